This design comes from an exercise in tuning for small area and a short achievable clock period on the open sky130 flow, not from production work. RTL that was checked went through simulation tests only; none was proved equivalent to the original. Order is by start time. A run may have started before the one above it ended, and the first run may already hold edits. Not every run is shown, and edits may drop behaviour that the tests do not exercise. For runs 7, 16, 21, 22, 25, 26, 29 to 31, 33, 37 and 44, only the layout was checked, not whether the RTL still works. No activity file was given, so power comes from the tool's default toggle rates.

### config.mk
export PLATFORM = sky130hd
export DESIGN_NAME = div_non_restore_pip
export DESIGN_NICKNAME = div_non_restore_pip
export VERILOG_FILES = /design/flow/design.v
export SDC_FILE = /design/flow/constraint.sdc
export NUM_CORES = 4
export LEC_CHECK = 0
export CAP_MARGIN = 20
export CORE_MARGIN = 2
export CORE_UTILIZATION = 40
export SLEW_MARGIN = 20
### constraint.sdc
create_clock -name core_clock -period 4.5 [get_ports {clk}]
set_input_delay 0.9000 -clock core_clock [delete_from_list [all_inputs] [get_ports {clk}]]
set_output_delay 0.9000 -clock core_clock [all_outputs]
set_load 0.01 [all_outputs]
### design.v
module div_non_restore_pip #(parameter N = 16) (
	input          clk,
	input  [N-1:0] dividend,
	input  [N-1:0] divisor,
	output [N-1:0] quotient
);
	reg [2*N-1:0] A[N:0];
	reg [  N-1:0] B[N:0], Q[N+1:1];
	always @(posedge clk) begin
		B[0] <= divisor;
		A[0] <= dividend + {16'hFFFF,~divisor} + 1'b1;
	end
	always @(posedge clk) begin
		if(A[0][2*N-1] == 1'b1) begin
			Q[1][0] <= 1'b0;
			A[1] 	<= {A[0][2*N-2:0],1'b0} + B[0];
		end 
		else begin
			Q[1][0] <= 1'b1;
			A[1] 	<= {A[0][2*N-2:0],1'b0} + {16'hFFFF,~B[0]} + 1'b1;
		end
		B[1] <= B[0];
	end
	genvar i;
	generate
		for (i=2; i<=N; i=i+1) begin: pipeline_block
			always @(posedge clk) begin
				if(A[i-1][2*N-1] == 1'b1) begin
					Q[i][0] <= 1'b0;
					A[i] 	<= {A[i-1][2*N-2:0],1'b0} + B[i-1];
				end 
				else begin
					Q[i][0] <= 1'b1;
					A[i] 	<= {A[i-1][2*N-2:0],1'b0} + {16'hFFFF,~B[i-1]} + 1'b1;
				end
				Q[i][N-1:1] <= Q[i-1][N-2:0];
				B[i] 		<= B[i-1];
			end
		end
	endgenerate
	always @(posedge clk) begin
		if(A[N][2*N-1] == 1'b1) begin
			Q[N+1][0] <= 1'b0;
		end 
		else begin
			Q[N+1][0] <= 1'b1;
		end
		Q[N+1][N-1:1] <= Q[N][N-2:0];
	end
	assign quotient = Q[N+1];
endmodule
### run.sh
#!/bin/bash
# synth_recipe.tcl (not shown) runs the flow's synth.tcl, then flattens the netlist and writes it again
# the make line also repeats each setting of config.mk as NAME=value (left out here)
make -C /OpenROAD-flow-scripts/flow DESIGN_CONFIG=/design/flow/config.mk WORK_HOME=/design/flow/orfs CLKGATE_MAP_FILE= SYNTH_SCRIPT=/design/flow/synth_recipe.tcl finish
==> flow_summary.yaml, run 1 <==
setup_path:
  critPathMaxStageDelay_ns: 0.58
  path_buf_inv: 1
  worstSetupPathType: "flop to flop"
  worstPathRequired_ns: 5.08
  path_cells: "inv_1, ha_1, nand2b_1, a221oi_1, nor4_1, o41a_1, o21ai_0, a21oi_1, o21bai_1, a32oi_1, xnor2_1"
  critPathTopFamily: "compound AO/OA/AOI/OAI gates"
  slowest_stage: "o21bai_1"
  crit_fanout: 8
  worstSetupEndpointType: "flop"
  start_kind: "flop"
  cp.arrival_ns: 4.09
detailed_routing:
  via_per_inst: 5.34
  first_pass_iters: 6
  wl_per_cell_um: 15.5
  antenna_left: 0
  drc: 0
  drt_iter0_drc: 2807
  num_vias: 38700
  wl_um: 113000
clock_network:
  htreeDepth: 3
  postCtsSetupBuffers: 0
  cts_tree: "yes"
  cts_root_buffer: "clkbuf_16"
  cts_made_buffers: 101
  cts_resized: 0
  hold_buffers: 0
  clkTransAtPathRegs_ns: 0.06
  clock_sinks: 889
  clk_latency_ns: 0.70
  clockBufferDepth: 3
global_routing:
  met2_usage: 0.324
  grt_first_pass_wirelength_um: 187000
  antenna_found_initial: 1
  grt.busiest_layer: "met2"
  grt_start_max_net_pins: 41
  grt_pass1_vias: 37600
  use_met3: 0.0221
  grt-ovfl-total: 0
  grt_use_total: 0.177
  use_met1: 0.210
timing:
  maxSlewHeadroom: 0.293
  min_period_over_period: 0.780
  slew_violations: 0
  clock-skew-final_ns: 0.0325
  hold_viol_final: 0
  fmax_mhz: 285
  setup_slack_ns: 0.992
  setup_viol: 0
  worstMarginPinSlew_ns: 1.06
  period_needed_ns: 3.51
  holdWs_ns: 0.322
  tns_ns: 0
  rsz0062_at_grt: "no"
logic_synthesis:
  synth_seq_cells: 889
  syn_nets: 6121
  synth_cell_types: 108
  yosysTopAreaCell: "dfxtp_1"
  synthCells: 5560
  synth_area_leaders: "dfxtp_1 (37%), ha_1 (13%), xnor2_1 (5.9%), a21oi_1 (4.2%), inv_1 (3.9%)"
  synth_edf_count: 0
  synth_ff_type: "dfxtp_1"
  async_flop_share: 0
  yosysTopAreaCellShare: 0.366
  yosysWarningCount: 18
  yosysSeqAreaShare: 0.366
  synthesis.area_um2: 48700
  syn_avg_cell_area_um2: 8.75
die:
  initial_core_util: 0.404
  fp.dieH_um: 353
  die_area_um2: 124000
  core_um2: 120000
  rows: 127
  die_w_um: 353
  io_pins: 49
power_and_ir_drop:
  p_leak_nw: 23.1
  peakVddDrop_mv: 0.367
  p_per_area_nw_per_um2: 702
run_status:
  status: "no timing/DRC/antenna violations"
layout:
  nets: 6112
  layout-drive-gt1-share: 0.0497
  antenna_cells_inserted: 0
  instances_no_fill: 7251
  fin_area_um2: 54200
  syn2layout_area_growth_pct: 11.4
place:
  placed_area_um2: 50600
  dpl.hpwl_um: 86600
  gp_congestion: 0.885
  portBuffers: 48
  dp_cells: 7060
  dp_slack_ns: 0.255
hold_path:
  hold_path.class: "flop to flop"
job:
  drv_cap: 0
registers in the layout, indices dropped and copies added (netlist names):
signal and flops:
Q 136, A 512, B 241
layer usage:
layer | vias up | share of wire
li1 | 19600 | -
met1 | 18000 | 0.43
met2 | 855 | 0.50
met3 | 234 | 0.035
met4 | 0 | 0.030
met5 | - | 0
per-stage QoR:
stage	util	total power [mW]
2_1_floorplan	-	25.1
3_3_place_gp	0.420	29.1
3_5_place_dp	0.420	29.2
4_1_cts	0.451	38.2
5_1_grt	0.451	41.0
6_report	0.451	38.0
cells by family after synthesis:
group                      Yosys count  share of synthesized area
DFF                                889                      0.366
AOI/OAI and AO/OA                 1455                      0.196
xor gates and xnor gates           461                     0.0830
buffers and inverters              696                     0.0545
adders and majority gates          528                      0.139
muxes                               27                    0.00558
and+or+nand+nor                   1504                      0.156
Yosys cell counts, types with 20 or more instances:
library cell  number
dfxtp_1          889
xnor2_1          328
mux2i_1           26
a21oi_1          412
a221oi_1          21
or2_2             36
o31ai_1           63
o21a_1            60
nor3_1           171
nor4_1            65
nand4_1           37
o211ai_1          40
and3_1            68
clkbuf_1         140
o41ai_1           21
nor2b_1           59
o21bai_1          56
a22oi_1           21
a211oi_1          48
and2_1            31
nand2_1          271
a21o_1            63
inv_1            510
nor3b_1           20
or4_1             32
xor2_1           133
nand3_1           99
a32oi_1           25
nor2_1           403
a31oi_1           94
o22ai_1           25
or3_1             74
ha_1             510
nand2b_1          76
o21ai_0          278
layout make-up:
type                       instances  area (µm²)
tap                             1612        2020
timing repair buffer              65         608
inverter                         519        1950
clock inverter                    61         850
clock buffer                     130        2800
sequential                       889       17800
fill                           11800       66100
multi-input combinational       3975       28200
report_power, final:
part | switching, mW | internal, mW | total [mW]
registers | 2.30 | 10.4 | 12.7
clock network | 3.43 | 5.36 | 8.79
logic | 9.53 | 7.01 | 16.5
worst reg2reg max path, delay by kind of cell (launching register included):
kind / cells / cell delay (ns)
AND/OR/NAND/NOR: 2 / 0.33
flip-flops: 1 / 0.37
buffers and inverters: 1 / 0.06
AO/OA/AOI/OAI: 6 / 2.01
adder cells (fa/ha/maj): 1 / 0.35
XOR/XNOR: 1 / 0.29
path summary, 6_finish.rpt:
kind                            cells after the start  slack, ns     start        to
worst max-delay path                               11       0.99   B[6][3]  A[7][19]
worst min-delay path                                0       0.32  Q[10][5]  Q[11][6]
worst max register to register                     11       0.99   B[6][3]  A[7][19]
worst min register to register                      0       0.32  Q[10][5]  Q[11][6]
layout by cell type, fill, tap and decap left out, types with 59 or more instances in the layout:
master     netlist  final
a21oi_1        412    412
nor3_1         171    171
a31oi_1         94     94
o21a_1          60     60
clkbuf_16        0    103
nand3_1         99     99
nor2_1         403    403
nand2_1        271    271
inv_1          510    510
nor4_1          65     65
dfxtp_1        889    889
o21ai_0        278    278
and3_1          68     68
xor2_1         133    133
xnor2_1        328    328
ha_1           510    510
o31ai_1         63     63
or3_1           74     74
nand2b_1        76     76
nor2b_1         59     59
a21o_1          63     63
==> run 2: changes to the inputs <==
==> design.v (replaced) <==
module div_non_restore_pip #(parameter N = 16) (
	input          clk,
	input  [N-1:0] dividend,
	input  [N-1:0] divisor,
	output [N-1:0] quotient
);
	reg [N-1:0] R [0:N-1];
	reg [N-1:0] D [0:N-1];
	reg [N-1:0] Q [1:N-1];
	reg [N-1:0] QO, QF;
	always @(posedge clk) begin
		R[0] <= dividend;
		D[0] <= divisor;
	end
	genvar s;
	generate
		for (s = 1; s < N; s = s + 1) begin : stage
			wire [N+1:0] diff = {1'b0, R[s-1], 1'b0} - {2'b00, D[s-1]};
			wire         q    = ~diff[N+1];
			always @(posedge clk) begin
				R[s] <= q ? diff[N-1:0] : {R[s-1][N-2:0], 1'b0};
				D[s] <= D[s-1];
				Q[s] <= (s == 1) ? {{(N-1){1'b0}}, q} : {Q[s-1][N-2:0], q};
			end
		end
	endgenerate
	wire [N+1:0] dlast = {1'b0, R[N-1], 1'b0} - {2'b00, D[N-1]};
	always @(posedge clk) begin
		QO <= {Q[N-1][N-2:0], ~dlast[N+1]};
		QF <= QO;
	end
	assign quotient = QF;
endmodule
==> flow_summary.yaml, run 2 <==
timing:
  worstMarginPinSlew_ns: 1.11
  setup_slack_ns: 1.12
  hold_viol_final: 0
  fmax_mhz: 296
  maxSlewHeadroom: 0.253
  period_needed_ns: 3.38
  holdWs_ns: 0.313
  rsz0062_at_grt: "no"
  slew_violations: 0
  min_period_over_period: 0.751
  clock-skew-final_ns: 0.0327
  setup_viol: 0
  tns_ns: 0
logic_synthesis:
  syn_avg_cell_area_um2: 10.2
  yosysTopAreaCell: "dfxtp_1"
  synthesis.area_um2: 27600
  syn_nets: 2997
  synth_most_common_cell: "dfxtp_1"
  synth_seq_cells: 664
  synth_cell_types: 70
  yosysWarningCount: 4
  async_flop_share: 0
  yosysSeqAreaShare: 0.481
  synth_ff_type: "dfxtp_1"
  synth_edf_count: 0
  yosysTopAreaCellShare: 0.481
  synth_area_leaders: "dfxtp_1 (48%), ha_1 (11%), inv_1 (4.5%), o21ai_0 (3.6%), mux2_2 (3.2%)"
  synthCells: 2709
  synth_commonest_cells: "dfxtp_1 (664), inv_1 (328), ha_1 (240)"
layout:
  syn2layout_area_growth_pct: 13.7
  reg_top3: "D (256), R (256), Q (120)"
  nets: 3088
  layout_commonest_cell: "dfxtp_1"
  fillCellCount: 6322
  multiInputGateArea_um2: 12800
  layout-drive-gt1-share: 0.102
  ff_latch_area_um2: 13300
  antenna_cells_inserted: 0
  final_cell_mix: "dfxtp_1 (664), inv_1 (328), ha_1 (240), o21ai_0 (197), nand2_1 (152)"
clock_network:
  clk_latency_ns: 0.62
  cts_tree: "yes"
  hold_buffers: 0
  cts_made_buffers: 70
  clockBufferDepth: 3
  postCtsSetupBuffers: 0
  cts_resized: 0
  clkTransAtPathRegs_ns: 0.06
  cts_root_buffer: "clkbuf_16"
  clock_sinks: 664
  htreeDepth: 3
die:
  die_w_um: 267
  die_area_um2: 71100
  fp.dieH_um: 267
  initial_core_util: 0.403
  rows: 96
  io_pins: 49
  core_um2: 68500
power_and_ir_drop:
  p_total_mw: 25.2
  peakVddDrop_mv: 0.322
  p_leak_nw: 14.3
  p_per_area_nw_per_um2: 802
setup_path:
  cp.arrival_ns: 3.86
  worstSetupPathType: "flop to flop"
  crit_fanout: 16
  worstSetupEndpointType: "flop"
  worstPathRequired_ns: 4.98
  start_kind: "flop"
detailed_routing:
  first_pass_iters: 8
  num_vias: 18700
  antenna_left: 0
  wl_um: 51900
  drt_iter0_drc: 956
  wl_per_cell_um: 13.9
  via_per_inst: 5.01
  drc: 0
job:
  drv_cap: 0
global_routing:
  grt_pass1_vias: 19200
  antenna_found_initial: 0
  grt_first_pass_wirelength_um: 87800
  grt_use_total: 0.148
  grt-ovfl-total: 0
  grt_start_max_net_pins: 26
run_status:
  status: "no timing/DRC/antenna violations"
place:
  dpl.hpwl_um: 39300
  gp_congestion: 0.853
  dp_slack_ns: 1.12
  portBuffers: 48
hold_path:
  hold_path.class: "flop to flop"
[run 2: critical path, stage by stage (launching register included)]
cell and delay (ns):
dfxtp_1 0.35, inv_1 0.05, ha_1 0.33, a21oi_1 0.22, nor2_1 0.07, a211oi_1 0.44, o2bb2ai_1 0.14, a311oi_1 0.29
o21bai_1 0.15, a21boi_2 0.77, mux2_2 0.42
[run 2: final cells by class]
cell class | instances | area share
Clock inverter | 27 | 0.0137
Clock buffer | 98 | 0.0637
Timing Repair Buffer | 57 | 0.0175
Tap cell | 882 | 0.0352
Sequential cell | 664 | 0.424
Inverter | 328 | 0.0392
Multi-Input combinational cell | 1679 | 0.407
[run 2: power by group]
group          leakage [nW]  switching (mW)  internal, mW  total (mW)
clock network          1.18            2.36          3.55        5.91
logic                  7.54            5.45          5.16        10.6
registers              5.59           0.878          7.77        8.65
total                  14.3            8.69          16.5        25.2
[run 2: final timing paths]
check	slack, ns	depth (start not counted)	start	end
setup / recovery	1.12	10	D[6][6]	R[7][13]
hold / removal	0.31	0	Q[12][3]	Q[13][4]
setup reg to reg	1.12	10	D[6][6]	R[7][13]
hold reg to reg	0.31	0	Q[12][3]	Q[13][4]
[run 2: cells by family after synthesis]
family	share of synthesized area
DFF	0.481
buffers and inverters	0.0561
AOI/OAI and AO/OA	0.157
xor gates and xnor gates	0.0454
and+or+nand+nor	0.0854
muxes	0.0556
adders and majority gates	0.120
[run 2: through the flow]
stage                     instance area, µm²  utilization  cells
after detailed placement               28900        0.423   3610
final                                  31400        0.458   3735
after global routing                   31400        0.458   3735
after floorplan                        27600            -   2709
after global placement                 28900        0.423   3610
after CTS                              31400        0.458   3735
[run 2: metal layers]
metal / up-vias / routed length (µm) / track usage
li1: 9504 / - / -
met1: 8746 / 21100 / 0.152
met2: 322 / 27300 / 0.289
met3: 133 / 1800 / 0.0277
met4: 0 / 1720 / 0.0635
met5: - / 0 / 0
==> run 3: changes to the inputs <==
--- a/config.mk
+++ b/config.mk
@@ -8,4 +8,5 @@
 export CAP_MARGIN = 20
 export CORE_MARGIN = 2
 export CORE_UTILIZATION = 40
+export SETUP_SLACK_MARGIN = 2.0
 export SLEW_MARGIN = 20
==> flow_summary.yaml, run 3 <==
run_status:
  status: "no timing/DRC/antenna violations"
hold_path:
  whs_path_depth: 0
  hold_path.class: "flop to flop"
  min_from: "Q[13][6]"
  whs_endpoint: "Q[14][7]"
clock_network:
  htreeDepth: 3
  clk_latency_ns: 0.60
  clkTransAtPathRegs_ns: 0.06
  clockBufferDepth: 3
  cts_made_buffers: 71
  cts_root_buffer: "clkbuf_16"
  clock_sinks: 664
  cts_tree: "yes"
  hold_buffers: 0
logic_synthesis:
  synthesis.area_um2: 27600
  synth_cell_types: 70
  synth_commonest_cells: "dfxtp_1 (664), inv_1 (328), ha_1 (240)"
  synth_edf_count: 0
  synth_ff_type: "dfxtp_1"
  syn_avg_cell_area_um2: 10.2
  syn_nets: 2997
  synthCells: 2709
  synth_most_common_cell: "dfxtp_1"
  yosysTopAreaCell: "dfxtp_1"
  async_flop_share: 0
  yosysTopAreaCellShare: 0.481
  synth_seq_cells: 664
  yosysSeqAreaShare: 0.481
  synth_area_leaders: "dfxtp_1 (48%), ha_1 (11%), inv_1 (4.5%), o21ai_0 (3.6%), mux2_2 (3.2%)"
  yosysWarningCount: 4
global_routing:
  antenna_found_initial: 0
  grt_pass1_vias: 20800
  grt-ovfl-total: 0
  grt_start_max_net_pins: 15
  grt_use_total: 0.168
  grt_first_pass_wirelength_um: 98500
power_and_ir_drop:
  p_per_area_nw_per_um2: 823
  peakVddDrop_mv: 0.402
  p_leak_nw: 15.9
setup_path:
  cp.arrival_ns: 3.18
  start_kind: "flop"
  path_cells: "inv_2, ha_4, nor2b_4, o31a_1, o2111ai_2, nand2_1, a311oi_2, o21bai_2, a21boi_4, buf_6, mux2_4"
  slowest_stage: "dfxtp_2"
  rrSetupSlack_ns: 1.81
  critPathMaxStageDelay_ns: 0.35
  r2r_start: "D[1][1]"
  worstSetupEndpointType: "flop"
  reg2regPathDepth: 11
  critPathTopFamily: "compound AO/OA/AOI/OAI gates"
  r2r_end: "R[2][7]"
  crit_fanout: 7
  worstSetupPathType: "flop to flop"
  worstPathRequired_ns: 4.99
  path_buf_inv: 2
layout:
  layout_commonest_cell: "dfxtp_1"
  layout-drive-gt1-share: 0.271
  instances_no_fill: 3940
  nets: 3290
  reg_top3: "D (256), R (256), Q (120)"
  fillCellCount: 5879
  antenna_cells_inserted: 0
  final_cell_mix: "dfxtp_1 (596), inv_1 (307), ha_1 (175), o21ai_0 (157), nand2_1 (145)"
  syn2layout_area_growth_pct: 28.9
timing:
  setup_viol: 0
  fmax_mhz: 371
  holdWs_ns: 0.317
  maxSlewHeadroom: 0.551
  setup_slack_ns: 1.81
  hold_viol_final: 0
  rsz0062_at_grt: "yes"
  clock-skew-final_ns: 0.0187
  period_needed_ns: 2.69
  min_period_over_period: 0.599
  tns_ns: 0
  slew_violations: 0
  worstMarginPinSlew_ns: 0.667
detailed_routing:
  num_vias: 20100
  wl_um: 61500
  first_pass_iters: 5
  drt_iter0_drc: 902
  drc: 0
  antenna_left: 0
  wl_per_cell_um: 15.6
  via_per_inst: 5.11
place:
  dp_cells: 3612
  gp_congestion: 0.841
  dp_slack_ns: 1.23
  portBuffers: 48
  dpl.hpwl_um: 39800
die:
  die_w_um: 267
  fp.dieH_um: 267
  rows: 96
  die_area_um2: 71100
  core_um2: 68500
  initial_core_util: 0.403
  io_pins: 49
job:
  drv_cap: 0
==> run 3: power by group <==
part	leakage, nW	switching (mW)	total [mW]	internal (mW)
clock network	1.16	2.34	5.79	3.45
registers	5.60	1.06	8.86	7.80
logic	9.11	6.91	14.6	7.70
==> run 3: repair_timing <==
item | CTS | global route
setup buffers | 107 | 78
gates resized for setup | 308 | 254
pin swaps | 123 | 152
setup endpoints to repair | 245 | 226
cloned | 14 | 0
==> run 3: logic make-up (layout without fill, tap and decap cells) <==
group	after synthesis	after routing	share of synthesized area
XOR/XNOR	143	143	0.0454
AO/OA/AOI/OAI	653	656	0.157
adder cells (fa/ha/maj)	255	255	0.120
buffers and inverters	366	707	0.0561
multiplexers	126	126	0.0556
flip-flops	664	664	0.481
AND/OR/NAND/NOR	502	507	0.0854
==> run 3: cell type report <==
class / count / area, µm² / share of cell area
multi-input cells: 1687 / 15100 / 0.423
repair buffers: 250 / 2410 / 0.0677
clock buffers: 106 / 2110 / 0.0593
clock inverters: 23 / 264 / 0.00742
well taps: 882 / 1100 / 0.0310
inverters: 328 / 1230 / 0.0346
flip-flops and latches: 664 / 13400 / 0.377
==> run 3: worst max-delay path by stage <==
stage	depth (start not counted)	endpoint	slack [ns]	start
after CTS	11	R[2][5]	1.71	D[1][1]
final	11	R[2][7]	1.81	D[1][1]
after global routing	11	R[2][13]	1.70	D[1][1]
after floorplan	12	R[3][10]	1.91	D[2][10]
after global placement	10	R[7][2]	1.35	D[6][1]
after detailed placement	9	R[1][1]	1.23	D[0][1]
==> run 3: stage by stage <==
step / instance area, µm² / power [mW] / utilization
floorplan: 27800 / 17.4 / -
global placement: 29100 / 19.1 / 0.425
detailed placement: 29100 / 19.4 / 0.425
CTS: 33900 / 27.6 / 0.495
global route: 35600 / 31.2 / 0.520
finish: 35600 / 29.3 / 0.520
==> run 3: per-layer routing <==
| layer | global-route usage | wire (µm) | vias to the layer above |
|---|---|---|---|
| li1 | - | - | 9946 |
| met5 | 0 | 0 | - |
| met1 | 0.175 | 23800 | 9585 |
| met3 | 0.0280 | 2080 | 184 |
| met2 | 0.328 | 33000 | 399 |
| met4 | 0.0758 | 2650 | 0 |
==> run 4: changes to the inputs <==
--- a/config.mk
+++ b/config.mk
@@ -8,5 +8,5 @@
 export CAP_MARGIN = 20
 export CORE_MARGIN = 2
 export CORE_UTILIZATION = 40
-export SETUP_SLACK_MARGIN = 2.0
+export SETUP_SLACK_MARGIN = 3.0
 export SLEW_MARGIN = 20
==> flow_summary.yaml, run 4 <==
run_status:
  status: "no timing/DRC/antenna violations"
global_routing:
  grt_first_pass_wirelength_um: 99300
  use_met1: 0.164
  antenna_found_initial: 0
  grt.busiest_layer: "met2"
  grt-ovfl-total: 0
  met2_usage: 0.344
  grt_start_max_net_pins: 15
  grt_use_total: 0.171
  use_met3: 0.0289
  grt_pass1_vias: 21200
die:
  rows: 96
  io_pins: 49
  die_area_um2: 71100
  fp.dieH_um: 267
  core_um2: 68500
  die_w_um: 267
  initial_core_util: 0.403
layout:
  nets: 3353
  layout_commonest_cell: "dfxtp_1"
  antenna_cells_inserted: 0
  syn2layout_area_growth_pct: 34.3
  layout-drive-gt1-share: 0.355
  final_cell_mix: "dfxtp_1 (573), inv_1 (294), ha_1 (168), buf_4 (152), nor2_1 (120)"
  instances_no_fill: 3999
  reg_top3: "D (256), R (256), Q (120)"
logic_synthesis:
  synth_ff_type: "dfxtp_1"
  synth_area_leaders: "dfxtp_1 (48%), ha_1 (11%), inv_1 (4.5%), o21ai_0 (3.6%), mux2_2 (3.2%)"
  synth_cell_types: 70
  async_flop_share: 0
  syn_avg_cell_area_um2: 10.2
  yosysTopAreaCellShare: 0.481
  syn_nets: 2997
  synthCells: 2709
  yosysSeqAreaShare: 0.481
  synthesis.area_um2: 27600
  yosysWarningCount: 4
  yosysTopAreaCell: "dfxtp_1"
  synth_edf_count: 0
  synth_most_common_cell: "dfxtp_1"
  synth_seq_cells: 664
  synth_commonest_cells: "dfxtp_1 (664), inv_1 (328), ha_1 (240)"
setup_path:
  worstSetupPathType: "flop to flop"
  cp.arrival_ns: 3.23
  worstSetupEndpointType: "flop"
  worstPathRequired_ns: 5.05
  rrSetupSlack_ns: 1.82
  reg2regPathDepth: 11
  start_kind: "flop"
  crit_fanout: 5
clock_network:
  cts_root_buffer: "clkbuf_16"
  cts_made_buffers: 71
  clockBufferDepth: 3
  clkTransAtPathRegs_ns: 0.06
  hold_buffers: 0
  htreeDepth: 3
  clk_latency_ns: 0.60
  cts_tree: "yes"
  clock_sinks: 664
detailed_routing:
  drt_iter0_drc: 824
  first_pass_iters: 5
  wl_per_cell_um: 15.7
  num_vias: 20500
  antenna_left: 0
  drc: 0
  wl_um: 62900
  via_per_inst: 5.12
place:
  dpl.hpwl_um: 38900
  portBuffers: 48
  gp_congestion: 0.823
  dp_cells: 3610
  dp_slack_ns: 1.06
timing:
  setup_slack_ns: 1.82
  period_needed_ns: 2.68
  slew_violations: 0
  setup_viol: 0
  min_period_over_period: 0.596
  worstMarginPinSlew_ns: 0.665
  tns_ns: 0
  clock-skew-final_ns: 0.0230
  fmax_mhz: 373
  hold_viol_final: 0
  maxSlewHeadroom: 0.552
  rsz0062_at_grt: "yes"
job:
  drv_cap: 0
hold_path:
  whs_path_depth: 0
  hold_path.class: "flop to flop"
[run 4: cell counts after synthesis]
No cell type changed its count.
[run 4: layout make-up]
cell class,instances,area [µm²]
Tap cell,882,1100
Timing Repair Buffer,310,3120
Clock buffer,93,2020
Clock inverter,32,302
Fill cell,5724,31400
Multi-Input combinational cell,1690,15800
Inverter,328,1250
Sequential cell,664,13400
[run 4: kinds of logic after synthesis]
group,Yosys count,share of synthesized area
buffers and inverters,366,0.0561
adders and majority gates,255,0.120
DFF,664,0.481
muxes,126,0.0556
and+or+nand+nor,502,0.0854
xor gates and xnor gates,143,0.0454
AOI/OAI and AO/OA,653,0.157
[run 4: routing by layer]
| metal | vias to the layer above | wire length (µm) | share of wire |
|---|---|---|---|
| li1 | 10100 | - | - |
| met1 | 9820 | 22800 | 0.36 |
| met2 | 409 | 34800 | 0.55 |
| met3 | 184 | 2090 | 0.033 |
| met4 | 0 | 3150 | 0.050 |
| met5 | - | 0 | 0 |
[run 4: path summary, 6_finish.rpt]
path,startpoint,to
max,D[7][0],R[8][14]
min,Q[10][8],Q[11][9]
max reg2reg,D[7][0],R[8][14]
min reg2reg,Q[10][8],Q[11][9]
[run 4: metrics by stage]
step | hold WS [ns] | utilization | area (µm²)
after floorplan | 0.310 | - | 28200
after global placement | 0.310 | 0.430 | 29400
after detailed placement | 0.312 | 0.430 | 29400
after CTS | 0.314 | 0.514 | 35200
after global routing | 0.327 | 0.542 | 37100
final | 0.310 | 0.542 | 37100
[run 4: worst max-delay path: stages, from the launching register on]
cell and delay, ns:
dfxtp_1 0.42, inv_1 0.09, fa_2 0.39, a21o_1 0.18
a21oi_2 0.17, o21bai_1 0.13, o221a_2 0.34, o41ai_4 0.22
buf_4 0.20, nor3_2 0.05, a311oi_1 0.26, mux2_4 0.19
[run 4: what timing repair did]
| item | 4_1_cts | 5_1_grt |
|---|---|---|
| pin swaps | 189 | 164 |
| hold endpoints to repair | 0 | 0 |
| resized for setup | 527 | 325 |
| cloned | 16 | 1 |
| endpoints found under the setup margin | 272 | 272 |
| buffers inserted | 172 | 75 |
Power of run 4 is not shown: the default activity estimate is doubtful for this run.
==> run 5: changes to the inputs <==
==> flow/run.sh (new file) <==
#!/bin/bash
bash standard.sh > standard.log 2>&1
==> standard.sh (new file) <==
#!/bin/bash
# synth_recipe.tcl (not shown) runs the flow's synth.tcl, then flattens the netlist and writes it again
# the make line also repeats each setting of config.mk as NAME=value (left out here)
make -C /OpenROAD-flow-scripts/flow DESIGN_CONFIG=/design/flow/config.mk WORK_HOME=/design/flow/orfs CLKGATE_MAP_FILE= SYNTH_SCRIPT=/design/flow/synth_recipe.tcl "${@:-finish}"
--- a/config.mk
+++ b/config.mk
@@ -8,5 +8,4 @@
 export CAP_MARGIN = 20
 export CORE_MARGIN = 2
 export CORE_UTILIZATION = 40
-export SETUP_SLACK_MARGIN = 3.0
 export SLEW_MARGIN = 20
removed: run.sh
==> flow_summary.yaml, run 5 <==
clock_network:
  clockBufferDepth: 3
  cts_tree: "yes"
  clock_sinks: 664
  postCtsSetupBuffers: 0
  hold_buffers: 0
  cts_root_buffer: "clkbuf_16"
  clk_latency_ns: 0.62
  clkTransAtPathRegs_ns: 0.06
  htreeDepth: 3
  cts_resized: 0
  cts_made_buffers: 70
logic_synthesis:
  synth_commonest_cells: "dfxtp_1 (664), inv_1 (328), ha_1 (240)"
  synthCells: 2709
  synth_area_leaders: "dfxtp_1 (48%), ha_1 (11%), inv_1 (4.5%), o21ai_0 (3.6%), mux2_2 (3.2%)"
  synthesis.area_um2: 27600
  yosysSeqAreaShare: 0.481
  async_flop_share: 0
  yosysTopAreaCell: "dfxtp_1"
  synth_ff_type: "dfxtp_1"
  synth_most_common_cell: "dfxtp_1"
  synth_seq_cells: 664
  synth_edf_count: 0
  syn_avg_cell_area_um2: 10.2
  yosysTopAreaCellShare: 0.481
  syn_nets: 2997
  yosysWarningCount: 4
  synth_cell_types: 70
place:
  portBuffers: 48
  placed_area_um2: 28900
  dpl.hpwl_um: 39300
  gp_congestion: 0.853
die:
  die_w_um: 267
  fp.dieH_um: 267
  die_area_um2: 71100
  rows: 96
  io_pins: 49
  core_um2: 68500
  initial_core_util: 0.403
setup_path:
  cp-startpoint: "D[6][6]"
  worstPathRequired_ns: 4.98
  start_kind: "flop"
  reg2regPathDepth: 10
  cp.arrival_ns: 3.86
  cp-endpoint: "R[7][13]"
  worstSetupPathType: "flop to flop"
  r2r_start: "D[6][6]"
  worstSetupEndpointType: "flop"
  r2r_end: "R[7][13]"
  rrSetupSlack_ns: 1.12
  crit_fanout: 16
timing:
  slew_violations: 0
  period_needed_ns: 3.38
  rsz0062_at_grt: "no"
  maxSlewHeadroom: 0.253
  hold_viol_final: 0
  worstMarginPinSlew_ns: 1.11
  tns_ns: 0
  clock-skew-final_ns: 0.0327
  setup_viol: 0
  fmax_mhz: 296
  min_period_over_period: 0.751
global_routing:
  grt_first_pass_wirelength_um: 87800
  grt_use_total: 0.148
  antenna_found_initial: 0
  grt_pass1_vias: 19200
  grt_start_max_net_pins: 26
  grt-ovfl-total: 0
layout:
  fin_area_um2: 31400
  layout_commonest_cell: "dfxtp_1"
  reg_top3: "D (256), R (256), Q (120)"
  final_cell_mix: "dfxtp_1 (664), inv_1 (328), ha_1 (240), o21ai_0 (197), nand2_1 (152)"
  nets: 3088
  antenna_cells_inserted: 0
  syn2layout_area_growth_pct: 13.7
  layout-drive-gt1-share: 0.102
detailed_routing:
  via_per_inst: 5.01
  antenna_left: 0
  num_vias: 18700
  wl_per_cell_um: 13.9
  drt_iter0_drc: 956
  first_pass_iters: 8
  drc: 0
  wl_um: 51900
hold_path:
  min_from: "Q[12][3]"
  hold_path.class: "flop to flop"
power_and_ir_drop:
  peakVddDrop_mv: 0.322
  p_per_area_nw_per_um2: 802
  p_leak_nw: 14.3
run_status:
  status: "no timing/DRC/antenna violations"
job:
  drv_cap: 0
## run 5: per-stage QoR
step	instances	hold slack [ns]	worst slack (ns)	total power, mW	utilization
floorplan	2709	0.310	1.84	17.2	-
global placement	3610	0.310	1.19	18.9	0.423
detailed placement	3610	0.312	1.12	19.3	0.423
CTS	3735	0.310	1.11	25.4	0.458
global route	3735	0.324	0.850	27.1	0.458
finish	3735	0.313	1.12	25.2	0.458
## run 5: cells by family (layout without fill, tap and decap cells)
logic type	after synthesis	count (layout)	synth area share
compound gates	653	653	0.157
xor+xnor	143	143	0.0454
fa+ha+maj	255	255	0.120
buf+inv	366	510	0.0561
flops	664	664	0.481
mux	126	126	0.0556
simple gates	502	502	0.0854
## run 5: report_power, final
group | switching, mW | internal [mW]
registers | 0.878 | 7.77
clock network | 2.36 | 3.55
logic | 5.45 | 5.16
## run 5: worst min path at each step
stage / endpoint / depth (start not counted)
after floorplan: QF[0] / 0
after global placement: Q[14][5] / 0
after detailed placement: Q[10][4] / 0
after CTS: Q[13][4] / 0
after global routing: Q[13][4] / 0
final: Q[13][4] / 0
## run 5: routing by layer
metal / vias to the layer above / track usage / wire length [µm] / share of wire
li1: 9504 / - / - / -
met5: - / 0 / 0 / 0
met4: 0 / 0.0635 / 1720 / 0.033
met3: 133 / 0.0277 / 1800 / 0.035
met2: 322 / 0.289 / 27300 / 0.53
met1: 8746 / 0.152 / 21100 / 0.41
## run 5: area by class of cell
type / count / area (µm²)
Clock buffer: 98 / 2000
Multi-Input combinational cell: 1679 / 12800
Tap cell: 882 / 1100
Inverter: 328 / 1230
Sequential cell: 664 / 13300
Timing Repair Buffer: 57 / 548
Fill cell: 6322 / 37100
Clock inverter: 27 / 430
## run 5: critical path, cell delays in order, from the launching register on
cell and delay, ns:
dfxtp_1 0.35, inv_1 0.05, ha_1 0.33, a21oi_1 0.22
nor2_1 0.07, a211oi_1 0.44, o2bb2ai_1 0.14, a311oi_1 0.29
o21bai_1 0.15, a21boi_2 0.77, mux2_2 0.42
==> run 6: changes to the inputs <==
==> flow/run.sh (replaced) <==
#!/bin/bash
# Own flow: the standard layout, with the synthesis's final ABC mapping
# run from flow/abc.script (delay-oriented) instead of ORFS's abc_speed.script.
set -euo pipefail
W=$(pwd)
export MY_ABC_SCRIPT=$W/flow/abc.script
export MY_ABC_D=${MY_ABC_D:-1000}
cat flow/abc_override.tcl synth_recipe.tcl > my_synth.tcl
sed "s#SYNTH_SCRIPT=[^ ]*#SYNTH_SCRIPT=$W/my_synth.tcl#" standard.sh > my_standard.sh
bash my_standard.sh > flow.log 2>&1
==> flow/abc.script (new file) <==
&get -n
&st
&dch
&nf -p
&put
buffer -p
upsize {D}
dnsize {D}
==> flow/abc_override.tcl (new file) <==
# Use our own ABC script and delay target for the final technology mapping
# (the generic abc inside yosys synth is unchanged).
proc abc {args} {
  set here [file dirname [file normalize [info script]]]
  set i [lsearch $args -script]
  if {$i >= 0} { lset args [expr {$i+1}] $::env(MY_ABC_SCRIPT) }
  set i [lsearch $args -D]
  if {$i >= 0} { lset args [expr {$i+1}] $::env(MY_ABC_D) } else { lappend args -D $::env(MY_ABC_D) }
  puts "abc (own script): $args"
  yosys abc {*}$args
}
--- a/config.mk
+++ b/config.mk
@@ -8,4 +8,5 @@
 export CAP_MARGIN = 20
 export CORE_MARGIN = 2
 export CORE_UTILIZATION = 40
+export SETUP_SLACK_MARGIN = 2.5
 export SLEW_MARGIN = 20
==> flow_summary.yaml, run 6 <==
timing:
  clock-skew-final_ns: 0.0245
  maxSlewHeadroom: 0.652
  setup_viol: 0
  holdWs_ns: 0.319
  rsz0062_at_grt: "yes"
  fmax_mhz: 461
  hold_viol_final: 0
  slew_violations: 0
  tns_ns: 0
  worstMarginPinSlew_ns: 0.523
  setup_slack_ns: 2.33
  min_period_over_period: 0.482
  period_needed_ns: 2.17
logic_synthesis:
  async_flop_share: 0
  synthesis.area_um2: 27800
  synth_area_leaders: "dfxtp_1 (48%), ha_1 (11%), a21oi_1 (8.6%), xnor2_1 (4.3%), nor2_1 (3.9%)"
  syn_nets: 3238
  yosys.area_share.simple: 0.101
  yosysWarningCount: 4
  synth_top_family_by_area: "compound AO/OA/AOI/OAI gates"
  synth_fa_ha_area_frac: 0.119
  yosysTopAreaCell: "dfxtp_1"
  yosysTopAreaCellShare: 0.478
  synth_edf_count: 0
  synth_seq_cells: 664
  synth_compound_area_frac: 0.178
  synth_most_common_cell: "dfxtp_1"
  synth_cell_types: 37
  synth_xor_area_frac: 0.0661
  synth_ff_type: "dfxtp_1"
  synth_commonest_cells: "dfxtp_1 (664), a21oi_1 (479), nor2_1 (286)"
  syn_avg_cell_area_um2: 9.43
  synthMuxAreaShare: 0.00607
  synthCells: 2950
  yosysSeqAreaShare: 0.478
detailed_routing:
  num_vias: 22800
  via_per_inst: 5.24
  wl_um: 80600
  first_pass_iters: 6
  drt_iter0_drc: 1588
  wl_per_cell_um: 18.5
  antenna_left: 0
  drc: 0
setup_path:
  rrSetupSlack_ns: 2.33
  r2r_start: "D[2][8]"
  reg2regPathDepth: 11
  start_kind: "flop"
  worstSetupEndpointType: "flop"
  r2r_end: "R[3][12]"
  crit_fanout: 8
  cp.arrival_ns: 2.68
  worstSetupPathType: "flop to flop"
  worstPathRequired_ns: 5.01
clock_network:
  clkTransAtPathRegs_ns: 0.06
  clockBufferDepth: 3
  htreeDepth: 3
  clock_sinks: 664
  cts_root_buffer: "clkbuf_16"
  clk_latency_ns: 0.63
  cts_tree: "yes"
  cts_made_buffers: 71
global_routing:
  grt_pass1_vias: 22200
  grt_first_pass_wirelength_um: 115000
  antenna_found_initial: 1
  grt-ovfl-total: 0
  grt_use_total: 0.199
  grt_start_max_net_pins: 25
place:
  dp_slack_ns: 1.66
  dpl.hpwl_um: 48200
  gp_congestion: 0.876
  portBuffers: 48
layout:
  reg_top3: "D (256), R (256), Q (120)"
  layout-drive-gt1-share: 0.461
  syn2layout_area_growth_pct: 47.6
  antenna_cells_inserted: 0
  final_cell_mix: "dfxtp_1 (438), a21oi_1 (273), inv_1 (228), buf_4 (225), dfxtp_2 (200)"
  layout_commonest_cell: "dfxtp_1"
  nets: 3650
run_status:
  status: "no timing/DRC/antenna violations"
hold_path:
  hold_path.class: "flop to flop"
  whs_path_depth: 0
  min_from: "Q[9][5]"
  whs_endpoint: "Q[10][6]"
die:
  fp.dieH_um: 268
  initial_core_util: 0.405
  rows: 96
  die_w_um: 268
  io_pins: 49
  core_um2: 68700
  die_area_um2: 71600
job:
  drv_cap: 0
## run 6: logic make-up after synthesis
logic type,Yosys count
AOI/OAI and AO/OA,824
adders and majority gates,255
DFF,664
muxes,15
and+or+nand+nor,652
xor gates and xnor gates,210
buffers and inverters,330
## run 6: timing repair
action,CTS,global route
hold buffers,0,0
cloned,19,13
resized for setup,798,737
hold endpoints to repair,0,0
buffers inserted,157,133
pin swaps,136,170
endpoints found under the setup margin,270,242
## run 6: final cells by class
class | instances | area [µm²]
timing repair buffer | 377 | 3770
fill | 5122 | 27700
multi-input combinational | 1963 | 18900
sequential | 664 | 13600
inverter | 285 | 1070
clock buffer | 87 | 1930
clock inverter | 39 | 548
tap | 931 | 1160
## run 6: worst max path at each step
stage               cells after the start       end      start
floorplan                               8  R[10][0]   D[9][14]
global placement                        9  R[3][13]    D[2][7]
detailed placement                      9  R[3][12]    D[2][7]
CTS                                     8  R[13][0]  D[12][14]
global route                           11   R[7][5]    D[6][8]
finish                                 11  R[3][12]    D[2][8]
## run 6: critical path, cell delays in order, from the launching register on
cell      delay (ns)
dfxtp_2         0.36
inv_2           0.05
ha_4            0.29
nand4_1         0.16
nor4_4          0.20
a211oi_2        0.08
buf_4           0.17
o21ai_4         0.17
buf_12          0.16
buf_12          0.15
nor2_4          0.04
a21oi_1         0.21
## run 6: metrics by stage
step	cell area, µm²	instances	util
floorplan	27800	2950	-
global placement	29200	3898	0.425
detailed placement	29200	3898	0.425
CTS	37000	4200	0.539
global route	41000	4346	0.597
finish	41000	4346	0.597
## run 6: routing by layer
metal	vias up	GRT usage	part of all wire
li1	11000	-	-
met1	10900	0.230	0.40
met2	633	0.361	0.51
met3	245	0.0309	0.041
met4	2	0.0903	0.048
met5	-	0	0.00022
Power of run 6 is not shown: the default activity estimate is doubtful for this run.
==> run 7: changes to the inputs <==
==> design.v (replaced) <==
module div_non_restore_pip #(parameter N = 16) (
	input          clk,
	input  [N-1:0] dividend,
	input  [N-1:0] divisor,
	output [N-1:0] quotient
);
	reg [N-1:0] R0, D0;
	reg [N:0]   R [1:N-1];
	reg [N-1:0] D [1:N-1];
	reg [N-1:0] Q [1:N-1];
	reg [N-1:0] QO, QF;
	always @(posedge clk) begin
		R0 <= dividend;
		D0 <= divisor;
	end
	always @(posedge clk) begin
		R[1] <= {R0, 1'b0} - {1'b0, D0};
		D[1] <= D0;
		Q[1] <= {N{1'b0}};
	end
	genvar s;
	generate
		for (s = 2; s < N; s = s + 1) begin : stage
			wire neg = R[s-1][N];
			always @(posedge clk) begin
				R[s] <= {R[s-1][N-1:0], 1'b0} + (neg ? {1'b0, D[s-1]} : ~{1'b0, D[s-1]} + 1'b1);
				D[s] <= D[s-1];
				Q[s] <= {Q[s-1][N-2:0], ~neg};
			end
		end
	endgenerate
	wire        negl = R[N-1][N];
	wire [N:0]  rl   = {R[N-1][N-1:0], 1'b0} + (negl ? {1'b0, D[N-1]} : ~{1'b0, D[N-1]} + 1'b1);
	always @(posedge clk) begin
		QO <= {Q[N-1][N-3:0], ~negl, ~rl[N]};
		QF <= QO;
	end
	assign quotient = QF;
endmodule
==> flow_summary.yaml, run 7 <==
run_status:
  status: "no timing/DRC/antenna violations"
clock_network:
  clk_latency_ns: 0.61
  cts_made_buffers: 72
  clkTransAtPathRegs_ns: 0.06
  htreeDepth: 3
  hold_buffers: 0
  cts_root_buffer: "clkbuf_16"
  clock_sinks: 649
  cts_tree: "yes"
  clockBufferDepth: 3
timing:
  min_period_over_period: 0.637
  period_needed_ns: 2.87
  hold_viol_final: 0
  clock-skew-final_ns: 0.0203
  fmax_mhz: 349
  rsz0062_at_grt: "yes"
  tns_ns: 0
  maxSlewHeadroom: 0.413
  worstMarginPinSlew_ns: 0.872
  slew_violations: 0
  setup_viol: 0
logic_synthesis:
  yosysSeqAreaShare: 0.459
  async_flop_share: 0
  synth_cell_types: 53
  yosysTopAreaCellShare: 0.459
  synth_top_family_by_area: "compound AO/OA/AOI/OAI gates"
  synth_seq_cells: 649
  synthCells: 2944
  synth_commonest_cells: "dfxtp_1 (649), a21oi_1 (363), xor2_1 (314)"
  synth_edf_count: 0
  syn_nets: 3249
  yosysWarningCount: 4
  yosysTopAreaCell: "dfxtp_1"
  synth_compound_area_frac: 0.144
  synth_most_common_cell: "dfxtp_1"
  synth_xor_area_frac: 0.134
  synth_fa_ha_area_frac: 0.124
  syn_avg_cell_area_um2: 9.62
  yosys.area_share.simple: 0.121
  synthMuxAreaShare: 0.00155
  synthesis.area_um2: 28300
  synth_ff_type: "dfxtp_1"
  synth_area_leaders: "dfxtp_1 (46%), ha_1 (11%), xor2_1 (9.7%), a21oi_1 (6.4%), xnor2_1 (3.7%)"
detailed_routing:
  wl_um: 78200
  drt_iter0_drc: 1134
  num_vias: 23000
  drc: 0
  antenna_left: 0
  wl_per_cell_um: 17.8
  via_per_inst: 5.25
  first_pass_iters: 5
die:
  io_pins: 49
  die_w_um: 270
  fp.dieH_um: 270
  initial_core_util: 0.405
  core_um2: 70000
  die_area_um2: 73000
  rows: 97
layout:
  nets: 3699
  reg_top3: "D (240), R (240), Q (105)"
  syn2layout_area_growth_pct: 48.7
  layout-drive-gt1-share: 0.449
  final_cell_mix: "dfxtp_1 (561), xor2_1 (276), buf_4 (254), nor2_1 (212), a21oi_2 (139)"
  layout_commonest_cell: "dfxtp_1"
global_routing:
  antenna_found_initial: 0
  grt-ovfl-total: 0
  grt_pass1_vias: 23100
  grt_first_pass_wirelength_um: 117000
  grt_use_total: 0.192
  grt_start_max_net_pins: 19
setup_path:
  crit_fanout: 4
  r2r_start: "D[12][1]"
  worstSetupEndpointType: "flop"
  worstSetupPathType: "flop to flop"
  reg2regPathDepth: 12
  start_kind: "flop"
  r2r_end: "R[13][16]"
  worstPathRequired_ns: 4.99
  cp.arrival_ns: 3.36
  rrSetupSlack_ns: 1.63
place:
  dpl.hpwl_um: 49500
  portBuffers: 48
  gp_congestion: 0.905
hold_path:
  whs_path_depth: 0
  whs_endpoint: "Q[14][12]"
  min_from: "Q[13][11]"
  hold_path.class: "flop to flop"
job:
  drv_cap: 0
==> run 7: cell types whose count changed in the layout (fill, tap and decap cells not counted), sizes merged, moves of 17 or more <==
cell   delta
inv     -195
ha       +17
o41ai    -17
nor4     +26
buf      +36
nor3     +37
o21ai    -29
xor2    +239
o21a     +17
a21oi   -136
a31oi    +32
==> run 7: cells by family after synthesis <==
family / after synthesis
multiplexers: 4
AO/OA/AOI/OAI: 719
AND/OR/NAND/NOR: 742
adder cells (fa/ha/maj): 272
buffers and inverters: 124
flip-flops: 649
XOR/XNOR: 434
==> run 7: metal layers <==
metal	global-route usage	wire length [µm]	share of wire
met1	0.249	34600	0.44
met2	0.331	39100	0.50
met3	0.0284	2820	0.036
met4	0.0539	1670	0.021
met5	0	0	0
==> run 7: layout make-up <==
type	count	area (µm²)
fillers	5331	27900
multi-input cells	2171	21400
flip-flops and latches	649	13200
repair buffers	403	3490
clock buffers	93	2030
well taps	940	1180
clock inverters	35	402
inverters	97	397
diodes	1	2.50
==> run 7: critical path, cell delays in order, from the launching register on <==
cell	delay (ns)
dfxtp_2	0.32
or4_4	0.55
buf_6	0.15
nor4_4	0.12
nor2_1	0.08
xor2_1	0.19
ha_4	0.32
nand2_4	0.07
o21ai_2	0.21
a21oi_2	0.07
buf_6	0.14
o41ai_4	0.42
xnor2_1	0.11
==> run 7: worst max path at each step <==
stage	from	end	slack [ns]	depth (start not counted)
floorplan	D[2][3]	R[3][14]	1.84	9
global placement	D[2][0]	R[3][14]	1.51	10
detailed placement	D[2][0]	R[3][14]	1.40	10
CTS	D[8][1]	R[9][15]	1.65	12
global route	D[2][2]	R[3][14]	1.52	10
finish	D[12][1]	R[13][16]	1.63	12
==> run 7: what timing repair did <==
action,CTS,global route
endpoints found under the setup margin,195,186
pin swaps,400,386
gates cloned,0,0
resized for setup,729,629
setup buffers,224,130
==> run 7: per-stage QoR <==
stage	area, µm²	std cells	worst slack, ns	utilization	hold slack, ns
global route	42100	4388	1.52	0.601	0.327
finish	42100	4389	1.63	0.602	0.314
CTS	38000	4258	1.65	0.542	0.319
global placement	31100	3906	1.51	0.445	0.310
detailed placement	31100	3906	1.40	0.445	0.312
floorplan	29600	2944	1.84	-	0.310
Power of run 7 is not shown: default switching activity piles up to over one toggle a cycle in this logic, so the estimate is an artifact.
==> run 8: changes to the inputs <==
==> design.v (replaced) <==
module div_non_restore_pip #(parameter N = 16) (
	input          clk,
	input  [N-1:0] dividend,
	input  [N-1:0] divisor,
	output [N-1:0] quotient
);
	reg [N-1:0] R [0:N-1];
	reg [N-1:0] D [0:N-1];
	reg [N-1:0] Q [1:N-1];
	reg [N-1:0] QO, QF;
	always @(posedge clk) begin
		R[0] <= dividend;
		D[0] <= divisor;
	end
	genvar s;
	generate
		for (s = 1; s < N; s = s + 1) begin : stage
			wire [N+1:0] diff = {1'b0, R[s-1], 1'b0} - {2'b00, D[s-1]};
			wire         q    = ~diff[N+1];
			always @(posedge clk) begin
				R[s] <= q ? diff[N-1:0] : {R[s-1][N-2:0], 1'b0};
				D[s] <= D[s-1];
				Q[s] <= (s == 1) ? {{(N-1){1'b0}}, q} : {Q[s-1][N-2:0], q};
			end
		end
	endgenerate
	wire [N+1:0] dlast = {1'b0, R[N-1], 1'b0} - {2'b00, D[N-1]};
	always @(posedge clk) begin
		QO <= {Q[N-1][N-2:0], ~dlast[N+1]};
		QF <= QO;
	end
	assign quotient = QF;
endmodule
--- a/config.mk
+++ b/config.mk
@@ -7,6 +7,8 @@
 export LEC_CHECK = 0
 export CAP_MARGIN = 20
 export CORE_MARGIN = 2
-export CORE_UTILIZATION = 40
-export SETUP_SLACK_MARGIN = 2.5
+export CORE_UTILIZATION = 70
+export PLACE_DENSITY = 0.85
+export SETUP_SLACK_MARGIN = 2.3
 export SLEW_MARGIN = 20
+export TNS_END_PERCENT = 100
==> flow_summary.yaml, run 8 <==
timing:
  period_needed_ns: 3.08
  clock-skew-final_ns: 0.0578
  rsz0062_at_grt: "yes"
  maxSlewHeadroom: 0.386
  hold_viol_final: 0
  min_period_over_period: 0.683
  slew_violations: 0
  worstMarginPinSlew_ns: 0.921
  setup_viol: 0
  fmax_mhz: 325
  tns_ns: 0
layout:
  syn2layout_area_growth_pct: 25.1
  nets: 3441
  final_cell_mix: "dfxtp_1 (596), a21oi_1 (393), inv_1 (279), nor2_1 (273), nand2_1 (188)"
  layout_commonest_cell: "dfxtp_1"
  ff_latch_area_um2: 13400
  multiInputGateArea_um2: 15700
  layout-drive-gt1-share: 0.238
  reg_top3: "D (256), R (256), Q (120)"
  fillCellCount: 1702
place:
  dpl.hpwl_um: 50400
  gp_congestion: 0.973
  portBuffers: 48
global_routing:
  grt_use_total: 0.366
  antenna_found_initial: 11
  grt-ovfl-total: 0
  grt_start_max_net_pins: 18
  grt_pass1_vias: 22800
  grt_first_pass_wirelength_um: 119000
die:
  initial_core_util: 0.705
  die_area_um2: 41300
  io_pins: 49
  core_um2: 39500
  die_w_um: 203
  rows: 73
  fp.dieH_um: 203
logic_synthesis:
  synth_edf_count: 0
  yosysTopAreaCellShare: 0.478
  synthCells: 2950
  synth_commonest_cells: "dfxtp_1 (664), a21oi_1 (479), nor2_1 (286)"
  yosysTopAreaCell: "dfxtp_1"
  synth_cell_types: 37
  synth_ff_type: "dfxtp_1"
  synth_seq_cells: 664
  synth_area_leaders: "dfxtp_1 (48%), ha_1 (11%), a21oi_1 (8.6%), xnor2_1 (4.3%), nor2_1 (3.9%)"
  synthesis.area_um2: 27800
  syn_nets: 3238
  yosysWarningCount: 4
  syn_avg_cell_area_um2: 9.43
  synth_most_common_cell: "dfxtp_1"
  async_flop_share: 0
  yosysSeqAreaShare: 0.478
detailed_routing:
  first_pass_iters: 12
  antenna_left: 0
  drt_iter0_drc: 3205
  wl_um: 94500
  drc: 0
  wl_per_cell_um: 25.3
  via_per_inst: 6.57
  num_vias: 24600
job:
  drv_cap: 0
clock_network:
  clockBufferDepth: 3
  cts_made_buffers: 61
  cts_tree: "yes"
  cts_root_buffer: "clkbuf_16"
  clk_latency_ns: 0.69
  htreeDepth: 2
  clkTransAtPathRegs_ns: 0.08
  clock_sinks: 664
setup_path:
  critPathMaxStageDelay_ns: 0.60
  path_buf_inv: 1
  critPathTopFamily: "simple AND/OR/NAND/NOR gates"
  crit_fanout: 5
  worstSetupPathType: "flop to flop"
  start_kind: "flop"
  slowest_stage: "nor2b_2"
  cp.arrival_ns: 3.64
  path_cells: "inv_1, fa_1, nand3_1, a21oi_1, nor2b_2, o21bai_1, xnor2_1, a21oi_1"
  worstPathRequired_ns: 5.06
  crit_top_cell: "a21oi_1"
  worstSetupEndpointType: "flop"
run_status:
  status: "no timing/DRC/antenna violations"
hold_path:
  hold_path.class: "flop to flop"
[run 8: cell types whose count changed after synthesis, moves of 20 or more]
cell	change
a31oi_1	-32
nor3_1	-36
xor2_1	-239
clkbuf_1	-27
a21oi_2	+20
inv_1	+188
a21oi_1	+116
nor4_1	-23
o21ai_2	+30
o21ai_0	-22
buf_4	+22
[run 8: per-layer routing]
metal / share of wire / up-vias / global-route usage
li1: - / 10500 / -
met1: 0.34 / 11400 / 0.407
met2: 0.47 / 1890 / 0.645
met3: 0.095 / 748 / 0.0622
met4: 0.094 / 10 / 0.241
met5: 0.0021 / - / 0
[run 8: worst paths after layout]
| check | endpoint | slack [ns] | startpoint | cells past startpoint |
|---|---|---|---|---|
| worst max register to register | R[11][10] | 1.42 | D[10][0] | 8 |
| worst min-delay path | D[14][3] | 0.30 | D[13][3] | 0 |
| worst max-delay path | R[11][10] | 1.42 | D[10][0] | 8 |
| worst min register to register | D[14][3] | 0.30 | D[13][3] | 0 |
[run 8: per-stage QoR]
step / hold slack, ns / setup WS, ns / util / area, µm² / std cells
4_1_cts: 0.322 / 2.26 / 0.825 / 32500 / 3684
6_report: 0.296 / 1.42 / 0.881 / 34800 / 3738
2_1_floorplan: 0.310 / 2.61 / - / 27800 / 2950
3_3_place_gp: 0.310 / 1.63 / 0.726 / 28700 / 3488
3_5_place_dp: 0.313 / 1.62 / 0.726 / 28700 / 3488
5_1_grt: 0.316 / 1.36 / 0.881 / 34800 / 3733
[run 8: final cells by class]
type / count / share of cell area
multi-input combinational: 1965 / 0.451
sequential: 664 / 0.385
clock buffer: 80 / 0.0491
timing repair buffer: 176 / 0.0481
inverter: 285 / 0.0308
tap: 525 / 0.0189
clock inverter: 36 / 0.0161
antenna: 7 / 0.000504
[run 8: cell families after synthesis]
| kind of cell | share of synthesized area |
|---|---|
| mux | 0.00607 |
| simple gates | 0.101 |
| compound gates | 0.178 |
| xor+xnor | 0.0661 |
| fa+ha+maj | 0.119 |
| buf+inv | 0.0513 |
| flops | 0.478 |
[run 8: repair_timing]
| action | 4_1_cts | 5_1_grt |
|---|---|---|
| pin swaps | 52 | 95 |
| gates cloned | 11 | 1 |
| setup endpoints to repair | 269 | 239 |
| hold buffers | 0 | 0 |
| setup buffers | 69 | 46 |
| resized for setup | 202 | 420 |
Power of run 8 is not shown: the default activity estimate is doubtful for this run.
==> run 9: changes to the inputs <==
--- a/config.mk
+++ b/config.mk
@@ -9,6 +9,4 @@
 export CORE_MARGIN = 2
 export CORE_UTILIZATION = 70
 export PLACE_DENSITY = 0.85
-export SETUP_SLACK_MARGIN = 2.3
 export SLEW_MARGIN = 20
-export TNS_END_PERCENT = 100
==> flow_summary.yaml, run 9 <==
setup_path:
  worstPathRequired_ns: 5.07
  path_cells: "inv_1, ha_1, nand2_1, o21ai_0, a211oi_1, o21ai_2, buf_4, nor2_1, a21oi_1"
  critPathMaxStageDelay_ns: 0.60
  worstSetupEndpointType: "flop"
  start_kind: "flop"
  crit_fanout: 18
  cp.arrival_ns: 3.49
  worstSetupPathType: "flop to flop"
  slowest_stage: "o21ai_2"
  path_buf_inv: 2
  critPathTopFamily: "compound AO/OA/AOI/OAI gates"
layout:
  fillCellCount: 2602
  syn2layout_area_growth_pct: 11.4
  antenna_cells_inserted: 0
  multiInputGateArea_um2: 13100
  final_cell_mix: "dfxtp_1 (664), a21oi_1 (479), nor2_1 (286), inv_1 (285), ha_1 (240)"
  ff_latch_area_um2: 13300
  layout_commonest_cell: "dfxtp_1"
  nets: 3314
  layout-drive-gt1-share: 0.0695
  reg_top3: "D (256), R (256), Q (120)"
clock_network:
  clk_latency_ns: 0.65
  cts_made_buffers: 61
  clock_sinks: 664
  clockBufferDepth: 3
  htreeDepth: 2
  postCtsSetupBuffers: 0
  hold_buffers: 0
  cts_resized: 0
  clkTransAtPathRegs_ns: 0.07
  cts_tree: "yes"
  cts_root_buffer: "clkbuf_16"
detailed_routing:
  wl_per_cell_um: 18.9
  drc: 0
  num_vias: 21100
  first_pass_iters: 7
  antenna_left: 0
  drt_iter0_drc: 1634
  via_per_inst: 5.85
  wl_um: 68000
logic_synthesis:
  yosysSeqAreaShare: 0.478
  synthCells: 2950
  synth_cell_types: 37
  yosysTopAreaCell: "dfxtp_1"
  yosysWarningCount: 4
  synth_seq_cells: 664
  synth_commonest_cells: "dfxtp_1 (664), a21oi_1 (479), nor2_1 (286)"
  synth_edf_count: 0
  synth_ff_type: "dfxtp_1"
  syn_nets: 3238
  syn_avg_cell_area_um2: 9.43
  synth_area_leaders: "dfxtp_1 (48%), ha_1 (11%), a21oi_1 (8.6%), xnor2_1 (4.3%), nor2_1 (3.9%)"
  yosysTopAreaCellShare: 0.478
  async_flop_share: 0
  synth_most_common_cell: "dfxtp_1"
  synthesis.area_um2: 27800
timing:
  maxSlewHeadroom: 0.470
  period_needed_ns: 2.92
  setup_viol: 0
  clock-skew-final_ns: 0.0399
  hold_viol_final: 0
  fmax_mhz: 343
  slew_violations: 0
  rsz0062_at_grt: "no"
  min_period_over_period: 0.648
  tns_ns: 0
  worstMarginPinSlew_ns: 0.795
place:
  portBuffers: 48
  gp_congestion: 0.973
  dpl.hpwl_um: 50400
global_routing:
  grt_start_max_net_pins: 32
  grt-ovfl-total: 0
  grt_first_pass_wirelength_um: 108000
  grt_pass1_vias: 21200
  grt_use_total: 0.329
  antenna_found_initial: 0
die:
  die_area_um2: 41300
  initial_core_util: 0.705
  io_pins: 49
  die_w_um: 203
  fp.dieH_um: 203
  core_um2: 39500
  rows: 73
hold_path:
  hold_path.class: "flop to flop"
job:
  drv_cap: 0
run_status:
  status: "no timing/DRC/antenna violations"
[run 9: layout make-up]
class	instances	area share
Clock inverter	36	0.0181
Tap cell	525	0.0212
Inverter	285	0.0345
Clock buffer	80	0.0552
Timing Repair Buffer	58	0.0179
Sequential cell	664	0.429
Multi-Input combinational cell	1956	0.424
[run 9: routing by layer]
layer  wire [µm]  track usage
met1       26900        0.379
met2       33800        0.588
met5           0            0
met4        3890        0.187
met3        3380       0.0446
[run 9: final timing paths]
path | startpoint | to | slack [ns] | cells past startpoint
min | Q[10][2] | Q[11][3] | 0.32 | 0
max reg2reg | D[10][4] | R[11][12] | 1.58 | 9
min reg2reg | Q[10][2] | Q[11][3] | 0.32 | 0
max | D[10][4] | R[11][12] | 1.58 | 9
[run 9: kinds of logic after synthesis]
family | count (synthesis) | synth area share
AO/OA/AOI/OAI | 824 | 0.178
flip-flops | 664 | 0.478
AND/OR/NAND/NOR | 652 | 0.101
buffers and inverters | 330 | 0.0513
adder cells (fa/ha/maj) | 255 | 0.119
XOR/XNOR | 210 | 0.0661
multiplexers | 15 | 0.00607
[run 9: through the flow]
stage / setup WS [ns] / hold WS (ns) / util / area (µm²) / std cells
after CTS: 1.61 / 0.322 / 0.784 / 30900 / 3604
final: 1.58 / 0.320 / 0.785 / 31000 / 3604
after global routing: 1.44 / 0.323 / 0.785 / 31000 / 3604
after floorplan: 2.61 / 0.310 / - / 27800 / 2950
after global placement: 1.63 / 0.310 / 0.726 / 28700 / 3488
after detailed placement: 1.62 / 0.313 / 0.726 / 28700 / 3488
[run 9: worst reg2reg max path, stage by stage, from the launching register on]
cell      delay, ns
dfxtp_1        0.39
inv_1          0.08
ha_1           0.41
nand2_1        0.16
o21ai_0        0.40
a211oi_1       0.23
o21ai_2        0.60
buf_4          0.33
nor2_1         0.07
a21oi_1        0.16
Power of run 9 is not shown: the default activity estimate is doubtful for this run.
==> run 10: changes to the inputs <==
--- a/config.mk
+++ b/config.mk
@@ -7,6 +7,7 @@
 export LEC_CHECK = 0
 export CAP_MARGIN = 20
 export CORE_MARGIN = 2
-export CORE_UTILIZATION = 70
-export PLACE_DENSITY = 0.85
+export CORE_UTILIZATION = 80
+export PLACE_DENSITY = 0.9
+export SETUP_SLACK_MARGIN = 2.6
 export SLEW_MARGIN = 20
==> flow_summary.yaml, run 10 <==
logic_synthesis:
  yosysWarningCount: 4
  yosysTopAreaCellShare: 0.478
  synth_edf_count: 0
  async_flop_share: 0
  synthesis.area_um2: 27800
  synth_seq_cells: 664
  synth_commonest_cells: "dfxtp_1 (664), a21oi_1 (479), nor2_1 (286)"
  synth_most_common_cell: "dfxtp_1"
  synth_cell_types: 37
  synth_ff_type: "dfxtp_1"
  syn_avg_cell_area_um2: 9.43
  synthCells: 2950
  yosysSeqAreaShare: 0.478
  synth_area_leaders: "dfxtp_1 (48%), ha_1 (11%), a21oi_1 (8.6%), xnor2_1 (4.3%), nor2_1 (3.9%)"
  yosysTopAreaCell: "dfxtp_1"
  syn_nets: 3238
clock_network:
  hold_buffers: 0
  htreeDepth: 2
  postCtsSetupBuffers: 319
  cts_resized: 1521
  cts_root_buffer: "clkbuf_16"
  clockBufferDepth: 3
  cts_made_buffers: 61
  clock_sinks: 664
place:
  portBuffers: 48
  dp_cells: 3418
  dpl.hpwl_um: 51000
  gp_congestion: 1.01
  dp_slack_ns: 1.52
run_status:
  stop_stage: "clock tree synthesis (4_1_cts)"
  status: "stopped before the end"
  first-error: "[ERROR DPL-0038] Utilization greater than 100%, impossible to legalize"
die:
  io_pins: 49
  fp.dieH_um: 190
  rows: 68
  initial_core_util: 0.809
  die_w_um: 190
-- run 10: cell counts after synthesis --
No cell type changed its count.
-- run 10: cell families after synthesis --
family	Yosys count	share of synthesized area
flip-flops	664	0.478
adder cells (fa/ha/maj)	255	0.119
multiplexers	15	0.00607
XOR/XNOR	210	0.0661
AND/OR/NAND/NOR	652	0.101
buffers and inverters	330	0.0513
AO/OA/AOI/OAI	824	0.178
-- run 10: worst max path at each step --
| stage | from | endpoint | cells after the start |
|---|---|---|---|
| floorplan | D[9][14] | R[10][0] | 8 |
| global placement | D[11][6] | R[12][1] | 7 |
| detailed placement | D[3][7] | R[4][1] | 7 |
-- run 10: stage by stage --
step | cell area [µm²] | utilization | hold slack, ns
2_1_floorplan | 27800 | - | 0.310
3_3_place_gp | 28600 | 0.831 | 0.310
3_5_place_dp | 28600 | 0.831 | 0.312
==> run 11: changes to the inputs <==
--- a/design.v
+++ b/design.v
@@ -20,7 +20,11 @@
 			always @(posedge clk) begin
 				R[s] <= q ? diff[N-1:0] : {R[s-1][N-2:0], 1'b0};
 				D[s] <= D[s-1];
-				Q[s] <= (s == 1) ? {{(N-1){1'b0}}, q} : {Q[s-1][N-2:0], q};
+			end
+			if (s == 1) begin : qfirst
+				always @(posedge clk) Q[s] <= {{(N-1){1'b0}}, q};
+			end else begin : qnext
+				always @(posedge clk) Q[s] <= {Q[s-1][N-2:0], q};
 			end
 		end
 	endgenerate
--- a/config.mk
+++ b/config.mk
@@ -7,7 +7,6 @@
 export LEC_CHECK = 0
 export CAP_MARGIN = 20
 export CORE_MARGIN = 2
-export CORE_UTILIZATION = 80
-export PLACE_DENSITY = 0.9
-export SETUP_SLACK_MARGIN = 2.6
+export CORE_UTILIZATION = 40
+export SETUP_SLACK_MARGIN = 2.5
 export SLEW_MARGIN = 20
==> flow_summary.yaml, run 11 <==
setup_path:
  start_kind: "flop"
  reg2regPathDepth: 11
  worstPathRequired_ns: 5.01
  crit_fanout: 8
  cp.arrival_ns: 2.68
  worstSetupPathType: "flop to flop"
  worstSetupEndpointType: "flop"
timing:
  rsz0062_at_grt: "yes"
  clock-skew-final_ns: 0.0245
  maxSlewHeadroom: 0.652
  slew_violations: 0
  setup_slack_ns: 2.33
  setup_viol: 0
  fmax_mhz: 461
  tns_ns: 0
  hold_viol_final: 0
  period_needed_ns: 2.17
  min_period_over_period: 0.482
  worstMarginPinSlew_ns: 0.523
  holdWs_ns: 0.319
layout:
  fillCellCount: 5122
  final_cell_mix: "dfxtp_1 (438), a21oi_1 (273), inv_1 (228), buf_4 (225), dfxtp_2 (200)"
  multiInputGateArea_um2: 18900
  syn2layout_area_growth_pct: 47.6
  nets: 3650
  antenna_cells_inserted: 0
  layout-drive-gt1-share: 0.461
  layout_commonest_cell: "dfxtp_1"
  fin_area_um2: 41000
  ff_latch_area_um2: 13600
  reg_top3: "D (256), R (256), Q (120)"
detailed_routing:
  antenna_left: 0
  via_per_inst: 5.24
  wl_per_cell_um: 18.5
  drt_iter0_drc: 1588
  num_vias: 22800
  first_pass_iters: 6
  wl_um: 80600
  drc: 0
logic_synthesis:
  synth_seq_cells: 664
  synth_commonest_cells: "dfxtp_1 (664), a21oi_1 (479), nor2_1 (286)"
  async_flop_share: 0
  synth_ff_type: "dfxtp_1"
  syn_avg_cell_area_um2: 9.43
  yosysTopAreaCellShare: 0.478
  synth_edf_count: 0
  synth_area_leaders: "dfxtp_1 (48%), ha_1 (11%), a21oi_1 (8.6%), xnor2_1 (4.3%), nor2_1 (3.9%)"
  yosysTopAreaCell: "dfxtp_1"
  synth_cell_types: 37
  yosysWarningCount: 4
  synthCells: 2950
  syn_nets: 3238
  synth_most_common_cell: "dfxtp_1"
  yosysSeqAreaShare: 0.478
  synthesis.area_um2: 27800
clock_network:
  clk_latency_ns: 0.63
  clkTransAtPathRegs_ns: 0.06
  clock_sinks: 664
  cts_root_buffer: "clkbuf_16"
  clockBufferDepth: 3
  cts_tree: "yes"
  cts_made_buffers: 71
  htreeDepth: 3
  hold_buffers: 0
die:
  fp.dieH_um: 268
  core_um2: 68700
  io_pins: 49
  die_area_um2: 71600
  rows: 96
  initial_core_util: 0.405
  die_w_um: 268
place:
  gp_congestion: 0.876
  dpl.hpwl_um: 48200
  dp_slack_ns: 1.66
  placed_area_um2: 29200
  portBuffers: 48
global_routing:
  antenna_found_initial: 1
  grt_use_total: 0.199
  grt_start_max_net_pins: 25
  grt-ovfl-total: 0
  grt_pass1_vias: 22200
  grt_first_pass_wirelength_um: 115000
hold_path:
  whs_path_depth: 0
  hold_path.class: "flop to flop"
run_status:
  status: "no timing/DRC/antenna violations"
job:
  drv_cap: 0
[run 11: cell counts after synthesis]
Identical to the previous run, type by type.
[run 11: layer usage]
metal  wire, µm  share of wire  global-route usage  vias up
li1           -              -                   -    11000
met1      32300           0.40               0.230    10900
met2      41200           0.51               0.361      633
met3       3280          0.041              0.0309      245
met4       3830          0.048              0.0903        2
met5         18        0.00022                   0        -
[run 11: through the flow]
step           cells  utilization
2_1_floorplan   2950            -
3_3_place_gp    3898        0.425
3_5_place_dp    3898        0.425
4_1_cts         4200        0.539
5_1_grt         4346        0.597
6_report        4346        0.597
[run 11: cell type report]
class / count / area share
clock buffers: 87 / 0.0470
clock inverters: 39 / 0.0134
inverters: 285 / 0.0262
multi-input cells: 1963 / 0.461
flip-flops and latches: 664 / 0.332
well taps: 931 / 0.0284
repair buffers: 377 / 0.0918
[run 11: cell families after synthesis]
logic type | synth area share
AOI/OAI and AO/OA | 0.178
xor gates and xnor gates | 0.0661
adders and majority gates | 0.119
buffers and inverters | 0.0513
DFF | 0.478
muxes | 0.00607
and+or+nand+nor | 0.101
[run 11: critical path, cell delays in order, from the launching register on]
cell	delay, ns
dfxtp_2	0.36
inv_2	0.05
ha_4	0.29
nand4_1	0.16
nor4_4	0.20
a211oi_2	0.08
buf_4	0.17
o21ai_4	0.17
buf_12	0.16
buf_12	0.15
nor2_4	0.04
a21oi_1	0.21
[run 11: repair_timing]
| item | CTS | global route |
|---|---|---|
| endpoints found under the setup margin | 270 | 242 |
| pin swaps | 136 | 170 |
| setup buffers | 157 | 133 |
| gates resized for setup | 798 | 737 |
| gates cloned | 19 | 13 |
[run 11: worst paths after layout]
check / from / slack [ns] / endpoint
max reg2reg: D[2][8] / 2.33 / R[3][12]
min reg2reg: Q[9][5] / 0.32 / Q[10][6]
max: D[2][8] / 2.33 / R[3][12]
min: Q[9][5] / 0.32 / Q[10][6]
Power of run 11 is not shown: the default activity estimate is doubtful for this run.
==> run 12: changes to the inputs <==
--- a/config.mk
+++ b/config.mk
@@ -7,6 +7,7 @@
 export LEC_CHECK = 0
 export CAP_MARGIN = 20
 export CORE_MARGIN = 2
-export CORE_UTILIZATION = 40
-export SETUP_SLACK_MARGIN = 2.5
+export CORE_UTILIZATION = 55
+export PLACE_DENSITY = 0.75
+export SETUP_SLACK_MARGIN = 2.4
 export SLEW_MARGIN = 20
==> flow_summary.yaml, run 12 <==
layout:
  nets: 3568
  final_cell_mix: "dfxtp_1 (536), a21oi_1 (345), inv_1 (257), nor2_1 (221), buf_4 (186)"
  layout_commonest_cell: "dfxtp_1"
  reg_top3: "D (256), R (256), Q (120)"
  fin_area_um2: 37900
  antenna_cells_inserted: 0
  layout-drive-gt1-share: 0.344
  fillCellCount: 3207
  syn2layout_area_growth_pct: 36.1
die:
  fp.dieH_um: 229
  die_w_um: 229
  core_um2: 50100
  die_area_um2: 52400
  initial_core_util: 0.555
  rows: 82
  io_pins: 49
clock_network:
  hold_buffers: 0
  htreeDepth: 3
  clk_latency_ns: 0.61
  clockBufferDepth: 3
  cts_root_buffer: "clkbuf_16"
  cts_made_buffers: 68
  clock_sinks: 664
  cts_tree: "yes"
  clkTransAtPathRegs_ns: 0.06
run_status:
  status: "no timing/DRC/antenna violations"
global_routing:
  antenna_found_initial: 2
  grt_start_max_net_pins: 19
  grt-ovfl-total: 0
  grt_first_pass_wirelength_um: 112000
  grt_pass1_vias: 22100
  grt_use_total: 0.265
logic_synthesis:
  synth_edf_count: 0
  synth_ff_type: "dfxtp_1"
  syn_nets: 3238
  synth_seq_cells: 664
  yosysTopAreaCell: "dfxtp_1"
  synthCells: 2950
  synth_area_leaders: "dfxtp_1 (48%), ha_1 (11%), a21oi_1 (8.6%), xnor2_1 (4.3%), nor2_1 (3.9%)"
  synth_most_common_cell: "dfxtp_1"
  synthesis.area_um2: 27800
  syn_avg_cell_area_um2: 9.43
  yosysWarningCount: 4
  yosysTopAreaCellShare: 0.478
  yosysSeqAreaShare: 0.478
  synth_cell_types: 37
  async_flop_share: 0
  synth_commonest_cells: "dfxtp_1 (664), a21oi_1 (479), nor2_1 (286)"
timing:
  worstMarginPinSlew_ns: 0.566
  tns_ns: 0
  period_needed_ns: 2.20
  maxSlewHeadroom: 0.623
  clock-skew-final_ns: 0.0188
  fmax_mhz: 455
  slew_violations: 0
  min_period_over_period: 0.489
  setup_viol: 0
  hold_viol_final: 0
  rsz0062_at_grt: "yes"
detailed_routing:
  via_per_inst: 5.63
  drc: 0
  antenna_left: 0
  num_vias: 22500
  wl_um: 77800
  drt_iter0_drc: 1572
  first_pass_iters: 7
  wl_per_cell_um: 19.4
setup_path:
  critPathTopFamily: "compound AO/OA/AOI/OAI gates"
  start_kind: "flop"
  worstSetupPathType: "flop to flop"
  path_buf_inv: 0
  worstPathRequired_ns: 4.97
  worstSetupEndpointType: "flop"
  slowest_stage: "dfxtp_1"
  path_cells: "ha_4, a21oi_1, o21ai_2, a21oi_1, o41ai_1, xnor2_1, a21oi_2"
  cp.arrival_ns: 2.67
  critPathMaxStageDelay_ns: 0.44
  crit_fanout: 4
  crit_top_cell: "a21oi_1"
job:
  drv_cap: 0
place:
  placed_area_um2: 28900
  gp_congestion: 0.942
  portBuffers: 48
  dpl.hpwl_um: 49200
hold_path:
  hold_path.class: "flop to flop"
## run 12: layout make-up
| class | instances | area (µm²) | share of cell area |
|---|---|---|---|
| timing repair buffer | 294 | 2850 | 0.0752 |
| inverter | 285 | 1070 | 0.0284 |
| tap | 672 | 841 | 0.0222 |
| multi-input combinational | 1967 | 17200 | 0.455 |
| sequential | 664 | 13500 | 0.356 |
| clock inverter | 37 | 520 | 0.0138 |
| clock buffer | 83 | 1870 | 0.0494 |
## run 12: worst reg2reg max path, stage by stage, from the launching register on
cell and delay (ns):
dfxtp_1 0.44, ha_4 0.25, a21oi_1 0.25, o21ai_2 0.14, a21oi_1 0.43, o41ai_1 0.17
xnor2_1 0.26, a21oi_2 0.12
## run 12: final timing paths
path,start,to,slack (ns),depth (start not counted)
worst max-delay path,R[11][1],R[12][15],2.30,7
worst min-delay path,Q[14][0],Q[15][1],0.32,0
worst max register to register,R[11][1],R[12][15],2.30,7
worst min register to register,Q[14][0],Q[15][1],0.32,0
## run 12: repair_timing
item                                    CTS  global route
endpoints found under the setup margin  269           252
gates resized for setup                 392           583
buffers inserted                         85           137
endpoints found under the hold margin     0             0
pin swaps                                77           145
cloned                                   15             8
## run 12: per-layer routing
layer,GRT usage,routed length (µm)
met5,0,0
met4,0.109,3340
met3,0.0398,3380
met2,0.481,40200
met1,0.311,30900
## run 12: cell families (layout without fill, tap and decap cells)
group,after synthesis,count (layout),synth area share
adders and majority gates,255,255,0.119
buffers and inverters,330,699,0.0513
muxes,15,15,0.00607
DFF,664,664,0.478
xor gates and xnor gates,210,210,0.0661
and+or+nand+nor,652,652,0.101
AOI/OAI and AO/OA,824,835,0.178
## run 12: through the flow
step	setup slack (ns)	util	std cells	hold WS, ns
after global placement	1.61	0.576	3637	0.310
after detailed placement	1.62	0.576	3637	0.312
after global routing	2.23	0.756	4002	0.327
after floorplan	2.61	-	2950	0.310
after CTS	2.36	0.681	3857	0.324
final	2.30	0.756	4002	0.321
Power of run 12 is not shown: the default activity estimate is doubtful for this run.
==> run 13: changes to the inputs <==
==> design.v (replaced) <==
module div_non_restore_pip #(parameter N = 16) (
	input          clk,
	input  [N-1:0] dividend,
	input  [N-1:0] divisor,
	output [N-1:0] quotient
);
	localparam H = N / 2;
	reg [N-1:0] R0, D0;
	reg [N:0]   R  [1:N-1];
	reg         QB [1:N-1];
	reg [N-1:0] D  [1:N-1];
	reg [N-1:0] Q  [1:N-1];
	reg [N-1:0] QO, QF;
	always @(posedge clk) begin
		R0 <= dividend;
		D0 <= divisor;
	end
	wire [N:0] r1 = {R0, 1'b0} - {1'b0, D0};
	always @(posedge clk) begin
		R[1]  <= r1;
		QB[1] <= ~r1[N];
		D[1]  <= D0;
		Q[1]  <= {N{1'b0}};
	end
	genvar s, j;
	generate
		for (s = 2; s <= N; s = s + 1) begin : stage
			wire        neg = R[s-1][N];
			wire        pos = QB[s-1];
			wire [N:0]  b;
			for (j = 0; j <= N; j = j + 1) begin : op
				wire dj = (j < N) ? D[s-1][j] : 1'b0;
				if (j < H) begin : lo
					assign b[j] = dj ^ pos;
				end else begin : hi
					assign b[j] = ~(dj ^ neg);
				end
			end
			wire [N:0] rn = {R[s-1][N-1:0], 1'b0} + b + {{N{1'b0}}, pos};
			if (s < N) begin : mid
				always @(posedge clk) begin
					R[s]  <= rn;
					QB[s] <= ~rn[N];
					D[s]  <= D[s-1];
					Q[s]  <= {Q[s-1][N-2:0], pos};
				end
			end else begin : last
				always @(posedge clk) begin
					QO <= {Q[N-1][N-3:0], pos, ~rn[N]};
					QF <= QO;
				end
			end
		end
	endgenerate
	assign quotient = QF;
endmodule
==> flow/run.sh (replaced) <==
#!/bin/bash
# Own flow: the standard layout, with the synthesis's final ABC mapping
# run from flow/abc.script (delay-oriented) instead of ORFS's abc_speed.script.
# flow/make_args, if present, holds extra make variable settings.
set -euo pipefail
W=$(pwd)
export MY_ABC_SCRIPT=$W/flow/abc.script
export MY_ABC_D=${MY_ABC_D:-1000}
EXTRA=()
if [[ -f flow/make_args ]]; then read -r -a EXTRA < flow/make_args; fi
cat flow/abc_override.tcl synth_recipe.tcl > my_synth.tcl
sed "s#SYNTH_SCRIPT=[^ ]*#SYNTH_SCRIPT=$W/my_synth.tcl#" standard.sh > my_standard.sh
bash my_standard.sh "${EXTRA[@]}" finish > flow.log 2>&1
==> flow_summary.yaml, run 13 <==
clock_network:
  cts_tree: "yes"
  clockBufferDepth: 3
  htreeDepth: 3
  clock_sinks: 678
  clk_latency_ns: 0.63
  cts_root_buffer: "clkbuf_16"
  cts_made_buffers: 69
  clkTransAtPathRegs_ns: 0.07
setup_path:
  rrSetupSlack_ns: 2.22
  worstPathRequired_ns: 5.01
  critPathMaxStageDelay_ns: 0.40
  start_kind: "flop"
  crit_top_cell: "xor2_1"
  slowest_stage: "dfxtp_4"
  path_cells: "xor2_1, ha_1, nand2_1, o21ai_4, a31oi_4, o21a_4, o31ai_4, xor2_1"
  worstSetupEndpointType: "flop"
  crit_fanout: 7
  worstSetupPathType: "flop to flop"
  reg2regPathDepth: 8
  cp.arrival_ns: 2.79
layout:
  ff_latch_area_um2: 13700
  largest_register: "R"
  layout_commonest_cell: "dfxtp_1"
  syn2layout_area_growth_pct: 39.9
  layout-drive-gt1-share: 0.375
  final_cell_mix: "dfxtp_1 (625), buf_4 (288), xnor2_1 (206), xor2_1 (160), nand2_1 (159)"
  fin_util: 0.780
  antenna_cells_inserted: 0
  reg_top3: "R (254), D (240), Q (105)"
  fin_area_um2: 38300
  fillCellCount: 2609
  nets: 3190
  largest_reg_flops: 254
  multiInputGateArea_um2: 18100
die:
  core_um2: 49100
  die_area_um2: 51500
  io_pins: 49
  die_w_um: 227
  rows: 81
  fp.dieH_um: 227
  initial_core_util: 0.558
place:
  placed_area_um2: 28500
  portBuffers: 48
  gp_congestion: 0.888
  dpl.hpwl_um: 39300
logic_synthesis:
  synth_cell_types: 30
  synth_most_common_cell: "dfxtp_1"
  synth_edf_count: 0
  synthesis.area_um2: 27300
  synthCells: 2522
  synth_commonest_cells: "dfxtp_1 (678), xnor2_1 (285), ha_1 (254)"
  synth_seq_cells: 678
  synth_area_leaders: "dfxtp_1 (50%), ha_1 (12%), xnor2_1 (9.1%), xor2_1 (6.7%), nand2_1 (2.5%)"
  yosysTopAreaCellShare: 0.496
  yosysWarningCount: 5
  yosysSeqAreaShare: 0.496
  yosysTopAreaCell: "dfxtp_1"
  syn_nets: 2824
  syn_avg_cell_area_um2: 10.8
  async_flop_share: 0
  synth_ff_type: "dfxtp_1"
detailed_routing:
  drt_iter0_drc: 1289
  first_pass_iters: 5
  drc: 0
  antenna_left: 0
  wl_um: 76900
  wl_per_cell_um: 21.3
  num_vias: 20400
  via_per_inst: 5.67
global_routing:
  antenna_found_initial: 1
  grt_use_total: 0.237
  grt-ovfl-total: 0
  grt_pass1_vias: 19400
  grt_first_pass_wirelength_um: 98000
  grt_start_max_net_pins: 16
timing:
  maxSlewHeadroom: 0.623
  clock-skew-final_ns: 0.0274
  period_needed_ns: 2.28
  worstMarginPinSlew_ns: 0.564
  hold_viol_final: 0
  slew_violations: 0
  fmax_mhz: 439
  tns_ns: 0
  rsz0062_at_grt: "yes"
  min_period_over_period: 0.506
  setup_viol: 0
hold_path:
  whs_path_depth: 0
  hold_path.class: "flop to flop"
job:
  drv_cap: 0
run_status:
  status: "no timing/DRC/antenna violations"
==> run 13: changes by cell type in the layout (fill, tap and decap cells not counted), moves of 86 or more <==
cell and change:
a21oi_1 -298, buf_4 +102, inv_1 -176, dfxtp_2 -97
a21o_1 +86, nor2_1 -117, dfxtp_1 +89
==> run 13: worst max-delay path: cells and delay by family (launching register included) <==
family,cells,cell delay (ns)
AOI/OAI and AO/OA,4,0.78
DFF,1,0.40
adders and majority gates,1,0.39
and+or+nand+nor,1,0.13
xor gates and xnor gates,2,0.47
==> run 13: cell type report <==
cell class / count / share of cell area
tap: 664 / 0.0217
multi-input combinational: 1684 / 0.472
inverter: 85 / 0.00834
sequential: 678 / 0.359
clock buffer: 95 / 0.0522
clock inverter: 28 / 0.00726
timing repair buffer: 370 / 0.0798
==> run 13: repair_timing <==
action,4_1_cts,5_1_grt
setup buffers,147,175
resized for setup,457,535
hold buffers,0,0
pin swaps,145,315
endpoints found under the setup margin,177,140
==> run 13: stage by stage <==
stage	setup slack [ns]	cells	hold WS [ns]
after global placement	1.75	3159	0.310
after global routing	2.15	3604	0.321
after floorplan	2.38	2522	0.310
final	2.22	3604	0.305
after CTS	2.32	3429	0.319
after detailed placement	1.79	3159	0.312
==> run 13: logic make-up (layout without fill, tap and decap cells) <==
logic type	Yosys count	after routing	share of synthesized area
AO/OA/AOI/OAI	506	506	0.130
adder cells (fa/ha/maj)	269	269	0.127
XOR/XNOR	495	495	0.159
AND/OR/NAND/NOR	414	414	0.0649
flip-flops	678	678	0.496
buffers and inverters	160	578	0.0234
==> run 13: path summary, 6_finish.rpt <==
check | start | endpoint
hold reg to reg | Q[7][0] | Q[8][1]
setup / recovery | QB[1] | QB[2]
setup reg to reg | QB[1] | QB[2]
hold / removal | Q[7][0] | Q[8][1]
==> run 13: routing by layer <==
layer  global-route usage  vias up  share of wire
li1                     -     9397              -
met3               0.0454      251          0.049
met1                0.307    10100           0.40
met5                    0        -              0
met4               0.0761        0          0.038
met2                0.400      693           0.51
Power of run 13 is not shown: default switching activity piles up to over one toggle a cycle in this logic, so the estimate is an artifact.
==> run 14: changes to the inputs <==
==> flow/make_args (new file) <==
ADDER_MAP_FILE=
==> flow_summary.yaml, run 14 <==
run_status:
  status: "no timing/DRC/antenna violations"
timing:
  maxSlewHeadroom: 0.635
  period_needed_ns: 2.15
  slew_violations: 0
  fmax_mhz: 464
  setup_viol: 0
  clock-skew-final_ns: 0.0176
  worstMarginPinSlew_ns: 0.544
  min_period_over_period: 0.479
  hold_viol_final: 0
  rsz0062_at_grt: "yes"
  tns_ns: 0
place:
  dpl.hpwl_um: 42500
  gp_congestion: 0.910
  portBuffers: 48
detailed_routing:
  drc: 0
  num_vias: 18400
  wl_met2_um: 28400
  wl_um: 60100
  wl_met1_um: 28200
  antenna_left: 0
  top_layer_used: "met4"
  drt_iter0_drc: 1035
  via_per_inst: 5.23
  wl_met3_um: 1980
  first_pass_iters: 5
  wl_per_cell_um: 17.1
clock_network:
  htreeDepth: 3
  hold_buffers: 0
  clkTransAtPathRegs_ns: 0.06
  cts_made_buffers: 69
  clock_sinks: 678
  cts_root_buffer: "clkbuf_16"
  clk_latency_ns: 0.60
  cts_tree: "yes"
  clockBufferDepth: 3
logic_synthesis:
  synth_edf_count: 0
  yosysSeqAreaShare: 0.502
  syn_nets: 2726
  syn_avg_cell_area_um2: 10.0
  synthCells: 2693
  synth_ff_type: "dfxtp_1"
  yosysTopAreaCell: "dfxtp_1"
  synth_commonest_cells: "dfxtp_1 (678), xnor2_1 (495), nand2_1 (341)"
  yosysWarningCount: 5
  synth_cell_types: 69
  async_flop_share: 0
  yosysTopAreaCellShare: 0.502
  synthesis.area_um2: 27100
  synth_area_leaders: "dfxtp_1 (50%), xnor2_1 (16%), xor2_1 (7.0%), nand2_1 (4.7%), o21ai_0 (4.1%)"
  synth_seq_cells: 678
  synth_most_common_cell: "dfxtp_1"
die:
  rows: 81
  die_area_um2: 51000
  die_w_um: 226
  io_pins: 49
  fp.dieH_um: 226
  initial_core_util: 0.555
  core_um2: 48700
global_routing:
  grt_pass1_vias: 18400
  grt_start_max_net_pins: 16
  grt_first_pass_wirelength_um: 92300
  grt_use_total: 0.228
  grt-ovfl-total: 0
  antenna_found_initial: 0
layout:
  largest_reg_flops: 254
  fillCellCount: 3582
  nets: 2843
  final_cell_mix: "dfxtp_1 (640), xnor2_1 (357), nand2_1 (340), o21ai_0 (187), nor2_1 (181)"
  largest_register: "R"
  multiInputGateArea_um2: 15400
  layout-drive-gt1-share: 0.190
  ff_latch_area_um2: 13700
  reg_top3: "R (254), D (240), Q (105)"
  syn2layout_area_growth_pct: 22.5
  layout_commonest_cell: "dfxtp_1"
  antenna_cells_inserted: 0
setup_path:
  worstPathRequired_ns: 4.98
  path_cells: "buf_8, o21bai_2, o21ai_4, maj3_4, a41oi_4, o311ai_4, buf_4, xnor2_1"
  slowest_stage: "dfxtp_4"
  worstSetupPathType: "flop to flop"
  start_kind: "flop"
  worstSetupEndpointType: "flop"
  crit_fanout: 6
  cp.arrival_ns: 2.64
  critPathMaxStageDelay_ns: 0.41
job:
  drv_cap: 0
hold_path:
  hold_path.class: "flop to flop"
-- run 14: path summary, 6_finish.rpt --
check	from	endpoint	slack, ns	cells after the start
max reg2reg	QB[1]	R[2][16]	2.35	8
max	QB[1]	R[2][16]	2.35	8
min reg2reg	QO[1]	QF[1]	0.32	0
min	QO[1]	QF[1]	0.32	0
-- run 14: final cells by class --
cell class / instances / area share
multi-input combinational: 1962 / 0.464
sequential: 678 / 0.413
clock buffer: 92 / 0.0594
tap: 664 / 0.0251
timing repair buffer: 90 / 0.0242
clock inverter: 28 / 0.0131
inverter: 9 / 0.00102
-- run 14: critical path, delay by kind of cell (launching register included) --
family                   cells  cell delay (ns)
buffers and inverters        2             0.34
XOR/XNOR                     1             0.11
flip-flops                   1             0.41
adder cells (fa/ha/maj)      1             0.38
AO/OA/AOI/OAI                4             0.79
-- run 14: cells by family (layout without fill, tap and decap cells) --
family,Yosys count,after routing,share of synthesized area
adders and majority gates,8,8,0.00310
and+or+nand+nor,642,642,0.0994
xor gates and xnor gates,725,725,0.241
AOI/OAI and AO/OA,585,585,0.143
muxes,2,2,0.000832
buffers and inverters,53,219,0.0108
DFF,678,678,0.502
-- run 14: per-layer routing --
metal,global-route usage,vias up
met5,0,-
met4,0.0793,0
met1,0.305,8763
met2,0.377,344
met3,0.0324,110
li1,-,9198
-- run 14: what timing repair did --
item                       in CTS  in global routing
setup endpoints to repair     189                134
pin swaps                      21                 44
resized for setup             184                282
hold endpoints to repair        0                  0
cloned                          0                  0
buffers inserted                8                 34
-- run 14: stage by stage --
step	instances	setup WS [ns]	area, µm²	hold slack [ns]	utilization
3_3_place_gp	3361	1.84	28100	0.310	0.577
4_1_cts	3489	2.31	31300	0.325	0.641
5_1_grt	3523	2.28	33100	0.330	0.680
3_5_place_dp	3361	1.78	28100	0.312	0.577
2_1_floorplan	2693	2.45	27100	0.310	-
6_report	3523	2.35	33100	0.324	0.680
Power of run 14 is left out for the same reason.
==> run 15: changes to the inputs <==
--- a/config.mk
+++ b/config.mk
@@ -9,5 +9,5 @@
 export CORE_MARGIN = 2
 export CORE_UTILIZATION = 55
 export PLACE_DENSITY = 0.75
-export SETUP_SLACK_MARGIN = 2.4
+export SETUP_SLACK_MARGIN = 2.7
 export SLEW_MARGIN = 20
==> flow_summary.yaml, run 15 <==
run_status:
  status: "no timing/DRC/antenna violations"
layout:
  largest_register: "R"
  antenna_cells_inserted: 0
  syn2layout_area_growth_pct: 50.3
  layout_commonest_cell: "dfxtp_1"
  fillCellCount: 2231
  final_cell_mix: "dfxtp_1 (625), nand2_1 (318), buf_4 (271), xnor2_1 (250), xnor2_2 (202)"
  nets: 3187
  largest_reg_flops: 254
  layout-drive-gt1-share: 0.434
  reg_top3: "R (254), D (240), Q (105)"
detailed_routing:
  wl_um: 89900
  wl_per_cell_um: 23.2
  first_pass_iters: 6
  via_per_inst: 5.80
  antenna_left: 0
  num_vias: 22500
  drc: 0
  drt_iter0_drc: 1801
global_routing:
  grt_use_total: 0.276
  grt_start_max_net_pins: 15
  antenna_found_initial: 2
  grt-ovfl-total: 0
  grt_pass1_vias: 21200
  grt_first_pass_wirelength_um: 111000
logic_synthesis:
  synth_ff_type: "dfxtp_1"
  synthCells: 2693
  syn_nets: 2726
  synth_edf_count: 0
  synth_commonest_cells: "dfxtp_1 (678), xnor2_1 (495), nand2_1 (341)"
  synth_xor_area_frac: 0.241
  synth_fa_ha_area_frac: 0.00310
  yosysWarningCount: 5
  yosysTopAreaCell: "dfxtp_1"
  synthesis.area_um2: 27100
  yosysTopAreaCellShare: 0.502
  synth_cell_types: 69
  yosysSeqAreaShare: 0.502
  synth_area_leaders: "dfxtp_1 (50%), xnor2_1 (16%), xor2_1 (7.0%), nand2_1 (4.7%), o21ai_0 (4.1%)"
  synth_top_family_by_area: "XOR/XNOR gates"
  yosys.area_share.simple: 0.0994
  synthMuxAreaShare: 0.000833
  async_flop_share: 0
  syn_avg_cell_area_um2: 10.0
  synth_seq_cells: 678
  synth_compound_area_frac: 0.143
  synth_most_common_cell: "dfxtp_1"
timing:
  period_needed_ns: 2.21
  min_period_over_period: 0.491
  rsz0062_at_grt: "yes"
  tns_ns: 0
  hold_viol_final: 0
  worstMarginPinSlew_ns: 0.543
  slew_violations: 0
  setup_viol: 0
  maxSlewHeadroom: 0.635
  clock-skew-final_ns: 0.0277
  fmax_mhz: 452
clock_network:
  htreeDepth: 3
  clk_latency_ns: 0.64
  cts_made_buffers: 71
  cts_root_buffer: "clkbuf_16"
  clockBufferDepth: 3
  clkTransAtPathRegs_ns: 0.07
  hold_buffers: 0
  clock_sinks: 678
  cts_tree: "yes"
setup_path:
  critPathMaxStageDelay_ns: 0.41
  cp.arrival_ns: 2.72
  crit_fanout: 6
  worstSetupEndpointType: "flop"
  worstSetupPathType: "flop to flop"
  worstPathRequired_ns: 5.01
  start_kind: "flop"
  slowest_stage: "dfxtp_4"
  path_cells: "buf_8, xnor2_4, xnor2_2, nor2_1, nand2_1, o311ai_4, xor2_1"
place:
  portBuffers: 48
  gp_congestion: 0.883
  dpl.hpwl_um: 42800
hold_path:
  hold_path.class: "flop to flop"
job:
  drv_cap: 0
die:
  io_pins: 49
  initial_core_util: 0.555
  die_w_um: 226
  core_um2: 48700
  rows: 81
  die_area_um2: 51000
  fp.dieH_um: 226
[run 15: cell counts after synthesis]
Identical to the previous run, type by type.
[run 15: repair_timing]
| action | in CTS | in global routing |
|---|---|---|
| gates resized for setup | 707 | 539 |
| pin swaps | 208 | 292 |
| hold endpoints to repair | 0 | 0 |
| setup endpoints to repair | 221 | 203 |
| setup buffers | 210 | 174 |
[run 15: worst max-delay path: cells and delay by family, from the launching register on]
| family | cells | cell delay, ns |
|---|---|---|
| buffers and inverters | 1 | 0.17 |
| flip-flops | 1 | 0.41 |
| AND/OR/NAND/NOR | 2 | 0.50 |
| XOR/XNOR | 3 | 0.68 |
| AO/OA/AOI/OAI | 1 | 0.36 |
[run 15: final cells by class]
class / instances / area, µm² / share of cell area
multi-input combinational: 1962 / 19700 / 0.484
timing repair buffer: 432 / 3960 / 0.0973
sequential: 678 / 13700 / 0.337
clock buffer: 101 / 2120 / 0.0523
inverter: 9 / 33.8 / 0.000831
tap: 664 / 831 / 0.0204
clock inverter: 29 / 312 / 0.00766
[run 15: worst paths after layout]
kind | cells past startpoint | slack (ns) | to | from
setup reg to reg | 7 | 2.29 | QB[8] | R[7][16]
hold / removal | 0 | 0.33 | Q[15][12] | Q[14][11]
setup / recovery | 7 | 2.29 | QB[8] | R[7][16]
hold reg to reg | 0 | 0.33 | Q[15][12] | Q[14][11]
[run 15: through the flow]
step	instances	setup slack [ns]	utilization	area, µm²	hold WS (ns)
6_report	3875	2.29	0.834	40700	0.325
5_1_grt	3875	2.24	0.834	40700	0.332
4_1_cts	3701	2.49	0.747	36400	0.323
3_5_place_dp	3361	1.99	0.598	29200	0.312
3_3_place_gp	3361	1.96	0.598	29200	0.310
2_1_floorplan	2693	2.60	-	28200	0.310
[run 15: routing by layer]
layer  vias to the layer above  routed length [µm]  track usage
met5                         -                  30            0
met1                     11000               34200        0.345
met3                       445                5100       0.0435
li1                       9919                   -            -
met4                         4                5610        0.106
met2                      1095               44900        0.479
[run 15: cell families (layout without fill, tap and decap cells)]
kind of cell               count (synthesis)  count (layout)
AOI/OAI and AO/OA                        585             585
DFF                                      678             678
adders and majority gates                  8               8
muxes                                      2               2
xor gates and xnor gates                 725             725
buffers and inverters                     53             571
and+or+nand+nor                          642             642
Power of run 15 is left out for the same reason.
==> run 16: changes to the inputs <==
==> design.v (replaced) <==
module nr_step (
	input  [15:0] R,
	input         neg,
	input         pos,
	input  [15:0] D,
	output [16:0] Rn
);
	wire [16:0] a = {R, 1'b0};
	wire [16:0] b;
	genvar j, l;
	generate
		for (j = 0; j <= 16; j = j + 1) begin : op
			if (j < 8) begin : lo
				assign b[j] = D[j] ^ pos;
			end else if (j < 16) begin : hi
				assign b[j] = ~(D[j] ^ neg);
			end else begin : top
				assign b[j] = ~neg;
			end
		end
	endgenerate
	wire [15:0] p, g;
	assign p[0] = 1'b0;
	assign g[0] = pos & ~D[0];
	generate
		for (j = 1; j < 16; j = j + 1) begin : pg
			assign p[j] = a[j] ^ b[j];
			assign g[j] = a[j] & b[j];
		end
	endgenerate
	wire [15:0] G [0:4];
	wire [15:0] P [0:4];
	assign G[0] = g;
	assign P[0] = p;
	generate
		for (l = 0; l < 4; l = l + 1) begin : lvl
			for (j = 0; j < 16; j = j + 1) begin : node
				if ((j >> l) % 2 == 1) begin : comb
					assign G[l+1][j] = G[l][j] | (P[l][j] & G[l][((j >> l) << l) - 1]);
					assign P[l+1][j] = P[l][j] & P[l][((j >> l) << l) - 1];
				end else begin : pass
					assign G[l+1][j] = G[l][j];
					assign P[l+1][j] = P[l][j];
				end
			end
		end
	endgenerate
	assign Rn[0] = D[0];
	generate
		for (j = 1; j <= 16; j = j + 1) begin : sum
			assign Rn[j] = a[j] ^ b[j] ^ G[4][j-1];
		end
	endgenerate
endmodule
module div_non_restore_pip #(parameter N = 16) (
	input          clk,
	input  [N-1:0] dividend,
	input  [N-1:0] divisor,
	output [N-1:0] quotient
);
	reg [N-1:0] R0, D0;
	reg [N:0]   R  [1:N-1];
	reg         QB [1:N-1];
	reg [N-1:0] D  [1:N-1];
	reg [N-1:0] Q  [1:N-1];
	reg [N-1:0] QO, QF;
	always @(posedge clk) begin
		R0 <= dividend;
		D0 <= divisor;
	end
	wire [N:0] r1;
	nr_step u_first (.R(R0), .neg(1'b0), .pos(1'b1), .D(D0), .Rn(r1));
	always @(posedge clk) begin
		R[1]  <= r1;
		QB[1] <= ~r1[N];
		D[1]  <= D0;
		Q[1]  <= {N{1'b0}};
	end
	genvar s;
	generate
		for (s = 2; s <= N; s = s + 1) begin : stage
			wire [N:0] rn;
			nr_step u_step (.R(R[s-1][N-1:0]), .neg(R[s-1][N]), .pos(QB[s-1]),
			                .D(D[s-1]), .Rn(rn));
			if (s < N) begin : mid
				always @(posedge clk) begin
					R[s]  <= rn;
					QB[s] <= ~rn[N];
					D[s]  <= D[s-1];
					Q[s]  <= {Q[s-1][N-2:0], QB[s-1]};
				end
			end else begin : last
				always @(posedge clk) begin
					QO <= {Q[N-1][N-3:0], QB[N-1], ~rn[N]};
					QF <= QO;
				end
			end
		end
	endgenerate
	assign quotient = QF;
endmodule
--- a/config.mk
+++ b/config.mk
@@ -9,5 +9,5 @@
 export CORE_MARGIN = 2
 export CORE_UTILIZATION = 55
 export PLACE_DENSITY = 0.75
-export SETUP_SLACK_MARGIN = 2.7
+export SETUP_SLACK_MARGIN = 2.4
 export SLEW_MARGIN = 20
==> flow_summary.yaml, run 16 <==
run_status:
  status: "no timing/DRC/antenna violations"
die:
  rows: 78
  fp.dieH_um: 218
  io_pins: 49
  die_w_um: 218
  die_area_um2: 47400
  core_um2: 45200
  initial_core_util: 0.556
setup_path:
  r2r_start: "D[6][10]"
  path_buf_inv: 0
  rrSetupSlack_ns: 2.09
  slowest_stage: "dfxtp_1"
  worstSetupPathType: "flop to flop"
  worstPathRequired_ns: 5.03
  critPathMaxStageDelay_ns: 0.49
  path_cells: "xnor2_2, xor2_1, nor2b_2, nand4_1, nor3_1, a221o_1, xor2_1"
  start_kind: "flop"
  worstSetupEndpointType: "flop"
  critPathTopFamily: "simple AND/OR/NAND/NOR gates"
  r2r_end: "QB[7]"
  cp.arrival_ns: 2.95
  reg2regPathDepth: 7
  crit_top_cell: "xor2_1"
  crit_fanout: 3
detailed_routing:
  num_vias: 18500
  wl_per_cell_um: 21.5
  wl_um: 70700
  antenna_left: 0
  first_pass_iters: 6
  drt_iter0_drc: 1006
  via_per_inst: 5.64
  drc: 0
hold_path:
  whs_endpoint: "Q[11][3]"
  min_from: "Q[10][2]"
  whs_path_depth: 0
  hold_path.class: "flop to flop"
clock_network:
  clk_latency_ns: 0.62
  cts_made_buffers: 66
  cts_root_buffer: "clkbuf_16"
  clock_sinks: 664
  htreeDepth: 3
  clkTransAtPathRegs_ns: 0.07
  hold_buffers: 0
  cts_tree: "yes"
  clockBufferDepth: 3
timing:
  hold_viol_final: 0
  min_period_over_period: 0.536
  period_needed_ns: 2.41
  tns_ns: 0
  maxSlewHeadroom: 0.573
  clock-skew-final_ns: 0.0300
  fmax_mhz: 414
  slew_violations: 0
  worstMarginPinSlew_ns: 0.636
  rsz0062_at_grt: "yes"
  setup_viol: 0
layout:
  ff_latch_area_um2: 13400
  antenna_cells_inserted: 0
  fin_area_um2: 34500
  syn2layout_area_growth_pct: 37.3
  nets: 2669
  final_cell_mix: "dfxtp_1 (624), nand2_1 (217), xnor2_1 (215), buf_4 (193), xor2_1 (187)"
  fillCellCount: 2310
  layout-drive-gt1-share: 0.323
  multiInputGateArea_um2: 15300
  reg_top3: "D (240), R (240), Q (105)"
  layout_commonest_cell: "dfxtp_1"
logic_synthesis:
  yosysTopAreaCell: "dfxtp_1"
  synth_area_leaders: "dfxtp_1 (53%), xnor2_1 (12%), xor2_1 (10%), nand2_1 (3.3%), o21ai_0 (2.4%)"
  synth_commonest_cells: "dfxtp_1 (664), xnor2_1 (333), xor2_1 (297)"
  synthesis.area_um2: 25100
  synth_most_common_cell: "dfxtp_1"
  syn_avg_cell_area_um2: 10.9
  synth_seq_cells: 664
  yosysWarningCount: 10
  synthCells: 2298
  yosysTopAreaCellShare: 0.529
  yosysSeqAreaShare: 0.529
  async_flop_share: 0
  synth_edf_count: 0
  syn_nets: 2331
  synth_ff_type: "dfxtp_1"
  synth_cell_types: 63
global_routing:
  grt_pass1_vias: 17600
  grt_use_total: 0.212
  met2_usage: 0.438
  grt-ovfl-total: 0
  grt_start_max_net_pins: 16
  use_met3: 0.0378
  antenna_found_initial: 0
  grt.busiest_layer: "met2"
  use_met1: 0.186
  grt_first_pass_wirelength_um: 81300
job:
  drv_cap: 0
place:
  gp_congestion: 0.835
  placed_area_um2: 26100
  dpl.hpwl_um: 30600
  portBuffers: 48
## run 16: cell count changes after synthesis, sizes merged, moves of 51 or more
| cell | change |
|---|---|
| o21ai | -87 |
| xnor2 | -136 |
| nor2 | -68 |
| xor2 | +91 |
| nand2 | -120 |
| a21oi | -51 |
## run 16: how the worst max path moves through the flow
stage | start | end | slack [ns] | cells after the start
detailed placement | QB[9] | QB[10] | 1.74 | 7
finish | D[6][10] | QB[7] | 2.09 | 7
floorplan | QB[6] | QB[7] | 2.40 | 8
CTS | QB[6] | QB[7] | 2.30 | 7
global route | R[6][16] | QB[7] | 2.04 | 7
global placement | QB[9] | QB[10] | 1.82 | 7
## run 16: through the flow
step                      worst slack, ns   util  instances  hold WS (ns)
after floorplan                      2.40      -       2298         0.310
after global placement               1.82  0.578       2916         0.310
after detailed placement             1.74  0.578       2916         0.312
after CTS                            2.30  0.683       3141         0.323
after global routing                 2.04  0.763       3286         0.331
final                                2.09  0.763       3286         0.326
## run 16: what timing repair did
item / 4_1_cts / 5_1_grt
cloned: 1 / 3
resized for setup: 316 / 418
setup endpoints to repair: 189 / 154
setup buffers: 106 / 142
pin swaps: 71 / 154
hold endpoints to repair: 0 / 0
## run 16: area by class of cell
cell class / instances / area share
flip-flops and latches: 664 / 0.389
clock buffers: 87 / 0.0534
well taps: 600 / 0.0218
multi-input cells: 1591 / 0.443
clock inverters: 31 / 0.0127
inverters: 17 / 0.00185
repair buffers: 296 / 0.0786
## run 16: layer usage
metal	share of wire	up-vias
li1	-	8287
met3	0.048	414
met2	0.55	824
met5	0	-
met1	0.31	9001
met4	0.087	0
## run 16: kinds of logic after synthesis
kind of cell,after synthesis,synth area share
buffers and inverters,47,0.0121
and+or+nand+nor,517,0.0928
xor gates and xnor gates,673,0.248
DFF,664,0.529
adders and majority gates,21,0.00837
AOI/OAI and AO/OA,376,0.109
## run 16: worst reg2reg max path: cells and delay by family, from the launching register on
family,cells,cell delay (ns)
AND/OR/NAND/NOR,3,0.89
AO/OA/AOI/OAI,1,0.25
flip-flops,1,0.49
XOR/XNOR,3,0.71
Power of run 16 is left out for the same reason.
==> run 17: changes to the inputs <==
==> design.v (replaced) <==
module div_non_restore_pip #(parameter N = 16) (
	input          clk,
	input  [N-1:0] dividend,
	input  [N-1:0] divisor,
	output [N-1:0] quotient
);
	localparam H = N / 2;
	reg [N-1:0] R0, D0;
	reg [N:0]   R  [1:N-1];
	reg         QB [1:N-1];
	reg [N-1:0] D  [1:N-1];
	reg [N-1:0] Q  [1:N-1];
	reg [N-1:0] QO, QF;
	always @(posedge clk) begin
		R0 <= dividend;
		D0 <= divisor;
	end
	wire [N:0] r1 = {R0, 1'b0} - {1'b0, D0};
	always @(posedge clk) begin
		R[1]  <= r1;
		QB[1] <= ~r1[N];
		D[1]  <= D0;
		Q[1]  <= {N{1'b0}};
	end
	genvar s, j;
	generate
		for (s = 2; s <= N; s = s + 1) begin : stage
			wire        neg = R[s-1][N];
			wire        pos = QB[s-1];
			wire [N:0]  b;
			for (j = 0; j <= N; j = j + 1) begin : op
				wire dj = (j < N) ? D[s-1][j] : 1'b0;
				if (j < H) begin : lo
					assign b[j] = dj ^ pos;
				end else begin : hi
					assign b[j] = ~(dj ^ neg);
				end
			end
			wire [N:0] rn = {R[s-1][N-1:0], 1'b0} + b + {{N{1'b0}}, pos};
			if (s < N) begin : mid
				always @(posedge clk) begin
					R[s]  <= rn;
					QB[s] <= ~rn[N];
					D[s]  <= D[s-1];
					Q[s]  <= {Q[s-1][N-2:0], pos};
				end
			end else begin : last
				always @(posedge clk) begin
					QO <= {Q[N-1][N-3:0], pos, ~rn[N]};
					QF <= QO;
				end
			end
		end
	endgenerate
	assign quotient = QF;
endmodule
--- a/config.mk
+++ b/config.mk
@@ -9,5 +9,5 @@
 export CORE_MARGIN = 2
 export CORE_UTILIZATION = 55
 export PLACE_DENSITY = 0.75
-export SETUP_SLACK_MARGIN = 2.4
+export SETUP_SLACK_MARGIN = 2.5
 export SLEW_MARGIN = 20
==> flow_summary.yaml, run 17 <==
detailed_routing:
  num_vias: 20100
  drc: 0
  drt_iter0_drc: 1413
  antenna_left: 0
  first_pass_iters: 6
  wl_um: 72700
  via_per_inst: 5.46
  wl_per_cell_um: 19.7
clock_network:
  cts_made_buffers: 69
  clock_sinks: 678
  cts_tree: "yes"
  cts_root_buffer: "clkbuf_16"
  clockBufferDepth: 3
  hold_buffers: 0
  clkTransAtPathRegs_ns: 0.06
  clk_latency_ns: 0.62
  htreeDepth: 3
timing:
  rsz0062_at_grt: "yes"
  worstMarginPinSlew_ns: 0.563
  holdWs_ns: 0.312
  tns_ns: 0
  maxSlewHeadroom: 0.621
  hold_viol_final: 0
  min_period_over_period: 0.482
  fmax_mhz: 461
  setup_slack_ns: 2.33
  setup_viol: 0
  slew_violations: 0
  period_needed_ns: 2.17
  clock-skew-final_ns: 0.0207
die:
  io_pins: 49
  initial_core_util: 0.555
  rows: 81
  fp.dieH_um: 226
  core_um2: 48700
  die_w_um: 226
  die_area_um2: 51000
logic_synthesis:
  yosysTopAreaCell: "dfxtp_1"
  synth_xor_area_frac: 0.241
  synthesis.area_um2: 27100
  synth_cell_types: 69
  yosysSeqAreaShare: 0.502
  yosysTopAreaCellShare: 0.502
  synth_fa_ha_area_frac: 0.00310
  synth_ff_type: "dfxtp_1"
  syn_avg_cell_area_um2: 10.0
  synth_edf_count: 0
  async_flop_share: 0
  synth_most_common_cell: "dfxtp_1"
  synthCells: 2693
  synth_compound_area_frac: 0.143
  yosysWarningCount: 5
  synth_area_leaders: "dfxtp_1 (50%), xnor2_1 (16%), xor2_1 (7.0%), nand2_1 (4.7%), o21ai_0 (4.1%)"
  yosys.area_share.simple: 0.0994
  synth_commonest_cells: "dfxtp_1 (678), xnor2_1 (495), nand2_1 (341)"
  synth_seq_cells: 678
  syn_nets: 2726
  synth_top_family_by_area: "XOR/XNOR gates"
  synthMuxAreaShare: 0.000833
layout:
  layout_commonest_cell: "dfxtp_1"
  final_cell_mix: "dfxtp_1 (632), nand2_1 (335), xnor2_1 (287), xnor2_2 (180), buf_4 (167)"
  instances_no_fill: 3685
  fillCellCount: 2906
  nets: 3001
  syn2layout_area_growth_pct: 36.5
  reg_top3: "R (254), D (240), Q (105)"
  largest_reg_flops: 254
  layout-drive-gt1-share: 0.318
  antenna_cells_inserted: 0
  largest_register: "R"
setup_path:
  slowest_stage: "o21ai_0"
  worstSetupPathType: "flop to flop"
  worstSetupEndpointType: "flop"
  path_cells: "xor2_2, xnor2_2, o21ai_0, o21bai_1, a21oi_2, o41ai_2, xor2_1"
  cp.arrival_ns: 2.72
  worstPathRequired_ns: 5.05
  start_kind: "flop"
  crit_fanout: 6
  critPathMaxStageDelay_ns: 0.49
place:
  dp_cells: 3361
  portBuffers: 48
  gp_congestion: 0.908
  dp_slack_ns: 1.77
  dpl.hpwl_um: 42500
global_routing:
  grt-ovfl-total: 0
  antenna_found_initial: 2
  grt_pass1_vias: 19000
  grt_start_max_net_pins: 17
  grt_use_total: 0.239
  grt_first_pass_wirelength_um: 96900
run_status:
  status: "no timing/DRC/antenna violations"
job:
  drv_cap: 0
hold_path:
  hold_path.class: "flop to flop"
==> run 17: changes by cell type after synthesis, sizes merged, moves of 18 or more <==
cell    previous run  this run
xnor2            359       495
nand2            222       342
xor2             311       220
o21ai            138       225
nor2             124       192
a21oi             57       108
o221ai            42         6
a21o              13        47
nand3             33        10
and2              31         9
o21a              26        45
or3               18         0
==> run 17: kinds of logic (layout without fill, tap and decap cells) <==
group | count (synthesis) | after routing
AND/OR/NAND/NOR | 642 | 642
adder cells (fa/ha/maj) | 8 | 8
XOR/XNOR | 725 | 725
AO/OA/AOI/OAI | 585 | 585
multiplexers | 2 | 2
buffers and inverters | 53 | 381
flip-flops | 678 | 678
==> run 17: area by class of cell <==
type	count	area, µm²	area share
clock inverters	38	609	0.0165
inverters	9	33.8	0.000915
repair buffers	248	2140	0.0581
well taps	664	831	0.0225
multi-input cells	1962	17700	0.480
flip-flops and latches	678	13700	0.371
clock buffers	86	1870	0.0506
==> run 17: routing by layer <==
metal  track usage  routed length (µm)  up-vias
met5             0                   0        -
met4        0.0769                2750        0
met3        0.0418                3110      204
met2         0.400               36100      617
met1         0.316               30800     9770
li1              -                   -     9521
==> run 17: worst max-delay path, delay by kind of cell (launching register included) <==
family | cells | cell delay (ns)
flip-flops | 1 | 0.44
XOR/XNOR | 3 | 0.54
AO/OA/AOI/OAI | 4 | 1.13
==> run 17: final timing paths <==
path	from	end	slack, ns	cells after the start
worst max-delay path	QB[9]	R[10][15]	2.33	7
worst min-delay path	QO[4]	QF[4]	0.31	0
worst max register to register	QB[9]	R[10][15]	2.33	7
worst min register to register	QO[4]	QF[4]	0.31	0
==> run 17: stage by stage <==
step,cell area [µm²],util
after floorplan,27100,-
after global placement,28100,0.577
after detailed placement,28100,0.577
after CTS,32600,0.668
after global routing,36900,0.758
final,36900,0.758
==> run 17: what timing repair did <==
| action | 4_1_cts | 5_1_grt |
|---|---|---|
| buffers inserted | 40 | 160 |
| cloned | 0 | 0 |
| pin swaps | 61 | 175 |
| endpoints found under the setup margin | 206 | 141 |
| resized for setup | 395 | 568 |
Power of run 17 is left out for the same reason.
==> run 18: changes to the inputs <==
--- a/config.mk
+++ b/config.mk
@@ -8,6 +8,9 @@
 export CAP_MARGIN = 20
 export CORE_MARGIN = 2
 export CORE_UTILIZATION = 55
+export CTS_BUF_LIST = sky130_fd_sc_hd__clkbuf_16
+export CTS_CLUSTER_DIAMETER = 80
+export CTS_CLUSTER_SIZE = 30
 export PLACE_DENSITY = 0.75
-export SETUP_SLACK_MARGIN = 2.5
+export SETUP_SLACK_MARGIN = 2.4
 export SLEW_MARGIN = 20
==> flow_summary.yaml, run 18 <==
clock_network:
  clk_latency_ns: 0.63
  htreeDepth: 1
  cts_made_buffers: 31
  clock_sinks: 678
  cts_tree: "yes"
  clkTransAtPathRegs_ns: 0.11
  clockBufferDepth: 3
  cts_root_buffer: "clkbuf_16"
  hold_buffers: 0
global_routing:
  grt_pass1_vias: 17800
  grt_start_max_net_pins: 31
  grt_use_total: 0.219
  grt_first_pass_wirelength_um: 89700
  grt-ovfl-total: 0
  antenna_found_initial: 1
setup_path:
  cp-startpoint: "QB[4]"
  worstPathRequired_ns: 5.04
  path_cells: "clkbuf_4, xor2_2, xnor2_2, o21ai_0, a21o_2, a31oi_4, o31ai_4, xor2_1"
  start_kind: "flop"
  rrSetupSlack_ns: 2.38
  worstSetupEndpointType: "flop"
  r2r_start: "QB[4]"
  cp_num_cells: 8
  path_buf_inv: 1
  reg2regPathDepth: 8
  slowest_stage: "dfxtp_4"
  r2r_end: "QB[5]"
  critPathMaxStageDelay_ns: 0.43
  worstSetupPathType: "flop to flop"
  cp-endpoint: "QB[5]"
  cp.arrival_ns: 2.66
  critPathTopFamily: "compound AO/OA/AOI/OAI gates"
  crit_fanout: 6
layout:
  largest_reg_flops: 254
  nets: 2839
  largest_register: "R"
  reg_top3: "R (254), D (240), Q (105)"
  final_cell_mix: "dfxtp_1 (637), xnor2_1 (351), nand2_1 (339), o21ai_0 (174), nor2_1 (172)"
  layout-drive-gt1-share: 0.203
  syn2layout_area_growth_pct: 19.5
  layout_commonest_cell: "dfxtp_1"
die:
  rows: 81
  io_pins: 49
  fp.dieH_um: 226
  die_w_um: 226
  core_um2: 48700
  initial_core_util: 0.555
  die_area_um2: 51000
logic_synthesis:
  yosysTopAreaCell: "dfxtp_1"
  synthCells: 2693
  yosysWarningCount: 5
  synth_cell_types: 69
  synth_edf_count: 0
  async_flop_share: 0
  synth_seq_cells: 678
  yosysTopAreaCellShare: 0.502
  synthesis.area_um2: 27100
  synth_area_leaders: "dfxtp_1 (50%), xnor2_1 (16%), xor2_1 (7.0%), nand2_1 (4.7%), o21ai_0 (4.1%)"
  synth_most_common_cell: "dfxtp_1"
  yosysSeqAreaShare: 0.502
  syn_avg_cell_area_um2: 10.0
  syn_nets: 2726
  synth_commonest_cells: "dfxtp_1 (678), xnor2_1 (495), nand2_1 (341)"
  synth_ff_type: "dfxtp_1"
place:
  dpl.hpwl_um: 42500
  gp_congestion: 0.910
  portBuffers: 48
timing:
  setup_viol: 0
  clock-skew-final_ns: 0.0162
  hold_viol_final: 0
  slew_violations: 0
  rsz0062_at_grt: "yes"
  fmax_mhz: 473
  period_needed_ns: 2.12
  tns_ns: 0
  worstMarginPinSlew_ns: 0.531
  holdWs_ns: 0.330
  maxSlewHeadroom: 0.645
  min_period_over_period: 0.470
job:
  drv_cap: 0
detailed_routing:
  via_per_inst: 5.23
  first_pass_iters: 5
  wl_um: 59900
  wl_per_cell_um: 17.2
  num_vias: 18200
  antenna_left: 0
  drt_iter0_drc: 992
  drc: 0
run_status:
  status: "no timing/DRC/antenna violations"
hold_path:
  hold_path.class: "flop to flop"
run 18: how the worst min path moves through the flow:
| stage | endpoint | start | cells after the start |
|---|---|---|---|
| after global routing | Q[12][6] | Q[11][5] | 0 |
| after global placement | Q[5][1] | Q[4][0] | 0 |
| after detailed placement | Q[10][4] | Q[9][3] | 0 |
| after CTS | Q[12][4] | Q[11][3] | 0 |
| after floorplan | QF[0] | QO[0] | 0 |
| final | Q[7][3] | Q[6][2] | 0 |
run 18: stage by stage:
step / cell area, µm² / utilization / std cells / setup slack (ns)
after floorplan: 27100 / - / 2693 / 2.45
after global placement: 28100 / 0.577 / 3361 / 1.84
after detailed placement: 28100 / 0.577 / 3361 / 1.78
after CTS: 29900 / 0.613 / 3421 / 2.34
after global routing: 32300 / 0.663 / 3488 / 2.22
final: 32300 / 0.663 / 3489 / 2.38
run 18: cells by family after synthesis:
group	Yosys count	synth area share
DFF	678	0.502
adders and majority gates	8	0.00310
buffers and inverters	53	0.0108
xor gates and xnor gates	725	0.241
AOI/OAI and AO/OA	585	0.143
and+or+nand+nor	642	0.0994
muxes	2	0.000832
run 18: worst reg2reg max path, cell delays in order (launching register included):
cell and delay [ns]:
dfxtp_4 0.43, clkbuf_4 0.21, xor2_2 0.24, xnor2_2 0.14
o21ai_0 0.22, a21o_2 0.20, a31oi_4 0.13, o31ai_4 0.30
xor2_1 0.17
run 18: what timing repair did:
item,in CTS,in global routing
setup buffers,9,67
gates resized for setup,204,375
endpoints found under the setup margin,193,145
pin swaps,23,65
run 18: area by class of cell:
| cell class | instances | area [µm²] |
|---|---|---|
| flip-flops and latches | 678 | 13700 |
| multi-input cells | 1962 | 15700 |
| clock buffers | 31 | 776 |
| repair buffers | 124 | 1040 |
| inverters | 9 | 33.8 |
| well taps | 664 | 831 |
| diodes | 1 | 2.50 |
| fillers | 3713 | 16400 |
| clock inverters | 20 | 259 |
run 18: layer usage:
layer  global-route usage  vias to the layer above  wire, µm
li1                     -                     9169         -
met1                0.299                     8665     27900
met2                0.373                      306     28600
met3               0.0212                      104      1750
met4               0.0549                        0      1670
met5                    0                        -         0
Power of run 18 is left out for the same reason.
==> run 19: changes to the inputs <==
--- a/config.mk
+++ b/config.mk
@@ -12,5 +12,5 @@
 export CTS_CLUSTER_DIAMETER = 80
 export CTS_CLUSTER_SIZE = 30
 export PLACE_DENSITY = 0.75
-export SETUP_SLACK_MARGIN = 2.4
+export SETUP_SLACK_MARGIN = 2.2
 export SLEW_MARGIN = 20
==> flow_summary.yaml, run 19 <==
run_status:
  status: "no timing/DRC/antenna violations"
layout:
  fillCellCount: 4051
  layout-drive-gt1-share: 0.0800
  antenna_cells_inserted: 0
  syn2layout_area_growth_pct: 9.96
  reg_top3: "R (254), D (240), Q (105)"
  ff_latch_area_um2: 13600
  final_cell_mix: "dfxtp_1 (649), xnor2_1 (457), nand2_1 (341), o21ai_0 (212), xor2_1 (208)"
  nets: 2766
  multiInputGateArea_um2: 13700
  largest_reg_flops: 254
  fin_util: 0.610
  instances_no_fill: 3415
  largest_register: "R"
  layout_commonest_cell: "dfxtp_1"
setup_path:
  start_kind: "flop"
  path_cells: "xnor2_4, and2_1, a221oi_4, o211ai_1, a31oi_2, o31a_1, xnor2_1"
  crit_fanout: 4
  cp.arrival_ns: 2.76
  slowest_stage: "o211ai_1"
  worstSetupPathType: "flop to flop"
  critPathTopFamily: "compound AO/OA/AOI/OAI gates"
  worstPathRequired_ns: 5.00
  path_buf_inv: 0
  worstSetupEndpointType: "flop"
  reg2regPathDepth: 7
  cp_num_cells: 7
  critPathMaxStageDelay_ns: 0.50
logic_synthesis:
  async_flop_share: 0
  synthCells: 2693
  synth_area_leaders: "dfxtp_1 (50%), xnor2_1 (16%), xor2_1 (7.0%), nand2_1 (4.7%), o21ai_0 (4.1%)"
  yosysTopAreaCellShare: 0.502
  synthesis.area_um2: 27100
  synth_seq_cells: 678
  yosysTopAreaCell: "dfxtp_1"
  yosysWarningCount: 5
  synth_commonest_cells: "dfxtp_1 (678), xnor2_1 (495), nand2_1 (341)"
  synth_edf_count: 0
  yosysSeqAreaShare: 0.502
  syn_avg_cell_area_um2: 10.0
  syn_nets: 2726
  synth_most_common_cell: "dfxtp_1"
  synth_cell_types: 69
  synth_ff_type: "dfxtp_1"
job:
  drv_cap: 0
place:
  portBuffers: 48
  gp_congestion: 0.910
  dp_cells: 3361
  dpl.hpwl_um: 42500
timing:
  clock-skew-final_ns: 0.0137
  hold_viol_final: 0
  worstMarginPinSlew_ns: 0.634
  tns_ns: 0
  maxSlewHeadroom: 0.573
  min_period_over_period: 0.502
  slew_violations: 0
  setup_viol: 0
  period_needed_ns: 2.26
  rsz0062_at_grt: "yes"
  fmax_mhz: 443
global_routing:
  grt_start_max_net_pins: 31
  antenna_found_initial: 0
  grt-ovfl-total: 0
  grt_pass1_vias: 17600
  grt_use_total: 0.215
  grt_first_pass_wirelength_um: 88000
detailed_routing:
  drc: 0
  via_per_inst: 5.17
  first_pass_iters: 5
  drt_iter0_drc: 957
  wl_um: 55500
  wl_per_cell_um: 16.3
  antenna_left: 0
  num_vias: 17600
die:
  die_w_um: 226
  core_um2: 48700
  rows: 81
  io_pins: 49
  initial_core_util: 0.555
  fp.dieH_um: 226
  die_area_um2: 51000
clock_network:
  clock_sinks: 678
  cts_made_buffers: 31
  cts_root_buffer: "clkbuf_16"
  clockBufferDepth: 3
  clk_latency_ns: 0.62
  clkTransAtPathRegs_ns: 0.11
  htreeDepth: 1
  cts_tree: "yes"
hold_path:
  hold_path.class: "flop to flop"
  whs_path_depth: 0
run 19: per-layer routing:
layer	wire (µm)	up-vias	GRT usage
li1	-	9033	-
met2	25400	292	0.360
met4	1450	0	0.0564
met1	27100	8244	0.296
met5	0	-	0
met3	1640	77	0.0209
run 19: worst paths after layout:
check | startpoint | to | slack [ns]
hold reg to reg | Q[11][3] | Q[12][4] | 0.33
hold / removal | Q[11][3] | Q[12][4] | 0.33
setup reg to reg | D0[2] | R[1][13] | 2.24
setup / recovery | D0[2] | R[1][13] | 2.24
run 19: final cells by class:
cell class,instances,share of cell area
clock inverters,20,0.00871
repair buffers,51,0.0162
flip-flops and latches,678,0.458
clock buffers,31,0.0261
well taps,664,0.0279
inverters,9,0.00114
multi-input cells,1962,0.461
run 19: cells by family after synthesis:
| logic type | Yosys count | share of synthesized area |
|---|---|---|
| and+or+nand+nor | 642 | 0.0994 |
| AOI/OAI and AO/OA | 585 | 0.143 |
| adders and majority gates | 8 | 0.00310 |
| buffers and inverters | 53 | 0.0108 |
| DFF | 678 | 0.502 |
| muxes | 2 | 0.000832 |
| xor gates and xnor gates | 725 | 0.241 |
run 19: worst register-to-register path, cell delays in order (launching register included):
cell and delay (ns):
dfxtp_1 0.49, xnor2_4 0.19, and2_1 0.21, a221oi_4 0.08, o211ai_1 0.50, a31oi_2 0.23
o31a_1 0.30, xnor2_1 0.13
run 19: repair_timing:
action                                  in CTS  in global routing
resized for setup                           54                 94
setup buffers                                0                  3
pin swaps                                    1                  3
endpoints found under the hold margin        0                  0
endpoints found under the setup margin     122                 91
hold buffers                                 0                  0
run 19: stage by stage:
stage / area, µm² / hold slack, ns / worst slack (ns)
after CTS: 29200 / 0.334 / 2.19
after detailed placement: 28100 / 0.312 / 1.78
after global placement: 28100 / 0.310 / 1.84
final: 29700 / 0.328 / 2.24
after global routing: 29700 / 0.336 / 2.17
after floorplan: 27100 / 0.310 / 2.45
Power of run 19 is left out for the same reason.
==> run 20: changes to the inputs <==
--- a/config.mk
+++ b/config.mk
@@ -12,5 +12,5 @@
 export CTS_CLUSTER_DIAMETER = 80
 export CTS_CLUSTER_SIZE = 30
 export PLACE_DENSITY = 0.75
-export SETUP_SLACK_MARGIN = 2.2
+export SETUP_SLACK_MARGIN = 2.3
 export SLEW_MARGIN = 20
==> flow_summary.yaml, run 20 <==
timing:
  clock-skew-final_ns: 0.0130
  rsz0062_at_grt: "yes"
  period_needed_ns: 2.18
  slew_violations: 0
  setup_slack_ns: 2.32
  maxSlewHeadroom: 0.656
  min_period_over_period: 0.484
  fmax_mhz: 459
  worstMarginPinSlew_ns: 0.514
  tns_ns: 0
  setup_viol: 0
  hold_viol_final: 0
layout:
  largest_register: "R"
  fillCellCount: 3971
  antenna_cells_inserted: 0
  largest_reg_flops: 254
  nets: 2778
  reg_top3: "R (254), D (240), Q (105)"
  layout-drive-gt1-share: 0.113
  layout_commonest_cell: "dfxtp_1"
  final_cell_mix: "dfxtp_1 (645), xnor2_1 (421), nand2_1 (341), o21ai_0 (206), xor2_1 (196)"
  syn2layout_area_growth_pct: 12.6
  fin_area_um2: 30500
hold_path:
  min_from: "Q[6][2]"
  hold_path.class: "flop to flop"
  whs_endpoint: "Q[7][3]"
  whs_path_depth: 0
die:
  fp.dieH_um: 226
  die_w_um: 226
  initial_core_util: 0.555
  core_um2: 48700
  io_pins: 49
  rows: 81
  die_area_um2: 51000
place:
  portBuffers: 48
  gp_congestion: 0.910
  dpl.hpwl_um: 42500
  placed_area_um2: 28100
  dp_slack_ns: 1.78
global_routing:
  grt-ovfl-total: 0
  grt_first_pass_wirelength_um: 88600
  antenna_found_initial: 0
  grt_use_total: 0.216
  grt_pass1_vias: 17700
  grt_start_max_net_pins: 31
setup_path:
  cp_num_cells: 6
  path_buf_inv: 0
  r2r_start: "QB[5]"
  slowest_stage: "xnor3_2"
  path_cells: "xnor3_2, nand2b_4, o21ai_1, a21oi_1, o31ai_2, xnor2_1"
  critPathTopFamily: "compound AO/OA/AOI/OAI gates"
  start_kind: "flop"
  r2r_end: "R[6][13]"
  critPathMaxStageDelay_ns: 0.47
  reg2regPathDepth: 6
  worstSetupEndpointType: "flop"
  worstSetupPathType: "flop to flop"
  crit_fanout: 10
  worstPathRequired_ns: 5.03
  cp.arrival_ns: 2.71
  rrSetupSlack_ns: 2.32
detailed_routing:
  first_pass_iters: 5
  drc: 0
  antenna_left: 0
  wl_um: 56700
  via_per_inst: 5.19
  wl_per_cell_um: 16.5
  num_vias: 17800
  drt_iter0_drc: 990
run_status:
  status: "no timing/DRC/antenna violations"
logic_synthesis:
  async_flop_share: 0
  synth_cell_types: 69
  synthesis.area_um2: 27100
  yosysSeqAreaShare: 0.502
  synth_edf_count: 0
  synthCells: 2693
  yosysWarningCount: 5
  synth_most_common_cell: "dfxtp_1"
  synth_seq_cells: 678
  synth_ff_type: "dfxtp_1"
  syn_avg_cell_area_um2: 10.0
  yosysTopAreaCell: "dfxtp_1"
  synth_area_leaders: "dfxtp_1 (50%), xnor2_1 (16%), xor2_1 (7.0%), nand2_1 (4.7%), o21ai_0 (4.1%)"
  yosysTopAreaCellShare: 0.502
  synth_commonest_cells: "dfxtp_1 (678), xnor2_1 (495), nand2_1 (341)"
  syn_nets: 2726
clock_network:
  clock_sinks: 678
  htreeDepth: 1
  clk_latency_ns: 0.62
  clkTransAtPathRegs_ns: 0.10
  clockBufferDepth: 3
  cts_tree: "yes"
  cts_made_buffers: 31
  cts_root_buffer: "clkbuf_16"
job:
  drv_cap: 0
==> run 20: cell counts after synthesis <==
Identical to the previous run, type by type.
==> run 20: worst max path at each step <==
stage                         from        to  slack, ns
final                        QB[5]  R[6][13]       2.32
after global routing         QB[6]     QB[7]       2.21
after CTS                   QB[10]    QB[11]       2.30
after detailed placement     QB[6]  R[7][13]       1.78
after global placement    R[7][16]     QB[8]       1.84
after floorplan              QB[6]  R[7][13]       2.45
==> run 20: what timing repair did <==
item,4_1_cts,5_1_grt
hold buffers,0,0
pin swaps,2,21
endpoints found under the hold margin,0,0
gates resized for setup,94,163
endpoints found under the setup margin,162,114
setup buffers,4,11
==> run 20: layer usage <==
metal,routed length (µm),track usage,up-vias
met3,1600,0.0208,79
met1,27400,0.296,8379
met2,26200,0.365,279
met4,1520,0.0573,0
li1,-,-,9058
met5,0,0,-
==> run 20: cells by family after synthesis <==
logic type	Yosys count	synth area share
compound gates	585	0.143
xor+xnor	725	0.241
fa+ha+maj	8	0.00310
buf+inv	53	0.0108
simple gates	642	0.0994
flops	678	0.502
mux	2	0.000832
==> run 20: stage by stage <==
| stage | std cells | util | hold slack [ns] |
|---|---|---|---|
| finish | 3427 | 0.625 | 0.334 |
| detailed placement | 3361 | 0.577 | 0.312 |
| floorplan | 2693 | - | 0.310 |
| global placement | 3361 | 0.577 | 0.310 |
| CTS | 3416 | 0.603 | 0.334 |
| global route | 3427 | 0.625 | 0.336 |
==> run 20: cell type report <==
class | instances | area (µm²) | area share
well taps | 664 | 831 | 0.0273
clock inverters | 20 | 259 | 0.00850
repair buffers | 63 | 586 | 0.0192
multi-input cells | 1962 | 14300 | 0.470
inverters | 9 | 33.8 | 0.00111
clock buffers | 31 | 776 | 0.0255
flip-flops and latches | 678 | 13700 | 0.449
==> run 20: worst reg2reg max path, stage by stage (launching register included) <==
cell	delay, ns
dfxtp_4	0.46
xnor3_2	0.48
nand2b_4	0.16
o21ai_1	0.29
a21oi_1	0.20
o31ai_2	0.31
xnor2_1	0.20
Power of run 20 is left out for the same reason.
==> run 21: changes to the inputs <==
--- a/design.v
+++ b/design.v
@@ -17,7 +17,7 @@
 	end
 	wire [N:0] r1 = {R0, 1'b0} - {1'b0, D0};
 	always @(posedge clk) begin
-		R[1]  <= r1;
+		R[1]  <= {r1[N:1], D0[0]};
 		QB[1] <= ~r1[N];
 		D[1]  <= D0;
 		Q[1]  <= {N{1'b0}};
@@ -39,7 +39,7 @@
 			wire [N:0] rn = {R[s-1][N-1:0], 1'b0} + b + {{N{1'b0}}, pos};
 			if (s < N) begin : mid
 				always @(posedge clk) begin
-					R[s]  <= rn;
+					R[s]  <= {rn[N:1], D[s-1][0]};
 					QB[s] <= ~rn[N];
 					D[s]  <= D[s-1];
 					Q[s]  <= {Q[s-1][N-2:0], pos};
==> flow/abc.script (replaced) <==
&get -n
&st
&nf -p
&put
buffer -p
upsize {D}
dnsize {D}
==> flow_summary.yaml, run 21 <==
die:
  die_w_um: 233
  core_um2: 51500
  die_area_um2: 54100
  io_pins: 49
  fp.dieH_um: 233
  initial_core_util: 0.558
  rows: 83
global_routing:
  grt_pass1_vias: 20200
  grt_start_max_net_pins: 31
  grt-ovfl-total: 0
  antenna_found_initial: 0
  grt_use_total: 0.232
  grt_first_pass_wirelength_um: 103000
layout:
  fin_util: 0.626
  instances_no_fill: 3648
  syn2layout_area_growth_pct: 12.2
  final_cell_mix: "dfxtp_1 (632), xnor2_1 (429), nand2_1 (314), nor2_1 (209), xor2_1 (197)"
  fin_area_um2: 32200
  layout-drive-gt1-share: 0.127
  reg_top3: "D (240), R (240), Q (105)"
  nets: 2985
  antenna_cells_inserted: 0
  layout_commonest_cell: "dfxtp_1"
logic_synthesis:
  syn_avg_cell_area_um2: 10.1
  synth_seq_cells: 664
  yosysWarningCount: 5
  synthesis.area_um2: 28700
  yosysSeqAreaShare: 0.463
  yosysTopAreaCellShare: 0.463
  syn_nets: 2890
  synth_most_common_cell: "dfxtp_1"
  synth_commonest_cells: "dfxtp_1 (664), xnor2_1 (460), nand2_1 (314)"
  async_flop_share: 0
  yosysTopAreaCell: "dfxtp_1"
  synth_edf_count: 0
  synth_ff_type: "dfxtp_1"
  synthCells: 2857
  synth_area_leaders: "dfxtp_1 (46%), xnor2_1 (14%), xor2_1 (6.3%), nand2_1 (4.1%), a21oi_1 (3.1%)"
  synth_cell_types: 51
clock_network:
  hold_buffers: 0
  htreeDepth: 1
  cts_tree: "yes"
  clock_sinks: 664
  cts_root_buffer: "clkbuf_16"
  clk_latency_ns: 0.64
  clkTransAtPathRegs_ns: 0.10
  clockBufferDepth: 3
  cts_made_buffers: 31
setup_path:
  start_kind: "flop"
  rrSetupSlack_ns: 2.28
  slowest_stage: "dfxtp_4"
  crit_top_cell: "buf_4"
  worstPathRequired_ns: 5.01
  path_cells: "xor2_1, xnor2_2, buf_4, buf_4, nor2_1, a221oi_2, o221ai_1, xnor2_1"
  crit_fanout: 12
  r2r_start: "QB[10]"
  cp-startpoint: "QB[10]"
  worstSetupPathType: "flop to flop"
  cp-endpoint: "R[11][14]"
  cp.arrival_ns: 2.73
  worstSetupEndpointType: "flop"
  reg2regPathDepth: 8
  r2r_end: "R[11][14]"
  critPathMaxStageDelay_ns: 0.42
timing:
  period_needed_ns: 2.22
  setup_slack_ns: 2.28
  clock-skew-final_ns: 0.0266
  min_period_over_period: 0.492
  rsz0062_at_grt: "yes"
  worstMarginPinSlew_ns: 0.741
  hold_viol_final: 0
  maxSlewHeadroom: 0.501
  tns_ns: 0
  holdWs_ns: 0.334
  slew_violations: 0
  fmax_mhz: 451
  setup_viol: 0
place:
  placed_area_um2: 29800
  portBuffers: 48
  dpl.hpwl_um: 49700
  dp_cells: 3555
  gp_congestion: 0.926
  dp_slack_ns: 1.91
detailed_routing:
  antenna_left: 0
  wl_per_cell_um: 17.8
  drc: 0
  first_pass_iters: 6
  via_per_inst: 5.67
  drt_iter0_drc: 1377
  num_vias: 20700
  wl_um: 64900
hold_path:
  hold_path.class: "flop to flop"
job:
  drv_cap: 0
run_status:
  status: "no timing/DRC/antenna violations"
## run 21: cell count changes after synthesis, sizes merged, moves of 23 or more
| cell | previous run | this run |
|---|---|---|
| o221ai | 6 | 100 |
| nand4 | 6 | 86 |
| a21oi | 108 | 178 |
| a221oi | 9 | 59 |
| a21o | 47 | 1 |
| o21ai | 225 | 181 |
| o21a | 45 | 2 |
| nor4 | 4 | 45 |
| a31oi | 34 | 2 |
| nand2 | 342 | 314 |
| o31ai | 29 | 2 |
| inv | 9 | 33 |
| nand3 | 10 | 33 |
## run 21: cell type report
| cell class | instances | area (µm²) |
|---|---|---|
| Fill cell | 4294 | 19300 |
| Multi-Input combinational cell | 2130 | 16000 |
| Sequential cell | 664 | 13400 |
| Tap cell | 680 | 851 |
| Timing Repair Buffer | 92 | 792 |
| Clock buffer | 31 | 776 |
| Clock inverter | 18 | 264 |
| Inverter | 33 | 124 |
## run 21: logic make-up after synthesis
kind of cell,count (synthesis),share of synthesized area
buffers and inverters,63,0.0126
xor gates and xnor gates,733,0.248
AOI/OAI and AO/OA,596,0.146
and+or+nand+nor,785,0.125
adders and majority gates,16,0.00558
DFF,664,0.463
## run 21: timing repair
item / in CTS / in global routing
gates cloned: 0 / 0
buffers inserted: 9 / 35
resized for setup: 88 / 157
pin swaps: 7 / 40
hold endpoints to repair: 0 / 0
endpoints found under the setup margin: 193 / 129
## run 21: worst min path at each step
stage,startpoint,to,depth (start not counted)
detailed placement,Q[9][7],Q[10][8],0
global route,Q[15][1],QO[3],0
finish,Q[15][9],QO[11],0
global placement,Q[12][3],Q[13][4],0
floorplan,QO[0],QF[0],0
CTS,Q[15][1],QO[3],0
## run 21: worst max-delay path, delay by kind of cell, from the launching register on
family	cells	cell delay, ns
xor+xnor	3	0.75
compound gates	2	0.59
flops	1	0.42
buf+inv	2	0.30
simple gates	1	0.06
## run 21: per-layer routing
| layer | vias up | global-route usage | routed length (µm) | share of wire |
|---|---|---|---|---|
| met4 | 0 | 0.0721 | 2130 | 0.033 |
| met3 | 126 | 0.0202 | 2230 | 0.034 |
| met2 | 491 | 0.425 | 32900 | 0.51 |
| met5 | - | 0 | 0 | 0 |
| li1 | 10200 | - | - | - |
| met1 | 9846 | 0.288 | 27600 | 0.43 |
Power of run 21 is left out for the same reason.
==> run 22: changes to the inputs <==
==> design.v (replaced) <==
module nr_step (
	input  [15:0] R,
	input         neg,
	input         pos,
	input  [15:0] D,
	output [16:0] Rn
);
	wire [16:0] a = {R, 1'b0};
	wire [16:0] b;
	genvar j, l;
	generate
		for (j = 0; j <= 16; j = j + 1) begin : op
			if (j < 8) begin : lo
				assign b[j] = D[j] ^ pos;
			end else if (j < 16) begin : hi
				assign b[j] = ~(D[j] ^ neg);
			end else begin : top
				assign b[j] = ~neg;
			end
		end
	endgenerate
	wire [15:0] p, g;
	assign p[0] = 1'b0;
	assign g[0] = pos & ~D[0];
	generate
		for (j = 1; j < 16; j = j + 1) begin : pg
			assign p[j] = a[j] ^ b[j];
			assign g[j] = a[j] & b[j];
		end
	endgenerate
	wire [15:0] G [0:4];
	wire [15:0] P [0:4];
	assign G[0] = g;
	assign P[0] = p;
	generate
		for (l = 0; l < 4; l = l + 1) begin : lvl
			for (j = 0; j < 16; j = j + 1) begin : node
				if ((j >> l) % 2 == 1) begin : comb
					assign G[l+1][j] = G[l][j] | (P[l][j] & G[l][((j >> l) << l) - 1]);
					assign P[l+1][j] = P[l][j] & P[l][((j >> l) << l) - 1];
				end else begin : pass
					assign G[l+1][j] = G[l][j];
					assign P[l+1][j] = P[l][j];
				end
			end
		end
	endgenerate
	assign Rn[0] = D[0];
	generate
		for (j = 1; j <= 16; j = j + 1) begin : sum
			assign Rn[j] = a[j] ^ b[j] ^ G[4][j-1];
		end
	endgenerate
endmodule
module div_non_restore_pip #(parameter N = 16) (
	input          clk,
	input  [N-1:0] dividend,
	input  [N-1:0] divisor,
	output [N-1:0] quotient
);
	reg [N-1:0] R0, D0;
	reg [N:0]   R  [1:N-1];
	reg         QB [1:N-1];
	reg [N-1:0] D  [1:N-1];
	reg [N-1:0] Q  [1:N-1];
	reg [N-1:0] QO, QF;
	always @(posedge clk) begin
		R0 <= dividend;
		D0 <= divisor;
	end
	wire [N:0] r1;
	nr_step u_first (.R(R0), .neg(1'b0), .pos(1'b1), .D(D0), .Rn(r1));
	always @(posedge clk) begin
		R[1]  <= r1;
		QB[1] <= ~r1[N];
		D[1]  <= D0;
		Q[1]  <= {N{1'b0}};
	end
	genvar s;
	generate
		for (s = 2; s <= N; s = s + 1) begin : stage
			wire [N:0] rn;
			nr_step u_step (.R(R[s-1][N-1:0]), .neg(R[s-1][N]), .pos(QB[s-1]),
			                .D(D[s-1]), .Rn(rn));
			if (s < N) begin : mid
				always @(posedge clk) begin
					R[s]  <= rn;
					QB[s] <= ~rn[N];
					D[s]  <= D[s-1];
					Q[s]  <= {Q[s-1][N-2:0], QB[s-1]};
				end
			end else begin : last
				always @(posedge clk) begin
					QO <= {Q[N-1][N-3:0], QB[N-1], ~rn[N]};
					QF <= QO;
				end
			end
		end
	endgenerate
	assign quotient = QF;
endmodule
==> flow_summary.yaml, run 22 <==
setup_path:
  worstSetupPathType: "flop to flop"
  critPathMaxStageDelay_ns: 0.47
  rrSetupSlack_ns: 2.30
  crit_fanout: 6
  cp_num_cells: 7
  critPathTopFamily: "XOR/XNOR gates"
  path_cells: "xnor3_2, or2_1, o221ai_4, a221oi_4, buf_6, o221ai_4, xor2_1"
  crit_top_cell: "o221ai_4"
  r2r_start: "QB[6]"
  slowest_stage: "xnor3_2"
  reg2regPathDepth: 7
  worstPathRequired_ns: 5.03
  worstSetupEndpointType: "flop"
  cp-endpoint: "QB[7]"
  path_buf_inv: 1
  cp.arrival_ns: 2.73
  start_kind: "flop"
  cp-startpoint: "QB[6]"
  r2r_end: "QB[7]"
logic_synthesis:
  yosysSeqAreaShare: 0.510
  yosysWarningCount: 10
  syn_avg_cell_area_um2: 11.2
  synthMuxAreaShare: 0
  synthesis.area_um2: 26000
  synth_cell_types: 42
  synth_ff_type: "dfxtp_1"
  synth_commonest_cells: "dfxtp_1 (664), xnor2_1 (463), xor2_1 (237)"
  syn_nets: 2353
  synth_area_leaders: "dfxtp_1 (51%), xnor2_1 (16%), xor2_1 (8.0%), nand2_1 (3.3%), xnor3_1 (2.4%)"
  yosysTopAreaCellShare: 0.510
  yosysTopAreaCell: "dfxtp_1"
  yosys.area_share.simple: 0.0806
  synth_edf_count: 0
  synth_seq_cells: 664
  synthCells: 2320
  synth_most_common_cell: "dfxtp_1"
  synth_compound_area_frac: 0.110
  synth_top_family_by_area: "XOR/XNOR gates"
  synth_xor_area_frac: 0.264
  synth_fa_ha_area_frac: 0.0135
  async_flop_share: 0
clock_network:
  cts_root_buffer: "clkbuf_16"
  cts_tree: "yes"
  clockBufferDepth: 3
  clkTransAtPathRegs_ns: 0.10
  clock_sinks: 664
  cts_made_buffers: 31
  htreeDepth: 1
  clk_latency_ns: 0.63
layout:
  instances_no_fill: 3104
  layout_commonest_cell: "dfxtp_1"
  reg_top3: "D (240), R (240), Q (105)"
  layout-drive-gt1-share: 0.186
  multiInputGateArea_um2: 14100
  nets: 2513
  antenna_cells_inserted: 0
  ff_latch_area_um2: 13400
  fillCellCount: 3266
  syn2layout_area_growth_pct: 18.5
  final_cell_mix: "dfxtp_1 (629), xnor2_1 (383), nand2_1 (226), xor2_1 (215), buf_4 (82)"
hold_path:
  hold_path.class: "flop to flop"
detailed_routing:
  wl_per_cell_um: 15.6
  num_vias: 16300
  wl_um: 48400
  first_pass_iters: 5
  drt_iter0_drc: 614
  via_per_inst: 5.25
  antenna_left: 0
  drc: 0
place:
  dp_cells: 2945
  portBuffers: 48
  dp_slack_ns: 1.64
  gp_congestion: 0.820
  dpl.hpwl_um: 30600
die:
  die_w_um: 222
  fp.dieH_um: 222
  io_pins: 49
  rows: 79
  initial_core_util: 0.558
  core_um2: 46700
  die_area_um2: 49100
global_routing:
  grt_first_pass_wirelength_um: 76600
  grt_use_total: 0.185
  grt_start_max_net_pins: 31
  grt-ovfl-total: 0
  grt_pass1_vias: 16900
  antenna_found_initial: 0
timing:
  holdWs_ns: 0.328
  slew_violations: 0
  rsz0062_at_grt: "yes"
  worstMarginPinSlew_ns: 0.705
  clock-skew-final_ns: 0.0241
  tns_ns: 0
  fmax_mhz: 454
  setup_slack_ns: 2.30
  period_needed_ns: 2.20
  min_period_over_period: 0.489
  setup_viol: 0
  hold_viol_final: 0
  maxSlewHeadroom: 0.526
job:
  drv_cap: 0
run_status:
  status: "no timing/DRC/antenna violations"
[run 22: kinds of logic after synthesis]
logic type,after synthesis
xor gates and xnor gates,734
DFF,664
and+or+nand+nor,453
AOI/OAI and AO/OA,337
buffers and inverters,97
adders and majority gates,35
[run 22: routing by layer]
metal | vias to the layer above | global-route usage | share of wire
met3 | 138 | 0.0211 | 0.022
met5 | - | 0 | 0
met2 | 266 | 0.395 | 0.58
met1 | 7777 | 0.170 | 0.35
met4 | 0 | 0.0826 | 0.047
li1 | 8120 | - | -
[run 22: through the flow]
step	instance area, µm²	utilization
2_1_floorplan	26100	-
3_3_place_gp	27000	0.578
3_5_place_dp	27000	0.578
4_1_cts	29400	0.630
5_1_grt	30900	0.662
6_report	30900	0.662
[run 22: worst reg2reg max path: stages, from the launching register on]
cell	delay [ns]
dfxtp_4	0.42
xnor3_2	0.48
or2_1	0.26
o221ai_4	0.32
a221oi_4	0.11
buf_6	0.17
o221ai_4	0.15
xor2_1	0.21
[run 22: area by class of cell]
cell class                 count  share of cell area
clock inverter                19             0.00888
inverter                      67             0.00815
multi-input combinational   1570               0.456
timing repair buffer         146              0.0428
tap                          607              0.0246
sequential                   664               0.434
clock buffer                  31              0.0251
[run 22: what timing repair did]
action | in CTS | in global routing
pin swaps | 45 | 65
hold buffers | 0 | 0
endpoints found under the setup margin | 203 | 130
resized for setup | 204 | 177
gates cloned | 11 | 0
setup buffers | 43 | 55
[run 22: how the worst min path moves through the flow]
stage              end  cells past startpoint       from  slack (ns)
4_1_cts        Q[5][2]                      0    Q[4][1]        0.33
3_3_place_gp    QO[14]                      0  Q[15][12]        0.31
5_1_grt        Q[5][2]                      0    Q[4][1]        0.33
6_report       Q[5][2]                      0    Q[4][1]        0.33
3_5_place_dp     QF[2]                      0      QO[2]        0.31
2_1_floorplan    QF[0]                      0      QO[0]        0.31
Power of run 22 is left out for the same reason.
==> run 23: changes to the inputs <==
==> design.v (replaced) <==
module div_non_restore_pip #(parameter N = 16) (
	input          clk,
	input  [N-1:0] dividend,
	input  [N-1:0] divisor,
	output [N-1:0] quotient
);
	localparam H = N / 2;
	reg [N-1:0] R0, D0;
	reg [N:0]   R  [1:N-1];
	reg         QB [1:N-1];
	reg [N-1:0] D  [1:N-1];
	reg [N-1:0] Q  [1:N-1];
	reg [N-1:0] QO, QF;
	always @(posedge clk) begin
		R0 <= dividend;
		D0 <= divisor;
	end
	wire [N:0] r1 = {R0, 1'b0} - {1'b0, D0};
	always @(posedge clk) begin
		R[1]  <= r1;
		QB[1] <= ~r1[N];
		D[1]  <= D0;
		Q[1]  <= {N{1'b0}};
	end
	genvar s, j;
	generate
		for (s = 2; s <= N; s = s + 1) begin : stage
			wire        neg = R[s-1][N];
			wire        pos = QB[s-1];
			wire [N:0]  b;
			for (j = 0; j <= N; j = j + 1) begin : op
				wire dj = (j < N) ? D[s-1][j] : 1'b0;
				if (j < H) begin : lo
					assign b[j] = dj ^ pos;
				end else begin : hi
					assign b[j] = ~(dj ^ neg);
				end
			end
			wire [N:0] rn = {R[s-1][N-1:0], 1'b0} + b + {{N{1'b0}}, pos};
			if (s < N) begin : mid
				always @(posedge clk) begin
					R[s]  <= rn;
					QB[s] <= ~rn[N];
					D[s]  <= D[s-1];
					Q[s]  <= {Q[s-1][N-2:0], pos};
				end
			end else begin : last
				always @(posedge clk) begin
					QO <= {Q[N-1][N-3:0], pos, ~rn[N]};
					QF <= QO;
				end
			end
		end
	endgenerate
	assign quotient = QF;
endmodule
==> flow/abc.script (replaced) <==
&get -n
&st
&dch
&nf -p
&put
buffer -p
upsize {D}
dnsize {D}
--- a/config.mk
+++ b/config.mk
@@ -7,10 +7,10 @@
 export LEC_CHECK = 0
 export CAP_MARGIN = 20
 export CORE_MARGIN = 2
-export CORE_UTILIZATION = 55
+export CORE_UTILIZATION = 62
 export CTS_BUF_LIST = sky130_fd_sc_hd__clkbuf_16
 export CTS_CLUSTER_DIAMETER = 80
 export CTS_CLUSTER_SIZE = 30
-export PLACE_DENSITY = 0.75
+export PLACE_DENSITY = 0.8
 export SETUP_SLACK_MARGIN = 2.3
 export SLEW_MARGIN = 20
==> flow_summary.yaml, run 23 <==
die:
  initial_core_util: 0.628
  io_pins: 49
  fp.dieH_um: 213
  die_w_um: 213
  die_area_um2: 45300
  rows: 76
  core_um2: 43100
global_routing:
  grt_pass1_vias: 17800
  grt_first_pass_wirelength_um: 88600
  antenna_found_initial: 0
  grt-ovfl-total: 0
  grt_start_max_net_pins: 31
  grt_use_total: 0.243
logic_synthesis:
  synth_cell_types: 69
  synthCells: 2693
  yosysSeqAreaShare: 0.502
  synth_most_common_cell: "dfxtp_1"
  synth_edf_count: 0
  synth_ff_type: "dfxtp_1"
  synth_seq_cells: 678
  syn_avg_cell_area_um2: 10.0
  synth_commonest_cells: "dfxtp_1 (678), xnor2_1 (495), nand2_1 (341)"
  async_flop_share: 0
  syn_nets: 2726
  yosysTopAreaCellShare: 0.502
  synth_area_leaders: "dfxtp_1 (50%), xnor2_1 (16%), xor2_1 (7.0%), nand2_1 (4.7%), o21ai_0 (4.1%)"
  yosysTopAreaCell: "dfxtp_1"
  yosysWarningCount: 5
  synthesis.area_um2: 27100
timing:
  period_needed_ns: 2.20
  tns_ns: 0
  min_period_over_period: 0.490
  maxSlewHeadroom: 0.574
  hold_viol_final: 0
  setup_viol: 0
  rsz0062_at_grt: "yes"
  slew_violations: 0
  fmax_mhz: 454
  worstMarginPinSlew_ns: 0.634
  clock-skew-final_ns: 0.0215
clock_network:
  clockBufferDepth: 3
  cts_made_buffers: 28
  hold_buffers: 0
  htreeDepth: 1
  cts_tree: "yes"
  clkTransAtPathRegs_ns: 0.10
  clock_sinks: 678
  cts_root_buffer: "clkbuf_16"
  clk_latency_ns: 0.61
setup_path:
  cp-startpoint: "QB[5]"
  r2r_end: "QB[6]"
  crit_fanout: 9
  worstSetupPathType: "flop to flop"
  path_cells: "xnor3_2, nand2b_4, nand2_1, a21o_2, a31oi_4, o311ai_4, xor2_1"
  rrSetupSlack_ns: 2.30
  cp-endpoint: "QB[6]"
  worstSetupEndpointType: "flop"
  slowest_stage: "dfxtp_4"
  worstPathRequired_ns: 5.00
  start_kind: "flop"
  reg2regPathDepth: 7
  critPathMaxStageDelay_ns: 0.47
  cp.arrival_ns: 2.71
  r2r_start: "QB[5]"
place:
  dpl.hpwl_um: 42600
  dp_cells: 3282
  portBuffers: 48
  gp_congestion: 0.910
layout:
  largest_reg_flops: 254
  layout_commonest_cell: "dfxtp_1"
  nets: 2782
  instances_no_fill: 3343
  syn2layout_area_growth_pct: 11.7
  reg_top3: "R (254), D (240), Q (105)"
  layout-drive-gt1-share: 0.115
  largest_register: "R"
  final_cell_mix: "dfxtp_1 (643), xnor2_1 (407), nand2_1 (341), o21ai_0 (208), xor2_1 (200)"
detailed_routing:
  drt_iter0_drc: 1076
  drc: 0
  wl_per_cell_um: 17.0
  num_vias: 18100
  wl_um: 57000
  via_per_inst: 5.41
  antenna_left: 0
  first_pass_iters: 5
hold_path:
  hold_path.class: "flop to flop"
  min_from: "Q[5][0]"
run_status:
  status: "no timing/DRC/antenna violations"
job:
  drv_cap: 0
-- run 23: cell families after synthesis --
group           share of synthesized area
xor+xnor                            0.241
flops                               0.502
simple gates                       0.0994
compound gates                      0.143
buf+inv                            0.0108
fa+ha+maj                         0.00310
mux                              0.000832
-- run 23: critical path: cells and delay by family (launching register included) --
kind,cells,cell delay (ns)
and+or+nand+nor,2,0.26
xor gates and xnor gates,2,0.70
AOI/OAI and AO/OA,3,0.69
DFF,1,0.47
-- run 23: cell type report --
cell class	count	area, µm²
tap	585	732
fill	3260	12900
multi-input combinational	1962	14300
clock inverter	9	92.6
timing repair buffer	70	637
inverter	9	33.8
antenna	1	2.50
clock buffer	29	726
sequential	678	13700
-- run 23: stage by stage --
step                area [µm²]  utilization  worst slack, ns  hold WS [ns]
CTS                      29000        0.674             2.27         0.329
global placement         28000        0.650             1.94         0.310
finish                   30200        0.701             2.30         0.329
global route             30200        0.701             2.20         0.334
floorplan                27100            -             2.45         0.310
detailed placement       28000        0.650             1.89         0.312
-- run 23: how the worst min path moves through the flow --
stage,to,cells after the start
floorplan,QF[0],0
global placement,Q[3][1],0
global route,Q[6][1],0
CTS,Q[13][2],0
detailed placement,QO[12],0
finish,Q[6][1],0
-- run 23: what timing repair did --
item,4_1_cts,5_1_grt
pin swaps,3,22
setup endpoints to repair,160,113
resized for setup,85,176
buffers inserted,3,19
-- run 23: routing by layer --
layer	global-route usage	part of all wire	routed length (µm)	vias up
li1	-	-	-	9059
met1	0.330	0.47	26900	8616
met2	0.421	0.48	27100	318
met3	0.0232	0.029	1630	86
met4	0.0567	0.024	1360	0
met5	0	0	0	-
Power of run 23 is left out for the same reason.
==> run 24: changes to the inputs <==
==> design.v (replaced) <==
module div_non_restore_pip #(parameter N = 16) (
	input          clk,
	input  [N-1:0] dividend,
	input  [N-1:0] divisor,
	output [N-1:0] quotient
);
	reg [N-1:0] R [0:N-1];
	reg [N-1:0] D [0:N-1];
	reg [N-1:0] Q [1:N-1];
	reg [N-1:0] QO, QF;
	always @(posedge clk) begin
		R[0] <= dividend;
		D[0] <= divisor;
	end
	genvar s;
	generate
		for (s = 1; s < N; s = s + 1) begin : stage
			wire [N+1:0] diff = {1'b0, R[s-1], 1'b0} - {2'b00, D[s-1]};
			wire         q    = ~diff[N+1];
			always @(posedge clk) begin
				R[s] <= q ? diff[N-1:0] : {R[s-1][N-2:0], 1'b0};
				D[s] <= D[s-1];
			end
			if (s == 1) begin : qfirst
				always @(posedge clk) Q[s] <= {{(N-1){1'b0}}, q};
			end else begin : qnext
				always @(posedge clk) Q[s] <= {Q[s-1][N-2:0], q};
			end
		end
	endgenerate
	wire [N+1:0] dlast = {1'b0, R[N-1], 1'b0} - {2'b00, D[N-1]};
	always @(posedge clk) begin
		QO <= {Q[N-1][N-2:0], ~dlast[N+1]};
		QF <= QO;
	end
	assign quotient = QF;
endmodule
--- a/config.mk
+++ b/config.mk
@@ -7,10 +7,10 @@
 export LEC_CHECK = 0
 export CAP_MARGIN = 20
 export CORE_MARGIN = 2
-export CORE_UTILIZATION = 62
+export CORE_UTILIZATION = 55
 export CTS_BUF_LIST = sky130_fd_sc_hd__clkbuf_16
 export CTS_CLUSTER_DIAMETER = 80
 export CTS_CLUSTER_SIZE = 30
-export PLACE_DENSITY = 0.8
+export PLACE_DENSITY = 0.75
 export SETUP_SLACK_MARGIN = 2.3
 export SLEW_MARGIN = 20
==> flow_summary.yaml, run 24 <==
detailed_routing:
  num_vias: 22800
  via_per_inst: 5.86
  wl_per_cell_um: 19.5
  antenna_left: 0
  drt_iter0_drc: 1585
  wl_um: 76100
  drc: 0
  first_pass_iters: 9
setup_path:
  cp-startpoint: "D[10][4]"
  start_kind: "flop"
  cp.arrival_ns: 2.67
  worstSetupPathType: "flop to flop"
  r2r_start: "D[10][4]"
  worstSetupEndpointType: "flop"
  crit_fanout: 13
  worstPathRequired_ns: 4.97
clock_network:
  clk_latency_ns: 0.59
  clock_sinks: 664
  clockBufferDepth: 3
  cts_root_buffer: "clkbuf_16"
  clkTransAtPathRegs_ns: 0.11
  htreeDepth: 2
  cts_tree: "yes"
  hold_buffers: 0
  cts_made_buffers: 36
timing:
  holdWs_ns: 0.322
  hold_viol_final: 0
  slew_violations: 0
  rsz0062_at_grt: "yes"
  fmax_mhz: 455
  setup_slack_ns: 2.30
  tns_ns: 0
  min_period_over_period: 0.488
  setup_viol: 0
  maxSlewHeadroom: 0.610
  period_needed_ns: 2.20
  clock-skew-final_ns: 0.0342
  worstMarginPinSlew_ns: 0.571
place:
  dp_slack_ns: 1.92
  portBuffers: 48
  dpl.hpwl_um: 55300
  placed_area_um2: 31200
  gp_congestion: 1.02
logic_synthesis:
  synth_ff_type: "dfxtp_1"
  yosysTopAreaCell: "dfxtp_1"
  async_flop_share: 0
  synth_seq_cells: 664
  synth_commonest_cells: "dfxtp_1 (664), xnor2_1 (264), nand2_1 (223)"
  synthCells: 2944
  yosysWarningCount: 4
  synth_area_leaders: "dfxtp_1 (44%), xnor2_1 (7.7%), mux2_4 (5.2%), xor2_1 (3.7%), nor2b_1 (3.5%)"
  syn_avg_cell_area_um2: 10.2
  synthesis.area_um2: 30100
  syn_nets: 2977
  yosysSeqAreaShare: 0.442
  synth_edf_count: 0
  synth_cell_types: 59
  yosysTopAreaCellShare: 0.442
  synth_most_common_cell: "dfxtp_1"
die:
  die_w_um: 238
  core_um2: 53900
  fp.dieH_um: 238
  rows: 85
  io_pins: 49
  initial_core_util: 0.558
  die_area_um2: 56600
global_routing:
  grt-ovfl-total: 0
  grt_pass1_vias: 22000
  grt_start_max_net_pins: 31
  grt_use_total: 0.255
  grt_first_pass_wirelength_um: 116000
  antenna_found_initial: 1
run_status:
  status: "no timing/DRC/antenna violations"
job:
  drv_cap: 0
power_and_ir_drop:
  p_leak_nw: 14.5
  p_total_mw: 29.5
  p_per_area_nw_per_um2: 805
  peakVddDrop_mv: 0.459
layout:
  layout-drive-gt1-share: 0.283
  layout_commonest_cell: "dfxtp_1"
  final_cell_mix: "dfxtp_1 (563), nand2_1 (195), a21oi_1 (195), nor2b_1 (170), buf_4 (166)"
  nets: 3216
  syn2layout_area_growth_pct: 21.8
  fin_area_um2: 36700
  antenna_cells_inserted: 0
  reg_top3: "D (256), R (256), Q (120)"
hold_path:
  hold_path.class: "flop to flop"
  min_from: "Q[5][0]"
==> run 24: cell types whose count changed after synthesis, moves of 67 or more <==
cell | before | now
a21oi_1 | 108 | 209
nand2_1 | 341 | 223
nor2b_1 | 34 | 170
o21ai_0 | 220 | 108
o211ai_1 | 10 | 77
inv_1 | 9 | 98
xnor2_1 | 495 | 264
nor2_1 | 192 | 115
mux2_4 | 0 | 105
xor2_1 | 216 | 128
==> run 24: per-stage QoR <==
stage,util,instances
final,0.680,3899
after global routing,0.680,3899
after CTS,0.646,3785
after detailed placement,0.579,3673
after global placement,0.579,3673
after floorplan,-,2944
==> run 24: kinds of logic after synthesis <==
group	Yosys count	synth area share
mux	165	0.0742
simple gates	770	0.134
xor+xnor	415	0.127
fa+ha+maj	33	0.0110
compound gates	769	0.190
flops	664	0.442
buf+inv	128	0.0231
==> run 24: per-layer routing <==
| layer | global-route usage | wire length [µm] |
|---|---|---|
| met1 | 0.334 | 33900 |
| met2 | 0.432 | 36100 |
| met3 | 0.0282 | 3180 |
| met4 | 0.0991 | 2830 |
| met5 | 0 | 0 |
==> run 24: layout make-up <==
type	instances	area, µm²
Clock buffer	37	926
Multi-Input combinational cell	2152	18800
Clock inverter	21	329
Sequential cell	664	13400
Inverter	113	552
Timing Repair Buffer	215	1730
Timing Repair inverter	1	8.76
Fill cell	4065	17300
Tap cell	696	871
==> run 24: final timing paths <==
kind	to	slack, ns	depth (start not counted)
max	R[11][6]	2.30	8
min	Q[6][1]	0.32	0
min reg2reg	Q[6][1]	0.32	0
max reg2reg	R[11][6]	2.30	8
==> run 24: timing repair <==
| item | in CTS | in global routing |
|---|---|---|
| gates cloned | 0 | 1 |
| gates resized for setup | 329 | 245 |
| endpoints found under the setup margin | 232 | 191 |
| buffers inserted | 54 | 113 |
| pin swaps | 62 | 109 |
==> run 24: power breakdown <==
part           internal (mW)  switching (mW)
clock network           1.70            2.14
registers               7.85            1.99
logic                   7.92            7.92
total                   17.5            12.0
==> run 24: critical path, cell delays in order (launching register included) <==
cell and delay, ns:
dfxtp_1 0.46, xnor2_4 0.11, buf_4 0.16, a21oi_2 0.23, o21ai_2 0.15, a211oi_4 0.33, o21a_4 0.24, clkinv_8 0.11
mux2_4 0.30
==> run 25: changes to the inputs <==
==> design.v (replaced) <==
module nr_step (
	input  [15:0] R,
	input         neg,
	input         pos,
	input  [15:0] D,
	output [16:0] Rn
);
	wire [16:0] a = {R, 1'b0};
	wire [16:0] b;
	genvar j, l;
	generate
		for (j = 0; j <= 16; j = j + 1) begin : op
			if (j < 8) begin : lo
				assign b[j] = D[j] ^ pos;
			end else if (j < 16) begin : hi
				assign b[j] = ~(D[j] ^ neg);
			end else begin : top
				assign b[j] = ~neg;
			end
		end
	endgenerate
	wire [15:0] p, g;
	assign p[0] = 1'b0;
	assign g[0] = pos & ~D[0];
	generate
		for (j = 1; j < 16; j = j + 1) begin : pg
			assign p[j] = a[j] ^ b[j];
			assign g[j] = a[j] & b[j];
		end
	endgenerate
	wire [15:0] G [0:4];
	wire [15:0] P [0:4];
	assign G[0] = g;
	assign P[0] = p;
	generate
		for (l = 0; l < 4; l = l + 1) begin : lvl
			for (j = 0; j < 16; j = j + 1) begin : node
				if ((j >> l) % 2 == 1) begin : comb
					assign G[l+1][j] = G[l][j] | (P[l][j] & G[l][((j >> l) << l) - 1]);
					assign P[l+1][j] = P[l][j] & P[l][((j >> l) << l) - 1];
				end else begin : pass
					assign G[l+1][j] = G[l][j];
					assign P[l+1][j] = P[l][j];
				end
			end
		end
	endgenerate
	assign Rn[0] = D[0];
	generate
		for (j = 1; j <= 16; j = j + 1) begin : sum
			assign Rn[j] = a[j] ^ b[j] ^ G[4][j-1];
		end
	endgenerate
endmodule
module div_non_restore_pip #(parameter N = 16) (
	input          clk,
	input  [N-1:0] dividend,
	input  [N-1:0] divisor,
	output [N-1:0] quotient
);
	reg [N-1:0] R0, D0;
	reg [N:0]   R  [1:N-1];
	reg         QB [1:N-1];
	reg [N-1:0] D  [1:N-1];
	reg [N-1:0] Q  [1:N-1];
	reg [N-1:0] QO, QF;
	always @(posedge clk) begin
		R0 <= dividend;
		D0 <= divisor;
	end
	wire [N:0] r1;
	nr_step u_first (.R(R0), .neg(1'b0), .pos(1'b1), .D(D0), .Rn(r1));
	always @(posedge clk) begin
		R[1]  <= r1;
		QB[1] <= ~r1[N];
		D[1]  <= D0;
		Q[1]  <= {N{1'b0}};
	end
	genvar s;
	generate
		for (s = 2; s <= N; s = s + 1) begin : stage
			wire [N:0] rn;
			nr_step u_step (.R(R[s-1][N-1:0]), .neg(R[s-1][N]), .pos(QB[s-1]),
			                .D(D[s-1]), .Rn(rn));
			if (s < N) begin : mid
				always @(posedge clk) begin
					R[s]  <= rn;
					QB[s] <= ~rn[N];
					D[s]  <= D[s-1];
					Q[s]  <= {Q[s-1][N-2:0], QB[s-1]};
				end
			end else begin : last
				always @(posedge clk) begin
					QO <= {Q[N-1][N-3:0], QB[N-1], ~rn[N]};
					QF <= QO;
				end
			end
		end
	endgenerate
	assign quotient = QF;
endmodule
==> flow_summary.yaml, run 25 <==
layout:
  nets: 2496
  layout_commonest_cell: "dfxtp_1"
  antenna_cells_inserted: 0
  instances_no_fill: 3075
  final_cell_mix: "dfxtp_1 (634), xnor2_1 (274), xor2_1 (230), nand2_1 (218), nor2_1 (110)"
  reg_top3: "D (240), R (240), Q (105)"
  syn2layout_area_growth_pct: 19.7
  layout-drive-gt1-share: 0.194
run_status:
  status: "no timing/DRC/antenna violations"
global_routing:
  use_met3: 0.0208
  grt-ovfl-total: 0
  antenna_found_initial: 0
  grt_first_pass_wirelength_um: 69400
  grt_start_max_net_pins: 31
  met2_usage: 0.370
  grt_use_total: 0.175
  grt_pass1_vias: 15700
  use_met1: 0.163
  grt.busiest_layer: "met2"
die:
  rows: 78
  core_um2: 45200
  initial_core_util: 0.556
  die_area_um2: 47400
  die_w_um: 218
  fp.dieH_um: 218
  io_pins: 49
clock_network:
  clock_sinks: 664
  htreeDepth: 1
  hold_buffers: 0
  cts_made_buffers: 29
  clk_latency_ns: 0.61
  cts_root_buffer: "clkbuf_16"
  clkTransAtPathRegs_ns: 0.11
  clockBufferDepth: 3
  cts_tree: "yes"
logic_synthesis:
  synth_commonest_cells: "dfxtp_1 (664), xnor2_1 (333), xor2_1 (297)"
  syn_avg_cell_area_um2: 10.9
  synth_cell_types: 63
  yosysWarningCount: 10
  yosysTopAreaCell: "dfxtp_1"
  synthesis.area_um2: 25100
  yosysTopAreaCellShare: 0.529
  synth_most_common_cell: "dfxtp_1"
  synth_seq_cells: 664
  syn_nets: 2331
  synthCells: 2298
  synth_area_leaders: "dfxtp_1 (53%), xnor2_1 (12%), xor2_1 (10%), nand2_1 (3.3%), o21ai_0 (2.4%)"
  synth_ff_type: "dfxtp_1"
  yosysSeqAreaShare: 0.529
  synth_edf_count: 0
  async_flop_share: 0
timing:
  maxSlewHeadroom: 0.635
  setup_slack_ns: 2.23
  min_period_over_period: 0.504
  slew_violations: 0
  setup_viol: 0
  rsz0062_at_grt: "yes"
  clock-skew-final_ns: 0.0316
  hold_viol_final: 0
  period_needed_ns: 2.27
  worstMarginPinSlew_ns: 0.544
  tns_ns: 0
  fmax_mhz: 441
place:
  dp_cells: 2916
  dp_slack_ns: 1.67
  gp_congestion: 0.831
  portBuffers: 48
  dpl.hpwl_um: 30400
setup_path:
  crit_fanout: 9
  cp.arrival_ns: 2.78
  worstPathRequired_ns: 5.01
  worstSetupPathType: "flop to flop"
  worstSetupEndpointType: "flop"
  start_kind: "flop"
detailed_routing:
  wl_met2_um: 27300
  via_per_inst: 5.17
  top_layer_used: "met4"
  drc: 0
  wl_per_cell_um: 15.2
  wl_met3_um: 1310
  antenna_left: 0
  wl_um: 46600
  num_vias: 15900
  wl_met1_um: 16000
  first_pass_iters: 5
  drt_iter0_drc: 651
hold_path:
  hold_path.class: "flop to flop"
job:
  drv_cap: 0
-- run 25: cell types whose count changed after synthesis, moves of 28 or more --
| cell | before | now |
|---|---|---|
| o211ai_1 | 77 | 4 |
| nor3_1 | 47 | 6 |
| xnor2_1 | 264 | 333 |
| a21oi_1 | 209 | 57 |
| o31ai_1 | 60 | 10 |
| nand4_1 | 49 | 14 |
| nor2b_1 | 170 | 42 |
| inv_1 | 98 | 17 |
| o21a_1 | 54 | 26 |
| mux2_2 | 45 | 0 |
| mux2_4 | 105 | 0 |
| xor2_1 | 128 | 297 |
-- run 25: worst paths after layout --
kind	startpoint	end	slack (ns)	cells past startpoint
hold / removal	Q[7][2]	Q[8][3]	0.33	0
hold reg to reg	Q[7][2]	Q[8][3]	0.33	0
setup / recovery	QB[8]	QB[9]	2.23	9
setup reg to reg	QB[8]	QB[9]	2.23	9
-- run 25: through the flow --
stage                     instance area, µm²  hold slack [ns]   util
after floorplan                        25100            0.310      -
after global placement                 26100            0.309  0.578
after detailed placement               26100            0.312  0.578
after CTS                              27900            0.331  0.617
after global routing                   30100            0.337  0.665
final                                  30100            0.328  0.665
-- run 25: layout make-up --
| class | instances | area, µm² |
|---|---|---|
| Clock buffer | 29 | 726 |
| Sequential cell | 664 | 13400 |
| Timing Repair Buffer | 161 | 1490 |
| Multi-Input combinational cell | 1590 | 13500 |
| Fill cell | 3140 | 15100 |
| Clock inverter | 14 | 184 |
| Tap cell | 600 | 751 |
| Inverter | 17 | 63.8 |
-- run 25: cells by family (layout without fill, tap and decap cells) --
kind of cell,after synthesis,after routing,share of synthesized area
AO/OA/AOI/OAI,376,379,0.109
XOR/XNOR,673,673,0.248
adder cells (fa/ha/maj),21,21,0.00837
buffers and inverters,47,221,0.0121
flip-flops,664,664,0.529
AND/OR/NAND/NOR,517,517,0.0928
-- run 25: critical path, cell delays in order (launching register included) --
cell,delay [ns]
dfxtp_4,0.47
buf_6,0.18
xor2_2,0.18
xnor2_1,0.14
o21ai_2,0.23
buf_4,0.16
a31oi_4,0.09
buf_12,0.16
o31ai_4,0.28
xor2_2,0.25
-- run 25: timing repair --
item / in CTS / in global routing
buffers inserted: 40 / 73
hold endpoints to repair: 0 / 0
gates cloned: 1 / 2
resized for setup: 129 / 251
endpoints found under the setup margin: 166 / 131
pin swaps: 28 / 66
Power of run 25 is left out: the tool's default activity adds up to more than one toggle a clock period on the data nets, which glitch-free logic cannot reach.
==> run 26: changes to the inputs <==
==> flow/abc.script (replaced) <==
&get -n
&st
&dch
&nf
&put
buffer -p
upsize {D}
dnsize {D}
==> flow_summary.yaml, run 26 <==
run_status:
  status: "no timing/DRC/antenna violations"
die:
  rows: 78
  initial_core_util: 0.554
  core_um2: 45100
  io_pins: 49
  die_area_um2: 47200
  fp.dieH_um: 217
  die_w_um: 217
detailed_routing:
  antenna_left: 0
  via_per_inst: 5.20
  num_vias: 16100
  drc: 0
  wl_um: 47500
  wl_per_cell_um: 15.3
  first_pass_iters: 5
  drt_iter0_drc: 636
clock_network:
  cts_made_buffers: 30
  cts_root_buffer: "clkbuf_16"
  clock_sinks: 664
  clkTransAtPathRegs_ns: 0.11
  htreeDepth: 1
  cts_tree: "yes"
  clk_latency_ns: 0.62
  hold_buffers: 0
  clockBufferDepth: 3
layout:
  layout_commonest_cell: "dfxtp_1"
  final_cell_mix: "dfxtp_1 (630), xnor2_1 (277), xor2_1 (225), nand2_1 (224), nor2_1 (116)"
  layout-drive-gt1-share: 0.206
  nets: 2517
  reg_top3: "D (240), R (240), Q (105)"
  fin_area_um2: 30400
  fillCellCount: 3136
  syn2layout_area_growth_pct: 21.6
timing:
  period_needed_ns: 2.28
  worstMarginPinSlew_ns: 0.554
  tns_ns: 0
  clock-skew-final_ns: 0.0185
  hold_viol_final: 0
  maxSlewHeadroom: 0.627
  min_period_over_period: 0.506
  fmax_mhz: 439
  setup_viol: 0
  rsz0062_at_grt: "yes"
  slew_violations: 0
setup_path:
  path_cells: "buf_4, xor2_2, o21ai_4, a2bb2oi_2, o21ai_4, a311oi_4, o31ai_1, xor2_1"
  worstPathRequired_ns: 5.02
  start_kind: "flop"
  worstSetupPathType: "flop to flop"
  crit_top_cell: "o21ai_4"
  slowest_stage: "dfxtp_4"
  worstSetupEndpointType: "flop"
  reg2regPathDepth: 8
  critPathMaxStageDelay_ns: 0.47
  crit_fanout: 6
  cp.arrival_ns: 2.79
place:
  placed_area_um2: 26000
  gp_congestion: 0.842
  dpl.hpwl_um: 30200
  portBuffers: 48
logic_synthesis:
  synth_area_leaders: "dfxtp_1 (53%), xnor2_1 (12%), xor2_1 (11%), nand2_1 (3.4%), o21ai_0 (2.5%)"
  synth_ff_type: "dfxtp_1"
  synthCells: 2305
  synth_cell_types: 65
  yosysWarningCount: 10
  syn_nets: 2338
  synth_edf_count: 0
  syn_avg_cell_area_um2: 10.8
  synth_commonest_cells: "dfxtp_1 (664), xnor2_1 (342), xor2_1 (302)"
  synth_seq_cells: 664
  synth_most_common_cell: "dfxtp_1"
  yosysSeqAreaShare: 0.532
  synthesis.area_um2: 25000
  yosysTopAreaCell: "dfxtp_1"
  async_flop_share: 0
  yosysTopAreaCellShare: 0.532
global_routing:
  grt_pass1_vias: 16000
  antenna_found_initial: 0
  grt-ovfl-total: 0
  grt_use_total: 0.182
  grt_start_max_net_pins: 31
  grt_first_pass_wirelength_um: 71700
hold_path:
  whs_path_depth: 0
  hold_path.class: "flop to flop"
job:
  drv_cap: 0
run 26: changes by cell type in the layout (fill, tap and decap cells not counted), sizes merged, moves of 5 or more:
cell / before / now
nor3: 6 / 13
buf: 110 / 127
nor2b: 42 / 21
or3: 18 / 7
inv: 24 / 33
nor2: 124 / 132
and2: 31 / 39
a31oi: 28 / 23
run 26: path summary, 6_finish.rpt:
check | slack [ns] | end | start
setup / recovery | 2.22 | R[7][12] | QB[6]
hold / removal | 0.32 | Q[6][4] | Q[5][3]
setup reg to reg | 2.22 | R[7][12] | QB[6]
hold reg to reg | 0.32 | Q[6][4] | Q[5][3]
run 26: cells by family after synthesis:
group / synth area share
AO/OA/AOI/OAI: 0.109
XOR/XNOR: 0.249
AND/OR/NAND/NOR: 0.0890
buffers and inverters: 0.0129
flip-flops: 0.532
adder cells (fa/ha/maj): 0.00886
run 26: timing repair:
action,4_1_cts,5_1_grt
setup buffers,58,71
pin swaps,31,83
gates resized for setup,185,240
setup endpoints to repair,167,120
run 26: area by class of cell:
type | count | area [µm²] | share of cell area
timing repair buffer | 177 | 1590 | 0.0523
sequential | 664 | 13400 | 0.441
tap | 600 | 751 | 0.0247
antenna | 1 | 2.50 | 0.0000823
clock buffer | 31 | 776 | 0.0255
clock inverter | 18 | 234 | 0.00770
inverter | 25 | 93.8 | 0.00309
multi-input combinational | 1586 | 13500 | 0.446
run 26: critical path, delay by kind of cell (launching register included):
kind                   cells  cell delay (ns)
XOR/XNOR                   2             0.51
AO/OA/AOI/OAI              5             1.02
flip-flops                 1             0.47
buffers and inverters      1             0.16
run 26: metrics by stage:
stage	setup WS (ns)	hold WS [ns]	std cells	util
finish	2.22	0.322	3102	0.674
global route	2.17	0.335	3101	0.674
CTS	2.07	0.330	3030	0.629
detailed placement	1.64	0.312	2923	0.577
global placement	1.68	0.310	2923	0.577
floorplan	2.37	0.310	2305	-
run 26: per-layer routing:
| layer | vias up | track usage | part of all wire |
|---|---|---|---|
| met4 | 0 | 0.0728 | 0.045 |
| met2 | 297 | 0.384 | 0.57 |
| met1 | 7715 | 0.172 | 0.36 |
| met3 | 123 | 0.0232 | 0.026 |
| li1 | 7988 | - | - |
| met5 | - | 0 | 0 |
Power of run 26 is left out for the same reason.
==> run 27: changes to the inputs <==
==> design.v (replaced) <==
module div_non_restore_pip #(parameter N = 16) (
	input          clk,
	input  [N-1:0] dividend,
	input  [N-1:0] divisor,
	output [N-1:0] quotient
);
	localparam H = N / 2;
	reg [N-1:0] R0, D0;
	reg [N:0]   R  [1:N-1];
	reg         QB [1:N-1];
	reg [N-1:0] D  [1:N-1];
	reg [N-1:0] Q  [1:N-1];
	reg [N-1:0] QO, QF;
	always @(posedge clk) begin
		R0 <= dividend;
		D0 <= divisor;
	end
	wire [N:0] r1 = {R0, 1'b0} - {1'b0, D0};
	always @(posedge clk) begin
		R[1]  <= r1;
		QB[1] <= ~r1[N];
		D[1]  <= D0;
		Q[1]  <= {N{1'b0}};
	end
	genvar s, j;
	generate
		for (s = 2; s <= N; s = s + 1) begin : stage
			wire        neg = R[s-1][N];
			wire        pos = QB[s-1];
			wire [N:0]  b;
			for (j = 0; j <= N; j = j + 1) begin : op
				wire dj = (j < N) ? D[s-1][j] : 1'b0;
				if (j < H) begin : lo
					assign b[j] = dj ^ pos;
				end else begin : hi
					assign b[j] = ~(dj ^ neg);
				end
			end
			wire [N:0] rn = {R[s-1][N-1:0], 1'b0} + b + {{N{1'b0}}, pos};
			if (s < N) begin : mid
				always @(posedge clk) begin
					R[s]  <= rn;
					QB[s] <= ~rn[N];
					D[s]  <= D[s-1];
					Q[s]  <= {Q[s-1][N-2:0], pos};
				end
			end else begin : last
				always @(posedge clk) begin
					QO <= {Q[N-1][N-3:0], pos, ~rn[N]};
					QF <= QO;
				end
			end
		end
	endgenerate
	assign quotient = QF;
endmodule
==> flow/abc.script (replaced) <==
&get -n
&st
&dch
&nf -p
&put
buffer -p
upsize {D}
dnsize {D}
--- a/config.mk
+++ b/config.mk
@@ -12,5 +12,5 @@
 export CTS_CLUSTER_DIAMETER = 80
 export CTS_CLUSTER_SIZE = 30
 export PLACE_DENSITY = 0.75
-export SETUP_SLACK_MARGIN = 2.3
+export SETUP_SLACK_MARGIN = 2.35
 export SLEW_MARGIN = 20
==> flow_summary.yaml, run 27 <==
clock_network:
  cts_root_buffer: "clkbuf_16"
  cts_made_buffers: 31
  clock_sinks: 678
  cts_tree: "yes"
  clk_latency_ns: 0.62
  clockBufferDepth: 3
  htreeDepth: 1
  hold_buffers: 0
  clkTransAtPathRegs_ns: 0.10
timing:
  setup_viol: 0
  tns_ns: 0
  rsz0062_at_grt: "yes"
  maxSlewHeadroom: 0.628
  slew_violations: 0
  hold_viol_final: 0
  clock-skew-final_ns: 0.0135
  min_period_over_period: 0.479
  holdWs_ns: 0.332
  period_needed_ns: 2.15
  fmax_mhz: 464
  worstMarginPinSlew_ns: 0.555
logic_synthesis:
  synth_most_common_cell: "dfxtp_1"
  syn_avg_cell_area_um2: 10.0
  synth_cell_types: 69
  yosysWarningCount: 5
  synth_commonest_cells: "dfxtp_1 (678), xnor2_1 (495), nand2_1 (341)"
  yosysTopAreaCellShare: 0.502
  synth_ff_type: "dfxtp_1"
  synthCells: 2693
  yosysTopAreaCell: "dfxtp_1"
  synth_edf_count: 0
  synth_area_leaders: "dfxtp_1 (50%), xnor2_1 (16%), xor2_1 (7.0%), nand2_1 (4.7%), o21ai_0 (4.1%)"
  async_flop_share: 0
  synth_seq_cells: 678
  yosysSeqAreaShare: 0.502
  synthesis.area_um2: 27100
  syn_nets: 2726
setup_path:
  crit_fanout: 8
  worstPathRequired_ns: 5.03
  cp.arrival_ns: 2.69
  worstSetupPathType: "flop to flop"
  start_kind: "flop"
  worstSetupEndpointType: "flop"
layout:
  fin_util: 0.640
  antenna_cells_inserted: 0
  final_cell_mix: "dfxtp_1 (644), xnor2_1 (393), nand2_1 (340), o21ai_0 (190), nor2_1 (188)"
  nets: 2802
  reg_top3: "R (254), D (240), Q (105)"
  layout_commonest_cell: "dfxtp_1"
  largest_reg_flops: 254
  instances_no_fill: 3451
  layout-drive-gt1-share: 0.149
  largest_register: "R"
  fillCellCount: 3859
  syn2layout_area_growth_pct: 15.4
die:
  io_pins: 49
  initial_core_util: 0.555
  core_um2: 48700
  rows: 81
  die_w_um: 226
  die_area_um2: 51000
  fp.dieH_um: 226
global_routing:
  grt_use_total: 0.218
  grt_start_max_net_pins: 31
  grt_pass1_vias: 17800
  grt_first_pass_wirelength_um: 89500
  grt-ovfl-total: 0
  antenna_found_initial: 1
place:
  dpl.hpwl_um: 42500
  gp_congestion: 0.910
  dp_cells: 3361
  portBuffers: 48
detailed_routing:
  drt_iter0_drc: 982
  num_vias: 18000
  wl_um: 58200
  antenna_left: 0
  first_pass_iters: 7
  drc: 0
  wl_per_cell_um: 16.9
  via_per_inst: 5.21
job:
  drv_cap: 0
hold_path:
  hold_path.class: "flop to flop"
run_status:
  status: "no timing/DRC/antenna violations"
## run 27: layout make-up
cell class | instances | area, µm² | area share
clock buffer | 31 | 776 | 0.0249
multi-input combinational | 1962 | 14900 | 0.477
timing repair buffer | 87 | 767 | 0.0246
sequential | 678 | 13700 | 0.438
inverter | 9 | 33.8 | 0.00108
tap | 664 | 831 | 0.0266
clock inverter | 20 | 259 | 0.00830
## run 27: metrics by stage
stage | setup WS, ns | cell area, µm²
6_report | 2.35 | 31200
3_5_place_dp | 1.78 | 28100
2_1_floorplan | 2.45 | 27100
3_3_place_gp | 1.84 | 28100
4_1_cts | 2.32 | 29600
5_1_grt | 2.18 | 31200
## run 27: worst max-delay path: stages, from the launching register on
cell and delay, ns:
dfxtp_4 0.45, xnor3_2 0.47, nand2b_4 0.16, nand2_1 0.10
a21o_2 0.19, a31oi_4 0.13, o311ai_4 0.35, xor2_1 0.22
## run 27: repair_timing
item,4_1_cts,5_1_grt
buffers inserted,9,30
setup endpoints to repair,181,136
pin swaps,10,32
gates resized for setup,130,251
## run 27: kinds of logic (layout without fill, tap and decap cells)
group	count (synthesis)	in the layout	share of synthesized area
xor+xnor	725	725	0.241
flops	678	678	0.502
simple gates	642	642	0.0994
compound gates	585	585	0.143
buf+inv	53	147	0.0108
fa+ha+maj	8	8	0.00310
mux	2	2	0.000832
## run 27: worst paths after layout
kind,start,end,slack (ns),cells after the start
worst max register to register,QB[5],QB[6],2.35,7
worst min register to register,Q[11][3],Q[12][4],0.33,0
worst max-delay path,QB[5],QB[6],2.35,7
worst min-delay path,Q[11][3],Q[12][4],0.33,0
## run 27: metal layers
| metal | track usage | part of all wire | vias to the layer above |
|---|---|---|---|
| li1 | - | - | 9091 |
| met1 | 0.299 | 0.48 | 8531 |
| met2 | 0.371 | 0.47 | 281 |
| met3 | 0.0209 | 0.026 | 88 |
| met4 | 0.0555 | 0.026 | 0 |
| met5 | 0 | 0 | - |
Power of run 27 is left out for the same reason.
==> run 28: changes to the inputs <==
==> flow/abc.script (replaced) <==
&get -n
&st
&dch -f
&nf -p
&put
&get -n
&st
&dch -f
&nf -p
&put
buffer -p
upsize {D}
dnsize {D}
--- a/config.mk
+++ b/config.mk
@@ -12,5 +12,5 @@
 export CTS_CLUSTER_DIAMETER = 80
 export CTS_CLUSTER_SIZE = 30
 export PLACE_DENSITY = 0.75
-export SETUP_SLACK_MARGIN = 2.35
+export SETUP_SLACK_MARGIN = 2.3
 export SLEW_MARGIN = 20
==> flow_summary.yaml, run 28 <==
logic_synthesis:
  synth_fa_ha_area_frac: 0.0133
  async_flop_share: 0
  synth_xor_area_frac: 0.224
  synth_commonest_cells: "dfxtp_1 (678), xnor2_1 (367), nand2_1 (279)"
  yosysSeqAreaShare: 0.506
  synth_seq_cells: 678
  synth_top_family_by_area: "XOR/XNOR gates"
  synthesis.area_um2: 26800
  synthCells: 2666
  synthMuxAreaShare: 0
  yosysWarningCount: 5
  yosys.area_share.simple: 0.139
  synth_compound_area_frac: 0.105
  synth_ff_type: "dfxtp_1"
  syn_nets: 2699
  synth_area_leaders: "dfxtp_1 (51%), xnor2_1 (12%), xor2_1 (8.8%), nand2_1 (3.9%), nor2_1 (2.8%)"
  yosysTopAreaCellShare: 0.506
  synth_cell_types: 78
  yosysTopAreaCell: "dfxtp_1"
  syn_avg_cell_area_um2: 10.1
  synth_most_common_cell: "dfxtp_1"
  synth_edf_count: 0
layout:
  final_cell_mix: "dfxtp_1 (625), xnor2_1 (308), nand2_1 (276), xor2_1 (207), nor2_1 (192)"
  fin_area_um2: 33100
  layout-drive-gt1-share: 0.228
  syn2layout_area_growth_pct: 23.4
  instances_no_fill: 3525
  layout_commonest_cell: "dfxtp_1"
  fillCellCount: 3363
  multiInputGateArea_um2: 15500
  largest_register: "R"
  largest_reg_flops: 254
  reg_top3: "R (254), D (240), Q (105)"
  nets: 2926
  ff_latch_area_um2: 13700
  antenna_cells_inserted: 0
run_status:
  status: "no timing/DRC/antenna violations"
die:
  die_w_um: 225
  fp.dieH_um: 225
  initial_core_util: 0.559
  rows: 80
  die_area_um2: 50500
  core_um2: 47900
  io_pins: 49
detailed_routing:
  wl_per_cell_um: 16.7
  wl_um: 58900
  drc: 0
  num_vias: 18600
  first_pass_iters: 5
  via_per_inst: 5.29
  antenna_left: 0
  drt_iter0_drc: 1210
timing:
  slew_violations: 0
  setup_slack_ns: 2.02
  rsz0062_at_grt: "yes"
  setup_viol: 0
  min_period_over_period: 0.552
  worstMarginPinSlew_ns: 0.563
  fmax_mhz: 403
  clock-skew-final_ns: 0.0275
  period_needed_ns: 2.48
  tns_ns: 0
  hold_viol_final: 0
  maxSlewHeadroom: 0.622
hold_path:
  hold_path.class: "flop to flop"
  min_from: "Q[12][5]"
setup_path:
  worstPathRequired_ns: 4.98
  r2r_start: "QB[4]"
  start_kind: "flop"
  cp-startpoint: "QB[4]"
  cp.arrival_ns: 2.96
  worstSetupPathType: "flop to flop"
  worstSetupEndpointType: "flop"
  crit_fanout: 7
clock_network:
  clock_sinks: 678
  htreeDepth: 1
  cts_made_buffers: 30
  clockBufferDepth: 3
  hold_buffers: 0
  clk_latency_ns: 0.63
  clkTransAtPathRegs_ns: 0.11
  cts_root_buffer: "clkbuf_16"
  cts_tree: "yes"
global_routing:
  grt-ovfl-total: 0
  use_met1: 0.292
  grt_use_total: 0.216
  grt_first_pass_wirelength_um: 89100
  use_met3: 0.0257
  antenna_found_initial: 0
  met2_usage: 0.368
  grt_start_max_net_pins: 31
  grt_pass1_vias: 18300
  grt.busiest_layer: "met2"
place:
  placed_area_um2: 28100
  dpl.hpwl_um: 39400
  dp_slack_ns: 1.60
  dp_cells: 3285
  gp_congestion: 0.876
  portBuffers: 48
job:
  drv_cap: 0
[run 28: cell types whose count changed in the layout (fill, tap and decap cells not counted), moves of 30 or more]
cell,previous run,this run
xnor2_1,393,308
xor2_1,177,207
nand2_1,340,276
a21oi_1,95,44
xnor2_2,102,50
nor2b_1,27,63
buf_4,35,163
o21ai_0,190,113
and2_1,9,42
o21a_1,45,8
[run 28: logic make-up after synthesis]
| family | after synthesis |
|---|---|
| DFF | 678 |
| adders and majority gates | 35 |
| AOI/OAI and AO/OA | 429 |
| xor gates and xnor gates | 656 |
| buffers and inverters | 69 |
| and+or+nand+nor | 799 |
[run 28: what timing repair did]
| item | CTS | global route |
|---|---|---|
| pin swaps | 125 | 134 |
| gates cloned | 0 | 0 |
| gates resized for setup | 253 | 270 |
| setup endpoints to repair | 174 | 116 |
| buffers inserted | 117 | 74 |
[run 28: layout make-up]
class                   count  share of cell area
repair buffers            239              0.0618
clock inverters            19             0.00722
flip-flops and latches    678               0.414
multi-input cells        1919               0.468
inverters                  25             0.00284
clock buffers              30              0.0227
well taps                 615              0.0233
[run 28: critical path, stage by stage, from the launching register on]
cell and delay (ns):
dfxtp_4 0.37, buf_6 0.13, xor3_2 0.44, nand3_1 0.09, and3_4 0.18, o221a_4 0.23, buf_4 0.14, or3_4 0.39
nor3_4 0.14, nor4_2 0.09, xnor2_1 0.14
[run 28: worst paths after layout]
check,end,slack [ns],depth (start not counted)
worst min register to register,Q[13][6],0.33,0
worst max-delay path,R[5][13],2.02,10
worst max register to register,R[5][13],2.02,10
worst min-delay path,Q[13][6],0.33,0
[run 28: routing by layer]
| metal | vias up | part of all wire | wire, µm |
|---|---|---|---|
| met1 | 8852 | 0.46 | 27000 |
| met2 | 391 | 0.48 | 28200 |
| met4 | 0 | 0.026 | 1500 |
| li1 | 9293 | - | - |
| met5 | - | 0 | 0 |
| met3 | 95 | 0.037 | 2190 |
[run 28: per-stage QoR]
step,util,hold WS (ns)
after floorplan,-,0.310
after global placement,0.585,0.310
after detailed placement,0.585,0.312
after CTS,0.647,0.335
after global routing,0.690,0.332
final,0.690,0.330
Power of run 28 is left out for the same reason.
==> run 29: changes to the inputs <==
==> design.v (replaced) <==
module div_non_restore_pip #(parameter N = 16) (
	input          clk,
	input  [N-1:0] dividend,
	input  [N-1:0] divisor,
	output [N-1:0] quotient
);
	reg [N-1:0] R0, D0;
	reg [N:0]   R  [1:N-1];
	reg         NB [1:N-1];
	reg         QB [1:N-1];
	reg         PB [1:N-1];
	reg [N-1:0] D  [1:N-1];
	reg [N-1:0] Q  [1:N-1];
	reg [N-1:0] QO, QF;
	always @(posedge clk) begin
		R0 <= dividend;
		D0 <= divisor;
	end
	wire [N:0] r1 = {R0, 1'b0} - {1'b0, D0};
	always @(posedge clk) begin
		R[1]  <= r1;
		NB[1] <= r1[N];
		QB[1] <= ~r1[N];
		PB[1] <= ~r1[N];
		D[1]  <= D0;
		Q[1]  <= {N{1'b0}};
	end
	genvar s, j;
	generate
		for (s = 2; s <= N; s = s + 1) begin : stage
			wire        neg  = R[s-1][N];
			wire        neg2 = NB[s-1];
			wire        pos  = QB[s-1];
			wire        pos2 = PB[s-1];
			wire [N:0]  b;
			for (j = 0; j < N; j = j + 1) begin : op
				if (j < N / 4)          begin : q0 assign b[j] = D[s-1][j] ^ pos;     end
				else if (j < N / 2)     begin : q1 assign b[j] = D[s-1][j] ^ pos2;    end
				else if (j < 3 * N / 4) begin : q2 assign b[j] = ~(D[s-1][j] ^ neg);  end
				else                    begin : q3 assign b[j] = ~(D[s-1][j] ^ neg2); end
			end
			assign b[N] = ~neg2;
			wire [N:0] rn = {R[s-1][N-1:0], 1'b0} + b + {{N{1'b0}}, pos};
			wire [N:0] t  = {R[s-1][N-1:0], 1'b0} + {pos2, b[N-1:0]} + {{N{1'b0}}, pos};
			if (s < N) begin : mid
				always @(posedge clk) begin
					R[s]  <= rn;
					NB[s] <= t[N];
					QB[s] <= ~rn[N];
					PB[s] <= ~t[N];
					D[s]  <= D[s-1];
					Q[s]  <= {Q[s-1][N-2:0], pos};
				end
			end else begin : last
				always @(posedge clk) begin
					QO <= {Q[N-1][N-3:0], pos, ~rn[N]};
					QF <= QO;
				end
			end
		end
	endgenerate
	assign quotient = QF;
endmodule
==> flow/abc.script (replaced) <==
&get -n
&st
&dch
&nf -p
&put
buffer -p
upsize {D}
dnsize {D}
==> flow_summary.yaml, run 29 <==
run_status:
  status: "no timing/DRC/antenna violations"
clock_network:
  cts_root_buffer: "clkbuf_16"
  htreeDepth: 1
  clk_latency_ns: 0.63
  clkTransAtPathRegs_ns: 0.10
  clockBufferDepth: 3
  clock_sinks: 706
  cts_made_buffers: 30
  cts_tree: "yes"
  hold_buffers: 0
setup_path:
  cp-startpoint: "D0[2]"
  reg2regPathDepth: 7
  worstSetupEndpointType: "flop"
  rrSetupSlack_ns: 2.28
  cp.arrival_ns: 2.76
  worstPathRequired_ns: 5.04
  cp-endpoint: "PB[1]"
  worstSetupPathType: "flop to flop"
  r2r_end: "PB[1]"
  crit_fanout: 3
  r2r_start: "D0[2]"
  start_kind: "flop"
logic_synthesis:
  async_flop_share: 0
  synthCells: 2760
  syn_nets: 2793
  synth_area_leaders: "dfxtp_1 (50%), xnor2_1 (16%), xor2_1 (8.0%), nand2_1 (4.3%), o21ai_0 (3.6%)"
  yosysSeqAreaShare: 0.504
  yosysWarningCount: 7
  synth_ff_type: "dfxtp_1"
  synth_most_common_cell: "dfxtp_1"
  syn_avg_cell_area_um2: 10.2
  synth_edf_count: 0
  synth_commonest_cells: "dfxtp_1 (706), xnor2_1 (502), nand2_1 (322)"
  synth_cell_types: 63
  yosysTopAreaCellShare: 0.504
  yosysTopAreaCell: "dfxtp_1"
  synth_seq_cells: 706
  synthesis.area_um2: 28000
place:
  portBuffers: 48
  gp_congestion: 0.901
  dp_cells: 3437
  dpl.hpwl_um: 45400
  placed_area_um2: 29200
timing:
  rsz0062_at_grt: "yes"
  period_needed_ns: 2.22
  clock-skew-final_ns: 0.0214
  slew_violations: 0
  min_period_over_period: 0.494
  tns_ns: 0
  setup_viol: 0
  fmax_mhz: 450
  hold_viol_final: 0
  worstMarginPinSlew_ns: 0.523
  maxSlewHeadroom: 0.649
detailed_routing:
  drt_iter0_drc: 1316
  antenna_left: 0
  wl_per_cell_um: 17.0
  drc: 0
  num_vias: 18400
  wl_um: 59200
  first_pass_iters: 6
  via_per_inst: 5.26
global_routing:
  grt_start_max_net_pins: 31
  grt_first_pass_wirelength_um: 94300
  grt_use_total: 0.219
  grt-ovfl-total: 0
  use_met1: 0.306
  grt.busiest_layer: "met2"
  use_met3: 0.0248
  antenna_found_initial: 1
  met2_usage: 0.363
  grt_pass1_vias: 18300
die:
  core_um2: 50300
  die_area_um2: 52800
  initial_core_util: 0.558
  rows: 82
  die_w_um: 230
  io_pins: 49
  fp.dieH_um: 230
layout:
  largest_register: "R"
  nets: 2840
  instances_no_fill: 3489
  syn2layout_area_growth_pct: 12.0
  layout-drive-gt1-share: 0.120
  antenna_cells_inserted: 0
  final_cell_mix: "dfxtp_1 (661), xnor2_1 (434), nand2_1 (322), xor2_1 (225), o21ai_0 (191)"
  multiInputGateArea_um2: 14900
  reg_top3: "R (254), D (240), Q (105)"
  ff_latch_area_um2: 14200
  largest_reg_flops: 254
  fin_area_um2: 31400
  layout_commonest_cell: "dfxtp_1"
  fillCellCount: 4100
  fin_util: 0.625
hold_path:
  hold_path.class: "flop to flop"
job:
  drv_cap: 0
## run 29: cell type report
class                           count  share of cell area
Inverter                           12             0.00143
Timing Repair Buffer               58              0.0171
Sequential cell                   706               0.452
Clock inverter                     12             0.00538
Tap cell                          672              0.0268
Clock buffer                       30              0.0239
Multi-Input combinational cell   1999               0.473
## run 29: how the worst min path moves through the flow
stage / slack, ns / endpoint / startpoint / depth (start not counted)
floorplan: 0.31 / QF[0] / QO[0] / 0
global placement: 0.31 / Q[11][7] / Q[10][6] / 0
CTS: 0.31 / Q[8][2] / Q[7][1] / 0
detailed placement: 0.31 / QF[2] / QO[2] / 0
finish: 0.32 / Q[8][2] / Q[7][1] / 0
global route: 0.31 / Q[8][2] / Q[7][1] / 0
## run 29: cells by family after synthesis
group                      after synthesis  synth area share
and+or+nand+nor                        652             0.101
muxes                                    2          0.000803
AOI/OAI and AO/OA                      569             0.139
DFF                                    706             0.504
adders and majority gates               11           0.00406
buffers and inverters                   55           0.00879
xor gates and xnor gates               765             0.242
## run 29: critical path, cell delays in order, from the launching register on
cell	delay, ns
dfxtp_2	0.36
xnor2_2	0.24
nand2_1	0.12
o21a_1	0.25
o31a_1	0.38
o21ba_4	0.23
o211ai_1	0.34
xor2_2	0.22
## run 29: layer usage
metal,vias up,share of wire
met5,-,0
met2,334,0.46
met3,76,0.034
met1,8696,0.49
met4,0,0.023
li1,9252,-
## run 29: timing repair
action,CTS,global route
gates resized for setup,87,174
pin swaps,11,18
endpoints found under the setup margin,130,134
setup buffers,4,6
hold endpoints to repair,0,0
## run 29: stage by stage
stage | setup slack (ns) | hold WS [ns]
detailed placement | 1.97 | 0.312
finish | 2.28 | 0.319
global placement | 2.01 | 0.310
CTS | 2.29 | 0.313
global route | 2.16 | 0.315
floorplan | 2.48 | 0.310
Power of run 29 is left out for the same reason.
==> run 30: changes to the inputs <==
--- a/config.mk
+++ b/config.mk
@@ -12,5 +12,5 @@
 export CTS_CLUSTER_DIAMETER = 80
 export CTS_CLUSTER_SIZE = 30
 export PLACE_DENSITY = 0.75
-export SETUP_SLACK_MARGIN = 2.3
+export SETUP_SLACK_MARGIN = 2.4
 export SLEW_MARGIN = 20
==> flow_summary.yaml, run 30 <==
run_status:
  status: "no timing/DRC/antenna violations"
detailed_routing:
  wl_met1_um: 29300
  drc: 0
  wl_um: 62200
  num_vias: 18700
  drt_iter0_drc: 1333
  top_layer_used: "met4"
  wl_per_cell_um: 17.6
  first_pass_iters: 8
  antenna_left: 0
  wl_met2_um: 29200
  via_per_inst: 5.31
  wl_met3_um: 2340
logic_synthesis:
  synth_edf_count: 0
  synth_xor_area_frac: 0.242
  yosysWarningCount: 7
  yosys.area_share.simple: 0.101
  synth_most_common_cell: "dfxtp_1"
  synth_fa_ha_area_frac: 0.00406
  yosysTopAreaCell: "dfxtp_1"
  synth_seq_cells: 706
  yosysSeqAreaShare: 0.504
  synth_ff_type: "dfxtp_1"
  synthMuxAreaShare: 0.000803
  synth_cell_types: 63
  async_flop_share: 0
  syn_nets: 2793
  synth_area_leaders: "dfxtp_1 (50%), xnor2_1 (16%), xor2_1 (8.0%), nand2_1 (4.3%), o21ai_0 (3.6%)"
  synth_top_family_by_area: "XOR/XNOR gates"
  synth_compound_area_frac: 0.139
  syn_avg_cell_area_um2: 10.2
  synthesis.area_um2: 28000
  synth_commonest_cells: "dfxtp_1 (706), xnor2_1 (502), nand2_1 (322)"
  synthCells: 2760
  yosysTopAreaCellShare: 0.504
timing:
  maxSlewHeadroom: 0.639
  clock-skew-final_ns: 0.0228
  period_needed_ns: 2.17
  rsz0062_at_grt: "yes"
  slew_violations: 0
  tns_ns: 0
  fmax_mhz: 461
  setup_slack_ns: 2.33
  worstMarginPinSlew_ns: 0.539
  setup_viol: 0
  hold_viol_final: 0
  min_period_over_period: 0.482
layout:
  antenna_cells_inserted: 0
  reg_top3: "R (254), D (240), Q (105)"
  layout_commonest_cell: "dfxtp_1"
  largest_reg_flops: 254
  final_cell_mix: "dfxtp_1 (638), xnor2_1 (348), nand2_1 (321), xor2_1 (184), o21ai_0 (177)"
  fin_area_um2: 33100
  syn2layout_area_growth_pct: 18.1
  largest_register: "R"
  nets: 2880
  layout-drive-gt1-share: 0.206
global_routing:
  grt_first_pass_wirelength_um: 95400
  grt_pass1_vias: 18500
  grt_start_max_net_pins: 31
  antenna_found_initial: 1
  grt-ovfl-total: 0
  grt_use_total: 0.221
hold_path:
  hold_path.class: "flop to flop"
  min_from: "Q[7][1]"
die:
  initial_core_util: 0.558
  io_pins: 49
  rows: 82
  core_um2: 50300
  die_w_um: 230
  die_area_um2: 52800
  fp.dieH_um: 230
setup_path:
  crit_fanout: 3
  start_kind: "flop"
  r2r_start: "R0[1]"
  worstSetupPathType: "flop to flop"
  cp.arrival_ns: 2.70
  worstSetupEndpointType: "flop"
  cp-startpoint: "R0[1]"
  worstPathRequired_ns: 5.03
place:
  dp_slack_ns: 1.97
  dpl.hpwl_um: 45400
  portBuffers: 48
  placed_area_um2: 29200
  gp_congestion: 0.901
clock_network:
  clk_latency_ns: 0.63
  htreeDepth: 1
  clkTransAtPathRegs_ns: 0.11
  cts_made_buffers: 30
  cts_tree: "yes"
  cts_root_buffer: "clkbuf_16"
  clock_sinks: 706
  clockBufferDepth: 3
job:
  drv_cap: 0
-- run 30: cell counts after synthesis --
Identical to the previous run, type by type.
-- run 30: area by class of cell --
class | count | area, µm²
multi-input combinational | 1999 | 16200
inverter | 12 | 45.0
timing repair buffer | 98 | 796
tap | 672 | 841
sequential | 706 | 14300
fill | 3862 | 17200
clock buffer | 30 | 751
clock inverter | 12 | 169
-- run 30: path summary, 6_finish.rpt --
check / cells after the start / endpoint / slack [ns]
worst min register to register: 0 / Q[8][2] / 0.32
worst max-delay path: 8 / R[1][13] / 2.33
worst max register to register: 8 / R[1][13] / 2.33
worst min-delay path: 0 / Q[8][2] / 0.32
-- run 30: layer usage --
layer,vias to the layer above,GRT usage
met4,0,0.0468
met3,88,0.0241
met2,383,0.370
met5,-,0
met1,8966,0.310
li1,9310,-
-- run 30: per-stage QoR --
step | std cells | hold WS, ns | utilization
2_1_floorplan | 2760 | 0.310 | -
3_3_place_gp | 3437 | 0.310 | 0.580
3_5_place_dp | 3437 | 0.312 | 0.580
4_1_cts | 3488 | 0.313 | 0.612
5_1_grt | 3529 | 0.312 | 0.659
6_report | 3529 | 0.320 | 0.659
-- run 30: kinds of logic after synthesis --
group | Yosys count
muxes | 2
AOI/OAI and AO/OA | 569
DFF | 706
xor gates and xnor gates | 765
buffers and inverters | 55
adders and majority gates | 11
and+or+nand+nor | 652
-- run 30: critical path, stage by stage (launching register included) --
cell and delay, ns:
dfxtp_2 0.37, xnor2_4 0.15, buf_4 0.15, and2_1 0.17, a221oi_4 0.38, o21bai_2 0.17, a31oi_4 0.26, o21ai_0 0.15
xnor2_1 0.27
-- run 30: timing repair --
action	CTS	global route
resized for setup	204	361
hold endpoints to repair	0	0
hold buffers	0	0
setup endpoints to repair	162	157
pin swaps	24	71
setup buffers	9	41
Power of run 30 is left out for the same reason.
==> run 31: changes to the inputs <==
==> flow/run.sh (replaced) <==
#!/bin/bash
# Own flow: the standard layout, with the synthesis's final ABC mapping
# run from flow/abc.script (delay-oriented) instead of ORFS's abc_speed.script.
# flow/make_args, if present, holds extra make variable settings; @W@ in it
# stands for this work folder.
set -euo pipefail
W=$(pwd)
export MY_ABC_SCRIPT=$W/flow/abc.script
export MY_ABC_D=${MY_ABC_D:-1000}
EXTRA=()
if [[ -f flow/make_args ]]; then read -r -a EXTRA < <(sed "s#@W@#$W#g" flow/make_args); fi
cat flow/abc_override.tcl synth_recipe.tcl > my_synth.tcl
sed "s#SYNTH_SCRIPT=[^ ]*#SYNTH_SCRIPT=$W/my_synth.tcl#" standard.sh > my_standard.sh
bash my_standard.sh "${EXTRA[@]}" finish > flow.log 2>&1
==> flow/io.tcl (new file) <==
# Keep the operand pins together, bit by bit, so the first stage's
# registers and logic sit close; keep the result pins together too.
set_io_pin_constraint -pin_names {dividend[15] divisor[15] dividend[14] divisor[14] dividend[13] divisor[13] dividend[12] divisor[12] dividend[11] divisor[11] dividend[10] divisor[10] dividend[9] divisor[9] dividend[8] divisor[8] dividend[7] divisor[7] dividend[6] divisor[6] dividend[5] divisor[5] dividend[4] divisor[4] dividend[3] divisor[3] dividend[2] divisor[2] dividend[1] divisor[1] dividend[0] divisor[0]} -region bottom:* -group -order
set_io_pin_constraint -pin_names {quotient[15] quotient[14] quotient[13] quotient[12] quotient[11] quotient[10] quotient[9] quotient[8] quotient[7] quotient[6] quotient[5] quotient[4] quotient[3] quotient[2] quotient[1] quotient[0]} -region top:* -group -order
==> flow/make_args (replaced) <==
ADDER_MAP_FILE= IO_CONSTRAINTS=@W@/flow/io.tcl
--- a/config.mk
+++ b/config.mk
@@ -12,5 +12,5 @@
 export CTS_CLUSTER_DIAMETER = 80
 export CTS_CLUSTER_SIZE = 30
 export PLACE_DENSITY = 0.75
-export SETUP_SLACK_MARGIN = 2.4
+export SETUP_SLACK_MARGIN = 2.3
 export SLEW_MARGIN = 20
==> flow_summary.yaml, run 31 <==
run_status:
  status: "no timing/DRC/antenna violations"
timing:
  min_period_over_period: 0.477
  tns_ns: 0
  maxSlewHeadroom: 0.648
  worstMarginPinSlew_ns: 0.521
  slew_violations: 0
  setup_viol: 0
  clock-skew-final_ns: 0.0321
  fmax_mhz: 466
  hold_viol_final: 0
  rsz0062_at_grt: "yes"
  period_needed_ns: 2.14
logic_synthesis:
  yosysSeqAreaShare: 0.504
  synthesis.area_um2: 28000
  synthMuxAreaShare: 0.000803
  yosysTopAreaCellShare: 0.504
  synth_most_common_cell: "dfxtp_1"
  synth_ff_type: "dfxtp_1"
  syn_avg_cell_area_um2: 10.2
  yosysTopAreaCell: "dfxtp_1"
  synthCells: 2760
  synth_commonest_cells: "dfxtp_1 (706), xnor2_1 (502), nand2_1 (322)"
  async_flop_share: 0
  synth_cell_types: 63
  synth_seq_cells: 706
  synth_area_leaders: "dfxtp_1 (50%), xnor2_1 (16%), xor2_1 (8.0%), nand2_1 (4.3%), o21ai_0 (3.6%)"
  yosys.area_share.simple: 0.101
  synth_fa_ha_area_frac: 0.00406
  synth_compound_area_frac: 0.139
  synth_top_family_by_area: "XOR/XNOR gates"
  syn_nets: 2793
  yosysWarningCount: 7
  synth_xor_area_frac: 0.242
  synth_edf_count: 0
clock_network:
  clockBufferDepth: 3
  cts_root_buffer: "clkbuf_16"
  cts_made_buffers: 34
  clock_sinks: 706
  cts_tree: "yes"
  htreeDepth: 2
  clkTransAtPathRegs_ns: 0.10
  clk_latency_ns: 0.59
global_routing:
  grt_use_total: 0.224
  antenna_found_initial: 0
  grt_first_pass_wirelength_um: 94800
  grt_pass1_vias: 18700
  grt-ovfl-total: 0
  grt_start_max_net_pins: 31
layout:
  largest_register: "R"
  layout-drive-gt1-share: 0.114
  instances_no_fill: 3496
  nets: 2839
  largest_reg_flops: 254
  antenna_cells_inserted: 0
  reg_top3: "R (254), D (240), Q (105)"
  syn2layout_area_growth_pct: 12.1
  fin_area_um2: 31400
  layout_commonest_cell: "dfxtp_1"
  fillCellCount: 4145
  fin_util: 0.625
  final_cell_mix: "dfxtp_1 (667), xnor2_1 (424), nand2_1 (322), xor2_1 (236), o21ai_0 (192)"
detailed_routing:
  wl_um: 59300
  drc: 0
  via_per_inst: 5.24
  num_vias: 18300
  wl_per_cell_um: 17.0
  drt_iter0_drc: 932
  first_pass_iters: 5
  antenna_left: 0
hold_path:
  whs_path_depth: 0
  hold_path.class: "flop to flop"
setup_path:
  slowest_stage: "dfxtp_4"
  start_kind: "flop"
  path_cells: "xor2_2, xnor2_1, o21ai_0, a21o_1, a31oi_2, o211ai_1, xor2_1"
  reg2regPathDepth: 7
  cp.arrival_ns: 2.64
  worstSetupEndpointType: "flop"
  worstSetupPathType: "flop to flop"
  critPathMaxStageDelay_ns: 0.41
  crit_fanout: 5
  worstPathRequired_ns: 5.00
die:
  initial_core_util: 0.558
  rows: 82
  die_area_um2: 52800
  io_pins: 49
  fp.dieH_um: 230
  core_um2: 50300
  die_w_um: 230
job:
  drv_cap: 0
place:
  gp_congestion: 0.927
  placed_area_um2: 29200
  portBuffers: 48
  dp_cells: 3437
  dpl.hpwl_um: 47300
==> run 31: cell count changes in the layout (fill, tap and decap cells not counted), sizes merged <==
| cell | change |
|---|---|
| dlygate4sd2 | +16 |
| clkinv | +7 |
| clkinvlp | +2 |
| clkbuf | +4 |
| bufinv | -1 |
| buf | -61 |
==> run 31: final timing paths <==
kind / from / endpoint / slack, ns
setup / recovery: PB[8] / R[9][15] / 2.36
setup reg to reg: PB[8] / R[9][15] / 2.36
hold reg to reg: Q[12][8] / Q[13][9] / 0.33
hold / removal: Q[12][8] / Q[13][9] / 0.33
==> run 31: kinds of logic after synthesis <==
family | Yosys count
multiplexers | 2
AO/OA/AOI/OAI | 569
flip-flops | 706
buffers and inverters | 55
AND/OR/NAND/NOR | 652
XOR/XNOR | 765
adder cells (fa/ha/maj) | 11
==> run 31: through the flow <==
stage	setup slack, ns	hold WS [ns]
after floorplan	2.48	0.310
after global placement	1.98	0.310
after detailed placement	1.99	0.312
after CTS	2.30	0.332
after global routing	2.24	0.338
final	2.36	0.330
==> run 31: routing by layer <==
layer | up-vias | global-route usage | routed length [µm]
met5 | - | 0 | 0
met3 | 115 | 0.0258 | 1570
met4 | 0 | 0.0716 | 1920
met1 | 8661 | 0.267 | 25300
met2 | 303 | 0.417 | 30600
li1 | 9243 | - | -
==> run 31: what timing repair did <==
item,in CTS,in global routing
setup endpoints to repair,114,123
setup buffers,1,4
hold buffers,0,0
cloned,0,0
gates resized for setup,74,160
pin swaps,4,16
==> run 31: cell type report <==
class	instances	area [µm²]	area share
Sequential cell	706	14200	0.452
Clock buffer	34	851	0.0271
Tap cell	672	841	0.0268
Clock inverter	20	248	0.00789
Multi-Input combinational cell	1999	14700	0.469
Timing Repair Buffer	53	498	0.0159
Inverter	12	45.0	0.00143
==> run 31: worst max-delay path, delay by kind of cell, from the launching register on <==
kind            cells  cell delay, ns
compound gates      4            0.84
xor+xnor            3            0.81
flops               1            0.41
Power of run 31 is left out for the same reason.
==> run 32: changes to the inputs <==
==> design.v (replaced) <==
module div_non_restore_pip #(parameter N = 16) (
	input          clk,
	input  [N-1:0] dividend,
	input  [N-1:0] divisor,
	output [N-1:0] quotient
);
	localparam H = N / 2;
	reg [N-1:0] R0, D0;
	reg [N:0]   R  [1:N-1];
	reg         QB [1:N-1];
	reg [N-1:0] D  [1:N-1];
	reg [N-1:0] Q  [1:N-1];
	reg [N-1:0] QO, QF;
	always @(posedge clk) begin
		R0 <= dividend;
		D0 <= divisor;
	end
	wire [N:0] r1 = {R0, 1'b0} - {1'b0, D0};
	always @(posedge clk) begin
		R[1]  <= r1;
		QB[1] <= ~r1[N];
		D[1]  <= D0;
		Q[1]  <= {N{1'b0}};
	end
	genvar s, j;
	generate
		for (s = 2; s <= N; s = s + 1) begin : stage
			wire        neg = R[s-1][N];
			wire        pos = QB[s-1];
			wire [N:0]  b;
			for (j = 0; j <= N; j = j + 1) begin : op
				wire dj = (j < N) ? D[s-1][j] : 1'b0;
				if (j < H) begin : lo
					assign b[j] = dj ^ pos;
				end else begin : hi
					assign b[j] = ~(dj ^ neg);
				end
			end
			wire [N:0] rn = {R[s-1][N-1:0], 1'b0} + b + {{N{1'b0}}, pos};
			if (s < N) begin : mid
				always @(posedge clk) begin
					R[s]  <= rn;
					QB[s] <= ~rn[N];
					D[s]  <= D[s-1];
					Q[s]  <= {Q[s-1][N-2:0], pos};
				end
			end else begin : last
				always @(posedge clk) begin
					QO <= {Q[N-1][N-3:0], pos, ~rn[N]};
					QF <= QO;
				end
			end
		end
	endgenerate
	assign quotient = QF;
endmodule
==> flow_summary.yaml, run 32 <==
timing:
  maxSlewHeadroom: 0.594
  min_period_over_period: 0.503
  rsz0062_at_grt: "yes"
  worstMarginPinSlew_ns: 0.603
  fmax_mhz: 441
  hold_viol_final: 0
  tns_ns: 0
  setup_viol: 0
  clock-skew-final_ns: 0.0260
  period_needed_ns: 2.27
  slew_violations: 0
global_routing:
  antenna_found_initial: 3
  grt_pass1_vias: 18400
  grt-ovfl-total: 0
  grt_first_pass_wirelength_um: 93500
  grt_use_total: 0.231
  grt_start_max_net_pins: 31
logic_synthesis:
  syn_nets: 2726
  synth_ff_type: "dfxtp_1"
  yosysWarningCount: 5
  synth_cell_types: 69
  yosysTopAreaCellShare: 0.502
  synthCells: 2693
  yosysTopAreaCell: "dfxtp_1"
  synth_most_common_cell: "dfxtp_1"
  synth_commonest_cells: "dfxtp_1 (678), xnor2_1 (495), nand2_1 (341)"
  yosysSeqAreaShare: 0.502
  synth_seq_cells: 678
  syn_avg_cell_area_um2: 10.0
  synthesis.area_um2: 27100
  synth_edf_count: 0
  synth_area_leaders: "dfxtp_1 (50%), xnor2_1 (16%), xor2_1 (7.0%), nand2_1 (4.7%), o21ai_0 (4.1%)"
  async_flop_share: 0
die:
  die_w_um: 226
  io_pins: 49
  die_area_um2: 51000
  rows: 81
  core_um2: 48700
  fp.dieH_um: 226
  initial_core_util: 0.555
setup_path:
  start_kind: "flop"
  cp.arrival_ns: 2.76
  worstSetupPathType: "flop to flop"
  worstSetupEndpointType: "flop"
  crit_fanout: 6
  reg2regPathDepth: 8
  worstPathRequired_ns: 5.00
detailed_routing:
  antenna_left: 0
  wl_um: 59900
  first_pass_iters: 7
  num_vias: 18300
  via_per_inst: 5.31
  drc: 0
  wl_per_cell_um: 17.3
  drt_iter0_drc: 981
layout:
  largest_register: "R"
  reg_top3: "R (254), D (240), Q (105)"
  ff_latch_area_um2: 13700
  multiInputGateArea_um2: 14500
  fillCellCount: 3881
  largest_reg_flops: 254
  nets: 2803
  final_cell_mix: "dfxtp_1 (646), xnor2_1 (413), nand2_1 (341), o21ai_0 (204), nor2_1 (188)"
  layout-drive-gt1-share: 0.132
  syn2layout_area_growth_pct: 14.6
  layout_commonest_cell: "dfxtp_1"
job:
  drv_cap: 0
clock_network:
  clkTransAtPathRegs_ns: 0.10
  cts_made_buffers: 35
  clockBufferDepth: 3
  cts_root_buffer: "clkbuf_16"
  clk_latency_ns: 0.60
  htreeDepth: 2
  clock_sinks: 678
  cts_tree: "yes"
run_status:
  status: "no timing/DRC/antenna violations"
place:
  portBuffers: 48
  gp_congestion: 0.917
  dpl.hpwl_um: 45400
hold_path:
  hold_path.class: "flop to flop"
  whs_path_depth: 0
[run 32: cell count changes after synthesis, sizes merged, moves of 6 or more]
cell	change
dfxtp	-28
nand2	+14
nor2b	-8
o21a	+15
o311ai	-6
o31ai	+9
or2	-7
xnor2	-7
xor2	-36
[run 32: layout make-up]
type                    count  area share
diodes                      1   0.0000807
repair buffers             84      0.0238
inverters                   9     0.00109
flip-flops and latches    678       0.440
well taps                 664      0.0268
multi-input cells        1962       0.469
clock buffers              35      0.0282
clock inverters            22      0.0105
[run 32: stage by stage]
stage          instance area [µm²]   util  worst slack (ns)  hold WS, ns  std cells
2_1_floorplan                27100      -              2.45        0.310       2693
3_3_place_gp                 28100  0.577              1.86        0.310       3361
3_5_place_dp                 28100  0.577              1.83        0.312       3361
4_1_cts                      29600  0.608              2.16        0.325       3426
5_1_grt                      31000  0.636              2.18        0.322       3454
6_report                     31000  0.636              2.23        0.328       3455
[run 32: metal layers]
| metal | share of wire | GRT usage | vias up |
|---|---|---|---|
| li1 | - | - | 9125 |
| met1 | 0.44 | 0.288 | 8716 |
| met2 | 0.48 | 0.400 | 363 |
| met3 | 0.037 | 0.0324 | 132 |
| met4 | 0.042 | 0.0961 | 6 |
| met5 | 0.00068 | 0 | - |
[run 32: cells by family (layout without fill, tap and decap cells)]
family	Yosys count	after routing	synth area share
buffers and inverters	53	150	0.0108
and+or+nand+nor	642	642	0.0994
xor gates and xnor gates	725	725	0.241
muxes	2	2	0.000832
DFF	678	678	0.502
other	0	1	0
AOI/OAI and AO/OA	585	585	0.143
adders and majority gates	8	8	0.00310
[run 32: critical path: stages (launching register included)]
cell and delay [ns]:
dfxtp_4 0.47, buf_4 0.17, xor2_4 0.19, xor2_2 0.27, nand2_1 0.13, o21bai_2 0.20, a41oi_4 0.08, o311ai_4 0.41
xor2_2 0.25
[run 32: path summary, 6_finish.rpt]
kind / slack (ns) / start / to
worst min-delay path: 0.33 / Q[9][1] / Q[10][2]
worst max-delay path: 2.23 / QB[1] / QB[2]
worst max register to register: 2.23 / QB[1] / QB[2]
worst min register to register: 0.33 / Q[9][1] / Q[10][2]
[run 32: what timing repair did]
action                                  4_1_cts  5_1_grt
endpoints found under the setup margin      159      111
pin swaps                                    10       35
hold buffers                                  0        0
buffers inserted                              8       28
gates resized for setup                     100      191
Power of run 32 is left out for the same reason.
==> run 33: changes to the inputs <==
--- a/design.v
+++ b/design.v
@@ -17,7 +17,7 @@
 	end
 	wire [N:0] r1 = {R0, 1'b0} - {1'b0, D0};
 	always @(posedge clk) begin
-		R[1]  <= r1;
+		R[1]  <= {r1[N:1], D0[0]};
 		QB[1] <= ~r1[N];
 		D[1]  <= D0;
 		Q[1]  <= {N{1'b0}};
@@ -39,7 +39,7 @@
 			wire [N:0] rn = {R[s-1][N-1:0], 1'b0} + b + {{N{1'b0}}, pos};
 			if (s < N) begin : mid
 				always @(posedge clk) begin
-					R[s]  <= rn;
+					R[s]  <= {rn[N:1], D[s-1][0]};
 					QB[s] <= ~rn[N];
 					D[s]  <= D[s-1];
 					Q[s]  <= {Q[s-1][N-2:0], pos};
==> flow_summary.yaml, run 33 <==
run_status:
  status: "no timing/DRC/antenna violations"
clock_network:
  htreeDepth: 2
  clockBufferDepth: 3
  cts_made_buffers: 34
  hold_buffers: 0
  cts_root_buffer: "clkbuf_16"
  clkTransAtPathRegs_ns: 0.10
  clk_latency_ns: 0.59
  clock_sinks: 664
  cts_tree: "yes"
setup_path:
  reg2regPathDepth: 8
  path_cells: "buf_2, buf_4, xor3_1, nand2b_1, a21oi_2, o31ai_2, o211ai_1, xnor2_1"
  r2r_start: "QB[14]"
  cp.arrival_ns: 2.69
  slowest_stage: "xor3_1"
  critPathMaxStageDelay_ns: 0.43
  rrSetupSlack_ns: 2.29
  start_kind: "flop"
  worstPathRequired_ns: 4.98
  crit_fanout: 6
  r2r_end: "R[15][15]"
  worstSetupEndpointType: "flop"
  worstSetupPathType: "flop to flop"
layout:
  layout-drive-gt1-share: 0.133
  fin_util: 0.638
  reg_top3: "D (240), R (240), Q (105)"
  fillCellCount: 4147
  nets: 3024
  syn2layout_area_growth_pct: 14.2
  antenna_cells_inserted: 0
  final_cell_mix: "dfxtp_1 (633), xnor2_1 (379), nand2_1 (345), nor2_1 (226), o21ai_0 (168)"
  layout_commonest_cell: "dfxtp_1"
die:
  die_w_um: 236
  core_um2: 52900
  initial_core_util: 0.559
  rows: 84
  fp.dieH_um: 236
  die_area_um2: 55600
  io_pins: 49
global_routing:
  antenna_found_initial: 0
  grt-ovfl-total: 0
  grt_pass1_vias: 20000
  grt_use_total: 0.233
  grt_start_max_net_pins: 31
  grt_first_pass_wirelength_um: 105000
detailed_routing:
  via_per_inst: 5.58
  wl_um: 67300
  drc: 0
  wl_per_cell_um: 18.2
  drt_iter0_drc: 1547
  antenna_left: 0
  first_pass_iters: 5
  num_vias: 20700
timing:
  maxSlewHeadroom: 0.527
  period_needed_ns: 2.21
  min_period_over_period: 0.492
  tns_ns: 0
  clock-skew-final_ns: 0.0289
  rsz0062_at_grt: "yes"
  hold_viol_final: 0
  fmax_mhz: 452
  setup_slack_ns: 2.29
  worstMarginPinSlew_ns: 0.704
  slew_violations: 0
  setup_viol: 0
hold_path:
  whs_path_depth: 0
  hold_path.class: "flop to flop"
  min_from: "QO[10]"
  whs_endpoint: "QF[10]"
logic_synthesis:
  synth_area_leaders: "dfxtp_1 (45%), xnor2_1 (12%), xor3_1 (8.4%), xor2_1 (5.3%), nand2_1 (4.4%)"
  synth_commonest_cells: "dfxtp_1 (664), xnor2_1 (407), nand2_1 (346)"
  synth_cell_types: 65
  synthCells: 2855
  synth_edf_count: 0
  yosysTopAreaCell: "dfxtp_1"
  yosysSeqAreaShare: 0.450
  yosysWarningCount: 5
  synthesis.area_um2: 29500
  synth_seq_cells: 664
  syn_avg_cell_area_um2: 10.3
  synth_most_common_cell: "dfxtp_1"
  yosysTopAreaCellShare: 0.450
  syn_nets: 2888
  async_flop_share: 0
  synth_ff_type: "dfxtp_1"
place:
  gp_congestion: 0.934
  portBuffers: 48
  dpl.hpwl_um: 50000
  dp_slack_ns: 1.72
job:
  drv_cap: 0
## run 33: critical path: cells and delay by family, from the launching register on
family	cells	cell delay [ns]
xor+xnor	2	0.65
compound gates	3	0.58
buf+inv	2	0.35
simple gates	1	0.11
flops	1	0.40
## run 33: cell type report
type | count | area (µm²) | share of cell area
Clock buffer | 37 | 926 | 0.0275
Clock inverter | 20 | 265 | 0.00787
Inverter | 28 | 105 | 0.00312
Multi-Input combinational cell | 2121 | 17000 | 0.503
Sequential cell | 664 | 13400 | 0.397
Tap cell | 688 | 861 | 0.0255
Timing Repair Buffer | 142 | 1200 | 0.0355
## run 33: cell families after synthesis
logic type / after synthesis / share of synthesized area
simple gates: 825 / 0.120
xor+xnor: 732 / 0.289
flops: 664 / 0.450
compound gates: 547 / 0.123
buf+inv: 70 / 0.0119
mux: 14 / 0.00474
fa+ha+maj: 3 / 0.00102
## run 33: how the worst max path moves through the flow
stage	from	to	slack, ns	cells past startpoint
after global routing	QB[14]	R[15][15]	2.20	8
after floorplan	QB[9]	QB[10]	2.36	7
after detailed placement	QB[9]	QB[10]	1.72	6
final	QB[14]	R[15][15]	2.29	8
after CTS	QB[9]	QB[10]	2.23	6
after global placement	QB[9]	QB[10]	1.80	6
## run 33: metal layers
metal  up-vias  routed length [µm]  GRT usage
li1      10100                   -          -
met4         0                2600     0.0928
met5         -                   0          0
met2       509               32800      0.404
met3       151                2370     0.0222
met1      9858               29600      0.300
## run 33: timing repair
action	4_1_cts	5_1_grt
endpoints found under the setup margin	188	98
pin swaps	9	44
resized for setup	127	166
buffers inserted	20	74
## run 33: per-stage QoR
step / cell area, µm² / hold WS (ns) / cells
2_1_floorplan: 29500 / 0.310 / 2855
3_3_place_gp: 30600 / 0.310 / 3549
3_5_place_dp: 30600 / 0.312 / 3549
4_1_cts: 32400 / 0.329 / 3626
5_1_grt: 33700 / 0.330 / 3700
6_report: 33700 / 0.328 / 3700
Power of run 33 is left out for the same reason.
==> run 34: changes to the inputs <==
--- a/design.v
+++ b/design.v
@@ -17,7 +17,7 @@
 	end
 	wire [N:0] r1 = {R0, 1'b0} - {1'b0, D0};
 	always @(posedge clk) begin
-		R[1]  <= {r1[N:1], D0[0]};
+		R[1]  <= r1;
 		QB[1] <= ~r1[N];
 		D[1]  <= D0;
 		Q[1]  <= {N{1'b0}};
@@ -39,7 +39,7 @@
 			wire [N:0] rn = {R[s-1][N-1:0], 1'b0} + b + {{N{1'b0}}, pos};
 			if (s < N) begin : mid
 				always @(posedge clk) begin
-					R[s]  <= {rn[N:1], D[s-1][0]};
+					R[s]  <= rn;
 					QB[s] <= ~rn[N];
 					D[s]  <= D[s-1];
 					Q[s]  <= {Q[s-1][N-2:0], pos};
==> flow/make_args (replaced) <==
ADDER_MAP_FILE=
--- a/config.mk
+++ b/config.mk
@@ -11,6 +11,6 @@
 export CTS_BUF_LIST = sky130_fd_sc_hd__clkbuf_16
 export CTS_CLUSTER_DIAMETER = 80
 export CTS_CLUSTER_SIZE = 30
-export PLACE_DENSITY = 0.75
+export PLACE_DENSITY = 0.65
 export SETUP_SLACK_MARGIN = 2.3
 export SLEW_MARGIN = 20
==> flow_summary.yaml, run 34 <==
run_status:
  status: "no timing/DRC/antenna violations"
clock_network:
  clock_sinks: 678
  cts_tree: "yes"
  hold_buffers: 0
  clkTransAtPathRegs_ns: 0.10
  clk_latency_ns: 0.60
  htreeDepth: 2
  cts_root_buffer: "clkbuf_16"
  cts_made_buffers: 36
  clockBufferDepth: 3
layout:
  layout-drive-gt1-share: 0.145
  largest_reg_flops: 254
  final_cell_mix: "dfxtp_1 (646), xnor2_1 (407), nand2_1 (341), o21ai_0 (192), nor2_1 (179)"
  multiInputGateArea_um2: 14800
  ff_latch_area_um2: 13700
  fillCellCount: 3977
  syn2layout_area_growth_pct: 15.6
  fin_area_um2: 31300
  nets: 2807
  antenna_cells_inserted: 0
  layout_commonest_cell: "dfxtp_1"
  largest_register: "R"
  reg_top3: "R (254), D (240), Q (105)"
detailed_routing:
  num_vias: 17900
  drt_iter0_drc: 806
  first_pass_iters: 5
  drc: 0
  via_per_inst: 5.18
  wl_per_cell_um: 16.9
  antenna_left: 0
  wl_um: 58400
logic_synthesis:
  synthCells: 2693
  synth_seq_cells: 678
  yosysTopAreaCellShare: 0.502
  synth_most_common_cell: "dfxtp_1"
  syn_nets: 2726
  yosysTopAreaCell: "dfxtp_1"
  async_flop_share: 0
  yosysWarningCount: 5
  synth_area_leaders: "dfxtp_1 (50%), xnor2_1 (16%), xor2_1 (7.0%), nand2_1 (4.7%), o21ai_0 (4.1%)"
  synth_edf_count: 0
  synth_commonest_cells: "dfxtp_1 (678), xnor2_1 (495), nand2_1 (341)"
  yosysSeqAreaShare: 0.502
  syn_avg_cell_area_um2: 10.0
  synth_cell_types: 69
  synth_ff_type: "dfxtp_1"
  synthesis.area_um2: 27100
die:
  rows: 81
  die_area_um2: 51000
  initial_core_util: 0.555
  fp.dieH_um: 226
  io_pins: 49
  die_w_um: 226
  core_um2: 48700
timing:
  slew_violations: 0
  fmax_mhz: 454
  setup_slack_ns: 2.30
  maxSlewHeadroom: 0.655
  tns_ns: 0
  clock-skew-final_ns: 0.0364
  holdWs_ns: 0.328
  period_needed_ns: 2.20
  worstMarginPinSlew_ns: 0.513
  hold_viol_final: 0
  setup_viol: 0
  min_period_over_period: 0.490
  rsz0062_at_grt: "yes"
global_routing:
  antenna_found_initial: 0
  grt_use_total: 0.224
  grt_start_max_net_pins: 31
  grt-ovfl-total: 0
  grt_first_pass_wirelength_um: 90700
  grt_pass1_vias: 17600
job:
  drv_cap: 0
place:
  portBuffers: 48
  gp_congestion: 0.868
  dpl.hpwl_um: 44100
  dp_slack_ns: 1.80
  placed_area_um2: 28100
hold_path:
  hold_path.class: "flop to flop"
setup_path:
  worstSetupEndpointType: "flop"
  cp.arrival_ns: 2.68
  worstPathRequired_ns: 4.98
  worstSetupPathType: "flop to flop"
  crit_fanout: 6
  start_kind: "flop"
[run 34: changes by cell type after synthesis, sizes merged, moves of 25 or more]
| cell | change |
|---|---|
| a21o | +44 |
| a31oi | +26 |
| nand3 | -103 |
| nor2 | -39 |
| nor2b | +27 |
| o2111ai | -31 |
| o211ai | -52 |
| o21a | +43 |
| xnor2 | +87 |
| xnor3 | -25 |
| xor2 | +38 |
| xor3 | -107 |
[run 34: kinds of logic (layout without fill, tap and decap cells)]
family,Yosys count,after routing,synth area share
fa+ha+maj,8,8,0.00310
buf+inv,53,152,0.0108
xor+xnor,725,725,0.241
mux,2,2,0.000832
compound gates,585,585,0.143
flops,678,678,0.502
simple gates,642,642,0.0994
[run 34: worst paths after layout]
kind,endpoint,slack (ns),from,cells past startpoint
setup reg to reg,R[5][11],2.30,QB[4],9
hold / removal,QF[8],0.33,QO[8],0
setup / recovery,R[5][11],2.30,QB[4],9
hold reg to reg,QF[8],0.33,QO[8],0
[run 34: per-layer routing]
layer,track usage,wire length (µm),vias to the layer above,part of all wire
met4,0.0754,1780,0,0.030
met5,0,0,-,0
met1,0.308,28300,8447,0.48
li1,-,-,9091,-
met2,0.363,26400,262,0.45
met3,0.0307,1970,92,0.034
[run 34: critical path, stage by stage (launching register included)]
cell     delay (ns)
dfxtp_4        0.39
buf_2          0.17
buf_4          0.15
xor2_2         0.19
xnor2_2        0.22
nor2_1         0.13
a21o_1         0.20
a31oi_4        0.20
o21ai_0        0.14
xnor2_1        0.31
[run 34: final cells by class]
type                       instances  share of cell area
clock inverter                    19             0.00928
tap                              664              0.0266
clock buffer                      37              0.0296
inverter                           9             0.00108
timing repair buffer              87              0.0247
sequential                       678               0.437
multi-input combinational       1962               0.472
[run 34: what timing repair did]
item | 4_1_cts | 5_1_grt
endpoints found under the hold margin | 0 | 0
setup buffers | 3 | 36
endpoints found under the setup margin | 165 | 118
pin swaps | 8 | 37
gates resized for setup | 104 | 243
[run 34: stage by stage]
| step | util | std cells |
|---|---|---|
| final | 0.642 | 3456 |
| after floorplan | - | 2693 |
| after global routing | 0.642 | 3456 |
| after CTS | 0.608 | 3420 |
| after global placement | 0.577 | 3361 |
| after detailed placement | 0.577 | 3361 |
Power of run 34 is left out for the same reason.
==> run 35: changes to the inputs <==
==> flow/run.sh (replaced) <==
#!/bin/bash
# Own flow: the standard layout, with the synthesis's final ABC mapping
# run from flow/abc.script (delay-oriented) instead of ORFS's abc_speed.script.
# flow/make_args, if present, holds extra make variable settings.
set -euo pipefail
W=$(pwd)
export MY_ABC_SCRIPT=$W/flow/abc.script
export MY_ABC_D=${MY_ABC_D:-1000}
EXTRA=()
if [[ -f flow/make_args ]]; then read -r -a EXTRA < flow/make_args; fi
cat flow/abc_override.tcl synth_recipe.tcl > my_synth.tcl
sed "s#SYNTH_SCRIPT=[^ ]*#SYNTH_SCRIPT=$W/my_synth.tcl#" standard.sh > my_standard.sh
bash my_standard.sh "${EXTRA[@]}" finish > flow.log 2>&1
--- a/config.mk
+++ b/config.mk
@@ -11,6 +11,6 @@
 export CTS_BUF_LIST = sky130_fd_sc_hd__clkbuf_16
 export CTS_CLUSTER_DIAMETER = 80
 export CTS_CLUSTER_SIZE = 30
-export PLACE_DENSITY = 0.65
+export PLACE_DENSITY = 0.8
 export SETUP_SLACK_MARGIN = 2.3
 export SLEW_MARGIN = 20
removed: flow/io.tcl
==> flow_summary.yaml, run 35 <==
timing:
  slew_violations: 0
  min_period_over_period: 0.495
  fmax_mhz: 449
  maxSlewHeadroom: 0.622
  tns_ns: 0
  setup_viol: 0
  clock-skew-final_ns: 0.0302
  setup_slack_ns: 2.27
  holdWs_ns: 0.325
  worstMarginPinSlew_ns: 0.563
  period_needed_ns: 2.23
  rsz0062_at_grt: "yes"
  hold_viol_final: 0
clock_network:
  clkTransAtPathRegs_ns: 0.11
  clock_sinks: 678
  clockBufferDepth: 3
  cts_tree: "yes"
  cts_made_buffers: 30
  htreeDepth: 1
  clk_latency_ns: 0.64
  cts_root_buffer: "clkbuf_16"
job:
  drv_cap: 0
layout:
  largest_register: "R"
  multiInputGateArea_um2: 14500
  layout_commonest_cell: "dfxtp_1"
  syn2layout_area_growth_pct: 13.1
  nets: 2789
  largest_reg_flops: 254
  ff_latch_area_um2: 13700
  reg_top3: "R (254), D (240), Q (105)"
  fillCellCount: 3952
  antenna_cells_inserted: 0
  final_cell_mix: "dfxtp_1 (642), xnor2_1 (422), nand2_1 (341), o21ai_0 (199), xor2_1 (187)"
  layout-drive-gt1-share: 0.123
place:
  dp_slack_ns: 1.78
  gp_congestion: 0.926
  portBuffers: 48
  dpl.hpwl_um: 45500
global_routing:
  grt_use_total: 0.226
  grt_first_pass_wirelength_um: 92200
  antenna_found_initial: 0
  grt_start_max_net_pins: 31
  grt_pass1_vias: 18100
  grt-ovfl-total: 0
die:
  die_area_um2: 51000
  die_w_um: 226
  rows: 81
  initial_core_util: 0.555
  core_um2: 48700
  fp.dieH_um: 226
  io_pins: 49
logic_synthesis:
  async_flop_share: 0
  synth_area_leaders: "dfxtp_1 (50%), xnor2_1 (16%), xor2_1 (7.0%), nand2_1 (4.7%), o21ai_0 (4.1%)"
  synth_seq_cells: 678
  yosysWarningCount: 5
  yosysTopAreaCellShare: 0.502
  synth_edf_count: 0
  synthesis.area_um2: 27100
  yosysTopAreaCell: "dfxtp_1"
  synth_most_common_cell: "dfxtp_1"
  synthCells: 2693
  syn_avg_cell_area_um2: 10.0
  synth_ff_type: "dfxtp_1"
  syn_nets: 2726
  yosysSeqAreaShare: 0.502
  synth_cell_types: 69
  synth_commonest_cells: "dfxtp_1 (678), xnor2_1 (495), nand2_1 (341)"
hold_path:
  hold_path.class: "flop to flop"
  whs_path_depth: 0
setup_path:
  crit_fanout: 6
  worstPathRequired_ns: 5.01
  worstSetupEndpointType: "flop"
  reg2regPathDepth: 7
  worstSetupPathType: "flop to flop"
  start_kind: "flop"
  cp.arrival_ns: 2.74
detailed_routing:
  antenna_left: 0
  drt_iter0_drc: 1041
  wl_per_cell_um: 17.3
  via_per_inst: 5.30
  first_pass_iters: 5
  drc: 0
  num_vias: 18200
  wl_um: 59400
run_status:
  status: "no timing/DRC/antenna violations"
[run 35: cell count changes in the layout (fill, tap and decap cells not counted), moves of 6 or more]
cell and change:
nor2_1 +7, xnor2_2 -15, xor2_2 -12, o31ai_2 -8, buf_4 -8, nor2_2 -6, clkbuf_16 -7, xnor2_1 +15
xor2_1 +12, o21ai_1 -9, o31ai_1 +7, o21ai_0 +7
[run 35: routing by layer]
metal,track usage,vias to the layer above,share of wire
li1,-,9076,-
met1,0.303,8680,0.46
met2,0.388,357,0.47
met3,0.0262,86,0.041
met4,0.0566,0,0.025
met5,0,-,0
[run 35: worst paths after layout]
kind / start / endpoint / slack (ns)
worst max-delay path: QB[1] / QB[2] / 2.27
worst min-delay path: Q[13][4] / Q[14][5] / 0.33
worst max register to register: QB[1] / QB[2] / 2.27
worst min register to register: Q[13][4] / Q[14][5] / 0.33
[run 35: worst max-delay path, cell delays in order (launching register included)]
cell and delay [ns]:
dfxtp_4 0.41, buf_4 0.19, o21bai_1 0.35, o21ai_4 0.14
maj3_4 0.38, a41oi_4 0.29, o311ai_4 0.15, xor2_1 0.19
[run 35: logic make-up (layout without fill, tap and decap cells)]
family / Yosys count / count (layout) / synth area share
buf+inv: 53 / 130 / 0.0108
fa+ha+maj: 8 / 8 / 0.00310
flops: 678 / 678 / 0.502
simple gates: 642 / 642 / 0.0994
xor+xnor: 725 / 725 / 0.241
compound gates: 585 / 585 / 0.143
mux: 2 / 2 / 0.000832
[run 35: cell type report]
cell class | count | area share
inverter | 9 | 0.00110
multi-input combinational | 1962 | 0.473
timing repair buffer | 75 | 0.0218
tap | 664 | 0.0272
clock inverter | 16 | 0.00597
clock buffer | 30 | 0.0245
sequential | 678 | 0.446
[run 35: metrics by stage]
step | cell area [µm²] | util | std cells
6_report | 30600 | 0.628 | 3434
3_5_place_dp | 28100 | 0.577 | 3361
2_1_floorplan | 27100 | - | 2693
5_1_grt | 30600 | 0.628 | 3434
4_1_cts | 29300 | 0.601 | 3411
3_3_place_gp | 28100 | 0.577 | 3361
[run 35: what timing repair did]
item / 4_1_cts / 5_1_grt
resized for setup: 95 / 202
endpoints found under the setup margin: 168 / 123
hold buffers: 0 / 0
setup buffers: 4 / 23
pin swaps: 5 / 24
cloned: 0 / 0
Power of run 35 is left out for the same reason.
==> run 36: changes to the inputs <==
--- a/config.mk
+++ b/config.mk
@@ -7,10 +7,10 @@
 export LEC_CHECK = 0
 export CAP_MARGIN = 20
 export CORE_MARGIN = 2
-export CORE_UTILIZATION = 55
+export CORE_UTILIZATION = 50
 export CTS_BUF_LIST = sky130_fd_sc_hd__clkbuf_16
 export CTS_CLUSTER_DIAMETER = 80
 export CTS_CLUSTER_SIZE = 30
-export PLACE_DENSITY = 0.8
+export PLACE_DENSITY = 0.7
 export SETUP_SLACK_MARGIN = 2.3
 export SLEW_MARGIN = 20
==> flow_summary.yaml, run 36 <==
run_status:
  status: "no timing/DRC/antenna violations"
detailed_routing:
  first_pass_iters: 5
  wl_per_cell_um: 16.3
  num_vias: 17900
  wl_um: 56600
  drc: 0
  drt_iter0_drc: 1048
  via_per_inst: 5.16
  antenna_left: 0
logic_synthesis:
  synth_seq_cells: 678
  synthesis.area_um2: 27100
  synth_commonest_cells: "dfxtp_1 (678), xnor2_1 (495), nand2_1 (341)"
  synth_cell_types: 69
  synth_most_common_cell: "dfxtp_1"
  synth_area_leaders: "dfxtp_1 (50%), xnor2_1 (16%), xor2_1 (7.0%), nand2_1 (4.7%), o21ai_0 (4.1%)"
  synthCells: 2693
  yosysSeqAreaShare: 0.502
  syn_avg_cell_area_um2: 10.0
  synth_ff_type: "dfxtp_1"
  syn_nets: 2726
  yosysTopAreaCellShare: 0.502
  synth_edf_count: 0
  yosysTopAreaCell: "dfxtp_1"
  yosysWarningCount: 5
  async_flop_share: 0
timing:
  worstMarginPinSlew_ns: 0.611
  hold_viol_final: 0
  fmax_mhz: 462
  clock-skew-final_ns: 0.0487
  maxSlewHeadroom: 0.588
  slew_violations: 0
  min_period_over_period: 0.481
  period_needed_ns: 2.16
  tns_ns: 0
  setup_viol: 0
  rsz0062_at_grt: "yes"
setup_path:
  r2r_end: "R[7][10]"
  worstSetupEndpointType: "flop"
  start_kind: "flop"
  worstSetupPathType: "flop to flop"
  r2r_start: "QB[6]"
  cp.arrival_ns: 2.65
  worstPathRequired_ns: 4.99
  crit_fanout: 6
  reg2regPathDepth: 8
  rrSetupSlack_ns: 2.34
die:
  initial_core_util: 0.504
  core_um2: 53700
  io_pins: 49
  die_area_um2: 56000
  fp.dieH_um: 237
  die_w_um: 237
  rows: 85
hold_path:
  hold_path.class: "flop to flop"
  whs_path_depth: 0
  whs_endpoint: "Q[7][1]"
  min_from: "Q[6][0]"
clock_network:
  cts_tree: "yes"
  htreeDepth: 1
  clkTransAtPathRegs_ns: 0.11
  clock_sinks: 678
  clk_latency_ns: 0.64
  cts_made_buffers: 31
  clockBufferDepth: 3
  cts_root_buffer: "clkbuf_16"
global_routing:
  grt_first_pass_wirelength_um: 90500
  antenna_found_initial: 1
  grt-ovfl-total: 0
  grt_pass1_vias: 17900
  grt_use_total: 0.196
  grt_start_max_net_pins: 31
layout:
  largest_register: "R"
  reg_top3: "R (254), D (240), Q (105)"
  syn2layout_area_growth_pct: 13.4
  largest_reg_flops: 254
  layout_commonest_cell: "dfxtp_1"
  nets: 2787
  fin_area_um2: 30700
  antenna_cells_inserted: 0
  layout-drive-gt1-share: 0.122
  final_cell_mix: "dfxtp_1 (646), xnor2_1 (406), nand2_1 (341), o21ai_0 (203), xor2_1 (192)"
job:
  drv_cap: 0
place:
  portBuffers: 48
  dpl.hpwl_um: 42500
  gp_congestion: 0.903
  placed_area_um2: 28100
==> run 36: cell count changes in the layout (fill, tap and decap cells not counted), moves of 4 or more <==
cell / change
dfxtp_1: +4
buf_4: -8
xor2_2: -4
a21oi_2: -5
xor2_1: +5
xnor2_2: +17
a21oi_1: +5
o21ai_0: +4
o21ai_2: -4
xnor2_1: -16
==> run 36: area by class of cell <==
class                   instances  area, µm²
flip-flops and latches        678      13700
clock buffers                  31        776
fillers                      4552      23000
multi-input cells            1962      14500
well taps                     696        871
clock inverters                18        208
repair buffers                 72        661
inverters                       9       33.8
==> run 36: per-stage QoR <==
stage,setup slack (ns),instances,hold WS (ns),utilization
after floorplan,2.45,2693,0.310,-
after global placement,1.90,3393,0.310,0.524
after detailed placement,1.88,3393,0.312,0.524
after CTS,2.23,3445,0.320,0.547
after global routing,2.14,3466,0.331,0.571
final,2.34,3466,0.328,0.571
==> run 36: timing repair <==
item,CTS,global route
pin swaps,2,22
endpoints found under the setup margin,158,109
gates resized for setup,93,185
buffers inserted,3,21
hold buffers,0,0
==> run 36: how the worst max path moves through the flow <==
stage,endpoint,depth (start not counted),start
floorplan,R[7][13],7,QB[6]
global placement,R[6][13],6,QB[5]
detailed placement,R[6][13],6,QB[5]
CTS,R[6][13],6,QB[5]
global route,R[8][15],8,QB[7]
finish,R[7][10],8,QB[6]
==> run 36: cells by family after synthesis <==
family	after synthesis	synth area share
xor+xnor	725	0.241
flops	678	0.502
simple gates	642	0.0994
compound gates	585	0.143
buf+inv	53	0.0108
fa+ha+maj	8	0.00310
mux	2	0.000832
==> run 36: routing by layer <==
metal,track usage,vias to the layer above,part of all wire
met4,0.0470,2,0.023
met2,0.320,323,0.45
li1,-,9080,-
met1,0.279,8384,0.50
met5,0,-,0.00023
met3,0.0224,92,0.032
==> run 36: critical path, stage by stage, from the launching register on <==
cell     delay (ns)
dfxtp_4        0.39
buf_4          0.14
xor2_1         0.26
xnor2_2        0.21
nor2_1         0.09
a21o_4         0.25
a21oi_1        0.32
o21ai_0        0.20
xnor2_1        0.17
Power of run 36 is left out for the same reason.
==> run 37: changes to the inputs <==
==> design.v (replaced) <==
module div_non_restore_pip #(parameter N = 16) (
	input          clk,
	input  [N-1:0] dividend,
	input  [N-1:0] divisor,
	output [N-1:0] quotient
);
	reg [N-1:0] R0, D0;
	reg [N:0]   R  [1:N-1];
	reg         NB [1:N-1];
	reg         QB [1:N-1];
	reg         PB [1:N-1];
	reg [N-1:0] D  [1:N-1];
	reg [N-1:0] Q  [1:N-1];
	reg [N-1:0] QO, QF;
	always @(posedge clk) begin
		R0 <= dividend;
		D0 <= divisor;
	end
	wire [N:0] r1 = {R0, 1'b0} - {1'b0, D0};
	always @(posedge clk) begin
		R[1]  <= r1;
		NB[1] <= r1[N];
		QB[1] <= ~r1[N];
		PB[1] <= ~r1[N];
		D[1]  <= D0;
		Q[1]  <= {N{1'b0}};
	end
	genvar s, j;
	generate
		for (s = 2; s <= N; s = s + 1) begin : stage
			wire        neg  = R[s-1][N];
			wire        neg2 = NB[s-1];
			wire        pos  = QB[s-1];
			wire        pos2 = PB[s-1];
			wire [N:0]  b;
			for (j = 0; j < N; j = j + 1) begin : op
				if (j < N / 4)          begin : q0 assign b[j] = D[s-1][j] ^ pos;     end
				else if (j < N / 2)     begin : q1 assign b[j] = D[s-1][j] ^ pos2;    end
				else if (j < 3 * N / 4) begin : q2 assign b[j] = ~(D[s-1][j] ^ neg);  end
				else                    begin : q3 assign b[j] = ~(D[s-1][j] ^ neg2); end
			end
			assign b[N] = ~neg2;
			wire [N:0] rn = {R[s-1][N-1:0], 1'b0} + b + {{N{1'b0}}, pos};
			wire [N:0] t  = {R[s-1][N-1:0], 1'b0} + {pos2, b[N-1:0]} + {{N{1'b0}}, pos};
			if (s < N) begin : mid
				always @(posedge clk) begin
					R[s]  <= rn;
					NB[s] <= t[N];
					QB[s] <= ~rn[N];
					PB[s] <= ~t[N];
					D[s]  <= D[s-1];
					Q[s]  <= {Q[s-1][N-2:0], pos};
				end
			end else begin : last
				always @(posedge clk) begin
					QO <= {Q[N-1][N-3:0], pos, ~rn[N]};
					QF <= QO;
				end
			end
		end
	endgenerate
	assign quotient = QF;
endmodule
==> flow/run.sh (replaced) <==
#!/bin/bash
# Own flow: the standard layout, with the synthesis's final ABC mapping
# run from flow/abc.script (delay-oriented) instead of ORFS's abc_speed.script,
# and the port buffers made with buf_2 cells.
# flow/make_args, if present, holds extra make variable settings.
set -euo pipefail
W=$(pwd)
export MY_ABC_SCRIPT=$W/flow/abc.script
export MY_ABC_D=${MY_ABC_D:-1000}
export BUFFER_PORTS_ARGS="-buffer_cell sky130_fd_sc_hd__buf_2"
EXTRA=()
if [[ -f flow/make_args ]]; then read -r -a EXTRA < flow/make_args; fi
cat flow/abc_override.tcl synth_recipe.tcl > my_synth.tcl
sed "s#SYNTH_SCRIPT=[^ ]*#SYNTH_SCRIPT=$W/my_synth.tcl#" standard.sh > my_standard.sh
bash my_standard.sh "${EXTRA[@]}" finish > flow.log 2>&1
--- a/config.mk
+++ b/config.mk
@@ -7,10 +7,10 @@
 export LEC_CHECK = 0
 export CAP_MARGIN = 20
 export CORE_MARGIN = 2
-export CORE_UTILIZATION = 50
+export CORE_UTILIZATION = 55
 export CTS_BUF_LIST = sky130_fd_sc_hd__clkbuf_16
 export CTS_CLUSTER_DIAMETER = 80
 export CTS_CLUSTER_SIZE = 30
-export PLACE_DENSITY = 0.7
+export PLACE_DENSITY = 0.75
 export SETUP_SLACK_MARGIN = 2.3
 export SLEW_MARGIN = 20
==> flow_summary.yaml, run 37 <==
logic_synthesis:
  synth_top_family_by_area: "XOR/XNOR gates"
  synthCells: 2760
  yosysTopAreaCellShare: 0.504
  syn_avg_cell_area_um2: 10.2
  syn_nets: 2793
  yosysSeqAreaShare: 0.504
  yosysWarningCount: 7
  synth_xor_area_frac: 0.242
  synthMuxAreaShare: 0.000803
  synth_compound_area_frac: 0.139
  synth_fa_ha_area_frac: 0.00406
  synth_ff_type: "dfxtp_1"
  yosysTopAreaCell: "dfxtp_1"
  synth_area_leaders: "dfxtp_1 (50%), xnor2_1 (16%), xor2_1 (8.0%), nand2_1 (4.3%), o21ai_0 (3.6%)"
  synth_seq_cells: 706
  synth_commonest_cells: "dfxtp_1 (706), xnor2_1 (502), nand2_1 (322)"
  synthesis.area_um2: 28000
  async_flop_share: 0
  synth_cell_types: 63
  yosys.area_share.simple: 0.101
  synth_edf_count: 0
  synth_most_common_cell: "dfxtp_1"
clock_network:
  clkTransAtPathRegs_ns: 0.11
  htreeDepth: 1
  cts_made_buffers: 31
  clk_latency_ns: 0.65
  clock_sinks: 706
  clockBufferDepth: 3
  cts_tree: "yes"
  cts_root_buffer: "clkbuf_16"
detailed_routing:
  num_vias: 18400
  wl_um: 59200
  antenna_left: 0
  first_pass_iters: 7
  wl_per_cell_um: 16.9
  via_per_inst: 5.26
  drt_iter0_drc: 1087
  drc: 0
setup_path:
  r2r_end: "PB[1]"
  path_buf_inv: 0
  worstPathRequired_ns: 5.01
  critPathTopFamily: "compound AO/OA/AOI/OAI gates"
  slowest_stage: "dfxtp_4"
  crit_fanout: 4
  rrSetupSlack_ns: 2.27
  path_cells: "xnor2_4, nand2_1, o21a_1, o31a_1, o21ba_4, o211ai_1, xor2_1"
  start_kind: "flop"
  worstSetupPathType: "flop to flop"
  r2r_start: "D0[3]"
  critPathMaxStageDelay_ns: 0.39
  reg2regPathDepth: 7
  worstSetupEndpointType: "flop"
  cp.arrival_ns: 2.74
layout:
  layout-drive-gt1-share: 0.136
  nets: 2848
  instances_no_fill: 3502
  largest_register: "R"
  syn2layout_area_growth_pct: 11.4
  multiInputGateArea_um2: 14800
  largest_reg_flops: 254
  fin_util: 0.621
  antenna_cells_inserted: 0
  reg_top3: "R (254), D (240), Q (105)"
  final_cell_mix: "dfxtp_1 (661), xnor2_1 (430), nand2_1 (322), xor2_1 (233), o21ai_0 (192)"
  ff_latch_area_um2: 14200
  fillCellCount: 4142
  layout_commonest_cell: "dfxtp_1"
  fin_area_um2: 31200
die:
  die_w_um: 230
  die_area_um2: 52800
  core_um2: 50300
  io_pins: 49
  initial_core_util: 0.558
  rows: 82
  fp.dieH_um: 230
timing:
  worstMarginPinSlew_ns: 0.545
  slew_violations: 0
  rsz0062_at_grt: "yes"
  hold_viol_final: 0
  clock-skew-final_ns: 0.0251
  setup_slack_ns: 2.27
  maxSlewHeadroom: 0.634
  holdWs_ns: 0.323
  period_needed_ns: 2.23
  fmax_mhz: 449
  tns_ns: 0
  setup_viol: 0
  min_period_over_period: 0.495
place:
  portBuffers: 48
  dpl.hpwl_um: 45600
  dp_cells: 3437
  placed_area_um2: 28900
  gp_congestion: 0.932
  dp_slack_ns: 1.96
global_routing:
  grt_start_max_net_pins: 31
  grt-ovfl-total: 0
  grt_pass1_vias: 18200
  grt_use_total: 0.218
  grt_first_pass_wirelength_um: 93700
  antenna_found_initial: 1
hold_path:
  whs_path_depth: 0
  min_from: "Q[5][0]"
  whs_endpoint: "Q[6][1]"
  hold_path.class: "flop to flop"
job:
  drv_cap: 0
run_status:
  status: "no timing/DRC/antenna violations"
## run 37: changes by cell type in the layout (fill, tap and decap cells not counted), moves of 16 or more
cell	change
xnor2_1	+24
dfxtp_2	+22
buf_2	+46
xnor2_2	-20
clkdlybuf4s50_1	-32
nand2_1	-19
xor2_1	+41
dlygate4sd2_1	-16
## run 37: worst reg2reg max path: stages (launching register included)
cell and delay (ns):
dfxtp_4 0.39, xnor2_4 0.20, nand2_1 0.08, o21a_1 0.23, o31a_1 0.35, o21ba_4 0.24, o211ai_1 0.26, xor2_1 0.35
## run 37: metal layers
layer	share of wire	GRT usage
met1	0.49	0.310
met2	0.46	0.361
met3	0.029	0.0205
met4	0.021	0.0482
met5	0	0
## run 37: cell type report
class	instances	share of cell area
Clock inverter	17	0.00685
Timing Repair Buffer	65	0.0118
Multi-Input combinational cell	1999	0.473
Tap cell	672	0.0269
Clock buffer	31	0.0249
Sequential cell	706	0.455
Inverter	12	0.00144
## run 37: worst max-delay path by stage
stage | startpoint | to | slack (ns) | cells after the start
after floorplan | PB[13] | NB[14] | 2.48 | 8
after global placement | PB[1] | R[2][15] | 1.99 | 7
after detailed placement | PB[1] | R[2][15] | 1.96 | 7
after CTS | D0[2] | PB[1] | 2.29 | 7
after global routing | D0[2] | R[1][13] | 2.17 | 7
final | D0[3] | PB[1] | 2.27 | 7
## run 37: cells by family (layout without fill, tap and decap cells)
kind of cell,count (synthesis),in the layout
and+or+nand+nor,652,652
xor gates and xnor gates,765,765
DFF,706,706
AOI/OAI and AO/OA,569,569
muxes,2,2
adders and majority gates,11,11
buffers and inverters,55,125
## run 37: timing repair
| action | CTS | global route |
|---|---|---|
| setup buffers | 3 | 14 |
| resized for setup | 67 | 166 |
| endpoints found under the setup margin | 105 | 140 |
| hold buffers | 0 | 0 |
| pin swaps | 9 | 26 |
Power of run 37 is left out for the same reason.
==> run 38: changes to the inputs <==
==> design.v (replaced) <==
module div_non_restore_pip #(parameter N = 16) (
	input          clk,
	input  [N-1:0] dividend,
	input  [N-1:0] divisor,
	output [N-1:0] quotient
);
	localparam H = N / 2;
	reg [N-1:0] R0, D0;
	reg [N:0]   R  [1:N-1];
	reg         QB [1:N-1];
	reg [N-1:0] D  [1:N-1];
	reg [N-1:0] Q  [1:N-1];
	reg [N-1:0] QO, QF;
	always @(posedge clk) begin
		R0 <= dividend;
		D0 <= divisor;
	end
	wire [N:0] r1 = {R0, 1'b0} - {1'b0, D0};
	always @(posedge clk) begin
		R[1]  <= r1;
		QB[1] <= ~r1[N];
		D[1]  <= D0;
		Q[1]  <= {N{1'b0}};
	end
	genvar s, j;
	generate
		for (s = 2; s <= N; s = s + 1) begin : stage
			wire        neg = R[s-1][N];
			wire        pos = QB[s-1];
			wire [N:0]  b;
			for (j = 0; j <= N; j = j + 1) begin : op
				wire dj = (j < N) ? D[s-1][j] : 1'b0;
				if (j < H) begin : lo
					assign b[j] = dj ^ pos;
				end else begin : hi
					assign b[j] = ~(dj ^ neg);
				end
			end
			wire [N:0] rn = {R[s-1][N-1:0], 1'b0} + b + {{N{1'b0}}, pos};
			if (s < N) begin : mid
				always @(posedge clk) begin
					R[s]  <= rn;
					QB[s] <= ~rn[N];
					D[s]  <= D[s-1];
					Q[s]  <= {Q[s-1][N-2:0], pos};
				end
			end else begin : last
				always @(posedge clk) begin
					QO <= {Q[N-1][N-3:0], pos, ~rn[N]};
					QF <= QO;
				end
			end
		end
	endgenerate
	assign quotient = QF;
endmodule
==> flow_summary.yaml, run 38 <==
clock_network:
  hold_buffers: 0
  cts_tree: "yes"
  htreeDepth: 1
  cts_root_buffer: "clkbuf_16"
  clock_sinks: 678
  cts_made_buffers: 31
  clk_latency_ns: 0.64
  clkTransAtPathRegs_ns: 0.10
  clockBufferDepth: 3
detailed_routing:
  antenna_left: 0
  drt_iter0_drc: 1114
  drc: 0
  wl_um: 54800
  wl_per_cell_um: 16.0
  via_per_inst: 5.25
  first_pass_iters: 5
  num_vias: 18000
global_routing:
  grt_pass1_vias: 17700
  antenna_found_initial: 0
  met2_usage: 0.337
  grt_start_max_net_pins: 31
  grt_use_total: 0.210
  grt.busiest_layer: "met2"
  use_met1: 0.301
  use_met3: 0.0226
  grt_first_pass_wirelength_um: 87400
  grt-ovfl-total: 0
logic_synthesis:
  yosysWarningCount: 5
  syn_nets: 2726
  synth_seq_cells: 678
  synth_area_leaders: "dfxtp_1 (50%), xnor2_1 (16%), xor2_1 (7.0%), nand2_1 (4.7%), o21ai_0 (4.1%)"
  synthCells: 2693
  synth_edf_count: 0
  synthMuxAreaShare: 0.000833
  synth_compound_area_frac: 0.143
  synth_commonest_cells: "dfxtp_1 (678), xnor2_1 (495), nand2_1 (341)"
  synth_fa_ha_area_frac: 0.00310
  synthesis.area_um2: 27100
  yosysTopAreaCellShare: 0.502
  synth_cell_types: 69
  synth_most_common_cell: "dfxtp_1"
  async_flop_share: 0
  yosysTopAreaCell: "dfxtp_1"
  syn_avg_cell_area_um2: 10.0
  synth_top_family_by_area: "XOR/XNOR gates"
  yosys.area_share.simple: 0.0994
  synth_ff_type: "dfxtp_1"
  yosysSeqAreaShare: 0.502
  synth_xor_area_frac: 0.241
layout:
  fillCellCount: 3914
  layout_commonest_cell: "dfxtp_1"
  nets: 2784
  final_cell_mix: "dfxtp_1 (647), xnor2_1 (421), nand2_1 (341), o21ai_0 (200), xor2_1 (192)"
  largest_reg_flops: 254
  syn2layout_area_growth_pct: 11.9
  largest_register: "R"
  reg_top3: "R (254), D (240), Q (105)"
  layout-drive-gt1-share: 0.132
  antenna_cells_inserted: 0
setup_path:
  rrSetupSlack_ns: 2.26
  worstSetupEndpointType: "flop"
  r2r_start: "QB[14]"
  worstSetupPathType: "flop to flop"
  worstPathRequired_ns: 5.02
  crit_top_cell: "xor2_1"
  cp-startpoint: "QB[14]"
  path_cells: "xor2_1, xnor2_1, o21ai_0, a21o_1, a31oi_1, o221ai_1, xor2_1"
  cp.arrival_ns: 2.76
  critPathMaxStageDelay_ns: 0.41
  slowest_stage: "dfxtp_4"
  start_kind: "flop"
  crit_fanout: 9
die:
  fp.dieH_um: 226
  die_w_um: 226
  initial_core_util: 0.555
  core_um2: 48700
  die_area_um2: 51000
  rows: 81
  io_pins: 49
timing:
  min_period_over_period: 0.497
  tns_ns: 0
  slew_violations: 0
  rsz0062_at_grt: "yes"
  fmax_mhz: 447
  setup_viol: 0
  maxSlewHeadroom: 0.621
  worstMarginPinSlew_ns: 0.563
  period_needed_ns: 2.24
  hold_viol_final: 0
  clock-skew-final_ns: 0.0391
place:
  gp_congestion: 0.942
  portBuffers: 48
  dpl.hpwl_um: 41200
job:
  drv_cap: 0
run_status:
  status: "no timing/DRC/antenna violations"
hold_path:
  min_from: "Q[8][1]"
  hold_path.class: "flop to flop"
[run 38: final timing paths]
path               end  cells past startpoint
min            Q[9][2]                      0
max          R[15][15]                      7
min reg2reg    Q[9][2]                      0
max reg2reg  R[15][15]                      7
[run 38: kinds of logic (layout without fill, tap and decap cells)]
| group | Yosys count | after routing |
|---|---|---|
| fa+ha+maj | 8 | 8 |
| buf+inv | 53 | 126 |
| simple gates | 642 | 642 |
| mux | 2 | 2 |
| xor+xnor | 725 | 725 |
| compound gates | 585 | 585 |
| flops | 678 | 678 |
[run 38: stage by stage]
| step | std cells | cell area (µm²) | utilization | setup WS (ns) | hold WS, ns |
|---|---|---|---|---|---|
| 3_5_place_dp | 3361 | 27900 | 0.572 | 1.88 | 0.312 |
| 6_report | 3430 | 30300 | 0.621 | 2.26 | 0.313 |
| 5_1_grt | 3430 | 30300 | 0.621 | 2.12 | 0.322 |
| 3_3_place_gp | 3361 | 27900 | 0.572 | 1.92 | 0.310 |
| 2_1_floorplan | 2693 | 27100 | - | 2.45 | 0.310 |
| 4_1_cts | 3410 | 29100 | 0.597 | 2.18 | 0.316 |
[run 38: timing repair]
| item | in CTS | in global routing |
|---|---|---|
| cloned | 0 | 0 |
| gates resized for setup | 66 | 179 |
| buffers inserted | 1 | 20 |
| pin swaps | 3 | 18 |
| setup endpoints to repair | 137 | 113 |
[run 38: worst max-delay path, delay by kind of cell (launching register included)]
family | cells | cell delay [ns]
xor gates and xnor gates | 3 | 0.74
AOI/OAI and AO/OA | 4 | 0.97
DFF | 1 | 0.41
[run 38: layout make-up]
class                           instances  area, µm²  area share
Tap cell                              664        831      0.0274
Clock buffer                           31        776      0.0256
Clock inverter                         17        254     0.00839
Inverter                                9       33.8     0.00112
Sequential cell                       678      13700       0.451
Multi-Input combinational cell       1962      14300       0.473
Timing Repair Buffer                   69        394      0.0130
[run 38: routing by layer]
layer / vias to the layer above / routed length (µm) / share of wire
met5: - / 0 / 0
met4: 0 / 1530 / 0.028
met3: 93 / 2240 / 0.041
met2: 394 / 24300 / 0.44
met1: 8458 / 26700 / 0.49
li1: 9065 / - / -
Power of run 38 is left out for the same reason.
==> run 39: changes to the inputs <==
--- a/config.mk
+++ b/config.mk
@@ -14,3 +14,4 @@
 export PLACE_DENSITY = 0.75
 export SETUP_SLACK_MARGIN = 2.3
 export SLEW_MARGIN = 20
+export TNS_END_PERCENT = 50
==> flow_summary.yaml, run 39 <==
run_status:
  status: "no timing/DRC/antenna violations"
die:
  io_pins: 49
  initial_core_util: 0.555
  die_w_um: 226
  core_um2: 48700
  rows: 81
  die_area_um2: 51000
  fp.dieH_um: 226
detailed_routing:
  drt_iter0_drc: 1122
  first_pass_iters: 5
  wl_um: 54500
  via_per_inst: 5.24
  antenna_left: 0
  wl_per_cell_um: 15.9
  num_vias: 18000
  drc: 0
logic_synthesis:
  synth_most_common_cell: "dfxtp_1"
  synthesis.area_um2: 27100
  synth_area_leaders: "dfxtp_1 (50%), xnor2_1 (16%), xor2_1 (7.0%), nand2_1 (4.7%), o21ai_0 (4.1%)"
  synthCells: 2693
  syn_avg_cell_area_um2: 10.0
  synth_cell_types: 69
  syn_nets: 2726
  synth_seq_cells: 678
  synth_commonest_cells: "dfxtp_1 (678), xnor2_1 (495), nand2_1 (341)"
  yosysTopAreaCell: "dfxtp_1"
  async_flop_share: 0
  yosysWarningCount: 5
  yosysSeqAreaShare: 0.502
  yosysTopAreaCellShare: 0.502
  synth_ff_type: "dfxtp_1"
  synth_edf_count: 0
timing:
  worstMarginPinSlew_ns: 0.579
  rsz0062_at_grt: "yes"
  period_needed_ns: 2.21
  slew_violations: 0
  min_period_over_period: 0.492
  hold_viol_final: 0
  tns_ns: 0
  clock-skew-final_ns: 0.0384
  fmax_mhz: 452
  maxSlewHeadroom: 0.611
  setup_viol: 0
clock_network:
  cts_tree: "yes"
  hold_buffers: 0
  clkTransAtPathRegs_ns: 0.10
  cts_root_buffer: "clkbuf_16"
  clock_sinks: 678
  clockBufferDepth: 3
  cts_made_buffers: 31
  htreeDepth: 1
  clk_latency_ns: 0.64
setup_path:
  crit_fanout: 9
  worstPathRequired_ns: 5.02
  start_kind: "flop"
  worstSetupEndpointType: "flop"
  cp.arrival_ns: 2.74
  worstSetupPathType: "flop to flop"
global_routing:
  antenna_found_initial: 0
  grt_first_pass_wirelength_um: 87300
  grt_start_max_net_pins: 31
  grt_pass1_vias: 17700
  grt-ovfl-total: 0
  grt_use_total: 0.210
layout:
  final_cell_mix: "dfxtp_1 (646), xnor2_1 (433), nand2_1 (341), o21ai_0 (202), xor2_1 (195)"
  syn2layout_area_growth_pct: 11.2
  fin_util: 0.617
  layout_commonest_cell: "dfxtp_1"
  largest_register: "R"
  antenna_cells_inserted: 0
  instances_no_fill: 3426
  reg_top3: "R (254), D (240), Q (105)"
  layout-drive-gt1-share: 0.122
  largest_reg_flops: 254
  fillCellCount: 3935
  nets: 2780
place:
  gp_congestion: 0.942
  dpl.hpwl_um: 41200
  dp_cells: 3361
  portBuffers: 48
hold_path:
  hold_path.class: "flop to flop"
job:
  drv_cap: 0
[run 39: worst paths after layout]
check,from,to,slack [ns],depth (start not counted)
max reg2reg,QB[14],R[15][15],2.29,7
max,QB[14],R[15][15],2.29,7
min reg2reg,Q[8][1],Q[9][2],0.32,0
min,Q[8][1],Q[9][2],0.32,0
[run 39: what timing repair did]
action,4_1_cts,5_1_grt
setup buffers,1,16
pin swaps,2,17
resized for setup,62,154
setup endpoints to repair,137,113
[run 39: through the flow]
step,instance area (µm²),setup slack [ns],hold WS (ns)
detailed placement,27900,1.88,0.312
finish,30100,2.29,0.316
global placement,27900,1.92,0.310
CTS,29100,2.18,0.316
global route,30100,2.14,0.322
floorplan,27100,2.45,0.310
[run 39: cell families (layout without fill, tap and decap cells)]
family | after synthesis | count (layout) | share of synthesized area
AOI/OAI and AO/OA | 585 | 585 | 0.143
muxes | 2 | 2 | 0.000832
and+or+nand+nor | 642 | 642 | 0.0994
adders and majority gates | 8 | 8 | 0.00310
DFF | 678 | 678 | 0.502
buffers and inverters | 53 | 122 | 0.0108
xor gates and xnor gates | 725 | 725 | 0.241
[run 39: per-layer routing]
layer | up-vias | part of all wire | global-route usage
li1 | 9061 | - | -
met1 | 8431 | 0.49 | 0.301
met2 | 368 | 0.44 | 0.337
met3 | 98 | 0.038 | 0.0226
met4 | 0 | 0.029 | 0.0579
met5 | - | 0 | 0
[run 39: worst max-delay path, stage by stage, from the launching register on]
cell,delay [ns]
dfxtp_4,0.41
xor2_1,0.20
xnor2_1,0.36
o21ai_0,0.18
a21o_1,0.21
a31oi_1,0.36
o221ai_1,0.20
xor2_1,0.17
[run 39: final cells by class]
class                      instances  area, µm²  area share
sequential                       678      13700       0.454
clock inverter                    17        254     0.00845
clock buffer                      31        776      0.0258
inverter                           9       33.8     0.00112
multi-input combinational       1962      14200       0.471
timing repair buffer              65        367      0.0122
tap                              664        831      0.0276
Power of run 39 is left out for the same reason.
==> run 40: changes to the inputs <==
--- a/config.mk
+++ b/config.mk
@@ -11,7 +11,7 @@
 export CTS_BUF_LIST = sky130_fd_sc_hd__clkbuf_16
 export CTS_CLUSTER_DIAMETER = 80
 export CTS_CLUSTER_SIZE = 30
+export GPL_ROUTABILITY_DRIVEN = 0
 export PLACE_DENSITY = 0.75
 export SETUP_SLACK_MARGIN = 2.3
 export SLEW_MARGIN = 20
-export TNS_END_PERCENT = 50
==> flow_summary.yaml, run 40 <==
global_routing:
  grt_use_total: 0.207
  grt_start_max_net_pins: 31
  antenna_found_initial: 1
  grt-ovfl-total: 0
  grt_first_pass_wirelength_um: 86300
  grt_pass1_vias: 17500
logic_synthesis:
  yosysTopAreaCellShare: 0.502
  yosysTopAreaCell: "dfxtp_1"
  synth_edf_count: 0
  synth_cell_types: 69
  syn_avg_cell_area_um2: 10.0
  synth_area_leaders: "dfxtp_1 (50%), xnor2_1 (16%), xor2_1 (7.0%), nand2_1 (4.7%), o21ai_0 (4.1%)"
  synth_seq_cells: 678
  yosysWarningCount: 5
  syn_nets: 2726
  synthesis.area_um2: 27100
  yosysSeqAreaShare: 0.502
  synth_commonest_cells: "dfxtp_1 (678), xnor2_1 (495), nand2_1 (341)"
  async_flop_share: 0
  synth_ff_type: "dfxtp_1"
  synthCells: 2693
  synth_most_common_cell: "dfxtp_1"
detailed_routing:
  drc: 0
  first_pass_iters: 7
  antenna_left: 0
  drt_iter0_drc: 1185
  via_per_inst: 5.30
  wl_um: 53900
  wl_per_cell_um: 15.8
  num_vias: 18100
run_status:
  status: "no timing/DRC/antenna violations"
clock_network:
  clk_latency_ns: 0.62
  hold_buffers: 0
  clkTransAtPathRegs_ns: 0.10
  cts_made_buffers: 28
  htreeDepth: 1
  cts_tree: "yes"
  clock_sinks: 678
  clockBufferDepth: 3
  cts_root_buffer: "clkbuf_16"
layout:
  largest_register: "R"
  layout_commonest_cell: "dfxtp_1"
  largest_reg_flops: 254
  layout-drive-gt1-share: 0.119
  syn2layout_area_growth_pct: 10.2
  final_cell_mix: "dfxtp_1 (646), xnor2_1 (424), nand2_1 (341), o21ai_0 (207), xor2_1 (202)"
  antenna_cells_inserted: 0
  fillCellCount: 3898
  reg_top3: "R (254), D (240), Q (105)"
  nets: 2773
setup_path:
  crit_top_cell: "o21ai_0"
  path_buf_inv: 0
  path_cells: "xor2_1, xnor2_2, o21ai_0, a21o_1, a31oi_2, o21ai_0, xnor2_1"
  critPathTopFamily: "compound AO/OA/AOI/OAI gates"
  slowest_stage: "dfxtp_4"
  worstPathRequired_ns: 5.01
  cp.arrival_ns: 2.69
  start_kind: "flop"
  crit_fanout: 10
  worstSetupEndpointType: "flop"
  critPathMaxStageDelay_ns: 0.44
  worstSetupPathType: "flop to flop"
timing:
  hold_viol_final: 0
  setup_viol: 0
  worstMarginPinSlew_ns: 0.548
  rsz0062_at_grt: "yes"
  fmax_mhz: 461
  clock-skew-final_ns: 0.0269
  tns_ns: 0
  slew_violations: 0
  min_period_over_period: 0.482
  maxSlewHeadroom: 0.625
  period_needed_ns: 2.17
die:
  rows: 81
  initial_core_util: 0.555
  die_area_um2: 51000
  io_pins: 49
  fp.dieH_um: 226
  core_um2: 48700
  die_w_um: 226
place:
  dpl.hpwl_um: 40600
  portBuffers: 48
job:
  drv_cap: 0
hold_path:
  hold_path.class: "flop to flop"
-- run 40: cell types whose count changed in the layout (fill, tap and decap cells not counted), moves of 3 or more --
cell,change
o21ai_0,+5
xor2_1,+7
clkbuf_16,-3
o21ai_1,-6
buf_4,-3
xnor2_1,-9
xor2_2,-7
xnor2_2,+9
a221oi_2,+3
a31oi_4,-4
a31oi_2,+5
inv_12,-4
-- run 40: per-layer routing --
metal  up-vias  global-route usage  share of wire
met2       469               0.334           0.44
met3       112              0.0196          0.036
met4         0              0.0566          0.028
met1      8451               0.296           0.49
met5         -                   0              0
li1       9047                   -              -
-- run 40: timing repair --
| item | 4_1_cts | 5_1_grt |
|---|---|---|
| resized for setup | 63 | 147 |
| setup buffers | 1 | 12 |
| endpoints found under the setup margin | 138 | 112 |
| pin swaps | 3 | 13 |
-- run 40: kinds of logic after synthesis --
family                   after synthesis  share of synthesized area
XOR/XNOR                             725                      0.241
flip-flops                           678                      0.502
AND/OR/NAND/NOR                      642                     0.0994
AO/OA/AOI/OAI                        585                      0.143
buffers and inverters                 53                     0.0108
adder cells (fa/ha/maj)                8                    0.00310
multiplexers                           2                   0.000832
-- run 40: worst register-to-register path, delay by kind of cell, from the launching register on --
kind	cells	cell delay (ns)
xor gates and xnor gates	3	0.77
AOI/OAI and AO/OA	4	0.87
DFF	1	0.44
-- run 40: metrics by stage --
step                instances  area [µm²]  hold slack, ns   util  setup WS, ns
floorplan                2693       27100           0.310      -          2.45
global placement         3361       27900           0.311  0.572          1.99
detailed placement       3361       27900           0.312  0.572          1.98
CTS                      3402       28900           0.335  0.593          2.30
global route             3414       29800           0.339  0.612          2.19
finish                   3414       29800           0.335  0.612          2.33
-- run 40: layout make-up --
class,instances,area [µm²],share of cell area
clock buffers,28,701,0.0235
clock inverters,12,119,0.00399
inverters,9,33.8,0.00113
multi-input cells,1962,14100,0.474
flip-flops and latches,678,13700,0.458
well taps,664,831,0.0279
repair buffers,61,339,0.0114
-- run 40: final timing paths --
path	start	end	slack [ns]	depth (start not counted)
worst max register to register	QB[6]	R[7][12]	2.33	7
worst min register to register	Q[14][8]	Q[15][9]	0.33	0
worst max-delay path	QB[6]	R[7][12]	2.33	7
worst min-delay path	Q[14][8]	Q[15][9]	0.33	0
Power of run 40 is left out for the same reason.
==> run 41: changes to the inputs <==
--- a/config.mk
+++ b/config.mk
@@ -15,3 +15,4 @@
 export PLACE_DENSITY = 0.75
 export SETUP_SLACK_MARGIN = 2.3
 export SLEW_MARGIN = 20
+export TNS_END_PERCENT = 25
==> flow_summary.yaml, run 41 <==
layout:
  largest_register: "R"
  syn2layout_area_growth_pct: 8.41
  nets: 2765
  antenna_cells_inserted: 0
  final_cell_mix: "dfxtp_1 (647), xnor2_1 (454), nand2_1 (341), o21ai_0 (211), xor2_1 (210)"
  fin_util: 0.602
  layout_commonest_cell: "dfxtp_1"
  layout-drive-gt1-share: 0.0959
  largest_reg_flops: 254
  fillCellCount: 3977
  reg_top3: "R (254), D (240), Q (105)"
timing:
  maxSlewHeadroom: 0.625
  slew_violations: 0
  min_period_over_period: 0.501
  setup_viol: 0
  tns_ns: 0
  rsz0062_at_grt: "yes"
  hold_viol_final: 0
  period_needed_ns: 2.25
  clock-skew-final_ns: 0.0290
  fmax_mhz: 444
  worstMarginPinSlew_ns: 0.548
logic_synthesis:
  synth_ff_type: "dfxtp_1"
  yosysWarningCount: 5
  synth_top_family_by_area: "XOR/XNOR gates"
  synth_most_common_cell: "dfxtp_1"
  synth_edf_count: 0
  synth_cell_types: 69
  synth_commonest_cells: "dfxtp_1 (678), xnor2_1 (495), nand2_1 (341)"
  yosysSeqAreaShare: 0.502
  yosysTopAreaCell: "dfxtp_1"
  yosys.area_share.simple: 0.0994
  async_flop_share: 0
  synthesis.area_um2: 27100
  synth_seq_cells: 678
  synth_compound_area_frac: 0.143
  synth_xor_area_frac: 0.241
  syn_avg_cell_area_um2: 10.0
  synthMuxAreaShare: 0.000833
  synth_fa_ha_area_frac: 0.00310
  yosysTopAreaCellShare: 0.502
  syn_nets: 2726
  synth_area_leaders: "dfxtp_1 (50%), xnor2_1 (16%), xor2_1 (7.0%), nand2_1 (4.7%), o21ai_0 (4.1%)"
  synthCells: 2693
setup_path:
  cp.arrival_ns: 2.74
  crit_fanout: 4
  path_buf_inv: 0
  slowest_stage: "dfxtp_1"
  reg2regPathDepth: 7
  worstSetupPathType: "flop to flop"
  worstSetupEndpointType: "flop"
  crit_top_cell: "o21ai_0"
  critPathMaxStageDelay_ns: 0.45
  path_cells: "xor2_1, xnor2_2, o21ai_0, a21o_1, a31oi_1, o21ai_0, xnor2_1"
  worstPathRequired_ns: 4.99
  critPathTopFamily: "XOR/XNOR gates"
  r2r_end: "R[7][11]"
  rrSetupSlack_ns: 2.25
  r2r_start: "D[6][6]"
  start_kind: "flop"
global_routing:
  antenna_found_initial: 0
  grt.busiest_layer: "met2"
  met2_usage: 0.333
  grt-ovfl-total: 0
  grt_start_max_net_pins: 31
  grt_use_total: 0.206
  grt_pass1_vias: 17400
  grt_first_pass_wirelength_um: 86200
  use_met1: 0.296
  use_met3: 0.0196
detailed_routing:
  wl_um: 53000
  wl_per_cell_um: 15.6
  drt_iter0_drc: 1298
  first_pass_iters: 5
  drc: 0
  antenna_left: 0
  via_per_inst: 5.25
  num_vias: 17900
clock_network:
  clkTransAtPathRegs_ns: 0.11
  clockBufferDepth: 3
  cts_root_buffer: "clkbuf_16"
  clk_latency_ns: 0.62
  clock_sinks: 678
  cts_made_buffers: 28
  cts_tree: "yes"
  htreeDepth: 1
die:
  io_pins: 49
  core_um2: 48700
  die_area_um2: 51000
  die_w_um: 226
  initial_core_util: 0.555
  fp.dieH_um: 226
  rows: 81
place:
  portBuffers: 48
  dpl.hpwl_um: 40600
hold_path:
  whs_endpoint: "Q[10][4]"
  min_from: "Q[9][3]"
  hold_path.class: "flop to flop"
  whs_path_depth: 0
job:
  drv_cap: 0
run_status:
  status: "no timing/DRC/antenna violations"
run 41: changes by cell type in the layout (fill, tap and decap cells not counted), moves of 3 or more:
cell / before / now
xor2_1: 202 / 210
xor2_2: 17 / 10
o21ai_0: 207 / 211
o21ai_2: 4 / 1
xnor2_1: 424 / 454
xnor2_2: 71 / 41
buf_4: 11 / 5
a31oi_1: 15 / 19
run 41: cell type report:
type | instances | area (µm²) | share of cell area
clock buffer | 28 | 701 | 0.0239
multi-input combinational | 1962 | 13700 | 0.468
tap | 664 | 831 | 0.0283
timing repair buffer | 53 | 278 | 0.00947
clock inverter | 12 | 119 | 0.00405
inverter | 9 | 33.8 | 0.00115
sequential | 678 | 13600 | 0.465
run 41: repair_timing:
action,4_1_cts,5_1_grt
setup endpoints to repair,138,121
resized for setup,48,88
pin swaps,3,8
hold buffers,0,0
setup buffers,1,4
cloned,0,0
hold endpoints to repair,0,0
run 41: cells by family (layout without fill, tap and decap cells):
| family | after synthesis | after routing |
|---|---|---|
| xor+xnor | 725 | 725 |
| flops | 678 | 678 |
| simple gates | 642 | 642 |
| compound gates | 585 | 585 |
| buf+inv | 53 | 102 |
| fa+ha+maj | 8 | 8 |
| mux | 2 | 2 |
run 41: stage by stage:
step | instance area (µm²) | cells | worst slack (ns) | hold WS (ns)
global route | 29300 | 3406 | 2.19 | 0.339
global placement | 27900 | 3361 | 1.99 | 0.311
CTS | 28800 | 3402 | 2.13 | 0.335
floorplan | 27100 | 2693 | 2.45 | 0.310
finish | 29300 | 3406 | 2.25 | 0.335
detailed placement | 27900 | 3361 | 1.98 | 0.312
run 41: worst max-delay path by stage:
stage	depth (start not counted)	slack [ns]	endpoint	start
3_3_place_gp	6	1.99	R[6][13]	QB[5]
4_1_cts	6	2.13	QB[15]	R[14][16]
3_5_place_dp	6	1.98	R[6][13]	QB[5]
5_1_grt	7	2.19	R[7][12]	QB[6]
2_1_floorplan	7	2.45	R[7][13]	QB[6]
6_report	7	2.25	R[7][11]	D[6][6]
run 41: routing by layer:
metal | routed length (µm) | vias up
li1 | - | 9025
met3 | 1890 | 100
met1 | 26200 | 8343
met5 | 0 | -
met4 | 1430 | 0
met2 | 23500 | 428
Power of run 41 is left out for the same reason.
==> run 42: changes to the inputs <==
--- a/config.mk
+++ b/config.mk
@@ -13,6 +13,6 @@
 export CTS_CLUSTER_SIZE = 30
 export GPL_ROUTABILITY_DRIVEN = 0
 export PLACE_DENSITY = 0.75
-export SETUP_SLACK_MARGIN = 2.3
+export SETUP_SLACK_MARGIN = 2.35
 export SLEW_MARGIN = 20
-export TNS_END_PERCENT = 25
+export TNS_END_PERCENT = 50
==> flow_summary.yaml, run 42 <==
logic_synthesis:
  synthesis.area_um2: 27100
  synth_most_common_cell: "dfxtp_1"
  synth_seq_cells: 678
  yosysSeqAreaShare: 0.502
  yosysTopAreaCellShare: 0.502
  yosysTopAreaCell: "dfxtp_1"
  syn_avg_cell_area_um2: 10.0
  synth_ff_type: "dfxtp_1"
  synth_edf_count: 0
  synth_commonest_cells: "dfxtp_1 (678), xnor2_1 (495), nand2_1 (341)"
  async_flop_share: 0
  syn_nets: 2726
  yosysWarningCount: 5
  synth_cell_types: 69
  synth_area_leaders: "dfxtp_1 (50%), xnor2_1 (16%), xor2_1 (7.0%), nand2_1 (4.7%), o21ai_0 (4.1%)"
  synthCells: 2693
layout:
  final_cell_mix: "dfxtp_1 (645), xnor2_1 (401), nand2_1 (341), o21ai_0 (195), xor2_1 (188)"
  syn2layout_area_growth_pct: 12.4
  nets: 2792
  layout_commonest_cell: "dfxtp_1"
  layout-drive-gt1-share: 0.144
  fillCellCount: 3809
  fin_area_um2: 30400
  instances_no_fill: 3433
  antenna_cells_inserted: 0
  reg_top3: "R (254), D (240), Q (105)"
  largest_reg_flops: 254
  largest_register: "R"
detailed_routing:
  wl_um: 55100
  antenna_left: 0
  drc: 0
  via_per_inst: 5.29
  first_pass_iters: 5
  drt_iter0_drc: 1113
  num_vias: 18100
  wl_per_cell_um: 16.1
global_routing:
  grt_start_max_net_pins: 31
  antenna_found_initial: 1
  grt-ovfl-total: 0
  grt_first_pass_wirelength_um: 87000
  grt_pass1_vias: 17600
  grt_use_total: 0.208
setup_path:
  worstSetupPathType: "flop to flop"
  worstSetupEndpointType: "flop"
  reg2regPathDepth: 8
  cp.arrival_ns: 2.73
  crit_fanout: 6
  path_cells: "clkbuf_4, xor2_2, xnor2_2, or2_1, nor3_1, a21oi_1, o41ai_2, xor2_1"
  start_kind: "flop"
  slowest_stage: "dfxtp_4"
  worstPathRequired_ns: 5.04
  rrSetupSlack_ns: 2.31
  critPathMaxStageDelay_ns: 0.38
place:
  portBuffers: 48
  dpl.hpwl_um: 40600
  dp_cells: 3361
  placed_area_um2: 27900
timing:
  hold_viol_final: 0
  period_needed_ns: 2.19
  fmax_mhz: 457
  setup_viol: 0
  min_period_over_period: 0.486
  rsz0062_at_grt: "yes"
  clock-skew-final_ns: 0.0251
  maxSlewHeadroom: 0.625
  tns_ns: 0
  worstMarginPinSlew_ns: 0.548
  slew_violations: 0
clock_network:
  clock_sinks: 678
  clk_latency_ns: 0.62
  clockBufferDepth: 3
  htreeDepth: 1
  cts_tree: "yes"
  clkTransAtPathRegs_ns: 0.11
  cts_made_buffers: 28
  cts_root_buffer: "clkbuf_16"
  hold_buffers: 0
job:
  drv_cap: 0
hold_path:
  whs_path_depth: 0
  hold_path.class: "flop to flop"
die:
  core_um2: 48700
  die_area_um2: 51000
  die_w_um: 226
  io_pins: 49
  initial_core_util: 0.555
  rows: 81
  fp.dieH_um: 226
run_status:
  status: "no timing/DRC/antenna violations"
==> run 42: cell counts after synthesis <==
No cell type changed its count.
==> run 42: layout make-up <==
cell class              count  area (µm²)  share of cell area
repair buffers             80         478              0.0157
flip-flops and latches    678       13700               0.450
well taps                 664         831              0.0273
clock inverters            12         119             0.00391
clock buffers              28         701              0.0230
inverters                   9        33.8             0.00111
multi-input cells        1962       14600               0.479
==> run 42: cells by family after synthesis <==
group                    synth area share
AND/OR/NAND/NOR                    0.0994
AO/OA/AOI/OAI                       0.143
XOR/XNOR                            0.241
adder cells (fa/ha/maj)           0.00310
buffers and inverters              0.0108
flip-flops                          0.502
multiplexers                     0.000832
==> run 42: path summary, 6_finish.rpt <==
path,startpoint,endpoint
min reg2reg,Q[13][6],Q[14][7]
min,Q[13][6],Q[14][7]
max reg2reg,QB[9],R[10][15]
max,QB[9],R[10][15]
==> run 42: timing repair <==
item	4_1_cts	5_1_grt
setup buffers	4	28
pin swaps	7	29
gates resized for setup	93	199
endpoints found under the setup margin	149	126
==> run 42: layer usage <==
metal  up-vias  part of all wire  global-route usage  wire length, µm
met2       448              0.45               0.339            25100
met3       103             0.039              0.0199             2130
met1      8506              0.48               0.296            26500
li1       9090                 -                   -                -
met4         0             0.026              0.0577             1440
met5         -                 0                   0                0
==> run 42: stage by stage <==
stage	hold slack, ns	setup slack [ns]	util
2_1_floorplan	0.310	2.45	-
3_3_place_gp	0.311	1.99	0.572
3_5_place_dp	0.312	1.98	0.572
4_1_cts	0.335	2.24	0.597
5_1_grt	0.340	2.18	0.624
6_report	0.336	2.31	0.624
==> run 42: worst max-delay path: cells and delay by family (launching register included) <==
family                    cells  cell delay [ns]
AOI/OAI and AO/OA             2             0.55
xor gates and xnor gates      3             0.55
buffers and inverters         1             0.20
DFF                           1             0.38
and+or+nand+nor               2             0.45
Power of run 42 is left out for the same reason.
==> run 43: changes to the inputs <==
--- a/config.mk
+++ b/config.mk
@@ -13,6 +13,6 @@
 export CTS_CLUSTER_SIZE = 30
 export GPL_ROUTABILITY_DRIVEN = 0
 export PLACE_DENSITY = 0.75
-export SETUP_SLACK_MARGIN = 2.35
+export SETUP_SLACK_MARGIN = 2.3
 export SLEW_MARGIN = 20
 export TNS_END_PERCENT = 50
==> flow_summary.yaml, run 43 <==
layout:
  layout-drive-gt1-share: 0.105
  instances_no_fill: 3410
  layout_commonest_cell: "dfxtp_1"
  syn2layout_area_growth_pct: 9.18
  reg_top3: "R (254), D (240), Q (105)"
  final_cell_mix: "dfxtp_1 (647), xnor2_1 (442), nand2_1 (341), o21ai_0 (210), xor2_1 (205)"
  largest_register: "R"
  nets: 2769
  antenna_cells_inserted: 0
  largest_reg_flops: 254
timing:
  maxSlewHeadroom: 0.625
  slew_violations: 0
  worstMarginPinSlew_ns: 0.548
  rsz0062_at_grt: "yes"
  fmax_mhz: 457
  tns_ns: 0
  min_period_over_period: 0.486
  hold_viol_final: 0
  period_needed_ns: 2.19
  holdWs_ns: 0.336
  setup_viol: 0
  clock-skew-final_ns: 0.0277
detailed_routing:
  antenna_left: 0
  first_pass_iters: 6
  num_vias: 18000
  drt_iter0_drc: 1158
  wl_per_cell_um: 15.7
  via_per_inst: 5.28
  drc: 0
  wl_um: 53400
logic_synthesis:
  async_flop_share: 0
  synth_ff_type: "dfxtp_1"
  synth_most_common_cell: "dfxtp_1"
  yosysSeqAreaShare: 0.502
  yosysTopAreaCell: "dfxtp_1"
  syn_avg_cell_area_um2: 10.0
  synth_area_leaders: "dfxtp_1 (50%), xnor2_1 (16%), xor2_1 (7.0%), nand2_1 (4.7%), o21ai_0 (4.1%)"
  yosysWarningCount: 5
  synth_seq_cells: 678
  synth_edf_count: 0
  yosysTopAreaCellShare: 0.502
  synthesis.area_um2: 27100
  synthCells: 2693
  syn_nets: 2726
  synth_cell_types: 69
  synth_commonest_cells: "dfxtp_1 (678), xnor2_1 (495), nand2_1 (341)"
setup_path:
  worstSetupPathType: "flop to flop"
  reg2regPathDepth: 7
  r2r_start: "QB[6]"
  cp-startpoint: "QB[6]"
  cp.arrival_ns: 2.70
  worstPathRequired_ns: 5.01
  worstSetupEndpointType: "flop"
  rrSetupSlack_ns: 2.31
  start_kind: "flop"
  crit_fanout: 10
clock_network:
  htreeDepth: 1
  clkTransAtPathRegs_ns: 0.11
  cts_tree: "yes"
  clock_sinks: 678
  hold_buffers: 0
  cts_root_buffer: "clkbuf_16"
  cts_made_buffers: 28
  clk_latency_ns: 0.62
  clockBufferDepth: 3
die:
  die_w_um: 226
  initial_core_util: 0.555
  io_pins: 49
  fp.dieH_um: 226
  core_um2: 48700
  rows: 81
  die_area_um2: 51000
place:
  dp_cells: 3361
  portBuffers: 48
  dpl.hpwl_um: 40600
hold_path:
  min_from: "Q[9][3]"
  whs_path_depth: 0
  hold_path.class: "flop to flop"
global_routing:
  grt_pass1_vias: 17500
  antenna_found_initial: 0
  grt_first_pass_wirelength_um: 86300
  grt_start_max_net_pins: 31
  grt_use_total: 0.207
  grt-ovfl-total: 0
job:
  drv_cap: 0
run_status:
  status: "no timing/DRC/antenna violations"
[run 43: cell count changes in the layout (fill, tap and decap cells not counted), sizes merged]
cell and change:
clkbuf -1, buf -22
[run 43: layout make-up]
class	count	area, µm²
Clock buffer	28	701
Sequential cell	678	13600
Clock inverter	12	119
Inverter	9	33.8
Timing Repair Buffer	57	312
Multi-Input combinational cell	1962	13900
Fill cell	3930	19200
Tap cell	664	831
[run 43: worst max-delay path, stage by stage (launching register included)]
cell,delay [ns]
dfxtp_4,0.45
xor2_1,0.34
xnor2_2,0.19
o21ai_0,0.18
a21o_1,0.21
a31oi_2,0.29
o21ai_0,0.17
xnor2_1,0.26
[run 43: stage by stage]
stage / utilization / worst slack [ns] / instance area (µm²)
4_1_cts: 0.593 / 2.18 / 28900
2_1_floorplan: - / 2.45 / 27100
3_5_place_dp: 0.572 / 1.98 / 27900
5_1_grt: 0.606 / 2.19 / 29500
6_report: 0.606 / 2.31 / 29500
3_3_place_gp: 0.572 / 1.99 / 27900
[run 43: cell families (layout without fill, tap and decap cells)]
kind of cell | after synthesis | after routing | share of synthesized area
flip-flops | 678 | 678 | 0.502
multiplexers | 2 | 2 | 0.000832
XOR/XNOR | 725 | 725 | 0.241
adder cells (fa/ha/maj) | 8 | 8 | 0.00310
AND/OR/NAND/NOR | 642 | 642 | 0.0994
buffers and inverters | 53 | 106 | 0.0108
AO/OA/AOI/OAI | 585 | 585 | 0.143
[run 43: routing by layer]
layer	GRT usage	routed length (µm)	part of all wire
met1	0.296	26400	0.49
met2	0.334	23600	0.44
met3	0.0196	2010	0.038
met4	0.0566	1460	0.027
met5	0	0	0
[run 43: final timing paths]
path / to
setup / recovery: R[7][12]
hold / removal: Q[10][4]
setup reg to reg: R[7][12]
hold reg to reg: Q[10][4]
[run 43: repair_timing]
action | in CTS | in global routing
gates resized for setup | 59 | 107
endpoints found under the setup margin | 138 | 114
buffers inserted | 1 | 8
pin swaps | 3 | 8
Power of run 43 is left out for the same reason.
==> run 44: changes to the inputs <==
==> design.v (replaced) <==
module nr_step (
	input  [15:0] R,
	input         neg,
	input         pos,
	input  [15:0] D,
	output [16:0] Rn
);
	wire [16:0] a = {R, 1'b0};
	wire [16:0] b;
	genvar j, l;
	generate
		for (j = 0; j <= 16; j = j + 1) begin : op
			if (j < 8) begin : lo
				assign b[j] = D[j] ^ pos;
			end else if (j < 16) begin : hi
				assign b[j] = ~(D[j] ^ neg);
			end else begin : top
				assign b[j] = ~neg;
			end
		end
	endgenerate
	wire [15:0] p, g;
	assign p[0] = 1'b0;
	assign g[0] = pos & ~D[0];
	generate
		for (j = 1; j < 16; j = j + 1) begin : pg
			assign p[j] = a[j] ^ b[j];
			assign g[j] = a[j] & b[j];
		end
	endgenerate
	wire [15:0] G [0:4];
	wire [15:0] P [0:4];
	assign G[0] = g;
	assign P[0] = p;
	generate
		for (l = 0; l < 4; l = l + 1) begin : lvl
			for (j = 0; j < 16; j = j + 1) begin : node
				if ((j >> l) % 2 == 1) begin : comb
					assign G[l+1][j] = G[l][j] | (P[l][j] & G[l][((j >> l) << l) - 1]);
					assign P[l+1][j] = P[l][j] & P[l][((j >> l) << l) - 1];
				end else begin : pass
					assign G[l+1][j] = G[l][j];
					assign P[l+1][j] = P[l][j];
				end
			end
		end
	endgenerate
	assign Rn[0] = D[0];
	generate
		for (j = 1; j <= 16; j = j + 1) begin : sum
			assign Rn[j] = a[j] ^ b[j] ^ G[4][j-1];
		end
	endgenerate
endmodule
module div_non_restore_pip #(parameter N = 16) (
	input          clk,
	input  [N-1:0] dividend,
	input  [N-1:0] divisor,
	output [N-1:0] quotient
);
	reg [N-1:0] R0, D0;
	reg [N:0]   R  [1:N-1];
	reg         QB [1:N-1];
	reg [N-1:0] D  [1:N-1];
	reg [N-1:0] Q  [1:N-1];
	reg [N-1:0] QO, QF;
	always @(posedge clk) begin
		R0 <= dividend;
		D0 <= divisor;
	end
	wire [N:0] r1;
	nr_step u_first (.R(R0), .neg(1'b0), .pos(1'b1), .D(D0), .Rn(r1));
	always @(posedge clk) begin
		R[1]  <= r1;
		QB[1] <= ~r1[N];
		D[1]  <= D0;
		Q[1]  <= {N{1'b0}};
	end
	genvar s;
	generate
		for (s = 2; s <= N; s = s + 1) begin : stage
			wire [N:0] rn;
			nr_step u_step (.R(R[s-1][N-1:0]), .neg(R[s-1][N]), .pos(QB[s-1]),
			                .D(D[s-1]), .Rn(rn));
			if (s < N) begin : mid
				always @(posedge clk) begin
					R[s]  <= rn;
					QB[s] <= ~rn[N];
					D[s]  <= D[s-1];
					Q[s]  <= {Q[s-1][N-2:0], QB[s-1]};
				end
			end else begin : last
				always @(posedge clk) begin
					QO <= {Q[N-1][N-3:0], QB[N-1], ~rn[N]};
					QF <= QO;
				end
			end
		end
	endgenerate
	assign quotient = QF;
endmodule
==> flow_summary.yaml, run 44 <==
die:
  die_w_um: 218
  die_area_um2: 47400
  io_pins: 49
  rows: 78
  initial_core_util: 0.556
  fp.dieH_um: 218
  core_um2: 45200
detailed_routing:
  wl_per_cell_um: 14.9
  via_per_inst: 5.20
  drt_iter0_drc: 594
  wl_um: 45500
  num_vias: 15900
  antenna_left: 0
  first_pass_iters: 5
  drc: 0
clock_network:
  clock_sinks: 664
  clockBufferDepth: 3
  clkTransAtPathRegs_ns: 0.11
  cts_made_buffers: 29
  clk_latency_ns: 0.63
  cts_tree: "yes"
  hold_buffers: 0
  cts_root_buffer: "clkbuf_16"
  htreeDepth: 1
timing:
  clock-skew-final_ns: 0.0514
  setup_viol: 0
  hold_viol_final: 0
  period_needed_ns: 2.33
  setup_slack_ns: 2.17
  slew_violations: 0
  fmax_mhz: 429
  maxSlewHeadroom: 0.642
  holdWs_ns: 0.328
  rsz0062_at_grt: "yes"
  min_period_over_period: 0.518
  worstMarginPinSlew_ns: 0.533
  tns_ns: 0
logic_synthesis:
  async_flop_share: 0
  yosysWarningCount: 10
  yosysSeqAreaShare: 0.529
  synth_area_leaders: "dfxtp_1 (53%), xnor2_1 (12%), xor2_1 (10%), nand2_1 (3.3%), o21ai_0 (2.4%)"
  synth_seq_cells: 664
  synthCells: 2298
  synthesis.area_um2: 25100
  synth_ff_type: "dfxtp_1"
  yosysTopAreaCellShare: 0.529
  syn_nets: 2331
  synth_edf_count: 0
  syn_avg_cell_area_um2: 10.9
  yosysTopAreaCell: "dfxtp_1"
  synth_most_common_cell: "dfxtp_1"
  synth_cell_types: 63
  synth_commonest_cells: "dfxtp_1 (664), xnor2_1 (333), xor2_1 (297)"
global_routing:
  grt-ovfl-total: 0
  grt_first_pass_wirelength_um: 69100
  grt_use_total: 0.174
  grt_start_max_net_pins: 31
  grt_pass1_vias: 15800
  antenna_found_initial: 0
setup_path:
  critPathMaxStageDelay_ns: 0.52
  crit_fanout: 6
  start_kind: "flop"
  path_buf_inv: 1
  worstSetupEndpointType: "flop"
  worstSetupPathType: "flop to flop"
  slowest_stage: "dfxtp_4"
  critPathTopFamily: "compound AO/OA/AOI/OAI gates"
  cp.arrival_ns: 2.87
  worstPathRequired_ns: 5.04
  path_cells: "xor2_4, xnor2_2, a2bb2oi_2, o21ai_4, a311o_1, buf_4, a211o_1, xnor2_1"
hold_path:
  hold_path.class: "flop to flop"
layout:
  final_cell_mix: "dfxtp_1 (634), xnor2_1 (276), xor2_1 (237), nand2_1 (221), nor2_1 (109)"
  layout_commonest_cell: "dfxtp_1"
  layout-drive-gt1-share: 0.200
  reg_top3: "D (240), R (240), Q (105)"
  nets: 2476
  antenna_cells_inserted: 0
  syn2layout_area_growth_pct: 17.7
  instances_no_fill: 3055
place:
  dp_slack_ns: 1.65
  portBuffers: 48
  dp_cells: 2916
  dpl.hpwl_um: 30700
job:
  drv_cap: 0
run_status:
  status: "no timing/DRC/antenna violations"
-- run 44: cell count changes after synthesis, moves of 19 or more --
cell | before | now
nand2_1 | 341 | 222
xnor2_2 | 0 | 26
xor2_1 | 216 | 297
o21a_1 | 45 | 26
xnor2_1 | 495 | 333
and2_1 | 9 | 31
a21oi_1 | 108 | 57
nand3_1 | 10 | 33
nor2_1 | 192 | 124
o21ai_0 | 220 | 122
o221ai_1 | 6 | 39
a21o_1 | 37 | 13
-- run 44: per-stage QoR --
stage,util,instance area (µm²)
final,0.654,29600
after global routing,0.654,29600
after CTS,0.609,27500
after detailed placement,0.572,25900
after global placement,0.572,25900
after floorplan,-,25100
-- run 44: final cells by class --
class                   count  area (µm²)
multi-input cells        1593       13400
clock buffers              29         726
flip-flops and latches    664       13400
inverters                  17        63.8
fillers                  3185       15600
clock inverters            14         166
well taps                 600         751
repair buffers            138        1070
-- run 44: metal layers --
metal	GRT usage	part of all wire	wire length, µm
met5	0	0	0
met4	0.0603	0.037	1700
met3	0.0204	0.026	1160
met2	0.383	0.60	27100
met1	0.157	0.34	15500
-- run 44: final timing paths --
| check | start | to | slack [ns] | cells past startpoint |
|---|---|---|---|---|
| setup reg to reg | QB[6] | R[7][15] | 2.17 | 8 |
| setup / recovery | QB[6] | R[7][15] | 2.17 | 8 |
| hold reg to reg | Q[14][3] | Q[15][4] | 0.33 | 0 |
| hold / removal | Q[14][3] | Q[15][4] | 0.33 | 0 |
-- run 44: repair_timing --
item                                    in CTS  in global routing
gates resized for setup                     99                244
gates cloned                                 1                  5
pin swaps                                   21                 59
setup buffers                               33                 57
endpoints found under the hold margin        0                  0
endpoints found under the setup margin     152                138
-- run 44: cell families (layout without fill, tap and decap cells) --
logic type                 Yosys count  count (layout)  share of synthesized area
xor gates and xnor gates           673             673                      0.248
and+or+nand+nor                    517             517                     0.0928
DFF                                664             664                      0.529
adders and majority gates           21              21                    0.00837
buffers and inverters               47             198                     0.0121
AOI/OAI and AO/OA                  376             382                      0.109
Power of run 44 is left out for the same reason.
==> run 45: changes to the inputs <==
==> design.v (replaced) <==
module div_non_restore_pip #(parameter N = 16) (
	input          clk,
	input  [N-1:0] dividend,
	input  [N-1:0] divisor,
	output [N-1:0] quotient
);
	localparam H = N / 2;
	reg [N-1:0] R0, D0;
	reg [N:0]   R  [1:N-1];
	reg         QB [1:N-1];
	reg [N-1:0] D  [1:N-1];
	reg [N-1:0] Q  [1:N-1];
	reg [N-1:0] QO, QF;
	always @(posedge clk) begin
		R0 <= dividend;
		D0 <= divisor;
	end
	wire [N:0] r1 = {R0, 1'b0} - {1'b0, D0};
	always @(posedge clk) begin
		R[1]  <= r1;
		QB[1] <= ~r1[N];
		D[1]  <= D0;
		Q[1]  <= {N{1'b0}};
	end
	genvar s, j;
	generate
		for (s = 2; s <= N; s = s + 1) begin : stage
			wire        neg = R[s-1][N];
			wire        pos = QB[s-1];
			wire [N:0]  b;
			for (j = 0; j <= N; j = j + 1) begin : op
				wire dj = (j < N) ? D[s-1][j] : 1'b0;
				if (j < H) begin : lo
					assign b[j] = dj ^ pos;
				end else begin : hi
					assign b[j] = ~(dj ^ neg);
				end
			end
			wire [N:0] rn = {R[s-1][N-1:0], 1'b0} + b + {{N{1'b0}}, pos};
			if (s < N) begin : mid
				always @(posedge clk) begin
					R[s]  <= rn;
					QB[s] <= ~rn[N];
					D[s]  <= D[s-1];
					Q[s]  <= {Q[s-1][N-2:0], pos};
				end
			end else begin : last
				always @(posedge clk) begin
					QO <= {Q[N-1][N-3:0], pos, ~rn[N]};
					QF <= QO;
				end
			end
		end
	endgenerate
	assign quotient = QF;
endmodule
--- a/config.mk
+++ b/config.mk
@@ -7,12 +7,12 @@
 export LEC_CHECK = 0
 export CAP_MARGIN = 20
 export CORE_MARGIN = 2
-export CORE_UTILIZATION = 55
+export CORE_UTILIZATION = 50
 export CTS_BUF_LIST = sky130_fd_sc_hd__clkbuf_16
 export CTS_CLUSTER_DIAMETER = 80
 export CTS_CLUSTER_SIZE = 30
 export GPL_ROUTABILITY_DRIVEN = 0
-export PLACE_DENSITY = 0.75
+export PLACE_DENSITY = 0.7
 export SETUP_SLACK_MARGIN = 2.3
 export SLEW_MARGIN = 20
 export TNS_END_PERCENT = 50
==> flow_summary.yaml, run 45 <==
run_status:
  status: "no timing/DRC/antenna violations"
setup_path:
  crit_fanout: 6
  worstSetupPathType: "flop to flop"
  worstSetupEndpointType: "flop"
  cp.arrival_ns: 2.77
  worstPathRequired_ns: 5.01
  start_kind: "flop"
global_routing:
  antenna_found_initial: 2
  grt_pass1_vias: 17900
  grt_start_max_net_pins: 31
  grt_use_total: 0.189
  grt-ovfl-total: 0
  grt_first_pass_wirelength_um: 87700
clock_network:
  cts_tree: "yes"
  clock_sinks: 678
  htreeDepth: 1
  clk_latency_ns: 0.63
  cts_made_buffers: 29
  clkTransAtPathRegs_ns: 0.10
  cts_root_buffer: "clkbuf_16"
  clockBufferDepth: 3
  hold_buffers: 0
die:
  fp.dieH_um: 237
  rows: 85
  core_um2: 53700
  initial_core_util: 0.504
  die_w_um: 237
  io_pins: 49
  die_area_um2: 56000
logic_synthesis:
  synth_most_common_cell: "dfxtp_1"
  synth_seq_cells: 678
  synth_ff_type: "dfxtp_1"
  async_flop_share: 0
  synth_commonest_cells: "dfxtp_1 (678), xnor2_1 (495), nand2_1 (341)"
  synth_cell_types: 69
  yosysTopAreaCellShare: 0.502
  synthesis.area_um2: 27100
  syn_nets: 2726
  yosysTopAreaCell: "dfxtp_1"
  syn_avg_cell_area_um2: 10.0
  yosysWarningCount: 5
  synth_edf_count: 0
  yosysSeqAreaShare: 0.502
  synthCells: 2693
  synth_area_leaders: "dfxtp_1 (50%), xnor2_1 (16%), xor2_1 (7.0%), nand2_1 (4.7%), o21ai_0 (4.1%)"
timing:
  hold_viol_final: 0
  setup_viol: 0
  slew_violations: 0
  fmax_mhz: 441
  period_needed_ns: 2.27
  min_period_over_period: 0.504
  holdWs_ns: 0.334
  clock-skew-final_ns: 0.0300
  maxSlewHeadroom: 0.555
  worstMarginPinSlew_ns: 0.661
  tns_ns: 0
  rsz0062_at_grt: "yes"
detailed_routing:
  top_layer_used: "met4"
  drt_iter0_drc: 1054
  wl_met2_um: 24200
  wl_met1_um: 27400
  wl_um: 54600
  wl_per_cell_um: 15.8
  via_per_inst: 5.20
  first_pass_iters: 5
  antenna_left: 0
  drc: 0
  wl_met3_um: 2010
  num_vias: 17900
layout:
  antenna_cells_inserted: 0
  nets: 2774
  layout-drive-gt1-share: 0.112
  reg_top3: "R (254), D (240), Q (105)"
  fillCellCount: 4577
  largest_register: "R"
  fin_util: 0.554
  fin_area_um2: 29800
  syn2layout_area_growth_pct: 10.1
  largest_reg_flops: 254
  final_cell_mix: "dfxtp_1 (646), xnor2_1 (448), nand2_1 (341), o21ai_0 (205), xor2_1 (198)"
  layout_commonest_cell: "dfxtp_1"
place:
  placed_area_um2: 27900
  dpl.hpwl_um: 41500
  portBuffers: 48
hold_path:
  hold_path.class: "flop to flop"
job:
  drv_cap: 0
run 45: area by class of cell:
class                           count  area [µm²]  area share
Multi-Input combinational cell   1962       14000       0.470
Sequential cell                   678       13600       0.458
Clock buffer                       29         726      0.0244
Clock inverter                     17         169     0.00567
Inverter                            9        33.8     0.00113
Tap cell                          696         871      0.0293
Timing Repair Buffer               61         342      0.0115
run 45: worst paths after layout:
| kind | startpoint | to | slack [ns] | depth (start not counted) |
|---|---|---|---|---|
| setup / recovery | QB[6] | R[7][11] | 2.23 | 8 |
| hold / removal | Q[13][10] | Q[14][11] | 0.33 | 0 |
| setup reg to reg | QB[6] | R[7][11] | 2.23 | 8 |
| hold reg to reg | Q[13][10] | Q[14][11] | 0.33 | 0 |
run 45: timing repair:
action | in CTS | in global routing
resized for setup | 57 | 128
setup buffers | 0 | 13
endpoints found under the setup margin | 137 | 133
pin swaps | 5 | 15
hold endpoints to repair | 0 | 0
run 45: logic make-up (layout without fill, tap and decap cells):
| logic type | count (synthesis) | after routing | synth area share |
|---|---|---|---|
| compound gates | 585 | 585 | 0.143 |
| xor+xnor | 725 | 725 | 0.241 |
| fa+ha+maj | 8 | 8 | 0.00310 |
| mux | 2 | 2 | 0.000832 |
| simple gates | 642 | 642 | 0.0994 |
| buf+inv | 53 | 116 | 0.0108 |
| flops | 678 | 678 | 0.502 |
run 45: routing by layer:
layer / vias to the layer above / global-route usage
met5: - / 0
met4: 0 / 0.0370
met3: 73 / 0.0212
met2: 383 / 0.307
met1: 8435 / 0.273
li1: 9057 / -
run 45: worst max-delay path: stages, from the launching register on:
cell	delay (ns)
dfxtp_4	0.39
clkbuf_4	0.19
xor2_2	0.20
xnor2_2	0.26
o21ai_0	0.20
a21o_1	0.19
a31oi_2	0.25
o21ai_0	0.16
xnor2_1	0.32
run 45: stage by stage:
stage / std cells / setup WS (ns)
after floorplan: 2693 / 2.45
after global placement: 3393 / 1.99
after detailed placement: 3393 / 1.95
after CTS: 3439 / 2.18
after global routing: 3452 / 2.13
final: 3452 / 2.23
Power of run 45 is left out for the same reason.
==> run 46: changes to the inputs <==
--- a/config.mk
+++ b/config.mk
@@ -7,12 +7,12 @@
 export LEC_CHECK = 0
 export CAP_MARGIN = 20
 export CORE_MARGIN = 2
-export CORE_UTILIZATION = 50
+export CORE_UTILIZATION = 55
 export CTS_BUF_LIST = sky130_fd_sc_hd__clkbuf_16
 export CTS_CLUSTER_DIAMETER = 80
 export CTS_CLUSTER_SIZE = 30
 export GPL_ROUTABILITY_DRIVEN = 0
-export PLACE_DENSITY = 0.7
-export SETUP_SLACK_MARGIN = 2.3
+export PLACE_DENSITY = 0.75
+export SETUP_SLACK_MARGIN = 2.25
 export SLEW_MARGIN = 20
 export TNS_END_PERCENT = 50
==> flow_summary.yaml, run 46 <==
setup_path:
  start_kind: "flop"
  worstSetupPathType: "flop to flop"
  worstSetupEndpointType: "flop"
  cp-startpoint: "R[15][16]"
  path_buf_inv: 0
  cp.arrival_ns: 2.78
  worstPathRequired_ns: 5.00
  path_cells: "xnor2_1, and2_1, a2111oi_0, o211ai_1, a211oi_1, nor4_1, xnor2_1"
  critPathMaxStageDelay_ns: 0.62
  r2r_start: "R[15][16]"
  crit_fanout: 9
  critPathTopFamily: "compound AO/OA/AOI/OAI gates"
  crit_top_cell: "xnor2_1"
  slowest_stage: "dfxtp_1"
logic_synthesis:
  synth_compound_area_frac: 0.143
  synth_fa_ha_area_frac: 0.00310
  synth_most_common_cell: "dfxtp_1"
  yosysSeqAreaShare: 0.502
  synth_ff_type: "dfxtp_1"
  synthesis.area_um2: 27100
  synthMuxAreaShare: 0.000833
  syn_nets: 2726
  syn_avg_cell_area_um2: 10.0
  yosys.area_share.simple: 0.0994
  synth_cell_types: 69
  yosysWarningCount: 5
  synth_area_leaders: "dfxtp_1 (50%), xnor2_1 (16%), xor2_1 (7.0%), nand2_1 (4.7%), o21ai_0 (4.1%)"
  synth_seq_cells: 678
  synth_commonest_cells: "dfxtp_1 (678), xnor2_1 (495), nand2_1 (341)"
  synth_top_family_by_area: "XOR/XNOR gates"
  yosysTopAreaCellShare: 0.502
  yosysTopAreaCell: "dfxtp_1"
  synth_edf_count: 0
  synth_xor_area_frac: 0.241
  async_flop_share: 0
  synthCells: 2693
clock_network:
  cts_made_buffers: 28
  clkTransAtPathRegs_ns: 0.10
  clockBufferDepth: 3
  cts_tree: "yes"
  htreeDepth: 1
  cts_root_buffer: "clkbuf_16"
  clk_latency_ns: 0.62
  hold_buffers: 0
  clock_sinks: 678
detailed_routing:
  drc: 0
  via_per_inst: 5.26
  wl_per_cell_um: 15.6
  num_vias: 17900
  wl_um: 53200
  antenna_left: 0
  drt_iter0_drc: 1246
  first_pass_iters: 7
layout:
  final_cell_mix: "dfxtp_1 (649), xnor2_1 (457), nand2_1 (341), o21ai_0 (214), xor2_1 (209)"
  fin_util: 0.601
  largest_reg_flops: 254
  nets: 2765
  layout_commonest_cell: "dfxtp_1"
  instances_no_fill: 3406
  layout-drive-gt1-share: 0.0930
  reg_top3: "R (254), D (240), Q (105)"
  fillCellCount: 3986
  largest_register: "R"
  antenna_cells_inserted: 0
  syn2layout_area_growth_pct: 8.38
global_routing:
  grt_start_max_net_pins: 31
  grt_first_pass_wirelength_um: 86100
  grt_pass1_vias: 17400
  grt_use_total: 0.206
  antenna_found_initial: 0
  grt-ovfl-total: 0
place:
  dpl.hpwl_um: 40600
  dp_slack_ns: 1.98
  dp_cells: 3361
  portBuffers: 48
die:
  initial_core_util: 0.555
  core_um2: 48700
  fp.dieH_um: 226
  die_area_um2: 51000
  rows: 81
  io_pins: 49
  die_w_um: 226
hold_path:
  hold_path.class: "flop to flop"
  min_from: "Q[11][6]"
timing:
  setup_viol: 0
  fmax_mhz: 439
  maxSlewHeadroom: 0.538
  worstMarginPinSlew_ns: 0.685
  clock-skew-final_ns: 0.0274
  setup_slack_ns: 2.22
  rsz0062_at_grt: "yes"
  hold_viol_final: 0
  tns_ns: 0
  min_period_over_period: 0.506
  period_needed_ns: 2.28
  slew_violations: 0
run_status:
  status: "no timing/DRC/antenna violations"
job:
  drv_cap: 0
run 46: changes by cell type in the layout (fill, tap and decap cells not counted), moves of 5 or more:
| cell | delta |
|---|---|
| xor2_1 | +11 |
| xor2_2 | -10 |
| o21ai_0 | +9 |
| xnor2_1 | +9 |
| xnor2_2 | -9 |
| buf_4 | -6 |
| a21oi_1 | +5 |
| a21oi_2 | -5 |
| o21ai_1 | -5 |
run 46: path summary, 6_finish.rpt:
check	end	slack, ns	depth (start not counted)
setup / recovery	QO[0]	2.22	7
hold / removal	Q[12][7]	0.34	0
setup reg to reg	QO[0]	2.22	7
hold reg to reg	Q[12][7]	0.34	0
run 46: logic make-up after synthesis:
group | after synthesis
XOR/XNOR | 725
flip-flops | 678
AND/OR/NAND/NOR | 642
AO/OA/AOI/OAI | 585
buffers and inverters | 53
adder cells (fa/ha/maj) | 8
multiplexers | 2
run 46: area by class of cell:
type	instances	area, µm²	area share
inverters	9	33.8	0.00115
clock buffers	28	701	0.0239
well taps	664	831	0.0283
clock inverters	12	119	0.00405
repair buffers	53	278	0.00947
multi-input cells	1962	13700	0.468
flip-flops and latches	678	13600	0.465
run 46: per-stage QoR:
stage               hold WS [ns]  cell area (µm²)
floorplan                  0.310            27100
global route               0.337            29300
CTS                        0.335            28800
global placement           0.311            27900
finish                     0.336            29300
detailed placement         0.312            27900
run 46: what timing repair did:
| item | 4_1_cts | 5_1_grt |
|---|---|---|
| setup buffers | 0 | 5 |
| pin swaps | 1 | 8 |
| gates cloned | 0 | 0 |
| endpoints found under the setup margin | 116 | 108 |
| resized for setup | 38 | 87 |
run 46: per-layer routing:
metal,vias up,track usage,wire [µm]
li1,9038,-,-
met1,8342,0.296,26300
met2,447,0.332,23500
met3,99,0.0196,2070
met4,0,0.0566,1450
met5,-,0,0
run 46: worst reg2reg max path: stages (launching register included):
cell       delay (ns)
dfxtp_1          0.62
xnor2_1          0.15
and2_1           0.19
a2111oi_0        0.53
o211ai_1         0.20
a211oi_1         0.25
nor4_1           0.10
xnor2_1          0.13
Power of run 46 is left out for the same reason.
==> run 47: changes to the inputs <==
--- a/config.mk
+++ b/config.mk
@@ -9,10 +9,10 @@
 export CORE_MARGIN = 2
 export CORE_UTILIZATION = 55
 export CTS_BUF_LIST = sky130_fd_sc_hd__clkbuf_16
-export CTS_CLUSTER_DIAMETER = 80
+export CTS_CLUSTER_DIAMETER = 60
 export CTS_CLUSTER_SIZE = 30
 export GPL_ROUTABILITY_DRIVEN = 0
 export PLACE_DENSITY = 0.75
-export SETUP_SLACK_MARGIN = 2.25
+export SETUP_SLACK_MARGIN = 2.3
 export SLEW_MARGIN = 20
 export TNS_END_PERCENT = 50
==> flow_summary.yaml, run 47 <==
timing:
  rsz0062_at_grt: "yes"
  tns_ns: 0
  holdWs_ns: 0.328
  period_needed_ns: 2.22
  slew_violations: 0
  setup_viol: 0
  maxSlewHeadroom: 0.625
  fmax_mhz: 451
  setup_slack_ns: 2.28
  worstMarginPinSlew_ns: 0.548
  hold_viol_final: 0
  clock-skew-final_ns: 0.0552
  min_period_over_period: 0.492
clock_network:
  cts_root_buffer: "clkbuf_16"
  cts_tree: "yes"
  clk_latency_ns: 0.61
  htreeDepth: 2
  cts_made_buffers: 38
  clock_sinks: 678
  clkTransAtPathRegs_ns: 0.10
  clockBufferDepth: 3
layout:
  layout-drive-gt1-share: 0.120
  layout_commonest_cell: "dfxtp_1"
  final_cell_mix: "dfxtp_1 (647), xnor2_1 (437), nand2_1 (341), o21ai_0 (205), xor2_1 (198)"
  fin_area_um2: 30200
  fin_util: 0.620
  largest_register: "R"
  largest_reg_flops: 254
  fillCellCount: 3843
  nets: 2778
  instances_no_fill: 3439
  antenna_cells_inserted: 0
  syn2layout_area_growth_pct: 11.8
  reg_top3: "R (254), D (240), Q (105)"
detailed_routing:
  num_vias: 18300
  drt_iter0_drc: 1207
  antenna_left: 0
  first_pass_iters: 5
  drc: 0
  wl_um: 54500
  via_per_inst: 5.32
  wl_per_cell_um: 15.8
logic_synthesis:
  synthCells: 2693
  synth_ff_type: "dfxtp_1"
  synth_most_common_cell: "dfxtp_1"
  yosysWarningCount: 5
  synth_commonest_cells: "dfxtp_1 (678), xnor2_1 (495), nand2_1 (341)"
  synth_cell_types: 69
  synth_edf_count: 0
  yosysSeqAreaShare: 0.502
  yosysTopAreaCell: "dfxtp_1"
  syn_nets: 2726
  synth_seq_cells: 678
  synth_area_leaders: "dfxtp_1 (50%), xnor2_1 (16%), xor2_1 (7.0%), nand2_1 (4.7%), o21ai_0 (4.1%)"
  synthesis.area_um2: 27100
  async_flop_share: 0
  yosysTopAreaCellShare: 0.502
  syn_avg_cell_area_um2: 10.0
place:
  dp_cells: 3361
  placed_area_um2: 27900
  portBuffers: 48
  dp_slack_ns: 1.98
  dpl.hpwl_um: 40600
global_routing:
  grt_start_max_net_pins: 31
  grt_use_total: 0.211
  grt-ovfl-total: 0
  grt_first_pass_wirelength_um: 87100
  antenna_found_initial: 1
  grt_pass1_vias: 17700
die:
  core_um2: 48700
  fp.dieH_um: 226
  initial_core_util: 0.555
  rows: 81
  die_w_um: 226
  die_area_um2: 51000
  io_pins: 49
setup_path:
  slowest_stage: "dfxtp_1"
  worstSetupEndpointType: "flop"
  critPathMaxStageDelay_ns: 0.38
  worstPathRequired_ns: 5.01
  start_kind: "flop"
  crit_fanout: 3
  cp.arrival_ns: 2.73
  path_cells: "nor2b_1, a21oi_1, o21a_1, o31a_1, o21ba_2, o2111ai_2, xor2_2"
  worstSetupPathType: "flop to flop"
job:
  drv_cap: 0
hold_path:
  hold_path.class: "flop to flop"
run_status:
  status: "no timing/DRC/antenna violations"
==> run 47: cell counts after synthesis <==
No cell type changed its count.
==> run 47: worst paths after layout <==
check,start,endpoint,slack [ns],depth (start not counted)
worst min register to register,Q[13][9],Q[14][10],0.33,0
worst max register to register,R0[0],QB[1],2.28,7
worst max-delay path,R0[0],QB[1],2.28,7
worst min-delay path,Q[13][9],Q[14][10],0.33,0
==> run 47: timing repair <==
action,CTS,global route
gates resized for setup,66,136
pin swaps,3,17
hold buffers,0,0
setup endpoints to repair,139,113
setup buffers,0,8
==> run 47: cells by family (layout without fill, tap and decap cells) <==
family | Yosys count | count (layout) | synth area share
AND/OR/NAND/NOR | 642 | 642 | 0.0994
XOR/XNOR | 725 | 725 | 0.241
buffers and inverters | 53 | 135 | 0.0108
AO/OA/AOI/OAI | 585 | 585 | 0.143
adder cells (fa/ha/maj) | 8 | 8 | 0.00310
flip-flops | 678 | 678 | 0.502
multiplexers | 2 | 2 | 0.000832
==> run 47: worst max-delay path, delay by kind of cell, from the launching register on <==
family                    cells  cell delay [ns]
AOI/OAI and AO/OA             5             1.27
xor gates and xnor gates      1             0.23
DFF                           1             0.38
and+or+nand+nor               1             0.24
==> run 47: layer usage <==
| metal | vias to the layer above | routed length [µm] | global-route usage |
|---|---|---|---|
| met2 | 541 | 24400 | 0.340 |
| met4 | 0 | 1270 | 0.0543 |
| met1 | 8564 | 26200 | 0.295 |
| met3 | 105 | 2640 | 0.0334 |
| met5 | - | 0 | 0 |
| li1 | 9082 | - | - |
==> run 47: area by class of cell <==
type | instances | area, µm² | share of cell area
Tap cell | 664 | 831 | 0.0275
Timing Repair Buffer | 56 | 308 | 0.0102
Sequential cell | 678 | 13600 | 0.451
Clock inverter | 31 | 357 | 0.0118
Clock buffer | 39 | 976 | 0.0323
Multi-Input combinational cell | 1962 | 14100 | 0.466
Inverter | 9 | 33.8 | 0.00112
Power of run 47 is left out for the same reason.
==> run 48: changes to the inputs <==
--- a/config.mk
+++ b/config.mk
@@ -7,9 +7,9 @@
 export LEC_CHECK = 0
 export CAP_MARGIN = 20
 export CORE_MARGIN = 2
-export CORE_UTILIZATION = 55
+export CORE_UTILIZATION = 58
 export CTS_BUF_LIST = sky130_fd_sc_hd__clkbuf_16
-export CTS_CLUSTER_DIAMETER = 60
+export CTS_CLUSTER_DIAMETER = 80
 export CTS_CLUSTER_SIZE = 30
 export GPL_ROUTABILITY_DRIVEN = 0
 export PLACE_DENSITY = 0.75
==> flow_summary.yaml, run 48 <==
run_status:
  status: "no timing/DRC/antenna violations"
die:
  core_um2: 46300
  fp.dieH_um: 220
  die_area_um2: 48400
  die_w_um: 220
  initial_core_util: 0.585
  io_pins: 49
  rows: 79
layout:
  layout-drive-gt1-share: 0.123
  final_cell_mix: "dfxtp_1 (647), xnor2_1 (438), nand2_1 (341), o21ai_0 (204), xor2_1 (188)"
  syn2layout_area_growth_pct: 10.7
  largest_reg_flops: 254
  fillCellCount: 3602
  reg_top3: "R (254), D (240), Q (105)"
  antenna_cells_inserted: 0
  layout_commonest_cell: "dfxtp_1"
  nets: 2782
  largest_register: "R"
timing:
  period_needed_ns: 2.22
  slew_violations: 0
  clock-skew-final_ns: 0.0180
  min_period_over_period: 0.494
  setup_slack_ns: 2.28
  setup_viol: 0
  rsz0062_at_grt: "yes"
  fmax_mhz: 450
  hold_viol_final: 0
  holdWs_ns: 0.327
  worstMarginPinSlew_ns: 0.501
  tns_ns: 0
  maxSlewHeadroom: 0.663
clock_network:
  cts_tree: "yes"
  clk_latency_ns: 0.61
  clock_sinks: 678
  clockBufferDepth: 3
  hold_buffers: 0
  cts_made_buffers: 30
  clkTransAtPathRegs_ns: 0.11
  htreeDepth: 1
  cts_root_buffer: "clkbuf_16"
logic_synthesis:
  syn_nets: 2726
  yosysSeqAreaShare: 0.502
  synth_most_common_cell: "dfxtp_1"
  synth_edf_count: 0
  yosysWarningCount: 5
  synth_compound_area_frac: 0.143
  synthMuxAreaShare: 0.000833
  synthesis.area_um2: 27100
  synthCells: 2693
  synth_fa_ha_area_frac: 0.00310
  synth_cell_types: 69
  synth_top_family_by_area: "XOR/XNOR gates"
  yosys.area_share.simple: 0.0994
  yosysTopAreaCell: "dfxtp_1"
  syn_avg_cell_area_um2: 10.0
  async_flop_share: 0
  synth_xor_area_frac: 0.241
  synth_seq_cells: 678
  synth_ff_type: "dfxtp_1"
  yosysTopAreaCellShare: 0.502
  synth_commonest_cells: "dfxtp_1 (678), xnor2_1 (495), nand2_1 (341)"
  synth_area_leaders: "dfxtp_1 (50%), xnor2_1 (16%), xor2_1 (7.0%), nand2_1 (4.7%), o21ai_0 (4.1%)"
detailed_routing:
  wl_per_cell_um: 16.4
  drc: 0
  num_vias: 18100
  via_per_inst: 5.38
  antenna_left: 0
  drt_iter0_drc: 1179
  wl_um: 55400
  first_pass_iters: 6
setup_path:
  worstSetupEndpointType: "flop"
  start_kind: "flop"
  rrSetupSlack_ns: 2.28
  crit_fanout: 9
  cp.arrival_ns: 2.70
  worstPathRequired_ns: 4.98
  worstSetupPathType: "flop to flop"
place:
  dp_slack_ns: 1.93
  dpl.hpwl_um: 41400
  portBuffers: 48
global_routing:
  grt_first_pass_wirelength_um: 87600
  grt-ovfl-total: 0
  antenna_found_initial: 3
  grt_start_max_net_pins: 31
  grt_use_total: 0.223
  grt_pass1_vias: 17900
job:
  drv_cap: 0
hold_path:
  hold_path.class: "flop to flop"
==> run 48: metal layers <==
layer  vias up  routed length (µm)  global-route usage
li1       9046                   -                   -
met1      8477               26500               0.313
met2       493               24800               0.361
met3       121                2320              0.0243
met4         2                1780              0.0725
met5         -                  10                   0
==> run 48: logic make-up after synthesis <==
kind of cell / after synthesis
xor gates and xnor gates: 725
DFF: 678
and+or+nand+nor: 642
AOI/OAI and AO/OA: 585
buffers and inverters: 53
adders and majority gates: 8
muxes: 2
==> run 48: worst paths after layout <==
| path | depth (start not counted) | to | startpoint |
|---|---|---|---|
| worst max-delay path | 6 | QB[6] | R[5][16] |
| worst min-delay path | 0 | Q[11][3] | Q[10][2] |
| worst max register to register | 6 | QB[6] | R[5][16] |
| worst min register to register | 0 | Q[11][3] | Q[10][2] |
==> run 48: cell type report <==
| type | instances | area, µm² | share of cell area |
|---|---|---|---|
| tap | 607 | 759 | 0.0254 |
| timing repair buffer | 68 | 389 | 0.0130 |
| clock buffer | 31 | 776 | 0.0259 |
| clock inverter | 15 | 156 | 0.00522 |
| sequential | 678 | 13600 | 0.456 |
| inverter | 9 | 33.8 | 0.00113 |
| multi-input combinational | 1962 | 14200 | 0.474 |
==> run 48: timing repair <==
item,in CTS,in global routing
setup buffers,0,20
endpoints found under the setup margin,131,126
endpoints found under the hold margin,0,0
gates resized for setup,59,157
pin swaps,2,25
==> run 48: worst max-delay path, cell delays in order (launching register included) <==
cell and delay [ns]:
dfxtp_2 0.50, xnor2_1 0.15, xnor2_1 0.32, o21ai_0 0.22, a221oi_1 0.47, o311ai_4 0.21
xor2_1 0.22
==> run 48: metrics by stage <==
step | std cells | util | instance area [µm²]
floorplan | 2693 | - | 27100
global placement | 3304 | 0.601 | 27800
global route | 3370 | 0.647 | 29900
detailed placement | 3304 | 0.601 | 27800
finish | 3370 | 0.647 | 29900
CTS | 3350 | 0.625 | 28900
Power of run 48 is left out for the same reason.
==> run 49: changes to the inputs <==
--- a/config.mk
+++ b/config.mk
@@ -7,7 +7,7 @@
 export LEC_CHECK = 0
 export CAP_MARGIN = 20
 export CORE_MARGIN = 2
-export CORE_UTILIZATION = 58
+export CORE_UTILIZATION = 55
 export CTS_BUF_LIST = sky130_fd_sc_hd__clkbuf_16
 export CTS_CLUSTER_DIAMETER = 80
 export CTS_CLUSTER_SIZE = 30
@@ -15,4 +15,4 @@
 export PLACE_DENSITY = 0.75
 export SETUP_SLACK_MARGIN = 2.3
 export SLEW_MARGIN = 20
-export TNS_END_PERCENT = 50
+export TNS_END_PERCENT = 75
==> flow_summary.yaml, run 49 <==
job:
  drv_cap: 0
detailed_routing:
  drc: 0
  wl_per_cell_um: 15.7
  num_vias: 18100
  drt_iter0_drc: 1176
  antenna_left: 0
  first_pass_iters: 8
  wl_um: 53600
  via_per_inst: 5.29
global_routing:
  grt-ovfl-total: 0
  grt_pass1_vias: 17500
  grt_use_total: 0.207
  antenna_found_initial: 1
  grt_start_max_net_pins: 31
  grt_first_pass_wirelength_um: 86300
timing:
  hold_viol_final: 0
  clock-skew-final_ns: 0.0285
  tns_ns: 0
  fmax_mhz: 459
  rsz0062_at_grt: "yes"
  maxSlewHeadroom: 0.625
  setup_slack_ns: 2.32
  min_period_over_period: 0.485
  setup_viol: 0
  slew_violations: 0
  period_needed_ns: 2.18
  holdWs_ns: 0.336
  worstMarginPinSlew_ns: 0.548
layout:
  syn2layout_area_growth_pct: 9.73
  reg_top3: "R (254), D (240), Q (105)"
  nets: 2772
  largest_reg_flops: 254
  fin_util: 0.609
  antenna_cells_inserted: 0
  layout-drive-gt1-share: 0.113
  largest_register: "R"
  layout_commonest_cell: "dfxtp_1"
  final_cell_mix: "dfxtp_1 (647), xnor2_1 (434), nand2_1 (341), o21ai_0 (208), xor2_1 (204)"
hold_path:
  whs_path_depth: 0
  hold_path.class: "flop to flop"
logic_synthesis:
  yosysTopAreaCell: "dfxtp_1"
  synth_ff_type: "dfxtp_1"
  yosysSeqAreaShare: 0.502
  yosysWarningCount: 5
  synth_edf_count: 0
  synth_commonest_cells: "dfxtp_1 (678), xnor2_1 (495), nand2_1 (341)"
  syn_avg_cell_area_um2: 10.0
  synth_seq_cells: 678
  syn_nets: 2726
  synthCells: 2693
  synthesis.area_um2: 27100
  async_flop_share: 0
  synth_most_common_cell: "dfxtp_1"
  synth_area_leaders: "dfxtp_1 (50%), xnor2_1 (16%), xor2_1 (7.0%), nand2_1 (4.7%), o21ai_0 (4.1%)"
  synth_cell_types: 69
  yosysTopAreaCellShare: 0.502
clock_network:
  clock_sinks: 678
  clk_latency_ns: 0.62
  htreeDepth: 1
  cts_root_buffer: "clkbuf_16"
  cts_tree: "yes"
  cts_made_buffers: 28
  clkTransAtPathRegs_ns: 0.11
  clockBufferDepth: 3
setup_path:
  worstSetupPathType: "flop to flop"
  cp.arrival_ns: 2.66
  worstPathRequired_ns: 4.98
  start_kind: "flop"
  slowest_stage: "dfxtp_1"
  reg2regPathDepth: 7
  path_cells: "xor2_1, xnor2_1, o21ai_0, a21o_1, a31oi_1, o21ai_0, xnor2_1"
  crit_fanout: 4
  critPathMaxStageDelay_ns: 0.46
  worstSetupEndpointType: "flop"
die:
  initial_core_util: 0.555
  fp.dieH_um: 226
  core_um2: 48700
  rows: 81
  io_pins: 49
  die_area_um2: 51000
  die_w_um: 226
place:
  dpl.hpwl_um: 40600
  portBuffers: 48
  dp_slack_ns: 1.98
run_status:
  status: "no timing/DRC/antenna violations"
-- run 49: cell types whose count changed in the layout (fill, tap and decap cells not counted), sizes merged --
| cell | change |
|---|---|
| inv | -2 |
| buf | -6 |
| clkbuf | -5 |
| clkinv | -2 |
| clkinvlp | +1 |
-- run 49: cell type report --
type,count,area (µm²)
clock buffer,28,701
clock inverter,12,119
fill,3909,19100
inverter,9,33.8
multi-input combinational,1962,14000
sequential,678,13700
tap,664,831
timing repair buffer,60,334
-- run 49: cells by family (layout without fill, tap and decap cells) --
family | count (synthesis) | after routing | synth area share
fa+ha+maj | 8 | 8 | 0.00310
flops | 678 | 678 | 0.502
buf+inv | 53 | 109 | 0.0108
mux | 2 | 2 | 0.000832
compound gates | 585 | 585 | 0.143
xor+xnor | 725 | 725 | 0.241
simple gates | 642 | 642 | 0.0994
-- run 49: routing by layer --
layer  track usage  part of all wire  vias to the layer above
met5             0                 0                        -
li1              -                 -                     9044
met2         0.334              0.44                      473
met3        0.0196             0.038                      102
met4        0.0566             0.028                        0
met1         0.296              0.49                     8447
-- run 49: through the flow --
stage | cells | instance area, µm²
3_5_place_dp | 3361 | 27900
6_report | 3413 | 29700
5_1_grt | 3413 | 29700
3_3_place_gp | 3361 | 27900
4_1_cts | 3402 | 28900
2_1_floorplan | 2693 | 27100
-- run 49: worst paths after layout --
kind	startpoint	end	slack [ns]
setup reg to reg	D[8][6]	R[9][11]	2.32
hold reg to reg	Q[9][3]	Q[10][4]	0.34
hold / removal	Q[9][3]	Q[10][4]	0.34
setup / recovery	D[8][6]	R[9][11]	2.32
-- run 49: repair_timing --
item,CTS,global route
setup buffers,1,11
pin swaps,3,13
resized for setup,62,128
cloned,0,0
setup endpoints to repair,138,113
hold buffers,0,0
-- run 49: critical path, delay by kind of cell (launching register included) --
family | cells | cell delay [ns]
DFF | 1 | 0.46
xor gates and xnor gates | 3 | 0.65
AOI/OAI and AO/OA | 4 | 0.94
Power of run 49 is left out for the same reason.
==> run 50: changes to the inputs <==
--- a/config.mk
+++ b/config.mk
@@ -10,9 +10,9 @@
 export CORE_UTILIZATION = 55
 export CTS_BUF_LIST = sky130_fd_sc_hd__clkbuf_16
 export CTS_CLUSTER_DIAMETER = 80
-export CTS_CLUSTER_SIZE = 30
+export CTS_CLUSTER_SIZE = 35
 export GPL_ROUTABILITY_DRIVEN = 0
 export PLACE_DENSITY = 0.75
 export SETUP_SLACK_MARGIN = 2.3
 export SLEW_MARGIN = 20
-export TNS_END_PERCENT = 75
+export TNS_END_PERCENT = 50
==> flow_summary.yaml, run 50 <==
timing:
  worstMarginPinSlew_ns: 0.668
  hold_viol_final: 0
  min_period_over_period: 0.498
  slew_violations: 0
  rsz0062_at_grt: "yes"
  clock-skew-final_ns: 0.0168
  tns_ns: 0
  maxSlewHeadroom: 0.549
  setup_viol: 0
  fmax_mhz: 447
  period_needed_ns: 2.24
detailed_routing:
  via_per_inst: 5.27
  wl_per_cell_um: 15.7
  drt_iter0_drc: 1104
  drc: 0
  antenna_left: 0
  num_vias: 18000
  first_pass_iters: 6
  wl_um: 53600
global_routing:
  grt_pass1_vias: 17500
  antenna_found_initial: 1
  grt-ovfl-total: 0
  grt_first_pass_wirelength_um: 86200
  grt_use_total: 0.206
  grt_start_max_net_pins: 36
place:
  dpl.hpwl_um: 40600
  placed_area_um2: 27900
  portBuffers: 48
  dp_cells: 3361
clock_network:
  clk_latency_ns: 0.62
  clockBufferDepth: 3
  cts_made_buffers: 27
  clock_sinks: 678
  cts_root_buffer: "clkbuf_16"
  cts_tree: "yes"
  htreeDepth: 1
  clkTransAtPathRegs_ns: 0.11
layout:
  antenna_cells_inserted: 0
  largest_register: "R"
  fillCellCount: 3894
  layout_commonest_cell: "dfxtp_1"
  final_cell_mix: "dfxtp_1 (647), xnor2_1 (440), nand2_1 (341), o21ai_0 (208), xor2_1 (202)"
  fin_util: 0.611
  nets: 2774
  syn2layout_area_growth_pct: 10.1
  reg_top3: "R (254), D (240), Q (105)"
  instances_no_fill: 3421
  fin_area_um2: 29800
  layout-drive-gt1-share: 0.111
  largest_reg_flops: 254
logic_synthesis:
  synth_cell_types: 69
  synth_ff_type: "dfxtp_1"
  syn_avg_cell_area_um2: 10.0
  yosysWarningCount: 5
  synthCells: 2693
  synth_edf_count: 0
  synth_area_leaders: "dfxtp_1 (50%), xnor2_1 (16%), xor2_1 (7.0%), nand2_1 (4.7%), o21ai_0 (4.1%)"
  synthesis.area_um2: 27100
  syn_nets: 2726
  yosysTopAreaCell: "dfxtp_1"
  synth_most_common_cell: "dfxtp_1"
  synth_commonest_cells: "dfxtp_1 (678), xnor2_1 (495), nand2_1 (341)"
  synth_seq_cells: 678
  yosysTopAreaCellShare: 0.502
  yosysSeqAreaShare: 0.502
  async_flop_share: 0
setup_path:
  r2r_start: "R0[0]"
  cp.arrival_ns: 2.75
  crit_fanout: 3
  worstPathRequired_ns: 5.01
  start_kind: "flop"
  worstSetupEndpointType: "flop"
  cp-startpoint: "R0[0]"
  worstSetupPathType: "flop to flop"
hold_path:
  hold_path.class: "flop to flop"
  min_from: "QO[2]"
die:
  rows: 81
  fp.dieH_um: 226
  initial_core_util: 0.555
  die_w_um: 226
  die_area_um2: 51000
  io_pins: 49
  core_um2: 48700
job:
  drv_cap: 0
run_status:
  status: "no timing/DRC/antenna violations"
run 50: cell counts after synthesis:
Identical to the previous run, type by type.
run 50: repair_timing:
| item | in CTS | in global routing |
|---|---|---|
| hold buffers | 0 | 0 |
| gates resized for setup | 58 | 125 |
| pin swaps | 1 | 13 |
| setup buffers | 0 | 15 |
| endpoints found under the setup margin | 139 | 118 |
run 50: through the flow:
step                setup slack (ns)  hold slack (ns)
floorplan                       2.45            0.310
detailed placement              1.98            0.312
global route                    2.17            0.334
CTS                             2.18            0.337
global placement                1.99            0.311
finish                          2.26            0.337
run 50: layout make-up:
type,count,area (µm²),share of cell area
multi-input cells,1962,14000,0.470
flip-flops and latches,678,13700,0.459
well taps,664,831,0.0279
clock buffers,27,676,0.0227
repair buffers,63,360,0.0121
clock inverters,18,219,0.00735
inverters,9,33.8,0.00113
run 50: final timing paths:
kind         endpoint  slack (ns)  cells after the start
max             QB[1]        2.26                      7
min             QF[2]        0.34                      0
max reg2reg     QB[1]        2.26                      7
min reg2reg     QF[2]        0.34                      0
run 50: cells by family after synthesis:
logic type               Yosys count  share of synthesized area
XOR/XNOR                         725                      0.241
flip-flops                       678                      0.502
AND/OR/NAND/NOR                  642                     0.0994
AO/OA/AOI/OAI                    585                      0.143
buffers and inverters             53                     0.0108
adder cells (fa/ha/maj)            8                    0.00310
multiplexers                       2                   0.000832
run 50: critical path: stages (launching register included):
cell	delay, ns
dfxtp_1	0.39
nor2b_1	0.24
a21oi_1	0.10
o21a_1	0.24
o31a_1	0.36
o21ba_2	0.26
o2111ai_2	0.30
xor2_2	0.25
run 50: metal layers:
layer / share of wire / GRT usage / vias to the layer above
met5: 0.00024 / 0 / -
met4: 0.027 / 0.0536 / 2
met3: 0.040 / 0.0194 / 104
met2: 0.44 / 0.334 / 470
met1: 0.49 / 0.297 / 8401
li1: - / - / 9054
Power of run 50 is left out for the same reason.
==> run 51: changes to the inputs <==
==> design.v (replaced) <==
module nr_step (
	input  [15:0] R,
	input         neg,
	input         pos,
	input  [15:0] D,
	output [16:0] Rn
);
	wire [16:0] a = {R, 1'b0};
	wire [16:0] b;
	genvar j, l;
	generate
		for (j = 0; j <= 16; j = j + 1) begin : op
			if (j < 8) begin : lo
				assign b[j] = D[j] ^ pos;
			end else if (j < 16) begin : hi
				assign b[j] = ~(D[j] ^ neg);
			end else begin : top
				assign b[j] = ~neg;
			end
		end
	endgenerate
	wire [15:0] p, g;
	assign p[0] = 1'b0;
	assign g[0] = pos & ~D[0];
	generate
		for (j = 1; j < 16; j = j + 1) begin : pg
			if (j < 8) begin : plo
				assign p[j] = (a[j] ^ D[j]) ^ pos;
			end else begin : phi
				assign p[j] = ~((a[j] ^ D[j]) ^ neg);
			end
			assign g[j] = a[j] & b[j];
		end
	endgenerate
	wire [15:0] G [0:4];
	wire [15:0] P [0:4];
	assign G[0] = g;
	assign P[0] = p;
	generate
		for (l = 0; l < 4; l = l + 1) begin : lvl
			for (j = 0; j < 16; j = j + 1) begin : node
				if ((j >> l) % 2 == 1) begin : comb
					assign G[l+1][j] = G[l][j] | (P[l][j] & G[l][((j >> l) << l) - 1]);
					assign P[l+1][j] = P[l][j] & P[l][((j >> l) << l) - 1];
				end else begin : pass
					assign G[l+1][j] = G[l][j];
					assign P[l+1][j] = P[l][j];
				end
			end
		end
	endgenerate
	assign Rn[0] = D[0];
	generate
		for (j = 1; j <= 16; j = j + 1) begin : sum
			assign Rn[j] = a[j] ^ b[j] ^ G[4][j-1];
		end
	endgenerate
endmodule
module div_non_restore_pip #(parameter N = 16) (
	input          clk,
	input  [N-1:0] dividend,
	input  [N-1:0] divisor,
	output [N-1:0] quotient
);
	reg [N-1:0] R0, D0;
	reg [N:0]   R  [1:N-1];
	reg         QB [1:N-1];
	reg [N-1:0] D  [1:N-1];
	reg [N-1:0] Q  [1:N-1];
	reg [N-1:0] QO, QF;
	always @(posedge clk) begin
		R0 <= dividend;
		D0 <= divisor;
	end
	wire [N:0] r1;
	nr_step u_first (.R(R0), .neg(1'b0), .pos(1'b1), .D(D0), .Rn(r1));
	always @(posedge clk) begin
		R[1]  <= r1;
		QB[1] <= ~r1[N];
		D[1]  <= D0;
		Q[1]  <= {N{1'b0}};
	end
	genvar s;
	generate
		for (s = 2; s <= N; s = s + 1) begin : stage
			wire [N:0] rn;
			nr_step u_step (.R(R[s-1][N-1:0]), .neg(R[s-1][N]), .pos(QB[s-1]),
			                .D(D[s-1]), .Rn(rn));
			if (s < N) begin : mid
				always @(posedge clk) begin
					R[s]  <= rn;
					QB[s] <= ~rn[N];
					D[s]  <= D[s-1];
					Q[s]  <= {Q[s-1][N-2:0], QB[s-1]};
				end
			end else begin : last
				always @(posedge clk) begin
					QO <= {Q[N-1][N-3:0], QB[N-1], ~rn[N]};
					QF <= QO;
				end
			end
		end
	endgenerate
	assign quotient = QF;
endmodule
--- a/config.mk
+++ b/config.mk
@@ -10,9 +10,9 @@
 export CORE_UTILIZATION = 55
 export CTS_BUF_LIST = sky130_fd_sc_hd__clkbuf_16
 export CTS_CLUSTER_DIAMETER = 80
-export CTS_CLUSTER_SIZE = 35
+export CTS_CLUSTER_SIZE = 30
 export GPL_ROUTABILITY_DRIVEN = 0
 export PLACE_DENSITY = 0.75
-export SETUP_SLACK_MARGIN = 2.3
+export SETUP_SLACK_MARGIN = 2.2
 export SLEW_MARGIN = 20
 export TNS_END_PERCENT = 50
==> flow_summary.yaml, run 51 <==
clock_network:
  clockBufferDepth: 3
  cts_made_buffers: 29
  clkTransAtPathRegs_ns: 0.11
  cts_tree: "yes"
  clock_sinks: 664
  clk_latency_ns: 0.61
  htreeDepth: 1
  cts_root_buffer: "clkbuf_16"
die:
  core_um2: 44300
  io_pins: 49
  die_area_um2: 46700
  die_w_um: 216
  rows: 77
  initial_core_util: 0.558
  fp.dieH_um: 216
timing:
  slew_violations: 0
  clock-skew-final_ns: 0.0267
  worstMarginPinSlew_ns: 0.641
  period_needed_ns: 2.34
  hold_viol_final: 0
  setup_viol: 0
  maxSlewHeadroom: 0.569
  min_period_over_period: 0.519
  rsz0062_at_grt: "yes"
  fmax_mhz: 428
  tns_ns: 0
logic_synthesis:
  synth_commonest_cells: "dfxtp_1 (664), xnor2_1 (408), nand2_1 (236)"
  syn_avg_cell_area_um2: 10.6
  async_flop_share: 0
  yosysTopAreaCell: "dfxtp_1"
  synth_seq_cells: 664
  synth_cell_types: 57
  yosysSeqAreaShare: 0.537
  synth_ff_type: "dfxtp_1"
  yosysTopAreaCellShare: 0.537
  synth_area_leaders: "dfxtp_1 (54%), xnor2_1 (14%), xor2_1 (7.8%), nand2_1 (3.6%), o21ai_0 (2.6%)"
  synth_edf_count: 0
  synthCells: 2328
  synthesis.area_um2: 24700
  yosysWarningCount: 10
  synth_most_common_cell: "dfxtp_1"
  syn_nets: 2361
setup_path:
  worstPathRequired_ns: 4.98
  r2r_start: "R[9][16]"
  worstSetupEndpointType: "flop"
  crit_fanout: 6
  worstSetupPathType: "flop to flop"
  start_kind: "flop"
  rrSetupSlack_ns: 2.16
  cp.arrival_ns: 2.82
  reg2regPathDepth: 7
  r2r_end: "QB[10]"
detailed_routing:
  drt_iter0_drc: 800
  drc: 0
  wl_per_cell_um: 14.1
  first_pass_iters: 6
  via_per_inst: 5.17
  num_vias: 15700
  antenna_left: 0
  wl_um: 42900
hold_path:
  whs_endpoint: "Q[15][1]"
  whs_path_depth: 0
  hold_path.class: "flop to flop"
  min_from: "Q[14][0]"
layout:
  instances_no_fill: 3042
  fin_area_um2: 28100
  reg_top3: "D (240), R (240), Q (105)"
  ff_latch_area_um2: 13400
  layout_commonest_cell: "dfxtp_1"
  fillCellCount: 3322
  antenna_cells_inserted: 0
  final_cell_mix: "dfxtp_1 (627), xnor2_1 (363), nand2_1 (236), xor2_1 (206), nor2_1 (129)"
  nets: 2469
  syn2layout_area_growth_pct: 13.6
  layout-drive-gt1-share: 0.149
  multiInputGateArea_um2: 12300
global_routing:
  grt_pass1_vias: 15800
  grt_use_total: 0.175
  grt-ovfl-total: 0
  grt_start_max_net_pins: 31
  antenna_found_initial: 0
  grt_first_pass_wirelength_um: 69700
job:
  drv_cap: 0
run_status:
  status: "no timing/DRC/antenna violations"
place:
  portBuffers: 48
  dp_cells: 2936
  dpl.hpwl_um: 30400
  placed_area_um2: 25500
run 51: cell count changes in the layout (fill, tap and decap cells not counted), moves of 17 or more:
| cell | change |
|---|---|
| buf_4 | +45 |
| a21oi_1 | -24 |
| a21o_1 | -35 |
| nor2_1 | -61 |
| nand2b_1 | +21 |
| xnor2_1 | -77 |
| nand2_1 | -105 |
| o221ai_1 | +17 |
| dfxtp_1 | -20 |
| o21ai_0 | -92 |
| or3_1 | +19 |
run 51: final cells by class:
class                      count  share of cell area
clock buffer                  29              0.0258
sequential                   664               0.477
inverter                      12             0.00160
tap                          592              0.0264
multi-input combinational   1619               0.437
timing repair buffer         110              0.0258
clock inverter                16             0.00619
run 51: metal layers:
metal  share of wire  vias up  GRT usage
met1            0.39     7473      0.184
met4           0.026        0     0.0502
met5               0        -          0
li1                -     7953          -
met3           0.023       82     0.0188
met2            0.56      205      0.360
run 51: through the flow:
stage	setup WS, ns	utilization	hold WS [ns]
after floorplan	2.23	-	0.310
after global placement	1.62	0.576	0.310
after detailed placement	1.57	0.576	0.312
after CTS	2.06	0.611	0.320
after global routing	2.07	0.634	0.318
final	2.16	0.634	0.327
run 51: critical path, cell delays in order, from the launching register on:
cell	delay, ns
dfxtp_4	0.43
xnor2_4	0.25
xnor2_4	0.12
or3_4	0.40
or2_1	0.25
or3_1	0.30
o221a_2	0.28
xor2_1	0.17
run 51: how the worst max path moves through the flow:
| stage | slack (ns) | end | startpoint | cells after the start |
|---|---|---|---|---|
| after floorplan | 2.23 | QB[10] | R[9][16] | 8 |
| after CTS | 2.06 | QB[15] | R[14][16] | 7 |
| after global routing | 2.07 | R[7][13] | QB[6] | 8 |
| after detailed placement | 1.57 | QB[12] | QB[11] | 7 |
| after global placement | 1.62 | QB[12] | QB[11] | 7 |
| final | 2.16 | QB[10] | R[9][16] | 7 |
run 51: cell families after synthesis:
logic type	after synthesis	synth area share
flip-flops	664	0.537
XOR/XNOR	644	0.236
AND/OR/NAND/NOR	558	0.103
AO/OA/AOI/OAI	396	0.105
buffers and inverters	45	0.00991
adder cells (fa/ha/maj)	18	0.00728
multiplexers	3	0.00121
run 51: timing repair:
action	CTS	global route
hold buffers	0	0
pin swaps	29	37
gates resized for setup	101	140
buffers inserted	29	32
setup endpoints to repair	149	117
Power of run 51 is left out for the same reason.
==> run 52: changes to the inputs <==
--- a/config.mk
+++ b/config.mk
@@ -13,6 +13,6 @@
 export CTS_CLUSTER_SIZE = 30
 export GPL_ROUTABILITY_DRIVEN = 0
 export PLACE_DENSITY = 0.75
-export SETUP_SLACK_MARGIN = 2.2
+export SETUP_SLACK_MARGIN = 2.3
 export SLEW_MARGIN = 20
 export TNS_END_PERCENT = 50
==> flow_summary.yaml, run 52 <==
layout:
  nets: 2512
  layout_commonest_cell: "dfxtp_1"
  antenna_cells_inserted: 0
  syn2layout_area_growth_pct: 17.4
  final_cell_mix: "dfxtp_1 (621), xnor2_1 (319), nand2_1 (235), xor2_1 (194), nor2_1 (128)"
  layout-drive-gt1-share: 0.194
  fillCellCount: 3218
  fin_util: 0.655
  reg_top3: "D (240), R (240), Q (105)"
timing:
  hold_viol_final: 0
  setup_slack_ns: 2.25
  tns_ns: 0
  rsz0062_at_grt: "yes"
  period_needed_ns: 2.25
  clock-skew-final_ns: 0.0185
  maxSlewHeadroom: 0.562
  slew_violations: 0
  setup_viol: 0
  fmax_mhz: 445
  min_period_over_period: 0.499
  worstMarginPinSlew_ns: 0.652
logic_synthesis:
  synthCells: 2328
  yosysSeqAreaShare: 0.537
  yosysTopAreaCellShare: 0.537
  synth_most_common_cell: "dfxtp_1"
  synth_ff_type: "dfxtp_1"
  yosysWarningCount: 10
  syn_avg_cell_area_um2: 10.6
  yosysTopAreaCell: "dfxtp_1"
  synth_commonest_cells: "dfxtp_1 (664), xnor2_1 (408), nand2_1 (236)"
  synth_cell_types: 57
  async_flop_share: 0
  synthesis.area_um2: 24700
  synth_edf_count: 0
  syn_nets: 2361
  synth_area_leaders: "dfxtp_1 (54%), xnor2_1 (14%), xor2_1 (7.8%), nand2_1 (3.6%), o21ai_0 (2.6%)"
  synth_seq_cells: 664
die:
  io_pins: 49
  die_w_um: 216
  core_um2: 44300
  fp.dieH_um: 216
  die_area_um2: 46700
  rows: 77
  initial_core_util: 0.558
detailed_routing:
  wl_per_cell_um: 15.3
  num_vias: 16000
  drt_iter0_drc: 711
  top_layer_used: "met4"
  drc: 0
  wl_met1_um: 18800
  antenna_left: 0
  first_pass_iters: 5
  wl_met3_um: 1120
  via_per_inst: 5.19
  wl_um: 47100
  wl_met2_um: 25800
place:
  portBuffers: 48
  dp_slack_ns: 1.76
  dpl.hpwl_um: 31700
hold_path:
  hold_path.class: "flop to flop"
global_routing:
  grt_pass1_vias: 15900
  grt_start_max_net_pins: 31
  grt_use_total: 0.188
  grt_first_pass_wirelength_um: 73700
  antenna_found_initial: 0
  grt-ovfl-total: 0
clock_network:
  clkTransAtPathRegs_ns: 0.10
  hold_buffers: 0
  htreeDepth: 1
  cts_root_buffer: "clkbuf_16"
  cts_made_buffers: 30
  clockBufferDepth: 3
  clk_latency_ns: 0.61
  clock_sinks: 664
  cts_tree: "yes"
setup_path:
  worstSetupPathType: "flop to flop"
  worstPathRequired_ns: 4.98
  start_kind: "flop"
  crit_fanout: 5
  cp.arrival_ns: 2.73
  worstSetupEndpointType: "flop"
job:
  drv_cap: 0
run_status:
  status: "no timing/DRC/antenna violations"
## run 52: cell counts after synthesis
Identical to the previous run, type by type.
## run 52: worst max-delay path, cell delays in order, from the launching register on
cell	delay, ns
dfxtp_4	0.41
xnor2_4	0.25
xnor2_4	0.11
or3_1	0.37
or2_1	0.23
or3_1	0.31
o221a_2	0.28
xor2_1	0.16
## run 52: metal layers
metal,up-vias,global-route usage
li1,8023,-
met1,7637,0.209
met2,247,0.369
met3,96,0.0187
met4,0,0.0674
met5,-,0
## run 52: through the flow
step                instance area, µm²  instances  hold slack, ns
global placement                 25600       2935           0.310
CTS                              27500       3023           0.334
floorplan                        24800       2328           0.310
global route                     29000       3086           0.339
finish                           29000       3086           0.331
detailed placement               25600       2935           0.312
## run 52: logic make-up after synthesis
logic type	count (synthesis)	synth area share
simple gates	558	0.103
xor+xnor	644	0.236
mux	3	0.00121
fa+ha+maj	18	0.00728
flops	664	0.537
buf+inv	45	0.00991
compound gates	396	0.105
## run 52: worst paths after layout
kind,startpoint,end,slack (ns),cells past startpoint
setup / recovery,R[9][16],QB[10],2.25,7
hold / removal,QO[11],QF[11],0.33,0
setup reg to reg,R[9][16],QB[10],2.25,7
hold reg to reg,QO[11],QF[11],0.33,0
## run 52: what timing repair did
item	4_1_cts	5_1_grt
resized for setup	126	193
gates cloned	0	2
buffers inserted	41	61
pin swaps	32	64
endpoints found under the setup margin	155	121
## run 52: final cells by class
class / instances / area (µm²) / area share
sequential: 664 / 13400 / 0.462
multi-input combinational: 1621 / 12800 / 0.442
timing repair buffer: 150 / 1040 / 0.0359
clock buffer: 31 / 776 / 0.0267
tap: 592 / 741 / 0.0255
clock inverter: 16 / 201 / 0.00693
inverter: 12 / 45.0 / 0.00155
Power of run 52 is left out for the same reason.
==> run 53: changes to the inputs <==
--- a/config.mk
+++ b/config.mk
@@ -13,6 +13,6 @@
 export CTS_CLUSTER_SIZE = 30
 export GPL_ROUTABILITY_DRIVEN = 0
 export PLACE_DENSITY = 0.75
-export SETUP_SLACK_MARGIN = 2.3
+export SETUP_SLACK_MARGIN = 2.4
 export SLEW_MARGIN = 20
 export TNS_END_PERCENT = 50
==> flow_summary.yaml, run 53 <==
logic_synthesis:
  synth_area_leaders: "dfxtp_1 (54%), xnor2_1 (14%), xor2_1 (7.8%), nand2_1 (3.6%), o21ai_0 (2.6%)"
  synth_most_common_cell: "dfxtp_1"
  yosysTopAreaCell: "dfxtp_1"
  async_flop_share: 0
  syn_avg_cell_area_um2: 10.6
  synthesis.area_um2: 24700
  syn_nets: 2361
  synth_edf_count: 0
  synth_commonest_cells: "dfxtp_1 (664), xnor2_1 (408), nand2_1 (236)"
  synth_seq_cells: 664
  synth_cell_types: 57
  yosysWarningCount: 10
  yosysSeqAreaShare: 0.537
  yosysTopAreaCellShare: 0.537
  synth_ff_type: "dfxtp_1"
  synthCells: 2328
setup_path:
  slowest_stage: "xor3_1"
  critPathMaxStageDelay_ns: 0.43
  crit_top_cell: "buf_6"
  worstPathRequired_ns: 4.99
  start_kind: "flop"
  crit_fanout: 8
  worstSetupEndpointType: "flop"
  worstSetupPathType: "flop to flop"
  path_cells: "xor3_1, o211ai_1, a31oi_2, and3b_2, a211oi_4, buf_6, buf_6, o31ai_4, xnor2_1"
  cp.arrival_ns: 2.77
clock_network:
  htreeDepth: 1
  cts_made_buffers: 30
  clkTransAtPathRegs_ns: 0.11
  clock_sinks: 664
  cts_tree: "yes"
  clockBufferDepth: 3
  cts_root_buffer: "clkbuf_16"
  clk_latency_ns: 0.64
timing:
  clock-skew-final_ns: 0.0426
  hold_viol_final: 0
  rsz0062_at_grt: "yes"
  period_needed_ns: 2.28
  maxSlewHeadroom: 0.565
  fmax_mhz: 438
  worstMarginPinSlew_ns: 0.648
  setup_viol: 0
  slew_violations: 0
  min_period_over_period: 0.507
  tns_ns: 0
global_routing:
  antenna_found_initial: 0
  grt-ovfl-total: 0
  grt_use_total: 0.185
  grt_pass1_vias: 16100
  grt_start_max_net_pins: 31
  grt_first_pass_wirelength_um: 73000
die:
  fp.dieH_um: 216
  die_area_um2: 46700
  initial_core_util: 0.558
  rows: 77
  die_w_um: 216
  core_um2: 44300
  io_pins: 49
layout:
  fillCellCount: 2965
  syn2layout_area_growth_pct: 23.8
  final_cell_mix: "dfxtp_1 (615), xnor2_1 (311), nand2_1 (229), xor2_1 (181), buf_4 (164)"
  reg_top3: "D (240), R (240), Q (105)"
  antenna_cells_inserted: 0
  layout_commonest_cell: "dfxtp_1"
  layout-drive-gt1-share: 0.258
  nets: 2594
job:
  drv_cap: 0
detailed_routing:
  wl_um: 48900
  wl_per_cell_um: 15.4
  drc: 0
  num_vias: 16400
  antenna_left: 0
  via_per_inst: 5.18
  drt_iter0_drc: 670
  first_pass_iters: 5
run_status:
  status: "no timing/DRC/antenna violations"
place:
  portBuffers: 48
  dpl.hpwl_um: 30500
hold_path:
  hold_path.class: "flop to flop"
## run 53: layer usage
layer	vias up	global-route usage	part of all wire	routed length (µm)
met2	267	0.363	0.55	26700
met4	0	0.0696	0.039	1920
met5	-	0	0	0
met3	131	0.0202	0.024	1180
li1	8203	-	-	-
met1	7839	0.203	0.39	19100
## run 53: final cells by class
type	instances	area, µm²	share of cell area
clock inverters	22	273	0.00891
well taps	592	741	0.0242
flip-flops and latches	664	13400	0.438
multi-input cells	1622	13700	0.447
repair buffers	231	1700	0.0555
clock buffers	30	751	0.0245
inverters	12	45.0	0.00147
## run 53: critical path: cells and delay by family (launching register included)
family	cells	cell delay, ns
simple gates	1	0.28
buf+inv	2	0.31
xor+xnor	2	0.58
compound gates	4	0.60
flops	1	0.35
## run 53: logic make-up after synthesis
group | count (synthesis) | synth area share
AO/OA/AOI/OAI | 396 | 0.105
XOR/XNOR | 644 | 0.236
adder cells (fa/ha/maj) | 18 | 0.00728
buffers and inverters | 45 | 0.00991
flip-flops | 664 | 0.537
multiplexers | 3 | 0.00121
AND/OR/NAND/NOR | 558 | 0.103
## run 53: repair_timing
action	in CTS	in global routing
buffers inserted	86	97
resized for setup	221	259
pin swaps	70	87
hold buffers	0	0
endpoints found under the setup margin	168	141
cloned	1	2
## run 53: path summary, 6_finish.rpt
path | from | end | slack, ns | cells past startpoint
max | R[8][1] | R[9][10] | 2.22 | 9
min | Q[12][5] | Q[13][6] | 0.33 | 0
max reg2reg | R[8][1] | R[9][10] | 2.22 | 9
min reg2reg | Q[12][5] | Q[13][6] | 0.33 | 0
## run 53: stage by stage
stage	hold slack [ns]	utilization	area, µm²	instances	worst slack (ns)
2_1_floorplan	0.310	-	24900	2328	2.33
3_3_place_gp	0.310	0.580	25700	2935	1.63
3_5_place_dp	0.312	0.580	25700	2935	1.56
4_1_cts	0.320	0.641	28400	3074	2.25
5_1_grt	0.316	0.691	30600	3173	2.15
6_report	0.330	0.691	30600	3173	2.22
Power of run 53 is left out for the same reason.
==> run 54: changes to the inputs <==
--- a/config.mk
+++ b/config.mk
@@ -11,8 +11,6 @@
 export CTS_BUF_LIST = sky130_fd_sc_hd__clkbuf_16
 export CTS_CLUSTER_DIAMETER = 80
 export CTS_CLUSTER_SIZE = 30
-export GPL_ROUTABILITY_DRIVEN = 0
 export PLACE_DENSITY = 0.75
-export SETUP_SLACK_MARGIN = 2.4
+export SETUP_SLACK_MARGIN = 2.3
 export SLEW_MARGIN = 20
-export TNS_END_PERCENT = 50
==> flow_summary.yaml, run 54 <==
timing:
  min_period_over_period: 0.506
  slew_violations: 0
  maxSlewHeadroom: 0.552
  setup_viol: 0
  fmax_mhz: 439
  rsz0062_at_grt: "yes"
  period_needed_ns: 2.28
  clock-skew-final_ns: 0.0381
  holdWs_ns: 0.321
  worstMarginPinSlew_ns: 0.667
  hold_viol_final: 0
  tns_ns: 0
clock_network:
  cts_tree: "yes"
  clkTransAtPathRegs_ns: 0.10
  hold_buffers: 0
  cts_root_buffer: "clkbuf_16"
  clock_sinks: 664
  clockBufferDepth: 3
  clk_latency_ns: 0.64
  htreeDepth: 1
  cts_made_buffers: 31
setup_path:
  path_cells: "xnor2_4, xnor2_4, or3_1, or2_1, or3_1, o221a_4, xor2_1"
  critPathMaxStageDelay_ns: 0.42
  start_kind: "flop"
  cp-startpoint: "R[9][16]"
  worstPathRequired_ns: 4.99
  slowest_stage: "dfxtp_4"
  r2r_start: "R[9][16]"
  cp.arrival_ns: 2.76
  crit_fanout: 6
  worstSetupPathType: "flop to flop"
  worstSetupEndpointType: "flop"
die:
  die_w_um: 216
  die_area_um2: 46700
  initial_core_util: 0.558
  fp.dieH_um: 216
  core_um2: 44300
  io_pins: 49
  rows: 77
logic_synthesis:
  synth_cell_types: 57
  synth_most_common_cell: "dfxtp_1"
  synthesis.area_um2: 24700
  async_flop_share: 0
  yosysTopAreaCellShare: 0.537
  syn_nets: 2361
  yosysTopAreaCell: "dfxtp_1"
  synth_seq_cells: 664
  syn_avg_cell_area_um2: 10.6
  synthCells: 2328
  synth_area_leaders: "dfxtp_1 (54%), xnor2_1 (14%), xor2_1 (7.8%), nand2_1 (3.6%), o21ai_0 (2.6%)"
  synth_commonest_cells: "dfxtp_1 (664), xnor2_1 (408), nand2_1 (236)"
  yosysWarningCount: 10
  yosysSeqAreaShare: 0.537
  synth_ff_type: "dfxtp_1"
  synth_edf_count: 0
place:
  dpl.hpwl_um: 30200
  portBuffers: 48
  gp_congestion: 0.838
layout:
  antenna_cells_inserted: 0
  syn2layout_area_growth_pct: 19.3
  nets: 2513
  layout_commonest_cell: "dfxtp_1"
  layout-drive-gt1-share: 0.209
  final_cell_mix: "dfxtp_1 (620), xnor2_1 (311), nand2_1 (234), xor2_1 (189), nor2_1 (125)"
  reg_top3: "D (240), R (240), Q (105)"
hold_path:
  hold_path.class: "flop to flop"
  min_from: "Q[15][1]"
global_routing:
  grt_first_pass_wirelength_um: 70700
  grt_pass1_vias: 15900
  grt-ovfl-total: 0
  grt_start_max_net_pins: 31
  grt_use_total: 0.178
  antenna_found_initial: 0
detailed_routing:
  antenna_left: 0
  wl_um: 45600
  drc: 0
  drt_iter0_drc: 674
  via_per_inst: 5.20
  first_pass_iters: 5
  wl_per_cell_um: 14.7
  num_vias: 16100
run_status:
  status: "no timing/DRC/antenna violations"
job:
  drv_cap: 0
## run 54: cell counts after synthesis
Identical to the previous run, type by type.
## run 54: cell families (layout without fill, tap and decap cells)
group,count (synthesis),count (layout),share of synthesized area
AO/OA/AOI/OAI,396,396,0.105
flip-flops,664,664,0.537
multiplexers,3,3,0.00121
AND/OR/NAND/NOR,558,561,0.103
buffers and inverters,45,214,0.00991
XOR/XNOR,644,644,0.236
adder cells (fa/ha/maj),18,18,0.00728
## run 54: layer usage
| layer | vias up | share of wire | wire [µm] | global-route usage |
|---|---|---|---|---|
| li1 | 8057 | - | - | - |
| met1 | 7767 | 0.40 | 18000 | 0.195 |
| met4 | 0 | 0.021 | 956 | 0.0468 |
| met2 | 174 | 0.56 | 25600 | 0.360 |
| met3 | 71 | 0.022 | 996 | 0.0181 |
| met5 | - | 0 | 0 | 0 |
## run 54: through the flow
step	area, µm²	worst slack [ns]	cells	util
after floorplan	24900	2.30	2328	-
after global placement	25600	1.65	2935	0.578
after detailed placement	25600	1.60	2935	0.578
after CTS	27700	2.26	3041	0.625
after global routing	29500	2.13	3092	0.666
final	29500	2.22	3092	0.666
## run 54: layout make-up
cell class                 instances  area, µm²
clock buffer                      31        776
clock inverter                    22        292
fill                            3163      14800
inverter                          12       45.0
multi-input combinational       1622      13200
sequential                       664      13400
tap                              592        741
timing repair buffer             149       1070
## run 54: path summary, 6_finish.rpt
| check | cells past startpoint | slack (ns) | end |
|---|---|---|---|
| worst max-delay path | 7 | 2.22 | QB[10] |
| worst min-delay path | 0 | 0.32 | QO[3] |
| worst max register to register | 7 | 2.22 | QB[10] |
| worst min register to register | 0 | 0.32 | QO[3] |
## run 54: what timing repair did
action                                  4_1_cts  5_1_grt
cloned                                        1        2
endpoints found under the setup margin      159      123
endpoints found under the hold margin         0        0
gates resized for setup                     139      238
pin swaps                                    46       77
buffers inserted                             52       49
## run 54: critical path, delay by kind of cell, from the launching register on
family           cells  cell delay, ns
AO/OA/AOI/OAI        1            0.25
XOR/XNOR             3            0.51
flip-flops           1            0.42
AND/OR/NAND/NOR      3            0.96
Power of run 54 is left out for the same reason.
==> run 55: changes to the inputs <==
--- a/config.mk
+++ b/config.mk
@@ -11,6 +11,8 @@
 export CTS_BUF_LIST = sky130_fd_sc_hd__clkbuf_16
 export CTS_CLUSTER_DIAMETER = 80
 export CTS_CLUSTER_SIZE = 30
+export GPL_ROUTABILITY_DRIVEN = 0
 export PLACE_DENSITY = 0.75
-export SETUP_SLACK_MARGIN = 2.3
+export SETUP_SLACK_MARGIN = 2.25
 export SLEW_MARGIN = 20
+export TNS_END_PERCENT = 50
==> flow_summary.yaml, run 55 <==
run_status:
  status: "no timing/DRC/antenna violations"
layout:
  antenna_cells_inserted: 0
  layout_commonest_cell: "dfxtp_1"
  final_cell_mix: "dfxtp_1 (622), xnor2_1 (346), nand2_1 (236), xor2_1 (199), nor2_1 (129)"
  nets: 2495
  fillCellCount: 3231
  reg_top3: "D (240), R (240), Q (105)"
  layout-drive-gt1-share: 0.175
  syn2layout_area_growth_pct: 15.6
timing:
  maxSlewHeadroom: 0.538
  min_period_over_period: 0.507
  worstMarginPinSlew_ns: 0.688
  fmax_mhz: 438
  clock-skew-final_ns: 0.0287
  tns_ns: 0
  hold_viol_final: 0
  period_needed_ns: 2.28
  rsz0062_at_grt: "yes"
  slew_violations: 0
  setup_viol: 0
logic_synthesis:
  syn_avg_cell_area_um2: 10.6
  synth_commonest_cells: "dfxtp_1 (664), xnor2_1 (408), nand2_1 (236)"
  synth_area_leaders: "dfxtp_1 (54%), xnor2_1 (14%), xor2_1 (7.8%), nand2_1 (3.6%), o21ai_0 (2.6%)"
  async_flop_share: 0
  yosysSeqAreaShare: 0.537
  synth_most_common_cell: "dfxtp_1"
  synth_edf_count: 0
  synth_cell_types: 57
  syn_nets: 2361
  yosysWarningCount: 10
  synthesis.area_um2: 24700
  yosysTopAreaCell: "dfxtp_1"
  yosysTopAreaCellShare: 0.537
  synthCells: 2328
  synth_ff_type: "dfxtp_1"
  synth_seq_cells: 664
clock_network:
  cts_tree: "yes"
  hold_buffers: 0
  clockBufferDepth: 3
  clk_latency_ns: 0.61
  clkTransAtPathRegs_ns: 0.11
  clock_sinks: 664
  cts_made_buffers: 29
  htreeDepth: 1
  cts_root_buffer: "clkbuf_16"
detailed_routing:
  antenna_left: 0
  via_per_inst: 5.17
  num_vias: 15900
  drc: 0
  first_pass_iters: 7
  wl_per_cell_um: 14.3
  wl_um: 43700
  drt_iter0_drc: 873
setup_path:
  slowest_stage: "dfxtp_4"
  rrSetupSlack_ns: 2.22
  r2r_start: "R[9][16]"
  critPathMaxStageDelay_ns: 0.43
  path_cells: "xnor2_4, xnor2_2, or3_4, or2_1, or3_1, o221a_2, xor2_1"
  start_kind: "flop"
  cp.arrival_ns: 2.76
  path_buf_inv: 0
  reg2regPathDepth: 7
  r2r_end: "QB[10]"
  worstPathRequired_ns: 4.98
  worstSetupPathType: "flop to flop"
  crit_fanout: 6
  worstSetupEndpointType: "flop"
  critPathTopFamily: "simple AND/OR/NAND/NOR gates"
  cp_num_cells: 7
global_routing:
  grt.busiest_layer: "met2"
  use_met1: 0.186
  use_met3: 0.0191
  grt-ovfl-total: 0
  grt_use_total: 0.179
  grt_first_pass_wirelength_um: 70900
  met2_usage: 0.366
  antenna_found_initial: 0
  grt_pass1_vias: 16100
  grt_start_max_net_pins: 31
hold_path:
  whs_path_depth: 0
  hold_path.class: "flop to flop"
  whs_endpoint: "Q[15][1]"
  min_from: "Q[14][0]"
die:
  die_w_um: 216
  rows: 77
  initial_core_util: 0.558
  io_pins: 49
  core_um2: 44300
  die_area_um2: 46700
  fp.dieH_um: 216
place:
  portBuffers: 48
  dpl.hpwl_um: 30400
job:
  drv_cap: 0
-- run 55: metrics by stage --
stage	cells	worst slack, ns	util	hold slack [ns]	cell area, µm²
final	3068	2.22	0.645	0.326	28600
after global routing	3068	2.12	0.645	0.321	28600
after CTS	3026	2.13	0.617	0.320	27300
after detailed placement	2936	1.57	0.576	0.312	25500
after global placement	2936	1.62	0.576	0.310	25500
after floorplan	2328	2.23	-	0.310	24700
-- run 55: layout make-up --
type | count | area [µm²] | share of cell area
clock buffer | 29 | 726 | 0.0254
clock inverter | 16 | 174 | 0.00608
inverter | 12 | 45.0 | 0.00158
multi-input combinational | 1621 | 12600 | 0.440
sequential | 664 | 13400 | 0.469
tap | 592 | 741 | 0.0259
timing repair buffer | 134 | 917 | 0.0321
-- run 55: kinds of logic after synthesis --
group           after synthesis  share of synthesized area
mux                           3                    0.00121
fa+ha+maj                    18                    0.00728
buf+inv                      45                    0.00991
flops                       664                      0.537
compound gates              396                      0.105
simple gates                558                      0.103
xor+xnor                    644                      0.236
-- run 55: timing repair --
item,CTS,global route
buffers inserted,44,41
pin swaps,39,65
gates cloned,1,1
resized for setup,127,177
endpoints found under the setup margin,156,122
-- run 55: worst max path at each step --
| stage | startpoint | to | slack, ns |
|---|---|---|---|
| after floorplan | R[9][16] | QB[10] | 2.23 |
| after global placement | QB[11] | QB[12] | 1.62 |
| after detailed placement | QB[11] | QB[12] | 1.57 |
| after CTS | QB[14] | QB[15] | 2.13 |
| after global routing | R[14][16] | QB[15] | 2.12 |
| final | R[9][16] | QB[10] | 2.22 |
-- run 55: per-layer routing --
layer,vias to the layer above,wire length [µm]
li1,8000,-
met1,7576,17100
met2,199,24400
met3,85,995
met4,0,1190
met5,-,0
Power of run 55 is left out for the same reason.
==> run 56: changes to the inputs <==
--- a/config.mk
+++ b/config.mk
@@ -12,7 +12,7 @@
 export CTS_CLUSTER_DIAMETER = 80
 export CTS_CLUSTER_SIZE = 30
 export GPL_ROUTABILITY_DRIVEN = 0
-export PLACE_DENSITY = 0.75
+export PLACE_DENSITY = 0.7
 export SETUP_SLACK_MARGIN = 2.25
 export SLEW_MARGIN = 20
 export TNS_END_PERCENT = 50
==> flow_summary.yaml, run 56 <==
run_status:
  status: "no timing/DRC/antenna violations"
layout:
  final_cell_mix: "dfxtp_1 (624), xnor2_1 (357), nand2_1 (235), xor2_1 (204), nor2_1 (129)"
  antenna_cells_inserted: 0
  layout_commonest_cell: "dfxtp_1"
  instances_no_fill: 3063
  fillCellCount: 3451
  reg_top3: "D (240), R (240), Q (105)"
  syn2layout_area_growth_pct: 14.7
  nets: 2488
  layout-drive-gt1-share: 0.163
job:
  drv_cap: 0
global_routing:
  antenna_found_initial: 0
  grt_start_max_net_pins: 31
  grt_first_pass_wirelength_um: 70400
  grt_pass1_vias: 15700
  grt-ovfl-total: 0
  grt_use_total: 0.178
timing:
  setup_viol: 0
  worstMarginPinSlew_ns: 0.698
  period_needed_ns: 2.37
  fmax_mhz: 422
  tns_ns: 0
  setup_slack_ns: 2.13
  hold_viol_final: 0
  min_period_over_period: 0.527
  holdWs_ns: 0.307
  maxSlewHeadroom: 0.531
  rsz0062_at_grt: "yes"
  clock-skew-final_ns: 0.0355
  slew_violations: 0
clock_network:
  cts_tree: "yes"
  clk_latency_ns: 0.62
  cts_root_buffer: "clkbuf_16"
  cts_made_buffers: 30
  clock_sinks: 664
  clockBufferDepth: 3
  clkTransAtPathRegs_ns: 0.10
  htreeDepth: 1
setup_path:
  path_cells: "xnor2_1, xnor2_2, nor2_1, a21oi_1, o21ai_0, a221oi_2, xor2_1"
  critPathMaxStageDelay_ns: 0.41
  worstPathRequired_ns: 4.98
  critPathTopFamily: "compound AO/OA/AOI/OAI gates"
  cp.arrival_ns: 2.85
  slowest_stage: "dfxtp_4"
  worstSetupPathType: "flop to flop"
  crit_fanout: 9
  start_kind: "flop"
  worstSetupEndpointType: "flop"
  path_buf_inv: 0
  rrSetupSlack_ns: 2.13
logic_synthesis:
  synth_seq_cells: 664
  synth_area_leaders: "dfxtp_1 (54%), xnor2_1 (14%), xor2_1 (7.8%), nand2_1 (3.6%), o21ai_0 (2.6%)"
  yosysSeqAreaShare: 0.537
  synth_most_common_cell: "dfxtp_1"
  synth_top_family_by_area: "XOR/XNOR gates"
  yosysTopAreaCell: "dfxtp_1"
  synthMuxAreaShare: 0.00121
  yosys.area_share.simple: 0.103
  syn_nets: 2361
  synth_compound_area_frac: 0.105
  yosysTopAreaCellShare: 0.537
  synth_fa_ha_area_frac: 0.00728
  synth_edf_count: 0
  synthCells: 2328
  synth_xor_area_frac: 0.236
  synthesis.area_um2: 24700
  synth_commonest_cells: "dfxtp_1 (664), xnor2_1 (408), nand2_1 (236)"
  synth_ff_type: "dfxtp_1"
  synth_cell_types: 57
  async_flop_share: 0
  syn_avg_cell_area_um2: 10.6
  yosysWarningCount: 10
detailed_routing:
  first_pass_iters: 5
  wl_um: 43400
  drc: 0
  drt_iter0_drc: 753
  via_per_inst: 5.12
  num_vias: 15700
  wl_per_cell_um: 14.2
  antenna_left: 0
die:
  rows: 77
  core_um2: 44300
  io_pins: 49
  die_area_um2: 46700
  initial_core_util: 0.558
  fp.dieH_um: 216
  die_w_um: 216
place:
  dp_slack_ns: 1.48
  portBuffers: 48
  dp_cells: 2935
  dpl.hpwl_um: 30900
hold_path:
  hold_path.class: "flop to flop"
==> run 56: changes by cell type in the layout (fill, tap and decap cells not counted), moves of 4 or more <==
cell	previous run	this run
o21ai_0	106	117
xor2_1	199	204
o21ai_1	20	11
inv_6	2	6
a211oi_2	7	11
buf_4	80	71
xnor2_1	346	357
xor2_2	22	17
xnor2_2	56	45
==> run 56: kinds of logic after synthesis <==
logic type	Yosys count
buf+inv	45
flops	664
simple gates	558
fa+ha+maj	18
compound gates	396
mux	3
xor+xnor	644
==> run 56: stage by stage <==
step           instance area (µm²)  utilization
3_5_place_dp                 25500        0.576
6_report                     28400        0.640
4_1_cts                      27300        0.615
5_1_grt                      28400        0.640
2_1_floorplan                24700            -
3_3_place_gp                 25500        0.576
==> run 56: metal layers <==
| metal | vias up | GRT usage | routed length (µm) |
|---|---|---|---|
| met1 | 7434 | 0.191 | 17500 |
| met3 | 76 | 0.0194 | 984 |
| met4 | 0 | 0.0566 | 1070 |
| met2 | 177 | 0.358 | 23900 |
| li1 | 7987 | - | - |
| met5 | - | 0 | 0 |
==> run 56: path summary, 6_finish.rpt <==
check	start	to	cells after the start
worst min register to register	Q[14][2]	Q[15][3]	0
worst min-delay path	Q[14][2]	Q[15][3]	0
worst max-delay path	R[11][16]	QB[12]	7
worst max register to register	R[11][16]	QB[12]	7
==> run 56: cell type report <==
type,instances,area (µm²),share of cell area
Inverter,12,45.0,0.00159
Tap cell,592,741,0.0261
Multi-Input combinational cell,1621,12300,0.435
Clock inverter,18,229,0.00807
Timing Repair Buffer,126,851,0.0300
Sequential cell,664,13400,0.473
Clock buffer,30,751,0.0265
==> run 56: timing repair <==
item / in CTS / in global routing
hold endpoints to repair: 0 / 0
gates resized for setup: 115 / 142
endpoints found under the setup margin: 151 / 122
gates cloned: 0 / 2
buffers inserted: 34 / 44
hold buffers: 0 / 0
pin swaps: 35 / 48
Power of run 56 is left out for the same reason.

==> static timing again, ports no longer ideal <==
Ports are ideal in the flow. The routed layouts listed here were re-timed in OpenROAD.
Step 1 (the two cells are an assumption about what drives the block):
set clk [get_ports {clk}]
set_driving_cell -lib_cell sky130_fd_sc_hd__clkbuf_16 $clk
set_driving_cell -lib_cell sky130_fd_sc_hd__buf_2 [delete_from_list [all_inputs] $clk]
Step 2 moves the port delays by t, midway between the first and last clock arrival at a register: inputs arrive t later, outputs are due t later. That takes back most of the time a late clock gives input paths.
Slacks: ideal ports / drivers / drivers and shift; pairs: ideal ports / drivers.
run	t (ns)	slack for setup (ns)	pins driven straight from the clock port
run 1	0.758	0.992 / 0.992 / 0.286	1
run 2	0.670	1.122 / 1.122 / 1.122	1
run 3	0.655	1.805 / 1.805 / 1.805	1
run 4	0.651	1.817 / 1.817 / 1.817	1
run 5	0.670	1.122 / 1.122 / 1.122	1
run 6	0.673	2.332 / 2.332 / 2.332	1
run 7	0.661	1.632 / 1.632 / 1.632	1
run 8	0.726	1.425 / 1.425 / 1.425	1
run 9	0.692	1.583 / 1.583 / 1.583	1
run 11	0.673	2.332 / 2.332 / 2.332	1
run 12	0.668	2.301 / 2.301 / 2.301	1
run 13	0.672	2.222 / 2.222 / 2.222	1
run 14	0.653	2.347 / 2.347 / 2.347	1
run 15	0.685	2.288 / 2.288 / 2.288	1
run 16	0.662	2.086 / 2.086 / 2.086	1
run 17	0.674	2.329 / 2.329 / 2.329	1
run 18	0.675	2.384 / 2.384 / 2.384	1
run 19	0.671	2.240 / 2.240 / 2.240	1
run 20	0.677	2.320 / 2.320 / 2.320	1
run 21	0.687	2.284 / 2.284 / 2.284	1
run 22	0.674	2.298 / 2.298 / 2.298	1
run 23	0.656	2.296 / 2.296 / 2.296	1
run 24	0.634	2.302 / 2.302 / 2.302	1
run 25	0.654	2.234 / 2.234 / 2.234	1
run 26	0.663	2.223 / 2.223 / 2.223	1
run 27	0.673	2.345 / 2.345 / 2.345	1
run 28	0.671	2.017 / 2.017 / 2.017	1
run 29	0.673	2.277 / 2.277 / 2.277	1
run 30	0.676	2.330 / 2.330 / 2.330	1
run 31	0.635	2.355 / 2.317 / 2.355	1
run 32	0.639	2.234 / 2.234 / 2.234	1
run 33	0.635	2.285 / 2.285 / 2.285	1
run 34	0.639	2.297 / 2.297 / 2.297	1
run 35	0.676	2.271 / 2.271 / 2.271	1
run 36	0.679	2.337 / 2.309 / 2.337	1
run 37	0.691	2.271 / 2.271 / 2.271	1
run 38	0.675	2.263 / 2.263 / 2.263	1
run 39	0.676	2.286 / 2.286 / 2.286	1
run 40	0.663	2.329 / 2.329 / 2.329	1
run 41	0.662	2.247 / 2.247 / 2.247	1
run 42	0.665	2.312 / 2.312 / 2.312	1
run 43	0.662	2.312 / 2.312 / 2.312	1
run 44	0.659	2.168 / 2.168 / 2.168	1
run 45	0.675	2.233 / 2.233 / 2.233	1
run 46	0.663	2.223 / 2.223 / 2.223	1
run 47	0.638	2.284 / 2.284 / 2.284	1
run 48	0.657	2.277 / 2.277 / 2.277	1
run 49	0.661	2.320 / 2.320 / 2.320	1
run 50	0.671	2.261 / 2.261 / 2.261	1
run 51	0.657	2.164 / 2.164 / 2.164	1
run 52	0.663	2.255 / 2.255 / 2.255	1
run 53	0.668	2.219 / 2.219 / 2.219	1
run 54	0.672	2.224 / 2.224 / 2.224	1
run 55	0.654	2.219 / 2.219 / 2.219	1
run 56	0.657	2.129 / 2.129 / 2.129	1
After both steps setup and hold are still met in every run listed. The setup slack of run 1, which loses most, moves by 0.000 ns with the drivers and by -0.706 ns with both steps.
